This is an optimization exercise on Yosys and OpenROAD, whose aim is small area, a short achievable clock period and few clock cycles, not a production implementation. At most, simulation tests tie the RTL to the original design; equivalence was not proved. Runs are listed by start time; runs that overlapped did not see each other's results, and the first one shown may already differ from the original design. Not every run is shown, and edits may drop behaviour that the tests do not exercise. No functional check of the RTL was part of runs 3, 4, 7 to 9, 12, 14, 20, 21, 37 and 38. No activity file was given, so power comes from the tool's default toggle rates.

File: flow/run.sh
#!/bin/bash
# synth_recipe.tcl (not shown) runs the flow's synth.tcl, then flattens the netlist and writes it again
# the make line also repeats each setting of config.mk as NAME=value (left out here)
make -C /OpenROAD-flow-scripts/flow DESIGN_CONFIG=/design/flow/config.mk WORK_HOME=/design/flow/orfs CLKGATE_MAP_FILE= SYNTH_SCRIPT=/design/flow/synth_recipe.tcl finish
File: flow/config.mk
export PLATFORM = sky130hd
export DESIGN_NAME = CONVCOR
export DESIGN_NICKNAME = CONVCOR
export VERILOG_FILES = /design/flow/design.v
export SDC_FILE = /design/flow/constraint.sdc
export NUM_CORES = 4
export LEC_CHECK = 0
export CAP_MARGIN = 20
export CORE_MARGIN = 2
export CORE_UTILIZATION = 40
export SLEW_MARGIN = 20
File: flow/constraint.sdc
create_clock -name core_clock -period 12.0 [get_ports {clk}]
set_input_delay 2.4000 -clock core_clock [delete_from_list [all_inputs] [get_ports {clk}]]
set_output_delay 2.4000 -clock core_clock [all_outputs]
set_load 0.01 [all_outputs]
File: flow/design.v
module CONVCOR(
        clk,
        rst_n,
        in_valid,
        in_a,
        in_b,
        in_mode,
        out_valid,
        out
);
input              clk;
input    	   	   rst_n;
input              in_valid;
input signed  [15:0]    in_a;
input signed  [15:0]    in_b;
input              in_mode;
output  reg        out_valid;
output  reg  [35:0]  out;
reg signed [8:0] a0_r,a1_r,a2_r,b0_r,b1_r,b2_r;
reg signed [8:0] a0_i,a1_i,a2_i,b0_i,b1_i,b2_i;
reg signed [8:0] b0_ic,b1_ic,b2_ic;
reg signed [17:0] out_r,out_i;
reg [3:0] step;
reg mode_tmp,in_finished;
wire last;
assign last = mode_tmp ? (step==4'd4) : (step==4'd8);
always@(posedge clk)
begin	
	if(in_valid)
	begin
		if(step==4'd0||last)
		begin
			a0_r<={{1{in_a[15]}},in_a[15:8]};
			b0_r<={{1{in_b[15]}},in_b[15:8]};
			a0_i<={{1{in_a[7]}},in_a[7:0]};
			b0_i<={{1{in_b[7]}},in_b[7:0]};
			b0_ic<=~{{1{in_b[7]}},in_b[7:0]}+1;			
		end
		if(step==4'd1)
		begin
			a1_r<={{1{in_a[15]}},in_a[15:8]};
			b1_r<={{1{in_b[15]}},in_b[15:8]};
			a1_i<={{1{in_a[7]}},in_a[7:0]};
			b1_i<={{1{in_b[7]}},in_b[7:0]};
			b1_ic<=~{{1{in_b[7]}},in_b[7:0]}+1;			
		end	
		if(step==4'd2)
		begin
			a2_r<={{1{in_a[15]}},in_a[15:8]};
			b2_r<={{1{in_b[15]}},in_b[15:8]};
			a2_i<={{1{in_a[7]}},in_a[7:0]};
			b2_i<={{1{in_b[7]}},in_b[7:0]};
			b2_ic<=~{{1{in_b[7]}},in_b[7:0]}+1;
		end
	end
end
always@(posedge clk)
begin
	if(!rst_n)
		step<=4'd0;
	else if(in_valid&&(step==4'd0||last))
		step<=4'd1;
	else if(last)
		step<=4'd0;
	else if(in_valid&&step<4'd3&&step!=4'd0)
		step<=step+4'd1;
	else if(in_finished)
		step<=step+4'd1;
	else
		step<=step;
end
always@(posedge clk)
begin
	if(in_valid&&(step==4'd0||last))
		mode_tmp<=in_mode;
	else   
		mode_tmp<=mode_tmp;
end
always@(posedge clk)
begin
	if(!rst_n)
		in_finished<=0;
	else if(in_valid&&step==4'd2)  
		in_finished<=1;
	else if(last)
		in_finished<=0;    
	else  
		in_finished<=in_finished;
end
always@(posedge clk)
begin
	if(!rst_n)
		out_valid<=0;
	else if(in_finished&&!mode_tmp&&step>=4'd3&&step<=4'd7)
		out_valid<=1;
	else if(in_finished&&mode_tmp&&step==4'd3)
		out_valid<=1;
	else
		out_valid<=0;
end
always@(*)
begin
	out_r=18'd0;
	out_i=18'd0;
	if(!mode_tmp)
	begin
		if(step==4'd3)
		begin
			out_r=a0_r*b0_r-a0_i*b0_i;
			out_i=a0_r*b0_i+b0_r*a0_i;
		end		
		if(step==4'd4)
		begin
			out_r=(a0_r*b1_r-a0_i*b1_i)+(a1_r*b0_r-a1_i*b0_i);
			out_i=(a0_r*b1_i+b1_r*a0_i)+(a1_r*b0_i+b0_r*a1_i);
		end		
		if(step==4'd5)
		begin
			out_r=(a0_r*b2_r-a0_i*b2_i)+(a1_r*b1_r-a1_i*b1_i)+(a2_r*b0_r-a2_i*b0_i);
			out_i=(a0_r*b2_i+b2_r*a0_i)+(a1_r*b1_i+b1_r*a1_i)+(a2_r*b0_i+b0_r*a2_i);
		end		
		if(step==4'd6)
		begin
			out_r=(a1_r*b2_r-a1_i*b2_i)+(a2_r*b1_r-a2_i*b1_i);
			out_i=(a1_r*b2_i+b2_r*a1_i)+(a2_r*b1_i+b1_r*a2_i);
		end	
		if(step==4'd7)	
		begin
			out_r=(a2_r*b2_r-a2_i*b2_i);
			out_i=(a2_r*b2_i+a2_i*b2_r);	
		end
	end
	else
	begin		
		out_r=(a0_r*b0_r+a1_r*b1_r+a2_r*b2_r)-(a0_i*b0_ic+a1_i*b1_ic+a2_i*b2_ic);
		out_i=(a0_r*b0_ic+b0_r*a0_i)+(a1_r*b1_ic+b1_r*a1_i)+(a2_r*b2_ic+b2_r*a2_i);		
	end	
end
always@(posedge clk)
begin
	if(!rst_n)
		out<=36'b0;
	else if(in_finished&&((!mode_tmp&&step>=4'd3&&step<=4'd7)||(mode_tmp&&step==4'd3)))
		out<={out_r,out_i};
	else
		out<=36'b0;   
end
endmodule
==> summary.md, run 1 <==
| Metric | Value |
|---|---|
| Crit-path max FO | 14 |
| DP HPWL | around 380000 um |
| Final Cycle Share | a little over nine tenths |
| Clock transition at path regs | ~100 ps |
| Depth of the worst hold-timing path | 2 |
| Area growth from synthesis to layout | 5.767% |
| Final WL | 468000 um |
| Worst-Skew Late Latency | slightly above 600 ps |
| CP dominant cell by count | fa_1 |
| Cell count of the worst reg-to-reg path | 39 |
| FFs w/ async S/R, synth | 0% |
| Synth cell types | 75 |
| Remaining global-route overflow | 0 |
| Tmin final | 11490 ps |
| GPL Wtd Cong | approximately 1.0 |
| Worst Setup End Kind | register |
| Setup TNS | 0 ps |
| Worst Hold Class | register to register |
| Die Ht | ~560 um |
| CP Launch Type | register |
| Slew @ Worst Pin | 1338 ps |
| Syn Area/Cell | a little under 10 um2 |
| Reg2reg end | out[17] |
| Final non-filler cell total | around 17000 |
| Synth area leader | fa_1 |
| WS Path Type | register to register |
| PortBufs | between 70 and 80 |
| Initial core utilization | between 40% and 50% |
| R2R Path Start | a2_i[1] |
| Clock Tree Root | clkbuf_16 |
| Routed WL per cell | approximately 28 um |
| Synthesized cell area | about 0.12 mm2 |
| CP required | 12460 ps |
| Worst path slowest cell | fa_1 |
| IO Count | between 70 and 80 |
| Clock Skew | between 30 and 40 ps |
| Final nets | 17326 |
| Post-synth EDFFs | ~120 |
| DP Cell Count | around 17000 |
| Seq/Total Area, Yosys | between 3 and 4% |
| Initial antenna violation count | 52 |
| Max Cap Viol | 0 |
| F_max | a little under 90 MHz |
| CTS max path bufs | 2 |
| Layout cell share with drive strength beyond 1 | 3.266% |
| Critical path data arrival time | about 12000 ps |
| Core Region | about 0.31 mm2 |
| Clock sinks | about 160 |
| RSZ-0062 raised after global routing | false |
| Slew HR | a little over a tenth |
| Number of setup violations in the final report | 0 |
| Synth Flop Type | edfxtp_1 |
| Synth area leaders | fa_1 53%, ha_1 12%, inv_1 11%, and2_1 6.7%, nand2_1 3.4% |
| Synth top area share | between 50% and 60% |
| Vias in the first global route | roughly 92000 |
| Num CTS Buffers | 17 |
| Global-route wire length before repair | around 680000 um |
| H-tree levels | 4 |
| Row Count | a little over 200 |
| Worst Hold Endpoint | in_finished |
| DRT Pass-1 Iters | 8 |
| Placed inst area | 0.1313 mm2 |
| Synth warn | 1 |
| Vias per cell | about 5.2 |
| Detailed-route DRC error count | 0 |
| Total GRT Usage | between 30% and 40% |
| Die width | 562.7 um |
| Post-CTS setup buffer count | 0 |
| Post-Syn Instances | approximately 13000 |
| Max-slew violation count | 0 |
| Via count | ~90000 |
| CP peak stage delay | 910 ps |
| CTS resizes | 0 |
| CTS Hold Bufs | 0 |
| Largest net degree at the start of global routing | slightly below 50 |
| CTS tree | done |
| Hold Vio Cnt, Final | 0 |
| Hold Slack | between 500 and 600 ps |
| Hold path start | in_finished |
| Flops & latches, synth | between 150 and 200 |
| Status | timing/DRC/antenna clean |
| Reg2Reg Setup Slack | ~500 ps |
| Routed Antenna Nets | 0 |
| Final instance area | between 0.1 and 0.15 mm2 |
| Iteration-0 DRC Markers | around 9700 |
| Die area | approximately 0.32 mm2 |
-- registers in the layout (all words and copies together) (netlist names), 4 cells and up --
register  flops
out          36
b0_ic         9
b1_ic         9
b2_ic         9
a0_i          8
a0_r          8
a1_i          8
a1_r          8
a2_i          8
a2_r          8
b0_r          8
b1_r          8
b2_r          8
b0_i          7
b1_i          7
b2_i          7
step          4
-- critical path: cells and delay by family (launching register included) --
kind | cells | cell delay (ps)
xor+xnor | 2 | 740
compound gates | 9 | 1680
fa+ha+maj | 14 | 6650
flops | 1 | 730
buf+inv | 10 | 840
simple gates | 4 | 680
-- Yosys cell counts, types with 35 or more instances --
library cell	number
inv_1	3530
fa_1	3293
and2_1	1337
ha_1	1179
nand2_1	1115
clkbuf_1	577
xnor2_1	358
nor2_1	284
nand2b_1	188
a21oi_1	184
edfxtp_1	121
xor2_1	112
o21ai_0	109
a21o_1	62
nor3_1	48
a211oi_1	44
dfxtp_1	42
o21bai_1	35
-- per-layer routing --
metal  vias up  GRT usage (%)  part of all wire (%)
li1      37100              -                     -
met2      4958          43.44                    41
met1     45872          43.22                    41
met3       716          7.676                    11
met5         -              0                 0.026
met4        18          14.94                   6.3
-- cells in the final DEF, fill, tap and decap left out, types with 23 or more instances in the layout --
cell type        count
buf_4              330
nand2b_1           188
nand2_1           1115
ha_1              1179
dfxtp_1             42
nor2_1             282
xor2_1             112
a21o_1              62
edfxtp_1           121
nand3_1             28
o21bai_1            35
inv_1             3529
o21ai_0            109
and2_1            1337
a221oi_1            25
a21oi_1            184
clkdlybuf4s50_1     70
diode_2             39
nor3_1              48
a31oi_1             23
a211oi_1            44
fa_1              3293
xnor2_1            356
-- how the worst max path moves through the flow --
stage / startpoint / to / slack [ps] / cells past startpoint
after CTS: a2_i[1] / out[17] / 600 / 39
after detailed placement: a2_i[1] / out[17] / 640 / 39
after floorplan: a1_i[7] / out[16] / 1610 / 40
final: a2_i[1] / out[17] / 510 / 39
after global routing: a2_i[1] / out[17] / 200 / 39
after global placement: a2_i[1] / out[17] / 130 / 38
-- cell type report --
cell class / instances / area (um2)
fillers: 30604 / 179100
multi-input cells: 8684 / 104900
inverters: 3534 / 13270
well taps: 4140 / 5180
flip-flops and latches: 163 / 4474
repair buffers: 418 / 3495
clock buffers: 17 / 425.4
clock inverters: 15 / 187.7
diodes: 39 / 97.59
-- metrics by stage --
| stage | utilization [%] | setup slack [ps] |
|---|---|---|
| after global routing | 42.42 | 203.0 |
| after global placement | 42.21 | 127.8 |
| final | 42.44 | 505.6 |
| after floorplan | - | 1605 |
| after CTS | 42.41 | 599.9 |
| after detailed placement | 42.21 | 644.1 |
-- logic make-up after synthesis --
family                   Yosys count  share of synthesized area (%)
AO/OA/AOI/OAI                    632                          3.330
XOR/XNOR                         471                          3.315
adder cells (fa/ha/maj)         4473                          64.62
buffers and inverters           4125                          12.40
multiplexers                       9                        0.07216
AND/OR/NAND/NOR                 3099                          12.67
flip-flops                       163                          3.584
Testbench counts, summed over its fixed seeds: cycles 48,036.
Power of run 1 is not shown: default switching activity piles up to over one toggle a cycle in this logic, so the estimate is an artifact.
==> run 2: changes to the inputs <==
==> flow/design.v (replaced) <==
module CONVCOR(
        clk,
        rst_n,
        in_valid,
        in_a,
        in_b,
        in_mode,
        out_valid,
        out
);
input              clk;
input              rst_n;
input              in_valid;
input      [15:0]  in_a;
input      [15:0]  in_b;
input              in_mode;
output reg         out_valid;
output reg [35:0]  out;
reg [15:0] a0, a1, a2, b0, b1, b2;
reg [3:0]  st;      
reg        mode;
wire       load_mode = (st == 4'd0) & in_valid;
wire       cur_mode  = (st == 4'd0) ? in_mode : mode;
wire [15:0] in_bx    = {in_b[15:8], in_b[7:0] ^ {8{~cur_mode}}};
always @(posedge clk) begin
    if (!rst_n)
        st <= 4'd0;
    else if (st == 4'd0)
        st <= in_valid ? 4'd1 : 4'd0;
    else if ((mode && st == 4'd3) || st == 4'd9)
        st <= 4'd0;
    else
        st <= st + 4'd1;
end
always @(posedge clk) begin
    if (load_mode) mode <= in_mode;
    if (load_mode) begin a0 <= in_a; b0 <= in_bx; end
    if (st == 4'd1) begin a1 <= in_a; b1 <= in_bx; end
    if (st == 4'd2) begin a2 <= in_a; b2 <= in_bx; end
end
reg [1:0] sa, sb;
reg       acc, last;
always @(*) begin
    sa = 2'd0; sb = 2'd0; acc = 1'b0; last = 1'b0;
    if (mode) begin
        case (st)
            4'd1: begin sa = 2'd0; sb = 2'd0; end
            4'd2: begin sa = 2'd1; sb = 2'd1; acc = 1'b1; end
            4'd3: begin sa = 2'd2; sb = 2'd2; acc = 1'b1; last = 1'b1; end
            default: ;
        endcase
    end else begin
        case (st)
            4'd1: begin sa = 2'd0; sb = 2'd0; last = 1'b1; end
            4'd2: begin sa = 2'd1; sb = 2'd0; end
            4'd3: begin sa = 2'd0; sb = 2'd1; acc = 1'b1; last = 1'b1; end
            4'd4: begin sa = 2'd0; sb = 2'd2; end
            4'd5: begin sa = 2'd1; sb = 2'd1; acc = 1'b1; end
            4'd6: begin sa = 2'd2; sb = 2'd0; acc = 1'b1; last = 1'b1; end
            4'd7: begin sa = 2'd1; sb = 2'd2; end
            4'd8: begin sa = 2'd2; sb = 2'd1; acc = 1'b1; last = 1'b1; end
            4'd9: begin sa = 2'd2; sb = 2'd2; last = 1'b1; end
            default: ;
        endcase
    end
end
wire [15:0] xa = (sa == 2'd0) ? a0 : (sa == 2'd1) ? a1 : a2;
wire [15:0] xb = (sb == 2'd0) ? b0 : (sb == 2'd1) ? b1 : b2;
wire signed [7:0] ar = xa[15:8];
wire signed [7:0] ai = xa[7:0];
wire signed [7:0] br = xb[15:8];
wire signed [7:0] bx = xb[7:0];    
wire signed [7:0] by = ~bx;        
wire signed [17:0] out_r = out[35:18];
wire signed [17:0] out_i = out[17:0];
wire signed [17:0] acc_r = acc ? out_r : 18'sd0;
wire signed [17:0] acc_i = acc ? out_i : 18'sd0;
wire signed [7:0]  cr    = mode ? 8'sd0 : ai;
wire signed [7:0]  ci    = mode ? ar : 8'sd0;
wire signed [17:0] nr = acc_r + ar * br + ai * bx + cr;
wire signed [17:0] ni = acc_i + ai * br + ar * by + ci;
always @(posedge clk) begin
    if (!rst_n)
        out_valid <= 1'b0;
    else
        out_valid <= last;
    out <= {nr, ni};
end
endmodule
==> summary.md, run 2 <==
| Metric | Value |
|---|---|
| Status | timing/DRC/antenna clean |
| H-tree levels | 4 |
| Via count | around 12000 |
| Number of setup violations in the final report | 0 |
| DP HPWL | ~36000 um |
| Synth cell types | 64 |
| Final nets | approximately 2300 |
| Most common cell after layout, fill and taps aside | fa_1 |
| Post-CTS setup buffer count | 0 |
| Area growth from synthesis to layout | 10.39% |
| Die width | ~220 um |
| PortBufs | 72 |
| Final Cycle Share | approximately three quarters |
| Max reg flops | 36 |
| Hold Slack | between 600 and 700 ps |
| Routed Antenna Nets | 0 |
| Vias per cell | 4.994 |
| DRT Pass-1 Iters | 6 |
| Slew @ Worst Pin | approximately 1100 ps |
| Clock transition at path regs | about 70 ps |
| Remaining global-route overflow | 0 |
| Worst Setup End Kind | register |
| Worst Hold Class | register to register |
| Worst slack, placed | 2980 ps |
| Synth top area share | roughly two fifths |
| Synth warn | 1 |
| Synth Flop Type | edfxtp_1 |
| Biggest register | out |
| Max Cap Viol | 0 |
| Final setup margin | between 2000 and 3000 ps |
| Final WL | approximately 44000 um |
| Syn Area/Cell | roughly 11 um2 |
| Max-slew violation count | 0 |
| Total GRT Usage | about a fifth |
| Largest net degree at the start of global routing | 46 |
| Synth area leader | fa_1 |
| Die area | approximately 0.047 mm2 |
| F_max | ~110 MHz |
| Synthesized cell area | approximately 0.018 mm2 |
| FFs w/ async S/R, synth | 0% |
| Tmin final | 9020 ps |
| Clock Skew | around 18 ps |
| Post-Syn Instances | about 1700 |
| Routed WL per cell | approximately 19 um |
| Ant diodes | 0 |
| Filler cell count | 4340 |
| WS Path Type | register to register |
| Clock sinks | about 140 |
| Core Region | 0.04528 mm2 |
| CP Launch Type | register |
| CTS resizes | 0 |
| CTS max path bufs | 2 |
| Detailed-route DRC error count | 0 |
| Crit-path max FO | 41 |
| Commonest cells in the synthesized netlist | 362 x fa_1, 335 x inv_1, 236 x nor2_1 |
| IO Count | 73 |
| RSZ-0062 raised after global routing | false |
| Clock Tree Root | clkbuf_16 |
| CTS Hold Bufs | 0 |
| Setup TNS | 0 ps |
| CP required | 12330 ps |
| Row Count | between 70 and 80 |
| Initial core utilization | about 40% |
| Count leader, synth | fa_1 |
| Reg2Reg Setup Slack | 2980 ps |
| Seq/Total Area, Yosys | roughly a fifth |
| Most frequent cells in the layout | 362 x fa_1, 335 x inv_1, 236 x nor2_1, 155 x ha_1, 97 x edfxtp_1 |
| Post-synth EDFFs | 97 |
| Num CTS Buffers | 17 |
| Global-route wire length before repair | ~73000 um |
| Initial antenna violation count | 0 |
| CTS tree | done |
| Vias in the first global route | 13396 |
| Flops & latches, synth | 138 |
| Hold Vio Cnt, Final | 0 |
| GPL Wtd Cong | roughly 0.83 |
| Iteration-0 DRC Markers | around 670 |
| Slew HR | approximately 30% |
| Die Ht | roughly 220 um |
| Layout cell share with drive strength beyond 1 | between 5 and 6% |
| Synth area leaders | fa_1 40%, edfxtp_1 16%, ha_1 11%, inv_1 6.9%, nor2_1 4.8% |
| Worst-Skew Late Latency | roughly 450 ps |
| Critical path data arrival time | between 9000 and 10000 ps |
run 2: cell types whose count changed after synthesis, sizes merged, moves of 90 or more:
cell / previous run / this run
and2: 1339 / 4
ha: 1179 / 155
inv: 3530 / 338
o21ai: 110 / 20
xnor2: 358 / 42
nand2: 1115 / 79
clkbuf: 578 / 6
a21oi: 184 / 40
nand2b: 188 / 19
fa: 3293 / 362
xor2: 112 / 16
run 2: layout make-up:
type	count	area, um2	area share [%]
multi-input cells	1154	12970	64.29
flip-flops and latches	138	3734	18.50
inverters	338	1271	6.300
repair buffers	87	833.3	4.129
well taps	600	750.7	3.720
clock buffers	20	456.7	2.263
clock inverters	12	161.4	0.7999
run 2: path summary, 6_finish.rpt:
check                               end  cells past startpoint   from
worst min-delay path              st[0]                      2  st[0]
worst max-delay path            out[17]                     24  st[0]
worst max register to register  out[17]                     24  st[0]
worst min register to register    st[0]                      2  st[0]
run 2: stage by stage:
| step | instances | cell area (um2) | util, % |
|---|---|---|---|
| 6_report | 2349 | 20180 | 44.56 |
| 5_1_grt | 2349 | 20180 | 44.56 |
| 4_1_cts | 2349 | 20180 | 44.56 |
| 3_5_place_dp | 2317 | 19560 | 43.20 |
| 3_3_place_gp | 2317 | 19560 | 43.20 |
| 2_1_floorplan | 1680 | 18280 | - |
run 2: cell families after synthesis:
kind of cell | Yosys count | share of synthesized area [%]
compound gates | 127 | 5.462
xor+xnor | 60 | 3.025
fa+ha+maj | 517 | 50.25
buf+inv | 388 | 8.658
flops | 138 | 20.42
mux | 40 | 2.266
simple gates | 410 | 9.911
run 2: routing by layer:
| layer | share of wire (%) | global-route usage (%) | vias up |
|---|---|---|---|
| li1 | - | - | 5279 |
| met2 | 48 | 34.21 | 331 |
| met5 | 0 | 0 | - |
| met1 | 43 | 26.31 | 6047 |
| met4 | 2.6 | 5.964 | 0 |
| met3 | 5.9 | 3.835 | 74 |
run 2: critical path, cell delays in order, from the launching register on:
cell and delay [ps]:
dfxtp_1 470, inv_1 120, ha_1 350, or4b_1 490
nand3_2 90, buf_4 490, nand2b_1 200, and2_1 340
nor2_1 860, fa_1 580, fa_1 530, inv_1 50
fa_1 450, fa_1 510, inv_1 50, fa_1 550
fa_1 430, fa_1 470, ha_1 340, o21ai_0 170
o21ai_0 270, nand4_1 190, a31o_2 260, o21ai_0 190
xnor3_1 420
Testbench counts for the RTL of run 2, summed over its fixed seeds: cycles 56,050.
Power of run 2 is left out for the same reason.
==> run 3: changes to the inputs <==
==> flow/design.v (replaced) <==
module CONVCOR(
        clk,
        rst_n,
        in_valid,
        in_a,
        in_b,
        in_mode,
        out_valid,
        out
);
input              clk;
input              rst_n;
input              in_valid;
input      [15:0]  in_a;
input      [15:0]  in_b;
input              in_mode;
output reg         out_valid;
output reg [35:0]  out;
reg [15:0] a0, a1, a2, b0, b1, b2;
reg [3:0]  st;      
reg        mode;
wire        start    = (st == 4'd0) & in_valid;
wire        cur_mode = (st == 4'd0) ? in_mode : mode;
wire [15:0] in_bx    = {in_b[15:8], in_b[7:0] ^ {8{~cur_mode}}};
reg [3:0] st_n;
always @(*) begin
    if (!rst_n)
        st_n = 4'd0;
    else if (st == 4'd0)
        st_n = in_valid ? 4'd1 : 4'd0;
    else if ((mode && st == 4'd3) || st == 4'd9)
        st_n = 4'd0;
    else
        st_n = st + 4'd1;
end
always @(posedge clk) begin
    st <= st_n;
    if (start) mode <= in_mode;
    if (start) begin a0 <= in_a; b0 <= in_bx; end
    if (st == 4'd1) begin a1 <= in_a; b1 <= in_bx; end
    if (st == 4'd2) begin a2 <= in_a; b2 <= in_bx; end
end
reg [3:0] la, lb;     
reg       acc_n, ov_n;
always @(*) begin
    la = 4'b0000; lb = 4'b0000; acc_n = 1'b0; ov_n = 1'b0;
    if (cur_mode) begin
        case (st_n)
            4'd1: begin la = 4'b0001; lb = 4'b0001; end
            4'd2: begin la = 4'b0001; lb = 4'b0001; acc_n = 1'b1; end
            4'd3: begin la = 4'b0001; lb = 4'b0001; acc_n = 1'b1; ov_n = 1'b1; end
            default: ;
        endcase
    end else begin
        case (st_n)
            4'd1: begin la = 4'b0001; lb = 4'b0001; ov_n = 1'b1; end
            4'd2: begin la = 4'b0001; lb = 4'b0010; end
            4'd3: begin la = 4'b0010; lb = 4'b0100; acc_n = 1'b1; ov_n = 1'b1; end
            4'd4: begin la = 4'b0010; lb = 4'b1000; end
            4'd5: begin la = 4'b0100; lb = 4'b0100; acc_n = 1'b1; end
            4'd6: begin la = 4'b1000; lb = 4'b0010; acc_n = 1'b1; ov_n = 1'b1; end
            4'd7: begin la = 4'b0100; lb = 4'b1000; end
            4'd8: begin la = 4'b1000; lb = 4'b0100; acc_n = 1'b1; ov_n = 1'b1; end
            4'd9: begin la = 4'b1000; lb = 4'b1000; ov_n = 1'b1; end
            default: ;
        endcase
    end
end
reg [15:0] xa, xb;
reg        acc, ov, m0;
always @(posedge clk) begin
    xa  <= ({16{la[0]}} & in_a) | ({16{la[1]}} & a0) | ({16{la[2]}} & a1) | ({16{la[3]}} & a2);
    xb  <= ({16{lb[0]}} & in_bx) | ({16{lb[1]}} & b0) | ({16{lb[2]}} & b1) | ({16{lb[3]}} & b2);
    acc <= acc_n;
    ov  <= ov_n;
    m0  <= ~cur_mode;
end
wire [7:0] ar = xa[15:8];
wire [7:0] ai = xa[7:0];
wire [7:0] br = xb[15:8];
wire [7:0] bx = xb[7:0];    
wire [7:0] by = ~bx;        
wire [7:0] cr = ai & {8{m0}};     
wire [7:0] ci = ar & {8{~m0}};    
wire [17:0] acc_r = out[35:18] & {18{acc}};
wire [17:0] acc_i = out[17:0]  & {18{acc}};
wire tr_1 = (ar[0] & br[5]) ^ (ar[1] & br[4]);
wire tr_2 = (ar[0] & br[5]) & (ar[1] & br[4]);
wire tr_3 = (ar[0] & br[6]) ^ (ar[1] & br[5]) ^ (ar[2] & br[4]);
wire tr_4 = ((ar[0] & br[6]) & (ar[1] & br[5])) | ((ar[0] & br[6]) & (ar[2] & br[4])) | ((ar[1] & br[5]) & (ar[2] & br[4]));
wire tr_5 = (ar[3] & br[3]) ^ (ar[4] & br[2]) ^ (ar[5] & br[1]);
wire tr_6 = ((ar[3] & br[3]) & (ar[4] & br[2])) | ((ar[3] & br[3]) & (ar[5] & br[1])) | ((ar[4] & br[2]) & (ar[5] & br[1]));
wire tr_7 = ~(ar[0] & br[7]) ^ (ar[1] & br[6]) ^ (ar[2] & br[5]);
wire tr_8 = (~(ar[0] & br[7]) & (ar[1] & br[6])) | (~(ar[0] & br[7]) & (ar[2] & br[5])) | ((ar[1] & br[6]) & (ar[2] & br[5]));
wire tr_9 = (ar[3] & br[4]) ^ (ar[4] & br[3]) ^ (ar[5] & br[2]);
wire tr_10 = ((ar[3] & br[4]) & (ar[4] & br[3])) | ((ar[3] & br[4]) & (ar[5] & br[2])) | ((ar[4] & br[3]) & (ar[5] & br[2]));
wire tr_11 = (ar[6] & br[1]) ^ ~(ar[7] & br[0]) ^ ~(ai[0] & bx[7]);
wire tr_12 = ((ar[6] & br[1]) & ~(ar[7] & br[0])) | ((ar[6] & br[1]) & ~(ai[0] & bx[7])) | (~(ar[7] & br[0]) & ~(ai[0] & bx[7]));
wire tr_13 = (ai[1] & bx[6]) ^ (ai[2] & bx[5]) ^ (ai[3] & bx[4]);
wire tr_14 = ((ai[1] & bx[6]) & (ai[2] & bx[5])) | ((ai[1] & bx[6]) & (ai[3] & bx[4])) | ((ai[2] & bx[5]) & (ai[3] & bx[4]));
wire tr_15 = ~(ar[1] & br[7]) ^ (ar[2] & br[6]) ^ (ar[3] & br[5]);
wire tr_16 = (~(ar[1] & br[7]) & (ar[2] & br[6])) | (~(ar[1] & br[7]) & (ar[3] & br[5])) | ((ar[2] & br[6]) & (ar[3] & br[5]));
wire tr_17 = (ar[4] & br[4]) ^ (ar[5] & br[3]) ^ (ar[6] & br[2]);
wire tr_18 = ((ar[4] & br[4]) & (ar[5] & br[3])) | ((ar[4] & br[4]) & (ar[6] & br[2])) | ((ar[5] & br[3]) & (ar[6] & br[2]));
wire tr_19 = ~(ar[7] & br[1]) ^ ~(ai[1] & bx[7]) ^ (ai[2] & bx[6]);
wire tr_20 = (~(ar[7] & br[1]) & ~(ai[1] & bx[7])) | (~(ar[7] & br[1]) & (ai[2] & bx[6])) | (~(ai[1] & bx[7]) & (ai[2] & bx[6]));
wire tr_21 = (ai[3] & bx[5]) ^ (ai[4] & bx[4]);
wire tr_22 = (ai[3] & bx[5]) & (ai[4] & bx[4]);
wire tr_23 = ~(ar[2] & br[7]) ^ (ar[3] & br[6]) ^ (ar[4] & br[5]);
wire tr_24 = (~(ar[2] & br[7]) & (ar[3] & br[6])) | (~(ar[2] & br[7]) & (ar[4] & br[5])) | ((ar[3] & br[6]) & (ar[4] & br[5]));
wire tr_25 = (ar[5] & br[4]) ^ (ar[6] & br[3]) ^ ~(ar[7] & br[2]);
wire tr_26 = ((ar[5] & br[4]) & (ar[6] & br[3])) | ((ar[5] & br[4]) & ~(ar[7] & br[2])) | ((ar[6] & br[3]) & ~(ar[7] & br[2]));
wire tr_27 = (ar[0] & br[3]) ^ (ar[1] & br[2]);
wire tr_28 = (ar[0] & br[3]) & (ar[1] & br[2]);
wire tr_29 = (ar[0] & br[4]) ^ (ar[1] & br[3]) ^ (ar[2] & br[2]);
wire tr_30 = ((ar[0] & br[4]) & (ar[1] & br[3])) | ((ar[0] & br[4]) & (ar[2] & br[2])) | ((ar[1] & br[3]) & (ar[2] & br[2]));
wire tr_31 = (ar[3] & br[1]) ^ (ar[4] & br[0]) ^ (ai[0] & bx[4]);
wire tr_32 = ((ar[3] & br[1]) & (ar[4] & br[0])) | ((ar[3] & br[1]) & (ai[0] & bx[4])) | ((ar[4] & br[0]) & (ai[0] & bx[4]));
wire tr_33 = (ar[2] & br[3]) ^ (ar[3] & br[2]) ^ (ar[4] & br[1]);
wire tr_34 = ((ar[2] & br[3]) & (ar[3] & br[2])) | ((ar[2] & br[3]) & (ar[4] & br[1])) | ((ar[3] & br[2]) & (ar[4] & br[1]));
wire tr_35 = (ar[5] & br[0]) ^ (ai[0] & bx[5]) ^ (ai[1] & bx[4]);
wire tr_36 = ((ar[5] & br[0]) & (ai[0] & bx[5])) | ((ar[5] & br[0]) & (ai[1] & bx[4])) | ((ai[0] & bx[5]) & (ai[1] & bx[4]));
wire tr_37 = (ai[2] & bx[3]) ^ (ai[3] & bx[2]) ^ (ai[4] & bx[1]);
wire tr_38 = ((ai[2] & bx[3]) & (ai[3] & bx[2])) | ((ai[2] & bx[3]) & (ai[4] & bx[1])) | ((ai[3] & bx[2]) & (ai[4] & bx[1]));
wire tr_39 = (ar[6] & br[0]) ^ (ai[0] & bx[6]) ^ (ai[1] & bx[5]);
wire tr_40 = ((ar[6] & br[0]) & (ai[0] & bx[6])) | ((ar[6] & br[0]) & (ai[1] & bx[5])) | ((ai[0] & bx[6]) & (ai[1] & bx[5]));
wire tr_41 = (ai[2] & bx[4]) ^ (ai[3] & bx[3]) ^ (ai[4] & bx[2]);
wire tr_42 = ((ai[2] & bx[4]) & (ai[3] & bx[3])) | ((ai[2] & bx[4]) & (ai[4] & bx[2])) | ((ai[3] & bx[3]) & (ai[4] & bx[2]));
wire tr_43 = (ai[5] & bx[1]) ^ (ai[6] & bx[0]) ^ cr[6];
wire tr_44 = ((ai[5] & bx[1]) & (ai[6] & bx[0])) | ((ai[5] & bx[1]) & cr[6]) | ((ai[6] & bx[0]) & cr[6]);
wire tr_45 = acc_r[6] ^ tr_3;
wire tr_46 = acc_r[6] & tr_3;
wire tr_47 = (ai[4] & bx[3]) ^ (ai[5] & bx[2]) ^ (ai[6] & bx[1]);
wire tr_48 = ((ai[4] & bx[3]) & (ai[5] & bx[2])) | ((ai[4] & bx[3]) & (ai[6] & bx[1])) | ((ai[5] & bx[2]) & (ai[6] & bx[1]));
wire tr_49 = ~(ai[7] & bx[0]) ^ ~cr[7] ^ acc_r[7];
wire tr_50 = (~(ai[7] & bx[0]) & ~cr[7]) | (~(ai[7] & bx[0]) & acc_r[7]) | (~cr[7] & acc_r[7]);
wire tr_51 = 1'b1 ^ tr_7 ^ tr_9;
wire tr_52 = (1'b1 & tr_7) | (1'b1 & tr_9) | (tr_7 & tr_9);
wire tr_53 = tr_11 ^ tr_13 ^ tr_4;
wire tr_54 = (tr_11 & tr_13) | (tr_11 & tr_4) | (tr_13 & tr_4);
wire tr_55 = (ai[5] & bx[3]) ^ (ai[6] & bx[2]) ^ ~(ai[7] & bx[1]);
wire tr_56 = ((ai[5] & bx[3]) & (ai[6] & bx[2])) | ((ai[5] & bx[3]) & ~(ai[7] & bx[1])) | ((ai[6] & bx[2]) & ~(ai[7] & bx[1]));
wire tr_57 = acc_r[8] ^ 1'b1 ^ tr_15;
wire tr_58 = (acc_r[8] & 1'b1) | (acc_r[8] & tr_15) | (1'b1 & tr_15);
wire tr_59 = tr_17 ^ tr_19 ^ tr_21;
wire tr_60 = (tr_17 & tr_19) | (tr_17 & tr_21) | (tr_19 & tr_21);
wire tr_61 = tr_8 ^ tr_10 ^ tr_12;
wire tr_62 = (tr_8 & tr_10) | (tr_8 & tr_12) | (tr_10 & tr_12);
wire tr_63 = ~(ai[2] & bx[7]) ^ (ai[3] & bx[6]) ^ (ai[4] & bx[5]);
wire tr_64 = (~(ai[2] & bx[7]) & (ai[3] & bx[6])) | (~(ai[2] & bx[7]) & (ai[4] & bx[5])) | ((ai[3] & bx[6]) & (ai[4] & bx[5]));
wire tr_65 = (ai[5] & bx[4]) ^ (ai[6] & bx[3]) ^ ~(ai[7] & bx[2]);
wire tr_66 = ((ai[5] & bx[4]) & (ai[6] & bx[3])) | ((ai[5] & bx[4]) & ~(ai[7] & bx[2])) | ((ai[6] & bx[3]) & ~(ai[7] & bx[2]));
wire tr_67 = acc_r[9] ^ tr_23 ^ tr_25;
wire tr_68 = (acc_r[9] & tr_23) | (acc_r[9] & tr_25) | (tr_23 & tr_25);
wire tr_69 = tr_16 ^ tr_18 ^ tr_20;
wire tr_70 = (tr_16 & tr_18) | (tr_16 & tr_20) | (tr_18 & tr_20);
wire tr_71 = ~(ar[3] & br[7]) ^ (ar[4] & br[6]) ^ (ar[5] & br[5]);
wire tr_72 = (~(ar[3] & br[7]) & (ar[4] & br[6])) | (~(ar[3] & br[7]) & (ar[5] & br[5])) | ((ar[4] & br[6]) & (ar[5] & br[5]));
wire tr_73 = (ar[6] & br[4]) ^ ~(ar[7] & br[3]) ^ ~(ai[3] & bx[7]);
wire tr_74 = ((ar[6] & br[4]) & ~(ar[7] & br[3])) | ((ar[6] & br[4]) & ~(ai[3] & bx[7])) | (~(ar[7] & br[3]) & ~(ai[3] & bx[7]));
wire tr_75 = (ai[4] & bx[6]) ^ (ai[5] & bx[5]) ^ (ai[6] & bx[4]);
wire tr_76 = ((ai[4] & bx[6]) & (ai[5] & bx[5])) | ((ai[4] & bx[6]) & (ai[6] & bx[4])) | ((ai[5] & bx[5]) & (ai[6] & bx[4]));
wire tr_77 = ~(ai[7] & bx[3]) ^ acc_r[10] ^ tr_24;
wire tr_78 = (~(ai[7] & bx[3]) & acc_r[10]) | (~(ai[7] & bx[3]) & tr_24) | (acc_r[10] & tr_24);
wire tr_79 = ~(ar[4] & br[7]) ^ (ar[5] & br[6]) ^ (ar[6] & br[5]);
wire tr_80 = (~(ar[4] & br[7]) & (ar[5] & br[6])) | (~(ar[4] & br[7]) & (ar[6] & br[5])) | ((ar[5] & br[6]) & (ar[6] & br[5]));
wire tr_81 = ~(ar[7] & br[4]) ^ ~(ai[4] & bx[7]) ^ (ai[5] & bx[6]);
wire tr_82 = (~(ar[7] & br[4]) & ~(ai[4] & bx[7])) | (~(ar[7] & br[4]) & (ai[5] & bx[6])) | (~(ai[4] & bx[7]) & (ai[5] & bx[6]));
wire tr_83 = (ar[0] & br[2]) ^ (ar[1] & br[1]) ^ (ar[2] & br[0]);
wire tr_84 = ((ar[0] & br[2]) & (ar[1] & br[1])) | ((ar[0] & br[2]) & (ar[2] & br[0])) | ((ar[1] & br[1]) & (ar[2] & br[0]));
wire tr_85 = (ar[2] & br[1]) ^ (ar[3] & br[0]) ^ (ai[0] & bx[3]);
wire tr_86 = ((ar[2] & br[1]) & (ar[3] & br[0])) | ((ar[2] & br[1]) & (ai[0] & bx[3])) | ((ar[3] & br[0]) & (ai[0] & bx[3]));
wire tr_87 = (ai[1] & bx[2]) ^ (ai[2] & bx[1]) ^ (ai[3] & bx[0]);
wire tr_88 = ((ai[1] & bx[2]) & (ai[2] & bx[1])) | ((ai[1] & bx[2]) & (ai[3] & bx[0])) | ((ai[2] & bx[1]) & (ai[3] & bx[0]));
wire tr_89 = (ai[1] & bx[3]) ^ (ai[2] & bx[2]) ^ (ai[3] & bx[1]);
wire tr_90 = ((ai[1] & bx[3]) & (ai[2] & bx[2])) | ((ai[1] & bx[3]) & (ai[3] & bx[1])) | ((ai[2] & bx[2]) & (ai[3] & bx[1]));
wire tr_91 = (ai[4] & bx[0]) ^ cr[4] ^ acc_r[4];
wire tr_92 = ((ai[4] & bx[0]) & cr[4]) | ((ai[4] & bx[0]) & acc_r[4]) | (cr[4] & acc_r[4]);
wire tr_93 = tr_29 ^ tr_31;
wire tr_94 = tr_29 & tr_31;
wire tr_95 = (ai[5] & bx[0]) ^ cr[5] ^ acc_r[5];
wire tr_96 = ((ai[5] & bx[0]) & cr[5]) | ((ai[5] & bx[0]) & acc_r[5]) | (cr[5] & acc_r[5]);
wire tr_97 = tr_1 ^ tr_33 ^ tr_35;
wire tr_98 = (tr_1 & tr_33) | (tr_1 & tr_35) | (tr_33 & tr_35);
wire tr_99 = tr_37 ^ tr_30 ^ tr_32;
wire tr_100 = (tr_37 & tr_30) | (tr_37 & tr_32) | (tr_30 & tr_32);
wire tr_101 = tr_5 ^ tr_2 ^ tr_39;
wire tr_102 = (tr_5 & tr_2) | (tr_5 & tr_39) | (tr_2 & tr_39);
wire tr_103 = tr_41 ^ tr_43 ^ tr_34;
wire tr_104 = (tr_41 & tr_43) | (tr_41 & tr_34) | (tr_43 & tr_34);
wire tr_105 = tr_36 ^ tr_38 ^ tr_45;
wire tr_106 = (tr_36 & tr_38) | (tr_36 & tr_45) | (tr_38 & tr_45);
wire tr_107 = tr_6 ^ tr_47 ^ tr_49;
wire tr_108 = (tr_6 & tr_47) | (tr_6 & tr_49) | (tr_47 & tr_49);
wire tr_109 = tr_40 ^ tr_42 ^ tr_44;
wire tr_110 = (tr_40 & tr_42) | (tr_40 & tr_44) | (tr_42 & tr_44);
wire tr_111 = tr_51 ^ tr_53 ^ tr_46;
wire tr_112 = (tr_51 & tr_53) | (tr_51 & tr_46) | (tr_53 & tr_46);
wire tr_113 = tr_14 ^ tr_55 ^ tr_48;
wire tr_114 = (tr_14 & tr_55) | (tr_14 & tr_48) | (tr_55 & tr_48);
wire tr_115 = tr_50 ^ tr_57 ^ tr_59;
wire tr_116 = (tr_50 & tr_57) | (tr_50 & tr_59) | (tr_57 & tr_59);
wire tr_117 = tr_61 ^ tr_52 ^ tr_54;
wire tr_118 = (tr_61 & tr_52) | (tr_61 & tr_54) | (tr_52 & tr_54);
wire tr_119 = tr_22 ^ tr_63 ^ tr_65;
wire tr_120 = (tr_22 & tr_63) | (tr_22 & tr_65) | (tr_63 & tr_65);
wire tr_121 = tr_56 ^ tr_67 ^ tr_69;
wire tr_122 = (tr_56 & tr_67) | (tr_56 & tr_69) | (tr_67 & tr_69);
wire tr_123 = tr_58 ^ tr_60 ^ tr_62;
wire tr_124 = (tr_58 & tr_60) | (tr_58 & tr_62) | (tr_60 & tr_62);
wire tr_125 = tr_26 ^ tr_71 ^ tr_73;
wire tr_126 = (tr_26 & tr_71) | (tr_26 & tr_73) | (tr_71 & tr_73);
wire tr_127 = tr_75 ^ tr_64 ^ tr_66;
wire tr_128 = (tr_75 & tr_64) | (tr_75 & tr_66) | (tr_64 & tr_66);
wire tr_129 = tr_77 ^ tr_68 ^ tr_70;
wire tr_130 = (tr_77 & tr_68) | (tr_77 & tr_70) | (tr_68 & tr_70);
wire tr_131 = (ai[6] & bx[5]) ^ ~(ai[7] & bx[4]) ^ acc_r[11];
wire tr_132 = ((ai[6] & bx[5]) & ~(ai[7] & bx[4])) | ((ai[6] & bx[5]) & acc_r[11]) | (~(ai[7] & bx[4]) & acc_r[11]);
wire tr_133 = tr_79 ^ tr_81 ^ tr_72;
wire tr_134 = (tr_79 & tr_81) | (tr_79 & tr_72) | (tr_81 & tr_72);
wire tr_135 = tr_74 ^ tr_76 ^ tr_78;
wire tr_136 = (tr_74 & tr_76) | (tr_74 & tr_78) | (tr_76 & tr_78);
wire tr_137 = ~(ar[5] & br[7]) ^ (ar[6] & br[6]) ^ ~(ar[7] & br[5]);
wire tr_138 = (~(ar[5] & br[7]) & (ar[6] & br[6])) | (~(ar[5] & br[7]) & ~(ar[7] & br[5])) | ((ar[6] & br[6]) & ~(ar[7] & br[5]));
wire tr_139 = ~(ai[5] & bx[7]) ^ (ai[6] & bx[6]) ^ ~(ai[7] & bx[5]);
wire tr_140 = (~(ai[5] & bx[7]) & (ai[6] & bx[6])) | (~(ai[5] & bx[7]) & ~(ai[7] & bx[5])) | ((ai[6] & bx[6]) & ~(ai[7] & bx[5]));
wire tr_141 = acc_r[12] ^ tr_80 ^ tr_82;
wire tr_142 = (acc_r[12] & tr_80) | (acc_r[12] & tr_82) | (tr_80 & tr_82);
wire tr_143 = ~(ar[6] & br[7]) ^ ~(ar[7] & br[6]) ^ ~(ai[6] & bx[7]);
wire tr_144 = (~(ar[6] & br[7]) & ~(ar[7] & br[6])) | (~(ar[6] & br[7]) & ~(ai[6] & bx[7])) | (~(ar[7] & br[6]) & ~(ai[6] & bx[7]));
wire tr_145 = (ar[0] & br[1]) ^ (ar[1] & br[0]) ^ (ai[0] & bx[1]);
wire tr_146 = ((ar[0] & br[1]) & (ar[1] & br[0])) | ((ar[0] & br[1]) & (ai[0] & bx[1])) | ((ar[1] & br[0]) & (ai[0] & bx[1]));
wire tr_147 = (ai[0] & bx[2]) ^ (ai[1] & bx[1]) ^ (ai[2] & bx[0]);
wire tr_148 = ((ai[0] & bx[2]) & (ai[1] & bx[1])) | ((ai[0] & bx[2]) & (ai[2] & bx[0])) | ((ai[1] & bx[1]) & (ai[2] & bx[0]));
wire tr_149 = cr[2] ^ acc_r[2];
wire tr_150 = cr[2] & acc_r[2];
wire tr_151 = cr[3] ^ acc_r[3] ^ tr_27;
wire tr_152 = (cr[3] & acc_r[3]) | (cr[3] & tr_27) | (acc_r[3] & tr_27);
wire tr_153 = tr_85 ^ tr_87 ^ tr_84;
wire tr_154 = (tr_85 & tr_87) | (tr_85 & tr_84) | (tr_87 & tr_84);
wire tr_155 = tr_28 ^ tr_89 ^ tr_91;
wire tr_156 = (tr_28 & tr_89) | (tr_28 & tr_91) | (tr_89 & tr_91);
wire tr_157 = tr_86 ^ tr_88 ^ tr_93;
wire tr_158 = (tr_86 & tr_88) | (tr_86 & tr_93) | (tr_88 & tr_93);
wire tr_159 = tr_95 ^ tr_90 ^ tr_92;
wire tr_160 = (tr_95 & tr_90) | (tr_95 & tr_92) | (tr_90 & tr_92);
wire tr_161 = tr_97 ^ tr_99 ^ tr_94;
wire tr_162 = (tr_97 & tr_99) | (tr_97 & tr_94) | (tr_99 & tr_94);
wire tr_163 = tr_96 ^ tr_101 ^ tr_103;
wire tr_164 = (tr_96 & tr_101) | (tr_96 & tr_103) | (tr_101 & tr_103);
wire tr_165 = tr_98 ^ tr_100 ^ tr_105;
wire tr_166 = (tr_98 & tr_100) | (tr_98 & tr_105) | (tr_100 & tr_105);
wire tr_167 = tr_107 ^ tr_109 ^ tr_102;
wire tr_168 = (tr_107 & tr_109) | (tr_107 & tr_102) | (tr_109 & tr_102);
wire tr_169 = tr_104 ^ tr_111 ^ tr_106;
wire tr_170 = (tr_104 & tr_111) | (tr_104 & tr_106) | (tr_111 & tr_106);
wire tr_171 = tr_113 ^ tr_108 ^ tr_110;
wire tr_172 = (tr_113 & tr_108) | (tr_113 & tr_110) | (tr_108 & tr_110);
wire tr_173 = tr_115 ^ tr_117 ^ tr_112;
wire tr_174 = (tr_115 & tr_117) | (tr_115 & tr_112) | (tr_117 & tr_112);
wire tr_175 = tr_119 ^ tr_114 ^ tr_121;
wire tr_176 = (tr_119 & tr_114) | (tr_119 & tr_121) | (tr_114 & tr_121);
wire tr_177 = tr_123 ^ tr_116 ^ tr_118;
wire tr_178 = (tr_123 & tr_116) | (tr_123 & tr_118) | (tr_116 & tr_118);
wire tr_179 = tr_125 ^ tr_127 ^ tr_120;
wire tr_180 = (tr_125 & tr_127) | (tr_125 & tr_120) | (tr_127 & tr_120);
wire tr_181 = tr_129 ^ tr_122 ^ tr_124;
wire tr_182 = (tr_129 & tr_122) | (tr_129 & tr_124) | (tr_122 & tr_124);
wire tr_183 = tr_131 ^ tr_133 ^ tr_126;
wire tr_184 = (tr_131 & tr_133) | (tr_131 & tr_126) | (tr_133 & tr_126);
wire tr_185 = tr_128 ^ tr_135 ^ tr_130;
wire tr_186 = (tr_128 & tr_135) | (tr_128 & tr_130) | (tr_135 & tr_130);
wire tr_187 = tr_137 ^ tr_139 ^ tr_132;
wire tr_188 = (tr_137 & tr_139) | (tr_137 & tr_132) | (tr_139 & tr_132);
wire tr_189 = tr_141 ^ tr_134 ^ tr_136;
wire tr_190 = (tr_141 & tr_134) | (tr_141 & tr_136) | (tr_134 & tr_136);
wire tr_191 = ~(ai[7] & bx[6]) ^ acc_r[13] ^ tr_143;
wire tr_192 = (~(ai[7] & bx[6]) & acc_r[13]) | (~(ai[7] & bx[6]) & tr_143) | (acc_r[13] & tr_143);
wire tr_193 = tr_138 ^ tr_140 ^ tr_142;
wire tr_194 = (tr_138 & tr_140) | (tr_138 & tr_142) | (tr_140 & tr_142);
wire tr_195 = (ar[7] & br[7]) ^ (ai[7] & bx[7]) ^ acc_r[14];
wire tr_196 = ((ar[7] & br[7]) & (ai[7] & bx[7])) | ((ar[7] & br[7]) & acc_r[14]) | ((ai[7] & bx[7]) & acc_r[14]);
wire tr_197 = (ar[0] & br[0]) ^ (ai[0] & bx[0]);
wire tr_198 = (ar[0] & br[0]) & (ai[0] & bx[0]);
wire tr_199 = (ai[1] & bx[0]) ^ cr[1] ^ acc_r[1];
wire tr_200 = ((ai[1] & bx[0]) & cr[1]) | ((ai[1] & bx[0]) & acc_r[1]) | (cr[1] & acc_r[1]);
wire tr_201 = tr_83 ^ tr_147 ^ tr_149;
wire tr_202 = (tr_83 & tr_147) | (tr_83 & tr_149) | (tr_147 & tr_149);
wire tr_203 = tr_148 ^ tr_150 ^ tr_151;
wire tr_204 = (tr_148 & tr_150) | (tr_148 & tr_151) | (tr_150 & tr_151);
wire tr_205 = tr_155 ^ tr_152 ^ tr_154;
wire tr_206 = (tr_155 & tr_152) | (tr_155 & tr_154) | (tr_152 & tr_154);
wire tr_207 = tr_159 ^ tr_156 ^ tr_161;
wire tr_208 = (tr_159 & tr_156) | (tr_159 & tr_161) | (tr_156 & tr_161);
wire tr_209 = tr_160 ^ tr_163 ^ tr_162;
wire tr_210 = (tr_160 & tr_163) | (tr_160 & tr_162) | (tr_163 & tr_162);
wire tr_211 = tr_167 ^ tr_164 ^ tr_169;
wire tr_212 = (tr_167 & tr_164) | (tr_167 & tr_169) | (tr_164 & tr_169);
wire tr_213 = tr_171 ^ tr_168 ^ tr_173;
wire tr_214 = (tr_171 & tr_168) | (tr_171 & tr_173) | (tr_168 & tr_173);
wire tr_215 = tr_172 ^ tr_175 ^ tr_177;
wire tr_216 = (tr_172 & tr_175) | (tr_172 & tr_177) | (tr_175 & tr_177);
wire tr_217 = tr_179 ^ tr_181 ^ tr_176;
wire tr_218 = (tr_179 & tr_181) | (tr_179 & tr_176) | (tr_181 & tr_176);
wire tr_219 = tr_183 ^ tr_180 ^ tr_185;
wire tr_220 = (tr_183 & tr_180) | (tr_183 & tr_185) | (tr_180 & tr_185);
wire tr_221 = tr_187 ^ tr_184 ^ tr_189;
wire tr_222 = (tr_187 & tr_184) | (tr_187 & tr_189) | (tr_184 & tr_189);
wire tr_223 = tr_191 ^ tr_188 ^ tr_193;
wire tr_224 = (tr_191 & tr_188) | (tr_191 & tr_193) | (tr_188 & tr_193);
wire tr_225 = tr_144 ^ tr_195 ^ tr_192;
wire tr_226 = (tr_144 & tr_195) | (tr_144 & tr_192) | (tr_195 & tr_192);
wire tr_227 = cr[0] ^ acc_r[0];
wire tr_228 = cr[0] & acc_r[0];
wire tr_229 = tr_145 ^ tr_199 ^ tr_198;
wire tr_230 = (tr_145 & tr_199) | (tr_145 & tr_198) | (tr_199 & tr_198);
wire tr_231 = tr_146 ^ tr_200 ^ tr_201;
wire tr_232 = (tr_146 & tr_200) | (tr_146 & tr_201) | (tr_200 & tr_201);
wire tr_233 = tr_153 ^ tr_202 ^ tr_203;
wire tr_234 = (tr_153 & tr_202) | (tr_153 & tr_203) | (tr_202 & tr_203);
wire tr_235 = tr_157 ^ tr_205 ^ tr_204;
wire tr_236 = (tr_157 & tr_205) | (tr_157 & tr_204) | (tr_205 & tr_204);
wire tr_237 = tr_158 ^ tr_206 ^ tr_207;
wire tr_238 = (tr_158 & tr_206) | (tr_158 & tr_207) | (tr_206 & tr_207);
wire tr_239 = tr_165 ^ tr_209 ^ tr_208;
wire tr_240 = (tr_165 & tr_209) | (tr_165 & tr_208) | (tr_209 & tr_208);
wire tr_241 = tr_166 ^ tr_210 ^ tr_211;
wire tr_242 = (tr_166 & tr_210) | (tr_166 & tr_211) | (tr_210 & tr_211);
wire tr_243 = tr_170 ^ tr_213 ^ tr_212;
wire tr_244 = (tr_170 & tr_213) | (tr_170 & tr_212) | (tr_213 & tr_212);
wire tr_245 = tr_174 ^ tr_215 ^ tr_214;
wire tr_246 = (tr_174 & tr_215) | (tr_174 & tr_214) | (tr_215 & tr_214);
wire tr_247 = tr_178 ^ tr_217 ^ tr_216;
wire tr_248 = (tr_178 & tr_217) | (tr_178 & tr_216) | (tr_217 & tr_216);
wire tr_249 = tr_182 ^ tr_219 ^ tr_218;
wire tr_250 = (tr_182 & tr_219) | (tr_182 & tr_218) | (tr_219 & tr_218);
wire tr_251 = tr_186 ^ tr_221 ^ tr_220;
wire tr_252 = (tr_186 & tr_221) | (tr_186 & tr_220) | (tr_221 & tr_220);
wire tr_253 = tr_190 ^ tr_223 ^ tr_222;
wire tr_254 = (tr_190 & tr_223) | (tr_190 & tr_222) | (tr_223 & tr_222);
wire tr_255 = tr_194 ^ tr_225 ^ tr_224;
wire tr_256 = (tr_194 & tr_225) | (tr_194 & tr_224) | (tr_225 & tr_224);
wire tr_257 = acc_r[15] ^ tr_196 ^ tr_226;
wire tr_258 = (acc_r[15] & tr_196) | (acc_r[15] & tr_226) | (tr_196 & tr_226);
wire tr_259 = acc_r[16] ^ 1'b1;
wire tr_260 = acc_r[16] & 1'b1;
wire tr_261 = acc_r[17] ^ 1'b1;
wire tr_262 = acc_r[17] & 1'b1;
wire [17:0] nr_x = {tr_261, tr_259, tr_257, tr_255, tr_253, tr_251, tr_249, tr_247, tr_245, tr_243, tr_241, tr_239, tr_237, tr_235, tr_233, tr_231, tr_229, tr_197};
wire [17:0] nr_y = {tr_260, tr_258, tr_256, tr_254, tr_252, tr_250, tr_248, tr_246, tr_244, tr_242, tr_240, tr_238, tr_236, tr_234, tr_232, tr_230, tr_228, tr_227};
wire [17:0] nr = nr_x + nr_y;
wire ti_1 = (ai[0] & br[5]) ^ (ai[1] & br[4]);
wire ti_2 = (ai[0] & br[5]) & (ai[1] & br[4]);
wire ti_3 = (ai[0] & br[6]) ^ (ai[1] & br[5]) ^ (ai[2] & br[4]);
wire ti_4 = ((ai[0] & br[6]) & (ai[1] & br[5])) | ((ai[0] & br[6]) & (ai[2] & br[4])) | ((ai[1] & br[5]) & (ai[2] & br[4]));
wire ti_5 = (ai[3] & br[3]) ^ (ai[4] & br[2]) ^ (ai[5] & br[1]);
wire ti_6 = ((ai[3] & br[3]) & (ai[4] & br[2])) | ((ai[3] & br[3]) & (ai[5] & br[1])) | ((ai[4] & br[2]) & (ai[5] & br[1]));
wire ti_7 = ~(ai[0] & br[7]) ^ (ai[1] & br[6]) ^ (ai[2] & br[5]);
wire ti_8 = (~(ai[0] & br[7]) & (ai[1] & br[6])) | (~(ai[0] & br[7]) & (ai[2] & br[5])) | ((ai[1] & br[6]) & (ai[2] & br[5]));
wire ti_9 = (ai[3] & br[4]) ^ (ai[4] & br[3]) ^ (ai[5] & br[2]);
wire ti_10 = ((ai[3] & br[4]) & (ai[4] & br[3])) | ((ai[3] & br[4]) & (ai[5] & br[2])) | ((ai[4] & br[3]) & (ai[5] & br[2]));
wire ti_11 = (ai[6] & br[1]) ^ ~(ai[7] & br[0]) ^ ~(ar[0] & by[7]);
wire ti_12 = ((ai[6] & br[1]) & ~(ai[7] & br[0])) | ((ai[6] & br[1]) & ~(ar[0] & by[7])) | (~(ai[7] & br[0]) & ~(ar[0] & by[7]));
wire ti_13 = (ar[1] & by[6]) ^ (ar[2] & by[5]) ^ (ar[3] & by[4]);
wire ti_14 = ((ar[1] & by[6]) & (ar[2] & by[5])) | ((ar[1] & by[6]) & (ar[3] & by[4])) | ((ar[2] & by[5]) & (ar[3] & by[4]));
wire ti_15 = ~(ai[1] & br[7]) ^ (ai[2] & br[6]) ^ (ai[3] & br[5]);
wire ti_16 = (~(ai[1] & br[7]) & (ai[2] & br[6])) | (~(ai[1] & br[7]) & (ai[3] & br[5])) | ((ai[2] & br[6]) & (ai[3] & br[5]));
wire ti_17 = (ai[4] & br[4]) ^ (ai[5] & br[3]) ^ (ai[6] & br[2]);
wire ti_18 = ((ai[4] & br[4]) & (ai[5] & br[3])) | ((ai[4] & br[4]) & (ai[6] & br[2])) | ((ai[5] & br[3]) & (ai[6] & br[2]));
wire ti_19 = ~(ai[7] & br[1]) ^ ~(ar[1] & by[7]) ^ (ar[2] & by[6]);
wire ti_20 = (~(ai[7] & br[1]) & ~(ar[1] & by[7])) | (~(ai[7] & br[1]) & (ar[2] & by[6])) | (~(ar[1] & by[7]) & (ar[2] & by[6]));
wire ti_21 = (ar[3] & by[5]) ^ (ar[4] & by[4]);
wire ti_22 = (ar[3] & by[5]) & (ar[4] & by[4]);
wire ti_23 = ~(ai[2] & br[7]) ^ (ai[3] & br[6]) ^ (ai[4] & br[5]);
wire ti_24 = (~(ai[2] & br[7]) & (ai[3] & br[6])) | (~(ai[2] & br[7]) & (ai[4] & br[5])) | ((ai[3] & br[6]) & (ai[4] & br[5]));
wire ti_25 = (ai[5] & br[4]) ^ (ai[6] & br[3]) ^ ~(ai[7] & br[2]);
wire ti_26 = ((ai[5] & br[4]) & (ai[6] & br[3])) | ((ai[5] & br[4]) & ~(ai[7] & br[2])) | ((ai[6] & br[3]) & ~(ai[7] & br[2]));
wire ti_27 = (ai[0] & br[3]) ^ (ai[1] & br[2]);
wire ti_28 = (ai[0] & br[3]) & (ai[1] & br[2]);
wire ti_29 = (ai[0] & br[4]) ^ (ai[1] & br[3]) ^ (ai[2] & br[2]);
wire ti_30 = ((ai[0] & br[4]) & (ai[1] & br[3])) | ((ai[0] & br[4]) & (ai[2] & br[2])) | ((ai[1] & br[3]) & (ai[2] & br[2]));
wire ti_31 = (ai[3] & br[1]) ^ (ai[4] & br[0]) ^ (ar[0] & by[4]);
wire ti_32 = ((ai[3] & br[1]) & (ai[4] & br[0])) | ((ai[3] & br[1]) & (ar[0] & by[4])) | ((ai[4] & br[0]) & (ar[0] & by[4]));
wire ti_33 = (ai[2] & br[3]) ^ (ai[3] & br[2]) ^ (ai[4] & br[1]);
wire ti_34 = ((ai[2] & br[3]) & (ai[3] & br[2])) | ((ai[2] & br[3]) & (ai[4] & br[1])) | ((ai[3] & br[2]) & (ai[4] & br[1]));
wire ti_35 = (ai[5] & br[0]) ^ (ar[0] & by[5]) ^ (ar[1] & by[4]);
wire ti_36 = ((ai[5] & br[0]) & (ar[0] & by[5])) | ((ai[5] & br[0]) & (ar[1] & by[4])) | ((ar[0] & by[5]) & (ar[1] & by[4]));
wire ti_37 = (ar[2] & by[3]) ^ (ar[3] & by[2]) ^ (ar[4] & by[1]);
wire ti_38 = ((ar[2] & by[3]) & (ar[3] & by[2])) | ((ar[2] & by[3]) & (ar[4] & by[1])) | ((ar[3] & by[2]) & (ar[4] & by[1]));
wire ti_39 = (ai[6] & br[0]) ^ (ar[0] & by[6]) ^ (ar[1] & by[5]);
wire ti_40 = ((ai[6] & br[0]) & (ar[0] & by[6])) | ((ai[6] & br[0]) & (ar[1] & by[5])) | ((ar[0] & by[6]) & (ar[1] & by[5]));
wire ti_41 = (ar[2] & by[4]) ^ (ar[3] & by[3]) ^ (ar[4] & by[2]);
wire ti_42 = ((ar[2] & by[4]) & (ar[3] & by[3])) | ((ar[2] & by[4]) & (ar[4] & by[2])) | ((ar[3] & by[3]) & (ar[4] & by[2]));
wire ti_43 = (ar[5] & by[1]) ^ (ar[6] & by[0]) ^ ci[6];
wire ti_44 = ((ar[5] & by[1]) & (ar[6] & by[0])) | ((ar[5] & by[1]) & ci[6]) | ((ar[6] & by[0]) & ci[6]);
wire ti_45 = acc_i[6] ^ ti_3;
wire ti_46 = acc_i[6] & ti_3;
wire ti_47 = (ar[4] & by[3]) ^ (ar[5] & by[2]) ^ (ar[6] & by[1]);
wire ti_48 = ((ar[4] & by[3]) & (ar[5] & by[2])) | ((ar[4] & by[3]) & (ar[6] & by[1])) | ((ar[5] & by[2]) & (ar[6] & by[1]));
wire ti_49 = ~(ar[7] & by[0]) ^ ~ci[7] ^ acc_i[7];
wire ti_50 = (~(ar[7] & by[0]) & ~ci[7]) | (~(ar[7] & by[0]) & acc_i[7]) | (~ci[7] & acc_i[7]);
wire ti_51 = 1'b1 ^ ti_7 ^ ti_9;
wire ti_52 = (1'b1 & ti_7) | (1'b1 & ti_9) | (ti_7 & ti_9);
wire ti_53 = ti_11 ^ ti_13 ^ ti_4;
wire ti_54 = (ti_11 & ti_13) | (ti_11 & ti_4) | (ti_13 & ti_4);
wire ti_55 = (ar[5] & by[3]) ^ (ar[6] & by[2]) ^ ~(ar[7] & by[1]);
wire ti_56 = ((ar[5] & by[3]) & (ar[6] & by[2])) | ((ar[5] & by[3]) & ~(ar[7] & by[1])) | ((ar[6] & by[2]) & ~(ar[7] & by[1]));
wire ti_57 = acc_i[8] ^ 1'b1 ^ ti_15;
wire ti_58 = (acc_i[8] & 1'b1) | (acc_i[8] & ti_15) | (1'b1 & ti_15);
wire ti_59 = ti_17 ^ ti_19 ^ ti_21;
wire ti_60 = (ti_17 & ti_19) | (ti_17 & ti_21) | (ti_19 & ti_21);
wire ti_61 = ti_8 ^ ti_10 ^ ti_12;
wire ti_62 = (ti_8 & ti_10) | (ti_8 & ti_12) | (ti_10 & ti_12);
wire ti_63 = ~(ar[2] & by[7]) ^ (ar[3] & by[6]) ^ (ar[4] & by[5]);
wire ti_64 = (~(ar[2] & by[7]) & (ar[3] & by[6])) | (~(ar[2] & by[7]) & (ar[4] & by[5])) | ((ar[3] & by[6]) & (ar[4] & by[5]));
wire ti_65 = (ar[5] & by[4]) ^ (ar[6] & by[3]) ^ ~(ar[7] & by[2]);
wire ti_66 = ((ar[5] & by[4]) & (ar[6] & by[3])) | ((ar[5] & by[4]) & ~(ar[7] & by[2])) | ((ar[6] & by[3]) & ~(ar[7] & by[2]));
wire ti_67 = acc_i[9] ^ ti_23 ^ ti_25;
wire ti_68 = (acc_i[9] & ti_23) | (acc_i[9] & ti_25) | (ti_23 & ti_25);
wire ti_69 = ti_16 ^ ti_18 ^ ti_20;
wire ti_70 = (ti_16 & ti_18) | (ti_16 & ti_20) | (ti_18 & ti_20);
wire ti_71 = ~(ai[3] & br[7]) ^ (ai[4] & br[6]) ^ (ai[5] & br[5]);
wire ti_72 = (~(ai[3] & br[7]) & (ai[4] & br[6])) | (~(ai[3] & br[7]) & (ai[5] & br[5])) | ((ai[4] & br[6]) & (ai[5] & br[5]));
wire ti_73 = (ai[6] & br[4]) ^ ~(ai[7] & br[3]) ^ ~(ar[3] & by[7]);
wire ti_74 = ((ai[6] & br[4]) & ~(ai[7] & br[3])) | ((ai[6] & br[4]) & ~(ar[3] & by[7])) | (~(ai[7] & br[3]) & ~(ar[3] & by[7]));
wire ti_75 = (ar[4] & by[6]) ^ (ar[5] & by[5]) ^ (ar[6] & by[4]);
wire ti_76 = ((ar[4] & by[6]) & (ar[5] & by[5])) | ((ar[4] & by[6]) & (ar[6] & by[4])) | ((ar[5] & by[5]) & (ar[6] & by[4]));
wire ti_77 = ~(ar[7] & by[3]) ^ acc_i[10] ^ ti_24;
wire ti_78 = (~(ar[7] & by[3]) & acc_i[10]) | (~(ar[7] & by[3]) & ti_24) | (acc_i[10] & ti_24);
wire ti_79 = ~(ai[4] & br[7]) ^ (ai[5] & br[6]) ^ (ai[6] & br[5]);
wire ti_80 = (~(ai[4] & br[7]) & (ai[5] & br[6])) | (~(ai[4] & br[7]) & (ai[6] & br[5])) | ((ai[5] & br[6]) & (ai[6] & br[5]));
wire ti_81 = ~(ai[7] & br[4]) ^ ~(ar[4] & by[7]) ^ (ar[5] & by[6]);
wire ti_82 = (~(ai[7] & br[4]) & ~(ar[4] & by[7])) | (~(ai[7] & br[4]) & (ar[5] & by[6])) | (~(ar[4] & by[7]) & (ar[5] & by[6]));
wire ti_83 = (ai[0] & br[2]) ^ (ai[1] & br[1]) ^ (ai[2] & br[0]);
wire ti_84 = ((ai[0] & br[2]) & (ai[1] & br[1])) | ((ai[0] & br[2]) & (ai[2] & br[0])) | ((ai[1] & br[1]) & (ai[2] & br[0]));
wire ti_85 = (ai[2] & br[1]) ^ (ai[3] & br[0]) ^ (ar[0] & by[3]);
wire ti_86 = ((ai[2] & br[1]) & (ai[3] & br[0])) | ((ai[2] & br[1]) & (ar[0] & by[3])) | ((ai[3] & br[0]) & (ar[0] & by[3]));
wire ti_87 = (ar[1] & by[2]) ^ (ar[2] & by[1]) ^ (ar[3] & by[0]);
wire ti_88 = ((ar[1] & by[2]) & (ar[2] & by[1])) | ((ar[1] & by[2]) & (ar[3] & by[0])) | ((ar[2] & by[1]) & (ar[3] & by[0]));
wire ti_89 = (ar[1] & by[3]) ^ (ar[2] & by[2]) ^ (ar[3] & by[1]);
wire ti_90 = ((ar[1] & by[3]) & (ar[2] & by[2])) | ((ar[1] & by[3]) & (ar[3] & by[1])) | ((ar[2] & by[2]) & (ar[3] & by[1]));
wire ti_91 = (ar[4] & by[0]) ^ ci[4] ^ acc_i[4];
wire ti_92 = ((ar[4] & by[0]) & ci[4]) | ((ar[4] & by[0]) & acc_i[4]) | (ci[4] & acc_i[4]);
wire ti_93 = ti_29 ^ ti_31;
wire ti_94 = ti_29 & ti_31;
wire ti_95 = (ar[5] & by[0]) ^ ci[5] ^ acc_i[5];
wire ti_96 = ((ar[5] & by[0]) & ci[5]) | ((ar[5] & by[0]) & acc_i[5]) | (ci[5] & acc_i[5]);
wire ti_97 = ti_1 ^ ti_33 ^ ti_35;
wire ti_98 = (ti_1 & ti_33) | (ti_1 & ti_35) | (ti_33 & ti_35);
wire ti_99 = ti_37 ^ ti_30 ^ ti_32;
wire ti_100 = (ti_37 & ti_30) | (ti_37 & ti_32) | (ti_30 & ti_32);
wire ti_101 = ti_5 ^ ti_2 ^ ti_39;
wire ti_102 = (ti_5 & ti_2) | (ti_5 & ti_39) | (ti_2 & ti_39);
wire ti_103 = ti_41 ^ ti_43 ^ ti_34;
wire ti_104 = (ti_41 & ti_43) | (ti_41 & ti_34) | (ti_43 & ti_34);
wire ti_105 = ti_36 ^ ti_38 ^ ti_45;
wire ti_106 = (ti_36 & ti_38) | (ti_36 & ti_45) | (ti_38 & ti_45);
wire ti_107 = ti_6 ^ ti_47 ^ ti_49;
wire ti_108 = (ti_6 & ti_47) | (ti_6 & ti_49) | (ti_47 & ti_49);
wire ti_109 = ti_40 ^ ti_42 ^ ti_44;
wire ti_110 = (ti_40 & ti_42) | (ti_40 & ti_44) | (ti_42 & ti_44);
wire ti_111 = ti_51 ^ ti_53 ^ ti_46;
wire ti_112 = (ti_51 & ti_53) | (ti_51 & ti_46) | (ti_53 & ti_46);
wire ti_113 = ti_14 ^ ti_55 ^ ti_48;
wire ti_114 = (ti_14 & ti_55) | (ti_14 & ti_48) | (ti_55 & ti_48);
wire ti_115 = ti_50 ^ ti_57 ^ ti_59;
wire ti_116 = (ti_50 & ti_57) | (ti_50 & ti_59) | (ti_57 & ti_59);
wire ti_117 = ti_61 ^ ti_52 ^ ti_54;
wire ti_118 = (ti_61 & ti_52) | (ti_61 & ti_54) | (ti_52 & ti_54);
wire ti_119 = ti_22 ^ ti_63 ^ ti_65;
wire ti_120 = (ti_22 & ti_63) | (ti_22 & ti_65) | (ti_63 & ti_65);
wire ti_121 = ti_56 ^ ti_67 ^ ti_69;
wire ti_122 = (ti_56 & ti_67) | (ti_56 & ti_69) | (ti_67 & ti_69);
wire ti_123 = ti_58 ^ ti_60 ^ ti_62;
wire ti_124 = (ti_58 & ti_60) | (ti_58 & ti_62) | (ti_60 & ti_62);
wire ti_125 = ti_26 ^ ti_71 ^ ti_73;
wire ti_126 = (ti_26 & ti_71) | (ti_26 & ti_73) | (ti_71 & ti_73);
wire ti_127 = ti_75 ^ ti_64 ^ ti_66;
wire ti_128 = (ti_75 & ti_64) | (ti_75 & ti_66) | (ti_64 & ti_66);
wire ti_129 = ti_77 ^ ti_68 ^ ti_70;
wire ti_130 = (ti_77 & ti_68) | (ti_77 & ti_70) | (ti_68 & ti_70);
wire ti_131 = (ar[6] & by[5]) ^ ~(ar[7] & by[4]) ^ acc_i[11];
wire ti_132 = ((ar[6] & by[5]) & ~(ar[7] & by[4])) | ((ar[6] & by[5]) & acc_i[11]) | (~(ar[7] & by[4]) & acc_i[11]);
wire ti_133 = ti_79 ^ ti_81 ^ ti_72;
wire ti_134 = (ti_79 & ti_81) | (ti_79 & ti_72) | (ti_81 & ti_72);
wire ti_135 = ti_74 ^ ti_76 ^ ti_78;
wire ti_136 = (ti_74 & ti_76) | (ti_74 & ti_78) | (ti_76 & ti_78);
wire ti_137 = ~(ai[5] & br[7]) ^ (ai[6] & br[6]) ^ ~(ai[7] & br[5]);
wire ti_138 = (~(ai[5] & br[7]) & (ai[6] & br[6])) | (~(ai[5] & br[7]) & ~(ai[7] & br[5])) | ((ai[6] & br[6]) & ~(ai[7] & br[5]));
wire ti_139 = ~(ar[5] & by[7]) ^ (ar[6] & by[6]) ^ ~(ar[7] & by[5]);
wire ti_140 = (~(ar[5] & by[7]) & (ar[6] & by[6])) | (~(ar[5] & by[7]) & ~(ar[7] & by[5])) | ((ar[6] & by[6]) & ~(ar[7] & by[5]));
wire ti_141 = acc_i[12] ^ ti_80 ^ ti_82;
wire ti_142 = (acc_i[12] & ti_80) | (acc_i[12] & ti_82) | (ti_80 & ti_82);
wire ti_143 = ~(ai[6] & br[7]) ^ ~(ai[7] & br[6]) ^ ~(ar[6] & by[7]);
wire ti_144 = (~(ai[6] & br[7]) & ~(ai[7] & br[6])) | (~(ai[6] & br[7]) & ~(ar[6] & by[7])) | (~(ai[7] & br[6]) & ~(ar[6] & by[7]));
wire ti_145 = (ai[0] & br[1]) ^ (ai[1] & br[0]) ^ (ar[0] & by[1]);
wire ti_146 = ((ai[0] & br[1]) & (ai[1] & br[0])) | ((ai[0] & br[1]) & (ar[0] & by[1])) | ((ai[1] & br[0]) & (ar[0] & by[1]));
wire ti_147 = (ar[0] & by[2]) ^ (ar[1] & by[1]) ^ (ar[2] & by[0]);
wire ti_148 = ((ar[0] & by[2]) & (ar[1] & by[1])) | ((ar[0] & by[2]) & (ar[2] & by[0])) | ((ar[1] & by[1]) & (ar[2] & by[0]));
wire ti_149 = ci[2] ^ acc_i[2];
wire ti_150 = ci[2] & acc_i[2];
wire ti_151 = ci[3] ^ acc_i[3] ^ ti_27;
wire ti_152 = (ci[3] & acc_i[3]) | (ci[3] & ti_27) | (acc_i[3] & ti_27);
wire ti_153 = ti_85 ^ ti_87 ^ ti_84;
wire ti_154 = (ti_85 & ti_87) | (ti_85 & ti_84) | (ti_87 & ti_84);
wire ti_155 = ti_28 ^ ti_89 ^ ti_91;
wire ti_156 = (ti_28 & ti_89) | (ti_28 & ti_91) | (ti_89 & ti_91);
wire ti_157 = ti_86 ^ ti_88 ^ ti_93;
wire ti_158 = (ti_86 & ti_88) | (ti_86 & ti_93) | (ti_88 & ti_93);
wire ti_159 = ti_95 ^ ti_90 ^ ti_92;
wire ti_160 = (ti_95 & ti_90) | (ti_95 & ti_92) | (ti_90 & ti_92);
wire ti_161 = ti_97 ^ ti_99 ^ ti_94;
wire ti_162 = (ti_97 & ti_99) | (ti_97 & ti_94) | (ti_99 & ti_94);
wire ti_163 = ti_96 ^ ti_101 ^ ti_103;
wire ti_164 = (ti_96 & ti_101) | (ti_96 & ti_103) | (ti_101 & ti_103);
wire ti_165 = ti_98 ^ ti_100 ^ ti_105;
wire ti_166 = (ti_98 & ti_100) | (ti_98 & ti_105) | (ti_100 & ti_105);
wire ti_167 = ti_107 ^ ti_109 ^ ti_102;
wire ti_168 = (ti_107 & ti_109) | (ti_107 & ti_102) | (ti_109 & ti_102);
wire ti_169 = ti_104 ^ ti_111 ^ ti_106;
wire ti_170 = (ti_104 & ti_111) | (ti_104 & ti_106) | (ti_111 & ti_106);
wire ti_171 = ti_113 ^ ti_108 ^ ti_110;
wire ti_172 = (ti_113 & ti_108) | (ti_113 & ti_110) | (ti_108 & ti_110);
wire ti_173 = ti_115 ^ ti_117 ^ ti_112;
wire ti_174 = (ti_115 & ti_117) | (ti_115 & ti_112) | (ti_117 & ti_112);
wire ti_175 = ti_119 ^ ti_114 ^ ti_121;
wire ti_176 = (ti_119 & ti_114) | (ti_119 & ti_121) | (ti_114 & ti_121);
wire ti_177 = ti_123 ^ ti_116 ^ ti_118;
wire ti_178 = (ti_123 & ti_116) | (ti_123 & ti_118) | (ti_116 & ti_118);
wire ti_179 = ti_125 ^ ti_127 ^ ti_120;
wire ti_180 = (ti_125 & ti_127) | (ti_125 & ti_120) | (ti_127 & ti_120);
wire ti_181 = ti_129 ^ ti_122 ^ ti_124;
wire ti_182 = (ti_129 & ti_122) | (ti_129 & ti_124) | (ti_122 & ti_124);
wire ti_183 = ti_131 ^ ti_133 ^ ti_126;
wire ti_184 = (ti_131 & ti_133) | (ti_131 & ti_126) | (ti_133 & ti_126);
wire ti_185 = ti_128 ^ ti_135 ^ ti_130;
wire ti_186 = (ti_128 & ti_135) | (ti_128 & ti_130) | (ti_135 & ti_130);
wire ti_187 = ti_137 ^ ti_139 ^ ti_132;
wire ti_188 = (ti_137 & ti_139) | (ti_137 & ti_132) | (ti_139 & ti_132);
wire ti_189 = ti_141 ^ ti_134 ^ ti_136;
wire ti_190 = (ti_141 & ti_134) | (ti_141 & ti_136) | (ti_134 & ti_136);
wire ti_191 = ~(ar[7] & by[6]) ^ acc_i[13] ^ ti_143;
wire ti_192 = (~(ar[7] & by[6]) & acc_i[13]) | (~(ar[7] & by[6]) & ti_143) | (acc_i[13] & ti_143);
wire ti_193 = ti_138 ^ ti_140 ^ ti_142;
wire ti_194 = (ti_138 & ti_140) | (ti_138 & ti_142) | (ti_140 & ti_142);
wire ti_195 = (ai[7] & br[7]) ^ (ar[7] & by[7]) ^ acc_i[14];
wire ti_196 = ((ai[7] & br[7]) & (ar[7] & by[7])) | ((ai[7] & br[7]) & acc_i[14]) | ((ar[7] & by[7]) & acc_i[14]);
wire ti_197 = (ai[0] & br[0]) ^ (ar[0] & by[0]);
wire ti_198 = (ai[0] & br[0]) & (ar[0] & by[0]);
wire ti_199 = (ar[1] & by[0]) ^ ci[1] ^ acc_i[1];
wire ti_200 = ((ar[1] & by[0]) & ci[1]) | ((ar[1] & by[0]) & acc_i[1]) | (ci[1] & acc_i[1]);
wire ti_201 = ti_83 ^ ti_147 ^ ti_149;
wire ti_202 = (ti_83 & ti_147) | (ti_83 & ti_149) | (ti_147 & ti_149);
wire ti_203 = ti_148 ^ ti_150 ^ ti_151;
wire ti_204 = (ti_148 & ti_150) | (ti_148 & ti_151) | (ti_150 & ti_151);
wire ti_205 = ti_155 ^ ti_152 ^ ti_154;
wire ti_206 = (ti_155 & ti_152) | (ti_155 & ti_154) | (ti_152 & ti_154);
wire ti_207 = ti_159 ^ ti_156 ^ ti_161;
wire ti_208 = (ti_159 & ti_156) | (ti_159 & ti_161) | (ti_156 & ti_161);
wire ti_209 = ti_160 ^ ti_163 ^ ti_162;
wire ti_210 = (ti_160 & ti_163) | (ti_160 & ti_162) | (ti_163 & ti_162);
wire ti_211 = ti_167 ^ ti_164 ^ ti_169;
wire ti_212 = (ti_167 & ti_164) | (ti_167 & ti_169) | (ti_164 & ti_169);
wire ti_213 = ti_171 ^ ti_168 ^ ti_173;
wire ti_214 = (ti_171 & ti_168) | (ti_171 & ti_173) | (ti_168 & ti_173);
wire ti_215 = ti_172 ^ ti_175 ^ ti_177;
wire ti_216 = (ti_172 & ti_175) | (ti_172 & ti_177) | (ti_175 & ti_177);
wire ti_217 = ti_179 ^ ti_181 ^ ti_176;
wire ti_218 = (ti_179 & ti_181) | (ti_179 & ti_176) | (ti_181 & ti_176);
wire ti_219 = ti_183 ^ ti_180 ^ ti_185;
wire ti_220 = (ti_183 & ti_180) | (ti_183 & ti_185) | (ti_180 & ti_185);
wire ti_221 = ti_187 ^ ti_184 ^ ti_189;
wire ti_222 = (ti_187 & ti_184) | (ti_187 & ti_189) | (ti_184 & ti_189);
wire ti_223 = ti_191 ^ ti_188 ^ ti_193;
wire ti_224 = (ti_191 & ti_188) | (ti_191 & ti_193) | (ti_188 & ti_193);
wire ti_225 = ti_144 ^ ti_195 ^ ti_192;
wire ti_226 = (ti_144 & ti_195) | (ti_144 & ti_192) | (ti_195 & ti_192);
wire ti_227 = ci[0] ^ acc_i[0];
wire ti_228 = ci[0] & acc_i[0];
wire ti_229 = ti_145 ^ ti_199 ^ ti_198;
wire ti_230 = (ti_145 & ti_199) | (ti_145 & ti_198) | (ti_199 & ti_198);
wire ti_231 = ti_146 ^ ti_200 ^ ti_201;
wire ti_232 = (ti_146 & ti_200) | (ti_146 & ti_201) | (ti_200 & ti_201);
wire ti_233 = ti_153 ^ ti_202 ^ ti_203;
wire ti_234 = (ti_153 & ti_202) | (ti_153 & ti_203) | (ti_202 & ti_203);
wire ti_235 = ti_157 ^ ti_205 ^ ti_204;
wire ti_236 = (ti_157 & ti_205) | (ti_157 & ti_204) | (ti_205 & ti_204);
wire ti_237 = ti_158 ^ ti_206 ^ ti_207;
wire ti_238 = (ti_158 & ti_206) | (ti_158 & ti_207) | (ti_206 & ti_207);
wire ti_239 = ti_165 ^ ti_209 ^ ti_208;
wire ti_240 = (ti_165 & ti_209) | (ti_165 & ti_208) | (ti_209 & ti_208);
wire ti_241 = ti_166 ^ ti_210 ^ ti_211;
wire ti_242 = (ti_166 & ti_210) | (ti_166 & ti_211) | (ti_210 & ti_211);
wire ti_243 = ti_170 ^ ti_213 ^ ti_212;
wire ti_244 = (ti_170 & ti_213) | (ti_170 & ti_212) | (ti_213 & ti_212);
wire ti_245 = ti_174 ^ ti_215 ^ ti_214;
wire ti_246 = (ti_174 & ti_215) | (ti_174 & ti_214) | (ti_215 & ti_214);
wire ti_247 = ti_178 ^ ti_217 ^ ti_216;
wire ti_248 = (ti_178 & ti_217) | (ti_178 & ti_216) | (ti_217 & ti_216);
wire ti_249 = ti_182 ^ ti_219 ^ ti_218;
wire ti_250 = (ti_182 & ti_219) | (ti_182 & ti_218) | (ti_219 & ti_218);
wire ti_251 = ti_186 ^ ti_221 ^ ti_220;
wire ti_252 = (ti_186 & ti_221) | (ti_186 & ti_220) | (ti_221 & ti_220);
wire ti_253 = ti_190 ^ ti_223 ^ ti_222;
wire ti_254 = (ti_190 & ti_223) | (ti_190 & ti_222) | (ti_223 & ti_222);
wire ti_255 = ti_194 ^ ti_225 ^ ti_224;
wire ti_256 = (ti_194 & ti_225) | (ti_194 & ti_224) | (ti_225 & ti_224);
wire ti_257 = acc_i[15] ^ ti_196 ^ ti_226;
wire ti_258 = (acc_i[15] & ti_196) | (acc_i[15] & ti_226) | (ti_196 & ti_226);
wire ti_259 = acc_i[16] ^ 1'b1;
wire ti_260 = acc_i[16] & 1'b1;
wire ti_261 = acc_i[17] ^ 1'b1;
wire ti_262 = acc_i[17] & 1'b1;
wire [17:0] ni_x = {ti_261, ti_259, ti_257, ti_255, ti_253, ti_251, ti_249, ti_247, ti_245, ti_243, ti_241, ti_239, ti_237, ti_235, ti_233, ti_231, ti_229, ti_197};
wire [17:0] ni_y = {ti_260, ti_258, ti_256, ti_254, ti_252, ti_250, ti_248, ti_246, ti_244, ti_242, ti_240, ti_238, ti_236, ti_234, ti_232, ti_230, ti_228, ti_227};
wire [17:0] ni = ni_x + ni_y;
always @(posedge clk) begin
    if (!rst_n)
        out_valid <= 1'b0;
    else
        out_valid <= ov;
    out <= {nr, ni};
end
endmodule
==> flow/flow/run.sh (new file) <==
#!/bin/bash
# Standard ORFS layout, with repair_timing aiming for extra setup slack so the
# layout is sized for a shorter period than the 12 ns constraint.
set -euo pipefail
bash standard.sh SETUP_SLACK_MARGIN=8 finish > flow_standard.log 2>&1
==> flow/standard.sh (new file) <==
#!/bin/bash
# synth_recipe.tcl (not shown) runs the flow's synth.tcl, then flattens the netlist and writes it again
# the make line also repeats each setting of config.mk as NAME=value (left out here)
make -C /OpenROAD-flow-scripts/flow DESIGN_CONFIG=/design/flow/config.mk WORK_HOME=/design/flow/orfs CLKGATE_MAP_FILE= SYNTH_SCRIPT=/design/flow/synth_recipe.tcl "${@:-finish}"
removed: flow/run.sh
==> summary.md, run 3 <==
| Metric | Value |
|---|---|
| Clock transition at path regs | 70 ps |
| DP HPWL | around 25000 um |
| IO Count | 73 |
| Synthesized cell area | 0.01493 mm2 |
| Tmin final | ~5100 ps |
| Iteration-0 DRC Markers | 521 |
| Worst Hold Class | register to register |
| Die width | 197.2 um |
| Clock Tree Root | clkbuf_16 |
| Final nets | 1900 |
| Synth warn | 1 |
| Synth cell types | 47 |
| Global-route wire length before repair | about 60000 um |
| Setup TNS | 0 ps |
| Worst Setup End Kind | register |
| Most common cell after layout, fill and taps aside | inv_1 |
| Die Ht | 197.2 um |
| WS Path Type | register to register |
| H-tree levels | 4 |
| Synth Flop Type | edfxtp_1 |
| Synth top area share | between 30% and 40% |
| Post-Syn Instances | around 1400 |
| Largest net degree at the start of global routing | 37 |
| Biggest register | out |
| Routed WL per cell | ~18 um |
| CP required | around 12000 ps |
| RSZ-0062 raised after global routing | true |
| Most frequent cells in the layout | 241 x inv_1, 222 x fa_1, 137 x and2_1, 110 x nand2_1, 97 x edfxtp_1 |
| DRT Pass-1 Iters | 5 |
| Clock sinks | 173 |
| FFs w/ async S/R, synth | 0% |
| Total GRT Usage | 20.08% |
| Core Region | ~0.037 mm2 |
| Row Count | 70 |
| Commonest cells in the synthesized netlist | 257 x inv_1, 240 x fa_1, 148 x and2_1 |
| Synth area leader | fa_1 |
| Post-synth EDFFs | 97 |
| Vias in the first global route | 11168 |
| Filler cell count | 3185 |
| Num CTS Buffers | 17 |
| CTS max path bufs | 2 |
| Max-slew violation count | 0 |
| Initial core utilization | 40.70% |
| Max Cap Viol | 0 |
| Hold Vio Cnt, Final | 0 |
| Die area | between 0.03 and 0.04 mm2 |
| Sequential cell area | ~0.0046 mm2 |
| Seq/Total Area, Yosys | between 20% and 30% |
| Area of the multi-input gates | around 0.01 mm2 |
| Synth area leaders | fa_1 32%, edfxtp_1 20%, dfxtp_1 10%, inv_1 6.5%, and2_1 6.2% |
| Ant diodes | 0 |
| Detailed-route DRC error count | 0 |
| Slew @ Worst Pin | roughly 760 ps |
| CP Launch Type | register |
| Remaining global-route overflow | 0 |
| Final Cycle Share | between 40% and 50% |
| F_max | ~190 MHz |
| Syn Area/Cell | around 11 um2 |
| PortBufs | 72 |
| Layout cell share with drive strength beyond 1 | ~22% |
| Crit-path max FO | 5 |
| Clock Skew | ~18 ps |
| Count leader, synth | inv_1 |
| Vias per cell | 5.066 |
| GPL Wtd Cong | 0.8320 |
| Initial antenna violation count | 0 |
| Max reg flops | 36 |
| Area growth from synthesis to layout | 25.94% |
| CTS tree | done |
| Worst-Skew Late Latency | between 400 and 500 ps |
| Via count | 10345 |
| Slew HR | just under 50% |
| Critical path data arrival time | 5510 ps |
| Routed Antenna Nets | 0 |
| Status | timing/DRC/antenna clean |
| Number of setup violations in the final report | 0 |
| Flops & latches, synth | between 150 and 200 |
| Final WL | approximately 37000 um |
-- run 3: changes by cell type in the layout (fill, tap and decap cells not counted), sizes merged, moves of 24 or more --
| cell | previous run | this run |
|---|---|---|
| nor2 | 240 | 34 |
| and2 | 4 | 149 |
| fa | 362 | 240 |
| buf | 15 | 132 |
| ha | 155 | 63 |
| inv | 342 | 266 |
| nand2 | 79 | 120 |
| dfxtp | 41 | 76 |
| a221o | 0 | 32 |
| a22o | 0 | 32 |
| mux2i | 35 | 3 |
| xnor2 | 42 | 17 |
| a21o | 32 | 8 |
-- run 3: cells by family (layout without fill, tap and decap cells) --
family / after synthesis / after routing / share of synthesized area (%)
and+or+nand+nor: 407 / 409 / 14.54
buffers and inverters: 307 / 492 / 7.900
adders and majority gates: 303 / 303 / 37.45
DFF: 173 / 173 / 29.69
AOI/OAI and AO/OA: 154 / 154 / 7.850
xor gates and xnor gates: 40 / 40 / 2.346
muxes: 3 / 3 / 0.2262
-- run 3: path summary, 6_finish.rpt --
path / cells after the start / startpoint / slack, ps / to
max: 15 / xb[9] / 6870 / out[14]
min: 1 / ov / 460 / out_valid
max reg2reg: 15 / xb[9] / 6870 / out[14]
min reg2reg: 1 / ov / 460 / out_valid
-- run 3: critical path: stages (launching register included) --
cell      delay, ps
dfxtp_4         370
and2_4          160
fa_1            520
inv_1            50
fa_1            530
fa_2            440
fa_1            500
inv_1            50
fa_1            490
fa_1            460
ha_4            180
or4_4           450
o211ai_1        330
o221ai_1        170
a21oi_1         190
xnor2_1         140
-- run 3: final cells by class --
class                   count  share of cell area, %
multi-input cells         909                  54.04
clock buffers              17                  2.262
clock inverters            15                 0.9779
repair buffers            203                  10.24
well taps                 468                  3.113
flip-flops and latches    173                  24.20
inverters                 257                  5.156
-- run 3: timing repair --
item,4_1_cts,5_1_grt
pin swaps,45,67
gates resized for setup,116,92
gates cloned,2,1
buffers inserted,99,23
endpoints found under the setup margin,61,44
hold buffers,0,0
-- run 3: metrics by stage --
step | hold slack [ps] | setup slack (ps) | utilization (%) | cells | cell area, um2
2_1_floorplan | 411.8 | 7145 | - | 1387 | 15620
3_3_place_gp | 452.4 | 6568 | 44.97 | 1885 | 16500
3_5_place_dp | 456.4 | 6592 | 44.97 | 1885 | 16500
4_1_cts | 469.6 | 6904 | 49.69 | 2018 | 18230
5_1_grt | 477.8 | 6767 | 51.25 | 2042 | 18810
6_report | 464.5 | 6867 | 51.25 | 2042 | 18810
-- run 3: layer usage --
layer / share of wire, % / wire length, um / track usage, %
met4: 1.4 / 536 / 5.180
met1: 43 / 16200 / 26.02
met2: 52 / 19400 / 35.75
met3: 3.2 / 1198 / 2.305
met5: 0 / 0 / 0
Power of run 3 is not shown: the default activity estimate is doubtful for this run.
==> run 4: changes to the inputs <==
==> flow/run.sh (new file) <==
#!/bin/bash
# synth_recipe.tcl (not shown) runs the flow's synth.tcl, then flattens the netlist and writes it again
# the make line also repeats each setting of config.mk as NAME=value (left out here)
make -C /OpenROAD-flow-scripts/flow DESIGN_CONFIG=/design/flow/config.mk WORK_HOME=/design/flow/orfs CLKGATE_MAP_FILE= SYNTH_SCRIPT=/design/flow/synth_recipe.tcl finish
removed: flow/flow/run.sh
removed: flow/standard.sh
==> summary.md, run 4 <==
| Metric | Value |
|---|---|
| Critical path data arrival time | between 6000 and 7000 ps |
| F_max | approximately 160 MHz |
| Routed Antenna Nets | 0 |
| Filler cell count | 3431 |
| Total GRT Usage | about a fifth |
| CP dominant cell by count | fa_1 |
| Vias per cell | 5.053 |
| Worst IR drop on VDD | roughly 0.29 mV |
| GPL Wtd Cong | roughly 0.83 |
| Final setup margin | 5868 ps |
| Num CTS Buffers | 17 |
| Global-route wire length before repair | 56350 um |
| Most common cell after layout, fill and taps aside | inv_1 |
| Routed WL per cell | between 15 and 20 um |
| Final Cycle Share | a little over 50% |
| Synthesized cell area | ~0.015 mm2 |
| Final non-filler cell total | 1921 |
| Overall Power | ~4400 uW |
| Post-Syn Instances | roughly 1400 |
| Biggest register | out |
| Die width | 197.2 um |
| WS Path Type | register to register |
| CTS resizes | 0 |
| Synth cell types | 47 |
| Max Cap Viol | 0 |
| Post-synth EDFFs | between 90 and 100 |
| CP cell instances | nand2_1 > fa_1 > inv_1 > fa_1 > fa_1 > fa_1 > inv_1 > fa_1 > fa_1 > ha_1 > nand2_1 > nor2_1 > a211oi_1 > o31ai_1 > a31oi_1 > xnor2_1 |
| Area growth from synthesis to layout | 11.96% |
| RSZ-0062 raised after global routing | false |
| Iteration-0 DRC Markers | roughly 430 |
| Remaining global-route overflow | 0 |
| Worst Setup End Kind | register |
| Via count | about 9700 |
| Largest net degree at the start of global routing | 37 |
| Clock sinks | between 150 and 200 |
| Synth area leader | fa_1 |
| Crit path buf inv count | 2 |
| CTS Hold Bufs | 0 |
| CTS tree | done |
| DP HPWL | between 20000 and 25000 um |
| DP Cell Count | between 1500 and 2000 |
| CP Launch Type | register |
| Die area | slightly below 0.04 mm2 |
| PortBufs | ~70 |
| Flops & latches, synth | between 150 and 200 |
| Ant diodes | 0 |
| Post-CTS setup buffer count | 0 |
| Commonest cells in the synthesized netlist | 257 x inv_1, 240 x fa_1, 148 x and2_1 |
| IO Count | 73 |
| Initial antenna violation count | 0 |
| Row Count | 70 |
| Worst path slowest cell | dfxtp_1 |
| Core Region | between 0.03 and 0.04 mm2 |
| Clock Tree Root | clkbuf_16 |
| Clock transition at path regs | about 80 ps |
| CP peak stage delay | 850 ps |
| Setup TNS | 0 ps |
| PD cells | roughly 260 mW/mm2 |
| Slew @ Worst Pin | roughly 900 ps |
| Static leakage | about 0.0073 uW |
| Status | timing/DRC/antenna clean |
| Slew HR | between 30% and 40% |
| H-tree levels | 4 |
| Vias in the first global route | about 11000 |
| Count leader, synth | inv_1 |
| CP required | ~12000 ps |
| FFs w/ async S/R, synth | 0% |
| Seq/Total Area, Yosys | 29.69% |
| CTS max path bufs | 2 |
| Largest delay contributor family on the critical path | adder cells |
| Worst-Skew Late Latency | ~460 ps |
| Layout cell share with drive strength beyond 1 | around 3.3% |
| Worst slack, placed | between 5000 and 6000 ps |
| Die Ht | 197.2 um |
| Worst Hold Class | register to register |
| Area of the multi-input gates | 0.009330 mm2 |
| Detailed-route DRC error count | 0 |
| Synth Flop Type | edfxtp_1 |
| Final WL | 33930 um |
| Number of setup violations in the final report | 0 |
| Max reg flops | 36 |
| Max-slew violation count | 0 |
| Initial core utilization | between 40% and 50% |
| Synth top area share | approximately a third |
| Synth warn | 1 |
| Most frequent cells in the layout | 257 x inv_1, 240 x fa_1, 148 x and2_1, 120 x nand2_1, 97 x edfxtp_1 |
| Crit-path max FO | 17 |
| Hold Vio Cnt, Final | 0 |
| Sequential cell area | around 0.0044 mm2 |
| Clock Skew | around 14 ps |
| Synth area leaders | fa_1 32%, edfxtp_1 20%, dfxtp_1 10%, inv_1 6.5%, and2_1 6.2% |
| Tmin final | 6132 ps |
| Syn Area/Cell | 10.77 um2 |
| Final nets | between 1500 and 2000 |
| DRT Pass-1 Iters | 5 |
[run 4: cell families (layout without fill, tap and decap cells)]
group,count (synthesis),after routing,synth area share [%]
adder cells (fa/ha/maj),303,303,37.45
AO/OA/AOI/OAI,154,154,7.850
buffers and inverters,307,373,7.900
AND/OR/NAND/NOR,407,407,14.54
flip-flops,173,173,29.69
multiplexers,3,3,0.2262
XOR/XNOR,40,40,2.346
[run 4: final cells by class]
type / instances / area share [%]
clock buffer: 17 / 2.544
clock inverter: 15 / 1.010
inverter: 257 / 5.770
multi-input combinational: 907 / 55.80
sequential: 173 / 26.52
tap: 468 / 3.502
timing repair buffer: 84 / 4.849
[run 4: report_power, final]
group	internal (uW)	switching, uW	total [uW]
Combinational	1300	1610	2910
Clock	281	288	569
Sequential	783	115	897
Total	2370	2010	4370
[run 4: final timing paths]
check	from	to	slack [ps]	cells past startpoint
setup reg to reg	xa[15]	out[35]	5870	16
setup / recovery	xa[15]	out[35]	5870	16
hold / removal	ov	out_valid	440	1
hold reg to reg	ov	out_valid	440	1
[run 4: routing by layer]
metal | vias up | share of wire [%] | GRT usage [%]
li1 | 4475 | - | -
met1 | 5011 | 44 | 24.10
met2 | 177 | 50 | 32.86
met3 | 44 | 3.0 | 2.663
met4 | 0 | 2.5 | 6.433
met5 | - | 0 | 0
[run 4: stage by stage]
| stage | hold slack [ps] | utilization [%] | instance area [um2] |
|---|---|---|---|
| after floorplan | 411.8 | - | 14930 |
| after global placement | 416.0 | 43.94 | 16130 |
| after detailed placement | 425.8 | 43.94 | 16130 |
| after CTS | 444.7 | 45.56 | 16720 |
| after global routing | 477.2 | 45.56 | 16720 |
| final | 440.9 | 45.56 | 16720 |
--- run 5: outline of the changes from run 4 ---
flow/design.v: 624 -> 733 lines; modules unchanged: 0
  CONVCOR: edited, 624 -> 733 lines, shown in part
==> module CONVCOR, changes in run 5, first 35 of 1235 lines <==
@@ -44,23 +44,23 @@
 reg       acc_n, ov_n;
 always @(*) begin
-    la = 4'b0000; lb = 4'b0000; acc_n = 1'b0; ov_n = 1'b0;
-    if (cur_mode) begin
-        case (st_n)
-            4'd1: begin la = 4'b0001; lb = 4'b0001; end
-            4'd2: begin la = 4'b0001; lb = 4'b0001; acc_n = 1'b1; end
-            4'd3: begin la = 4'b0001; lb = 4'b0001; acc_n = 1'b1; ov_n = 1'b1; end
+    la = 4'b0001; lb = 4'b0001; acc_n = 1'b0; ov_n = 1'b0;
+    if (st == 4'd0) begin
+        ov_n = in_valid & ~in_mode;
+    end else if (mode) begin
+        case (st)
+            4'd1: begin la = 4'b0001; lb = 4'b0001; acc_n = 1'b1; end
+            4'd2: begin la = 4'b0001; lb = 4'b0001; acc_n = 1'b1; ov_n = 1'b1; end
             default: ;
         endcase
     end else begin
-        case (st_n)
-            4'd1: begin la = 4'b0001; lb = 4'b0001; ov_n = 1'b1; end
-            4'd2: begin la = 4'b0001; lb = 4'b0010; end
-            4'd3: begin la = 4'b0010; lb = 4'b0100; acc_n = 1'b1; ov_n = 1'b1; end
-            4'd4: begin la = 4'b0010; lb = 4'b1000; end
-            4'd5: begin la = 4'b0100; lb = 4'b0100; acc_n = 1'b1; end
-            4'd6: begin la = 4'b1000; lb = 4'b0010; acc_n = 1'b1; ov_n = 1'b1; end
-            4'd7: begin la = 4'b0100; lb = 4'b1000; end
-            4'd8: begin la = 4'b1000; lb = 4'b0100; acc_n = 1'b1; ov_n = 1'b1; end
-            4'd9: begin la = 4'b1000; lb = 4'b1000; ov_n = 1'b1; end
+        case (st)
+            4'd1: begin la = 4'b0001; lb = 4'b0010; end
+            4'd2: begin la = 4'b0010; lb = 4'b0100; acc_n = 1'b1; ov_n = 1'b1; end
+            4'd3: begin la = 4'b0010; lb = 4'b1000; end
+            4'd4: begin la = 4'b0100; lb = 4'b0100; acc_n = 1'b1; end
+            4'd5: begin la = 4'b1000; lb = 4'b0010; acc_n = 1'b1; ov_n = 1'b1; end
==> summary.md, run 5 <==
| Metric | Value |
|---|---|
| Die area | 0.04469 mm2 |
| Detailed-route DRC error count | 0 |
| Largest delay contributor family on the critical path | buffers and inverters |
| Die width | 211.4 um |
| GPL Wtd Cong | roughly 0.86 |
| Post-CTS setup buffer count | 0 |
| Post-synthesis mux area share | less than 1% |
| Area of the multi-input gates | 0.009410 mm2 |
| Most common cell after layout, fill and taps aside | inv_1 |
| Hold Vio Cnt, Final | 0 |
| Synth top area share | 27.92% |
| Setup TNS | 0 ps |
| Final core occ | between 40% and 50% |
| Number of setup violations in the final report | 0 |
| Post-synthesis adder-cell area fraction | 32.58% |
| FFs w/ async S/R, synth | 0% |
| Synth area leader | fa_1 |
| Global-route wire length before repair | 61110 um |
| Clock Skew | 30.98 ps |
| Synth area leaders | fa_1 28%, dfxtp_1 20%, edfxtp_1 17%, inv_1 7.3%, and2_1 5.2% |
| CTS resizes | 0 |
| CP required | roughly 9600 ps |
| H-tree levels | 1 |
| CP peak stage delay | ~550 ps |
| Largest family of logic cells by synthesized area | adder cells |
| Worst Hold Class | register to register |
| Reg2Reg Setup Slack | between 8000 and 9000 ps |
| Seq/Total Area, Yosys | a little under two fifths |
| Clock transition at path regs | ~60 ps |
| Layout cell share with drive strength beyond 1 | 4.824% |
| RSZ-0062 raised after global routing | false |
| Post-Syn Instances | between 1500 and 2000 |
| CP Launch Type | register |
| Final WL | 36750 um |
| Slew HR | 28.32% |
| Cell count of the worst reg-to-reg path | 8 |
| Synthesized cell area | around 0.017 mm2 |
| Synth warn | 1 |
| Iteration-0 DRC Markers | roughly 670 |
| Initial core utilization | just over 40% |
| Initial antenna violation count | 0 |
| Routed Antenna Nets | 0 |
| Hold Slack | roughly 330 ps |
| Status | timing/DRC/antenna clean |
| Post-synthesis simple-gate area fraction | roughly 14% |
| Synth Flop Type | dfxtp_1 |
| Vias per cell | between 4 and 5 |
| Reg2reg end | ti_p9_1 |
| Area growth from synthesis to layout | 13.67% |
| Worst path slowest cell | clkdlybuf4s50_1 |
| Total GRT Usage | around 17% |
| F_max | roughly 260 MHz |
| Biggest register | out |
| Tmin final | 3901 ps |
| Routed WL per cell | 16.57 um |
| CTS tree | done |
| PortBufs | 72 |
| Vias in the first global route | ~12000 |
| Depth of the worst hold-timing path | 0 |
| Final Cycle Share | between 30 and 40% |
| DP Cell Count | ~2200 |
| Syn Area/Cell | ~11 um2 |
| Hold path start | acc |
| CTS max path bufs | 3 |
| Remaining global-route overflow | 0 |
| Max-slew violation count | 0 |
| Clock Tree Root | clkbuf_16 |
| Filler cell count | slightly below 4000 |
| Post-synth EDFFs | 97 |
| Compound-gate portion of the synthesized area | 6.275% |
| Via count | approximately 11000 |
| R2R Path Start | xb[15] |
| Die Ht | 211.4 um |
| Worst-Skew Late Latency | 580 ps |
| WS Path Type | register to output pin |
| Slew @ Worst Pin | 1071 ps |
| Ant diodes | 0 |
| Final non-filler cell total | roughly 2200 |
| Flops & latches, synth | roughly 270 |
| DRT Pass-1 Iters | 5 |
| CTS Hold Bufs | 0 |
| Crit path buf inv count | 1 |
| Largest net degree at the start of global routing | 37 |
| Xor/xnor share of the synthesized area | roughly 1.7% |
| Final nets | between 1500 and 2000 |
| Commonest cells in the synthesized netlist | 333 x inv_1, 240 x fa_1, 180 x nand2_1 |
| Worst Setup End Kind | output pin |
| Max reg flops | 36 |
| Count leader, synth | inv_1 |
| Max Cap Viol | 0 |
| Clock sinks | around 270 |
| IO Count | 73 |
| Synth cell types | 60 |
| Num CTS Buffers | 30 |
| DP HPWL | approximately 26000 um |
| Critical path data arrival time | 1500 ps |
| Sequential cell area | 0.006316 mm2 |
| Most frequent cells in the layout | 333 x inv_1, 240 x fa_1, 180 x nand2_1, 170 x dfxtp_1, 142 x and2_1 |
| Core Region | 0.04223 mm2 |
| Worst Hold Endpoint | acc2 |
| Crit-path max FO | 3 |
| Row Count | 75 |
| CP cell instances | clkdlybuf4s50_1 |
run 5: layer usage:
metal | part of all wire (%) | wire [um] | vias to the layer above | global-route usage, %
met5 | 0 | 0 | - | 0
met4 | 2.4 | 875 | 0 | 4.395
met3 | 5.5 | 2031 | 61 | 2.997
met2 | 49 | 17930 | 258 | 30.17
met1 | 43 | 15910 | 5507 | 22.70
li1 | - | - | 5048 | -
run 5: kinds of logic after synthesis:
family          after synthesis
simple gates                464
buf+inv                     391
fa+ha+maj                   304
flops                       267
compound gates              140
xor+xnor                     34
mux                           1
run 5: through the flow:
step           instance area [um2]  worst slack, ps
6_report                     19560             8099
3_5_place_dp                 18430             7724
4_1_cts                      19560             8053
5_1_grt                      19560             8030
2_1_floorplan                17210             8451
3_3_place_gp                 18430             7747
run 5: worst max-delay path by stage:
| stage | startpoint | to | cells after the start |
|---|---|---|---|
| 4_1_cts | out[34] | out[34] | 1 |
| 6_report | out[16] | out[16] | 1 |
| 5_1_grt | out[34] | out[34] | 1 |
| 3_3_place_gp | in_valid | a0[0] | 4 |
| 3_5_place_dp | in_valid | a0[0] | 4 |
| 2_1_floorplan | in_valid | a0[0] | 2 |
run 5: area by class of cell:
| class | count | share of cell area [%] |
|---|---|---|
| Timing Repair Buffer | 80 | 3.992 |
| Clock buffer | 35 | 4.190 |
| Clock inverter | 21 | 1.574 |
| Sequential cell | 267 | 32.29 |
| Multi-Input combinational cell | 943 | 48.11 |
| Inverter | 333 | 6.391 |
| Tap cell | 539 | 3.448 |
Testbench counts for the RTL of run 5, summed over its fixed seeds: cycles 64,050.
Power of run 5 is not shown: the default activity estimate is doubtful for this run.
==> run 6: changes to the inputs <==
==> flow/flow/run.sh (new file) <==
#!/bin/bash
# Standard ORFS layout, with repair_timing aiming for extra setup slack so the
# layout is sized for a shorter period than the 12 ns constraint.
set -euo pipefail
bash standard.sh SETUP_SLACK_MARGIN=8.7 finish > flow_standard.log 2>&1
==> flow/standard.sh (new file) <==
#!/bin/bash
# synth_recipe.tcl (not shown) runs the flow's synth.tcl, then flattens the netlist and writes it again
# the make line also repeats each setting of config.mk as NAME=value (left out here)
make -C /OpenROAD-flow-scripts/flow DESIGN_CONFIG=/design/flow/config.mk WORK_HOME=/design/flow/orfs CLKGATE_MAP_FILE= SYNTH_SCRIPT=/design/flow/synth_recipe.tcl "${@:-finish}"
removed: flow/run.sh
==> summary.md, run 6 <==
| Metric | Value |
|---|---|
| Worst-Skew Late Latency | 590 ps |
| FFs w/ async S/R, synth | 0% |
| DRT Pass-1 Iters | 7 |
| CP Launch Type | register |
| Largest net degree at the start of global routing | 37 |
| Status | timing/DRC/antenna clean |
| Final nets | 2071 |
| Routed Antenna Nets | 0 |
| CTS Hold Bufs | 0 |
| Clock Tree Root | clkbuf_16 |
| Filler cell count | ~3900 |
| Total GRT Usage | about 18% |
| Reg2reg end | tr_p9_1 |
| Clock Skew | between 30 and 40 ps |
| Iteration-0 DRC Markers | around 640 |
| Synth Flop Type | dfxtp_1 |
| Worst Setup End Kind | output pin |
| Commonest cells in the synthesized netlist | 333 x inv_1, 240 x fa_1, 180 x nand2_1 |
| Die Ht | between 200 and 250 um |
| Tmin final | 3427 ps |
| Hold Vio Cnt, Final | 0 |
| Biggest register | out |
| Die width | roughly 210 um |
| Routed WL per cell | between 15 and 20 um |
| Worst Hold Class | register to register |
| Area of the multi-input gates | ~0.0095 mm2 |
| Row Count | 75 |
| Hold path start | acc |
| Most common cell after layout, fill and taps aside | inv_1 |
| Final core occ | between 40% and 50% |
| Most frequent cells in the layout | 332 x inv_1, 237 x fa_1, 179 x nand2_1, 142 x and2_1, 104 x dfxtp_1 |
| Ant diodes | 0 |
| WS Path Type | register to output pin |
| Synth area leaders | fa_1 28%, dfxtp_1 20%, edfxtp_1 17%, inv_1 7.3%, and2_1 5.2% |
| Initial core utilization | 40.75% |
| Vias in the first global route | roughly 12000 |
| Seq/Total Area, Yosys | ~37% |
| GPL Wtd Cong | 0.8552 |
| Global-route wire length before repair | between 60000 and 70000 um |
| Slew HR | about a third |
| Detailed-route DRC error count | 0 |
| Clock sinks | 267 |
| H-tree levels | 1 |
| Core Region | about 0.042 mm2 |
| Worst Hold Endpoint | acc2 |
| CTS tree | done |
| Largest delay contributor family on the critical path | flip-flops |
| CP cell instances | buf_6 |
| Syn Area/Cell | between 10 and 15 um2 |
| Clock transition at path regs | around 60 ps |
| DP HPWL | between 20000 and 30000 um |
| CTS max path bufs | 3 |
| Area growth from synthesis to layout | 18.59% |
| Final Cycle Share | between 20% and 30% |
| Sequential cell area | roughly 0.0065 mm2 |
| IO Count | 73 |
| Crit-path max FO | 2 |
| Via count | around 11000 |
| Max-slew violation count | 0 |
| Worst path slowest cell | dfxtp_2 |
| PortBufs | 72 |
| Die area | around 0.045 mm2 |
| Remaining global-route overflow | 0 |
| F_max | around 290 MHz |
| Final WL | 38430 um |
| Initial antenna violation count | 0 |
| Setup TNS | 0 ps |
| Synth area leader | fa_1 |
| Number of setup violations in the final report | 0 |
| Num CTS Buffers | 29 |
| Layout cell share with drive strength beyond 1 | ~16% |
| Vias per cell | approximately 4.8 |
| Flops & latches, synth | about 270 |
| Slew @ Worst Pin | roughly 980 ps |
| Post-Syn Instances | approximately 1600 |
| CP peak stage delay | approximately 330 ps |
| Synth warn | 1 |
| R2R Path Start | xb[14] |
| Depth of the worst hold-timing path | 0 |
| Synthesized cell area | roughly 0.017 mm2 |
| Cell count of the worst reg-to-reg path | 9 |
| Post-synth EDFFs | 97 |
| Reg2Reg Setup Slack | about 8700 ps |
| RSZ-0062 raised after global routing | true |
| Synth top area share | approximately 28% |
| Synth cell types | 60 |
| Max Cap Viol | 0 |
| Max reg flops | 36 |
| Crit path buf inv count | 1 |
| Count leader, synth | inv_1 |
| CP required | about 9600 ps |
| Critical path data arrival time | roughly 1000 ps |
==> run 6: cell counts after synthesis <==
Identical to the previous run, type by type.
==> run 6: final cells by class <==
class                   count  area share (%)
inverters                 333           6.144
multi-input cells         943           46.68
clock inverters            15           1.220
repair buffers            156           7.033
flip-flops and latches    267           31.65
well taps                 539           3.305
repair inverters            1         0.03679
clock buffers              38           3.924
==> run 6: timing repair <==
item | 4_1_cts | 5_1_grt
setup buffers | 37 | 42
endpoints found under the setup margin | 98 | 68
cloned | 1 | 0
gates resized for setup | 266 | 40
pin swaps | 2 | 14
==> run 6: cell families after synthesis <==
kind of cell,share of synthesized area (%)
mux,0.1309
fa+ha+maj,32.58
flops,36.71
xor+xnor,1.731
buf+inv,8.668
compound gates,6.275
simple gates,13.91
==> run 6: worst max path at each step <==
stage / startpoint / endpoint / slack (ps) / cells past startpoint
2_1_floorplan: xa[2] / ti_p9_1 / 8700 / 9
3_3_place_gp: in_valid / a0[14] / 7850 / 3
3_5_place_dp: in_valid / a0[7] / 7830 / 3
4_1_cts: out[34] / out[34] / 8430 / 1
5_1_grt: out[34] / out[34] / 8530 / 1
6_report: out[30] / out[30] / 8570 / 1
==> run 6: metrics by stage <==
stage          cells  setup slack [ps]  hold WS, ps  cell area (um2)
3_5_place_dp    2158              7829        318.4            18430
2_1_floorplan   1601              8704        309.6            17250
5_1_grt         2292              8529        341.9            20400
6_report        2292              8573        327.9            20400
4_1_cts         2249              8431        331.9            19950
3_3_place_gp    2158              7847        312.0            18420
==> run 6: layer usage <==
metal | global-route usage, % | part of all wire (%)
met1 | 23.30 | 43
met2 | 31.39 | 49
met3 | 2.670 | 5.7
met4 | 4.638 | 2.2
met5 | 0 | 0
Power of run 6 is not shown: the default activity estimate is doubtful for this run.
--- run 7: outline of the changes from run 6 ---
flow/design.v: 733 -> 745 lines; modules unchanged: 0
  CONVCOR: edited, 733 -> 733 lines, shown in part
  CONVCOR_fa: new, 6 lines
  CONVCOR_ha: new, 6 lines
==> module CONVCOR as of run 7, first 59 of 733 lines <==
module CONVCOR(
        clk,
        rst_n,
        in_valid,
        in_a,
        in_b,
        in_mode,
        out_valid,
        out
);
input              clk;
input              rst_n;
input              in_valid;
input      [15:0]  in_a;
input      [15:0]  in_b;
input              in_mode;
output reg         out_valid;
output reg [35:0]  out;
reg [15:0] a0, a1, a2, b0, b1, b2;
reg [3:0]  st;      
reg        mode;
wire        start    = (st == 4'd0) & in_valid;
wire        cur_mode = (st == 4'd0) ? in_mode : mode;
wire [15:0] in_bx    = {in_b[15:8], in_b[7:0] ^ {8{~cur_mode}}};
reg [3:0] st_n;
always @(*) begin
    if (!rst_n)
        st_n = 4'd0;
    else if (st == 4'd0)
        st_n = in_valid ? 4'd1 : 4'd0;
    else if ((mode && st == 4'd3) || st == 4'd9)
        st_n = 4'd0;
    else
        st_n = st + 4'd1;
end
always @(posedge clk) begin
    st <= st_n;
    if (start) mode <= in_mode;
    if (start) begin a0 <= in_a; b0 <= in_bx; end
    if (st == 4'd1) begin a1 <= in_a; b1 <= in_bx; end
    if (st == 4'd2) begin a2 <= in_a; b2 <= in_bx; end
end
reg [3:0] la, lb;     
reg       acc_n, ov_n;
always @(*) begin
    la = 4'b0001; lb = 4'b0001; acc_n = 1'b0; ov_n = 1'b0;
    if (st == 4'd0) begin
        ov_n = in_valid & ~in_mode;
    end else if (mode) begin
        case (st)
            4'd1: begin la = 4'b0001; lb = 4'b0001; acc_n = 1'b1; end
            4'd2: begin la = 4'b0001; lb = 4'b0001; acc_n = 1'b1; ov_n = 1'b1; end
            default: ;
        endcase
    end else begin
        case (st)
            4'd1: begin la = 4'b0001; lb = 4'b0010; end
            4'd2: begin la = 4'b0010; lb = 4'b0100; acc_n = 1'b1; ov_n = 1'b1; end
            4'd3: begin la = 4'b0010; lb = 4'b1000; end
==> module CONVCOR_fa as of run 7 <==
module CONVCOR_fa(a, b, c, s, co);
input  a, b, c;
output s, co;
assign s  = a ^ b ^ c;
assign co = (a & b) | (a & c) | (b & c);
endmodule
==> module CONVCOR_ha as of run 7 <==
module CONVCOR_ha(a, b, s, co);
input  a, b;
output s, co;
assign s  = a ^ b;
assign co = a & b;
endmodule
--- a/flow/config.mk
+++ b/flow/config.mk
@@ -10,2 +10,3 @@
 export CORE_UTILIZATION = 40
 export SLEW_MARGIN = 20
+export SYNTH_HIERARCHICAL = 1
==> summary.md, run 7 <==
| Metric | Value |
|---|---|
| Status | timing/DRC/antenna clean |
| Largest net degree at the start of global routing | 37 |
| Die width | about 200 um |
| Max-slew violation count | 0 |
| PortBufs | between 70 and 80 |
| Final Cycle Share | 28.70% |
| Hold Vio Cnt, Final | 0 |
| Sequential cell area | 0.006434 mm2 |
| Commonest cells in the synthesized netlist | 240 x fa_1, 196 x and2_1, 170 x dfxtp_1 |
| Max reg flops | 36 |
| Critical path data arrival time | ~1000 ps |
| Core Region | roughly 0.04 mm2 |
| Die area | 0.04207 mm2 |
| FFs w/ async S/R, synth | 0% |
| Synth top area share | between 20% and 30% |
| CP cell instances | buf_6 |
| Clock sinks | around 270 |
| Via count | between 9000 and 10000 |
| Area growth from synthesis to layout | 16.33% |
| Initial antenna violation count | 1 |
| Post-synth EDFFs | 97 |
| Vias per cell | roughly 5 |
| Area of the multi-input gates | between 0.009 and 0.01 mm2 |
| Clock Skew | between 40 and 50 ps |
| Synth cell types | 59 |
| GPL Wtd Cong | 0.8038 |
| Global-route wire length before repair | between 50000 and 60000 um |
| Placed inst area | approximately 0.017 mm2 |
| Biggest register | out |
| Crit-path max FO | 2 |
| DRT Pass-1 Iters | 6 |
| Count leader, synth | fa_1 |
| CTS max path bufs | 3 |
| Detailed-route DRC error count | 0 |
| Total GRT Usage | between 15 and 20% |
| Syn Area/Cell | between 10 and 15 um2 |
| CP required | 9600 ps |
| CTS tree | done |
| Worst Hold Class | register to register |
| DP Cell Count | about 1800 |
| CP peak stage delay | 330 ps |
| Final WL | roughly 34000 um |
| Layout cell share with drive strength beyond 1 | 14.63% |
| Iteration-0 DRC Markers | a little under 600 |
| Remaining global-route overflow | 0 |
| DP HPWL | around 24000 um |
| Flops & latches, synth | 267 |
| RSZ-0062 raised after global routing | true |
| Max Cap Viol | 0 |
| Row Count | 73 |
| Filler cell count | 3652 |
| Num CTS Buffers | 30 |
| Tmin final | around 3400 ps |
| Final non-filler cell total | a little under 2000 |
| Initial core utilization | 40.63% |
| Worst-Skew Late Latency | around 600 ps |
| F_max | roughly 290 MHz |
| Reg2Reg Setup Slack | 8780 ps |
| Setup TNS | 0 ps |
| Synth warn | 7 |
| H-tree levels | 1 |
| Clock transition at path regs | 60 ps |
| Most frequent cells in the layout | 239 x fa_1, 194 x and2_1, 129 x nand2_1, 108 x dfxtp_1, 97 x edfxtp_1 |
| Largest delay contributor family on the critical path | flip-flops |
| Ant diodes | 0 |
| Clock Tree Root | clkbuf_16 |
| Final instance area | 0.01882 mm2 |
| WS Path Type | register to output pin |
| Post-Syn Instances | 1295 |
| Slew HR | about 29% |
| Crit path buf inv count | 1 |
| Vias in the first global route | 10669 |
| Worst Setup End Kind | output pin |
| Synth area leader | fa_1 |
| Synthesized cell area | 0.01618 mm2 |
| Hold Slack | between 300 and 400 ps |
| Final nets | ~1700 |
| Synth Flop Type | dfxtp_1 |
| Number of setup violations in the final report | 0 |
| CP Launch Type | register |
| Most common cell after layout, fill and taps aside | fa_1 |
| Routed Antenna Nets | 0 |
| Synth area leaders | fa_1 30%, dfxtp_1 21%, edfxtp_1 18%, and2_1 7.6%, ha_1 4.9% |
| Seq/Total Area, Yosys | about two fifths |
| Die Ht | 205.1 um |
| Worst path slowest cell | dfxtp_2 |
| Routed WL per cell | between 15 and 20 um |
| Slew @ Worst Pin | 1051 ps |
| IO Count | 73 |
==> run 7: changes by cell type after synthesis, sizes merged, moves of 6 or more <==
| cell | delta |
|---|---|
| a21o | -8 |
| clkbuf | -9 |
| and2 | +54 |
| nand2 | -51 |
| o21ai | -6 |
| inv | -301 |
| a21oi | +11 |
==> run 7: per-stage QoR <==
| stage | worst slack, ps | utilization (%) |
|---|---|---|
| after floorplan | 8707 | - |
| after global placement | 7864 | 43.63 |
| after detailed placement | 7853 | 43.63 |
| after CTS | 8495 | 46.69 |
| after global routing | 8510 | 47.26 |
| final | 8556 | 47.26 |
==> run 7: final timing paths <==
check / start / endpoint / depth (start not counted)
setup / recovery: out[15] / out[15] / 1
hold / removal: acc / acc2 / 0
setup reg to reg: xb[12] / tr_p9_1 / 6
hold reg to reg: acc / acc2 / 0
==> run 7: kinds of logic (layout without fill, tap and decap cells) <==
family / after synthesis / in the layout / synth area share [%]
XOR/XNOR: 39 / 39 / 2.111
adder cells (fa/ha/maj): 303 / 303 / 34.57
flip-flops: 267 / 267 / 39.04
multiplexers: 1 / 1 / 0.1392
AND/OR/NAND/NOR: 470 / 470 / 15.90
AO/OA/AOI/OAI: 130 / 130 / 6.086
buffers and inverters: 85 / 191 / 2.158
==> run 7: modules after synthesis (local to each module, per instance) <==
module | cells | flops+latches | copies in the design
CONVCOR_fa | 1 | 0 | 238
CONVCOR_ha | 1 | 0 | 20
CONVCOR | 1037 | 267 | 1
==> run 7: per-layer routing <==
metal | global-route usage (%) | routed length (um) | vias to the layer above
met2 | 29.22 | 17150 | 234
met3 | 2.545 | 1537 | 40
met1 | 23.07 | 15090 | 4990
li1 | - | - | 4474
met5 | 0 | 0 | -
met4 | 3.983 | 628 | 0
==> run 7: what timing repair did <==
item / CTS / global route
cloned: 1 / 0
resized for setup: 256 / 21
hold buffers: 0 / 0
buffers inserted: 7 / 20
endpoints found under the hold margin: 0 / 0
pin swaps: 1 / 8
endpoints found under the setup margin: 86 / 77
==> run 7: layout make-up <==
cell class	count	area share (%)
Multi-Input combinational cell	943	50.81
Sequential cell	267	34.18
Timing Repair Buffer	103	5.385
Clock buffer	36	4.215
Tap cell	525	3.490
Clock inverter	19	1.217
Inverter	32	0.6582
Timing Repair inverter	1	0.03989
Power of run 7 is not shown: the default activity estimate is doubtful for this run.
## Run 8: large edit since run 7, in outline
flow/design.v: 745 -> 745 lines; modules unchanged: 2
  CONVCOR: edited, 733 -> 733 lines, shown in part
==> module CONVCOR, changes in run 8, first 25 of 552 lines <==
@@ -89,87 +89,87 @@
 wire [17:0] acc_i = out[17:0]  & {18{acc2}};
 wire tra_1, tra_2;
-CONVCOR_fa u_tra_1 (.a((ar[0] & br[6])), .b((ar[1] & br[5])), .c((ar[2] & br[4])), .s(tra_1), .co(tra_2));
+CONVCOR_fa u_tra_1 (.a(~(ar[0] & br[6])), .b(~(ar[1] & br[5])), .c(~(ar[2] & br[4])), .s(tra_1), .co(tra_2));
 wire tra_3, tra_4;
-CONVCOR_fa u_tra_3 (.a(~(ar[0] & br[7])), .b((ar[1] & br[6])), .c((ar[2] & br[5])), .s(tra_3), .co(tra_4));
+CONVCOR_fa u_tra_3 (.a((ar[0] & br[7])), .b(~(ar[1] & br[6])), .c(~(ar[2] & br[5])), .s(tra_3), .co(tra_4));
 wire tra_5, tra_6;
-CONVCOR_fa u_tra_5 (.a((ar[3] & br[4])), .b((ar[4] & br[3])), .c((ar[5] & br[2])), .s(tra_5), .co(tra_6));
+CONVCOR_fa u_tra_5 (.a(~(ar[3] & br[4])), .b(~(ar[4] & br[3])), .c(~(ar[5] & br[2])), .s(tra_5), .co(tra_6));
 wire tra_7, tra_8;
-CONVCOR_fa u_tra_7 (.a((ar[6] & br[1])), .b(~(ar[7] & br[0])), .c(~(ai[0] & bx[7])), .s(tra_7), .co(tra_8));
+CONVCOR_fa u_tra_7 (.a(~(ar[6] & br[1])), .b((ar[7] & br[0])), .c((ai[0] & bx[7])), .s(tra_7), .co(tra_8));
 wire tra_9, tra_10;
-CONVCOR_fa u_tra_9 (.a(~(ar[1] & br[7])), .b((ar[2] & br[6])), .c((ar[3] & br[5])), .s(tra_9), .co(tra_10));
+CONVCOR_fa u_tra_9 (.a((ar[1] & br[7])), .b(~(ar[2] & br[6])), .c(~(ar[3] & br[5])), .s(tra_9), .co(tra_10));
 wire tra_11, tra_12;
-CONVCOR_fa u_tra_11 (.a((ar[4] & br[4])), .b((ar[5] & br[3])), .c((ar[6] & br[2])), .s(tra_11), .co(tra_12));
-wire tra_13, tra_14;
-CONVCOR_ha u_tra_13 (.a(~(ar[7] & br[1])), .b(~(ai[1] & bx[7])), .s(tra_13), .co(tra_14));
+CONVCOR_fa u_tra_11 (.a(~(ar[4] & br[4])), .b(~(ar[5] & br[3])), .c(~(ar[6] & br[2])), .s(tra_11), .co(tra_12));
+wire tra_13 = ~((ar[7] & br[1]) ^ (ai[1] & bx[7]));
+wire tra_14 = (ar[7] & br[1]) | (ai[1] & bx[7]);
 wire tra_15, tra_16;
==> flow/flow/run.sh (replaced) <==
#!/bin/bash
# Standard ORFS layout, with repair_timing aiming for extra setup slack so the
# layout is sized for a shorter period than the 12 ns constraint, plain
# buffers on the ports, and no dummy clock-tree loads.
set -euo pipefail
bash standard.sh SETUP_SLACK_MARGIN=8.7 \
  "BUFFER_PORTS_ARGS=-buffer_cell sky130_fd_sc_hd__buf_1" \
  "CTS_ARGS=-sink_clustering_enable -repair_clock_nets -dont_use_dummy_load" \
  finish > flow_standard.log 2>&1
==> summary.md, run 8 <==
| Metric | Value |
|---|---|
| Largest net degree at the start of global routing | 37 |
| Biggest register | out |
| CP required | 9600 ps |
| Hold path start | acc |
| Most common cell after layout, fill and taps aside | fa_1 |
| Compound-gate portion of the synthesized area | 7.159% |
| FFs w/ async S/R, synth | 0% |
| Clock Tree Root | clkbuf_16 |
| Seq/Total Area, Yosys | 39.20% |
| Worst-Skew Late Latency | 560 ps |
| Clock Skew | 36.31 ps |
| Syn Area/Cell | between 10 and 15 um2 |
| Row Count | 73 |
| PortBufs | just over 70 |
| Worst path slowest cell | dfxtp_2 |
| Met1 Use GR | about 23% |
| Synth cell types | 57 |
| Clock sinks | approximately 270 |
| Detailed-route DRC error count | 0 |
| Commonest cells in the synthesized netlist | 240 x fa_1, 232 x nand2_1, 170 x dfxtp_1 |
| Post-synthesis simple-gate area fraction | approximately 14% |
| Flops & latches, synth | ~270 |
| CP peak stage delay | 350 ps |
| Cell count of the worst reg-to-reg path | 9 |
| Reg2Reg Setup Slack | roughly 8700 ps |
| Post-synthesis adder-cell area fraction | a little over a third |
| Final WL | about 35000 um |
| Area growth from synthesis to layout | 14.05% |
| Worst Hold Class | register to register |
| Post-synthesis mux area share | less than 1% |
| M3 GR Usage | under 10% |
| Initial antenna violation count | 1 |
| Max-slew violation count | 0 |
| Status | timing/DRC/antenna clean |
| Die Ht | 204.7 um |
| CP Launch Type | register |
| Post-Syn Instances | 1353 |
| Vias per cell | 5.127 |
| Clock transition at path regs | ~60 ps |
| Core Region | just under 0.04 mm2 |
| Die width | a little over 200 um |
| Count leader, synth | fa_1 |
| CTS tree | done |
| DRT Pass-1 Iters | 7 |
| Final nets | ~1800 |
| Slew @ Worst Pin | just under 1000 ps |
| Worst Hold Endpoint | acc2 |
| Synth area leaders | fa_1 30%, dfxtp_1 21%, edfxtp_1 18%, nand2_1 5.4%, ha_1 4.9% |
| DP HPWL | 24360 um |
| Tmin final | between 3000 and 4000 ps |
| Number of setup violations in the final report | 0 |
| Iteration-0 DRC Markers | slightly below 900 |
| Total GRT Usage | between 10% and 20% |
| Layout cell share with drive strength beyond 1 | a little over an eighth |
| Initial core utilization | 40.55% |
| Via count | just over 10000 |
| Global-route wire length before repair | 56270 um |
| R2R Path Start | ti_p1_0 |
| Synth top area share | slightly below 30% |
| Largest family of logic cells by synthesized area | adder cells |
| Synth Flop Type | dfxtp_1 |
| Largest delay contributor family on the critical path | flip-flops |
| Hold Vio Cnt, Final | 0 |
| Reg2reg end | out[14] |
| Setup TNS | 0 ps |
| Slew HR | 33.73% |
| Synth area leader | fa_1 |
| GR peak layer | met2 |
| Worst Setup End Kind | output pin |
| Routed WL per cell | about 18 um |
| Vias in the first global route | roughly 11000 |
| Die area | ~0.042 mm2 |
| RSZ-0062 raised after global routing | true |
| Synth warn | 7 |
| Post-synth EDFFs | slightly below 100 |
| Met2 Use GR | 29.57% |
| IO Count | 73 |
| H-tree levels | 1 |
| GPL Wtd Cong | roughly 0.77 |
| CP cell instances | buf_6 |
| Routed Antenna Nets | 0 |
| Most frequent cells in the layout | 239 x fa_1, 232 x nand2_1, 106 x dfxtp_1, 97 x edfxtp_1, 70 x and2_1 |
| Depth of the worst hold-timing path | 0 |
| Xor/xnor share of the synthesized area | ~2.0% |
| Num CTS Buffers | 29 |
| Remaining global-route overflow | 0 |
| CTS max path bufs | 3 |
| WS Path Type | register to output pin |
| Max Cap Viol | 0 |
| Max reg flops | 36 |
| Crit-path max FO | 2 |
| Synthesized cell area | around 0.016 mm2 |
| Critical path data arrival time | 1010 ps |
| Crit path buf inv count | 1 |
| F_max | just under 300 MHz |
| Final Cycle Share | 28.42% |
==> run 8: what timing repair did <==
item | in CTS | in global routing
pin swaps | 0 | 7
hold buffers | 0 | 0
setup buffers | 23 | 24
resized for setup | 139 | 26
setup endpoints to repair | 56 | 53
==> run 8: metrics by stage <==
step	setup slack (ps)	cell area, um2	std cells	hold WS [ps]	utilization [%]
3_5_place_dp	8197	16880	1896	314.3	42.48
6_report	8590	18380	1973	325.9	46.25
5_1_grt	8539	18380	1972	339.8	46.25
4_1_cts	8549	18130	1948	326.7	45.64
2_1_floorplan	8691	16140	1353	309.6	-
3_3_place_gp	8206	16870	1896	314.7	42.46
==> run 8: kinds of logic after synthesis <==
| family | Yosys count |
|---|---|
| compound gates | 163 |
| xor+xnor | 37 |
| fa+ha+maj | 303 |
| buf+inv | 129 |
| flops | 267 |
| mux | 3 |
| simple gates | 451 |
==> run 8: worst max path at each step <==
stage	end	cells past startpoint	slack [ps]	from
2_1_floorplan	a0[0]	2	8690	in_valid
3_3_place_gp	a0[11]	3	8210	in_valid
3_5_place_dp	a0[11]	3	8200	in_valid
4_1_cts	out[33]	1	8550	out[33]
5_1_grt	out[33]	1	8540	out[33]
6_report	out[33]	1	8590	out[33]
==> run 8: modules after synthesis, one instance, submodules excluded <==
| module | cell area [um2] | flip-flops and latches |
|---|---|---|
| CONVCOR | 11300 | 267 |
| CONVCOR_fa | 20.02 | 0 |
| CONVCOR_ha | 12.51 | 0 |
==> run 8: routing by layer <==
layer	up-vias	wire (um)
met4	0	553
met2	253	17410
met5	-	0
li1	4654	-
met3	47	1811
met1	5162	14880
==> run 8: layout make-up <==
class                           instances  area (um2)
Fill cell                            3656       21350
Multi-Input combinational cell        957        9338
Sequential cell                       267        6444
Timing Repair Buffer                  124       944.7
Clock buffer                           29       725.7
Tap cell                              525       656.9
Inverter                               70       266.5
Antenna cell                            1       2.502
Power of run 8 is not shown: the default activity estimate is doubtful for this run.
==> run 9: changes to the inputs <==
==> flow/flow/run.sh (replaced) <==
#!/bin/bash
# Standard ORFS layout, with repair_timing aiming for extra setup slack so the
# layout is sized for a shorter period than the 12 ns constraint.
set -euo pipefail
bash standard.sh SETUP_SLACK_MARGIN=8.7 finish > flow_standard.log 2>&1
==> summary.md, run 9 <==
| Metric | Value |
|---|---|
| Flops & latches, synth | between 200 and 300 |
| Ant diodes | 0 |
| Max reg flops | 36 |
| Met1 Use GR | around 23% |
| Vias per cell | between 5 and 6 |
| Synth cell types | 57 |
| RSZ-0062 raised after global routing | true |
| Seq/Total Area, Yosys | approximately two fifths |
| Clock Tree Root | clkbuf_16 |
| Worst Setup End Kind | output pin |
| Synthesized cell area | 0.01611 mm2 |
| Initial core utilization | 40.55% |
| Slew @ Worst Pin | 1014 ps |
| GR peak layer | met2 |
| Syn Area/Cell | ~12 um2 |
| Crit path buf inv count | 1 |
| DRT Pass-1 Iters | 6 |
| Clock transition at path regs | about 60 ps |
| CP cell instances | buf_6 |
| Clock Skew | between 10 and 15 ps |
| Final WL | between 30000 and 40000 um |
| Hold path start | acc |
| CP peak stage delay | approximately 350 ps |
| Detailed-route DRC error count | 0 |
| Area growth from synthesis to layout | 16.97% |
| Layout cell share with drive strength beyond 1 | roughly 14% |
| Most frequent cells in the layout | 239 x fa_1, 231 x nand2_1, 111 x dfxtp_1, 97 x edfxtp_1 |
| Max Cap Viol | 0 |
| Commonest cells in the synthesized netlist | 240 x fa_1, 232 x nand2_1, 170 x dfxtp_1 |
| CP Launch Type | register |
| Remaining global-route overflow | 0 |
| Clock sinks | 267 |
| WS Path Type | register to output pin |
| Total GRT Usage | 17.63% |
| Core Region | 0.03973 mm2 |
| Setup TNS | 0 ps |
| Synth warn | 7 |
| Routed WL per cell | around 18 um |
| Hold Vio Cnt, Final | 0 |
| Number of setup violations in the final report | 0 |
| Slew HR | between 30% and 40% |
| Count leader, synth | fa_1 |
| Iteration-0 DRC Markers | between 600 and 700 |
| Global-route wire length before repair | 57990 um |
| Initial antenna violation count | 0 |
| H-tree levels | 1 |
| Filler cell count | between 3000 and 4000 |
| Depth of the worst hold-timing path | 0 |
| M3 GR Usage | around 2.4% |
| IO Count | 73 |
| Largest net degree at the start of global routing | 37 |
| Cell count of the worst reg-to-reg path | 7 |
| Vias in the first global route | about 11000 |
| Largest delay contributor family on the critical path | flip-flops |
| Hold Slack | about 330 ps |
| Most common cell after layout, fill and taps aside | fa_1 |
| Routed Antenna Nets | 0 |
| Met2 Use GR | between 30% and 40% |
| Die area | roughly 0.042 mm2 |
| R2R Path Start | xa[13] |
| CTS max path bufs | 3 |
| Synth top area share | between 20% and 30% |
| Synth area leaders | fa_1 30%, dfxtp_1 21%, edfxtp_1 18%, nand2_1 5.4%, ha_1 4.9% |
| PortBufs | 72 |
| F_max | about 300 MHz |
| Synth Flop Type | dfxtp_1 |
| Biggest register | out |
| GPL Wtd Cong | around 0.8 |
| Synth area leader | fa_1 |
| Post-synth EDFFs | 97 |
| Reg2reg end | tr_p9_1 |
| Final nets | 1788 |
| Via count | just over 10000 |
| Worst-Skew Late Latency | around 570 ps |
| Row Count | 73 |
| Tmin final | 3419 ps |
| Num CTS Buffers | 29 |
| Die Ht | around 200 um |
| Final Cycle Share | ~28% |
| Critical path data arrival time | approximately 1000 ps |
| Status | timing/DRC/antenna clean |
| Worst Hold Endpoint | acc2 |
| Worst path slowest cell | dfxtp_2 |
| Reg2Reg Setup Slack | 8780 ps |
| Die width | roughly 200 um |
| Worst Hold Class | register to register |
| FFs w/ async S/R, synth | 0% |
| Crit-path max FO | 2 |
| CTS tree | done |
| DP HPWL | roughly 25000 um |
| Max-slew violation count | 0 |
| CP required | between 9000 and 10000 ps |
| Post-Syn Instances | 1353 |
-- run 9: routing by layer --
| metal | routed length (um) | share of wire (%) |
|---|---|---|
| met3 | 1631 | 4.6 |
| met1 | 15170 | 43 |
| met4 | 795 | 2.2 |
| met2 | 17920 | 50 |
| met5 | 0 | 0 |
-- run 9: kinds of logic after synthesis --
logic type / synth area share (%)
fa+ha+maj: 34.71
flops: 39.20
mux: 0.2640
compound gates: 7.160
simple gates: 13.59
xor+xnor: 2.011
buf+inv: 3.067
-- run 9: final cells by class --
| cell class | instances | area (um2) | share of cell area [%] |
|---|---|---|---|
| multi-input combinational | 957 | 9351 | 49.62 |
| sequential | 267 | 6427 | 34.10 |
| timing repair buffer | 123 | 1169 | 6.201 |
| clock buffer | 42 | 834.6 | 4.428 |
| tap | 525 | 656.9 | 3.485 |
| inverter | 70 | 266.5 | 1.414 |
| clock inverter | 12 | 133.9 | 0.7103 |
| timing repair inverter | 1 | 7.507 | 0.03983 |
-- run 9: repair_timing --
| action | 4_1_cts | 5_1_grt |
|---|---|---|
| setup buffers | 23 | 22 |
| pin swaps | 0 | 5 |
| gates cloned | 1 | 0 |
| hold buffers | 0 | 0 |
| gates resized for setup | 251 | 18 |
| endpoints found under the setup margin | 97 | 48 |
-- run 9: per-module statistics from Yosys (local to each module, per instance) --
module / area [um2] / flip-flops and latches / cells inside / times used
CONVCOR_fa: 20.02 / 0 / 1 / 238
CONVCOR_ha: 12.51 / 0 / 1 / 4
CONVCOR: 11300 / 267 / 1111 / 1
-- run 9: metrics by stage --
step	utilization, %	std cells	area, um2	setup slack (ps)
after floorplan	-	1353	16140	8691
after global placement	43.62	1897	17330	7868
after detailed placement	43.62	1897	17330	7850
after CTS	46.87	1975	18620	8509
after global routing	47.44	1997	18850	8544
final	47.44	1997	18850	8581
-- run 9: how the worst max path moves through the flow --
| stage | startpoint | end | slack [ps] | depth (start not counted) |
|---|---|---|---|---|
| after floorplan | in_valid | a0[0] | 8690 | 2 |
| after global placement | in_valid | a0[10] | 7870 | 3 |
| after detailed placement | in_valid | a0[10] | 7850 | 3 |
| after CTS | out[26] | out[26] | 8510 | 1 |
| after global routing | out[26] | out[26] | 8540 | 1 |
| final | out[14] | out[14] | 8580 | 1 |
Power of run 9 is not shown: the default activity estimate is doubtful for this run.
==> run 10: changes to the inputs <==
--- a/flow/design.v
+++ b/flow/design.v
@@ -17,8 +17,7 @@
 output reg         out_valid;
 output reg [35:0]  out;
-reg [15:0] a0, a1, a2, b0, b1, b2;
+reg [15:0] xa, ra1, ra2, xb, rb1, rb2;
 reg [3:0]  st;      
 reg        mode;
-wire        start    = (st == 4'd0) & in_valid;
 wire        cur_mode = (st == 4'd0) ? in_mode : mode;
 wire [15:0] in_bx    = {in_b[15:8], in_b[7:0] ^ {8{~cur_mode}}};
@@ -34,38 +33,38 @@
         st_n = st + 4'd1;
 end
+wire s0 = (st == 4'd0), s1 = (st == 4'd1), s2 = (st == 4'd2), s3 = (st == 4'd3);
+wire s4 = (st == 4'd4), s5 = (st == 4'd5), s6 = (st == 4'd6), s7 = (st == 4'd7);
+wire s8 = (st == 4'd8);
+wire xa_pins = s0 | (mode & (s1 | s2));
+wire xa_ra2  = ~mode & (s2 | s4 | s5 | s6 | s7);
+wire xb_pins = s0 | s1 | (mode & s2);
+wire xb_rb2  = ~mode & (s2 | s3 | s4 | s7 | s8);
+wire xb_rb1  = ~mode & s5;
 always @(posedge clk) begin
     st <= st_n;
-    if (start) mode <= in_mode;
-    if (start) begin a0 <= in_a; b0 <= in_bx; end
-    if (st == 4'd1) begin a1 <= in_a; b1 <= in_bx; end
-    if (st == 4'd2) begin a2 <= in_a; b2 <= in_bx; end
+    if (s0 & in_valid) mode <= in_mode;
+    if (xa_pins)     xa <= in_a;
+    else if (xa_ra2) xa <= ra2;
+    if (~s3) ra1 <= xa;
+    if (~s3) ra2 <= (s1 | s2) ? in_a : ra1;
+    if (xb_pins)     xb <= in_bx;
+    else if (xb_rb2) xb <= rb2;
+    else if (xb_rb1) xb <= rb1;
+    if (s2) rb1 <= in_bx;
+    if (~(s5 | s6)) rb2 <= xb;
 end
-reg [3:0] la, lb;     
-reg       acc_n, ov_n;
+reg acc_n, ov_n;
 always @(*) begin
-    la = 4'b0001; lb = 4'b0001; acc_n = 1'b0; ov_n = 1'b0;
-    if (st == 4'd0) begin
+    acc_n = 1'b0; ov_n = 1'b0;
+    if (s0)
         ov_n = in_valid & ~in_mode;
-    end else if (mode) begin
-        case (st)
-            4'd1: begin la = 4'b0001; lb = 4'b0001; acc_n = 1'b1; end
-            4'd2: begin la = 4'b0001; lb = 4'b0001; acc_n = 1'b1; ov_n = 1'b1; end
-            default: ;
-        endcase
+    else if (mode) begin
+        acc_n = s1 | s2;
+        ov_n  = s2;
     end else begin
-        case (st)
-            4'd1: begin la = 4'b0001; lb = 4'b0010; end
-            4'd2: begin la = 4'b0010; lb = 4'b0100; acc_n = 1'b1; ov_n = 1'b1; end
-            4'd3: begin la = 4'b0010; lb = 4'b1000; end
-            4'd4: begin la = 4'b0100; lb = 4'b0100; acc_n = 1'b1; end
-            4'd5: begin la = 4'b1000; lb = 4'b0010; acc_n = 1'b1; ov_n = 1'b1; end
-            4'd6: begin la = 4'b0100; lb = 4'b1000; end
-            4'd7: begin la = 4'b1000; lb = 4'b0100; acc_n = 1'b1; ov_n = 1'b1; end
-            4'd8: begin la = 4'b1000; lb = 4'b1000; ov_n = 1'b1; end
-            default: ;
-        endcase
+        acc_n = s2 | s4 | s5 | s7;
+        ov_n  = s2 | s5 | s7 | s8;
     end
 end
-reg [15:0] xa, xb;
 reg        acc, ov, m0;      
 reg        acc2, ov2;        
@@ -73,6 +72,4 @@
     acc2 <= acc;
     ov2  <= ov & rst_n;
-    xa  <= ({16{la[0]}} & in_a) | ({16{la[1]}} & a0) | ({16{la[2]}} & a1) | ({16{la[3]}} & a2);
-    xb  <= ({16{lb[0]}} & in_bx) | ({16{lb[1]}} & b0) | ({16{lb[2]}} & b1) | ({16{lb[3]}} & b2);
     acc <= acc_n;
     ov  <= ov_n & rst_n;
==> flow/flow/run.sh (replaced) <==
#!/bin/bash
# Standard ORFS layout, with repair_timing aiming for extra setup slack so the
# layout is sized for a shorter period than the 12 ns constraint, plain
# buffers on the ports, and no dummy clock-tree loads.
set -euo pipefail
bash standard.sh SETUP_SLACK_MARGIN=8.7 \
  "BUFFER_PORTS_ARGS=-buffer_cell sky130_fd_sc_hd__buf_1" \
  "CTS_ARGS=-sink_clustering_enable -repair_clock_nets -dont_use_dummy_load" \
  finish > flow_standard.log 2>&1
==> summary.md, run 10 <==
| Metric | Value |
|---|---|
| Status | timing/DRC/antenna clean |
| CTS max path bufs | 3 |
| Synth top area share | a little under a third |
| Worst slack, placed | 8226 ps |
| Area growth from synthesis to layout | 18.23% |
| DP Cell Count | ~1800 |
| Crit-path max FO | 2 |
| Number of setup violations in the final report | 0 |
| Synth Flop Type | dfxtp_1 |
| Die area | roughly 0.04 mm2 |
| Flops & latches, synth | ~240 |
| Most frequent cells in the layout | 235 x fa_1, 199 x nand2_1, 100 x dfxtp_1, 99 x buf_4, 97 x edfxtp_1 |
| Slew HR | 26.77% |
| Remaining global-route overflow | 0 |
| Die width | between 150 and 200 um |
| Post-Syn Instances | approximately 1300 |
| CP Launch Type | register |
| Syn Area/Cell | 12.08 um2 |
| Largest net degree at the start of global routing | 37 |
| Sequential cell area | roughly 0.0057 mm2 |
| Reg2Reg Setup Slack | slightly below 9000 ps |
| CP peak stage delay | roughly 320 ps |
| Final non-filler cell total | approximately 1900 |
| Largest delay contributor family on the critical path | flip-flops |
| Clock transition at path regs | approximately 60 ps |
| Hold Vio Cnt, Final | 0 |
| Count leader, synth | fa_1 |
| Clock Tree Root | clkbuf_16 |
| Worst Setup End Kind | output pin |
| Vias in the first global route | between 10000 and 15000 |
| PortBufs | slightly above 70 |
| Vias per cell | around 5.1 |
| Clock sinks | about 240 |
| Crit path buf inv count | 1 |
| Routed WL per cell | 18.37 um |
| Synth cell types | around 50 |
| Initial antenna violation count | 1 |
| Final instance area | between 0.015 and 0.02 mm2 |
| Core Region | around 0.038 mm2 |
| Final setup margin | between 8000 and 9000 ps |
| CP required | 9600 ps |
| H-tree levels | 1 |
| Synth warn | 7 |
| Post-synth EDFFs | between 90 and 100 |
| Max Cap Viol | 0 |
| Worst-Skew Late Latency | approximately 550 ps |
| Crit path to | out[14] |
| Die Ht | 199.8 um |
| Most common cell after layout, fill and taps aside | fa_1 |
| Global-route wire length before repair | 56440 um |
| Critical path data arrival time | just under 1000 ps |
| Synthesized cell area | approximately 0.015 mm2 |
| Ant diodes | 0 |
| Crit. path cell count | 1 |
| CP cell instances | buf_6 |
| Worst Hold Class | register to register |
| Final Cycle Share | between 20% and 30% |
| F_max | around 300 MHz |
| Row Count | 71 |
| Setup crit start | out[14] |
| Filler cell count | approximately 3400 |
| Total GRT Usage | 18.40% |
| Cell count of the worst reg-to-reg path | 6 |
| Clock Skew | 62.69 ps |
| Num CTS Buffers | 28 |
| Final nets | 1768 |
| Via count | approximately 9900 |
| DP HPWL | ~23000 um |
| Slew @ Worst Pin | roughly 1100 ps |
| GPL Wtd Cong | between 0.8 and 0.9 |
| CTS tree | done |
| Placed inst area | about 0.016 mm2 |
| Setup TNS | 0 ps |
| IO Count | 73 |
| Max-slew violation count | 0 |
| FFs w/ async S/R, synth | 0% |
| Biggest register | out |
| Detailed-route DRC error count | 0 |
| Synth area leaders | fa_1 31%, edfxtp_1 19%, dfxtp_1 18%, ha_1 5.1%, nand2_1 5.0% |
| Iteration-0 DRC Markers | approximately 470 |
| Max reg flops | 36 |
| Final WL | around 36000 um |
| WS Path Type | register to output pin |
| Routed Antenna Nets | 0 |
| Initial core utilization | 40.70% |
| Tmin final | around 3400 ps |
| Worst path slowest cell | dfxtp_2 |
| Area of the multi-input gates | ~0.0093 mm2 |
| Commonest cells in the synthesized netlist | 240 x fa_1, 204 x nand2_1, 138 x dfxtp_1 |
| RSZ-0062 raised after global routing | true |
| DRT Pass-1 Iters | 5 |
| Reg2reg end | tr_p9_1 |
| Layout cell share with drive strength beyond 1 | between 10% and 20% |
| R2R Path Start | xa[12] |
| Synth area leader | fa_1 |
| Seq/Total Area, Yosys | 37.02% |
## run 10: per-layer routing
| layer | GRT usage (%) | vias up | wire length (um) |
|---|---|---|---|
| li1 | - | 4437 | - |
| met1 | 24.75 | 5103 | 15420 |
| met2 | 31.43 | 272 | 17540 |
| met3 | 2.772 | 53 | 1810 |
| met4 | 4.527 | 0 | 843 |
| met5 | 0 | - | 0 |
## run 10: timing repair
action,4_1_cts,5_1_grt
hold buffers,0,0
buffers inserted,87,18
gates resized for setup,113,31
endpoints found under the setup margin,58,57
hold endpoints to repair,0,0
pin swaps,2,21
gates cloned,0,2
## run 10: final cells by class
type / count / area share [%]
inverter: 60 / 1.243
tap: 511 / 3.528
timing repair buffer: 187 / 8.615
clock buffer: 28 / 3.866
sequential: 235 / 31.58
multi-input combinational: 918 / 51.17
## run 10: Yosys stat by module, one instance, submodules excluded
module	cells inside	times used	flops+latches	area, um2
CONVCOR	1027	1	235	10520
CONVCOR_ha	1	4	0	12.51
CONVCOR_fa	1	238	0	20.02
## run 10: worst min path at each step
| stage | from | to | slack (ps) | cells after the start |
|---|---|---|---|---|
| floorplan | acc | acc2 | 310 | 0 |
| global placement | acc | acc2 | 320 | 0 |
| detailed placement | acc | acc2 | 320 | 0 |
| CTS | acc | acc2 | 330 | 0 |
| global route | acc | acc2 | 340 | 0 |
| finish | acc | acc2 | 330 | 0 |
## run 10: cell families after synthesis
| group | Yosys count | synth area share (%) |
|---|---|---|
| adders and majority gates | 302 | 36.40 |
| and+or+nand+nor | 403 | 12.75 |
| AOI/OAI and AO/OA | 122 | 5.044 |
| xor gates and xnor gates | 41 | 2.342 |
| muxes | 50 | 3.526 |
| buffers and inverters | 116 | 2.914 |
| DFF | 235 | 37.02 |
## run 10: through the flow
stage / util [%] / hold slack [ps]
3_3_place_gp: 42.70 / 319.3
2_1_floorplan: - / 309.6
3_5_place_dp: 42.74 / 317.2
5_1_grt: 48.12 / 339.4
6_report: 48.12 / 327.6
4_1_cts: 47.39 / 329.9
Testbench counts for the RTL of run 10, summed over its fixed seeds: cycles 64,050.
Power of run 10 is left out: the tool's default activity adds up to more than one toggle a clock period on the data nets, which glitch-free logic cannot reach.
==> run 11: changes to the inputs <==
--- a/flow/config.mk
+++ b/flow/config.mk
@@ -9,4 +9,6 @@
 export CORE_MARGIN = 2
 export CORE_UTILIZATION = 40
+export CTS_CLUSTER_DIAMETER = 100
+export CTS_CLUSTER_SIZE = 50
 export SLEW_MARGIN = 20
 export SYNTH_HIERARCHICAL = 1
==> summary.md, run 11 <==
| Metric | Value |
|---|---|
| Status | timing/DRC/antenna clean |
| Clock Skew | 62.69 ps |
| Number of setup violations in the final report | 0 |
| Die width | between 150 and 200 um |
| WS Path Type | register to output pin |
| Most common cell after layout, fill and taps aside | fa_1 |
| GPL Wtd Cong | about 0.83 |
| Synth top area share | 31.34% |
| Flops & latches, synth | 235 |
| DP HPWL | between 20000 and 25000 um |
| Syn Area/Cell | roughly 12 um2 |
| M3 GR Usage | between 2 and 3% |
| Area growth from synthesis to layout | 18.23% |
| Synth area leader | fa_1 |
| PortBufs | between 70 and 80 |
| Critical path data arrival time | a little under 1000 ps |
| Reg2Reg Setup Slack | just under 9000 ps |
| Post-Syn Instances | between 1000 and 1500 |
| Synth Flop Type | dfxtp_1 |
| GR peak layer | met2 |
| Slew @ Worst Pin | 1098 ps |
| Hold Slack | 327.6 ps |
| CP cell instances | buf_6 |
| Seq/Total Area, Yosys | between 30% and 40% |
| Biggest register | out |
| CP peak stage delay | 320 ps |
| Die area | around 0.040 mm2 |
| Detailed-route DRC error count | 0 |
| Remaining global-route overflow | 0 |
| Max Cap Viol | 0 |
| Vias per cell | 5.088 |
| CTS tree | done |
| Largest family of logic cells by synthesized area | adder cells |
| F_max | just under 300 MHz |
| Largest net degree at the start of global routing | 37 |
| Initial core utilization | 40.70% |
| Synthesized cell area | between 0.015 and 0.02 mm2 |
| Initial antenna violation count | 1 |
| DRT Pass-1 Iters | 5 |
| Xor/xnor share of the synthesized area | about 2.3% |
| Largest delay contributor family on the critical path | flip-flops |
| Die Ht | around 200 um |
| Worst Setup End Kind | output pin |
| Max-slew violation count | 0 |
| Crit-path max FO | 2 |
| Tmin final | about 3400 ps |
| Routed WL per cell | roughly 18 um |
| Post-synthesis mux area share | 3.526% |
| Vias in the first global route | about 11000 |
| CP Launch Type | register |
| FFs w/ async S/R, synth | 0% |
| Row Count | between 70 and 80 |
| Met2 Use GR | 31.43% |
| Setup TNS | 0 ps |
| Commonest cells in the synthesized netlist | 240 x fa_1, 204 x nand2_1, 138 x dfxtp_1 |
| Final nets | between 1500 and 2000 |
| Ant diodes | 0 |
| Core Region | around 0.038 mm2 |
| Final WL | 35620 um |
| CTS Hold Bufs | 0 |
| CTS max path bufs | 3 |
| Global-route wire length before repair | 56440 um |
| Post-synthesis adder-cell area fraction | between 30% and 40% |
| Routed Antenna Nets | 0 |
| RSZ-0062 raised after global routing | true |
| Worst Hold Endpoint | acc2 |
| Clock transition at path regs | 60 ps |
| Layout cell share with drive strength beyond 1 | between 10% and 20% |
| Clock Tree Root | clkbuf_16 |
| Worst-Skew Late Latency | ~550 ps |
| Post-synthesis simple-gate area fraction | 12.75% |
| Cell count of the worst reg-to-reg path | 6 |
| Worst path slowest cell | dfxtp_2 |
| Final Cycle Share | between 20% and 30% |
| Worst Hold Class | register to register |
| Synth area leaders | fa_1 31%, edfxtp_1 19%, dfxtp_1 18%, ha_1 5.1%, nand2_1 5.0% |
| Hold path start | acc |
| Met1 Use GR | about a quarter |
| Num CTS Buffers | 28 |
| Synth cell types | 51 |
| Iteration-0 DRC Markers | ~470 |
| Slew HR | 26.77% |
| H-tree levels | 1 |
| R2R Path Start | xa[12] |
| Max reg flops | 36 |
| Hold Vio Cnt, Final | 0 |
| CP required | ~9600 ps |
| Compound-gate portion of the synthesized area | 5.044% |
| Crit path buf inv count | 1 |
| Synth warn | 7 |
| Most frequent cells in the layout | 235 x fa_1, 199 x nand2_1, 100 x dfxtp_1, 99 x buf_4, 97 x edfxtp_1 |
| Clock sinks | ~240 |
| Via count | about 9900 |
| Depth of the worst hold-timing path | 0 |
| Post-synth EDFFs | between 90 and 100 |
| Count leader, synth | fa_1 |
| Reg2reg end | tr_p9_1 |
| IO Count | between 70 and 80 |
| Total GRT Usage | 18.40% |
-- run 11: cell counts in the layout (fill, tap and decap cells not counted) --
Identical to the previous run, type by type.
-- run 11: how the worst max path moves through the flow --
stage	startpoint	endpoint	cells past startpoint
2_1_floorplan	xa[4]	ti_p9_1	7
3_3_place_gp	in_mode	xb[6]	5
3_5_place_dp	in_mode	xb[5]	5
4_1_cts	out[15]	out[15]	1
5_1_grt	out[12]	out[12]	1
6_report	out[14]	out[14]	1
-- run 11: area by class of cell --
type | count | area, um2
Tap cell | 511 | 639.4
Timing Repair Buffer | 187 | 1562
Multi-Input combinational cell | 918 | 9275
Fill cell | 3435 | 19540
Inverter | 60 | 225.2
Sequential cell | 235 | 5723
Clock buffer | 28 | 700.7
-- run 11: what timing repair did --
action,in CTS,in global routing
buffers inserted,87,18
cloned,0,2
pin swaps,2,21
endpoints found under the setup margin,58,57
resized for setup,113,31
-- run 11: kinds of logic after synthesis --
group,after synthesis
muxes,50
AOI/OAI and AO/OA,122
xor gates and xnor gates,41
buffers and inverters,116
adders and majority gates,302
DFF,235
and+or+nand+nor,403
-- run 11: metrics by stage --
step | cell area, um2 | std cells | utilization (%) | setup WS [ps]
CTS | 17850 | 1919 | 47.39 | 8570
detailed placement | 16100 | 1804 | 42.74 | 8226
global placement | 16080 | 1803 | 42.70 | 7943
finish | 18120 | 1939 | 48.12 | 8613
floorplan | 15340 | 1269 | - | 8682
global route | 18120 | 1939 | 48.12 | 8573
-- run 11: modules after synthesis, one instance, submodules excluded --
module / cells inside / area (um2) / times used / flops+latches
CONVCOR: 1027 / 10520 / 1 / 235
CONVCOR_fa: 1 / 20.02 / 238 / 0
CONVCOR_ha: 1 / 12.51 / 4 / 0
-- run 11: metal layers --
metal  part of all wire, %  vias up
met1                    43     5103
met5                     0        -
met4                   2.4        0
met2                    49      272
li1                      -     4437
met3                   5.1       53
Power of run 11 is left out for the same reason.
==> run 12: changes to the inputs <==
--- a/flow/design.v
+++ b/flow/design.v
@@ -285,33 +285,44 @@
 wire tra_199, tra_200;
 CONVCOR_fa u_tra_199 (.a(~(ar[7] & br[7])), .b(~(ai[7] & bx[7])), .c(tra_170), .s(tra_199), .co(tra_200));
-reg tr_p0_0, tr_p0_1, tr_p0_2, tr_p1_0, tr_p1_1, tr_p1_2, tr_p2_0, tr_p2_1, tr_p2_2, tr_p3_0, tr_p3_1, tr_p3_2, tr_p4_0, tr_p4_1, tr_p4_2, tr_p5_0, tr_p5_1, tr_p5_2, tr_p6_0, tr_p6_1, tr_p6_2, tr_p7_0, tr_p7_1, tr_p7_2, tr_p8_0, tr_p8_1, tr_p8_2, tr_p9_0, tr_p9_1, tr_p9_2, tr_p10_0, tr_p10_1, tr_p10_2, tr_p11_0, tr_p11_1, tr_p11_2, tr_p12_0, tr_p12_1, tr_p12_2, tr_p13_0, tr_p13_1, tr_p13_2, tr_p14_0, tr_p14_1, tr_p14_2, tr_p15_0;
+wire tra_201, tra_202;
+CONVCOR_fa u_tra_201 (.a(~(ar[0] & br[0])), .b(~(ai[0] & bx[0])), .c(~cr[0]), .s(tra_201), .co(tra_202));
+wire tra_203, tra_204;
+CONVCOR_fa u_tra_203 (.a(~cr[1]), .b(tra_123), .c(tra_173), .s(tra_203), .co(tra_204));
+wire tra_205, tra_206;
+CONVCOR_fa u_tra_205 (.a(tra_124), .b(tra_174), .c(tra_175), .s(tra_205), .co(tra_206));
+wire tra_207, tra_208;
+CONVCOR_fa u_tra_207 (.a(tra_131), .b(tra_177), .c(tra_176), .s(tra_207), .co(tra_208));
+wire tra_209, tra_210;
+CONVCOR_fa u_tra_209 (.a(tra_132), .b(tra_178), .c(tra_179), .s(tra_209), .co(tra_210));
+wire tra_211, tra_212;
+CONVCOR_fa u_tra_211 (.a(tra_139), .b(tra_181), .c(tra_180), .s(tra_211), .co(tra_212));
+wire tra_213, tra_214;
+CONVCOR_fa u_tra_213 (.a(tra_140), .b(tra_182), .c(tra_183), .s(tra_213), .co(tra_214));
+wire tra_215, tra_216;
+CONVCOR_fa u_tra_215 (.a(tra_168), .b(tra_197), .c(tra_196), .s(tra_215), .co(tra_216));
+wire tra_217, tra_218;
+CONVCOR_fa u_tra_217 (.a(tra_172), .b(tra_199), .c(tra_198), .s(tra_217), .co(tra_218));
+reg tr_p0_0, tr_p1_0, tr_p1_1, tr_p2_0, tr_p2_1, tr_p3_0, tr_p3_1, tr_p4_0, tr_p4_1, tr_p5_0, tr_p5_1, tr_p6_0, tr_p6_1, tr_p7_0, tr_p7_1, tr_p7_2, tr_p7_3, tr_p8_0, tr_p8_1, tr_p8_2, tr_p9_0, tr_p9_1, tr_p9_2, tr_p10_0, tr_p10_1, tr_p10_2, tr_p11_0, tr_p11_1, tr_p11_2, tr_p12_0, tr_p12_1, tr_p12_2, tr_p13_0, tr_p14_0, tr_p14_1, tr_p15_0, tr_p15_1;
 always @(posedge clk) begin
-    tr_p0_0 <= ~(ar[0] & br[0]);
-    tr_p0_1 <= ~(ai[0] & bx[0]);
-    tr_p0_2 <= ~cr[0];
-    tr_p1_0 <= ~cr[1];
-    tr_p1_1 <= tra_123;
-    tr_p1_2 <= tra_173;
-    tr_p2_0 <= tra_124;
-    tr_p2_1 <= tra_175;
-    tr_p2_2 <= tra_174;
-    tr_p3_0 <= tra_131;
-    tr_p3_1 <= tra_177;
-    tr_p3_2 <= tra_176;
-    tr_p4_0 <= tra_132;
-    tr_p4_1 <= tra_179;
-    tr_p4_2 <= tra_178;
-    tr_p5_0 <= tra_139;
-    tr_p5_1 <= tra_181;
-    tr_p5_2 <= tra_180;
-    tr_p6_0 <= tra_140;
-    tr_p6_1 <= tra_183;
-    tr_p6_2 <= tra_182;
+    tr_p0_0 <= tra_201;
+    tr_p1_0 <= tra_202;
+    tr_p1_1 <= tra_203;
+    tr_p2_0 <= tra_204;
+    tr_p2_1 <= tra_205;
+    tr_p3_0 <= tra_206;
+    tr_p3_1 <= tra_207;
+    tr_p4_0 <= tra_208;
+    tr_p4_1 <= tra_209;
+    tr_p5_0 <= tra_210;
+    tr_p5_1 <= tra_211;
+    tr_p6_0 <= tra_212;
+    tr_p6_1 <= tra_213;
     tr_p7_0 <= tra_147;
     tr_p7_1 <= tra_185;
     tr_p7_2 <= tra_184;
+    tr_p7_3 <= tra_214;
     tr_p8_0 <= tra_148;
-    tr_p8_1 <= tra_187;
-    tr_p8_2 <= tra_186;
+    tr_p8_1 <= tra_186;
+    tr_p8_2 <= tra_187;
     tr_p9_0 <= tra_152;
     tr_p9_1 <= tra_189;
@@ -326,80 +337,76 @@
     tr_p12_1 <= tra_195;
     tr_p12_2 <= tra_194;
-    tr_p13_0 <= tra_168;
-    tr_p13_1 <= tra_197;
-    tr_p13_2 <= tra_196;
-    tr_p14_0 <= tra_172;
-    tr_p14_1 <= tra_199;
-    tr_p14_2 <= tra_198;
+    tr_p13_0 <= tra_215;
+    tr_p14_0 <= tra_217;
+    tr_p14_1 <= tra_216;
     tr_p15_0 <= tra_200;
+    tr_p15_1 <= tra_218;
 end
-wire trb_1 = ~(tr_p0_0 ^ tr_p0_1);
-wire trb_2 = tr_p0_0 | tr_p0_1;
-wire trb_3, trb_4;
-CONVCOR_fa u_trb_3 (.a(tr_p1_0), .b(tr_p1_1), .c(tr_p1_2), .s(trb_3), .co(trb_4));
-wire trb_5, trb_6;
-CONVCOR_fa u_trb_5 (.a(tr_p2_0), .b(tr_p2_1), .c(tr_p2_2), .s(trb_5), .co(trb_6));
-wire trb_7, trb_8;
-CONVCOR_fa u_trb_7 (.a(tr_p3_0), .b(tr_p3_1), .c(tr_p3_2), .s(trb_7), .co(trb_8));
-wire trb_9, trb_10;
-CONVCOR_fa u_trb_9 (.a(tr_p4_0), .b(tr_p4_1), .c(tr_p4_2), .s(trb_9), .co(trb_10));
-wire trb_11, trb_12;
-CONVCOR_fa u_trb_11 (.a(tr_p5_0), .b(tr_p5_1), .c(tr_p5_2), .s(trb_11), .co(trb_12));
-wire trb_13, trb_14;
-CONVCOR_fa u_trb_13 (.a(tr_p6_0), .b(tr_p6_1), .c(tr_p6_2), .s(trb_13), .co(trb_14));
+wire trb_1 = ~(tr_p7_0 ^ tr_p7_1);
+wire trb_2 = tr_p7_0 | tr_p7_1;
+wire trb_3 = ~(tr_p8_0 ^ tr_p8_1);
+wire trb_4 = tr_p8_0 | tr_p8_1;
+wire trb_5 = ~(tr_p9_0 ^ tr_p9_1);
+wire trb_6 = tr_p9_0 | tr_p9_1;
+wire trb_7 = ~(tr_p10_0 ^ tr_p10_1);
+wire trb_8 = tr_p10_0 | tr_p10_1;
+wire trb_9 = ~(tr_p11_0 ^ tr_p11_1);
+wire trb_10 = tr_p11_0 | tr_p11_1;
+wire trb_11 = ~(tr_p12_0 ^ tr_p12_1);
+wire trb_12 = tr_p12_0 | tr_p12_1;
+wire trb_13 = ~(tr_p7_2 ^ tr_p7_3);
+wire trb_14 = tr_p7_2 | tr_p7_3;
 wire trb_15, trb_16;
-CONVCOR_fa u_trb_15 (.a(tr_p7_0), .b(tr_p7_1), .c(tr_p7_2), .s(trb_15), .co(trb_16));
+CONVCOR_fa u_trb_15 (.a(tr_p8_2), .b(~acc_r[8]), .c(trb_3), .s(trb_15), .co(trb_16));
 wire trb_17, trb_18;
-CONVCOR_fa u_trb_17 (.a(tr_p8_0), .b(tr_p8_1), .c(tr_p8_2), .s(trb_17), .co(trb_18));
+CONVCOR_fa u_trb_17 (.a(tr_p9_2), .b(~acc_r[9]), .c(trb_5), .s(trb_17), .co(trb_18));
 wire trb_19, trb_20;
-CONVCOR_fa u_trb_19 (.a(tr_p9_0), .b(tr_p9_1), .c(tr_p9_2), .s(trb_19), .co(trb_20));
+CONVCOR_fa u_trb_19 (.a(tr_p10_2), .b(~acc_r[10]), .c(trb_7), .s(trb_19), .co(trb_20));
 wire trb_21, trb_22;
-CONVCOR_fa u_trb_21 (.a(tr_p10_0), .b(tr_p10_1), .c(tr_p10_2), .s(trb_21), .co(trb_22));
+CONVCOR_fa u_trb_21 (.a(tr_p11_2), .b(~acc_r[11]), .c(trb_9), .s(trb_21), .co(trb_22));
 wire trb_23, trb_24;
-CONVCOR_fa u_trb_23 (.a(tr_p11_0), .b(tr_p11_1), .c(tr_p11_2), .s(trb_23), .co(trb_24));
-wire trb_25, trb_26;
-CONVCOR_fa u_trb_25 (.a(tr_p12_0), .b(tr_p12_1), .c(tr_p12_2), .s(trb_25), .co(trb_26));
-wire trb_27, trb_28;
-CONVCOR_fa u_trb_27 (.a(tr_p13_0), .b(tr_p13_1), .c(tr_p13_2), .s(trb_27), .co(trb_28));
-wire trb_29, trb_30;
-CONVCOR_fa u_trb_29 (.a(tr_p14_0), .b(tr_p14_1), .c(tr_p14_2), .s(trb_29), .co(trb_30));
-wire trb_31 = ~(tr_p0_2 ^ ~acc_r[0]);
-wire trb_32 = tr_p0_2 | ~acc_r[0];
+CONVCOR_fa u_trb_23 (.a(tr_p12_2), .b(~acc_r[12]), .c(trb_11), .s(trb_23), .co(trb_24));
+wire trb_25 = ~(tr_p13_0 ^ ~acc_r[13]);
+wire trb_26 = tr_p13_0 | ~acc_r[13];
+wire trb_27 = ~(tr_p14_0 ^ tr_p14_1);
+wire trb_28 = tr_p14_0 | tr_p14_1;
+wire trb_29 = ~(tr_p15_0 ^ tr_p15_1);
+wire trb_30 = tr_p15_0 | tr_p15_1;
+wire trb_31 = ~(tr_p1_0 ^ tr_p1_1);
+wire trb_32 = tr_p1_0 | tr_p1_1;
 wire trb_33, trb_34;
-CONVCOR_fa u_trb_33 (.a(~acc_r[1]), .b(trb_3), .c(trb_2), .s(trb_33), .co(trb_34));
+CONVCOR_fa u_trb_33 (.a(tr_p2_0), .b(tr_p2_1), .c(~acc_r[2]), .s(trb_33), .co(trb_34));
 wire trb_35, trb_36;
-CONVCOR_fa u_trb_35 (.a(~acc_r[2]), .b(trb_5), .c(trb_4), .s(trb_35), .co(trb_36));
+CONVCOR_fa u_trb_35 (.a(tr_p3_0), .b(tr_p3_1), .c(~acc_r[3]), .s(trb_35), .co(trb_36));
 wire trb_37, trb_38;
-CONVCOR_fa u_trb_37 (.a(~acc_r[3]), .b(trb_7), .c(trb_6), .s(trb_37), .co(trb_38));
+CONVCOR_fa u_trb_37 (.a(tr_p4_0), .b(tr_p4_1), .c(~acc_r[4]), .s(trb_37), .co(trb_38));
 wire trb_39, trb_40;
-CONVCOR_fa u_trb_39 (.a(~acc_r[4]), .b(trb_9), .c(trb_8), .s(trb_39), .co(trb_40));
+CONVCOR_fa u_trb_39 (.a(tr_p5_0), .b(tr_p5_1), .c(~acc_r[5]), .s(trb_39), .co(trb_40));
 wire trb_41, trb_42;
-CONVCOR_fa u_trb_41 (.a(~acc_r[5]), .b(trb_11), .c(trb_10), .s(trb_41), .co(trb_42));
+CONVCOR_fa u_trb_41 (.a(tr_p6_0), .b(tr_p6_1), .c(~acc_r[6]), .s(trb_41), .co(trb_42));
 wire trb_43, trb_44;
-CONVCOR_fa u_trb_43 (.a(~acc_r[6]), .b(trb_13), .c(trb_12), .s(trb_43), .co(trb_44));
+CONVCOR_fa u_trb_43 (.a(~acc_r[7]), .b(trb_1), .c(trb_13), .s(trb_43), .co(trb_44));
 wire trb_45, trb_46;
-CONVCOR_fa u_trb_45 (.a(~acc_r[7]), .b(trb_15), .c(trb_14), .s(trb_45), .co(trb_46));
+CONVCOR_fa u_trb_45 (.a(trb_2), .b(trb_14), .c(trb_15), .s(trb_45), .co(trb_46));
 wire trb_47, trb_48;
-CONVCOR_fa u_trb_47 (.a(~acc_r[8]), .b(trb_17), .c(trb_16), .s(trb_47), .co(trb_48));
+CONVCOR_fa u_trb_47 (.a(trb_4), .b(trb_17), .c(trb_16), .s(trb_47), .co(trb_48));
 wire trb_49, trb_50;
-CONVCOR_fa u_trb_49 (.a(~acc_r[9]), .b(trb_19), .c(trb_18), .s(trb_49), .co(trb_50));
+CONVCOR_fa u_trb_49 (.a(trb_6), .b(trb_19), .c(trb_18), .s(trb_49), .co(trb_50));
 wire trb_51, trb_52;
-CONVCOR_fa u_trb_51 (.a(~acc_r[10]), .b(trb_21), .c(trb_20), .s(trb_51), .co(trb_52));
+CONVCOR_fa u_trb_51 (.a(trb_8), .b(trb_21), .c(trb_20), .s(trb_51), .co(trb_52));
 wire trb_53, trb_54;
-CONVCOR_fa u_trb_53 (.a(~acc_r[11]), .b(trb_23), .c(trb_22), .s(trb_53), .co(trb_54));
+CONVCOR_fa u_trb_53 (.a(trb_10), .b(trb_23), .c(trb_22), .s(trb_53), .co(trb_54));
 wire trb_55, trb_56;
-CONVCOR_fa u_trb_55 (.a(~acc_r[12]), .b(trb_25), .c(trb_24), .s(trb_55), .co(trb_56));
+CONVCOR_fa u_trb_55 (.a(trb_12), .b(trb_25), .c(trb_24), .s(trb_55), .co(trb_56));
 wire trb_57, trb_58;
-CONVCOR_fa u_trb_57 (.a(~acc_r[13]), .b(trb_27), .c(trb_26), .s(trb_57), .co(trb_58));
+CONVCOR_fa u_trb_57 (.a(~acc_r[14]), .b(trb_27), .c(trb_26), .s(trb_57), .co(trb_58));
 wire trb_59, trb_60;
-CONVCOR_fa u_trb_59 (.a(~acc_r[14]), .b(trb_29), .c(trb_28), .s(trb_59), .co(trb_60));
+CONVCOR_fa u_trb_59 (.a(~acc_r[15]), .b(trb_29), .c(trb_28), .s(trb_59), .co(trb_60));
 wire trb_61, trb_62;
-CONVCOR_fa u_trb_61 (.a(tr_p15_0), .b(~acc_r[15]), .c(trb_30), .s(trb_61), .co(trb_62));
-wire trb_63 = ~(~acc_r[16]);
-wire trb_64 = ~acc_r[16];
-wire trb_65 = ~(~acc_r[17]);
-wire trb_66 = ~acc_r[17];
-wire [17:0] nr_x = {trb_65, trb_63, trb_61, trb_59, trb_57, trb_55, trb_53, trb_51, trb_49, trb_47, trb_45, trb_43, trb_41, trb_39, trb_37, trb_35, trb_33, trb_1};
-wire [17:0] nr_y = {trb_64, trb_62, trb_60, trb_58, trb_56, trb_54, trb_52, trb_50, trb_48, trb_46, trb_44, trb_42, trb_40, trb_38, trb_36, trb_34, trb_32, trb_31};
+CONVCOR_ha u_trb_61 (.a(~acc_r[16]), .b(trb_30), .s(trb_61), .co(trb_62));
+wire trb_63 = ~(~acc_r[17]);
+wire trb_64 = ~acc_r[17];
+wire [17:0] nr_x = {trb_63, trb_61, trb_59, trb_57, trb_55, trb_53, trb_51, trb_49, trb_47, trb_45, trb_43, trb_41, trb_39, trb_37, trb_35, trb_33, ~acc_r[1], tr_p0_0};
+wire [17:0] nr_y = {trb_62, trb_60, trb_58, trb_56, trb_54, trb_52, trb_50, trb_48, trb_46, trb_44, trb_42, trb_40, trb_38, trb_36, trb_34, trb_32, trb_31, ~acc_r[0]};
 wire [17:0] nr = ~(nr_x + nr_y + 18'd1);    
 wire tia_1, tia_2;
@@ -603,33 +610,44 @@
 wire tia_199, tia_200;
 CONVCOR_fa u_tia_199 (.a(~(ai[7] & br[7])), .b(~(ar[7] & by[7])), .c(tia_170), .s(tia_199), .co(tia_200));
-reg ti_p0_0, ti_p0_1, ti_p0_2, ti_p1_0, ti_p1_1, ti_p1_2, ti_p2_0, ti_p2_1, ti_p2_2, ti_p3_0, ti_p3_1, ti_p3_2, ti_p4_0, ti_p4_1, ti_p4_2, ti_p5_0, ti_p5_1, ti_p5_2, ti_p6_0, ti_p6_1, ti_p6_2, ti_p7_0, ti_p7_1, ti_p7_2, ti_p8_0, ti_p8_1, ti_p8_2, ti_p9_0, ti_p9_1, ti_p9_2, ti_p10_0, ti_p10_1, ti_p10_2, ti_p11_0, ti_p11_1, ti_p11_2, ti_p12_0, ti_p12_1, ti_p12_2, ti_p13_0, ti_p13_1, ti_p13_2, ti_p14_0, ti_p14_1, ti_p14_2, ti_p15_0;
+wire tia_201, tia_202;
+CONVCOR_fa u_tia_201 (.a(~(ai[0] & br[0])), .b(~(ar[0] & by[0])), .c(~ci[0]), .s(tia_201), .co(tia_202));
+wire tia_203, tia_204;
+CONVCOR_fa u_tia_203 (.a(~ci[1]), .b(tia_123), .c(tia_173), .s(tia_203), .co(tia_204));
+wire tia_205, tia_206;
+CONVCOR_fa u_tia_205 (.a(tia_124), .b(tia_174), .c(tia_175), .s(tia_205), .co(tia_206));
+wire tia_207, tia_208;
+CONVCOR_fa u_tia_207 (.a(tia_131), .b(tia_177), .c(tia_176), .s(tia_207), .co(tia_208));
+wire tia_209, tia_210;
+CONVCOR_fa u_tia_209 (.a(tia_132), .b(tia_178), .c(tia_179), .s(tia_209), .co(tia_210));
+wire tia_211, tia_212;
+CONVCOR_fa u_tia_211 (.a(tia_139), .b(tia_181), .c(tia_180), .s(tia_211), .co(tia_212));
+wire tia_213, tia_214;
+CONVCOR_fa u_tia_213 (.a(tia_140), .b(tia_182), .c(tia_183), .s(tia_213), .co(tia_214));
+wire tia_215, tia_216;
+CONVCOR_fa u_tia_215 (.a(tia_168), .b(tia_197), .c(tia_196), .s(tia_215), .co(tia_216));
+wire tia_217, tia_218;
+CONVCOR_fa u_tia_217 (.a(tia_172), .b(tia_199), .c(tia_198), .s(tia_217), .co(tia_218));
+reg ti_p0_0, ti_p1_0, ti_p1_1, ti_p2_0, ti_p2_1, ti_p3_0, ti_p3_1, ti_p4_0, ti_p4_1, ti_p5_0, ti_p5_1, ti_p6_0, ti_p6_1, ti_p7_0, ti_p7_1, ti_p7_2, ti_p7_3, ti_p8_0, ti_p8_1, ti_p8_2, ti_p9_0, ti_p9_1, ti_p9_2, ti_p10_0, ti_p10_1, ti_p10_2, ti_p11_0, ti_p11_1, ti_p11_2, ti_p12_0, ti_p12_1, ti_p12_2, ti_p13_0, ti_p14_0, ti_p14_1, ti_p15_0, ti_p15_1;
 always @(posedge clk) begin
-    ti_p0_0 <= ~(ai[0] & br[0]);
-    ti_p0_1 <= ~(ar[0] & by[0]);
-    ti_p0_2 <= ~ci[0];
-    ti_p1_0 <= ~ci[1];
-    ti_p1_1 <= tia_123;
-    ti_p1_2 <= tia_173;
-    ti_p2_0 <= tia_124;
-    ti_p2_1 <= tia_175;
-    ti_p2_2 <= tia_174;
-    ti_p3_0 <= tia_131;
-    ti_p3_1 <= tia_177;
-    ti_p3_2 <= tia_176;
-    ti_p4_0 <= tia_132;
-    ti_p4_1 <= tia_179;
-    ti_p4_2 <= tia_178;
-    ti_p5_0 <= tia_139;
-    ti_p5_1 <= tia_181;
-    ti_p5_2 <= tia_180;
-    ti_p6_0 <= tia_140;
-    ti_p6_1 <= tia_183;
-    ti_p6_2 <= tia_182;
+    ti_p0_0 <= tia_201;
+    ti_p1_0 <= tia_202;
+    ti_p1_1 <= tia_203;
+    ti_p2_0 <= tia_204;
+    ti_p2_1 <= tia_205;
+    ti_p3_0 <= tia_206;
+    ti_p3_1 <= tia_207;
+    ti_p4_0 <= tia_208;
+    ti_p4_1 <= tia_209;
+    ti_p5_0 <= tia_210;
+    ti_p5_1 <= tia_211;
+    ti_p6_0 <= tia_212;
+    ti_p6_1 <= tia_213;
     ti_p7_0 <= tia_147;
     ti_p7_1 <= tia_185;
     ti_p7_2 <= tia_184;
+    ti_p7_3 <= tia_214;
     ti_p8_0 <= tia_148;
-    ti_p8_1 <= tia_187;
-    ti_p8_2 <= tia_186;
+    ti_p8_1 <= tia_186;
+    ti_p8_2 <= tia_187;
     ti_p9_0 <= tia_152;
     ti_p9_1 <= tia_189;
@@ -644,80 +662,76 @@
     ti_p12_1 <= tia_195;
     ti_p12_2 <= tia_194;
-    ti_p13_0 <= tia_168;
-    ti_p13_1 <= tia_197;
-    ti_p13_2 <= tia_196;
-    ti_p14_0 <= tia_172;
-    ti_p14_1 <= tia_199;
-    ti_p14_2 <= tia_198;
+    ti_p13_0 <= tia_215;
+    ti_p14_0 <= tia_217;
+    ti_p14_1 <= tia_216;
     ti_p15_0 <= tia_200;
+    ti_p15_1 <= tia_218;
 end
-wire tib_1 = ~(ti_p0_0 ^ ti_p0_1);
-wire tib_2 = ti_p0_0 | ti_p0_1;
-wire tib_3, tib_4;
-CONVCOR_fa u_tib_3 (.a(ti_p1_0), .b(ti_p1_1), .c(ti_p1_2), .s(tib_3), .co(tib_4));
-wire tib_5, tib_6;
-CONVCOR_fa u_tib_5 (.a(ti_p2_0), .b(ti_p2_1), .c(ti_p2_2), .s(tib_5), .co(tib_6));
-wire tib_7, tib_8;
-CONVCOR_fa u_tib_7 (.a(ti_p3_0), .b(ti_p3_1), .c(ti_p3_2), .s(tib_7), .co(tib_8));
-wire tib_9, tib_10;
-CONVCOR_fa u_tib_9 (.a(ti_p4_0), .b(ti_p4_1), .c(ti_p4_2), .s(tib_9), .co(tib_10));
-wire tib_11, tib_12;
-CONVCOR_fa u_tib_11 (.a(ti_p5_0), .b(ti_p5_1), .c(ti_p5_2), .s(tib_11), .co(tib_12));
-wire tib_13, tib_14;
-CONVCOR_fa u_tib_13 (.a(ti_p6_0), .b(ti_p6_1), .c(ti_p6_2), .s(tib_13), .co(tib_14));
+wire tib_1 = ~(ti_p7_0 ^ ti_p7_1);
+wire tib_2 = ti_p7_0 | ti_p7_1;
+wire tib_3 = ~(ti_p8_0 ^ ti_p8_1);
+wire tib_4 = ti_p8_0 | ti_p8_1;
+wire tib_5 = ~(ti_p9_0 ^ ti_p9_1);
+wire tib_6 = ti_p9_0 | ti_p9_1;
+wire tib_7 = ~(ti_p10_0 ^ ti_p10_1);
+wire tib_8 = ti_p10_0 | ti_p10_1;
+wire tib_9 = ~(ti_p11_0 ^ ti_p11_1);
+wire tib_10 = ti_p11_0 | ti_p11_1;
+wire tib_11 = ~(ti_p12_0 ^ ti_p12_1);
+wire tib_12 = ti_p12_0 | ti_p12_1;
+wire tib_13 = ~(ti_p7_2 ^ ti_p7_3);
+wire tib_14 = ti_p7_2 | ti_p7_3;
 wire tib_15, tib_16;
-CONVCOR_fa u_tib_15 (.a(ti_p7_0), .b(ti_p7_1), .c(ti_p7_2), .s(tib_15), .co(tib_16));
+CONVCOR_fa u_tib_15 (.a(ti_p8_2), .b(~acc_i[8]), .c(tib_3), .s(tib_15), .co(tib_16));
 wire tib_17, tib_18;
-CONVCOR_fa u_tib_17 (.a(ti_p8_0), .b(ti_p8_1), .c(ti_p8_2), .s(tib_17), .co(tib_18));
+CONVCOR_fa u_tib_17 (.a(ti_p9_2), .b(~acc_i[9]), .c(tib_5), .s(tib_17), .co(tib_18));
 wire tib_19, tib_20;
-CONVCOR_fa u_tib_19 (.a(ti_p9_0), .b(ti_p9_1), .c(ti_p9_2), .s(tib_19), .co(tib_20));
+CONVCOR_fa u_tib_19 (.a(ti_p10_2), .b(~acc_i[10]), .c(tib_7), .s(tib_19), .co(tib_20));
 wire tib_21, tib_22;
-CONVCOR_fa u_tib_21 (.a(ti_p10_0), .b(ti_p10_1), .c(ti_p10_2), .s(tib_21), .co(tib_22));
+CONVCOR_fa u_tib_21 (.a(ti_p11_2), .b(~acc_i[11]), .c(tib_9), .s(tib_21), .co(tib_22));
 wire tib_23, tib_24;
-CONVCOR_fa u_tib_23 (.a(ti_p11_0), .b(ti_p11_1), .c(ti_p11_2), .s(tib_23), .co(tib_24));
-wire tib_25, tib_26;
-CONVCOR_fa u_tib_25 (.a(ti_p12_0), .b(ti_p12_1), .c(ti_p12_2), .s(tib_25), .co(tib_26));
-wire tib_27, tib_28;
-CONVCOR_fa u_tib_27 (.a(ti_p13_0), .b(ti_p13_1), .c(ti_p13_2), .s(tib_27), .co(tib_28));
-wire tib_29, tib_30;
-CONVCOR_fa u_tib_29 (.a(ti_p14_0), .b(ti_p14_1), .c(ti_p14_2), .s(tib_29), .co(tib_30));
-wire tib_31 = ~(ti_p0_2 ^ ~acc_i[0]);
-wire tib_32 = ti_p0_2 | ~acc_i[0];
+CONVCOR_fa u_tib_23 (.a(ti_p12_2), .b(~acc_i[12]), .c(tib_11), .s(tib_23), .co(tib_24));
+wire tib_25 = ~(ti_p13_0 ^ ~acc_i[13]);
+wire tib_26 = ti_p13_0 | ~acc_i[13];
+wire tib_27 = ~(ti_p14_0 ^ ti_p14_1);
+wire tib_28 = ti_p14_0 | ti_p14_1;
+wire tib_29 = ~(ti_p15_0 ^ ti_p15_1);
+wire tib_30 = ti_p15_0 | ti_p15_1;
+wire tib_31 = ~(ti_p1_0 ^ ti_p1_1);
+wire tib_32 = ti_p1_0 | ti_p1_1;
 wire tib_33, tib_34;
-CONVCOR_fa u_tib_33 (.a(~acc_i[1]), .b(tib_3), .c(tib_2), .s(tib_33), .co(tib_34));
+CONVCOR_fa u_tib_33 (.a(ti_p2_0), .b(ti_p2_1), .c(~acc_i[2]), .s(tib_33), .co(tib_34));
 wire tib_35, tib_36;
-CONVCOR_fa u_tib_35 (.a(~acc_i[2]), .b(tib_5), .c(tib_4), .s(tib_35), .co(tib_36));
+CONVCOR_fa u_tib_35 (.a(ti_p3_0), .b(ti_p3_1), .c(~acc_i[3]), .s(tib_35), .co(tib_36));
 wire tib_37, tib_38;
-CONVCOR_fa u_tib_37 (.a(~acc_i[3]), .b(tib_7), .c(tib_6), .s(tib_37), .co(tib_38));
+CONVCOR_fa u_tib_37 (.a(ti_p4_0), .b(ti_p4_1), .c(~acc_i[4]), .s(tib_37), .co(tib_38));
 wire tib_39, tib_40;
-CONVCOR_fa u_tib_39 (.a(~acc_i[4]), .b(tib_9), .c(tib_8), .s(tib_39), .co(tib_40));
+CONVCOR_fa u_tib_39 (.a(ti_p5_0), .b(ti_p5_1), .c(~acc_i[5]), .s(tib_39), .co(tib_40));
 wire tib_41, tib_42;
-CONVCOR_fa u_tib_41 (.a(~acc_i[5]), .b(tib_11), .c(tib_10), .s(tib_41), .co(tib_42));
+CONVCOR_fa u_tib_41 (.a(ti_p6_0), .b(ti_p6_1), .c(~acc_i[6]), .s(tib_41), .co(tib_42));
 wire tib_43, tib_44;
-CONVCOR_fa u_tib_43 (.a(~acc_i[6]), .b(tib_13), .c(tib_12), .s(tib_43), .co(tib_44));
+CONVCOR_fa u_tib_43 (.a(~acc_i[7]), .b(tib_1), .c(tib_13), .s(tib_43), .co(tib_44));
 wire tib_45, tib_46;
-CONVCOR_fa u_tib_45 (.a(~acc_i[7]), .b(tib_15), .c(tib_14), .s(tib_45), .co(tib_46));
+CONVCOR_fa u_tib_45 (.a(tib_2), .b(tib_14), .c(tib_15), .s(tib_45), .co(tib_46));
 wire tib_47, tib_48;
-CONVCOR_fa u_tib_47 (.a(~acc_i[8]), .b(tib_17), .c(tib_16), .s(tib_47), .co(tib_48));
+CONVCOR_fa u_tib_47 (.a(tib_4), .b(tib_17), .c(tib_16), .s(tib_47), .co(tib_48));
 wire tib_49, tib_50;
-CONVCOR_fa u_tib_49 (.a(~acc_i[9]), .b(tib_19), .c(tib_18), .s(tib_49), .co(tib_50));
+CONVCOR_fa u_tib_49 (.a(tib_6), .b(tib_19), .c(tib_18), .s(tib_49), .co(tib_50));
 wire tib_51, tib_52;
-CONVCOR_fa u_tib_51 (.a(~acc_i[10]), .b(tib_21), .c(tib_20), .s(tib_51), .co(tib_52));
+CONVCOR_fa u_tib_51 (.a(tib_8), .b(tib_21), .c(tib_20), .s(tib_51), .co(tib_52));
 wire tib_53, tib_54;
-CONVCOR_fa u_tib_53 (.a(~acc_i[11]), .b(tib_23), .c(tib_22), .s(tib_53), .co(tib_54));
+CONVCOR_fa u_tib_53 (.a(tib_10), .b(tib_23), .c(tib_22), .s(tib_53), .co(tib_54));
 wire tib_55, tib_56;
-CONVCOR_fa u_tib_55 (.a(~acc_i[12]), .b(tib_25), .c(tib_24), .s(tib_55), .co(tib_56));
+CONVCOR_fa u_tib_55 (.a(tib_12), .b(tib_25), .c(tib_24), .s(tib_55), .co(tib_56));
 wire tib_57, tib_58;
-CONVCOR_fa u_tib_57 (.a(~acc_i[13]), .b(tib_27), .c(tib_26), .s(tib_57), .co(tib_58));
+CONVCOR_fa u_tib_57 (.a(~acc_i[14]), .b(tib_27), .c(tib_26), .s(tib_57), .co(tib_58));
 wire tib_59, tib_60;
-CONVCOR_fa u_tib_59 (.a(~acc_i[14]), .b(tib_29), .c(tib_28), .s(tib_59), .co(tib_60));
+CONVCOR_fa u_tib_59 (.a(~acc_i[15]), .b(tib_29), .c(tib_28), .s(tib_59), .co(tib_60));
 wire tib_61, tib_62;
-CONVCOR_fa u_tib_61 (.a(ti_p15_0), .b(~acc_i[15]), .c(tib_30), .s(tib_61), .co(tib_62));
-wire tib_63 = ~(~acc_i[16]);
-wire tib_64 = ~acc_i[16];
-wire tib_65 = ~(~acc_i[17]);
-wire tib_66 = ~acc_i[17];
-wire [17:0] ni_x = {tib_65, tib_63, tib_61, tib_59, tib_57, tib_55, tib_53, tib_51, tib_49, tib_47, tib_45, tib_43, tib_41, tib_39, tib_37, tib_35, tib_33, tib_1};
-wire [17:0] ni_y = {tib_64, tib_62, tib_60, tib_58, tib_56, tib_54, tib_52, tib_50, tib_48, tib_46, tib_44, tib_42, tib_40, tib_38, tib_36, tib_34, tib_32, tib_31};
+CONVCOR_ha u_tib_61 (.a(~acc_i[16]), .b(tib_30), .s(tib_61), .co(tib_62));
+wire tib_63 = ~(~acc_i[17]);
+wire tib_64 = ~acc_i[17];
+wire [17:0] ni_x = {tib_63, tib_61, tib_59, tib_57, tib_55, tib_53, tib_51, tib_49, tib_47, tib_45, tib_43, tib_41, tib_39, tib_37, tib_35, tib_33, ~acc_i[1], ti_p0_0};
+wire [17:0] ni_y = {tib_62, tib_60, tib_58, tib_56, tib_54, tib_52, tib_50, tib_48, tib_46, tib_44, tib_42, tib_40, tib_38, tib_36, tib_34, tib_32, tib_31, ~acc_i[0]};
 wire [17:0] ni = ~(ni_x + ni_y + 18'd1);    
 always @(posedge clk) begin
--- a/flow/config.mk
+++ b/flow/config.mk
@@ -9,6 +9,4 @@
 export CORE_MARGIN = 2
 export CORE_UTILIZATION = 40
-export CTS_CLUSTER_DIAMETER = 100
-export CTS_CLUSTER_SIZE = 50
 export SLEW_MARGIN = 20
 export SYNTH_HIERARCHICAL = 1
==> summary.md, run 12 <==
| Metric | Value |
|---|---|
| Status | timing/DRC/antenna clean |
| CP cell instances | buf_6 |
| Slew @ Worst Pin | 1040 ps |
| CTS max path bufs | 3 |
| Synth cell types | between 50 and 60 |
| CP peak stage delay | around 340 ps |
| Post-Syn Instances | around 1400 |
| Worst-Skew Late Latency | around 560 ps |
| Crit path buf inv count | 1 |
| DRT Pass-1 Iters | 5 |
| Placed inst area | roughly 0.017 mm2 |
| Filler cell count | between 3000 and 4000 |
| DP HPWL | 24880 um |
| Routed WL per cell | between 15 and 20 um |
| CP required | 9600 ps |
| Synth top area share | 30.04% |
| Num CTS Buffers | 27 |
| Synthesized cell area | roughly 0.016 mm2 |
| Layout cell share with drive strength beyond 1 | 22.23% |
| Detailed-route DRC error count | 0 |
| Row Count | 72 |
| Max reg flops | 36 |
| Syn Area/Cell | 11.41 um2 |
| PortBufs | between 70 and 80 |
| Via count | between 10000 and 15000 |
| H-tree levels | 1 |
| FFs w/ async S/R, synth | 0% |
| Synth area leaders | fa_1 30%, edfxtp_1 18%, dfxtp_1 15%, ha_1 6.5%, nand2_1 4.9% |
| Final instance area | ~0.019 mm2 |
| Clock transition at path regs | approximately 60 ps |
| Crit-path max FO | 2 |
| Count leader, synth | fa_1 |
| CP Launch Type | register |
| Most common cell after layout, fill and taps aside | fa_1 |
| Largest net degree at the start of global routing | 26 |
| Routed Antenna Nets | 0 |
| Number of setup violations in the final report | 0 |
| Clock Tree Root | clkbuf_16 |
| Post-synth EDFFs | 97 |
| IO Count | 73 |
| Commonest cells in the synthesized netlist | 238 x fa_1, 207 x nand2_1, 138 x inv_1 |
| Initial core utilization | about two fifths |
| Final Cycle Share | between 20 and 30% |
| Max Cap Viol | 0 |
| Initial antenna violation count | 0 |
| Remaining global-route overflow | 0 |
| Largest delay contributor family on the critical path | flip-flops |
| GPL Wtd Cong | around 0.83 |
| Vias in the first global route | between 10000 and 15000 |
| Area growth from synthesis to layout | 20.64% |
| Tmin final | approximately 3400 ps |
| Final nets | around 1900 |
| Clock Skew | about 59 ps |
| Flops & latches, synth | 217 |
| Synth warn | 7 |
| CTS Hold Bufs | 0 |
| Total GRT Usage | approximately a fifth |
| RSZ-0062 raised after global routing | true |
| WS Path Type | register to output pin |
| Slew HR | a little under a third |
| Worst path slowest cell | dfxtp_2 |
| Worst Setup End Kind | output pin |
| CTS tree | done |
| Core Region | about 0.039 mm2 |
| Max-slew violation count | 0 |
| Vias per cell | roughly 5.1 |
| Hold Vio Cnt, Final | 0 |
| Seq/Total Area, Yosys | about a third |
| Die area | roughly 0.041 mm2 |
| Clock sinks | about 220 |
| F_max | 293.6 MHz |
| Die width | roughly 200 um |
| Final WL | roughly 39000 um |
| Worst Hold Class | register to register |
| Ant diodes | 0 |
| Iteration-0 DRC Markers | about 650 |
| Synth Flop Type | dfxtp_1 |
| Most frequent cells in the layout | 224 x fa_1, 205 x nand2_1, 138 x inv_1, 126 x buf_4, 97 x edfxtp_1 |
| Setup TNS | 0 ps |
| Global-route wire length before repair | 61820 um |
| Biggest register | out |
| Die Ht | approximately 200 um |
| Synth area leader | fa_1 |
| Critical path data arrival time | 1010 ps |
run 12: worst paths after layout:
kind | startpoint | endpoint | slack, ps | cells after the start
max | out[16] | out[16] | 8590 | 1
min | acc | acc2 | 330 | 0
max reg2reg | xb[8] | ti_p8_2 | 8610 | 8
min reg2reg | acc | acc2 | 330 | 0
run 12: cell type report:
class / count / area [um2] / share of cell area (%)
multi-input combinational: 975 / 9987 / 52.20
sequential: 217 / 5365 / 28.04
timing repair buffer: 222 / 1939 / 10.14
clock buffer: 27 / 675.6 / 3.531
tap: 518 / 648.1 / 3.387
inverter: 138 / 518.0 / 2.707
run 12: per-module statistics from Yosys, one instance, submodules excluded:
| module | area [um2] | flops+latches | copies in the design |
|---|---|---|---|
| CONVCOR_fa | 20.02 | 0 | 236 |
| CONVCOR_ha | 12.51 | 0 | 6 |
| CONVCOR | 11060 | 217 | 1 |
run 12: timing repair:
item / in CTS / in global routing
setup endpoints to repair: 78 / 62
resized for setup: 134 / 37
gates cloned: 1 / 1
pin swaps: 13 / 18
buffers inserted: 127 / 14
run 12: cell families after synthesis:
logic type               synth area share (%)
AO/OA/AOI/OAI                           5.720
XOR/XNOR                                1.878
adder cells (fa/ha/maj)                 36.51
buffers and inverters                   4.970
flip-flops                              33.51
multiplexers                            4.276
AND/OR/NAND/NOR                         13.14
run 12: stage by stage:
stage	instances	hold slack [ps]	utilization (%)	worst slack (ps)
after global routing	2097	349.6	49.16	8559
final	2097	333.6	49.16	8594
after global placement	1926	310.7	42.54	7845
after floorplan	1390	309.6	-	8682
after CTS	2082	338.0	48.29	8575
after detailed placement	1927	330.2	42.56	8107
run 12: metal layers:
| metal | up-vias | track usage [%] | part of all wire [%] |
|---|---|---|---|
| met5 | - | 0 | 0 |
| met1 | 5446 | 26.48 | 44 |
| met2 | 330 | 31.38 | 47 |
| met4 | 0 | 5.448 | 2.5 |
| li1 | 4870 | - | - |
| met3 | 67 | 3.098 | 5.6 |
Power of run 12 is left out for the same reason.
==> run 13: changes to the inputs <==
==> flow/design.v: back to that of run 10 <==
==> flow/flow/run.sh (replaced) <==
#!/bin/bash
# Standard ORFS layout, with repair_timing aiming for extra setup slack so the
# layout is sized for a shorter period than the 12 ns constraint, plain
# buffers on the ports, larger clock sink clusters and no dummy clock loads.
set -euo pipefail
bash standard.sh SETUP_SLACK_MARGIN=8.7 \
  "BUFFER_PORTS_ARGS=-buffer_cell sky130_fd_sc_hd__buf_1" \
  "CTS_ARGS=-sink_clustering_enable -repair_clock_nets -dont_use_dummy_load -sink_clustering_size 30 -sink_clustering_max_diameter 150" \
  finish > flow_standard.log 2>&1
==> summary.md, run 13 <==
| Metric | Value |
|---|---|
| Status | timing/DRC/antenna clean |
| Final setup margin | 8649 ps |
| Count leader, synth | fa_1 |
| Commonest cells in the synthesized netlist | 240 x fa_1, 204 x nand2_1, 138 x dfxtp_1 |
| Crit path buf inv count | 1 |
| Tmin final | ~3400 ps |
| DP HPWL | ~23000 um |
| Clock sinks | 235 |
| Final WL | between 30000 and 40000 um |
| Synth area leader | fa_1 |
| CTS tree | done |
| Clock Skew | around 25 ps |
| Slew HR | a little over a quarter |
| Core Region | between 0.03 and 0.04 mm2 |
| RSZ-0062 raised after global routing | true |
| DRT Pass-1 Iters | 5 |
| Worst path slowest cell | dfxtp_2 |
| CP cell instances | buf_6 |
| Flops & latches, synth | between 200 and 250 |
| Final nets | ~1700 |
| Row Count | between 70 and 80 |
| Worst Setup End Kind | output pin |
| Largest delay contributor family on the critical path | flip-flops |
| Max-slew violation count | 0 |
| Synth Flop Type | dfxtp_1 |
| Final instance area | 0.01758 mm2 |
| Filler cell count | 3503 |
| FFs w/ async S/R, synth | 0% |
| Layout cell share with drive strength beyond 1 | about 18% |
| Ant diodes | 0 |
| Synthesized cell area | ~0.015 mm2 |
| Routed WL per cell | ~18 um |
| Total GRT Usage | a little under a fifth |
| Iteration-0 DRC Markers | 484 |
| Initial core utilization | slightly above 40% |
| Critical path data arrival time | between 900 and 1000 ps |
| Number of setup violations in the final report | 0 |
| Post-synth EDFFs | 97 |
| Synth warn | 7 |
| Placed inst area | ~0.016 mm2 |
| Biggest register | out |
| Clock Tree Root | clkbuf_16 |
| Final Cycle Share | 27.92% |
| Crit-path max FO | 2 |
| Setup TNS | 0 ps |
| H-tree levels | 1 |
| CP required | ~9600 ps |
| Post-Syn Instances | about 1300 |
| Synth cell types | between 50 and 60 |
| CTS Hold Bufs | 0 |
| GPL Wtd Cong | between 0.8 and 0.9 |
| Detailed-route DRC error count | 0 |
| CP Launch Type | register |
| Worst-Skew Late Latency | 490 ps |
| IO Count | 73 |
| Die area | around 0.040 mm2 |
| Syn Area/Cell | 12.08 um2 |
| Most common cell after layout, fill and taps aside | fa_1 |
| PortBufs | 72 |
| Synth top area share | between 30% and 40% |
| Die width | roughly 200 um |
| Worst slack, placed | a little over 8000 ps |
| Largest net degree at the start of global routing | 37 |
| Slew @ Worst Pin | 1088 ps |
| Max reg flops | 36 |
| Global-route wire length before repair | 55610 um |
| CTS max path bufs | 3 |
| Synth area leaders | fa_1 31%, edfxtp_1 19%, dfxtp_1 18%, ha_1 5.1%, nand2_1 5.0% |
| F_max | slightly below 300 MHz |
| Die Ht | around 200 um |
| CP peak stage delay | around 340 ps |
| Most frequent cells in the layout | 235 x fa_1, 202 x nand2_1, 99 x dfxtp_1, 97 x edfxtp_1, 93 x buf_4 |
| Seq/Total Area, Yosys | between 30% and 40% |
| Area growth from synthesis to layout | 14.71% |
| Remaining global-route overflow | 0 |
| Vias per cell | approximately 5.1 |
| Max Cap Viol | 0 |
| Worst Hold Class | register to register |
| WS Path Type | register to output pin |
| Hold Vio Cnt, Final | 0 |
| Routed Antenna Nets | 0 |
| Initial antenna violation count | 0 |
| Vias in the first global route | 10492 |
| Via count | approximately 9700 |
| Clock transition at path regs | ~120 ps |
| Num CTS Buffers | 11 |
| Final core occ | 46.68% |
## run 13: cell types whose count changed in the layout (fill, tap and decap cells not counted), sizes merged, moves of 16 or more
cell	previous run	this run
dfxtp	120	138
inv	138	60
o21ai	25	42
ha	82	62
clkbuf	28	11
mux2	48	32
buf	220	177
## run 13: cell type report
class,count,area (um2),share of cell area (%)
sequential,235,5724,32.55
clock buffer,11,275.3,1.565
multi-input combinational,918,9295,52.86
timing repair buffer,177,1425,8.104
tap,511,639.4,3.636
inverter,60,225.2,1.281
## run 13: path summary, 6_finish.rpt
check,to,depth (start not counted),slack (ps),start
worst max-delay path,out[21],1,8650,out[21]
worst min-delay path,acc2,0,340,acc
worst max register to register,out[15],9,8710,ti_p1_2
worst min register to register,acc2,0,340,acc
## run 13: kinds of logic (layout without fill, tap and decap cells)
group,Yosys count,count (layout),synth area share [%]
mux,50,50,3.526
simple gates,403,403,12.75
buf+inv,116,248,2.914
compound gates,122,122,5.044
fa+ha+maj,302,302,36.40
flops,235,235,37.02
xor+xnor,41,41,2.342
## run 13: layer usage
layer | global-route usage [%] | vias to the layer above | part of all wire, % | routed length, um
li1 | - | 4374 | - | -
met1 | 24.76 | 5023 | 44 | 15160
met2 | 31.02 | 232 | 49 | 16980
met3 | 2.419 | 31 | 4.8 | 1644
met4 | 3.676 | 0 | 1.9 | 654
met5 | 0 | - | 0 | 0
## run 13: per-stage QoR
step	std cells	hold WS [ps]
floorplan	1269	309.6
global placement	1803	319.3
detailed placement	1804	317.2
CTS	1900	342.1
global route	1912	354.7
finish	1912	337.7
## run 13: Yosys stat by module, one instance, submodules excluded
module	copies in the design	cells
CONVCOR	1	1027
CONVCOR_fa	238	1
CONVCOR_ha	4	1
## run 13: what timing repair did
action                     CTS  global route
resized for setup          117            31
pin swaps                    2            24
buffers inserted            85            12
setup endpoints to repair   57            68
Testbench counts for the RTL of run 13, summed over its fixed seeds: cycles 64,050.
Power of run 13 is left out for the same reason.
## Run 14: large edit since run 13, in outline
flow/design.v: 742 -> 633 lines; modules unchanged: 2
  CONVCOR: edited, 730 -> 621 lines, shown in part
==> module CONVCOR as of run 14, first 65 of 621 lines <==
module CONVCOR(
        clk,
        rst_n,
        in_valid,
        in_a,
        in_b,
        in_mode,
        out_valid,
        out
);
input              clk;
input              rst_n;
input              in_valid;
input      [15:0]  in_a;
input      [15:0]  in_b;
input              in_mode;
output reg         out_valid;
output reg [35:0]  out;
reg [15:0] xa, ra1, ra2, xb, rb1, rb2;
reg [3:0]  st;      
reg        mode;
wire        cur_mode = (st == 4'd0) ? in_mode : mode;
wire [15:0] in_bx    = {in_b[15:8], in_b[7:0] ^ {8{~cur_mode}}};
reg [3:0] st_n;
always @(*) begin
    if (!rst_n)
        st_n = 4'd0;
    else if (st == 4'd0)
        st_n = in_valid ? 4'd1 : 4'd0;
    else if ((mode && st == 4'd3) || st == 4'd9)
        st_n = 4'd0;
    else
        st_n = st + 4'd1;
end
wire s0 = (st == 4'd0), s1 = (st == 4'd1), s2 = (st == 4'd2), s3 = (st == 4'd3);
wire s4 = (st == 4'd4), s5 = (st == 4'd5), s6 = (st == 4'd6), s7 = (st == 4'd7);
wire s8 = (st == 4'd8);
wire xa_pins = s0 | (mode & (s1 | s2));
wire xa_ra2  = ~mode & (s2 | s4 | s5 | s6 | s7);
wire xb_pins = s0 | s1 | (mode & s2);
wire xb_rb2  = ~mode & (s2 | s3 | s4 | s7 | s8);
wire xb_rb1  = ~mode & s5;
always @(posedge clk) begin
    st <= st_n;
    if (s0 & in_valid) mode <= in_mode;
    if (xa_pins)     xa <= in_a;
    else if (xa_ra2) xa <= ra2;
    if (~s3) ra1 <= xa;
    if (~s3) ra2 <= (s1 | s2) ? in_a : ra1;
    if (xb_pins)     xb <= in_bx;
    else if (xb_rb2) xb <= rb2;
    else if (xb_rb1) xb <= rb1;
    if (s2) rb1 <= in_bx;
    if (~(s5 | s6)) rb2 <= xb;
end
reg acc_n, ov_n;
always @(*) begin
    acc_n = 1'b0; ov_n = 1'b0;
    if (s0)
        ov_n = in_valid & ~in_mode;
    else if (mode) begin
        acc_n = s1 | s2;
        ov_n  = s2;
    end else begin
        acc_n = s2 | s4 | s5 | s7;
==> flow/flow/run.sh (replaced) <==
#!/bin/bash
# Standard ORFS layout, with repair_timing aiming for extra setup slack so the
# layout is sized for a shorter period than the 12 ns constraint, plain
# buffers on the ports, larger clock sink clusters and no dummy clock loads.
set -euo pipefail
bash standard.sh SETUP_SLACK_MARGIN=8.0 \
  "BUFFER_PORTS_ARGS=-buffer_cell sky130_fd_sc_hd__buf_1" \
  "CTS_ARGS=-sink_clustering_enable -repair_clock_nets -dont_use_dummy_load -sink_clustering_size 24 -sink_clustering_max_diameter 150" \
  finish > flow_standard.log 2>&1
==> summary.md, run 14 <==
| Metric | Value |
|---|---|
| CTS tree | done |
| Synth Flop Type | edfxtp_1 |
| Synthesized cell area | approximately 0.013 mm2 |
| Max Cap Viol | 0 |
| FFs w/ async S/R, synth | 0% |
| Biggest register | out |
| Final nets | between 1500 and 2000 |
| IO Count | 73 |
| Initial core utilization | between 40 and 50% |
| Clock Skew | 30.16 ps |
| CTS Hold Bufs | 0 |
| RSZ-0062 raised after global routing | true |
| PortBufs | slightly above 70 |
| Synth area leaders | fa_1 36%, edfxtp_1 22%, dfxtp_1 6.6%, nand2_1 5.8%, ha_1 5.4% |
| Critical path data arrival time | roughly 5700 ps |
| Most frequent cells in the layout | 209 x fa_1, 195 x nand2_1, 109 x buf_4, 97 x edfxtp_1, 72 x buf_1 |
| Compound-gate portion of the synthesized area | 5.738% |
| Final Cycle Share | between 40 and 50% |
| Status | timing/DRC/antenna clean |
| F_max | between 150 and 200 MHz |
| Row Count | 66 |
| Routed Antenna Nets | 0 |
| Initial antenna violation count | 0 |
| Flops & latches, synth | 141 |
| CTS max path bufs | 2 |
| H-tree levels | 4 |
| Synth area leader | fa_1 |
| Max-slew violation count | 0 |
| Placed inst area | roughly 0.014 mm2 |
| Via count | just over 9000 |
| Post-synthesis adder-cell area fraction | about two fifths |
| Die area | 0.03495 mm2 |
| Commonest cells in the synthesized netlist | 240 x fa_1, 207 x nand2_1, 97 x edfxtp_1 |
| Vias in the first global route | between 10000 and 15000 |
| Clock transition at path regs | about 70 ps |
| Routed WL per cell | 20.95 um |
| Final instance area | 0.01650 mm2 |
| Worst path slowest cell | fa_2 |
| Seq/Total Area, Yosys | 28.34% |
| Synth warn | 7 |
| Global-route wire length before repair | 57720 um |
| Setup TNS | 0 ps |
| WS Path Type | register to register |
| Detailed-route DRC error count | 0 |
| Remaining global-route overflow | 0 |
| Xor/xnor share of the synthesized area | under 10% |
| CP peak stage delay | around 570 ps |
| Die width | between 150 and 200 um |
| DP HPWL | about 24000 um |
| Max reg flops | 36 |
| Iteration-0 DRC Markers | 712 |
| Slew HR | a little under a third |
| CP cell instances | and2_4 > fa_2 > fa_1 > fa_2 > fa_2 > fa_2 > fa_2 > ha_4 > a211oi_2 > nor2_1 > or4b_1 > a31o_1 > a31oi_2 > xor2_1 |
| Largest net degree at the start of global routing | 34 |
| Vias per cell | around 5.3 |
| CP required | 12350 ps |
| Slew @ Worst Pin | slightly above 1000 ps |
| Clock Tree Root | clkbuf_16 |
| Clock sinks | ~140 |
| Syn Area/Cell | 11.52 um2 |
| Layout cell share with drive strength beyond 1 | ~24% |
| Total GRT Usage | a little over a fifth |
| Synth cell types | 58 |
| Largest family of logic cells by synthesized area | adder cells |
| Number of setup violations in the final report | 0 |
| Worst Setup End Kind | register |
| Tmin final | roughly 5300 ps |
| CP dominant cell by count | fa_2 |
| Post-Syn Instances | between 1000 and 1500 |
| Core Region | 0.03278 mm2 |
| Num CTS Buffers | 17 |
| Worst Hold Class | register to register |
| Crit-path max FO | 5 |
| Hold Vio Cnt, Final | 0 |
| Post-synthesis mux area share | between 4 and 5% |
| Synth top area share | a little over a third |
| Worst-Skew Late Latency | about 430 ps |
| Count leader, synth | fa_1 |
| DRT Pass-1 Iters | 5 |
| Die Ht | ~190 um |
| CP Launch Type | register |
| Area growth from synthesis to layout | 23.26% |
| Post-synth EDFFs | slightly below 100 |
| Most common cell after layout, fill and taps aside | fa_1 |
| Ant diodes | 0 |
| GPL Wtd Cong | 0.8450 |
| Post-synthesis simple-gate area fraction | about 15% |
| Final WL | 37240 um |
==> run 14: cell types whose count changed after synthesis, sizes merged, moves of 5 or more <==
cell / change
dfxtp: -94
inv: -16
o21ai: -8
nor2: -7
nor3: +5
==> run 14: kinds of logic (layout without fill, tap and decap cells) <==
family | Yosys count | count (layout)
AO/OA/AOI/OAI | 121 | 121
XOR/XNOR | 40 | 40
adder cells (fa/ha/maj) | 298 | 298
buffers and inverters | 103 | 276
flip-flops | 141 | 141
multiplexers | 50 | 50
AND/OR/NAND/NOR | 409 | 409
==> run 14: repair_timing <==
action	CTS	global route
gates resized for setup	53	66
buffers inserted	106	26
cloned	0	1
pin swaps	44	48
endpoints found under the setup margin	29	26
==> run 14: metrics by stage <==
step | cells | hold slack (ps) | util, % | worst slack [ps]
detailed placement | 1627 | 426.7 | 43.77 | 6340
floorplan | 1162 | 411.8 | - | 6792
global placement | 1627 | 419.4 | 43.77 | 6398
CTS | 1750 | 445.0 | 48.65 | 6747
finish | 1777 | 437.9 | 50.34 | 6681
global route | 1777 | 482.1 | 50.34 | 6586
==> run 14: final cells by class <==
| type | instances | area, um2 |
|---|---|---|
| clock buffers | 17 | 425.4 |
| fillers | 2929 | 16280 |
| inverters | 44 | 165.2 |
| multi-input cells | 918 | 9945 |
| flip-flops and latches | 141 | 3799 |
| well taps | 442 | 553.0 |
| repair buffers | 215 | 1615 |
==> run 14: final timing paths <==
kind / slack (ps) / cells after the start / end / from
worst max-delay path: 6680 / 14 / out[35] / xa[15]
worst min-delay path: 440 / 1 / out_valid / ov
worst max register to register: 6680 / 14 / out[35] / xa[15]
worst min register to register: 440 / 1 / out_valid / ov
==> run 14: critical path, delay by kind of cell (launching register included) <==
family | cells | cell delay (ps)
XOR/XNOR | 1 | 150
AND/OR/NAND/NOR | 3 | 810
AO/OA/AOI/OAI | 3 | 610
flip-flops | 1 | 550
adder cells (fa/ha/maj) | 7 | 3120
==> run 14: Yosys stat by module (local to each module, per instance) <==
module / cell area (um2) / copies in the design / flip-flops and latches
CONVCOR: 8573 / 1 / 141
CONVCOR_ha: 12.51 / 4 / 0
CONVCOR_fa: 20.02 / 238 / 0
==> run 14: layer usage <==
| metal | vias to the layer above | GRT usage (%) | part of all wire (%) |
|---|---|---|---|
| li1 | 4146 | - | - |
| met1 | 4792 | 29.91 | 44 |
| met2 | 334 | 34.62 | 47 |
| met3 | 61 | 4.090 | 6.2 |
| met4 | 0 | 6.593 | 2.5 |
| met5 | - | 0 | 0 |
Power of run 14 is left out for the same reason.
==> run 15: changes to the inputs <==
==> flow/design.v: back to that of run 10 <==
--- a/flow/flow/run.sh
+++ b/flow/flow/run.sh
@@ -4,5 +4,5 @@
 # buffers on the ports, larger clock sink clusters and no dummy clock loads.
 set -euo pipefail
-bash standard.sh SETUP_SLACK_MARGIN=8.0 \
+bash standard.sh SETUP_SLACK_MARGIN=8.7 \
   "BUFFER_PORTS_ARGS=-buffer_cell sky130_fd_sc_hd__buf_1" \
   "CTS_ARGS=-sink_clustering_enable -repair_clock_nets -dont_use_dummy_load -sink_clustering_size 24 -sink_clustering_max_diameter 150" \
--- a/flow/config.mk
+++ b/flow/config.mk
@@ -8,5 +8,5 @@
 export CAP_MARGIN = 20
 export CORE_MARGIN = 2
-export CORE_UTILIZATION = 40
+export CORE_UTILIZATION = 60
 export SLEW_MARGIN = 20
 export SYNTH_HIERARCHICAL = 1
==> summary.md, run 15 <==
| Metric | Value |
|---|---|
| Status | timing/DRC/antenna clean |
| Largest delay contributor family on the critical path | flip-flops |
| Global-route wire length before repair | roughly 52000 um |
| Critical path data arrival time | about 950 ps |
| Max reg flops | 36 |
| Synth top area share | between 30% and 40% |
| Filler cell count | roughly 1900 |
| Post-Syn Instances | 1269 |
| CTS max path bufs | 3 |
| CP required | between 9000 and 10000 ps |
| H-tree levels | 1 |
| Setup TNS | 0 ps |
| Initial core utilization | approximately 61% |
| Detailed-route DRC error count | 0 |
| Core Region | approximately 0.025 mm2 |
| Vias per cell | 5.569 |
| Initial antenna violation count | 1 |
| Number of setup violations in the final report | 0 |
| Via count | roughly 9600 |
| Synth area leaders | fa_1 31%, edfxtp_1 19%, dfxtp_1 18%, ha_1 5.1%, nand2_1 5.0% |
| Placed inst area | 0.01588 mm2 |
| CP peak stage delay | approximately 340 ps |
| Most common cell after layout, fill and taps aside | fa_1 |
| Remaining global-route overflow | 0 |
| Clock Tree Root | clkbuf_16 |
| Final instance area | about 0.017 mm2 |
| Most frequent cells in the layout | 231 x fa_1, 204 x nand2_1, 100 x dfxtp_1, 97 x edfxtp_1, 84 x buf_4 |
| DRT Pass-1 Iters | 7 |
| Area growth from synthesis to layout | 13.08% |
| Largest net degree at the start of global routing | 37 |
| Crit path buf inv count | 1 |
| Clock Skew | roughly 39 ps |
| Row Count | 58 |
| Worst Hold Class | register to register |
| Final WL | 32810 um |
| Final nets | approximately 1700 |
| FFs w/ async S/R, synth | 0% |
| Routed Antenna Nets | 0 |
| Flops & latches, synth | 235 |
| Sequential cell area | roughly 0.0057 mm2 |
| Worst path slowest cell | dfxtp_2 |
| Routed WL per cell | roughly 19 um |
| Post-synth EDFFs | 97 |
| GPL Wtd Cong | 0.8440 |
| Die area | approximately 0.027 mm2 |
| Syn Area/Cell | approximately 12 um2 |
| Slew @ Worst Pin | 990.8 ps |
| Cell count of the worst reg-to-reg path | 6 |
| Area of the multi-input gates | 0.009298 mm2 |
| Total GRT Usage | 25.43% |
| CP cell instances | buf_6 |
| Tmin final | between 3000 and 4000 ps |
| Synth Flop Type | dfxtp_1 |
| F_max | ~300 MHz |
| Clock transition at path regs | roughly 90 ps |
| Crit-path max FO | 2 |
| Hold Vio Cnt, Final | 0 |
| Ant diodes | 0 |
| Biggest register | out |
| Synth area leader | fa_1 |
| CP Launch Type | register |
| DP HPWL | roughly 22000 um |
| Synth cell types | roughly 50 |
| Worst Setup End Kind | output pin |
| Die width | around 160 um |
| IO Count | 73 |
| Max-slew violation count | 0 |
| CTS tree | done |
| Layout cell share with drive strength beyond 1 | 17.53% |
| Commonest cells in the synthesized netlist | 240 x fa_1, 204 x nand2_1, 138 x dfxtp_1 |
| Synth warn | 7 |
| Die Ht | about 160 um |
| CTS Hold Bufs | 0 |
| Seq/Total Area, Yosys | about 37% |
| Depth of the worst hold-timing path | 0 |
| Slew HR | 33.93% |
| Max Cap Viol | 0 |
| Num CTS Buffers | 13 |
| WS Path Type | register to output pin |
| Final Cycle Share | 27.91% |
| Vias in the first global route | between 10000 and 15000 |
| Iteration-0 DRC Markers | 516 |
| RSZ-0062 raised after global routing | true |
| Crit. path cell count | 1 |
| Count leader, synth | fa_1 |
| Clock sinks | about 240 |
| Synthesized cell area | ~0.015 mm2 |
| PortBufs | a little over 70 |
| Worst-Skew Late Latency | roughly 500 ps |
run 15: changes by cell type in the layout (fill, tap and decap cells not counted), sizes merged, moves of 5 or more:
cell	delta
buf	-48
clkbuf	-5
dfxtp	+94
inv	+16
nor2	+7
nor3	-5
o21ai	+8
run 15: final timing paths:
path                start       to  slack, ps
setup / recovery  out[12]  out[12]       8650
hold / removal        acc     acc2        310
setup reg to reg   xb[15]  ti_p9_1       8670
hold reg to reg       acc     acc2        310
run 15: per-stage QoR:
stage / cells / setup slack (ps) / hold slack (ps) / utilization (%)
finish: 1722 / 8651 / 308.9 / 69.04
detailed placement: 1625 / 8381 / 315.4 / 63.25
floorplan: 1269 / 8682 / 309.6 / -
global route: 1722 / 8601 / 318.0 / 69.04
global placement: 1624 / 8433 / 318.0 / 63.21
CTS: 1698 / 8641 / 313.8 / 67.64
run 15: layout make-up:
class                   instances  area share [%]
clock buffers                  13           1.877
inverters                      60           1.299
multi-input cells             918           53.63
flip-flops and latches        235           33.01
well taps                     330           2.382
repair buffers                166           7.795
run 15: worst register-to-register path, cell delays in order (launching register included):
cell,delay [ps]
edfxtp_1,550
and2_4,220
fa_1,570
fa_1,440
fa_1,470
fa_1,560
fa_2,430
run 15: repair_timing:
action / in CTS / in global routing
pin swaps: 5 / 23
setup endpoints to repair: 56 / 76
buffers inserted: 60 / 24
gates resized for setup: 112 / 31
run 15: cell families after synthesis:
logic type / share of synthesized area [%]
and+or+nand+nor: 12.75
adders and majority gates: 36.40
DFF: 37.02
AOI/OAI and AO/OA: 5.044
buffers and inverters: 2.914
muxes: 3.526
xor gates and xnor gates: 2.342
run 15: metal layers:
layer | global-route usage [%] | share of wire [%] | up-vias
met4 | 6.978 | 2.5 | 0
li1 | - | - | 4355
met5 | 0 | 0 | -
met2 | 43.39 | 50 | 286
met1 | 34.74 | 43 | 4895
met3 | 3.182 | 4.9 | 53
run 15: per-module statistics from Yosys, one instance, submodules excluded:
| module | cell area [um2] | cells inside | times used |
|---|---|---|---|
| CONVCOR_ha | 12.51 | 1 | 4 |
| CONVCOR | 10520 | 1027 | 1 |
| CONVCOR_fa | 20.02 | 1 | 238 |
Testbench counts for the RTL of run 15, summed over its fixed seeds: cycles 64,050.
Power of run 15 is left out for the same reason.
==> run 16: changes to the inputs <==
--- a/flow/flow/run.sh
+++ b/flow/flow/run.sh
@@ -4,5 +4,5 @@
 # buffers on the ports, larger clock sink clusters and no dummy clock loads.
 set -euo pipefail
-bash standard.sh SETUP_SLACK_MARGIN=8.7 \
+bash standard.sh SETUP_SLACK_MARGIN=8.4 \
   "BUFFER_PORTS_ARGS=-buffer_cell sky130_fd_sc_hd__buf_1" \
   "CTS_ARGS=-sink_clustering_enable -repair_clock_nets -dont_use_dummy_load -sink_clustering_size 24 -sink_clustering_max_diameter 150" \
--- a/flow/config.mk
+++ b/flow/config.mk
@@ -8,5 +8,5 @@
 export CAP_MARGIN = 20
 export CORE_MARGIN = 2
-export CORE_UTILIZATION = 60
+export CORE_UTILIZATION = 40
 export SLEW_MARGIN = 20
 export SYNTH_HIERARCHICAL = 1
==> summary.md, run 16 <==
| Metric | Value |
|---|---|
| CTS max path bufs | 3 |
| Synth Flop Type | dfxtp_1 |
| Clock Tree Root | clkbuf_16 |
| Detailed-route DRC error count | 0 |
| Initial core utilization | between 40% and 50% |
| PortBufs | 72 |
| Area growth from synthesis to layout | 9.754% |
| Final core occ | approximately 45% |
| Sequential cell area | 0.005675 mm2 |
| Worst Hold Class | register to register |
| Num CTS Buffers | 13 |
| Core Region | between 0.03 and 0.04 mm2 |
| Iteration-0 DRC Markers | a little under 500 |
| FFs w/ async S/R, synth | 0% |
| Number of setup violations in the final report | 0 |
| Final Cycle Share | slightly below 30% |
| Reg2Reg Setup Slack | ~8400 ps |
| CP cell instances | and2_1 > fa_1 > fa_1 > fa_1 > fa_1 > fa_1 |
| Syn Area/Cell | 12.08 um2 |
| DP HPWL | 23320 um |
| Via count | roughly 9400 |
| Die Ht | 199.8 um |
| Worst slack, placed | just over 8000 ps |
| R2R Path Start | xb[8] |
| Final setup margin | between 8000 and 9000 ps |
| Final instance area | about 0.017 mm2 |
| Hold path start | acc |
| Die width | between 150 and 200 um |
| Total GRT Usage | 17.25% |
| Most frequent cells in the layout | 240 x fa_1, 204 x nand2_1, 138 x dfxtp_1, 97 x edfxtp_1, 72 x buf_1 |
| CP dominant cell by count | fa_1 |
| Reg2reg end | tr_p8_1 |
| Max Cap Viol | 0 |
| Routed Antenna Nets | 0 |
| H-tree levels | 1 |
| Remaining global-route overflow | 0 |
| Vias per cell | 5.041 |
| Max-slew violation count | 0 |
| F_max | 280.7 MHz |
| Routed WL per cell | 17.76 um |
| Largest net degree at the start of global routing | 37 |
| Synth warn | 7 |
| Flops & latches, synth | between 200 and 250 |
| Hold Vio Cnt, Final | 0 |
| Most common cell after layout, fill and taps aside | fa_1 |
| Seq/Total Area, Yosys | about 37% |
| GPL Wtd Cong | ~0.83 |
| Filler cell count | around 3500 |
| Worst Hold Endpoint | acc2 |
| Worst-Skew Late Latency | around 500 ps |
| Global-route wire length before repair | about 53000 um |
| Largest delay contributor family on the critical path | adder cells |
| Worst Setup End Kind | register |
| Crit-path max FO | 17 |
| Setup TNS | 0 ps |
| CP required | between 10000 and 15000 ps |
| Post-Syn Instances | approximately 1300 |
| Max reg flops | 36 |
| Commonest cells in the synthesized netlist | 240 x fa_1, 204 x nand2_1, 138 x dfxtp_1 |
| DRT Pass-1 Iters | 5 |
| Initial antenna violation count | 2 |
| Biggest register | out |
| WS Path Type | register to register |
| Row Count | 71 |
| Clock Skew | roughly 44 ps |
| Final WL | approximately 33000 um |
| Tmin final | around 3600 ps |
| Vias in the first global route | between 10000 and 15000 |
| Cell count of the worst reg-to-reg path | 6 |
| Post-synth EDFFs | 97 |
| Status | timing/DRC/antenna clean |
| Clock sinks | between 200 and 250 |
| Synth area leader | fa_1 |
| Critical path data arrival time | around 4000 ps |
| Crit path buf inv count | 0 |
| CP Launch Type | register |
| Layout cell share with drive strength beyond 1 | 8.074% |
| CTS Hold Bufs | 0 |
| Synthesized cell area | 0.01533 mm2 |
| CP peak stage delay | 830 ps |
| RSZ-0062 raised after global routing | true |
| Synth cell types | just over 50 |
| Count leader, synth | fa_1 |
| Worst path slowest cell | edfxtp_1 |
| CTS tree | done |
| Slew @ Worst Pin | ~1000 ps |
| IO Count | 73 |
| Area of the multi-input gates | 0.009243 mm2 |
| Depth of the worst hold-timing path | 0 |
| Die area | about 0.040 mm2 |
| Placed inst area | 0.01610 mm2 |
| Synth area leaders | fa_1 31%, edfxtp_1 19%, dfxtp_1 18%, ha_1 5.1%, nand2_1 5.0% |
| Clock transition at path regs | ~100 ps |
| Slew HR | 31.88% |
| Synth top area share | between 30% and 40% |
| Final nets | 1690 |
run 16: how the worst max path moves through the flow:
stage / startpoint / endpoint / slack [ps] / cells after the start
floorplan: xa[3] / ti_p9_1 / 8530 / 8
global placement: in_mode / xb[4] / 7910 / 5
detailed placement: in_mode / xb[6] / 8240 / 5
CTS: xb[13] / tr_p9_1 / 8400 / 6
global route: xa[15] / tr_p8_1 / 8350 / 6
finish: xb[8] / tr_p8_1 / 8440 / 6
run 16: per-layer routing:
layer,up-vias,GRT usage [%],share of wire (%)
li1,4283,-,-
met1,4823,23.15,43
met2,248,30.09,50
met3,30,2.369,5.0
met4,2,3.320,1.8
met5,-,0,0.039
run 16: worst reg2reg max path: stages (launching register included):
cell	delay [ps]
edfxtp_1	830
and2_1	250
fa_1	430
fa_1	400
fa_1	490
fa_1	580
fa_1	420
run 16: layout make-up:
type / count / share of cell area (%)
Tap cell: 511 / 3.800
Antenna cell: 1 / 0.01487
Multi-Input combinational cell: 918 / 54.93
Sequential cell: 235 / 33.73
Timing Repair Buffer: 124 / 4.246
Inverter: 60 / 1.339
Clock buffer: 13 / 1.934
run 16: through the flow:
step / instances / hold WS [ps]
2_1_floorplan: 1269 / 309.6
3_3_place_gp: 1803 / 315.8
3_5_place_dp: 1803 / 312.1
4_1_cts: 1843 / 318.2
5_1_grt: 1861 / 322.4
6_report: 1862 / 317.5
run 16: logic make-up (layout without fill, tap and decap cells):
logic type	count (synthesis)	count (layout)	share of synthesized area (%)
adder cells (fa/ha/maj)	302	302	36.40
XOR/XNOR	41	41	2.342
multiplexers	50	50	3.526
other	0	1	0
AND/OR/NAND/NOR	403	403	12.75
flip-flops	235	235	37.02
buffers and inverters	116	197	2.914
AO/OA/AOI/OAI	122	122	5.044
run 16: what timing repair did:
action | CTS | global route
pin swaps | 0 | 0
cloned | 0 | 0
endpoints found under the setup margin | 6 | 11
setup buffers | 27 | 18
resized for setup | 0 | 1
run 16: Yosys stat by module (local to each module, per instance):
module,flops+latches,copies in the design
CONVCOR_ha,0,4
CONVCOR_fa,0,238
CONVCOR,235,1
Power of run 16 is left out for the same reason.
==> run 17: changes to the inputs <==
--- a/flow/flow/run.sh
+++ b/flow/flow/run.sh
@@ -4,5 +4,5 @@
 # buffers on the ports, larger clock sink clusters and no dummy clock loads.
 set -euo pipefail
-bash standard.sh SETUP_SLACK_MARGIN=8.4 \
+bash standard.sh SETUP_SLACK_MARGIN=8.7 \
   "BUFFER_PORTS_ARGS=-buffer_cell sky130_fd_sc_hd__buf_1" \
   "CTS_ARGS=-sink_clustering_enable -repair_clock_nets -dont_use_dummy_load -sink_clustering_size 24 -sink_clustering_max_diameter 150" \
==> summary.md, run 17 <==
| Metric | Value |
|---|---|
| Synthesized cell area | 0.01533 mm2 |
| Area growth from synthesis to layout | 15.30% |
| Slew HR | between 20% and 30% |
| CP Launch Type | register |
| Synth Flop Type | dfxtp_1 |
| Count leader, synth | fa_1 |
| Via count | roughly 9700 |
| Iteration-0 DRC Markers | between 400 and 500 |
| Setup TNS | 0 ps |
| Worst slack, placed | between 8000 and 9000 ps |
| Placed inst area | between 0.015 and 0.02 mm2 |
| Layout cell share with drive strength beyond 1 | 18.29% |
| Synth warn | 7 |
| Synth area leaders | fa_1 31%, edfxtp_1 19%, dfxtp_1 18%, ha_1 5.1%, nand2_1 5.0% |
| Critical path data arrival time | 950 ps |
| Final instance area | between 0.015 and 0.02 mm2 |
| IO Count | 73 |
| Crit-path max FO | 2 |
| CP peak stage delay | approximately 340 ps |
| Max Cap Viol | 0 |
| CTS Hold Bufs | 0 |
| Global-route wire length before repair | about 56000 um |
| Worst Hold Class | register to register |
| F_max | 298.1 MHz |
| Post-synth EDFFs | between 90 and 100 |
| Biggest register | out |
| Syn Area/Cell | between 10 and 15 um2 |
| Final setup margin | slightly below 9000 ps |
| Remaining global-route overflow | 0 |
| Synth cell types | 51 |
| Row Count | 71 |
| Num CTS Buffers | 13 |
| Final WL | around 35000 um |
| Final nets | ~1700 |
| FFs w/ async S/R, synth | 0% |
| Clock Tree Root | clkbuf_16 |
| DP HPWL | about 23000 um |
| Clock sinks | 235 |
| Hold Vio Cnt, Final | 0 |
| DRT Pass-1 Iters | 5 |
| Most frequent cells in the layout | 233 x fa_1, 202 x nand2_1, 99 x dfxtp_1, 97 x edfxtp_1, 96 x buf_4 |
| Most common cell after layout, fill and taps aside | fa_1 |
| Routed Antenna Nets | 0 |
| RSZ-0062 raised after global routing | true |
| Worst path slowest cell | dfxtp_2 |
| Post-Syn Instances | around 1300 |
| Final Cycle Share | between 20% and 30% |
| Max-slew violation count | 0 |
| Core Region | 0.03767 mm2 |
| Crit path buf inv count | 1 |
| Die area | approximately 0.04 mm2 |
| Detailed-route DRC error count | 0 |
| Vias in the first global route | approximately 11000 |
| Commonest cells in the synthesized netlist | 240 x fa_1, 204 x nand2_1, 138 x dfxtp_1 |
| Tmin final | between 3000 and 4000 ps |
| CTS tree | done |
| Largest delay contributor family on the critical path | flip-flops |
| Flops & latches, synth | between 200 and 250 |
| H-tree levels | 1 |
| Worst-Skew Late Latency | 500 ps |
| CP required | 9600 ps |
| Die width | around 200 um |
| Number of setup violations in the final report | 0 |
| Routed WL per cell | roughly 18 um |
| CP cell instances | buf_6 |
| Initial core utilization | 40.70% |
| Die Ht | 199.8 um |
| Clock Skew | 41.69 ps |
| Status | timing/DRC/antenna clean |
| Vias per cell | between 5 and 6 |
| Ant diodes | 0 |
| PortBufs | 72 |
| WS Path Type | register to output pin |
| Hold Slack | around 350 ps |
| GPL Wtd Cong | 0.8300 |
| CTS max path bufs | 3 |
| Initial antenna violation count | 0 |
| Largest net degree at the start of global routing | 37 |
| Slew @ Worst Pin | roughly 1100 ps |
| Synth top area share | a little under a third |
| Synth area leader | fa_1 |
| Seq/Total Area, Yosys | 37.02% |
| Clock transition at path regs | approximately 90 ps |
| Total GRT Usage | 18.12% |
| Worst Setup End Kind | output pin |
| Max reg flops | 36 |
run 17: cell types whose count changed in the layout (fill, tap and decap cells not counted), moves of 4 or more:
cell,change
fa_1,-7
fa_2,+7
buf_6,+38
dfxtp_2,+39
dfxtp_1,-39
buf_4,+49
buf_12,+4
buf_1,-37
run 17: Yosys stat by module, one instance, submodules excluded:
module | area [um2] | cells inside | flip-flops and latches
CONVCOR | 10520 | 1027 | 235
CONVCOR_fa | 20.02 | 1 | 0
CONVCOR_ha | 12.51 | 1 | 0
run 17: layer usage:
layer / wire length [um] / up-vias / GRT usage (%)
li1: - / 4386 / -
met1: 15290 / 5041 / 24.84
met2: 17180 / 252 / 31.20
met3: 1404 / 38 / 2.134
met4: 630 / 0 / 3.704
met5: 0 / - / 0
run 17: final cells by class:
class / instances / area, um2
clock buffer: 13 / 325.3
fill: 3481 / 19990
inverter: 60 / 225.2
multi-input combinational: 918 / 9304
sequential: 235 / 5724
tap: 511 / 639.4
timing repair buffer: 179 / 1456
run 17: timing repair:
item	CTS	global route
setup buffers	86	12
setup endpoints to repair	57	67
endpoints found under the hold margin	0	0
pin swaps	2	22
gates cloned	0	1
resized for setup	112	36
run 17: kinds of logic after synthesis:
kind of cell / after synthesis / synth area share [%]
and+or+nand+nor: 403 / 12.75
muxes: 50 / 3.526
adders and majority gates: 302 / 36.40
AOI/OAI and AO/OA: 122 / 5.044
buffers and inverters: 116 / 2.914
xor gates and xnor gates: 41 / 2.342
DFF: 235 / 37.02
run 17: final timing paths:
| check | slack [ps] | depth (start not counted) | end | start |
|---|---|---|---|---|
| min reg2reg | 350 | 0 | acc2 | acc |
| max reg2reg | 8730 | 10 | out[14] | ti_p1_2 |
| max | 8650 | 1 | out[35] | out[35] |
| min | 350 | 0 | acc2 | acc |
run 17: through the flow:
stage	cells	util (%)
after floorplan	1269	-
final	1916	46.92
after CTS	1903	46.30
after global placement	1803	42.70
after detailed placement	1804	42.74
after global routing	1916	46.92
Power of run 17 is left out for the same reason.
==> run 18: changes to the inputs <==
--- a/flow/flow/run.sh
+++ b/flow/flow/run.sh
@@ -6,4 +6,4 @@
 bash standard.sh SETUP_SLACK_MARGIN=8.7 \
   "BUFFER_PORTS_ARGS=-buffer_cell sky130_fd_sc_hd__buf_1" \
-  "CTS_ARGS=-sink_clustering_enable -repair_clock_nets -dont_use_dummy_load -sink_clustering_size 24 -sink_clustering_max_diameter 150" \
+  "CTS_ARGS=-sink_clustering_enable -repair_clock_nets -dont_use_dummy_load -sink_clustering_size 24 -sink_clustering_max_diameter 150 -distance_between_buffers 500 -branching_point_buffers_distance 500" \
   finish > flow_standard.log 2>&1
==> summary.md, run 18 <==
| Metric | Value |
|---|---|
| Vias in the first global route | roughly 11000 |
| Crit path buf inv count | 1 |
| Synthesized cell area | between 0.015 and 0.02 mm2 |
| F_max | 298.1 MHz |
| Vias per cell | about 5.1 |
| Commonest cells in the synthesized netlist | 240 x fa_1, 204 x nand2_1, 138 x dfxtp_1 |
| Layout cell share with drive strength beyond 1 | approximately 18% |
| Status | timing/DRC/antenna clean |
| Clock Tree Root | clkbuf_16 |
| Iteration-0 DRC Markers | between 400 and 500 |
| Area growth from synthesis to layout | 15.30% |
| Depth of the worst hold-timing path | 0 |
| Seq/Total Area, Yosys | a little under two fifths |
| Biggest register | out |
| Slew @ Worst Pin | ~1100 ps |
| Met1 Use GR | between 20% and 30% |
| RSZ-0062 raised after global routing | true |
| Max Cap Viol | 0 |
| CTS tree | done |
| Ant diodes | 0 |
| Num CTS Buffers | 13 |
| Synth area leaders | fa_1 31%, edfxtp_1 19%, dfxtp_1 18%, ha_1 5.1%, nand2_1 5.0% |
| H-tree levels | 1 |
| GPL Wtd Cong | between 0.8 and 0.9 |
| Largest net degree at the start of global routing | 37 |
| Hold path start | acc |
| Row Count | 71 |
| Global-route wire length before repair | roughly 56000 um |
| Core Region | around 0.038 mm2 |
| Setup TNS | 0 ps |
| WS Path Type | register to output pin |
| FFs w/ async S/R, synth | 0% |
| Post-synth EDFFs | 97 |
| Crit-path max FO | 2 |
| CP Launch Type | register |
| Filler cell count | roughly 3500 |
| DP HPWL | approximately 23000 um |
| Final core occ | 46.92% |
| Synth Flop Type | dfxtp_1 |
| Cell count of the worst reg-to-reg path | 10 |
| Worst Hold Class | register to register |
| Die area | approximately 0.04 mm2 |
| Initial antenna violation count | 0 |
| Largest delay contributor family on the critical path | flip-flops |
| Worst Setup End Kind | output pin |
| CP required | approximately 9600 ps |
| Most common cell after layout, fill and taps aside | fa_1 |
| DRT Pass-1 Iters | 5 |
| Synth cell types | between 50 and 60 |
| Tmin final | about 3400 ps |
| Hold Slack | around 350 ps |
| CTS max path bufs | 3 |
| Slew HR | between 20% and 30% |
| Synth top area share | 31.34% |
| Routed WL per cell | between 15 and 20 um |
| Routed Antenna Nets | 0 |
| GR peak layer | met2 |
| Synth warn | 7 |
| Initial core utilization | about two fifths |
| Final nets | ~1700 |
| PortBufs | between 70 and 80 |
| Remaining global-route overflow | 0 |
| Number of setup violations in the final report | 0 |
| Clock transition at path regs | around 90 ps |
| Flops & latches, synth | between 200 and 250 |
| Count leader, synth | fa_1 |
| R2R Path Start | ti_p1_2 |
| CP peak stage delay | roughly 340 ps |
| M3 GR Usage | 2.134% |
| Reg2reg end | out[14] |
| Clock Skew | about 42 ps |
| Max-slew violation count | 0 |
| Worst Hold Endpoint | acc2 |
| Reg2Reg Setup Slack | slightly below 9000 ps |
| Total GRT Usage | around 18% |
| Hold Vio Cnt, Final | 0 |
| Die width | around 200 um |
| Clock sinks | roughly 240 |
| Max reg flops | 36 |
| Met2 Use GR | between 30% and 40% |
| Critical path data arrival time | about 950 ps |
| IO Count | between 70 and 80 |
| Via count | around 9700 |
| Most frequent cells in the layout | 233 x fa_1, 202 x nand2_1, 99 x dfxtp_1, 97 x edfxtp_1, 96 x buf_4 |
| Final WL | between 30000 and 40000 um |
| Worst-Skew Late Latency | approximately 500 ps |
| Die Ht | 199.8 um |
| CTS Hold Bufs | 0 |
| Post-Syn Instances | about 1300 |
| Syn Area/Cell | between 10 and 15 um2 |
| Final Cycle Share | ~28% |
| CP cell instances | buf_6 |
| Detailed-route DRC error count | 0 |
| Worst path slowest cell | dfxtp_2 |
| Synth area leader | fa_1 |
-- run 18: cell families (layout without fill, tap and decap cells) --
group	Yosys count	count (layout)	synth area share, %
fa+ha+maj	302	302	36.40
simple gates	403	403	12.75
xor+xnor	41	41	2.342
flops	235	235	37.02
buf+inv	116	252	2.914
compound gates	122	122	5.044
mux	50	50	3.526
-- run 18: how the worst max path moves through the flow --
stage	start	endpoint	depth (start not counted)
3_5_place_dp	in_mode	xb[5]	5
5_1_grt	ti_p1_2	out[10]	10
2_1_floorplan	xa[4]	ti_p9_1	7
3_3_place_gp	in_mode	xb[6]	5
4_1_cts	out[17]	out[17]	1
6_report	out[35]	out[35]	1
-- run 18: layer usage --
metal  vias up  routed length [um]
met5         -                   0
met4         0                 630
met3        38                1404
met2       252               17180
met1      5041               15290
li1       4386                   -
-- run 18: repair_timing --
action | 4_1_cts | 5_1_grt
pin swaps | 2 | 22
hold endpoints to repair | 0 | 0
gates cloned | 0 | 1
setup buffers | 86 | 12
gates resized for setup | 112 | 36
setup endpoints to repair | 57 | 67
-- run 18: final cells by class --
type / instances / area, um2 / share of cell area (%)
Clock buffer: 13 / 325.3 / 1.841
Inverter: 60 / 225.2 / 1.274
Multi-Input combinational cell: 918 / 9304 / 52.64
Sequential cell: 235 / 5724 / 32.39
Tap cell: 511 / 639.4 / 3.617
Timing Repair Buffer: 179 / 1456 / 8.240
-- run 18: Yosys stat by module (local to each module, per instance) --
module	copies in the design	area [um2]	flops+latches	cells
CONVCOR_fa	238	20.02	0	1
CONVCOR_ha	4	12.51	0	1
CONVCOR	1	10520	235	1027
-- run 18: metrics by stage --
step / cell area [um2] / instances / setup WS (ps)
finish: 17670 / 1916 / 8646
global route: 17670 / 1916 / 8610
CTS: 17440 / 1903 / 8626
detailed placement: 16100 / 1804 / 8226
global placement: 16080 / 1803 / 7943
floorplan: 15340 / 1269 / 8682
Power of run 18 is left out for the same reason.
==> run 19: changes to the inputs <==
==> flow/flow/run.sh (replaced) <==
#!/bin/bash
# Standard ORFS layout, with repair_timing aiming for extra setup slack so the
# layout is sized for a shorter period than the 12 ns constraint, plain
# buffers on the ports, larger clock sink clusters and no dummy clock loads.
set -euo pipefail
bash standard.sh SETUP_SLACK_MARGIN=8.7 \
  "BUFFER_PORTS_ARGS=-buffer_cell sky130_fd_sc_hd__buf_1" \
  "CTS_ARGS=-sink_clustering_enable -dont_use_dummy_load -sink_clustering_size 24 -sink_clustering_max_diameter 150 -distance_between_buffers 500 -branching_point_buffers_distance 500" \
  finish > flow_standard.log 2>&1
==> summary.md, run 19 <==
| Metric | Value |
|---|---|
| CTS tree | done |
| Vias in the first global route | about 11000 |
| Hold Vio Cnt, Final | 0 |
| IO Count | 73 |
| WS Path Type | register to output pin |
| Max reg flops | 36 |
| Final nets | 1745 |
| Critical path data arrival time | between 900 and 1000 ps |
| GPL Wtd Cong | approximately 0.83 |
| Die area | roughly 0.04 mm2 |
| Cell count of the worst reg-to-reg path | 10 |
| Reg2reg end | out[14] |
| Filler cell count | 3481 |
| Post-synth EDFFs | 97 |
| Largest net degree at the start of global routing | 37 |
| Routed WL per cell | 18.01 um |
| Num CTS Buffers | 13 |
| Initial core utilization | roughly two fifths |
| Core Region | 0.03767 mm2 |
| Clock Tree Root | clkbuf_16 |
| CTS max path bufs | 3 |
| Detailed-route DRC error count | 0 |
| H-tree levels | 1 |
| Reg2Reg Setup Slack | just under 9000 ps |
| Largest delay contributor family on the critical path | flip-flops |
| DP HPWL | 23000 um |
| Worst Hold Class | register to register |
| Worst-Skew Late Latency | approximately 500 ps |
| Initial antenna violation count | 0 |
| Row Count | slightly above 70 |
| Seq/Total Area, Yosys | a little under two fifths |
| Syn Area/Cell | ~12 um2 |
| Worst Setup End Kind | output pin |
| Layout cell share with drive strength beyond 1 | around 18% |
| Most common cell after layout, fill and taps aside | fa_1 |
| CP Launch Type | register |
| Slew HR | a little over a quarter |
| Die Ht | between 150 and 200 um |
| CP required | around 9600 ps |
| CP cell instances | buf_6 |
| Area of the multi-input gates | slightly above 0.009 mm2 |
| Most frequent cells in the layout | 233 x fa_1, 202 x nand2_1, 99 x dfxtp_1, 97 x edfxtp_1, 96 x buf_4 |
| Synth top area share | about a third |
| Die width | 199.8 um |
| Iteration-0 DRC Markers | between 400 and 500 |
| Count leader, synth | fa_1 |
| Sequential cell area | around 0.0057 mm2 |
| Vias per cell | roughly 5 |
| Commonest cells in the synthesized netlist | 240 x fa_1, 204 x nand2_1, 138 x dfxtp_1 |
| Synthesized cell area | about 0.015 mm2 |
| Via count | 9717 |
| Max-slew violation count | 0 |
| Crit path buf inv count | 1 |
| Status | timing/DRC/antenna clean |
| Depth of the worst hold-timing path | 0 |
| Routed Antenna Nets | 0 |
| Ant diodes | 0 |
| Synth Flop Type | dfxtp_1 |
| Hold path start | acc |
| Synth area leader | fa_1 |
| Biggest register | out |
| F_max | a little under 300 MHz |
| DRT Pass-1 Iters | 5 |
| Crit-path max FO | 2 |
| Clock transition at path regs | ~90 ps |
| Clock Skew | around 42 ps |
| R2R Path Start | ti_p1_2 |
| Area growth from synthesis to layout | 15.30% |
| Final WL | 34510 um |
| Number of setup violations in the final report | 0 |
| Setup TNS | 0 ps |
| FFs w/ async S/R, synth | 0% |
| Global-route wire length before repair | 55720 um |
| Synth area leaders | fa_1 31%, edfxtp_1 19%, dfxtp_1 18%, ha_1 5.1%, nand2_1 5.0% |
| CP peak stage delay | ~340 ps |
| Synth warn | 7 |
| Flops & latches, synth | between 200 and 250 |
| Worst Hold Endpoint | acc2 |
| Total GRT Usage | between 15 and 20% |
| Slew @ Worst Pin | 1093 ps |
| Tmin final | between 3000 and 4000 ps |
| Clock sinks | around 240 |
| Final Cycle Share | 27.95% |
| Crit. path cell count | 1 |
| Post-Syn Instances | ~1300 |
| Worst path slowest cell | dfxtp_2 |
| Max Cap Viol | 0 |
| RSZ-0062 raised after global routing | true |
| Remaining global-route overflow | 0 |
| PortBufs | slightly above 70 |
| Synth cell types | around 50 |
run 19: cell counts after synthesis:
No cell type changed its count.
run 19: worst max path at each step:
stage | start | endpoint | slack, ps
floorplan | xa[4] | ti_p9_1 | 8680
CTS | out[17] | out[17] | 8630
global placement | in_mode | xb[6] | 7940
global route | ti_p1_2 | out[10] | 8610
detailed placement | in_mode | xb[5] | 8230
finish | out[35] | out[35] | 8650
run 19: Yosys stat by module (local to each module, per instance):
module / copies in the design / flip-flops and latches
CONVCOR: 1 / 235
CONVCOR_fa: 238 / 0
CONVCOR_ha: 4 / 0
run 19: cell families (layout without fill, tap and decap cells):
| group | after synthesis | in the layout | synth area share [%] |
|---|---|---|---|
| compound gates | 122 | 122 | 5.044 |
| xor+xnor | 41 | 41 | 2.342 |
| fa+ha+maj | 302 | 302 | 36.40 |
| buf+inv | 116 | 252 | 2.914 |
| flops | 235 | 235 | 37.02 |
| mux | 50 | 50 | 3.526 |
| simple gates | 403 | 403 | 12.75 |
run 19: metrics by stage:
stage / instances / utilization, % / setup WS, ps / hold slack [ps] / cell area [um2]
2_1_floorplan: 1269 / - / 8682 / 309.6 / 15340
3_3_place_gp: 1803 / 42.70 / 7943 / 319.3 / 16080
5_1_grt: 1916 / 46.92 / 8610 / 367.3 / 17670
4_1_cts: 1903 / 46.30 / 8626 / 351.6 / 17440
6_report: 1916 / 46.92 / 8646 / 349.2 / 17670
3_5_place_dp: 1804 / 42.74 / 8226 / 317.2 / 16100
run 19: metal layers:
metal  vias to the layer above  GRT usage (%)  part of all wire (%)  wire length, um
li1                       4386              -                     -                -
met1                      5041          24.84                    44            15290
met2                       252          31.20                    50            17180
met3                        38          2.134                   4.1             1404
met4                         0          3.704                   1.8              630
met5                         -              0                     0                0
run 19: what timing repair did:
action                     4_1_cts  5_1_grt
gates cloned                     0        1
pin swaps                        2       22
setup buffers                   86       12
hold buffers                     0        0
resized for setup              112       36
setup endpoints to repair       57       67
run 19: final cells by class:
type / count / area share [%]
Tap cell: 511 / 3.617
Clock buffer: 13 / 1.841
Timing Repair Buffer: 179 / 8.240
Multi-Input combinational cell: 918 / 52.64
Inverter: 60 / 1.274
Sequential cell: 235 / 32.39
run 19: worst reg2reg max path, stage by stage, from the launching register on:
cell and delay (ps):
dfxtp_2 340, fa_1 550, fa_2 470, buf_4 160, fa_1 450, a21oi_1 210, o21ai_1 140, a21oi_2 270
nor2_1 120, or4_1 410, o211ai_1 110
Power of run 19 is left out for the same reason.
==> run 20: changes to the inputs <==
--- a/flow/design.v
+++ b/flow/design.v
@@ -402,5 +402,68 @@
 wire [17:0] nr_x = {trb_65, trb_63, trb_61, trb_59, trb_57, trb_55, trb_53, trb_51, trb_49, trb_47, trb_45, trb_43, trb_41, trb_39, trb_37, trb_35, trb_33, trb_1};
 wire [17:0] nr_y = {trb_64, trb_62, trb_60, trb_58, trb_56, trb_54, trb_52, trb_50, trb_48, trb_46, trb_44, trb_42, trb_40, trb_38, trb_36, trb_34, trb_32, trb_31};
-wire [17:0] nr = ~(nr_x + nr_y + 18'd1);    
+wire [17:0] nr_g = nr_x & nr_y;
+wire [17:0] nr_p = nr_x ^ nr_y;
+wire nr_G1 = nr_g[0] | (nr_p[0] & 1'b1);
+wire nr_P1 = nr_p[0] & 1'b0;
+wire nr_G2 = nr_g[2] | (nr_p[2] & nr_g[1]);
+wire nr_P2 = nr_p[2] & nr_p[1];
+wire nr_G3 = nr_g[4] | (nr_p[4] & nr_g[3]);
+wire nr_P3 = nr_p[4] & nr_p[3];
+wire nr_G4 = nr_g[6] | (nr_p[6] & nr_g[5]);
+wire nr_P4 = nr_p[6] & nr_p[5];
+wire nr_G5 = nr_g[8] | (nr_p[8] & nr_g[7]);
+wire nr_P5 = nr_p[8] & nr_p[7];
+wire nr_G6 = nr_g[10] | (nr_p[10] & nr_g[9]);
+wire nr_P6 = nr_p[10] & nr_p[9];
+wire nr_G7 = nr_g[12] | (nr_p[12] & nr_g[11]);
+wire nr_P7 = nr_p[12] & nr_p[11];
+wire nr_G8 = nr_g[14] | (nr_p[14] & nr_g[13]);
+wire nr_P8 = nr_p[14] & nr_p[13];
+wire nr_G9 = nr_g[16] | (nr_p[16] & nr_g[15]);
+wire nr_P9 = nr_p[16] & nr_p[15];
+wire nr_G10 = nr_G2 | (nr_P2 & nr_G1);
+wire nr_P10 = nr_P2 & nr_P1;
+wire nr_G11 = nr_G4 | (nr_P4 & nr_G3);
+wire nr_P11 = nr_P4 & nr_P3;
+wire nr_G12 = nr_G6 | (nr_P6 & nr_G5);
+wire nr_P12 = nr_P6 & nr_P5;
+wire nr_G13 = nr_G8 | (nr_P8 & nr_G7);
+wire nr_P13 = nr_P8 & nr_P7;
+wire nr_G14 = nr_G11 | (nr_P11 & nr_G10);
+wire nr_P14 = nr_P11 & nr_P10;
+wire nr_G15 = nr_G13 | (nr_P13 & nr_G12);
+wire nr_P15 = nr_P13 & nr_P12;
+wire nr_G16 = nr_G15 | (nr_P15 & nr_G14);
+wire nr_P16 = nr_P15 & nr_P14;
+wire nr_G17 = nr_G12 | (nr_P12 & nr_G14);
+wire nr_P17 = nr_P12 & nr_P14;
+wire nr_G18 = nr_G3 | (nr_P3 & nr_G10);
+wire nr_P18 = nr_P3 & nr_P10;
+wire nr_G19 = nr_G5 | (nr_P5 & nr_G14);
+wire nr_P19 = nr_P5 & nr_P14;
+wire nr_G20 = nr_G7 | (nr_P7 & nr_G17);
+wire nr_P20 = nr_P7 & nr_P17;
+wire nr_G21 = nr_G9 | (nr_P9 & nr_G16);
+wire nr_P21 = nr_P9 & nr_P16;
+wire nr_G22 = nr_g[1] | (nr_p[1] & nr_G1);
+wire nr_P22 = nr_p[1] & nr_P1;
+wire nr_G23 = nr_g[3] | (nr_p[3] & nr_G10);
+wire nr_P23 = nr_p[3] & nr_P10;
+wire nr_G24 = nr_g[5] | (nr_p[5] & nr_G18);
+wire nr_P24 = nr_p[5] & nr_P18;
+wire nr_G25 = nr_g[7] | (nr_p[7] & nr_G14);
+wire nr_P25 = nr_p[7] & nr_P14;
+wire nr_G26 = nr_g[9] | (nr_p[9] & nr_G19);
+wire nr_P26 = nr_p[9] & nr_P19;
+wire nr_G27 = nr_g[11] | (nr_p[11] & nr_G17);
+wire nr_P27 = nr_p[11] & nr_P17;
+wire nr_G28 = nr_g[13] | (nr_p[13] & nr_G20);
+wire nr_P28 = nr_p[13] & nr_P20;
+wire nr_G29 = nr_g[15] | (nr_p[15] & nr_G16);
+wire nr_P29 = nr_p[15] & nr_P16;
+wire nr_G30 = nr_g[17] | (nr_p[17] & nr_G21);
+wire nr_P30 = nr_p[17] & nr_P21;
+wire [17:0] nr_c = {nr_G21, nr_G29, nr_G16, nr_G28, nr_G20, nr_G27, nr_G17, nr_G26, nr_G19, nr_G25, nr_G14, nr_G24, nr_G18, nr_G23, nr_G10, nr_G22, nr_G1, 1'b1};
+wire [17:0] nr = ~(nr_p ^ nr_c);
 wire tia_1, tia_2;
 CONVCOR_fa u_tia_1 (.a(~(ai[0] & br[6])), .b(~(ai[1] & br[5])), .c(~(ai[2] & br[4])), .s(tia_1), .co(tia_2));
@@ -720,5 +783,68 @@
 wire [17:0] ni_x = {tib_65, tib_63, tib_61, tib_59, tib_57, tib_55, tib_53, tib_51, tib_49, tib_47, tib_45, tib_43, tib_41, tib_39, tib_37, tib_35, tib_33, tib_1};
 wire [17:0] ni_y = {tib_64, tib_62, tib_60, tib_58, tib_56, tib_54, tib_52, tib_50, tib_48, tib_46, tib_44, tib_42, tib_40, tib_38, tib_36, tib_34, tib_32, tib_31};
-wire [17:0] ni = ~(ni_x + ni_y + 18'd1);    
+wire [17:0] ni_g = ni_x & ni_y;
+wire [17:0] ni_p = ni_x ^ ni_y;
+wire ni_G1 = ni_g[0] | (ni_p[0] & 1'b1);
+wire ni_P1 = ni_p[0] & 1'b0;
+wire ni_G2 = ni_g[2] | (ni_p[2] & ni_g[1]);
+wire ni_P2 = ni_p[2] & ni_p[1];
+wire ni_G3 = ni_g[4] | (ni_p[4] & ni_g[3]);
+wire ni_P3 = ni_p[4] & ni_p[3];
+wire ni_G4 = ni_g[6] | (ni_p[6] & ni_g[5]);
+wire ni_P4 = ni_p[6] & ni_p[5];
+wire ni_G5 = ni_g[8] | (ni_p[8] & ni_g[7]);
+wire ni_P5 = ni_p[8] & ni_p[7];
+wire ni_G6 = ni_g[10] | (ni_p[10] & ni_g[9]);
+wire ni_P6 = ni_p[10] & ni_p[9];
+wire ni_G7 = ni_g[12] | (ni_p[12] & ni_g[11]);
+wire ni_P7 = ni_p[12] & ni_p[11];
+wire ni_G8 = ni_g[14] | (ni_p[14] & ni_g[13]);
+wire ni_P8 = ni_p[14] & ni_p[13];
+wire ni_G9 = ni_g[16] | (ni_p[16] & ni_g[15]);
+wire ni_P9 = ni_p[16] & ni_p[15];
+wire ni_G10 = ni_G2 | (ni_P2 & ni_G1);
+wire ni_P10 = ni_P2 & ni_P1;
+wire ni_G11 = ni_G4 | (ni_P4 & ni_G3);
+wire ni_P11 = ni_P4 & ni_P3;
+wire ni_G12 = ni_G6 | (ni_P6 & ni_G5);
+wire ni_P12 = ni_P6 & ni_P5;
+wire ni_G13 = ni_G8 | (ni_P8 & ni_G7);
+wire ni_P13 = ni_P8 & ni_P7;
+wire ni_G14 = ni_G11 | (ni_P11 & ni_G10);
+wire ni_P14 = ni_P11 & ni_P10;
+wire ni_G15 = ni_G13 | (ni_P13 & ni_G12);
+wire ni_P15 = ni_P13 & ni_P12;
+wire ni_G16 = ni_G15 | (ni_P15 & ni_G14);
+wire ni_P16 = ni_P15 & ni_P14;
+wire ni_G17 = ni_G12 | (ni_P12 & ni_G14);
+wire ni_P17 = ni_P12 & ni_P14;
+wire ni_G18 = ni_G3 | (ni_P3 & ni_G10);
+wire ni_P18 = ni_P3 & ni_P10;
+wire ni_G19 = ni_G5 | (ni_P5 & ni_G14);
+wire ni_P19 = ni_P5 & ni_P14;
+wire ni_G20 = ni_G7 | (ni_P7 & ni_G17);
+wire ni_P20 = ni_P7 & ni_P17;
+wire ni_G21 = ni_G9 | (ni_P9 & ni_G16);
+wire ni_P21 = ni_P9 & ni_P16;
+wire ni_G22 = ni_g[1] | (ni_p[1] & ni_G1);
+wire ni_P22 = ni_p[1] & ni_P1;
+wire ni_G23 = ni_g[3] | (ni_p[3] & ni_G10);
+wire ni_P23 = ni_p[3] & ni_P10;
+wire ni_G24 = ni_g[5] | (ni_p[5] & ni_G18);
+wire ni_P24 = ni_p[5] & ni_P18;
+wire ni_G25 = ni_g[7] | (ni_p[7] & ni_G14);
+wire ni_P25 = ni_p[7] & ni_P14;
+wire ni_G26 = ni_g[9] | (ni_p[9] & ni_G19);
+wire ni_P26 = ni_p[9] & ni_P19;
+wire ni_G27 = ni_g[11] | (ni_p[11] & ni_G17);
+wire ni_P27 = ni_p[11] & ni_P17;
+wire ni_G28 = ni_g[13] | (ni_p[13] & ni_G20);
+wire ni_P28 = ni_p[13] & ni_P20;
+wire ni_G29 = ni_g[15] | (ni_p[15] & ni_G16);
+wire ni_P29 = ni_p[15] & ni_P16;
+wire ni_G30 = ni_g[17] | (ni_p[17] & ni_G21);
+wire ni_P30 = ni_p[17] & ni_P21;
+wire [17:0] ni_c = {ni_G21, ni_G29, ni_G16, ni_G28, ni_G20, ni_G27, ni_G17, ni_G26, ni_G19, ni_G25, ni_G14, ni_G24, ni_G18, ni_G23, ni_G10, ni_G22, ni_G1, 1'b1};
+wire [17:0] ni = ~(ni_p ^ ni_c);
 always @(posedge clk) begin
     if (!rst_n)
--- a/flow/flow/run.sh
+++ b/flow/flow/run.sh
@@ -6,4 +6,4 @@
 bash standard.sh SETUP_SLACK_MARGIN=8.7 \
   "BUFFER_PORTS_ARGS=-buffer_cell sky130_fd_sc_hd__buf_1" \
-  "CTS_ARGS=-sink_clustering_enable -dont_use_dummy_load -sink_clustering_size 24 -sink_clustering_max_diameter 150 -distance_between_buffers 500 -branching_point_buffers_distance 500" \
+  "CTS_ARGS=-sink_clustering_enable -repair_clock_nets -dont_use_dummy_load -sink_clustering_size 24 -sink_clustering_max_diameter 150" \
   finish > flow_standard.log 2>&1
==> summary.md, run 20 <==
| Metric | Value |
|---|---|
| Status | timing/DRC/antenna clean |
| Syn Area/Cell | around 13 um2 |
| Post-synth EDFFs | between 90 and 100 |
| Iteration-0 DRC Markers | just over 500 |
| Vias in the first global route | between 10000 and 15000 |
| Worst Hold Class | register to register |
| Worst path slowest cell | dfxtp_4 |
| Remaining global-route overflow | 0 |
| DP HPWL | 22980 um |
| Clock Tree Root | clkbuf_16 |
| CP peak stage delay | approximately 370 ps |
| Clock Skew | ~26 ps |
| Area growth from synthesis to layout | 17.27% |
| Final instance area | around 0.018 mm2 |
| Die area | around 0.040 mm2 |
| Layout cell share with drive strength beyond 1 | 21.64% |
| PortBufs | 72 |
| Synth cell types | 48 |
| DR WL met2 | approximately 16000 um |
| Num CTS Buffers | 13 |
| RSZ-0062 raised after global routing | true |
| Synth area leader | fa_1 |
| Seq/Total Area, Yosys | 37.24% |
| Crit. path cell count | 1 |
| Number of setup violations in the final report | 0 |
| Depth of the worst hold-timing path | 0 |
| CTS Hold Bufs | 0 |
| CTS tree | done |
| Post-Syn Instances | 1213 |
| DRT Pass-1 Iters | 5 |
| Synth top area share | 33.36% |
| H-tree levels | 1 |
| Max-slew violation count | 0 |
| Final setup margin | 8631 ps |
| F_max | just under 300 MHz |
| Largest delay contributor family on the critical path | flip-flops |
| Worst Setup End Kind | output pin |
| Vias per cell | slightly below 5 |
| Biggest register | out |
| Slew HR | a little under two fifths |
| Row Count | 71 |
| Reg2Reg Setup Slack | between 8000 and 9000 ps |
| Max Cap Viol | 0 |
| Detailed-route DRC error count | 0 |
| Final nets | 1731 |
| Critical path data arrival time | 970 ps |
| Clock transition at path regs | ~90 ps |
| Synthesized cell area | ~0.015 mm2 |
| Routed WL per cell | 18.32 um |
| Synth warn | 7 |
| Die Ht | 199.2 um |
| Most common cell after layout, fill and taps aside | fa_1 |
| Crit path buf inv count | 1 |
| DR top layer | met4 |
| IO Count | between 70 and 80 |
| Worst slack, placed | 8182 ps |
| WS Path Type | register to output pin |
| Synth area leaders | fa_1 33%, edfxtp_1 19%, dfxtp_1 18%, ha_1 5.1%, nand2_1 5.0% |
| Routed Antenna Nets | 0 |
| Worst-Skew Late Latency | 490 ps |
| Total GRT Usage | about 18% |
| Placed inst area | approximately 0.016 mm2 |
| Tmin final | 3369 ps |
| CP cell instances | buf_6 |
| Count leader, synth | fa_1 |
| Largest net degree at the start of global routing | 34 |
| Slew @ Worst Pin | 929.2 ps |
| CTS max path bufs | 3 |
| Core Region | about 0.038 mm2 |
| Max reg flops | 36 |
| Met3 wire len | 2087 um |
| Most frequent cells in the layout | 246 x fa_1, 201 x nand2_1, 118 x buf_4, 100 x dfxtp_1, 97 x edfxtp_1 |
| Synth Flop Type | dfxtp_1 |
| Hold Vio Cnt, Final | 0 |
| Final Cycle Share | roughly 28% |
| CP required | between 9000 and 10000 ps |
| Via count | roughly 9300 |
| Clock sinks | ~240 |
| Initial core utilization | approximately two fifths |
| FFs w/ async S/R, synth | 0% |
| Die width | roughly 200 um |
| Commonest cells in the synthesized netlist | 254 x fa_1, 203 x nand2_1, 138 x dfxtp_1 |
| Initial antenna violation count | 1 |
| CP Launch Type | register |
| Crit-path max FO | 2 |
| Final WL | 34600 um |
| DP Cell Count | roughly 1700 |
| GPL Wtd Cong | 0.7780 |
| Flops & latches, synth | approximately 240 |
| Global-route wire length before repair | 55250 um |
| Cell count of the worst reg-to-reg path | 7 |
| Final non-filler cell total | around 1900 |
| Setup TNS | 0 ps |
| Met1 Wirelength | between 10000 and 15000 um |
==> run 20: changes by cell type after synthesis, moves of 6 or more <==
cell | before | now
fa_1 | 240 | 254
xor2_1 | 25 | 18
mux2_4 | 0 | 10
mux2_2 | 32 | 22
xnor2_1 | 16 | 10
a21oi_1 | 30 | 17
nor2_1 | 23 | 12
inv_1 | 60 | 76
o21ai_0 | 40 | 16
o21ai_1 | 2 | 11
==> run 20: cell type report <==
class	instances	area, um2
fill	3367	19700
tap	511	639.4
multi-input combinational	848	9193
sequential	235	5728
inverter	76	285.3
antenna	1	2.502
clock buffer	13	325.3
timing repair buffer	205	1702
==> run 20: path summary, 6_finish.rpt <==
kind | start | end
worst max-delay path | out[17] | out[17]
worst min-delay path | acc | acc2
worst max register to register | xb[13] | tr_p9_1
worst min register to register | acc | acc2
==> run 20: per-stage QoR <==
step | hold slack [ps] | util (%)
after floorplan | 309.6 | -
after CTS | 413.9 | 46.38
final | 396.3 | 47.57
after global placement | 401.9 | 42.46
after detailed placement | 405.9 | 42.46
after global routing | 401.9 | 47.56
==> run 20: logic make-up after synthesis <==
logic type / Yosys count / synth area share [%]
AND/OR/NAND/NOR: 377 / 12.01
adder cells (fa/ha/maj): 316 / 38.45
flip-flops: 235 / 37.24
buffers and inverters: 130 / 3.571
AO/OA/AOI/OAI: 76 / 3.185
multiplexers: 49 / 3.727
XOR/XNOR: 30 / 1.822
==> run 20: modules after synthesis, one instance, submodules excluded <==
module | cells inside | area [um2]
CONVCOR | 971 | 10430
CONVCOR_fa | 1 | 20.02
CONVCOR_ha | 1 | 12.51
==> run 20: metal layers <==
metal / vias to the layer above / global-route usage (%)
met5: - / 0
met4: 0 / 6.219
met3: 65 / 3.004
met2: 288 / 30.33
met1: 4790 / 24.18
li1: 4170 / -
==> run 20: repair_timing <==
action	CTS	global route
pin swaps	8	34
buffers inserted	98	28
gates resized for setup	122	38
endpoints found under the setup margin	76	60
Power of run 20 is left out for the same reason.
==> run 21: changes to the inputs <==
--- a/flow/flow/run.sh
+++ b/flow/flow/run.sh
@@ -4,5 +4,5 @@
 # buffers on the ports, larger clock sink clusters and no dummy clock loads.
 set -euo pipefail
-bash standard.sh SETUP_SLACK_MARGIN=8.7 \
+bash standard.sh SETUP_SLACK_MARGIN=9.0 \
   "BUFFER_PORTS_ARGS=-buffer_cell sky130_fd_sc_hd__buf_1" \
   "CTS_ARGS=-sink_clustering_enable -repair_clock_nets -dont_use_dummy_load -sink_clustering_size 24 -sink_clustering_max_diameter 150" \
==> summary.md, run 21 <==
| Metric | Value |
|---|---|
| Post-Syn Instances | between 1000 and 1500 |
| Hold Vio Cnt, Final | 0 |
| Final WL | 35510 um |
| CP Launch Type | register |
| Hold Slack | 375.6 ps |
| Die width | around 200 um |
| Remaining global-route overflow | 0 |
| Most common cell after layout, fill and taps aside | fa_1 |
| CP required | 9600 ps |
| Die Ht | ~200 um |
| Syn Area/Cell | 12.57 um2 |
| Crit-path max FO | 2 |
| Layout cell share with drive strength beyond 1 | 28.69% |
| Status | timing/DRC/antenna clean |
| Most frequent cells in the layout | 210 x fa_1, 193 x nand2_1, 131 x buf_4, 97 x edfxtp_1, 91 x dfxtp_1 |
| DP HPWL | approximately 23000 um |
| Crit path buf inv count | 1 |
| Max reg flops | 36 |
| Setup TNS | 0 ps |
| Largest net degree at the start of global routing | 34 |
| Clock Skew | around 19 ps |
| Commonest cells in the synthesized netlist | 254 x fa_1, 203 x nand2_1, 138 x dfxtp_1 |
| Final Cycle Share | 27.86% |
| Vias per cell | between 4 and 5 |
| Core Region | about 0.038 mm2 |
| Biggest register | out |
| CTS tree | done |
| FFs w/ async S/R, synth | 0% |
| Num CTS Buffers | 13 |
| CP peak stage delay | 360 ps |
| Routed Antenna Nets | 0 |
| Final core occ | 49.28% |
| Die area | a little under 0.04 mm2 |
| Max-slew violation count | 0 |
| Slew @ Worst Pin | 933.1 ps |
| Largest delay contributor family on the critical path | flip-flops |
| Clock sinks | approximately 240 |
| Ant diodes | 0 |
| Iteration-0 DRC Markers | 638 |
| Via count | around 9400 |
| Worst-Skew Late Latency | 480 ps |
| IO Count | 73 |
| Worst Hold Class | register to register |
| RSZ-0062 raised after global routing | true |
| Detailed-route DRC error count | 0 |
| Critical path data arrival time | 940 ps |
| Initial antenna violation count | 0 |
| Seq/Total Area, Yosys | a little under two fifths |
| Final instance area | about 0.019 mm2 |
| Synth area leader | fa_1 |
| Final nets | approximately 1800 |
| Synth warn | 7 |
| Synth top area share | between 30 and 40% |
| H-tree levels | 1 |
| Synthesized cell area | ~0.015 mm2 |
| GPL Wtd Cong | approximately 0.85 |
| Slew HR | 37.79% |
| Worst path slowest cell | dfxtp_2 |
| Total GRT Usage | 18.59% |
| Placed inst area | roughly 0.016 mm2 |
| Row Count | between 70 and 80 |
| Vias in the first global route | between 10000 and 15000 |
| Synth area leaders | fa_1 33%, edfxtp_1 19%, dfxtp_1 18%, ha_1 5.1%, nand2_1 5.0% |
| CP cell instances | buf_6 |
| F_max | approximately 300 MHz |
| Max Cap Viol | 0 |
| DRT Pass-1 Iters | 7 |
| Number of setup violations in the final report | 0 |
| Count leader, synth | fa_1 |
| Post-synth EDFFs | 97 |
| WS Path Type | register to output pin |
| Synth cell types | between 40 and 50 |
| Clock transition at path regs | 100 ps |
| Clock Tree Root | clkbuf_16 |
| Global-route wire length before repair | roughly 57000 um |
| Tmin final | roughly 3300 ps |
| Initial core utilization | about 41% |
| Synth Flop Type | dfxtp_1 |
| CTS max path bufs | 3 |
| PortBufs | about 70 |
| Routed WL per cell | 18.44 um |
| Flops & latches, synth | between 200 and 250 |
| Area growth from synthesis to layout | 21.48% |
| Worst Setup End Kind | output pin |
==> run 21: cell counts after synthesis <==
No cell type changed its count.
==> run 21: cell type report <==
cell class,count,area (um2)
clock buffers,13,325.3
fillers,3256,19060
inverters,76,285.3
multi-input cells,848,9453
flip-flops and latches,235,5737
well taps,511,639.4
repair buffers,243,2077
==> run 21: per-layer routing <==
layer  up-vias  GRT usage (%)  share of wire [%]
met5         -              0                  0
met4         0          5.252                3.2
met3        55          3.882                7.3
met2       320          31.81                 48
met1      4785          23.89                 41
li1       4242              -                  -
==> run 21: Yosys stat by module, one instance, submodules excluded <==
module | area, um2 | flops+latches | cells | copies in the design
CONVCOR_fa | 20.02 | 0 | 1 | 238
CONVCOR | 10430 | 235 | 971 | 1
CONVCOR_ha | 12.51 | 0 | 1 | 4
==> run 21: what timing repair did <==
| action | in CTS | in global routing |
|---|---|---|
| endpoints found under the setup margin | 98 | 88 |
| resized for setup | 193 | 57 |
| hold buffers | 0 | 0 |
| setup buffers | 137 | 28 |
| pin swaps | 67 | 59 |
==> run 21: kinds of logic (layout without fill, tap and decap cells) <==
kind of cell	after synthesis	count (layout)	synth area share, %
AOI/OAI and AO/OA	76	76	3.185
xor gates and xnor gates	30	30	1.822
adders and majority gates	316	316	38.45
buffers and inverters	130	332	3.571
DFF	235	235	37.24
muxes	49	49	3.727
and+or+nand+nor	377	377	12.01
==> run 21: path summary, 6_finish.rpt <==
kind            from      end  slack [ps]  depth (start not counted)
max          out[19]  out[19]        8660                          1
min              acc     acc2         380                          0
max reg2reg    xa[2]  ti_p9_1        8720                          6
min reg2reg      acc     acc2         380                          0
==> run 21: per-stage QoR <==
step / setup WS (ps) / std cells
global placement: 8269 / 1748
floorplan: 8813 / 1213
finish: 8656 / 1926
detailed placement: 8296 / 1748
global route: 8607 / 1926
CTS: 8615 / 1898
Power of run 21 is left out for the same reason.
==> run 22: changes to the inputs <==
==> flow/design.v: back to that of run 10 <==
==> flow/flow/run.sh (replaced) <==
#!/bin/bash
# Standard ORFS layout, with repair_timing aiming for extra setup slack so the
# layout is sized for a shorter period than the 12 ns constraint, plain
# buffers on the ports, larger clock sink clusters and no dummy clock loads.
set -euo pipefail
bash standard.sh SETUP_SLACK_MARGIN=8.7 \
  "BUFFER_PORTS_ARGS=-buffer_cell sky130_fd_sc_hd__buf_1" \
  "CTS_ARGS=-sink_clustering_enable -repair_clock_nets -dont_use_dummy_load -sink_clustering_size 24 -sink_clustering_max_diameter 150 -sink_clustering_levels 1" \
  finish > flow_standard.log 2>&1
==> summary.md, run 22 <==
| Metric | Value |
|---|---|
| M3 GR Usage | approximately 2.1% |
| IO Count | 73 |
| Detailed-route DRC error count | 0 |
| Max Cap Viol | 0 |
| GR peak layer | met2 |
| Largest net degree at the start of global routing | 37 |
| Die Ht | 199.8 um |
| Remaining global-route overflow | 0 |
| Count leader, synth | fa_1 |
| DP HPWL | approximately 23000 um |
| Crit-path max FO | 2 |
| Final core occ | 46.92% |
| Clock Tree Root | clkbuf_16 |
| Critical path data arrival time | ~950 ps |
| H-tree levels | 1 |
| Final WL | between 30000 and 40000 um |
| WS Path Type | register to output pin |
| Most common cell after layout, fill and taps aside | fa_1 |
| Worst Setup End Kind | output pin |
| Initial antenna violation count | 0 |
| Synth Flop Type | dfxtp_1 |
| Final setup margin | between 8000 and 9000 ps |
| Synth area leaders | fa_1 31%, edfxtp_1 19%, dfxtp_1 18%, ha_1 5.1%, nand2_1 5.0% |
| R2R Path Start | ti_p1_2 |
| Layout cell share with drive strength beyond 1 | a little under a fifth |
| Reg2Reg Setup Slack | between 8000 and 9000 ps |
| Synthesized cell area | between 0.015 and 0.02 mm2 |
| Filler cell count | between 3000 and 4000 |
| CTS Hold Bufs | 0 |
| Most frequent cells in the layout | 233 x fa_1, 202 x nand2_1, 99 x dfxtp_1, 97 x edfxtp_1, 96 x buf_4 |
| Area growth from synthesis to layout | 15.30% |
| Number of setup violations in the final report | 0 |
| Setup crit start | out[35] |
| GPL Wtd Cong | just over 0.8 |
| Final Cycle Share | 27.95% |
| Row Count | 71 |
| Max reg flops | 36 |
| PortBufs | 72 |
| Crit path buf inv count | 1 |
| Total GRT Usage | a little under a fifth |
| Hold Vio Cnt, Final | 0 |
| Largest delay contributor family on the critical path | flip-flops |
| Core Region | 0.03767 mm2 |
| Met2 Use GR | about 31% |
| CP peak stage delay | 340 ps |
| Slew HR | 27.14% |
| Die area | about 0.040 mm2 |
| Cell count of the worst reg-to-reg path | 10 |
| Seq/Total Area, Yosys | between 30 and 40% |
| Vias per cell | between 5 and 6 |
| Crit. path cell count | 1 |
| Clock Skew | approximately 42 ps |
| CTS tree | done |
| Iteration-0 DRC Markers | a little under 500 |
| Post-synth EDFFs | 97 |
| Post-Syn Instances | 1269 |
| Hold Slack | around 350 ps |
| Flops & latches, synth | around 240 |
| Synth area leader | fa_1 |
| Clock sinks | 235 |
| Syn Area/Cell | ~12 um2 |
| Routed Antenna Nets | 0 |
| Biggest register | out |
| Max-slew violation count | 0 |
| Synth cell types | 51 |
| Vias in the first global route | about 11000 |
| Crit path to | out[35] |
| Met1 Use GR | between 20% and 30% |
| CP required | 9600 ps |
| CP Launch Type | register |
| CTS max path bufs | 3 |
| DRT Pass-1 Iters | 5 |
| Status | timing/DRC/antenna clean |
| Clock transition at path regs | about 90 ps |
| Via count | approximately 9700 |
| F_max | 298.1 MHz |
| Num CTS Buffers | 13 |
| Final nets | ~1700 |
| Synth top area share | a little under a third |
| Routed WL per cell | about 18 um |
| Worst path slowest cell | dfxtp_2 |
| FFs w/ async S/R, synth | 0% |
| Die width | around 200 um |
| Worst Hold Class | register to register |
| Reg2reg end | out[14] |
| Slew @ Worst Pin | roughly 1100 ps |
| Worst slack, placed | roughly 8200 ps |
| Initial core utilization | between 40% and 50% |
| Commonest cells in the synthesized netlist | 240 x fa_1, 204 x nand2_1, 138 x dfxtp_1 |
| Worst-Skew Late Latency | around 500 ps |
| Setup TNS | 0 ps |
| RSZ-0062 raised after global routing | true |
| Tmin final | 3354 ps |
| CP cell instances | buf_6 |
| Global-route wire length before repair | between 50000 and 60000 um |
| Ant diodes | 0 |
| Synth warn | 7 |
## run 22: cell types whose count changed in the layout (fill, tap and decap cells not counted), moves of 10 or more
cell and change:
a21oi_1 +15, buf_4 -35, buf_6 -24, fa_1 +23, fa_2 -37, inv_1 -15, mux2_2 +10, mux2_4 -10
nor2_1 +11, o21ai_0 +25, o21ai_1 -11
## run 22: metal layers
layer | up-vias | part of all wire, %
met3 | 38 | 4.1
li1 | 4386 | -
met1 | 5041 | 44
met5 | - | 0
met2 | 252 | 50
met4 | 0 | 1.8
## run 22: cell type report
cell class | instances | area, um2 | area share [%]
clock buffers | 13 | 325.3 | 1.841
inverters | 60 | 225.2 | 1.274
multi-input cells | 918 | 9304 | 52.64
flip-flops and latches | 235 | 5724 | 32.39
well taps | 511 | 639.4 | 3.617
repair buffers | 179 | 1456 | 8.240
## run 22: Yosys stat by module, one instance, submodules excluded
module,flops+latches,cell area [um2]
CONVCOR,235,10520
CONVCOR_fa,0,20.02
CONVCOR_ha,0,12.51
## run 22: stage by stage
stage               cells  instance area [um2]
global route         1916                17670
global placement     1803                16080
detailed placement   1804                16100
CTS                  1903                17440
finish               1916                17670
floorplan            1269                15340
## run 22: timing repair
action / in CTS / in global routing
setup endpoints to repair: 57 / 67
buffers inserted: 86 / 12
pin swaps: 2 / 22
cloned: 0 / 1
resized for setup: 112 / 36
## run 22: worst min path at each step
stage | cells past startpoint | startpoint | to | slack (ps)
6_report | 0 | acc | acc2 | 350
3_5_place_dp | 0 | acc | acc2 | 320
4_1_cts | 0 | acc | acc2 | 350
2_1_floorplan | 0 | acc | acc2 | 310
3_3_place_gp | 0 | acc | acc2 | 320
5_1_grt | 0 | acc | acc2 | 370
## run 22: cells by family (layout without fill, tap and decap cells)
kind of cell	Yosys count	count (layout)	synth area share, %
simple gates	403	403	12.75
fa+ha+maj	302	302	36.40
flops	235	235	37.02
compound gates	122	122	5.044
buf+inv	116	252	2.914
mux	50	50	3.526
xor+xnor	41	41	2.342
Testbench counts for the RTL of run 22, summed over its fixed seeds: cycles 64,050.
Power of run 22 is left out for the same reason.
==> run 23: changes to the inputs <==
--- a/flow/flow/run.sh
+++ b/flow/flow/run.sh
@@ -6,4 +6,4 @@
 bash standard.sh SETUP_SLACK_MARGIN=8.7 \
   "BUFFER_PORTS_ARGS=-buffer_cell sky130_fd_sc_hd__buf_1" \
-  "CTS_ARGS=-sink_clustering_enable -repair_clock_nets -dont_use_dummy_load -sink_clustering_size 24 -sink_clustering_max_diameter 150 -sink_clustering_levels 1" \
+  "CTS_ARGS=-sink_clustering_enable -repair_clock_nets -dont_use_dummy_load -sink_clustering_size 24 -sink_clustering_max_diameter 150 -num_static_layers 1" \
   finish > flow_standard.log 2>&1
==> summary.md, run 23 <==
| Metric | Value |
|---|---|
| Synth area leader | fa_1 |
| Die area | ~0.04 mm2 |
| Clock transition at path regs | roughly 90 ps |
| RSZ-0062 raised after global routing | true |
| Flops & latches, synth | about 240 |
| Ant diodes | 0 |
| Core Region | 0.03767 mm2 |
| Seq/Total Area, Yosys | 37.02% |
| Synth warn | 7 |
| Post-Syn Instances | 1269 |
| Clock Tree Root | clkbuf_16 |
| Routed Antenna Nets | 0 |
| Iteration-0 DRC Markers | around 490 |
| Area growth from synthesis to layout | 15.30% |
| IO Count | 73 |
| GPL Wtd Cong | about 0.83 |
| Commonest cells in the synthesized netlist | 240 x fa_1, 204 x nand2_1, 138 x dfxtp_1 |
| Worst slack, placed | roughly 8000 ps |
| Most common cell after layout, fill and taps aside | fa_1 |
| Synth top area share | roughly a third |
| Vias per cell | about 5.1 |
| Area of the multi-input gates | between 0.009 and 0.01 mm2 |
| Largest family of logic cells by synthesized area | adder cells |
| Synth Flop Type | dfxtp_1 |
| Post-synth EDFFs | 97 |
| Final WL | 34450 um |
| Die width | around 200 um |
| Slew @ Worst Pin | around 1100 ps |
| CP cell instances | buf_6 |
| Max Cap Viol | 0 |
| Syn Area/Cell | between 10 and 15 um2 |
| Post-synthesis adder-cell area fraction | 36.40% |
| Synthesized cell area | around 0.015 mm2 |
| Count leader, synth | fa_1 |
| Initial core utilization | 40.70% |
| FFs w/ async S/R, synth | 0% |
| Filler cell count | approximately 3500 |
| CTS Hold Bufs | 0 |
| Critical path data arrival time | approximately 950 ps |
| Clock Skew | 38.44 ps |
| Final Cycle Share | between 20 and 30% |
| CTS max path bufs | 3 |
| Num CTS Buffers | 13 |
| Hold Vio Cnt, Final | 0 |
| Compound-gate portion of the synthesized area | under 10% |
| Worst Hold Class | register to register |
| Remaining global-route overflow | 0 |
| Crit path buf inv count | 1 |
| Global-route wire length before repair | roughly 56000 um |
| CP required | 9600 ps |
| Routed WL per cell | about 18 um |
| DRT Pass-1 Iters | 5 |
| Worst Setup End Kind | output pin |
| Die Ht | 199.8 um |
| Worst-Skew Late Latency | about 500 ps |
| Initial antenna violation count | 0 |
| Vias in the first global route | 10502 |
| Slew HR | 27.30% |
| Final setup margin | about 8700 ps |
| CP peak stage delay | around 340 ps |
| Most frequent cells in the layout | 233 x fa_1, 202 x nand2_1, 99 x dfxtp_1, 97 x edfxtp_1, 96 x buf_4 |
| Via count | about 9700 |
| Detailed-route DRC error count | 0 |
| H-tree levels | 1 |
| WS Path Type | register to output pin |
| F_max | 298.5 MHz |
| Synth area leaders | fa_1 31%, edfxtp_1 19%, dfxtp_1 18%, ha_1 5.1%, nand2_1 5.0% |
| Largest delay contributor family on the critical path | flip-flops |
| Max reg flops | 36 |
| Total GRT Usage | a little under a fifth |
| Xor/xnor share of the synthesized area | 2.342% |
| Crit-path max FO | 2 |
| CP Launch Type | register |
| Clock sinks | between 200 and 250 |
| Setup TNS | 0 ps |
| Layout cell share with drive strength beyond 1 | 18.29% |
| Number of setup violations in the final report | 0 |
| CTS tree | done |
| Worst path slowest cell | dfxtp_2 |
| Status | timing/DRC/antenna clean |
| Post-synthesis mux area share | under 10% |
| Max-slew violation count | 0 |
| DP HPWL | around 23000 um |
| Biggest register | out |
| Final nets | ~1700 |
| PortBufs | 72 |
| Row Count | 71 |
| Largest net degree at the start of global routing | 37 |
| Synth cell types | between 50 and 60 |
| Sequential cell area | about 0.0057 mm2 |
| Post-synthesis simple-gate area fraction | around an eighth |
| Tmin final | between 3000 and 4000 ps |
## run 23: cells by family after synthesis
group	Yosys count
AND/OR/NAND/NOR	403
adder cells (fa/ha/maj)	302
flip-flops	235
AO/OA/AOI/OAI	122
buffers and inverters	116
multiplexers	50
XOR/XNOR	41
## run 23: metrics by stage
step / instance area [um2] / hold slack, ps / std cells / utilization, %
after floorplan: 15340 / 309.6 / 1269 / -
after global placement: 16080 / 319.3 / 1803 / 42.70
after detailed placement: 16100 / 317.2 / 1804 / 42.74
after CTS: 17440 / 351.6 / 1903 / 46.30
after global routing: 17670 / 367.3 / 1916 / 46.92
final: 17670 / 349.9 / 1916 / 46.92
## run 23: area by class of cell
class / count / area share (%)
well taps: 511 / 3.617
flip-flops and latches: 235 / 32.39
clock buffers: 13 / 1.841
multi-input cells: 918 / 52.64
inverters: 60 / 1.274
repair buffers: 179 / 8.240
## run 23: per-module statistics from Yosys, one instance, submodules excluded
| module | copies in the design | area (um2) |
|---|---|---|
| CONVCOR_ha | 4 | 12.51 |
| CONVCOR_fa | 238 | 20.02 |
| CONVCOR | 1 | 10520 |
## run 23: timing repair
item                       CTS  global route
setup endpoints to repair   57            67
setup buffers               86            12
resized for setup          112            36
pin swaps                    2            22
cloned                       0             1
## run 23: layer usage
layer | vias to the layer above | global-route usage (%) | wire length (um)
li1 | 4387 | - | -
met2 | 233 | 31.08 | 17030
met1 | 5022 | 24.80 | 15120
met3 | 39 | 2.302 | 1575
met5 | - | 0 | 0
met4 | 0 | 3.813 | 727
## run 23: final timing paths
path | end | startpoint | slack (ps) | depth (start not counted)
setup / recovery | out[12] | out[12] | 8650 | 1
hold / removal | acc2 | acc | 350 | 0
setup reg to reg | out[14] | ti_p1_2 | 8740 | 10
hold reg to reg | acc2 | acc | 350 | 0
Power of run 23 is left out for the same reason.
==> run 24: changes to the inputs <==
--- a/flow/flow/run.sh
+++ b/flow/flow/run.sh
@@ -6,4 +6,4 @@
 bash standard.sh SETUP_SLACK_MARGIN=8.7 \
   "BUFFER_PORTS_ARGS=-buffer_cell sky130_fd_sc_hd__buf_1" \
-  "CTS_ARGS=-sink_clustering_enable -repair_clock_nets -dont_use_dummy_load -sink_clustering_size 24 -sink_clustering_max_diameter 150 -num_static_layers 1" \
+  "CTS_ARGS=-sink_clustering_enable -repair_clock_nets -dont_use_dummy_load -sink_clustering_size 24 -sink_clustering_max_diameter 150" \
   finish > flow_standard.log 2>&1
--- a/flow/config.mk
+++ b/flow/config.mk
@@ -6,4 +6,5 @@
 export NUM_CORES = 4
 export LEC_CHECK = 0
+export ABC_AREA = 1
 export CAP_MARGIN = 20
 export CORE_MARGIN = 2
==> summary.md, run 24 <==
| Metric | Value |
|---|---|
| Status | timing/DRC/antenna clean |
| Biggest register | out |
| Max reg flops | 36 |
| Synth Flop Type | dfxtp_1 |
| DP HPWL | between 20000 and 30000 um |
| Die Ht | between 200 and 250 um |
| CTS max path bufs | 3 |
| Crit-path max FO | 2 |
| Final Cycle Share | ~28% |
| Initial antenna violation count | 0 |
| Slew @ Worst Pin | ~960 ps |
| Post-synthesis adder-cell area fraction | 35.28% |
| Post-synth EDFFs | 97 |
| FFs w/ async S/R, synth | 0% |
| Setup TNS | 0 ps |
| Via count | between 10000 and 15000 |
| Worst Hold Endpoint | acc2 |
| Worst Setup End Kind | output pin |
| Syn Area/Cell | slightly below 10 um2 |
| Hold path start | acc |
| Post-synthesis mux area share | 0% |
| CP required | between 9000 and 10000 ps |
| Final instance area | roughly 0.018 mm2 |
| Filler cell count | 3639 |
| Clock Skew | between 40 and 50 ps |
| Sequential cell area | about 0.0057 mm2 |
| Synth area leaders | fa_1 30%, edfxtp_1 18%, dfxtp_1 17%, nand2_1 12%, inv_1 5.1% |
| Global-route wire length before repair | slightly above 60000 um |
| Xor/xnor share of the synthesized area | ~1.8% |
| Largest family of logic cells by synthesized area | adder cells |
| Final nets | 2073 |
| Total GRT Usage | between 10% and 20% |
| Iteration-0 DRC Markers | 705 |
| Depth of the worst hold-timing path | 0 |
| Commonest cells in the synthesized netlist | 519 x nand2_1, 240 x fa_1, 217 x inv_1 |
| Max-slew violation count | 0 |
| Most frequent cells in the layout | 517 x nand2_1, 238 x fa_1, 216 x inv_1, 102 x dfxtp_1, 100 x buf_4 |
| Largest delay contributor family on the critical path | flip-flops |
| RSZ-0062 raised after global routing | true |
| Die width | 202.9 um |
| Crit path buf inv count | 1 |
| DP Cell Count | between 2000 and 2500 |
| GPL Wtd Cong | between 0.8 and 0.9 |
| Largest net degree at the start of global routing | 37 |
| Post-Syn Instances | approximately 1600 |
| Reg2reg end | tr_p9_1 |
| Remaining global-route overflow | 0 |
| CP Launch Type | register |
| Tmin final | around 3400 ps |
| Detailed-route DRC error count | 0 |
| Synth warn | 7 |
| PortBufs | just over 70 |
| Number of setup violations in the final report | 0 |
| Die area | 0.04115 mm2 |
| Synth area leader | fa_1 |
| Synth top area share | between 30 and 40% |
| Count leader, synth | nand2_1 |
| Flops & latches, synth | 235 |
| Hold Vio Cnt, Final | 0 |
| Core Region | a little under 0.04 mm2 |
| Synth cell types | 33 |
| Worst Hold Class | register to register |
| Area growth from synthesis to layout | 13.47% |
| Placed inst area | ~0.016 mm2 |
| Row Count | 72 |
| Area of the multi-input gates | approximately 0.009 mm2 |
| Final non-filler cell total | 2251 |
| Final WL | roughly 38000 um |
| F_max | approximately 300 MHz |
| Slew HR | a little over a third |
| Reg2Reg Setup Slack | 8680 ps |
| Worst-Skew Late Latency | roughly 500 ps |
| Routed WL per cell | roughly 17 um |
| Clock Tree Root | clkbuf_16 |
| Num CTS Buffers | 13 |
| H-tree levels | 1 |
| Clock sinks | about 240 |
| CTS tree | done |
| Post-synthesis simple-gate area fraction | around 17% |
| Clock transition at path regs | 100 ps |
| Vias per cell | 4.852 |
| CTS Hold Bufs | 0 |
| Initial core utilization | 40.74% |
| Cell count of the worst reg-to-reg path | 8 |
| Ant diodes | 0 |
| IO Count | 73 |
| R2R Path Start | xb[15] |
| Worst path slowest cell | dfxtp_2 |
| CP cell instances | buf_6 |
| WS Path Type | register to output pin |
| DRT Pass-1 Iters | 5 |
| Max Cap Viol | 0 |
| Critical path data arrival time | roughly 960 ps |
| Routed Antenna Nets | 0 |
| Layout cell share with drive strength beyond 1 | roughly 13% |
| Vias in the first global route | about 12000 |
| Seq/Total Area, Yosys | between 30 and 40% |
| Compound-gate portion of the synthesized area | a little under 3% |
| CP peak stage delay | roughly 360 ps |
| Most common cell after layout, fill and taps aside | nand2_1 |
| Synthesized cell area | 0.01582 mm2 |
## run 24: modules after synthesis (local to each module, per instance)
module      copies in the design  cells  area [um2]  flip-flops and latches
CONVCOR                        1   1370       11000                     235
CONVCOR_fa                   238      1       20.02                       0
CONVCOR_ha                     4      1       12.51                       0
## run 24: worst max path at each step
| stage | startpoint | end | cells after the start |
|---|---|---|---|
| CTS | out[34] | out[34] | 1 |
| floorplan | xa[14] | tr_p8_1 | 8 |
| finish | out[34] | out[34] | 1 |
| global route | out[34] | out[34] | 1 |
| global placement | xa[11] | tr_p9_1 | 6 |
| detailed placement | xa[2] | ti_p9_1 | 7 |
## run 24: cells by family (layout without fill, tap and decap cells)
logic type,after synthesis,count (layout)
AOI/OAI and AO/OA,90,90
and+or+nand+nor,670,670
buffers and inverters,290,411
adders and majority gates,302,302
xor gates and xnor gates,25,25
DFF,235,235
## run 24: cell type report
type | instances | area share [%]
Timing Repair Buffer | 178 | 7.773
Multi-Input combinational cell | 1087 | 50.33
Inverter | 220 | 4.601
Sequential cell | 235 | 31.87
Clock buffer | 13 | 1.813
Tap cell | 518 | 3.611
## run 24: metrics by stage
step,hold slack [ps],utilization [%],setup slack [ps]
5_1_grt,359.5,46.22,8604
4_1_cts,341.0,45.97,8617
2_1_floorplan,309.6,-,8701
6_report,348.4,46.22,8644
3_5_place_dp,316.1,42.49,8394
3_3_place_gp,313.5,42.49,8423
## run 24: repair_timing
action / CTS / global route
setup buffers: 88 / 11
pin swaps: 2 / 11
setup endpoints to repair: 56 / 50
resized for setup: 112 / 6
## run 24: metal layers
layer  vias to the layer above  wire (um)  global-route usage [%]
li1                       5132          -                       -
met1                      5439      16140                   24.98
met2                       299      18330                   32.19
met3                        52       2283                   3.323
met4                         0       1002                   5.240
met5                         -          0                       0
Power of run 24 is left out for the same reason.
==> run 25: changes to the inputs <==
--- a/flow/config.mk
+++ b/flow/config.mk
@@ -6,5 +6,5 @@
 export NUM_CORES = 4
 export LEC_CHECK = 0
-export ABC_AREA = 1
+export ABC_CLOCK_PERIOD_IN_PS = 3300
 export CAP_MARGIN = 20
 export CORE_MARGIN = 2
==> summary.md, run 25 <==
| Metric | Value |
|---|---|
| Status | timing/DRC/antenna clean |
| Post-synthesis simple-gate area fraction | approximately an eighth |
| Number of setup violations in the final report | 0 |
| Slew HR | 27.14% |
| Worst path slowest cell | dfxtp_2 |
| GPL Wtd Cong | approximately 0.83 |
| Post-Syn Instances | around 1300 |
| CTS max path bufs | 3 |
| Post-synthesis adder-cell area fraction | a little over a third |
| Max reg flops | 36 |
| Cell count of the worst reg-to-reg path | 10 |
| Clock sinks | 235 |
| Worst Hold Class | register to register |
| Remaining global-route overflow | 0 |
| Initial core utilization | 40.70% |
| Flops & latches, synth | roughly 240 |
| Global-route wire length before repair | 55720 um |
| Routed WL per cell | about 18 um |
| Reg2reg end | out[14] |
| CP Launch Type | register |
| RSZ-0062 raised after global routing | true |
| Initial antenna violation count | 0 |
| Synth warn | 7 |
| Critical path data arrival time | ~950 ps |
| PortBufs | roughly 70 |
| Final nets | about 1700 |
| Post-synth EDFFs | 97 |
| WS Path Type | register to output pin |
| Xor/xnor share of the synthesized area | about 2.3% |
| Clock Skew | ~42 ps |
| Clock transition at path regs | 90 ps |
| Compound-gate portion of the synthesized area | 5.044% |
| Crit path to | out[35] |
| Biggest register | out |
| Die Ht | approximately 200 um |
| Detailed-route DRC error count | 0 |
| DP HPWL | 23000 um |
| Die width | approximately 200 um |
| Hold Vio Cnt, Final | 0 |
| Slew @ Worst Pin | around 1100 ps |
| Area growth from synthesis to layout | 15.30% |
| F_max | roughly 300 MHz |
| Vias per cell | approximately 5.1 |
| CP required | around 9600 ps |
| Die area | 0.03991 mm2 |
| CTS tree | done |
| Synthesized cell area | about 0.015 mm2 |
| FFs w/ async S/R, synth | 0% |
| Synth cell types | roughly 50 |
| Routed Antenna Nets | 0 |
| Post-synthesis mux area share | 3.526% |
| Layout cell share with drive strength beyond 1 | between 10% and 20% |
| Via count | ~10000 |
| Largest family of logic cells by synthesized area | adder cells |
| CP peak stage delay | between 300 and 400 ps |
| Crit path buf inv count | 1 |
| Reg2Reg Setup Slack | approximately 8700 ps |
| Syn Area/Cell | 12.08 um2 |
| Core Region | 0.03767 mm2 |
| Most frequent cells in the layout | 233 x fa_1, 202 x nand2_1, 99 x dfxtp_1, 97 x edfxtp_1, 96 x buf_4 |
| Setup crit start | out[35] |
| Synth area leaders | fa_1 31%, edfxtp_1 19%, dfxtp_1 18%, ha_1 5.1%, nand2_1 5.0% |
| Setup TNS | 0 ps |
| Max Cap Viol | 0 |
| DRT Pass-1 Iters | 5 |
| Synth Flop Type | dfxtp_1 |
| Seq/Total Area, Yosys | 37.02% |
| CP cell instances | buf_6 |
| R2R Path Start | ti_p1_2 |
| Crit-path max FO | 2 |
| Clock Tree Root | clkbuf_16 |
| Commonest cells in the synthesized netlist | 240 x fa_1, 204 x nand2_1, 138 x dfxtp_1 |
| Filler cell count | around 3500 |
| Synth top area share | a little under a third |
| Num CTS Buffers | 13 |
| Ant diodes | 0 |
| Largest net degree at the start of global routing | 37 |
| H-tree levels | 1 |
| Worst Setup End Kind | output pin |
| Iteration-0 DRC Markers | slightly below 500 |
| Final Cycle Share | about 28% |
| Most common cell after layout, fill and taps aside | fa_1 |
| Final WL | 34510 um |
| Total GRT Usage | approximately 18% |
| IO Count | 73 |
| Vias in the first global route | roughly 11000 |
| Worst-Skew Late Latency | 500 ps |
| Largest delay contributor family on the critical path | flip-flops |
| Count leader, synth | fa_1 |
| Max-slew violation count | 0 |
| Tmin final | roughly 3400 ps |
| Crit. path cell count | 1 |
| Synth area leader | fa_1 |
| Row Count | about 70 |
-- run 25: changes by cell type after synthesis, moves of 22 or more --
cell	change
and2_1	+63
inv_1	-157
mux2_2	+32
nand2_1	-315
nand2b_1	+53
nand3_1	-54
nor2_1	-39
nor2b_1	+29
xor2_1	+22
-- run 25: how the worst min path moves through the flow --
| stage | start | end | cells after the start | slack (ps) |
|---|---|---|---|---|
| 3_5_place_dp | acc | acc2 | 0 | 320 |
| 5_1_grt | acc | acc2 | 0 | 370 |
| 3_3_place_gp | acc | acc2 | 0 | 320 |
| 2_1_floorplan | acc | acc2 | 0 | 310 |
| 4_1_cts | acc | acc2 | 0 | 350 |
| 6_report | acc | acc2 | 0 | 350 |
-- run 25: cell type report --
type                            count  area [um2]  area share [%]
Multi-Input combinational cell    918        9304           52.64
Sequential cell                   235        5724           32.39
Timing Repair Buffer              179        1456           8.240
Tap cell                          511       639.4           3.617
Clock buffer                       13       325.3           1.841
Inverter                           60       225.2           1.274
-- run 25: per-layer routing --
layer	wire [um]	GRT usage, %	share of wire (%)
met5	0	0	0
met4	630	3.704	1.8
met3	1404	2.134	4.1
met2	17180	31.20	50
met1	15290	24.84	44
-- run 25: through the flow --
stage	utilization, %	cell area (um2)	hold slack, ps	setup WS, ps	std cells
after global placement	42.70	16080	319.3	7943	1803
final	46.92	17670	349.2	8646	1916
after floorplan	-	15340	309.6	8682	1269
after global routing	46.92	17670	367.3	8610	1916
after detailed placement	42.74	16100	317.2	8226	1804
after CTS	46.30	17440	351.6	8626	1903
-- run 25: what timing repair did --
item | in CTS | in global routing
endpoints found under the hold margin | 0 | 0
buffers inserted | 86 | 12
endpoints found under the setup margin | 57 | 67
hold buffers | 0 | 0
gates cloned | 0 | 1
gates resized for setup | 112 | 36
pin swaps | 2 | 22
-- run 25: logic make-up (layout without fill, tap and decap cells) --
logic type | Yosys count | count (layout)
AO/OA/AOI/OAI | 122 | 122
XOR/XNOR | 41 | 41
buffers and inverters | 116 | 252
AND/OR/NAND/NOR | 403 | 403
adder cells (fa/ha/maj) | 302 | 302
flip-flops | 235 | 235
multiplexers | 50 | 50
-- run 25: modules after synthesis (local to each module, per instance) --
module	cells	copies in the design	cell area (um2)
CONVCOR_ha	1	4	12.51
CONVCOR	1027	1	10520
CONVCOR_fa	1	238	20.02
Power of run 25 is left out for the same reason.
==> run 26: changes to the inputs <==
--- a/flow/flow/run.sh
+++ b/flow/flow/run.sh
@@ -4,5 +4,5 @@
 # buffers on the ports, larger clock sink clusters and no dummy clock loads.
 set -euo pipefail
-bash standard.sh SETUP_SLACK_MARGIN=8.7 \
+bash standard.sh SETUP_SLACK_MARGIN=8.8 \
   "BUFFER_PORTS_ARGS=-buffer_cell sky130_fd_sc_hd__buf_1" \
   "CTS_ARGS=-sink_clustering_enable -repair_clock_nets -dont_use_dummy_load -sink_clustering_size 24 -sink_clustering_max_diameter 150" \
--- a/flow/config.mk
+++ b/flow/config.mk
@@ -6,5 +6,4 @@
 export NUM_CORES = 4
 export LEC_CHECK = 0
-export ABC_CLOCK_PERIOD_IN_PS = 3300
 export CAP_MARGIN = 20
 export CORE_MARGIN = 2
==> summary.md, run 26 <==
| Metric | Value |
|---|---|
| Max Cap Viol | 0 |
| Biggest register | out |
| Worst slack, placed | 7969 ps |
| Synth area leaders | fa_1 31%, edfxtp_1 19%, dfxtp_1 18%, ha_1 5.1%, nand2_1 5.0% |
| F_max | about 300 MHz |
| Syn Area/Cell | about 12 um2 |
| GPL Wtd Cong | 0.8430 |
| Count leader, synth | fa_1 |
| Synth top area share | between 30% and 40% |
| Vias per cell | 5.005 |
| Critical path data arrival time | between 900 and 1000 ps |
| Final core occ | roughly 48% |
| Clock Tree Root | clkbuf_16 |
| Die width | between 150 and 200 um |
| Largest net degree at the start of global routing | 37 |
| Detailed-route DRC error count | 0 |
| Crit path buf inv count | 1 |
| Max-slew violation count | 0 |
| Worst Setup End Kind | output pin |
| Most frequent cells in the layout | 221 x fa_1, 201 x nand2_1, 100 x buf_4, 99 x dfxtp_1, 97 x edfxtp_1 |
| H-tree levels | 1 |
| Synth area leader | fa_1 |
| Final setup margin | slightly below 9000 ps |
| Seq/Total Area, Yosys | a little under two fifths |
| Most common cell after layout, fill and taps aside | fa_1 |
| Clock transition at path regs | around 100 ps |
| CP required | between 9000 and 10000 ps |
| Worst path slowest cell | dfxtp_2 |
| Global-route wire length before repair | 56000 um |
| DP Cell Count | 1805 |
| DP HPWL | 23830 um |
| Sequential cell area | around 0.0057 mm2 |
| Crit-path max FO | 2 |
| IO Count | 73 |
| Worst Hold Class | register to register |
| Via count | between 9000 and 10000 |
| Crit. path cell count | 1 |
| Synth Flop Type | dfxtp_1 |
| Initial core utilization | 40.70% |
| Routed WL per cell | roughly 18 um |
| Synth cell types | approximately 50 |
| CTS tree | done |
| Final nets | 1760 |
| Status | timing/DRC/antenna clean |
| Die Ht | between 150 and 200 um |
| Ant diodes | 0 |
| Slew HR | a little over a third |
| Final non-filler cell total | a little under 2000 |
| DRT Pass-1 Iters | 5 |
| CP peak stage delay | 340 ps |
| Num CTS Buffers | 13 |
| Post-Syn Instances | between 1000 and 1500 |
| Commonest cells in the synthesized netlist | 240 x fa_1, 204 x nand2_1, 138 x dfxtp_1 |
| Clock sinks | about 240 |
| Synth warn | 7 |
| Core Region | roughly 0.038 mm2 |
| CP Launch Type | register |
| Slew @ Worst Pin | 967.1 ps |
| Setup TNS | 0 ps |
| Total GRT Usage | 18.35% |
| Post-synth EDFFs | slightly below 100 |
| Hold Vio Cnt, Final | 0 |
| Flops & latches, synth | approximately 240 |
| Max reg flops | 36 |
| CP cell instances | buf_6 |
| Cell count of the worst reg-to-reg path | 7 |
| Initial antenna violation count | 1 |
| Final Cycle Share | 27.97% |
| FFs w/ async S/R, synth | 0% |
| Synthesized cell area | ~0.015 mm2 |
| Clock Skew | around 48 ps |
| Iteration-0 DRC Markers | roughly 530 |
| Final WL | ~35000 um |
| Depth of the worst hold-timing path | 0 |
| Area of the multi-input gates | approximately 0.0094 mm2 |
| Remaining global-route overflow | 0 |
| RSZ-0062 raised after global routing | true |
| Routed Antenna Nets | 0 |
| Vias in the first global route | between 10000 and 15000 |
| Filler cell count | approximately 3500 |
| Row Count | 71 |
| Tmin final | 3356 ps |
| PortBufs | just over 70 |
| WS Path Type | register to output pin |
| Die area | between 0.03 and 0.04 mm2 |
| Layout cell share with drive strength beyond 1 | 20.63% |
| Worst-Skew Late Latency | approximately 510 ps |
| Number of setup violations in the final report | 0 |
| Area growth from synthesis to layout | 16.86% |
| Largest delay contributor family on the critical path | flip-flops |
| CTS max path bufs | 3 |
run 26: cell types whose count changed in the layout (fill, tap and decap cells not counted), moves of 3 or more:
cell / change
buf_6: +12
buf_4: +4
fa_1: -12
a21oi_1: -4
fa_2: +12
a21oi_2: +3
run 26: worst paths after layout:
check / from / endpoint / slack (ps)
min reg2reg: acc / acc2 / 330
max: out[24] / out[24] / 8640
max reg2reg: xb[15] / ti_p9_1 / 8700
min: acc / acc2 / 330
run 26: per-stage QoR:
step | hold WS [ps] | area [um2]
after floorplan | 309.6 | 15400
after global placement | 311.4 | 16110
after detailed placement | 312.1 | 16110
after CTS | 335.3 | 17590
after global routing | 335.3 | 17910
final | 330.3 | 17910
run 26: logic make-up (layout without fill, tap and decap cells):
logic type	Yosys count	count (layout)	share of synthesized area, %
adder cells (fa/ha/maj)	302	302	36.40
buffers and inverters	116	267	2.914
flip-flops	235	235	37.02
XOR/XNOR	41	41	2.342
multiplexers	50	50	3.526
AO/OA/AOI/OAI	122	122	5.044
AND/OR/NAND/NOR	403	403	12.75
run 26: per-layer routing:
layer | global-route usage [%] | wire length (um) | up-vias
met3 | 3.091 | 1957 | 42
met4 | 4.527 | 756 | 0
li1 | - | - | 4414
met2 | 30.38 | 16860 | 267
met1 | 25.28 | 15810 | 4942
met5 | 0 | 0 | -
run 26: repair_timing:
item,in CTS,in global routing
cloned,0,1
pin swaps,13,30
endpoints found under the hold margin,0,0
hold buffers,0,0
gates resized for setup,135,45
buffers inserted,96,16
endpoints found under the setup margin,121,73
run 26: layout make-up:
class	count	share of cell area, %
Tap cell	511	3.569
Clock buffer	13	1.816
Sequential cell	235	31.98
Inverter	60	1.257
Multi-Input combinational cell	918	52.35
Timing Repair Buffer	194	9.024
run 26: per-module statistics from Yosys, one instance, submodules excluded:
module      times used  cells  cell area, um2
CONVCOR_ha           4      1           12.51
CONVCOR_fa         238      1           20.02
CONVCOR              1   1027           10520
Power of run 26 is left out for the same reason.
==> run 27: changes to the inputs <==
--- a/flow/flow/run.sh
+++ b/flow/flow/run.sh
@@ -4,5 +4,5 @@
 # buffers on the ports, larger clock sink clusters and no dummy clock loads.
 set -euo pipefail
-bash standard.sh SETUP_SLACK_MARGIN=8.8 \
+bash standard.sh SETUP_SLACK_MARGIN=8.65 \
   "BUFFER_PORTS_ARGS=-buffer_cell sky130_fd_sc_hd__buf_1" \
   "CTS_ARGS=-sink_clustering_enable -repair_clock_nets -dont_use_dummy_load -sink_clustering_size 24 -sink_clustering_max_diameter 150" \
==> summary.md, run 27 <==
| Metric | Value |
|---|---|
| Final nets | between 1500 and 2000 |
| Clock sinks | 235 |
| CP peak stage delay | ~360 ps |
| GPL Wtd Cong | 0.8440 |
| IO Count | 73 |
| FFs w/ async S/R, synth | 0% |
| Tmin final | ~3400 ps |
| Die width | 199.8 um |
| DRT Pass-1 Iters | 5 |
| Filler cell count | ~3500 |
| Biggest register | out |
| Vias per cell | around 5 |
| Remaining global-route overflow | 0 |
| WS Path Type | register to output pin |
| Synth cell types | about 50 |
| Final setup margin | 8617 ps |
| Vias in the first global route | roughly 10000 |
| Commonest cells in the synthesized netlist | 240 x fa_1, 204 x nand2_1, 138 x dfxtp_1 |
| RSZ-0062 raised after global routing | true |
| Worst Setup End Kind | output pin |
| Worst path slowest cell | dfxtp_4 |
| CP Launch Type | register |
| CP required | roughly 9600 ps |
| Critical path data arrival time | 980 ps |
| Crit path buf inv count | 1 |
| Post-Syn Instances | ~1300 |
| Num CTS Buffers | 13 |
| Slew HR | 35.23% |
| CTS max path bufs | 3 |
| Worst-Skew Late Latency | about 510 ps |
| Largest delay contributor family on the critical path | flip-flops |
| Post-synth EDFFs | just under 100 |
| Worst slack, placed | about 8300 ps |
| Synthesized cell area | 0.01533 mm2 |
| Detailed-route DRC error count | 0 |
| Clock Tree Root | clkbuf_16 |
| Synth area leader | fa_1 |
| Die area | about 0.040 mm2 |
| Final Cycle Share | between 20% and 30% |
| Initial antenna violation count | 1 |
| Routed Antenna Nets | 0 |
| CTS Hold Bufs | 0 |
| Hold Vio Cnt, Final | 0 |
| Total GRT Usage | roughly 18% |
| Number of setup violations in the final report | 0 |
| Global-route wire length before repair | about 55000 um |
| Clock transition at path regs | 100 ps |
| Synth area leaders | fa_1 31%, edfxtp_1 19%, dfxtp_1 18%, ha_1 5.1%, nand2_1 5.0% |
| DP HPWL | 23340 um |
| Iteration-0 DRC Markers | ~600 |
| Row Count | slightly above 70 |
| Final WL | 34010 um |
| Flops & latches, synth | between 200 and 250 |
| F_max | 295.6 MHz |
| Worst Hold Class | register to register |
| Most frequent cells in the layout | 238 x fa_1, 204 x nand2_1, 102 x dfxtp_1, 97 x edfxtp_1, 95 x buf_4 |
| Seq/Total Area, Yosys | 37.02% |
| Crit-path max FO | 2 |
| Syn Area/Cell | ~12 um2 |
| Max reg flops | 36 |
| Via count | around 9600 |
| Die Ht | 199.8 um |
| Setup TNS | 0 ps |
| Routed WL per cell | around 18 um |
| Synth warn | 7 |
| Most common cell after layout, fill and taps aside | fa_1 |
| Area growth from synthesis to layout | 14.76% |
| Layout cell share with drive strength beyond 1 | between 15 and 20% |
| Initial core utilization | 40.70% |
| CP cell instances | buf_6 |
| Count leader, synth | fa_1 |
| Synth Flop Type | dfxtp_1 |
| Status | timing/DRC/antenna clean |
| CTS tree | done |
| Core Region | approximately 0.038 mm2 |
| Clock Skew | approximately 45 ps |
| Max Cap Viol | 0 |
| Largest net degree at the start of global routing | 37 |
| Synth top area share | a little under a third |
| PortBufs | just over 70 |
| H-tree levels | 1 |
| Max-slew violation count | 0 |
| Ant diodes | 0 |
| Slew @ Worst Pin | between 900 and 1000 ps |
## run 27: cell counts after synthesis
Identical to the previous run, type by type.
## run 27: per-stage QoR
step | utilization [%] | instances | area, um2 | hold WS [ps]
floorplan | - | 1269 | 15340 | 309.6
global placement | 42.75 | 1805 | 16100 | 313.5
detailed placement | 42.76 | 1805 | 16110 | 317.8
CTS | 45.98 | 1894 | 17320 | 337.3
global route | 46.70 | 1914 | 17590 | 348.2
finish | 46.70 | 1914 | 17590 | 336.6
## run 27: cell families (layout without fill, tap and decap cells)
logic type	count (synthesis)	count (layout)	share of synthesized area, %
fa+ha+maj	302	302	36.40
mux	50	50	3.526
buf+inv	116	250	2.914
xor+xnor	41	41	2.342
simple gates	403	403	12.75
flops	235	235	37.02
compound gates	122	122	5.044
## run 27: what timing repair did
item                       in CTS  in global routing
cloned                          0                  1
setup endpoints to repair      55                 51
setup buffers                  76                 19
pin swaps                       0                  9
gates resized for setup       106                 17
## run 27: layout make-up
| cell class | instances | area [um2] | area share [%] |
|---|---|---|---|
| Tap cell | 511 | 639.4 | 3.634 |
| Timing Repair Buffer | 177 | 1416 | 8.051 |
| Inverter | 60 | 225.2 | 1.280 |
| Sequential cell | 235 | 5723 | 32.53 |
| Multi-Input combinational cell | 918 | 9263 | 52.65 |
| Clock buffer | 13 | 325.3 | 1.849 |
## run 27: path summary, 6_finish.rpt
check | start | depth (start not counted) | end | slack, ps
worst max-delay path | out[16] | 1 | out[16] | 8620
worst min-delay path | acc | 0 | acc2 | 340
worst max register to register | xb[15] | 7 | ti_p9_1 | 8710
worst min register to register | acc | 0 | acc2 | 340
## run 27: metal layers
metal / global-route usage (%) / vias to the layer above / part of all wire [%]
met5: 0 / - / 0.032
met4: 4.554 / 2 / 2.8
met3: 2.688 / 44 / 5.2
met2: 30.26 / 235 / 49
met1: 24.03 / 4949 / 43
li1: - / 4385 / -
## run 27: per-module statistics from Yosys, one instance, submodules excluded
module      area, um2  flops+latches
CONVCOR         10520            235
CONVCOR_fa      20.02              0
CONVCOR_ha      12.51              0
Power of run 27 is left out for the same reason.
==> run 28: changes to the inputs <==
--- a/flow/flow/run.sh
+++ b/flow/flow/run.sh
@@ -4,5 +4,5 @@
 # buffers on the ports, larger clock sink clusters and no dummy clock loads.
 set -euo pipefail
-bash standard.sh SETUP_SLACK_MARGIN=8.65 \
+bash standard.sh SETUP_SLACK_MARGIN=8.55 \
   "BUFFER_PORTS_ARGS=-buffer_cell sky130_fd_sc_hd__buf_1" \
   "CTS_ARGS=-sink_clustering_enable -repair_clock_nets -dont_use_dummy_load -sink_clustering_size 24 -sink_clustering_max_diameter 150" \
==> summary.md, run 28 <==
| Metric | Value |
|---|---|
| Layout cell share with drive strength beyond 1 | approximately a tenth |
| Post-synth EDFFs | between 90 and 100 |
| Routed WL per cell | 17.90 um |
| Final nets | around 1700 |
| CP peak stage delay | around 350 ps |
| Most frequent cells in the layout | 240 x fa_1, 204 x nand2_1, 132 x dfxtp_1, 97 x edfxtp_1, 65 x and2_1 |
| Biggest register | out |
| Synth area leader | fa_1 |
| Slew @ Worst Pin | between 900 and 1000 ps |
| DR WL met2 | ~17000 um |
| CTS tree | done |
| Final setup margin | between 8000 and 9000 ps |
| Core Region | roughly 0.038 mm2 |
| Worst slack, placed | roughly 8300 ps |
| Hold Vio Cnt, Final | 0 |
| Remaining global-route overflow | 0 |
| Clock sinks | 235 |
| H-tree levels | 1 |
| Slew HR | 35.13% |
| Commonest cells in the synthesized netlist | 240 x fa_1, 204 x nand2_1, 138 x dfxtp_1 |
| Largest delay contributor family on the critical path | flip-flops |
| Row Count | 71 |
| FFs w/ async S/R, synth | 0% |
| Critical path data arrival time | between 1000 and 1500 ps |
| Worst path slowest cell | dfxtp_1 |
| Initial core utilization | 40.70% |
| Number of setup violations in the final report | 0 |
| Synth cell types | between 50 and 60 |
| CTS max path bufs | 3 |
| Die area | 0.03991 mm2 |
| Ant diodes | 0 |
| Vias in the first global route | between 10000 and 15000 |
| CP required | between 9000 and 10000 ps |
| CP Launch Type | register |
| DP HPWL | around 23000 um |
| CP cell instances | buf_1 |
| Initial antenna violation count | 0 |
| Met1 Wirelength | roughly 14000 um |
| Worst-Skew Late Latency | 510 ps |
| WS Path Type | register to output pin |
| Detailed-route DRC error count | 0 |
| Synth top area share | between 30% and 40% |
| Count leader, synth | fa_1 |
| Worst Hold Class | register to register |
| IO Count | 73 |
| Die Ht | roughly 200 um |
| F_max | a little under 300 MHz |
| PortBufs | 72 |
| Max-slew violation count | 0 |
| Synth Flop Type | dfxtp_1 |
| Via count | 9483 |
| CTS Hold Bufs | 0 |
| DRT Pass-1 Iters | 5 |
| Seq/Total Area, Yosys | a little under two fifths |
| Final Cycle Share | between 20 and 30% |
| Synthesized cell area | 0.01533 mm2 |
| GPL Wtd Cong | roughly 0.83 |
| Largest net degree at the start of global routing | 37 |
| Setup TNS | 0 ps |
| Most common cell after layout, fill and taps aside | fa_1 |
| Post-Syn Instances | around 1300 |
| Crit-path max FO | 2 |
| DR top layer | met4 |
| Synth area leaders | fa_1 31%, edfxtp_1 19%, dfxtp_1 18%, ha_1 5.1%, nand2_1 5.0% |
| Clock Skew | ~44 ps |
| Tmin final | roughly 3400 ps |
| Total GRT Usage | ~18% |
| Clock transition at path regs | around 90 ps |
| Max Cap Viol | 0 |
| Max reg flops | 36 |
| Status | timing/DRC/antenna clean |
| Flops & latches, synth | ~240 |
| Clock Tree Root | clkbuf_16 |
| Iteration-0 DRC Markers | approximately 600 |
| Synth warn | 7 |
| Die width | ~200 um |
| Global-route wire length before repair | 54120 um |
| Num CTS Buffers | 13 |
| Final WL | ~33000 um |
| Syn Area/Cell | 12.08 um2 |
| Met3 wire len | roughly 1800 um |
| Final core occ | between 40% and 50% |
| Vias per cell | about 5.1 |
| Worst Setup End Kind | output pin |
| Crit path buf inv count | 1 |
| Routed Antenna Nets | 0 |
| Area growth from synthesis to layout | 10.10% |
| RSZ-0062 raised after global routing | false |
[run 28: cell counts after synthesis]
Identical to the previous run, type by type.
[run 28: per-stage QoR]
step / area, um2 / std cells / hold slack (ps)
final: 16880 / 1867 / 343.0
after global placement: 16090 / 1804 / 312.7
after global routing: 16880 / 1867 / 348.0
after detailed placement: 16100 / 1804 / 315.0
after CTS: 16820 / 1865 / 347.1
after floorplan: 15330 / 1269 / 309.6
[run 28: cell type report]
cell class / instances / area [um2]
well taps: 511 / 639.4
repair buffers: 130 / 762.0
clock buffers: 13 / 325.3
inverters: 60 / 225.2
flip-flops and latches: 235 / 5683
fillers: 3570 / 20790
multi-input cells: 918 / 9244
[run 28: worst paths after layout]
kind | to | from | depth (start not counted) | slack, ps
max | out[24] | out[24] | 1 | 8590
min | acc2 | acc | 0 | 340
max reg2reg | ti_p9_1 | xb[15] | 6 | 8630
min reg2reg | acc2 | acc | 0 | 340
[run 28: timing repair]
action,in CTS,in global routing
endpoints found under the setup margin,21,37
cloned,0,0
resized for setup,9,19
pin swaps,0,7
setup buffers,48,2
hold endpoints to repair,0,0
[run 28: modules after synthesis, one instance, submodules excluded]
module      flops+latches  times used
CONVCOR_ha              0           4
CONVCOR               235           1
CONVCOR_fa              0         238
[run 28: cells by family after synthesis]
group	Yosys count	share of synthesized area, %
simple gates	403	12.75
fa+ha+maj	302	36.40
buf+inv	116	2.914
mux	50	3.526
xor+xnor	41	2.342
flops	235	37.02
compound gates	122	5.044
[run 28: per-layer routing]
layer  global-route usage, %  vias up
li1                        -     4290
met2                   30.58      264
met5                       0        -
met1                   24.01     4890
met3                   2.100       39
met4                   3.484        0
Power of run 28 is left out for the same reason.
==> run 29: changes to the inputs <==
--- a/flow/flow/run.sh
+++ b/flow/flow/run.sh
@@ -4,5 +4,5 @@
 # buffers on the ports, larger clock sink clusters and no dummy clock loads.
 set -euo pipefail
-bash standard.sh SETUP_SLACK_MARGIN=8.55 \
+bash standard.sh SETUP_SLACK_MARGIN=8.6 \
   "BUFFER_PORTS_ARGS=-buffer_cell sky130_fd_sc_hd__buf_1" \
   "CTS_ARGS=-sink_clustering_enable -repair_clock_nets -dont_use_dummy_load -sink_clustering_size 24 -sink_clustering_max_diameter 150" \
==> summary.md, run 29 <==
| Metric | Value |
|---|---|
| Final Cycle Share | approximately 28% |
| Via count | about 9500 |
| Seq/Total Area, Yosys | a little under two fifths |
| CP cell instances | buf_2 |
| RSZ-0062 raised after global routing | true |
| Clock Tree Root | clkbuf_16 |
| F_max | around 300 MHz |
| Vias in the first global route | about 10000 |
| Max Cap Viol | 0 |
| Flops & latches, synth | between 200 and 250 |
| Clock transition at path regs | 90 ps |
| Critical path data arrival time | between 900 and 1000 ps |
| Crit-path max FO | 2 |
| Iteration-0 DRC Markers | about 510 |
| Most frequent cells in the layout | 240 x fa_1, 204 x nand2_1, 109 x dfxtp_1, 97 x edfxtp_1, 67 x and2_1 |
| Largest delay contributor family on the critical path | flip-flops |
| Die Ht | between 150 and 200 um |
| Synth area leaders | fa_1 31%, edfxtp_1 19%, dfxtp_1 18%, ha_1 5.1%, nand2_1 5.0% |
| Routed WL per cell | roughly 18 um |
| Clock Skew | between 30 and 40 ps |
| Worst path slowest cell | dfxtp_2 |
| Vias per cell | between 5 and 6 |
| Final setup margin | approximately 8600 ps |
| Total GRT Usage | 17.65% |
| Num CTS Buffers | 13 |
| Synth cell types | between 50 and 60 |
| Synth warn | 7 |
| Core Region | around 0.038 mm2 |
| CP peak stage delay | between 300 and 400 ps |
| Slew HR | approximately a third |
| Most common cell after layout, fill and taps aside | fa_1 |
| Tmin final | around 3400 ps |
| Synth Flop Type | dfxtp_1 |
| GPL Wtd Cong | 0.7936 |
| FFs w/ async S/R, synth | 0% |
| Row Count | 71 |
| Setup TNS | 0 ps |
| Slew @ Worst Pin | 1011 ps |
| Remaining global-route overflow | 0 |
| Initial antenna violation count | 1 |
| Worst slack, placed | around 8400 ps |
| Clock sinks | between 200 and 250 |
| Die width | between 150 and 200 um |
| Max-slew violation count | 0 |
| Hold Vio Cnt, Final | 0 |
| CTS max path bufs | 3 |
| Count leader, synth | fa_1 |
| Biggest register | out |
| CP required | around 9600 ps |
| Initial core utilization | around two fifths |
| Die area | about 0.04 mm2 |
| DP HPWL | between 20000 and 25000 um |
| Final nets | between 1500 and 2000 |
| CTS tree | done |
| DRT Pass-1 Iters | 5 |
| Commonest cells in the synthesized netlist | 240 x fa_1, 204 x nand2_1, 138 x dfxtp_1 |
| Global-route wire length before repair | between 50000 and 60000 um |
| Worst Setup End Kind | output pin |
| Post-Syn Instances | about 1300 |
| Status | timing/DRC/antenna clean |
| CP Launch Type | register |
| Largest net degree at the start of global routing | 37 |
| Worst Hold Class | register to register |
| Area growth from synthesis to layout | 10.83% |
| Syn Area/Cell | ~12 um2 |
| Crit path buf inv count | 1 |
| IO Count | 73 |
| Layout cell share with drive strength beyond 1 | 13.53% |
| PortBufs | 72 |
| Routed Antenna Nets | 0 |
| Synth area leader | fa_1 |
| Final WL | between 30000 and 40000 um |
| Worst-Skew Late Latency | 500 ps |
| Post-synth EDFFs | 97 |
| CTS Hold Bufs | 0 |
| Max reg flops | 36 |
| Synthesized cell area | about 0.015 mm2 |
| Number of setup violations in the final report | 0 |
| H-tree levels | 1 |
| Synth top area share | a little under a third |
| Filler cell count | about 3500 |
| WS Path Type | register to output pin |
| Detailed-route DRC error count | 0 |
run 29: modules after synthesis, one instance, submodules excluded:
| module | flops+latches | cells | copies in the design | cell area, um2 |
|---|---|---|---|---|
| CONVCOR | 235 | 1027 | 1 | 10520 |
| CONVCOR_ha | 0 | 1 | 4 | 12.51 |
| CONVCOR_fa | 0 | 1 | 238 | 20.02 |
run 29: path summary, 6_finish.rpt:
path              cells after the start  startpoint  slack (ps)  endpoint
setup / recovery                      1     out[13]        8640   out[13]
hold / removal                        0         acc         330      acc2
setup reg to reg                      6      xb[12]        8670   ti_p9_1
hold reg to reg                       0         acc         330      acc2
run 29: cells by family (layout without fill, tap and decap cells):
family / count (synthesis) / count (layout) / share of synthesized area, %
compound gates: 122 / 122 / 5.044
xor+xnor: 41 / 41 / 2.342
fa+ha+maj: 302 / 302 / 36.40
buf+inv: 116 / 207 / 2.914
flops: 235 / 235 / 37.02
mux: 50 / 50 / 3.526
other cells: 0 / 1 / 0
simple gates: 403 / 403 / 12.75
run 29: what timing repair did:
action | 4_1_cts | 5_1_grt
hold endpoints to repair | 0 | 0
gates resized for setup | 41 | 31
setup endpoints to repair | 48 | 33
pin swaps | 0 | 6
buffers inserted | 52 | 3
run 29: final cells by class:
type / instances / area, um2 / area share, %
Multi-Input combinational cell: 918 / 9243 / 54.40
Tap cell: 511 / 639.4 / 3.763
Inverter: 60 / 225.2 / 1.326
Clock buffer: 13 / 325.3 / 1.915
Timing Repair Buffer: 134 / 843.3 / 4.964
Sequential cell: 235 / 5712 / 33.62
Antenna cell: 1 / 2.502 / 0.01473
run 29: per-layer routing:
layer	global-route usage [%]	wire length, um	part of all wire (%)	up-vias
li1	-	-	-	4309
met1	24.01	14430	43	4833
met2	30.16	16420	49	291
met3	2.151	1799	5.4	38
met4	4.444	786	2.4	0
met5	0	0	0	-
run 29: metrics by stage:
step / util, % / hold WS (ps) / std cells / area (um2)
2_1_floorplan: - / 309.6 / 1269 / 15330
3_3_place_gp: 42.71 / 320.1 / 1803 / 16090
3_5_place_dp: 42.73 / 312.1 / 1803 / 16090
4_1_cts: 44.87 / 330.6 / 1868 / 16900
5_1_grt: 45.10 / 332.8 / 1871 / 16990
6_report: 45.11 / 331.1 / 1872 / 16990
Power of run 29 is left out for the same reason.
==> run 30: changes to the inputs <==
--- a/flow/design.v
+++ b/flow/design.v
@@ -36,21 +36,20 @@
 wire s4 = (st == 4'd4), s5 = (st == 4'd5), s6 = (st == 4'd6), s7 = (st == 4'd7);
 wire s8 = (st == 4'd8);
+wire early   = s0 | s1 | s2;           
 wire xa_pins = s0 | (mode & (s1 | s2));
-wire xa_ra2  = ~mode & (s2 | s4 | s5 | s6 | s7);
 wire xb_pins = s0 | s1 | (mode & s2);
-wire xb_rb2  = ~mode & (s2 | s3 | s4 | s7 | s8);
-wire xb_rb1  = ~mode & s5;
+wire xb_rb2  = ~mode & (s2 | s4 | s5);
+wire xb_rb1  = ~mode & s7;
 always @(posedge clk) begin
     st <= st_n;
     if (s0 & in_valid) mode <= in_mode;
-    if (xa_pins)     xa <= in_a;
-    else if (xa_ra2) xa <= ra2;
-    if (~s3) ra1 <= xa;
-    if (~s3) ra2 <= (s1 | s2) ? in_a : ra1;
+    xa  <= xa_pins ? in_a : ra1;
+    ra1 <= early ? in_a : ra2;
+    ra2 <= (s5 | s6) ? ra1 : xa;
     if (xb_pins)     xb <= in_bx;
     else if (xb_rb2) xb <= rb2;
     else if (xb_rb1) xb <= rb1;
-    if (s2) rb1 <= in_bx;
-    if (~(s5 | s6)) rb2 <= xb;
+    rb1 <= early ? in_bx : rb2;
+    rb2 <= rb1;
 end
 reg acc_n, ov_n;
==> summary.md, run 30 <==
| Metric | Value |
|---|---|
| Worst Setup End Kind | register |
| PortBufs | about 70 |
| Slew @ Worst Pin | between 800 and 900 ps |
| H-tree levels | 1 |
| Total GRT Usage | 16.91% |
| Initial antenna violation count | 3 |
| Worst slack, placed | between 8000 and 9000 ps |
| Most common cell after layout, fill and taps aside | fa_1 |
| CTS Hold Bufs | 0 |
| Max-slew violation count | 0 |
| WS Path Type | register to register |
| CP peak stage delay | approximately 540 ps |
| Most frequent cells in the layout | 240 x fa_1, 206 x nand2_1, 184 x dfxtp_1, 65 x and2_1, 64 x mux2_2 |
| CTS max path bufs | 3 |
| CP dominant cell by count | fa_1 |
| Synth cell types | 55 |
| DP HPWL | approximately 23000 um |
| Synth area leader | fa_1 |
| Number of setup violations in the final report | 0 |
| Final core occ | 44.47% |
| Commonest cells in the synthesized netlist | 240 x fa_1, 218 x dfxtp_1, 206 x nand2_1 |
| Clock Skew | ~34 ps |
| Via count | just over 9000 |
| Worst path slowest cell | fa_1 |
| Seq/Total Area, Yosys | around a third |
| Count leader, synth | fa_1 |
| Die width | 197.2 um |
| Vias in the first global route | roughly 10000 |
| Vias per cell | between 5 and 6 |
| Iteration-0 DRC Markers | 428 |
| Remaining global-route overflow | 0 |
| Met2 Use GR | 29.85% |
| Largest net degree at the start of global routing | 37 |
| Met1 Use GR | about 22% |
| Detailed-route DRC error count | 0 |
| Flops & latches, synth | about 240 |
| F_max | about 300 MHz |
| CP Launch Type | register |
| Final setup margin | between 8000 and 9000 ps |
| Initial core utilization | between 40% and 50% |
| Final nets | between 1500 and 2000 |
| GR peak layer | met2 |
| Max Cap Viol | 0 |
| Post-Syn Instances | around 1300 |
| M3 GR Usage | about 2.6% |
| IO Count | 73 |
| Synth Flop Type | dfxtp_1 |
| FFs w/ async S/R, synth | 0% |
| Num CTS Buffers | 13 |
| Syn Area/Cell | 11.43 um2 |
| Core Region | roughly 0.037 mm2 |
| CTS tree | done |
| Biggest register | out |
| Max reg flops | 36 |
| Synthesized cell area | between 0.01 and 0.015 mm2 |
| Crit-path max FO | 5 |
| Routed WL per cell | about 17 um |
| CP cell instances | fa_1 > fa_1 > ha_2 > a21o_1 > a21oi_2 > a31oi_1 > a311o_2 > or4_1 > nand3_1 |
| Die area | slightly below 0.04 mm2 |
| Die Ht | slightly below 200 um |
| Synth area leaders | fa_1 32%, dfxtp_1 29%, ha_1 5.2%, nand2_1 5.2%, mux2_2 4.8% |
| Synth warn | 7 |
| Setup TNS | 0 ps |
| CP required | 12430 ps |
| Slew HR | about 45% |
| Status | timing/DRC/antenna clean |
| Clock transition at path regs | around 90 ps |
| Post-synth EDFFs | 17 |
| DRT Pass-1 Iters | 5 |
| Tmin final | about 3400 ps |
| Layout cell share with drive strength beyond 1 | between 10% and 20% |
| Worst-Skew Late Latency | 490 ps |
| Final WL | about 32000 um |
| Row Count | 70 |
| DP Cell Count | approximately 1800 |
| Area growth from synthesis to layout | 9.284% |
| GPL Wtd Cong | 0.8448 |
| Worst Hold Class | register to register |
| Synth top area share | around a third |
| Hold Vio Cnt, Final | 0 |
| Clock sinks | ~240 |
| RSZ-0062 raised after global routing | true |
| Global-route wire length before repair | about 52000 um |
| Final Cycle Share | between 20% and 30% |
| Routed Antenna Nets | 0 |
| Critical path data arrival time | 3800 ps |
| Final non-filler cell total | about 1800 |
| Clock Tree Root | clkbuf_16 |
## run 30: changes by cell type after synthesis, moves of 4 or more
| cell | before | now |
|---|---|---|
| dfxtp_1 | 138 | 218 |
| edfxtp_1 | 97 | 17 |
| mux2_2 | 32 | 64 |
| a21oi_1 | 30 | 22 |
| a21o_1 | 9 | 16 |
| o21ai_0 | 40 | 33 |
| clkbuf_1 | 49 | 55 |
| inv_1 | 60 | 54 |
| nand3_1 | 5 | 10 |
| nand3b_1 | 0 | 5 |
| or3_1 | 4 | 0 |
| xor2_1 | 25 | 21 |
## run 30: worst paths after layout
check,start,end,slack [ps],cells past startpoint
min reg2reg,acc,acc2,330,0
max,ti_p3_0,out[17],8630,9
max reg2reg,ti_p3_0,out[17],8630,9
min,acc,acc2,330,0
## run 30: per-layer routing
layer  wire length [um]  vias up
met3               1615       32
met1              13800     4781
met2              15730      198
li1                   -     4316
met4                506        4
met5                 23        -
## run 30: final cells by class
| class | count | area (um2) |
|---|---|---|
| fill | 3425 | 20380 |
| multi-input combinational | 955 | 9679 |
| sequential | 235 | 4922 |
| timing repair buffer | 106 | 601.8 |
| tap | 468 | 585.6 |
| clock buffer | 13 | 325.3 |
| inverter | 54 | 202.7 |
| antenna | 1 | 2.502 |
## run 30: kinds of logic (layout without fill, tap and decap cells)
kind of cell	Yosys count	count (layout)	synth area share [%]
other cells	0	1	0
fa+ha+maj	302	302	37.37
simple gates	411	411	13.35
compound gates	123	123	5.371
mux	81	81	5.991
xor+xnor	38	38	2.229
flops	235	235	32.64
buf+inv	116	173	3.050
## run 30: what timing repair did
item                                    4_1_cts  5_1_grt
buffers inserted                             18        7
endpoints found under the setup margin       46       30
cloned                                        0        0
pin swaps                                     2        3
resized for setup                            58       29
hold endpoints to repair                      0        0
## run 30: worst max-delay path, delay by kind of cell (launching register included)
kind,cells,cell delay (ps)
compound gates,4,1060
fa+ha+maj,3,1370
flops,1,330
simple gates,2,600
## run 30: stage by stage
step / hold slack (ps) / instance area (um2)
floorplan: 309.6 / 14940
global placement: 315.6 / 15620
detailed placement: 312.1 / 15620
CTS: 332.0 / 16170
global route: 350.0 / 16320
finish: 330.8 / 16320
## run 30: Yosys stat by module, one instance, submodules excluded
module,cell area [um2],flops+latches,cells
CONVCOR_fa,20.02,0,1
CONVCOR,10120,235,1064
CONVCOR_ha,12.51,0,1
Testbench counts for the RTL of run 30, summed over its fixed seeds: cycles 64,050.
Power of run 30 is left out for the same reason.
==> run 31: changes to the inputs <==
--- a/flow/flow/run.sh
+++ b/flow/flow/run.sh
@@ -4,5 +4,5 @@
 # buffers on the ports, larger clock sink clusters and no dummy clock loads.
 set -euo pipefail
-bash standard.sh SETUP_SLACK_MARGIN=8.6 \
+bash standard.sh SETUP_SLACK_MARGIN=8.65 \
   "BUFFER_PORTS_ARGS=-buffer_cell sky130_fd_sc_hd__buf_1" \
   "CTS_ARGS=-sink_clustering_enable -repair_clock_nets -dont_use_dummy_load -sink_clustering_size 24 -sink_clustering_max_diameter 150" \
==> summary.md, run 31 <==
| Metric | Value |
|---|---|
| Synth Flop Type | dfxtp_1 |
| Area growth from synthesis to layout | 12.79% |
| Met2 Use GR | 29.60% |
| Die width | ~200 um |
| Seq/Total Area, Yosys | 32.64% |
| Critical path data arrival time | about 950 ps |
| Count leader, synth | fa_1 |
| DRT Pass-1 Iters | 5 |
| Layout cell share with drive strength beyond 1 | 18.39% |
| CP peak stage delay | between 300 and 400 ps |
| Commonest cells in the synthesized netlist | 240 x fa_1, 218 x dfxtp_1, 206 x nand2_1 |
| GR peak layer | met2 |
| CP cell instances | buf_6 |
| Worst Hold Class | register to register |
| Slew @ Worst Pin | between 800 and 900 ps |
| Vias per cell | between 5 and 6 |
| Initial core utilization | between 40% and 50% |
| Synth area leader | fa_1 |
| PortBufs | 72 |
| Clock Skew | approximately 43 ps |
| Hold Vio Cnt, Final | 0 |
| Synth area leaders | fa_1 32%, dfxtp_1 29%, ha_1 5.2%, nand2_1 5.2%, mux2_2 4.8% |
| Biggest register | out |
| CTS max path bufs | 3 |
| M3 GR Usage | under 10% |
| Most common cell after layout, fill and taps aside | fa_1 |
| CTS tree | done |
| Remaining global-route overflow | 0 |
| IO Count | 73 |
| Tmin final | 3353 ps |
| Met1 Use GR | between 20% and 30% |
| Setup TNS | 0 ps |
| Clock sinks | 235 |
| Routed WL per cell | ~17 um |
| Number of setup violations in the final report | 0 |
| Synth cell types | 55 |
| Final Cycle Share | 27.94% |
| H-tree levels | 1 |
| FFs w/ async S/R, synth | 0% |
| Max-slew violation count | 0 |
| Row Count | 70 |
| Crit path buf inv count | 1 |
| DP HPWL | around 23000 um |
| Largest delay contributor family on the critical path | flip-flops |
| Total GRT Usage | 16.92% |
| Worst path slowest cell | dfxtp_2 |
| CP required | between 9000 and 10000 ps |
| Global-route wire length before repair | ~52000 um |
| Synth warn | 7 |
| Flops & latches, synth | about 240 |
| Die Ht | between 150 and 200 um |
| Detailed-route DRC error count | 0 |
| Synth top area share | 32.17% |
| Num CTS Buffers | 13 |
| GPL Wtd Cong | about 0.85 |
| Max Cap Viol | 0 |
| Slew HR | a little over two fifths |
| Final nets | between 1500 and 2000 |
| WS Path Type | register to output pin |
| Clock transition at path regs | about 90 ps |
| Most frequent cells in the layout | 236 x fa_1, 206 x nand2_1, 168 x dfxtp_1, 65 x and2_1, 64 x mux2_2 |
| Die area | about 0.04 mm2 |
| F_max | 298.2 MHz |
| CP Launch Type | register |
| Crit. path cell count | 1 |
| Core Region | ~0.037 mm2 |
| Largest net degree at the start of global routing | 37 |
| Clock Tree Root | clkbuf_16 |
| Via count | roughly 9500 |
| Cell count of the worst reg-to-reg path | 10 |
| Iteration-0 DRC Markers | approximately 420 |
| Synthesized cell area | around 0.015 mm2 |
| Worst-Skew Late Latency | approximately 500 ps |
| Status | timing/DRC/antenna clean |
| Final WL | 31990 um |
| Post-synth EDFFs | 17 |
| Vias in the first global route | 10048 |
| Routed Antenna Nets | 0 |
| Crit-path max FO | 2 |
| RSZ-0062 raised after global routing | true |
| Worst Setup End Kind | output pin |
| Max reg flops | 36 |
| Initial antenna violation count | 2 |
| Syn Area/Cell | 11.43 um2 |
| Post-Syn Instances | about 1300 |
| Filler cell count | 3362 |
| Depth of the worst hold-timing path | 0 |
run 31: cell count changes in the layout (fill, tap and decap cells not counted), sizes merged:
| cell | before | now |
|---|---|---|
| buf | 99 | 134 |
| diode | 1 | 2 |
| clkbuf | 20 | 14 |
run 31: worst reg2reg max path: stages, from the launching register on:
cell and delay, ps:
dfxtp_2 330, fa_1 560, fa_2 480, buf_4 160
fa_1 490, a211oi_2 240, o211a_1 280, o31ai_4 110
a31oi_2 250, o21ai_0 180, xnor2_1 170
run 31: cell families (layout without fill, tap and decap cells):
| logic type | after synthesis | count (layout) | share of synthesized area (%) |
|---|---|---|---|
| compound gates | 123 | 123 | 5.371 |
| fa+ha+maj | 302 | 302 | 37.37 |
| simple gates | 411 | 411 | 13.35 |
| xor+xnor | 38 | 38 | 2.229 |
| flops | 235 | 235 | 32.64 |
| mux | 81 | 81 | 5.991 |
| other cells | 0 | 2 | 0 |
| buf+inv | 116 | 202 | 3.050 |
run 31: final timing paths:
path / from / end / slack, ps
setup / recovery: out[17] / out[17] / 8650
hold / removal: acc / acc2 / 330
setup reg to reg: ti_p1_2 / out[16] / 8680
hold reg to reg: acc / acc2 / 330
run 31: per-layer routing:
layer  wire length, um  vias to the layer above
met5                16                        -
met4               668                        2
met3              1366                       32
met2             15940                      183
met1             13990                     4871
li1                  -                     4385
run 31: repair_timing:
action | 4_1_cts | 5_1_grt
gates resized for setup | 107 | 54
hold buffers | 0 | 0
setup buffers | 42 | 12
hold endpoints to repair | 0 | 0
pin swaps | 3 | 18
endpoints found under the setup margin | 58 | 48
run 31: per-module statistics from Yosys, one instance, submodules excluded:
module,cells,flops+latches,copies in the design
CONVCOR,1064,235,1
CONVCOR_fa,1,0,238
CONVCOR_ha,1,0,4
run 31: layout make-up:
| cell class | count | area (um2) | area share [%] |
|---|---|---|---|
| clock buffer | 13 | 325.3 | 1.931 |
| timing repair buffer | 135 | 1032 | 6.128 |
| inverter | 54 | 202.7 | 1.203 |
| antenna | 2 | 5.005 | 0.02971 |
| multi-input combinational | 955 | 9728 | 57.76 |
| sequential | 235 | 4965 | 29.48 |
| tap | 468 | 585.6 | 3.476 |
run 31: through the flow:
step	util [%]	setup slack, ps	std cells	cell area, um2	hold slack (ps)
after floorplan	-	8653	1306	14940	309.6
after global placement	42.57	8411	1793	15620	316.8
after detailed placement	42.57	8384	1793	15620	315.4
after CTS	44.94	8600	1848	16490	334.2
after global routing	45.88	8570	1860	16840	340.0
final	45.90	8647	1862	16840	332.3
Power of run 31 is left out for the same reason.
==> run 32: changes to the inputs <==
--- a/flow/flow/run.sh
+++ b/flow/flow/run.sh
@@ -4,5 +4,5 @@
 # buffers on the ports, larger clock sink clusters and no dummy clock loads.
 set -euo pipefail
-bash standard.sh SETUP_SLACK_MARGIN=8.65 \
+bash standard.sh SETUP_SLACK_MARGIN=8.55 \
   "BUFFER_PORTS_ARGS=-buffer_cell sky130_fd_sc_hd__buf_1" \
   "CTS_ARGS=-sink_clustering_enable -repair_clock_nets -dont_use_dummy_load -sink_clustering_size 24 -sink_clustering_max_diameter 150" \
==> summary.md, run 32 <==
| Metric | Value |
|---|---|
| CP peak stage delay | 350 ps |
| Core Region | around 0.037 mm2 |
| Setup crit start | out[19] |
| Worst-Skew Late Latency | between 400 and 500 ps |
| Largest net degree at the start of global routing | 37 |
| Synth Flop Type | dfxtp_1 |
| Synth cell types | 55 |
| Detailed-route DRC error count | 0 |
| Largest delay contributor family on the critical path | flip-flops |
| Die Ht | about 200 um |
| Vias per cell | 5.090 |
| Synth area leader | fa_1 |
| Max reg flops | 36 |
| F_max | roughly 300 MHz |
| Total GRT Usage | between 10% and 20% |
| Crit. path cell count | 1 |
| Final nets | 1700 |
| Area of the multi-input gates | roughly 0.0096 mm2 |
| WS Path Type | register to output pin |
| Synth top area share | roughly 32% |
| Final Cycle Share | 28.42% |
| H-tree levels | 1 |
| Global-route wire length before repair | approximately 51000 um |
| DRT Pass-1 Iters | 5 |
| Post-Syn Instances | approximately 1300 |
| Commonest cells in the synthesized netlist | 240 x fa_1, 218 x dfxtp_1, 206 x nand2_1 |
| Status | timing/DRC/antenna clean |
| Critical path data arrival time | between 1000 and 1500 ps |
| RSZ-0062 raised after global routing | true |
| Biggest register | out |
| Synth warn | 7 |
| Tmin final | 3411 ps |
| CP cell instances | buf_1 |
| Hold Vio Cnt, Final | 0 |
| Die width | around 200 um |
| Initial core utilization | between 40% and 50% |
| Most common cell after layout, fill and taps aside | fa_1 |
| Final core occ | between 40 and 50% |
| CP Launch Type | register |
| Clock Skew | just over 30 ps |
| Routed Antenna Nets | 0 |
| Most frequent cells in the layout | 240 x fa_1, 206 x nand2_1, 199 x dfxtp_1, 65 x and2_1, 64 x mux2_2 |
| Final setup margin | approximately 8600 ps |
| Worst Setup End Kind | output pin |
| Layout cell share with drive strength beyond 1 | approximately an eighth |
| Setup TNS | 0 ps |
| Max-slew violation count | 0 |
| Row Count | 70 |
| Clock sinks | approximately 240 |
| Filler cell count | about 3500 |
| Clock Tree Root | clkbuf_16 |
| Remaining global-route overflow | 0 |
| Count leader, synth | fa_1 |
| Clock transition at path regs | about 90 ps |
| Syn Area/Cell | ~11 um2 |
| PortBufs | 72 |
| Crit-path max FO | 2 |
| Vias in the first global route | about 10000 |
| Final WL | about 31000 um |
| CTS Hold Bufs | 0 |
| Worst slack, placed | about 8000 ps |
| Seq/Total Area, Yosys | 32.64% |
| Slew @ Worst Pin | 841.9 ps |
| Reg2reg end | tr_p9_1 |
| CP required | 9600 ps |
| Cell count of the worst reg-to-reg path | 6 |
| DP HPWL | 22880 um |
| Hold Slack | between 300 and 400 ps |
| GPL Wtd Cong | just over 0.8 |
| Initial antenna violation count | 3 |
| R2R Path Start | xa[10] |
| Reg2Reg Setup Slack | between 8000 and 9000 ps |
| Die area | 0.03889 mm2 |
| Post-synth EDFFs | 17 |
| Iteration-0 DRC Markers | approximately 470 |
| Hold path start | acc |
| Max Cap Viol | 0 |
| CTS max path bufs | 3 |
| Crit path to | out[19] |
| Flops & latches, synth | 235 |
| Via count | ~9300 |
| Num CTS Buffers | 13 |
| Synthesized cell area | roughly 0.015 mm2 |
| FFs w/ async S/R, synth | 0% |
| Slew HR | about 44% |
| Synth area leaders | fa_1 32%, dfxtp_1 29%, ha_1 5.2%, nand2_1 5.2%, mux2_2 4.8% |
| Number of setup violations in the final report | 0 |
| Worst path slowest cell | dfxtp_1 |
| Sequential cell area | ~0.0049 mm2 |
| Area growth from synthesis to layout | 8.697% |
| Routed WL per cell | around 17 um |
| Worst Hold Class | register to register |
| IO Count | 73 |
| CTS tree | done |
| Crit path buf inv count | 1 |
-- run 32: worst min-delay path by stage --
stage | end | slack [ps] | depth (start not counted)
5_1_grt | acc2 | 350 | 0
4_1_cts | acc2 | 340 | 0
3_3_place_gp | acc2 | 310 | 0
2_1_floorplan | acc2 | 310 | 0
3_5_place_dp | acc2 | 320 | 0
6_report | acc2 | 330 | 0
-- run 32: Yosys stat by module, one instance, submodules excluded --
module | times used | cell area, um2 | cells inside | flops+latches
CONVCOR_fa | 238 | 20.02 | 1 | 0
CONVCOR | 1 | 10120 | 1064 | 235
CONVCOR_ha | 4 | 12.51 | 1 | 0
-- run 32: area by class of cell --
type | count | share of cell area, %
antenna | 1 | 0.01542
clock buffer | 13 | 2.004
inverter | 54 | 1.249
multi-input combinational | 955 | 59.42
sequential | 235 | 30.22
tap | 468 | 3.607
timing repair buffer | 103 | 3.484
-- run 32: what timing repair did --
item | in CTS | in global routing
pin swaps | 1 | 3
resized for setup | 20 | 25
buffers inserted | 17 | 6
endpoints found under the setup margin | 20 | 24
endpoints found under the hold margin | 0 | 0
-- run 32: per-stage QoR --
stage               instance area [um2]  instances
finish                            16230       1829
global placement                  15610       1792
floorplan                         14930       1306
global route                      16230       1828
detailed placement                15610       1792
CTS                               16110       1822
-- run 32: logic make-up (layout without fill, tap and decap cells) --
family | Yosys count | in the layout | share of synthesized area, %
mux | 81 | 81 | 5.991
compound gates | 123 | 123 | 5.371
buf+inv | 116 | 170 | 3.050
other cells | 0 | 1 | 0
flops | 235 | 235 | 32.64
simple gates | 411 | 411 | 13.35
fa+ha+maj | 302 | 302 | 37.37
xor+xnor | 38 | 38 | 2.229
-- run 32: metal layers --
layer / track usage [%] / routed length [um]
met5: 0 / 30
met4: 2.813 / 445
met3: 2.424 / 1612
met2: 29.24 / 15520
met1: 22.16 / 13640
Power of run 32 is left out for the same reason.
==> run 33: changes to the inputs <==
==> flow/flow/run.sh (replaced) <==
#!/bin/bash
set -euo pipefail
knobs=(
  SETUP_SLACK_MARGIN=8.6
  "BUFFER_PORTS_ARGS=-buffer_cell sky130_fd_sc_hd__buf_1"
  "CTS_ARGS=-sink_clustering_enable -repair_clock_nets -dont_use_dummy_load -sink_clustering_size 24 -sink_clustering_max_diameter 150"
)
for stage in synth floorplan place cts route finish; do
  bash standard.sh "${knobs[@]}" "$stage" > "log_${stage}.log" 2>&1
done
==> summary.md, run 33 <==
| Metric | Value |
|---|---|
| Status | timing/DRC/antenna clean |
| Worst Setup End Kind | register |
| Critical path data arrival time | 3800 ps |
| Syn Area/Cell | 11.43 um2 |
| CP required | about 12000 ps |
| Clock sinks | roughly 240 |
| Via count | ~9300 |
| Synth top area share | roughly 32% |
| Die width | between 150 and 200 um |
| Final WL | 31680 um |
| Seq/Total Area, Yosys | 32.64% |
| Final nets | approximately 1700 |
| Max reg flops | 36 |
| RSZ-0062 raised after global routing | true |
| Iteration-0 DRC Markers | around 430 |
| Worst-Skew Late Latency | about 490 ps |
| Number of setup violations in the final report | 0 |
| Total GRT Usage | approximately 17% |
| FFs w/ async S/R, synth | 0% |
| Layout cell share with drive strength beyond 1 | between 10% and 20% |
| Synth area leader | fa_1 |
| Area of the multi-input gates | approximately 0.0097 mm2 |
| Post-synth EDFFs | 17 |
| Flops & latches, synth | 235 |
| Clock Skew | between 30 and 40 ps |
| Clock Tree Root | clkbuf_16 |
| Slew HR | between 40 and 50% |
| Synth cell types | between 50 and 60 |
| Routed WL per cell | roughly 17 um |
| Hold Vio Cnt, Final | 0 |
| Vias in the first global route | 10022 |
| CTS tree | done |
| Sequential cell area | slightly below 0.005 mm2 |
| Tmin final | between 3000 and 4000 ps |
| Final core occ | roughly 44% |
| Initial core utilization | 40.69% |
| Slew @ Worst Pin | slightly above 800 ps |
| F_max | between 200 and 300 MHz |
| Largest net degree at the start of global routing | 37 |
| Area growth from synthesis to layout | 9.284% |
| Hold path start | acc |
| Core Region | between 0.03 and 0.04 mm2 |
| Post-Syn Instances | 1306 |
| Synth area leaders | fa_1 32%, dfxtp_1 29%, ha_1 5.2%, nand2_1 5.2%, mux2_2 4.8% |
| Setup crit start | ti_p3_0 |
| Synthesized cell area | ~0.015 mm2 |
| Num CTS Buffers | 13 |
| Synth Flop Type | dfxtp_1 |
| Detailed-route DRC error count | 0 |
| Die area | around 0.039 mm2 |
| Global-route wire length before repair | slightly above 50000 um |
| Synth warn | 7 |
| IO Count | 73 |
| H-tree levels | 1 |
| Worst Hold Class | register to register |
| Count leader, synth | fa_1 |
| GPL Wtd Cong | 0.8448 |
| WS Path Type | register to register |
| DP HPWL | around 23000 um |
| Crit-path max FO | 5 |
| Biggest register | out |
| Final Cycle Share | between 20% and 30% |
| Commonest cells in the synthesized netlist | 240 x fa_1, 218 x dfxtp_1, 206 x nand2_1 |
| Setup TNS | 0 ps |
| Initial antenna violation count | 3 |
| Clock transition at path regs | about 90 ps |
| Vias per cell | about 5 |
| R2R Path Start | ti_p3_0 |
| Most common cell after layout, fill and taps aside | fa_1 |
| Routed Antenna Nets | 0 |
| CP Launch Type | register |
| Row Count | 70 |
| PortBufs | 72 |
| DRT Pass-1 Iters | 5 |
| Max-slew violation count | 0 |
| Most frequent cells in the layout | 240 x fa_1, 206 x nand2_1, 184 x dfxtp_1, 65 x and2_1, 64 x mux2_2 |
| CTS Hold Bufs | 0 |
| Die Ht | a little under 200 um |
| Filler cell count | around 3400 |
| Max Cap Viol | 0 |
| CTS max path bufs | 3 |
| Remaining global-route overflow | 0 |
==> run 33: cell counts after synthesis <==
No cell type changed its count.
==> run 33: worst paths after layout <==
kind / to / slack [ps] / cells past startpoint
hold reg to reg: acc2 / 330 / 0
setup reg to reg: out[17] / 8630 / 9
setup / recovery: out[17] / 8630 / 9
hold / removal: acc2 / 330 / 0
==> run 33: logic make-up (layout without fill, tap and decap cells) <==
kind of cell             after synthesis  in the layout  share of synthesized area [%]
AO/OA/AOI/OAI                        123            123                          5.371
XOR/XNOR                              38             38                          2.229
adder cells (fa/ha/maj)              302            302                          37.37
buffers and inverters                116            173                          3.050
flip-flops                           235            235                          32.64
multiplexers                          81             81                          5.991
other                                  0              1                              0
AND/OR/NAND/NOR                      411            411                          13.35
==> run 33: per-stage QoR <==
stage / std cells / instance area, um2 / setup slack (ps) / hold WS [ps]
floorplan: 1306 / 14940 / 8608 / 309.6
global placement: 1793 / 15620 / 8406 / 315.6
detailed placement: 1793 / 15620 / 8381 / 312.1
CTS: 1824 / 16170 / 8600 / 332.0
global route: 1831 / 16320 / 8534 / 350.0
finish: 1832 / 16320 / 8627 / 330.8
==> run 33: per-layer routing <==
metal,global-route usage [%],routed length (um)
met4,2.757,506
met5,0,23
met1,22.33,13800
met2,29.85,15730
met3,2.595,1615
==> run 33: per-module statistics from Yosys, one instance, submodules excluded <==
module | times used | cells inside | flip-flops and latches
CONVCOR | 1 | 1064 | 235
CONVCOR_fa | 238 | 1 | 0
CONVCOR_ha | 4 | 1 | 0
==> run 33: worst max-delay path: stages, from the launching register on <==
cell and delay, ps:
dfxtp_1 330, fa_1 520, fa_1 540, ha_2 310, a21o_1 200, a21oi_2 170
a31oi_1 190, a311o_2 500, or4_1 510, nand3_1 90
==> run 33: area by class of cell <==
| class | instances | area share, % |
|---|---|---|
| timing repair buffer | 106 | 3.688 |
| multi-input combinational | 955 | 59.31 |
| clock buffer | 13 | 1.993 |
| inverter | 54 | 1.242 |
| tap | 468 | 3.588 |
| antenna | 1 | 0.01533 |
| sequential | 235 | 30.16 |
==> run 33: what timing repair did <==
item | 4_1_cts | 5_1_grt
buffers inserted | 18 | 7
pin swaps | 2 | 3
resized for setup | 58 | 29
endpoints found under the setup margin | 46 | 30
Power of run 33 is left out for the same reason.
==> run 34: changes to the inputs <==
--- a/flow/config.mk
+++ b/flow/config.mk
@@ -8,5 +8,5 @@
 export CAP_MARGIN = 20
 export CORE_MARGIN = 2
-export CORE_UTILIZATION = 40
+export CORE_UTILIZATION = 65
 export SLEW_MARGIN = 20
 export SYNTH_HIERARCHICAL = 1
==> summary.md, run 34 <==
| Metric | Value |
|---|---|
| Worst Setup End Kind | output pin |
| Detailed-route DRC error count | 0 |
| Synthesized cell area | 0.01493 mm2 |
| Max-slew violation count | 0 |
| RSZ-0062 raised after global routing | true |
| Initial core utilization | 66.16% |
| Via count | about 9400 |
| Crit. path cell count | 1 |
| Post-synthesis adder-cell area fraction | a little under two fifths |
| M3 GR Usage | between 3 and 4% |
| Vias in the first global route | about 9900 |
| Die area | 0.02420 mm2 |
| Clock Skew | between 30 and 40 ps |
| Synth top area share | 32.17% |
| Worst path slowest cell | dfxtp_2 |
| Ant diodes | 0 |
| Status | timing/DRC/antenna clean |
| CTS tree | done |
| Clock transition at path regs | approximately 100 ps |
| Sequential cell area | about 0.005 mm2 |
| Row Count | 55 |
| Cell count of the worst reg-to-reg path | 6 |
| Clock Tree Root | clkbuf_16 |
| DRT Pass-1 Iters | 5 |
| Final WL | slightly above 30000 um |
| WS Path Type | register to output pin |
| CTS max path bufs | 3 |
| Layout cell share with drive strength beyond 1 | between 10% and 20% |
| Worst slack, placed | 8407 ps |
| IO Count | 73 |
| Max Cap Viol | 0 |
| Final nets | 1700 |
| Max reg flops | 36 |
| Num CTS Buffers | 13 |
| R2R Path Start | xb[15] |
| Remaining global-route overflow | 0 |
| Synth area leaders | fa_1 32%, dfxtp_1 29%, ha_1 5.2%, nand2_1 5.2%, mux2_2 4.8% |
| Largest delay contributor family on the critical path | flip-flops |
| CP cell instances | buf_2 |
| Crit path buf inv count | 1 |
| Xor/xnor share of the synthesized area | 2.229% |
| F_max | 296.2 MHz |
| Synth Flop Type | dfxtp_1 |
| Area of the multi-input gates | between 0.009 and 0.01 mm2 |
| H-tree levels | 1 |
| Worst-Skew Late Latency | slightly below 500 ps |
| FFs w/ async S/R, synth | 0% |
| GR peak layer | met2 |
| Reg2Reg Setup Slack | around 8700 ps |
| Critical path data arrival time | slightly below 1000 ps |
| Routed Antenna Nets | 0 |
| Most common cell after layout, fill and taps aside | fa_1 |
| Post-synthesis mux area share | about 6% |
| Seq/Total Area, Yosys | between 30% and 40% |
| Largest family of logic cells by synthesized area | adder cells |
| Post-synth EDFFs | 17 |
| Clock sinks | 235 |
| CP peak stage delay | roughly 360 ps |
| Setup TNS | 0 ps |
| Filler cell count | between 1500 and 2000 |
| CP required | ~9600 ps |
| Worst Hold Class | register to register |
| Number of setup violations in the final report | 0 |
| Setup crit start | out[34] |
| Vias per cell | around 5.7 |
| Synth cell types | 55 |
| Flops & latches, synth | 235 |
| Total GRT Usage | between 20% and 30% |
| Count leader, synth | fa_1 |
| GPL Wtd Cong | ~0.83 |
| Post-Syn Instances | around 1300 |
| Synth area leader | fa_1 |
| Reg2reg end | tr_p9_1 |
| DP HPWL | 21600 um |
| Initial antenna violation count | 0 |
| Most frequent cells in the layout | 240 x fa_1, 206 x nand2_1, 187 x dfxtp_1, 64 x mux2_2, 63 x and2_1 |
| Die Ht | 155.6 um |
| Commonest cells in the synthesized netlist | 240 x fa_1, 218 x dfxtp_1, 206 x nand2_1 |
| Met2 Use GR | a little under half |
| Slew @ Worst Pin | a little over 900 ps |
| Final setup margin | ~8600 ps |
| Tmin final | 3377 ps |
| Global-route wire length before repair | 49180 um |
| Core Region | between 0.02 and 0.025 mm2 |
| CP Launch Type | register |
| PortBufs | slightly above 70 |
| Crit-path max FO | 3 |
| Iteration-0 DRC Markers | roughly 650 |
| Largest net degree at the start of global routing | 37 |
| Routed WL per cell | 18.34 um |
| Die width | around 160 um |
| Crit path to | out[34] |
| Compound-gate portion of the synthesized area | 5.371% |
| Biggest register | out |
| Syn Area/Cell | 11.43 um2 |
| Met1 Use GR | 34.79% |
| Final Cycle Share | ~28% |
| Post-synthesis simple-gate area fraction | 13.35% |
| Hold Vio Cnt, Final | 0 |
| Area growth from synthesis to layout | 7.382% |
| Synth warn | 7 |
| Slew HR | approximately 38% |
[run 34: changes by cell type in the layout (fill, tap and decap cells not counted), sizes merged]
cell	before	now
clkbuf	20	32
diode	1	0
buf	99	84
[run 34: how the worst min path moves through the flow]
stage	from	endpoint	slack [ps]	cells past startpoint
2_1_floorplan	acc	acc2	310	0
3_3_place_gp	acc	acc2	310	0
3_5_place_dp	acc	acc2	320	0
4_1_cts	acc	acc2	330	0
5_1_grt	acc	acc2	350	0
6_report	acc	acc2	330	0
[run 34: what timing repair did]
action / 4_1_cts / 5_1_grt
hold buffers: 0 / 0
pin swaps: 0 / 6
setup buffers: 16 / 8
gates resized for setup: 35 / 45
endpoints found under the setup margin: 32 / 44
[run 34: final cells by class]
cell class | count | area share [%]
Sequential cell | 235 | 30.67
Inverter | 54 | 1.264
Timing Repair Buffer | 103 | 3.535
Multi-Input combinational cell | 955 | 60.28
Clock buffer | 13 | 2.029
Tap cell | 285 | 2.224
[run 34: Yosys stat by module, one instance, submodules excluded]
module / times used / flops+latches / area, um2 / cells inside
CONVCOR: 1 / 235 / 10120 / 1064
CONVCOR_fa: 238 / 0 / 20.02 / 1
CONVCOR_ha: 4 / 0 / 12.51 / 1
[run 34: logic make-up (layout without fill, tap and decap cells)]
group,count (synthesis),in the layout
muxes,81,81
xor gates and xnor gates,38,38
AOI/OAI and AO/OA,123,123
DFF,235,235
adders and majority gates,302,302
buffers and inverters,116,170
and+or+nand+nor,411,411
[run 34: stage by stage]
step	cell area (um2)	util, %	cells	hold slack [ps]
floorplan	14940	-	1306	309.6
global route	16040	71.04	1645	352.1
global placement	15380	68.13	1608	311.1
CTS	15870	70.31	1637	334.4
finish	16040	71.04	1645	331.0
detailed placement	15380	68.13	1608	315.7
[run 34: metal layers]
layer / up-vias / part of all wire [%]
li1: 4299 / -
met1: 4768 / 42
met2: 276 / 51
met3: 46 / 5.7
met4: 0 / 2.1
met5: - / 0
Power of run 34 is left out for the same reason.
==> run 35: changes to the inputs <==
--- a/flow/config.mk
+++ b/flow/config.mk
@@ -8,5 +8,5 @@
 export CAP_MARGIN = 20
 export CORE_MARGIN = 2
-export CORE_UTILIZATION = 65
+export CORE_UTILIZATION = 75
 export SLEW_MARGIN = 20
 export SYNTH_HIERARCHICAL = 1
==> summary.md, run 35 <==
| Metric | Value |
|---|---|
| CP peak stage delay | between 300 and 400 ps |
| Count leader, synth | fa_1 |
| Syn Area/Cell | approximately 11 um2 |
| Final Cycle Share | between 20% and 30% |
| Synth cell types | between 50 and 60 |
| CP cell instances | buf_2 |
| Total GRT Usage | roughly 30% |
| RSZ-0062 raised after global routing | true |
| Synth Flop Type | dfxtp_1 |
| Worst Hold Class | register to register |
| Remaining global-route overflow | 0 |
| Biggest register | out |
| IO Count | between 70 and 80 |
| Critical path data arrival time | between 900 and 1000 ps |
| Most common cell after layout, fill and taps aside | fa_1 |
| F_max | 296.6 MHz |
| Worst-Skew Late Latency | around 500 ps |
| Largest delay contributor family on the critical path | flip-flops |
| CTS Hold Bufs | 0 |
| Routed Antenna Nets | 0 |
| CP required | about 9600 ps |
| Hold Vio Cnt, Final | 0 |
| Clock transition at path regs | roughly 90 ps |
| Ant diodes | 0 |
| Area of the multi-input gates | between 0.009 and 0.01 mm2 |
| Detailed-route DRC error count | 0 |
| Vias per cell | about 6 |
| Clock Tree Root | clkbuf_16 |
| Synth area leader | fa_1 |
| Die width | about 150 um |
| Max Cap Viol | 0 |
| Max-slew violation count | 0 |
| Synth warn | 7 |
| GPL Wtd Cong | between 0.8 and 0.9 |
| WS Path Type | register to output pin |
| Synthesized cell area | between 0.01 and 0.015 mm2 |
| CP Launch Type | register |
| DRT Pass-1 Iters | 5 |
| Layout cell share with drive strength beyond 1 | a little over an eighth |
| Post-synth EDFFs | 17 |
| Max reg flops | 36 |
| Core Region | about 0.020 mm2 |
| Largest net degree at the start of global routing | 37 |
| Clock sinks | approximately 240 |
| Global-route wire length before repair | 51070 um |
| Iteration-0 DRC Markers | between 500 and 600 |
| Vias in the first global route | about 10000 |
| Via count | just under 10000 |
| Sequential cell area | 0.004917 mm2 |
| FFs w/ async S/R, synth | 0% |
| H-tree levels | 1 |
| Die area | ~0.021 mm2 |
| Post-Syn Instances | between 1000 and 1500 |
| Synth area leaders | fa_1 32%, dfxtp_1 29%, ha_1 5.2%, nand2_1 5.2%, mux2_2 4.8% |
| Slew @ Worst Pin | approximately 810 ps |
| Worst path slowest cell | dfxtp_2 |
| CTS tree | done |
| Flops & latches, synth | between 200 and 250 |
| Commonest cells in the synthesized netlist | 240 x fa_1, 218 x dfxtp_1, 206 x nand2_1 |
| Slew HR | between 40% and 50% |
| Setup TNS | 0 ps |
| Most frequent cells in the layout | 236 x fa_1, 206 x nand2_1, 194 x dfxtp_1, 64 x and2_1, 64 x mux2_2 |
| Number of setup violations in the final report | 0 |
| Seq/Total Area, Yosys | 32.64% |
| Initial antenna violation count | 0 |
| Status | timing/DRC/antenna clean |
| Tmin final | ~3400 ps |
| DP HPWL | roughly 22000 um |
| Area growth from synthesis to layout | 7.281% |
| Clock Skew | between 40 and 50 ps |
| Final nets | 1702 |
| Worst Setup End Kind | output pin |
| Row Count | 51 |
| Synth top area share | between 30% and 40% |
| Filler cell count | ~1200 |
| Routed WL per cell | about 19 um |
| CTS max path bufs | 3 |
| Die Ht | between 100 and 150 um |
| Initial core utilization | 76.48% |
| Num CTS Buffers | 13 |
| Crit-path max FO | 2 |
| PortBufs | just over 70 |
| Final WL | 31000 um |
| Crit path buf inv count | 1 |
==> run 35: cell types whose count changed in the layout (fill, tap and decap cells not counted), moves of 2 or more <==
cell,change
fa_1,-4
buf_4,+3
dfxtp_2,-10
clkbuf_2,-2
buf_1,+10
fa_2,+4
dfxtp_4,+3
dfxtp_1,+7
buf_2,-8
==> run 35: cell type report <==
cell class | count | share of cell area (%)
inverters | 54 | 1.265
well taps | 265 | 2.070
flip-flops and latches | 235 | 30.69
multi-input cells | 955 | 60.41
clock buffers | 13 | 2.031
repair buffers | 105 | 3.530
==> run 35: layer usage <==
layer  part of all wire (%)  track usage, %  wire (um)
met1                     39           39.27      12070
met2                     51           53.14      15930
met3                    6.3           5.314       1955
met4                    3.4           9.853       1046
met5                      0               0          0
==> run 35: final timing paths <==
kind,slack [ps],end,depth (start not counted),from
min reg2reg,330,acc2,0,acc
max,8630,out[33],1,out[33]
max reg2reg,8630,ti_p9_1,6,xa[6]
min,330,acc2,0,acc
==> run 35: metrics by stage <==
stage	area (um2)	worst slack, ps	utilization [%]	std cells	hold WS [ps]
after floorplan	14940	8608	-	1306	309.6
after global placement	15360	8466	78.67	1589	310.3
after detailed placement	15360	8424	78.67	1589	313.8
after CTS	15900	8601	81.40	1625	331.5
after global routing	16020	8551	82.05	1627	338.5
final	16020	8628	82.05	1627	328.8
==> run 35: repair_timing <==
item | CTS | global route
gates cloned | 0 | 0
resized for setup | 25 | 49
buffers inserted | 23 | 2
setup endpoints to repair | 23 | 36
pin swaps | 1 | 10
==> run 35: Yosys stat by module, one instance, submodules excluded <==
module	flip-flops and latches	area (um2)	copies in the design	cells inside
CONVCOR_fa	0	20.02	238	1
CONVCOR_ha	0	12.51	4	1
CONVCOR	235	10120	1	1064
==> run 35: cells by family after synthesis <==
kind of cell | count (synthesis) | share of synthesized area (%)
AO/OA/AOI/OAI | 123 | 5.371
XOR/XNOR | 38 | 2.229
adder cells (fa/ha/maj) | 302 | 37.37
buffers and inverters | 116 | 3.050
flip-flops | 235 | 32.64
multiplexers | 81 | 5.991
AND/OR/NAND/NOR | 411 | 13.35
Power of run 35 is left out for the same reason.
==> run 36: changes to the inputs <==
--- a/flow/config.mk
+++ b/flow/config.mk
@@ -8,5 +8,5 @@
 export CAP_MARGIN = 20
 export CORE_MARGIN = 2
-export CORE_UTILIZATION = 75
+export CORE_UTILIZATION = 55
 export SLEW_MARGIN = 20
 export SYNTH_HIERARCHICAL = 1
==> summary.md, run 36 <==
| Metric | Value |
|---|---|
| Most frequent cells in the layout | 233 x fa_1, 206 x nand2_1, 194 x dfxtp_1, 64 x mux2_2, 63 x and2_1 |
| IO Count | 73 |
| Row Count | 60 |
| Final nets | ~1700 |
| Layout cell share with drive strength beyond 1 | between 10% and 20% |
| CTS tree | done |
| Final Cycle Share | ~28% |
| R2R Path Start | xb[15] |
| CP peak stage delay | 360 ps |
| WS Path Type | register to output pin |
| Slew @ Worst Pin | between 800 and 900 ps |
| Remaining global-route overflow | 0 |
| Routed Antenna Nets | 0 |
| Post-synth EDFFs | 17 |
| Worst Setup End Kind | output pin |
| Initial antenna violation count | 0 |
| Count leader, synth | fa_1 |
| H-tree levels | 1 |
| Synth area leaders | fa_1 32%, dfxtp_1 29%, ha_1 5.2%, nand2_1 5.2%, mux2_2 4.8% |
| Worst slack, placed | ~8400 ps |
| Setup TNS | 0 ps |
| Via count | 9173 |
| Routed WL per cell | 18.04 um |
| Syn Area/Cell | approximately 11 um2 |
| Die Ht | 168.8 um |
| Worst Hold Endpoint | acc2 |
| Die width | ~170 um |
| Reg2Reg Setup Slack | 8660 ps |
| Clock sinks | between 200 and 250 |
| Vias in the first global route | 9663 |
| Commonest cells in the synthesized netlist | 240 x fa_1, 218 x dfxtp_1, 206 x nand2_1 |
| Detailed-route DRC error count | 0 |
| Synth warn | 7 |
| Synth Flop Type | dfxtp_1 |
| Slew HR | 43.57% |
| Cell count of the worst reg-to-reg path | 7 |
| RSZ-0062 raised after global routing | true |
| CP cell instances | clkbuf_2 |
| Clock Skew | roughly 37 ps |
| Synthesized cell area | between 0.01 and 0.015 mm2 |
| Initial core utilization | 55.72% |
| Max reg flops | 36 |
| Area growth from synthesis to layout | 8.119% |
| DP Cell Count | between 1500 and 2000 |
| Final non-filler cell total | 1703 |
| Worst-Skew Late Latency | approximately 490 ps |
| Flops & latches, synth | about 240 |
| Biggest register | out |
| Largest delay contributor family on the critical path | flip-flops |
| Worst path slowest cell | dfxtp_1 |
| Vias per cell | around 5.4 |
| Clock transition at path regs | ~100 ps |
| Num CTS Buffers | 13 |
| Most common cell after layout, fill and taps aside | fa_1 |
| Reg2reg end | tr_p8_1 |
| Hold Vio Cnt, Final | 0 |
| Synth cell types | 55 |
| Synth area leader | fa_1 |
| Crit-path max FO | 2 |
| Synth top area share | 32.17% |
| PortBufs | slightly above 70 |
| Filler cell count | approximately 2300 |
| Hold path start | acc |
| Worst Hold Class | register to register |
| CP Launch Type | register |
| Core Region | between 0.02 and 0.03 mm2 |
| Global-route wire length before repair | 49700 um |
| CTS max path bufs | 3 |
| Max Cap Viol | 0 |
| Critical path data arrival time | 970 ps |
| DRT Pass-1 Iters | 5 |
| DP HPWL | about 22000 um |
| GPL Wtd Cong | 0.8050 |
| Depth of the worst hold-timing path | 0 |
| Final setup margin | between 8000 and 9000 ps |
| Crit path buf inv count | 1 |
| Clock Tree Root | clkbuf_16 |
| Seq/Total Area, Yosys | roughly 33% |
| F_max | 296.9 MHz |
| Die area | between 0.02 and 0.03 mm2 |
| Iteration-0 DRC Markers | about 460 |
| CTS Hold Bufs | 0 |
| Number of setup violations in the final report | 0 |
| Post-Syn Instances | between 1000 and 1500 |
| Largest net degree at the start of global routing | 37 |
| Ant diodes | 0 |
| FFs w/ async S/R, synth | 0% |
| Max-slew violation count | 0 |
| Final WL | just over 30000 um |
| Tmin final | 3368 ps |
| Status | timing/DRC/antenna clean |
| CP required | 9600 ps |
| Total GRT Usage | between 20 and 25% |
[run 36: how the worst max path moves through the flow]
stage,startpoint,end,cells after the start
global route,ti_p4_0,out[16],9
floorplan,xa[4],ti_p9_1,8
finish,out[23],out[23],1
CTS,xb[15],ti_p9_1,6
detailed placement,xa[2],ti_p9_1,6
global placement,xa[2],ti_p9_1,6
[run 36: repair_timing]
item | in CTS | in global routing
setup endpoints to repair | 33 | 30
resized for setup | 39 | 42
buffers inserted | 18 | 5
pin swaps | 2 | 15
[run 36: area by class of cell]
| cell class | count | area, um2 | area share (%) |
|---|---|---|---|
| clock buffers | 13 | 325.3 | 2.015 |
| inverters | 54 | 202.7 | 1.255 |
| multi-input cells | 955 | 9704 | 60.11 |
| flip-flops and latches | 235 | 4907 | 30.39 |
| well taps | 341 | 426.7 | 2.643 |
| repair buffers | 105 | 579.3 | 3.588 |
[run 36: per-module statistics from Yosys, one instance, submodules excluded]
module	times used	cells inside	flops+latches	cell area, um2
CONVCOR_ha	4	1	0	12.51
CONVCOR_fa	238	1	0	20.02
CONVCOR	1	1064	235	10120
[run 36: cell families after synthesis]
logic type	share of synthesized area (%)
adders and majority gates	37.37
buffers and inverters	3.050
xor gates and xnor gates	2.229
DFF	32.64
and+or+nand+nor	13.35
muxes	5.991
AOI/OAI and AO/OA	5.371
[run 36: metrics by stage]
step	cell area [um2]	utilization, %	hold slack (ps)
CTS	16000	59.70	332.5
floorplan	14940	-	309.6
detailed placement	15470	57.73	313.2
global route	16150	60.24	336.7
global placement	15470	57.73	310.7
finish	16150	60.24	328.7
[run 36: per-layer routing]
metal  track usage [%]  routed length [um]  vias to the layer above  part of all wire [%]
met1             30.72               13770                     4689                    45
met5                 0                   0                        -                     0
met2             39.31               15500                      165                    50
met4             3.373                 391                        0                   1.3
li1                  -                   -                     4304                     -
met3             2.104                1062                       15                   3.5
Power of run 36 is left out for the same reason.
==> run 37: changes to the inputs <==
--- a/flow/design.v
+++ b/flow/design.v
@@ -66,5 +66,5 @@
     end
 end
-reg        acc, ov, m0;      
+reg        acc, ov;          
 reg        acc2, ov2;        
 always @(posedge clk) begin
@@ -73,5 +73,4 @@
     acc <= acc_n;
     ov  <= ov_n & rst_n;
-    m0  <= ~cur_mode;
 end
 wire [7:0] ar = xa[15:8];
@@ -80,6 +79,6 @@
 wire [7:0] bx = xb[7:0];    
 wire [7:0] by = ~bx;        
-wire [7:0] cr = ai & {8{m0}};     
-wire [7:0] ci = ar & {8{~m0}};    
+wire [7:0] cr = ai & {8{~mode}};  
+wire [7:0] ci = ar & {8{mode}};   
 wire [17:0] acc_r = out[35:18] & {18{acc2}};
 wire [17:0] acc_i = out[17:0]  & {18{acc2}};
@@ -96,6 +95,6 @@
 wire tra_11, tra_12;
 CONVCOR_fa u_tra_11 (.a(~(ar[4] & br[4])), .b(~(ar[5] & br[3])), .c(~(ar[6] & br[2])), .s(tra_11), .co(tra_12));
-wire tra_13 = ~((ar[7] & br[1]) ^ (ai[1] & bx[7]));
-wire tra_14 = (ar[7] & br[1]) | (ai[1] & bx[7]);
+wire tra_13, tra_14;
+CONVCOR_fa u_tra_13 (.a((ar[7] & br[1])), .b((ai[1] & bx[7])), .c(1'b1), .s(tra_13), .co(tra_14));
 wire tra_15, tra_16;
 CONVCOR_fa u_tra_15 (.a((ar[2] & br[7])), .b(~(ar[3] & br[6])), .c(~(ar[4] & br[5])), .s(tra_15), .co(tra_16));
@@ -106,6 +105,6 @@
 wire tra_21, tra_22;
 CONVCOR_fa u_tra_21 (.a(~(ar[3] & br[2])), .b(~(ar[4] & br[1])), .c(~(ar[5] & br[0])), .s(tra_21), .co(tra_22));
-wire tra_23 = ~(~(ai[0] & bx[5]) ^ ~(ai[1] & bx[4]));
-wire tra_24 = ~(ai[0] & bx[5]) | ~(ai[1] & bx[4]);
+wire tra_23, tra_24;
+CONVCOR_fa u_tra_23 (.a(~(ai[0] & bx[5])), .b(~(ai[1] & bx[4])), .c(1'b1), .s(tra_23), .co(tra_24));
 wire tra_25, tra_26;
 CONVCOR_fa u_tra_25 (.a(~(ar[3] & br[3])), .b(~(ar[4] & br[2])), .c(~(ar[5] & br[1])), .s(tra_25), .co(tra_26));
@@ -114,6 +113,6 @@
 wire tra_29, tra_30;
 CONVCOR_fa u_tra_29 (.a(~(ai[2] & bx[4])), .b(~(ai[3] & bx[3])), .c(~(ai[4] & bx[2])), .s(tra_29), .co(tra_30));
-wire tra_31 = ~(~(ai[5] & bx[1]) ^ ~(ai[6] & bx[0]));
-wire tra_32 = ~(ai[5] & bx[1]) | ~(ai[6] & bx[0]);
+wire tra_31, tra_32;
+CONVCOR_fa u_tra_31 (.a(~(ai[5] & bx[1])), .b(~(ai[6] & bx[0])), .c(1'b1), .s(tra_31), .co(tra_32));
 wire tra_33, tra_34;
 CONVCOR_fa u_tra_33 (.a(~(ai[1] & bx[6])), .b(~(ai[2] & bx[5])), .c(~(ai[3] & bx[4])), .s(tra_33), .co(tra_34));
@@ -148,6 +147,6 @@
 wire tra_63, tra_64;
 CONVCOR_fa u_tra_63 (.a((ar[4] & br[7])), .b(~(ar[5] & br[6])), .c(~(ar[6] & br[5])), .s(tra_63), .co(tra_64));
-wire tra_65 = ~(~(ar[0] & br[2]) ^ ~(ar[1] & br[1]));
-wire tra_66 = ~(ar[0] & br[2]) | ~(ar[1] & br[1]);
+wire tra_65, tra_66;
+CONVCOR_fa u_tra_65 (.a(~(ar[0] & br[2])), .b(~(ar[1] & br[1])), .c(1'b1), .s(tra_65), .co(tra_66));
 wire tra_67, tra_68;
 CONVCOR_fa u_tra_67 (.a(~(ar[0] & br[3])), .b(~(ar[1] & br[2])), .c(~(ar[2] & br[1])), .s(tra_67), .co(tra_68));
@@ -158,6 +157,6 @@
 wire tra_73, tra_74;
 CONVCOR_fa u_tra_73 (.a(~(ai[1] & bx[3])), .b(~(ai[2] & bx[2])), .c(~(ai[3] & bx[1])), .s(tra_73), .co(tra_74));
-wire tra_75 = ~(~(ai[4] & bx[0]) ^ ~cr[4]);
-wire tra_76 = ~(ai[4] & bx[0]) | ~cr[4];
+wire tra_75, tra_76;
+CONVCOR_fa u_tra_75 (.a(~(ai[4] & bx[0])), .b(~cr[4]), .c(1'b1), .s(tra_75), .co(tra_76));
 wire tra_77, tra_78;
 CONVCOR_fa u_tra_77 (.a(~(ai[2] & bx[3])), .b(~(ai[3] & bx[2])), .c(~(ai[4] & bx[1])), .s(tra_77), .co(tra_78));
@@ -206,10 +205,10 @@
 wire tra_121, tra_122;
 CONVCOR_fa u_tra_121 (.a((ai[5] & bx[7])), .b(~(ai[6] & bx[6])), .c((ai[7] & bx[5])), .s(tra_121), .co(tra_122));
-wire tra_123 = ~(~(ar[0] & br[1]) ^ ~(ar[1] & br[0]));
-wire tra_124 = ~(ar[0] & br[1]) | ~(ar[1] & br[0]);
+wire tra_123, tra_124;
+CONVCOR_fa u_tra_123 (.a(~(ar[0] & br[1])), .b(~(ar[1] & br[0])), .c(1'b1), .s(tra_123), .co(tra_124));
 wire tra_125, tra_126;
 CONVCOR_fa u_tra_125 (.a(~(ar[2] & br[0])), .b(~(ai[0] & bx[2])), .c(~(ai[1] & bx[1])), .s(tra_125), .co(tra_126));
-wire tra_127 = ~(~(ai[2] & bx[0]) ^ ~cr[2]);
-wire tra_128 = ~(ai[2] & bx[0]) | ~cr[2];
+wire tra_127, tra_128;
+CONVCOR_fa u_tra_127 (.a(~(ai[2] & bx[0])), .b(~cr[2]), .c(1'b1), .s(tra_127), .co(tra_128));
 wire tra_129, tra_130;
 CONVCOR_fa u_tra_129 (.a(~(ai[2] & bx[1])), .b(~(ai[3] & bx[0])), .c(~cr[3]), .s(tra_129), .co(tra_130));
@@ -256,6 +255,6 @@
 wire tra_171, tra_172;
 CONVCOR_fa u_tra_171 (.a((ai[7] & bx[6])), .b(tra_120), .c(tra_122), .s(tra_171), .co(tra_172));
-wire tra_173 = ~(~(ai[0] & bx[1]) ^ ~(ai[1] & bx[0]));
-wire tra_174 = ~(ai[0] & bx[1]) | ~(ai[1] & bx[0]);
+wire tra_173, tra_174;
+CONVCOR_fa u_tra_173 (.a(~(ai[0] & bx[1])), .b(~(ai[1] & bx[0])), .c(1'b1), .s(tra_173), .co(tra_174));
 wire tra_175, tra_176;
 CONVCOR_fa u_tra_175 (.a(tra_65), .b(tra_125), .c(tra_127), .s(tra_175), .co(tra_176));
@@ -333,6 +332,6 @@
     tr_p15_0 <= tra_200;
 end
-wire trb_1 = ~(tr_p0_0 ^ tr_p0_1);
-wire trb_2 = tr_p0_0 | tr_p0_1;
+wire trb_1, trb_2;
+CONVCOR_fa u_trb_1 (.a(tr_p0_0), .b(tr_p0_1), .c(1'b1), .s(trb_1), .co(trb_2));
 wire trb_3, trb_4;
 CONVCOR_fa u_trb_3 (.a(tr_p1_0), .b(tr_p1_1), .c(tr_p1_2), .s(trb_3), .co(trb_4));
@@ -363,6 +362,6 @@
 wire trb_29, trb_30;
 CONVCOR_fa u_trb_29 (.a(tr_p14_0), .b(tr_p14_1), .c(tr_p14_2), .s(trb_29), .co(trb_30));
-wire trb_31 = ~(tr_p0_2 ^ ~acc_r[0]);
-wire trb_32 = tr_p0_2 | ~acc_r[0];
+wire trb_31, trb_32;
+CONVCOR_fa u_trb_31 (.a(tr_p0_2), .b(~acc_r[0]), .c(1'b1), .s(trb_31), .co(trb_32));
 wire trb_33, trb_34;
 CONVCOR_fa u_trb_33 (.a(~acc_r[1]), .b(trb_3), .c(trb_2), .s(trb_33), .co(trb_34));
@@ -414,6 +413,6 @@
 wire tia_11, tia_12;
 CONVCOR_fa u_tia_11 (.a(~(ai[4] & br[4])), .b(~(ai[5] & br[3])), .c(~(ai[6] & br[2])), .s(tia_11), .co(tia_12));
-wire tia_13 = ~((ai[7] & br[1]) ^ (ar[1] & by[7]));
-wire tia_14 = (ai[7] & br[1]) | (ar[1] & by[7]);
+wire tia_13, tia_14;
+CONVCOR_fa u_tia_13 (.a((ai[7] & br[1])), .b((ar[1] & by[7])), .c(1'b1), .s(tia_13), .co(tia_14));
 wire tia_15, tia_16;
 CONVCOR_fa u_tia_15 (.a((ai[2] & br[7])), .b(~(ai[3] & br[6])), .c(~(ai[4] & br[5])), .s(tia_15), .co(tia_16));
@@ -424,6 +423,6 @@
 wire tia_21, tia_22;
 CONVCOR_fa u_tia_21 (.a(~(ai[3] & br[2])), .b(~(ai[4] & br[1])), .c(~(ai[5] & br[0])), .s(tia_21), .co(tia_22));
-wire tia_23 = ~(~(ar[0] & by[5]) ^ ~(ar[1] & by[4]));
-wire tia_24 = ~(ar[0] & by[5]) | ~(ar[1] & by[4]);
+wire tia_23, tia_24;
+CONVCOR_fa u_tia_23 (.a(~(ar[0] & by[5])), .b(~(ar[1] & by[4])), .c(1'b1), .s(tia_23), .co(tia_24));
 wire tia_25, tia_26;
 CONVCOR_fa u_tia_25 (.a(~(ai[3] & br[3])), .b(~(ai[4] & br[2])), .c(~(ai[5] & br[1])), .s(tia_25), .co(tia_26));
@@ -432,6 +431,6 @@
 wire tia_29, tia_30;
 CONVCOR_fa u_tia_29 (.a(~(ar[2] & by[4])), .b(~(ar[3] & by[3])), .c(~(ar[4] & by[2])), .s(tia_29), .co(tia_30));
-wire tia_31 = ~(~(ar[5] & by[1]) ^ ~(ar[6] & by[0]));
-wire tia_32 = ~(ar[5] & by[1]) | ~(ar[6] & by[0]);
+wire tia_31, tia_32;
+CONVCOR_fa u_tia_31 (.a(~(ar[5] & by[1])), .b(~(ar[6] & by[0])), .c(1'b1), .s(tia_31), .co(tia_32));
 wire tia_33, tia_34;
 CONVCOR_fa u_tia_33 (.a(~(ar[1] & by[6])), .b(~(ar[2] & by[5])), .c(~(ar[3] & by[4])), .s(tia_33), .co(tia_34));
@@ -466,6 +465,6 @@
 wire tia_63, tia_64;
 CONVCOR_fa u_tia_63 (.a((ai[4] & br[7])), .b(~(ai[5] & br[6])), .c(~(ai[6] & br[5])), .s(tia_63), .co(tia_64));
-wire tia_65 = ~(~(ai[0] & br[2]) ^ ~(ai[1] & br[1]));
-wire tia_66 = ~(ai[0] & br[2]) | ~(ai[1] & br[1]);
+wire tia_65, tia_66;
+CONVCOR_fa u_tia_65 (.a(~(ai[0] & br[2])), .b(~(ai[1] & br[1])), .c(1'b1), .s(tia_65), .co(tia_66));
 wire tia_67, tia_68;
 CONVCOR_fa u_tia_67 (.a(~(ai[0] & br[3])), .b(~(ai[1] & br[2])), .c(~(ai[2] & br[1])), .s(tia_67), .co(tia_68));
@@ -476,6 +475,6 @@
 wire tia_73, tia_74;
 CONVCOR_fa u_tia_73 (.a(~(ar[1] & by[3])), .b(~(ar[2] & by[2])), .c(~(ar[3] & by[1])), .s(tia_73), .co(tia_74));
-wire tia_75 = ~(~(ar[4] & by[0]) ^ ~ci[4]);
-wire tia_76 = ~(ar[4] & by[0]) | ~ci[4];
+wire tia_75, tia_76;
+CONVCOR_fa u_tia_75 (.a(~(ar[4] & by[0])), .b(~ci[4]), .c(1'b1), .s(tia_75), .co(tia_76));
 wire tia_77, tia_78;
 CONVCOR_fa u_tia_77 (.a(~(ar[2] & by[3])), .b(~(ar[3] & by[2])), .c(~(ar[4] & by[1])), .s(tia_77), .co(tia_78));
@@ -524,10 +523,10 @@
 wire tia_121, tia_122;
 CONVCOR_fa u_tia_121 (.a((ar[5] & by[7])), .b(~(ar[6] & by[6])), .c((ar[7] & by[5])), .s(tia_121), .co(tia_122));
-wire tia_123 = ~(~(ai[0] & br[1]) ^ ~(ai[1] & br[0]));
-wire tia_124 = ~(ai[0] & br[1]) | ~(ai[1] & br[0]);
+wire tia_123, tia_124;
+CONVCOR_fa u_tia_123 (.a(~(ai[0] & br[1])), .b(~(ai[1] & br[0])), .c(1'b1), .s(tia_123), .co(tia_124));
 wire tia_125, tia_126;
 CONVCOR_fa u_tia_125 (.a(~(ai[2] & br[0])), .b(~(ar[0] & by[2])), .c(~(ar[1] & by[1])), .s(tia_125), .co(tia_126));
-wire tia_127 = ~(~(ar[2] & by[0]) ^ ~ci[2]);
-wire tia_128 = ~(ar[2] & by[0]) | ~ci[2];
+wire tia_127, tia_128;
+CONVCOR_fa u_tia_127 (.a(~(ar[2] & by[0])), .b(~ci[2]), .c(1'b1), .s(tia_127), .co(tia_128));
 wire tia_129, tia_130;
 CONVCOR_fa u_tia_129 (.a(~(ar[2] & by[1])), .b(~(ar[3] & by[0])), .c(~ci[3]), .s(tia_129), .co(tia_130));
@@ -574,6 +573,6 @@
 wire tia_171, tia_172;
 CONVCOR_fa u_tia_171 (.a((ar[7] & by[6])), .b(tia_120), .c(tia_122), .s(tia_171), .co(tia_172));
-wire tia_173 = ~(~(ar[0] & by[1]) ^ ~(ar[1] & by[0]));
-wire tia_174 = ~(ar[0] & by[1]) | ~(ar[1] & by[0]);
+wire tia_173, tia_174;
+CONVCOR_fa u_tia_173 (.a(~(ar[0] & by[1])), .b(~(ar[1] & by[0])), .c(1'b1), .s(tia_173), .co(tia_174));
 wire tia_175, tia_176;
 CONVCOR_fa u_tia_175 (.a(tia_65), .b(tia_125), .c(tia_127), .s(tia_175), .co(tia_176));
@@ -651,6 +650,6 @@
     ti_p15_0 <= tia_200;
 end
-wire tib_1 = ~(ti_p0_0 ^ ti_p0_1);
-wire tib_2 = ti_p0_0 | ti_p0_1;
+wire tib_1, tib_2;
+CONVCOR_fa u_tib_1 (.a(ti_p0_0), .b(ti_p0_1), .c(1'b1), .s(tib_1), .co(tib_2));
 wire tib_3, tib_4;
 CONVCOR_fa u_tib_3 (.a(ti_p1_0), .b(ti_p1_1), .c(ti_p1_2), .s(tib_3), .co(tib_4));
@@ -681,6 +680,6 @@
 wire tib_29, tib_30;
 CONVCOR_fa u_tib_29 (.a(ti_p14_0), .b(ti_p14_1), .c(ti_p14_2), .s(tib_29), .co(tib_30));
-wire tib_31 = ~(ti_p0_2 ^ ~acc_i[0]);
-wire tib_32 = ti_p0_2 | ~acc_i[0];
+wire tib_31, tib_32;
+CONVCOR_fa u_tib_31 (.a(ti_p0_2), .b(~acc_i[0]), .c(1'b1), .s(tib_31), .co(tib_32));
 wire tib_33, tib_34;
 CONVCOR_fa u_tib_33 (.a(~acc_i[1]), .b(tib_3), .c(tib_2), .s(tib_33), .co(tib_34));
--- a/flow/config.mk
+++ b/flow/config.mk
@@ -8,5 +8,5 @@
 export CAP_MARGIN = 20
 export CORE_MARGIN = 2
-export CORE_UTILIZATION = 55
+export CORE_UTILIZATION = 65
 export SLEW_MARGIN = 20
 export SYNTH_HIERARCHICAL = 1
==> summary.md, run 37 <==
| Metric | Value |
|---|---|
| Clock Tree Root | clkbuf_16 |
| Vias per cell | 5.675 |
| Iteration-0 DRC Markers | just under 600 |
| Die width | around 150 um |
| Number of setup violations in the final report | 0 |
| Worst Setup End Kind | output pin |
| CTS tree | done |
| Remaining global-route overflow | 0 |
| Final Cycle Share | about 28% |
| Routed Antenna Nets | 0 |
| Status | timing/DRC/antenna clean |
| Slew @ Worst Pin | 986.0 ps |
| Layout cell share with drive strength beyond 1 | between 10% and 20% |
| Slew HR | around 34% |
| Core Region | approximately 0.023 mm2 |
| Area growth from synthesis to layout | 8.923% |
| Largest delay contributor family on the critical path | flip-flops |
| Biggest register | out |
| Seq/Total Area, Yosys | ~33% |
| Count leader, synth | fa_1 |
| Final nets | between 1500 and 2000 |
| Most frequent cells in the layout | 259 x fa_1, 230 x nand2_1, 193 x dfxtp_1, 65 x nand2b_1, 64 x mux2_2 |
| IO Count | 73 |
| GPL Wtd Cong | roughly 0.85 |
| Max reg flops | 36 |
| Crit. path cell count | 1 |
| Routed WL per cell | 18.73 um |
| Total GRT Usage | around a quarter |
| Commonest cells in the synthesized netlist | 260 x fa_1, 230 x nand2_1, 217 x dfxtp_1 |
| Depth of the worst hold-timing path | 0 |
| Global-route wire length before repair | between 40000 and 50000 um |
| PortBufs | 72 |
| Flops & latches, synth | about 230 |
| Initial antenna violation count | 0 |
| Worst-Skew Late Latency | slightly below 500 ps |
| Worst Hold Class | register to register |
| Ant diodes | 0 |
| Clock Skew | 31.19 ps |
| CP Launch Type | register |
| Critical path data arrival time | 980 ps |
| Synth Flop Type | dfxtp_1 |
| Final WL | a little over 30000 um |
| FFs w/ async S/R, synth | 0% |
| Via count | around 9200 |
| CP peak stage delay | ~350 ps |
| CTS max path bufs | 3 |
| Setup TNS | 0 ps |
| Synth cell types | 55 |
| RSZ-0062 raised after global routing | true |
| Clock sinks | 234 |
| Detailed-route DRC error count | 0 |
| Worst path slowest cell | dfxtp_1 |
| Synth area leaders | fa_1 35%, dfxtp_1 29%, nand2_1 5.8%, mux2_2 4.9%, ha_1 3.6% |
| Cell count of the worst reg-to-reg path | 7 |
| Max Cap Viol | 0 |
| Synth top area share | a little over a third |
| Post-Syn Instances | ~1300 |
| Synthesized cell area | about 0.015 mm2 |
| DP HPWL | about 21000 um |
| Synth area leader | fa_1 |
| Row Count | 55 |
| Synth warn | 7 |
| Die area | about 0.024 mm2 |
| F_max | 296.1 MHz |
| Num CTS Buffers | 13 |
| Clock transition at path regs | 90 ps |
| Vias in the first global route | just under 10000 |
| Syn Area/Cell | roughly 12 um2 |
| Post-synth EDFFs | 17 |
| Initial core utilization | 65.68% |
| Tmin final | about 3400 ps |
| Largest net degree at the start of global routing | 37 |
| DRT Pass-1 Iters | 13 |
| Most common cell after layout, fill and taps aside | fa_1 |
| H-tree levels | 1 |
| Die Ht | 154.8 um |
| WS Path Type | register to output pin |
| CP cell instances | clkbuf_2 |
| Hold Vio Cnt, Final | 0 |
| Crit path buf inv count | 1 |
| Max-slew violation count | 0 |
| Crit-path max FO | 2 |
| CP required | approximately 9600 ps |
[run 37: logic make-up after synthesis]
family / after synthesis / share of synthesized area, %
AO/OA/AOI/OAI: 104 / 4.521
adder cells (fa/ha/maj): 302 / 38.77
XOR/XNOR: 42 / 2.489
AND/OR/NAND/NOR: 411 / 13.22
other: 1 / 0.02537
flip-flops: 234 / 32.85
multiplexers: 82 / 6.121
buffers and inverters: 76 / 1.998
[run 37: final cells by class]
class	instances	area, um2
clock buffer	13	325.3
fill	1618	6405
inverter	14	52.55
multi-input combinational	961	9768
sequential	234	4910
tap	285	356.6
timing repair buffer	112	685.7
[run 37: routing by layer]
layer  vias up  GRT usage (%)  share of wire [%]
li1       4163              -                  -
met1      4739          34.19                 42
met2       241          46.83                 52
met3        45          2.830                3.8
met4         0          6.085                2.3
met5         -              0                  0
[run 37: worst register-to-register path, cell delays in order (launching register included)]
cell,delay [ps]
edfxtp_1,560
buf_12,160
nand2_1,70
fa_1,500
fa_1,470
fa_1,500
fa_1,540
fa_1,410
[run 37: final timing paths]
check / start / end / slack [ps]
max: out[33] / out[33] / 8620
min: acc / acc2 / 350
max reg2reg: xb[14] / ti_p8_1 / 8670
min reg2reg: acc / acc2 / 350
[run 37: repair_timing]
item,in CTS,in global routing
gates cloned,0,1
endpoints found under the hold margin,0,0
setup endpoints to repair,27,41
setup buffers,22,5
resized for setup,26,49
pin swaps,0,7
hold buffers,0,0
[run 37: per-module statistics from Yosys (local to each module, per instance)]
module,times used,flops+latches,cell area [um2]
CONVCOR_fa,258,0,20.02
CONVCOR_ha,4,0,12.51
CONVCOR,1,234,9564
[run 37: through the flow]
step	utilization, %	setup WS (ps)	cell area [um2]	hold WS, ps	instances
final	71.54	8623	16100	345.9	1619
after global routing	71.54	8571	16100	348.5	1619
after CTS	70.85	8581	15940	348.2	1613
after detailed placement	68.20	8250	15350	315.4	1578
after global placement	68.20	8304	15350	311.3	1578
after floorplan	-	8607	14850	309.6	1271
Power of run 37 is left out for the same reason.
==> run 38: changes to the inputs <==
--- a/flow/config.mk
+++ b/flow/config.mk
@@ -8,5 +8,5 @@
 export CAP_MARGIN = 20
 export CORE_MARGIN = 2
-export CORE_UTILIZATION = 65
+export CORE_UTILIZATION = 55
 export SLEW_MARGIN = 20
 export SYNTH_HIERARCHICAL = 1
==> summary.md, run 38 <==
| Metric | Value |
|---|---|
| Synth cell types | 55 |
| CP cell instances | buf_2 |
| Seq/Total Area, Yosys | approximately 33% |
| Sequential cell area | roughly 0.0049 mm2 |
| Crit path buf inv count | 1 |
| Cell count of the worst reg-to-reg path | 6 |
| Syn Area/Cell | about 12 um2 |
| Post-Syn Instances | approximately 1300 |
| Final instance area | 0.01624 mm2 |
| CTS max path bufs | 3 |
| Synthesized cell area | around 0.015 mm2 |
| Clock Skew | between 20 and 30 ps |
| CP peak stage delay | between 300 and 400 ps |
| Number of setup violations in the final report | 0 |
| Final nets | about 1700 |
| Status | timing/DRC/antenna clean |
| Most common cell after layout, fill and taps aside | fa_1 |
| Worst-Skew Late Latency | 500 ps |
| Post-synth EDFFs | 17 |
| Area of the multi-input gates | roughly 0.0098 mm2 |
| Initial antenna violation count | 0 |
| Placed inst area | ~0.015 mm2 |
| H-tree levels | 1 |
| Final WL | 30840 um |
| Max reg flops | 36 |
| CTS Hold Bufs | 0 |
| Critical path data arrival time | roughly 960 ps |
| Most frequent cells in the layout | 260 x fa_1, 230 x nand2_1, 187 x dfxtp_1, 65 x nand2b_1, 64 x mux2_2 |
| Worst Hold Class | register to register |
| Core Region | 0.02665 mm2 |
| Setup TNS | 0 ps |
| Routed Antenna Nets | 0 |
| Die width | 167.9 um |
| Ant diodes | 0 |
| Slew HR | a little over a third |
| RSZ-0062 raised after global routing | true |
| Synth area leader | fa_1 |
| Global-route wire length before repair | 50670 um |
| Area growth from synthesis to layout | 9.913% |
| Reg2reg end | ti_p9_1 |
| Row Count | 60 |
| Filler cell count | approximately 2200 |
| CP required | ~9600 ps |
| Reg2Reg Setup Slack | about 8700 ps |
| Final Cycle Share | around 28% |
| Max-slew violation count | 0 |
| Hold path start | acc |
| F_max | just under 300 MHz |
| Largest net degree at the start of global routing | 37 |
| Die area | 0.02820 mm2 |
| R2R Path Start | xb[15] |
| IO Count | 73 |
| Initial core utilization | between 50% and 60% |
| DRT Pass-1 Iters | 5 |
| Largest delay contributor family on the critical path | flip-flops |
| Detailed-route DRC error count | 0 |
| Slew @ Worst Pin | ~960 ps |
| Max Cap Viol | 0 |
| Synth warn | 7 |
| Synth area leaders | fa_1 35%, dfxtp_1 29%, nand2_1 5.8%, mux2_2 4.9%, ha_1 3.6% |
| Worst Setup End Kind | output pin |
| Routed WL per cell | around 18 um |
| Clock transition at path regs | 100 ps |
| Iteration-0 DRC Markers | approximately 430 |
| Hold Vio Cnt, Final | 0 |
| Synth top area share | between 30% and 40% |
| PortBufs | between 70 and 80 |
| Vias in the first global route | ~9800 |
| CP Launch Type | register |
| DP HPWL | 21930 um |
| Worst path slowest cell | dfxtp_1 |
| Commonest cells in the synthesized netlist | 260 x fa_1, 230 x nand2_1, 217 x dfxtp_1 |
| Tmin final | around 3400 ps |
| Clock sinks | ~230 |
| Count leader, synth | fa_1 |
| Crit-path max FO | 2 |
| Synth Flop Type | dfxtp_1 |
| Worst Hold Endpoint | acc2 |
| Via count | about 9100 |
| CTS tree | done |
| Layout cell share with drive strength beyond 1 | between 15 and 20% |
| Num CTS Buffers | 13 |
| Flops & latches, synth | ~230 |
| Total GRT Usage | 23.08% |
| Worst slack, placed | just over 8000 ps |
| Depth of the worst hold-timing path | 0 |
| FFs w/ async S/R, synth | 0% |
| GPL Wtd Cong | ~0.82 |
| Biggest register | out |
| Vias per cell | approximately 5.4 |
| Die Ht | around 170 um |
| Remaining global-route overflow | 0 |
| Final setup margin | 8636 ps |
| WS Path Type | register to output pin |
| Clock Tree Root | clkbuf_16 |
run 38: cell count changes in the layout (fill, tap and decap cells not counted), moves of 3 or more:
| cell | change |
|---|---|
| buf_1 | -7 |
| buf_2 | +8 |
| buf_4 | +6 |
| clkbuf_2 | -3 |
| dfxtp_1 | -6 |
| dfxtp_2 | +8 |
run 38: Yosys stat by module, one instance, submodules excluded:
module	cells inside	flip-flops and latches	times used
CONVCOR	990	234	1
CONVCOR_fa	1	0	258
CONVCOR_ha	1	0	4
run 38: worst max path at each step:
stage,from,to,slack [ps],cells after the start
final,out[27],out[27],8640,1
after global routing,tr_p1_0,out[34],8550,9
after CTS,out[14],out[14],8600,1
after detailed placement,in_mode,xb[4],8310,5
after global placement,in_mode,xb[3],8310,5
after floorplan,in_mode,xb[0],8610,4
run 38: kinds of logic (layout without fill, tap and decap cells):
group	count (synthesis)	after routing	share of synthesized area, %
flops	234	234	32.85
fa+ha+maj	302	302	38.77
other cells	1	20	0.02537
compound gates	104	104	4.521
simple gates	411	411	13.22
mux	82	82	6.121
xor+xnor	42	42	2.489
buf+inv	76	145	1.998
run 38: final cells by class:
class | instances | share of cell area [%]
Clock buffer | 13 | 2.003
Inverter | 14 | 0.3235
Multi-Input combinational cell | 961 | 60.18
Sequential cell | 234 | 30.24
Tap cell | 341 | 2.627
Timing Repair Buffer | 118 | 4.629
run 38: metrics by stage:
step | hold WS (ps) | cells | util [%]
4_1_cts | 349.9 | 1668 | 60.10
5_1_grt | 343.9 | 1681 | 60.95
3_3_place_gp | 328.3 | 1634 | 57.87
6_report | 336.4 | 1681 | 60.95
3_5_place_dp | 326.5 | 1634 | 57.87
2_1_floorplan | 309.6 | 1271 | -
run 38: worst reg2reg max path, cell delays in order, from the launching register on:
cell and delay, ps:
edfxtp_1 540, and2_4 240, fa_1 540, fa_1 450
fa_1 560, fa_1 440, fa_1 430
run 38: layer usage:
layer	up-vias	wire length, um	global-route usage (%)
li1	4176	-	-
met1	4656	13030	29.88
met2	187	15670	41.56
met3	39	1397	3.150
met4	0	733	5.104
met5	-	0	0
run 38: timing repair:
action	CTS	global route
resized for setup	40	50
endpoints found under the setup margin	40	47
pin swaps	0	9
buffers inserted	21	12
cloned	0	1
Power of run 38 is left out for the same reason.

## port drivers added, routing unchanged
The flow's constraints put no driver on any port. The routed layouts listed below were extracted and timed again, unchanged, in two steps. Step 1 sets driving cells, clkbuf_16 on the clock port and buf_2 on the other inputs (assumed; they add their load-dependent delay and slew). Step 2, shift: input delay + t, output delay - t, t = (earliest + latest rising clock arrival at the registers) / 2. This alone moves slack from input paths to output paths. a / b / c = ideal / step 1 / step 2; a / b = the first two.
run	t (ns)	slack for setup (ns)	slew at the worst register clock pin (ns)
run 1	0.695	0.506 / 0.506 / 0.506	0.12 / 0.12
run 2	0.493	2.980 / 2.980 / 2.980	0.07 / 0.07
run 3	0.502	6.867 / 6.867 / 6.867	0.09 / 0.09
run 4	0.500	5.868 / 5.868 / 5.868	0.08 / 0.08
run 5	0.619	8.099 / 8.048 / 7.778	0.06 / 0.06
run 6	0.627	8.573 / 8.517 / 8.142	0.07 / 0.07
run 7	0.625	8.556 / 8.506 / 8.182	0.07 / 0.07
run 8	0.593	8.590 / 8.541 / 8.245	0.07 / 0.07
run 9	0.619	8.581 / 8.529 / 8.174	0.06 / 0.06
run 10	0.571	8.613 / 8.563 / 8.476	0.06 / 0.06
run 11	0.571	8.613 / 8.563 / 8.476	0.06 / 0.06
run 12	0.580	8.594 / 8.540 / 8.327	0.06 / 0.06
run 13	0.529	8.649 / 8.600 / 8.482	0.12 / 0.12
run 14	0.467	6.681 / 6.681 / 6.681	0.07 / 0.07
run 15	0.526	8.651 / 8.600 / 8.539	0.10 / 0.10
run 16	0.529	8.438 / 8.438 / 8.312	0.10 / 0.10
run 17	0.532	8.646 / 8.595 / 8.488	0.10 / 0.10
run 18	0.532	8.646 / 8.595 / 8.488	0.10 / 0.10
run 19	0.532	8.646 / 8.595 / 8.488	0.10 / 0.10
run 20	0.527	8.631 / 8.582 / 8.459	0.10 / 0.10
run 21	0.525	8.656 / 8.607 / 8.636	0.10 / 0.10
run 22	0.532	8.646 / 8.595 / 8.488	0.10 / 0.10
run 23	0.532	8.650 / 8.598 / 8.486	0.11 / 0.11
run 24	0.528	8.644 / 8.596 / 8.609	0.10 / 0.10
run 25	0.532	8.646 / 8.595 / 8.488	0.10 / 0.10
run 26	0.543	8.644 / 8.590 / 8.503	0.11 / 0.11
run 27	0.538	8.617 / 8.566 / 8.489	0.10 / 0.10
run 28	0.534	8.593 / 8.543 / 8.305	0.10 / 0.10
run 29	0.532	8.637 / 8.587 / 8.612	0.10 / 0.10
run 30	0.522	8.627 / 8.581 / 8.459	0.10 / 0.10
run 31	0.524	8.647 / 8.599 / 8.470	0.09 / 0.09
run 32	0.528	8.589 / 8.540 / 8.209	0.10 / 0.10
run 33	0.522	8.627 / 8.581 / 8.459	0.10 / 0.10
run 34	0.528	8.623 / 8.572 / 8.460	0.10 / 0.10
run 35	0.522	8.628 / 8.579 / 8.486	0.09 / 0.09
run 36	0.524	8.632 / 8.581 / 8.443	0.10 / 0.10
run 37	0.520	8.623 / 8.573 / 8.281	0.10 / 0.10
run 38	0.538	8.636 / 8.585 / 8.333	0.10 / 0.10
After both steps setup and hold are still met in every run listed. The setup slack of run 6, which loses most, moves by -0.056 ns with the drivers and by -0.431 ns with both steps.
